This is an optimization exercise on Yosys and OpenROAD, whose aim is small area, a short achievable clock period and few clock cycles per item, not a production implementation. RTL that was checked went through simulation tests only; none was proved equivalent to the original. Order is by start time. A run may have started before the one above it ended, and the first run may already hold edits. Not every run is shown, and edits may drop behaviour that the tests do not exercise. Function not checked in run 1: the RTL went through the layout flow alone. Power figures rest on the tool's default switching activity, not on a simulated workload.

==> run.sh <==
#!/bin/bash
# synth_recipe.tcl (not shown) runs the flow's synth.tcl, then flattens the netlist and writes it again
# the make line also repeats each setting of config.mk as NAME=value (left out here)
make -C /OpenROAD-flow-scripts/flow DESIGN_CONFIG=/design/flow/config.mk WORK_HOME=/design/flow/orfs CLKGATE_MAP_FILE= SYNTH_SCRIPT=/design/flow/synth_recipe.tcl finish
==> config.mk <==
export PLATFORM = sky130hd
export DESIGN_NAME = svm_axi_wrapper
export DESIGN_NICKNAME = svm_axi_wrapper
export VERILOG_FILES = /design/flow/design.v
export SDC_FILE = /design/flow/constraint.sdc
export NUM_CORES = 4
export LEC_CHECK = 0
export CAP_MARGIN = 20
export CORE_MARGIN = 2
export CORE_UTILIZATION = 40
export SLEW_MARGIN = 20
==> constraint.sdc <==
create_clock -name core_clock -period 12.0 [get_ports {axi_clk}]
set_input_delay 2.4000 -clock core_clock [delete_from_list [all_inputs] [get_ports {axi_clk}]]
set_output_delay 2.4000 -clock core_clock [all_outputs]
set_load 0.01 [all_outputs]
==> design.v <==
`timescale 1ns / 1ps
module cordic_0 (
    input  wire        aclk,
    input  wire        aresetn,
    input  wire        s_axis_phase_tvalid,
    input  wire [15:0] s_axis_phase_tdata,
    output wire        m_axis_dout_tvalid,
    output wire [31:0] m_axis_dout_tdata
);
    localparam N_ST = 16;
    function [3:0] st_shift;
        input integer k;
        begin
            case (k)
                0: st_shift = 4'd1;   1: st_shift = 4'd2;   2: st_shift = 4'd3;
                3: st_shift = 4'd4;   4: st_shift = 4'd4;   5: st_shift = 4'd5;
                6: st_shift = 4'd6;   7: st_shift = 4'd7;   8: st_shift = 4'd8;
                9: st_shift = 4'd9;  10: st_shift = 4'd10; 11: st_shift = 4'd11;
               12: st_shift = 4'd12; 13: st_shift = 4'd13; 14: st_shift = 4'd13;
               default: st_shift = 4'd14;
            endcase
        end
    endfunction
    function signed [17:0] st_angle;
        input integer k;
        begin
            case (k)
                0: st_angle = 18'sd18000;  1: st_angle = 18'sd8369;
                2: st_angle = 18'sd4118;   3: st_angle = 18'sd2051;
                4: st_angle = 18'sd2051;   5: st_angle = 18'sd1024;
                6: st_angle = 18'sd512;    7: st_angle = 18'sd256;
                8: st_angle = 18'sd128;    9: st_angle = 18'sd64;
               10: st_angle = 18'sd32;    11: st_angle = 18'sd16;
               12: st_angle = 18'sd8;     13: st_angle = 18'sd4;
               14: st_angle = 18'sd4;     default: st_angle = 18'sd2;
            endcase
        end
    endfunction
    reg signed [17:0] xs [0:N_ST];
    reg signed [17:0] ys [0:N_ST];
    reg signed [17:0] zs [0:N_ST];
    reg [N_ST:0]      vs;
    always @(posedge aclk) begin
        if (!aresetn) begin
            vs <= {(N_ST+1){1'b0}};
        end else begin
            vs <= {vs[N_ST-1:0], s_axis_phase_tvalid};
        end
    end
    always @(posedge aclk) begin
        zs[0] <= {s_axis_phase_tdata, 2'b00};
    end
    genvar g;
    generate
        for (g = 0; g < N_ST; g = g + 1) begin : stage
            wire signed [17:0] xi  = (g == 0) ? 18'sd19784 : xs[g];
            wire signed [17:0] yi  = (g == 0) ? 18'sd0     : ys[g];
            wire signed [17:0] xsh = xi >>> st_shift(g);
            wire signed [17:0] ysh = yi >>> st_shift(g);
            always @(posedge aclk) begin
                if (zs[g] >= 0) begin
                    xs[g+1] <= xi + ysh;
                    ys[g+1] <= yi + xsh;
                    zs[g+1] <= zs[g] - st_angle(g);
                end else begin
                    xs[g+1] <= xi - ysh;
                    ys[g+1] <= yi - xsh;
                    zs[g+1] <= zs[g] + st_angle(g);
                end
            end
        end
    endgenerate
    assign m_axis_dout_tvalid = vs[N_ST];
    assign m_axis_dout_tdata  = {ys[N_ST][15:0], xs[N_ST][15:0]};
endmodule
`timescale 1ns / 1ps
module exp_ip(
    input wire clk,
    input wire rst,
    input wire signed [15:0] z_in,      
    input wire valid_in,
    output reg signed [15:0] exp_out,   
    output reg valid_out
    ); 
    wire signed [15:0] z_cordic = z_in <<< 1;
    wire [31:0] cordic_out;
    wire cordic_valid;
    cordic_0 cordic_inst(
        .aclk(clk),
        .aresetn(~rst),
        .s_axis_phase_tvalid(valid_in),
        .s_axis_phase_tdata(z_cordic),
        .m_axis_dout_tvalid(cordic_valid),
        .m_axis_dout_tdata(cordic_out)
    );
    reg signed [15:0] z_fifo [0:31];
    reg [4:0] wr_ptr, rd_ptr;
    always @(posedge clk) begin
        if (rst) begin
            wr_ptr <= 5'd0;
            rd_ptr <= 5'd0;
        end else begin
            if (valid_in) begin
                z_fifo[wr_ptr] <= z_in;
                wr_ptr <= wr_ptr + 1'b1;
            end
            if (cordic_valid) begin
                rd_ptr <= rd_ptr + 1'b1;
            end
        end
    end
    wire signed [15:0] z_delayed = z_fifo[rd_ptr];
    wire signed [15:0] sinh = cordic_out[31:16];
    wire signed [15:0] cosh = cordic_out[15:0];
    wire signed [16:0] sum = $signed(cosh) + $signed(sinh);
    localparam signed [15:0] K_INV = 16'h69ff;
    wire signed [32:0] scaled_result = sum * K_INV;  
    always @(posedge clk) begin
        if (rst) begin
            exp_out   <= 16'd0;
            valid_out <= 1'b0;
        end else begin
            valid_out <= cordic_valid;
            if (z_delayed <= 16'shEE00) begin 
                    exp_out <= 16'h0000;  
                end else 
                if (z_delayed > 16'sh11D0) begin
                    exp_out <= 16'h30ee;
                end else begin
                    exp_out <= scaled_result >>> 17; 
                end
        end
    end
endmodule
`timescale 1ns / 1ps
`timescale 1ns / 1ps
module dist_calc #(
    parameter N_FEATURES = 4,
    parameter WIDTH      = 16
)(
    input  wire              clk,
    input  wire              rst,
    input  wire              start,         
    input  wire signed [WIDTH-1:0] x_in,
    input  wire signed [WIDTH-1:0] sv_in,
    output reg signed [31:0] dist_out,
    output reg               done
);
    reg [2:0]         feature_count;
    reg signed [31:0] accumulator;
    reg               active;              
    wire signed [WIDTH-1:0]  diff   = x_in - sv_in;
    wire signed [31:0]        square = diff * diff;
    always @(posedge clk) begin
        if (rst) begin
            accumulator   <= 32'd0;
            dist_out      <= 32'd0;
            feature_count <= 3'd0;
            done          <= 1'b0;
            active        <= 1'b0;
        end else begin
            done <= 1'b0;  
            if (start) begin
                accumulator   <= square;
                feature_count <= 3'd1;
                active        <= 1'b1;
            end else if (active) begin
                if (feature_count < N_FEATURES - 1) begin
                    accumulator   <= accumulator + square;
                    feature_count <= feature_count + 1'b1;
                end else begin
                    dist_out      <= accumulator + square;
                    done          <= 1'b1;
                    feature_count <= 3'd0;
                    accumulator   <= 32'd0;
                    active        <= 1'b0;
                end
            end
        end
    end
endmodule
`timescale 1ns / 1ps
module kernel #(
    parameter WIDTH = 16,
    parameter N_FEATURES = 4
)(
    input wire clk,
    input wire rst,
    input wire start,
    input wire signed [WIDTH-1:0] x_in,    
    input wire signed [WIDTH-1:0] sv_in,   
    output wire signed [15:0] kernel_out,  
    output wire valid_out
);
    wire signed [31:0] squared_dist_q24;  
    wire dist_done;
    reg signed [15:0] z_to_exp;
    reg z_valid;
    dist_calc #(
        .N_FEATURES(N_FEATURES),
        .WIDTH(WIDTH)
    ) distance_inst (
        .clk(clk),
        .rst(rst),
        .start(start),
        .x_in(x_in),
        .sv_in(sv_in),
        .dist_out(squared_dist_q24), 
        .done(dist_done)
    );
    always @(posedge clk) begin
        if (rst) begin
            z_to_exp <= 16'd0;
            z_valid  <= 1'b0;
        end else if (dist_done) begin
            z_valid <= 1'b1;
            begin : scaling_logic
                integer scaled_z;
                scaled_z = -(squared_dist_q24 >>> 14);
                if (scaled_z < -16'sh1100) begin  
                    z_to_exp <= 16'shEE00;        
                end else begin
                    z_to_exp <= scaled_z[15:0];
                end
            end
        end else begin
            z_valid <= 1'b0;
        end
    end
    exp_ip exponential_inst (
        .clk(clk),
        .rst(rst),
        .z_in(z_to_exp),       
        .valid_in(z_valid),
        .exp_out(kernel_out),  
        .valid_out(valid_out)
    );
endmodule
`timescale 1ns / 1ps
module svm_decision_engine #(
    parameter WIDTH = 16,
    parameter FRAC = 12,
    parameter N_SV = 31
)(
    input  wire              clk,
    input  wire              rst,
    input  wire              start,          
    input  wire signed [15:0] kernel_val,     
    input  wire              kernel_valid,   
    input  wire signed [15:0] dual_coeff,     
    input  wire signed [15:0] intercept,      
    output reg signed [31:0]  decision_out,   
    output reg               done,           
    output wire [5:0]        sv_count_o      
);
    reg signed [31:0] accumulator;
    reg [5:0]         sv_count;
    assign sv_count_o = sv_count;
    wire signed [31:0] product = $signed(dual_coeff) * $signed(kernel_val);
    always @(posedge clk) begin
        if (rst) begin
            sv_count     <= 6'd0;
            done         <= 1'b0;
            decision_out <= 32'd0;
            accumulator  <= 32'd0;
        end else if (start) begin
            accumulator  <= -{ {4{intercept[15]}}, intercept, 12'd0 };
            sv_count     <= 6'd0;
            done         <= 1'b0;
        end else if (kernel_valid) begin
            accumulator <= accumulator + product;
            if (sv_count == (N_SV - 1)) begin
                done         <= 1'b1; 
                decision_out <= accumulator + product;
                sv_count     <= 6'd0; 
            end else begin
                sv_count     <= sv_count + 1;
                done         <= 1'b0;
            end
        end else begin
            done <= 1'b0;  
        end
    end
endmodule
`timescale 1ns / 1ps
module svm_top #(
    parameter WIDTH = 16,
    parameter N_FEATURES = 4,
    parameter N_SV = 31
)(
    input  wire              clk,
    input  wire              rst,
    input  wire              sample_start,    
    input  wire              sv_start,        
    input  wire signed [WIDTH-1:0] x_in,      
    input  wire signed [WIDTH-1:0] sv_in,     
    input  wire signed [WIDTH-1:0] alpha_0,   
    input  wire signed [WIDTH-1:0] alpha_1,   
    input  wire signed [WIDTH-1:0] rho_0,     
    input  wire signed [WIDTH-1:0] rho_1,     
    input  wire signed [WIDTH-1:0] rho_2,     
    output wire [1:0]        predicted_class,
    output wire              ready,           
    output wire              k_valid_out      
);
    wire signed [15:0] k_out;
    wire               k_valid;
    assign k_valid_out = k_valid;    
    wire signed [31:0] score_01, score_02, score_12;
    wire               done_01, done_02, done_12;
    reg signed [15:0] coeff_01, coeff_02, coeff_12;
    wire [5:0] sv_idx;
    always @(*) begin
        if (sv_idx < 7) begin
            coeff_01 = alpha_0;
            coeff_02 = alpha_1;
            coeff_12 = 16'd0;
        end else if (sv_idx < 20) begin
            coeff_01 = alpha_0;
            coeff_02 = 16'd0;
            coeff_12 = alpha_1;
        end else begin
            coeff_01 = 16'd0;
            coeff_02 = alpha_0;
            coeff_12 = alpha_1;
        end
    end
    kernel #(
        .WIDTH(WIDTH),
        .N_FEATURES(N_FEATURES)
    ) kernel_unit (
        .clk(clk),
        .rst(rst),
        .start(sv_start),
        .x_in(x_in),
        .sv_in(sv_in),
        .kernel_out(k_out),
        .valid_out(k_valid)
    );
    svm_decision_engine #(
        .WIDTH(WIDTH),
        .N_SV(N_SV)
    ) engine_01 (
        .clk(clk),
        .rst(rst),
        .start(sample_start),
        .kernel_val(k_out),
        .kernel_valid(k_valid),
        .dual_coeff(coeff_01),
        .intercept(rho_0),
        .decision_out(score_01),
        .done(done_01),
        .sv_count_o(sv_idx)
    );
    svm_decision_engine #(
        .WIDTH(WIDTH),
        .N_SV(N_SV)
    ) engine_02 (
        .clk(clk),
        .rst(rst),
        .start(sample_start),
        .kernel_val(k_out),
        .kernel_valid(k_valid),
        .dual_coeff(coeff_02),
        .intercept(rho_1),
        .decision_out(score_02),
        .done(done_02),
        .sv_count_o()
    );
    svm_decision_engine #(
        .WIDTH(WIDTH),
        .N_SV(N_SV)
    ) engine_12 (
        .clk(clk),
        .rst(rst),
        .start(sample_start),
        .kernel_val(k_out),
        .kernel_valid(k_valid),
        .dual_coeff(coeff_12),
        .intercept(rho_2),
        .decision_out(score_12),
        .done(done_12),
        .sv_count_o()
    );
    assign ready = done_01 & done_02 & done_12;
    wire [1:0] votes_0 = (score_01 > 0 ? 1 : 0) + (score_02 > 0 ? 1 : 0);
    wire [1:0] votes_1 = (score_01 <= 0 ? 1 : 0) + (score_12 > 0 ? 1 : 0);
    wire [1:0] votes_2 = (score_02 <= 0 ? 1 : 0) + (score_12 <= 0 ? 1 : 0);
    assign predicted_class = (votes_0 >= votes_1 && votes_0 >= votes_2) ? 2'd0 :
                             (votes_1 >= votes_0 && votes_1 >= votes_2) ? 2'd1 :
                                                                          2'd2;
endmodule
`timescale 1ns / 1ps
module svm_axi_wrapper #(
    parameter WIDTH     = 16,
    parameter N_FEATURES = 4,
    parameter N_SV      = 31,
    parameter C_S_AXIS_TDATA_WIDTH = 32,
    parameter C_M_AXIS_TDATA_WIDTH = 32
)(
    input  wire axi_clk,
    input  wire axi_reset_n,
    input  wire [C_S_AXIS_TDATA_WIDTH-1:0] s_axis_tdata,
    input  wire                            s_axis_tvalid,
    output wire                            s_axis_tready,
    input  wire                            s_axis_tlast,
    output wire [C_M_AXIS_TDATA_WIDTH-1:0] m_axis_tdata,
    output reg                             m_axis_tvalid,
    input  wire                            m_axis_tready,
    output reg                             m_axis_tlast
);
    wire rst = ~axi_reset_n;
    localparam [3:0]
        S_IDLE        = 4'd0,    
        S_LOAD_HDR    = 4'd1,    
        S_LOAD_SV     = 4'd2,    
        S_FEED_F0     = 4'd3,    
        S_FEED_F1     = 4'd4,    
        S_FEED_F2     = 4'd5,    
        S_FEED_F3     = 4'd6,    
        S_WAIT_KERNEL = 4'd7,    
        S_DONE_WAIT   = 4'd8,    
        S_OUTPUT      = 4'd9;    
    reg [3:0] state;
    reg signed [15:0] x_reg [0:N_FEATURES-1];
    reg signed [15:0] sv_reg [0:N_FEATURES-1];
    reg signed [15:0] alpha0_reg;        
    reg signed [15:0] alpha1_reg;        
    reg signed [15:0] rho_reg [0:2];
    reg [1:0] hdr_cnt;           
    reg [1:0] sv_word_cnt;       
    reg [5:0] sv_idx;            
    reg       first_sv_flag;     
    reg       tlast_captured;    
    reg              sample_start_r;     
    reg              sv_start_r;         
    reg signed [15:0] x_in_r;            
    reg signed [15:0] sv_in_r;           
    wire [1:0] predicted_class;          
    wire       svm_ready;                
    wire       k_valid;                  
    assign s_axis_tready = (state == S_IDLE) 
                         | (state == S_LOAD_HDR) 
                         | (state == S_LOAD_SV);
    wire axis_handshake = s_axis_tvalid & s_axis_tready;
    assign m_axis_tdata = {30'd0, predicted_class};
    always @(posedge axi_clk) begin
        if (rst) begin
            state          <= S_IDLE;
            hdr_cnt        <= 2'd0;
            sv_word_cnt    <= 2'd0;
            sv_idx         <= 6'd0;
            first_sv_flag  <= 1'b0;
            tlast_captured <= 1'b0;
            sample_start_r <= 1'b0;
            sv_start_r     <= 1'b0;
            m_axis_tvalid  <= 1'b0;
            m_axis_tlast   <= 1'b0;
            x_in_r         <= 16'd0;
            sv_in_r        <= 16'd0;
            alpha0_reg     <= 16'd0;
            alpha1_reg     <= 16'd0;
        end else begin
            sample_start_r <= 1'b0;
            sv_start_r     <= 1'b0;
            if (axis_handshake && s_axis_tlast) begin
                tlast_captured <= 1'b1;
            end
            case (state)
                S_IDLE: begin
                    m_axis_tvalid <= 1'b0;
                    m_axis_tlast  <= 1'b0;
                    if (axis_handshake) begin
                        x_reg[0] <= s_axis_tdata[15:0];
                        x_reg[1] <= s_axis_tdata[31:16];
                        hdr_cnt  <= 2'd1;
                        state    <= S_LOAD_HDR;
                    end
                end
                S_LOAD_HDR: begin
                    if (axis_handshake) begin
                        case (hdr_cnt)
                            2'd1: begin
                                x_reg[2] <= s_axis_tdata[15:0];
                                x_reg[3] <= s_axis_tdata[31:16];
                                hdr_cnt  <= 2'd2;
                            end
                            2'd2: begin
                                rho_reg[0] <= s_axis_tdata[15:0];
                                rho_reg[1] <= s_axis_tdata[31:16];
                                hdr_cnt    <= 2'd3;
                            end
                            2'd3: begin
                                rho_reg[2]    <= s_axis_tdata[15:0];
                                sv_idx        <= 6'd0;
                                first_sv_flag <= 1'b1;
                                sv_word_cnt   <= 2'd0;
                                hdr_cnt       <= 2'd0;
                                state         <= S_LOAD_SV;
                            end
                            default: ;
                        endcase
                    end
                end
                S_LOAD_SV: begin
                    if (axis_handshake) begin
                        case (sv_word_cnt)
                            2'd0: begin
                                sv_reg[0]   <= s_axis_tdata[15:0];
                                sv_reg[1]   <= s_axis_tdata[31:16];
                                sv_word_cnt <= 2'd1;
                            end
                            2'd1: begin
                                sv_reg[2]   <= s_axis_tdata[15:0];
                                sv_reg[3]   <= s_axis_tdata[31:16];
                                sv_word_cnt <= 2'd2;
                            end
                            2'd2: begin
                                alpha0_reg  <= s_axis_tdata[15:0];
                                alpha1_reg  <= s_axis_tdata[31:16];
                                sv_word_cnt <= 2'd0;
                                state <= S_FEED_F0;
                            end
                            default: ;
                        endcase
                    end
                end
                S_FEED_F0: begin
                    sv_start_r     <= 1'b1;
                    sample_start_r <= first_sv_flag;
                    first_sv_flag  <= 1'b0;
                    x_in_r         <= x_reg[0];
                    sv_in_r        <= sv_reg[0];
                    state          <= S_FEED_F1;
                end
                S_FEED_F1: begin
                    x_in_r  <= x_reg[1];
                    sv_in_r <= sv_reg[1];
                    state   <= S_FEED_F2;
                end
                S_FEED_F2: begin
                    x_in_r  <= x_reg[2];
                    sv_in_r <= sv_reg[2];
                    state   <= S_FEED_F3;
                end
                S_FEED_F3: begin
                    x_in_r  <= x_reg[3];
                    sv_in_r <= sv_reg[3];
                    state   <= S_WAIT_KERNEL;
                end
                S_WAIT_KERNEL: begin
                    if (k_valid) begin
                        if (sv_idx == N_SV - 1) begin
                            state <= S_DONE_WAIT;
                        end else begin
                            sv_idx <= sv_idx + 1'b1;
                            state  <= S_LOAD_SV;
                        end
                    end
                end
                S_DONE_WAIT: begin
                    m_axis_tvalid <= 1'b1;
                    m_axis_tlast  <= tlast_captured;
                    state         <= S_OUTPUT;
                end
                S_OUTPUT: begin
                    if (m_axis_tready) begin
                        m_axis_tvalid  <= 1'b0;
                        m_axis_tlast   <= 1'b0;
                        tlast_captured <= 1'b0;
                        state          <= S_IDLE;
                    end
                end
                default: state <= S_IDLE;
            endcase
        end
    end
    svm_top #(
        .WIDTH(WIDTH),
        .N_FEATURES(N_FEATURES),
        .N_SV(N_SV)
    ) svm_inst (
        .clk           (axi_clk),
        .rst           (rst),
        .sample_start  (sample_start_r),
        .sv_start      (sv_start_r),
        .x_in          (x_in_r),
        .sv_in         (sv_in_r),
        .alpha_0       (alpha0_reg),
        .alpha_1       (alpha1_reg),
        .rho_0         (rho_reg[0]),
        .rho_1         (rho_reg[1]),
        .rho_2         (rho_reg[2]),
        .predicted_class (predicted_class),
        .ready         (svm_ready),
        .k_valid_out   (k_valid)
    );
endmodule
==> impl_metrics.toml, run 1 <==
[sta]
final_hold_viol_count = 0
worstMarginPinSlew_ns = 1.085
finClkSkew_ns = 0.08457
rsz0062_at_grt = "no"
finalSetupViolCount = 0
layout_min_cycle_time_ns = 11.06
slew_headroom = 0.2714
fmax_mhz = 90.41
final_max_slew_viol_count = 0
tns_ns = 0
fin_crit_sh = 0.9218

[drt]
first_pass_iters = 7
dr.first_iter.drc_count = 5593
via_per_inst = 5.103
vias = 93950
wl_um = 323500
drc = 0
wl_per_cell_um = 17.57
antenna_left = 0

[global_route]
grt_max_degree = 138
grt_overflow = 0
grt_usage = 0.1856
antenna_found_initial = 13
grt_pass1_wl_um = 524700
first_global_vias = 95440

[clocking]
insertion_delay_ns = 0.89
postCtsSetupBuffers = 0
clkSinkCount = 1870
clockRootBuffer = "clkbuf_16"
cts_buffers = 211
cts.clk_slew.worst_paths_ns = 0.06
h-tree-depth = 4
clockBufferDepth = 4
cts_tree = "built"

[setup_path]
cp_max_fo = 12
r2r.worst_path.cells = 45
cpMostUsedCell = "fa_1"
worstReg2RegStart = "x_in_r[0]$_SDFFE_PN0P_"
cp_top_family = "adder cells"
arrival_ns = 11.81
crit_buf_inv = 7
crit_slowest_cell = "fa_1"
worst_ep_required_time_ns = 12.75
rrSetupSlack_ns = 0.94
path_depth = 45
critPathMaxStageDelay_ns = 0.57
crit_type = "register to register"
end_kind = "register"
start_kind = "register"

[status]
run_status = "no timing/DRC/antenna violations"

[floorplanning]
fp.dieH_um = 592.9
fp.dieW_um = 592.9
fp.dieArea_mm2 = 0.3515
io_pins = 72
start_util = 0.4013
core_mm2 = 0.3457
rows = 216

[synth]
syn_inst = 13650
postSynthAreaPerCell_um2 = 10.16
synth_edf_count = 688
ys_types = 87
synth_seq_area_share = 0.3195
synth-main-ff-cell = "dfxtp_1"
synth_area_mm2 = 0.1387
synth-async-reset-ratio = 0
ys_ff_latch = 1870
yosysWarnings = 16

[finish]
largest_register_ffs = 512
nNetsFinal = 16280
syn_to_final_growth_pct = 9.190
drive_above_1_share = 0.05699
top_register = "svm_inst.kernel_unit.exponential_inst.z_fifo"
largestRegisters = "svm_inst.kernel_unit.exponential_inst.z_fifo: 512 flops, svm_inst.kernel_unit.exponential_inst.cordic_inst.ys: 267 flops, svm_inst.kernel_unit.exponential_inst.cordic_inst.xs: 259 flops"

[placed_design]
port_buffers = 41
place_congestion = 0.8645
hpwl_um = 246700

[worst_hold_path]
worst_hold_path.num_cells = 0
hold_class = "register to register"

[flow_run]
drv_cap = 0
-- cells by family (layout without fill, tap and decap cells) --
family,Yosys count,in the layout,share of synthesized area
multiplexers,229,229,0.02862
AND/OR/NAND/NOR,3419,3419,0.1146
flip-flops,1870,1870,0.3195
AO/OA/AOI/OAI,2286,2286,0.1044
other,1,35,0.00002704
buffers and inverters,2162,2311,0.05981
adder cells (fa/ha/maj),2596,2596,0.3044
XOR/XNOR,1086,1086,0.06857
-- worst max path at each step --
| stage | from | to | slack [ns] |
|---|---|---|---|
| floorplan | x_in_r[0]$_SDFFE_PN0P_ | register | 2.15 |
| global placement | sv_in_r[1]$_SDFFE_PN0P_ | register | 1.14 |
| detailed placement | sv_in_r[1]$_SDFFE_PN0P_ | register | 1.04 |
| CTS | sv_in_r[1]$_SDFFE_PN0P_ | register | 1.02 |
| global route | sv_in_r[1]$_SDFFE_PN0P_ | register | 0.03 |
| finish | x_in_r[0]$_SDFFE_PN0P_ | register | 0.94 |
-- placed cells by master (no fill, tap or decap), types with 44 or more instances in the layout --
cell type  Yosys  routed
ha_1        1298    1298
o41ai_1       68      68
inv_1       1712    1711
nand3_1      141     141
nor2b_1      102     100
nand4_1       44      44
xor2_1       241     240
fa_1        1298    1297
nor4_1        86      85
and3_1       255     255
clkbuf_1     368      45
nand2_1     1200    1199
clkbuf_16      0     213
a21o_1       181     181
buf_4         32     155
and2_1       186     186
a211oi_1      95      95
a221oi_1      56      56
o21a_1       142     142
o31ai_1       58      58
a21oi_1      758     758
xnor2_1      845     844
edfxtp_1     688     688
nand2b_1     145     145
nor2_1       884     880
o21ai_0      462     462
mux2i_1       58      58
or3_1         86      86
dfxtp_1     1182    1153
o21bai_1     154     154
nor3_1       177     173
mux4_2       130     130
-- metrics by stage --
stage	cells	area, um2	util	setup slack, ns	hold WS (ns)
floorplan	13680	138800	-	2.152	0.3096
CTS	18400	151400	0.4380	1.016	0.3251
finish	18410	151500	0.4382	0.9388	0.3245
global placement	18010	144400	0.4178	1.139	0.3104
detailed placement	18010	144400	0.4178	1.042	0.3121
global route	18410	151400	0.4381	0.03342	0.3304
-- worst reg2reg max path, delay by kind of cell (launching register included) --
kind	cells	cell delay, ns
adders and majority gates	10	4.32
AOI/OAI and AO/OA	15	3.39
and+or+nand+nor	10	1.55
buffers and inverters	7	0.89
xor gates and xnor gates	3	0.53
DFF	1	0.29
-- repair_timing --
action | 4_1_cts | 5_1_grt
resized for setup | 0 | 1
setup endpoints to repair | 0 | 1
hold buffers | 0 | 0
-- metal layers --
metal / wire length, um / vias to the layer above / global-route usage
li1: - / 45840 / -
met1: 147700 / 45940 / 0.2541
met2: 154600 / 1764 / 0.3159
met3: 13990 / 404 / 0.01875
met4: 7269 / 0 / 0.04319
met5: 0 / - / 0
-- layout make-up --
cell class / instances / area (um2)
clock buffers: 286 / 5884
inverters: 1723 / 6475
flip-flops and latches: 1870 / 44370
clock inverters: 105 / 1106
diodes: 5 / 12.51
fillers: 32820 / 194200
multi-input cells: 9646 / 86280
repair buffers: 197 / 1599
well taps: 4578 / 5728
-- cell usage after synthesis (all sizes together) (58+ instances only) --
master / number / area, um2
mux2i: 58 / 580.6
a21o: 181 / 1359
nor2: 885 / 3324
inv: 1714 / 6434
a211oi: 95 / 713.2
edfxtp: 688 / 20660
xor2: 241 / 2111
dfxtp: 1182 / 23660
a21oi: 759 / 3802
fa: 1298 / 25980
nand3: 141 / 705.7
nor4: 86 / 538.0
or3: 86 / 538.0
o21a: 142 / 1066
clkbuf: 368 / 1381
nand2: 1200 / 4504
nor2b: 102 / 638.1
nand2b: 146 / 920.9
o21ai: 463 / 2317
nor3: 178 / 895.9
ha: 1298 / 16240
o21bai: 154 / 1156
and3: 255 / 1595
buf: 71 / 447.9
o41ai: 68 / 595.6
mux4: 130 / 2928
and2: 190 / 1189
o31ai: 58 / 435.4
xnor2: 845 / 7401
Power of run 1 is not shown: default switching activity piles up to over one toggle a cycle in this logic, so the estimate is an artifact.
==> inputs of run 2 (changes only) <==
==> design.v (replaced) <==
`timescale 1ns / 1ps
module svm_axi_wrapper #(
    parameter WIDTH     = 16,
    parameter N_FEATURES = 4,
    parameter N_SV      = 31,
    parameter C_S_AXIS_TDATA_WIDTH = 32,
    parameter C_M_AXIS_TDATA_WIDTH = 32
)(
    input  wire axi_clk,
    input  wire axi_reset_n,
    input  wire [C_S_AXIS_TDATA_WIDTH-1:0] s_axis_tdata,
    input  wire                            s_axis_tvalid,
    output wire                            s_axis_tready,
    input  wire                            s_axis_tlast,
    output wire [C_M_AXIS_TDATA_WIDTH-1:0] m_axis_tdata,
    output reg                             m_axis_tvalid,
    input  wire                            m_axis_tready,
    output reg                             m_axis_tlast
);
    wire rst = ~axi_reset_n;
    reg        in_hdr;       
    reg  [1:0] wp;           
    reg  [4:0] svi;          
    reg        tl_acc;       
    reg        s_rdy;
    assign s_axis_tready = s_rdy;
    wire hs = s_axis_tvalid & s_rdy;
    wire at_last  = ~in_hdr & (wp == 2'd2) & (svi == 5'd30);
    wire pre_last = ~in_hdr & (wp == 2'd1) & (svi == 5'd30);
    reg signed [15:0] x0, x1, x2, x3;
    reg signed [15:0] rho0, rho1, rho2;
    reg [31:0] W;            
    reg        wv;           
    reg        wsec;         
    reg [31:0] A1, A2;
    reg [4:0]  T1, T2;       
    reg        tl1, tl2;     
    reg        zgo, c1, c2, c3, m0, m1, vt;
    wire [15:0] xsel_lo = (wp == 2'd0) ? x0 : x2;
    wire [15:0] xsel_hi = (wp == 2'd0) ? x1 : x3;
    wire [15:0] d_lo = xsel_lo - s_axis_tdata[15:0];
    wire [15:0] d_hi = xsel_hi - s_axis_tdata[31:16];
    wire [1:0] grp = (svi < 5'd7) ? 2'd0 : (svi < 5'd20) ? 2'd1 : 2'd2;
    reg  [1:0] cls;
    wire       mv_next;
    always @(posedge axi_clk) begin
        if (rst) begin
            in_hdr <= 1'b1;
            wp     <= 2'd0;
            svi    <= 5'd0;
            tl_acc <= 1'b0;
            wv     <= 1'b0;
            zgo    <= 1'b0;
        end else begin
            wv  <= 1'b0;
            zgo <= 1'b0;
            if (hs) begin
                if (in_hdr) begin
                    wp <= wp + 2'd1;
                    if (wp == 2'd3) begin
                        in_hdr <= 1'b0;
                        wp     <= 2'd0;
                        svi    <= 5'd0;
                    end
                    tl_acc <= tl_acc | s_axis_tlast;
                end else begin
                    if (wp == 2'd2) begin
                        wp  <= 2'd0;
                        zgo <= 1'b1;
                        if (svi == 5'd30) begin
                            in_hdr <= 1'b1;
                            tl_acc <= 1'b0;
                        end else begin
                            svi    <= svi + 5'd1;
                            tl_acc <= tl_acc | s_axis_tlast;
                        end
                    end else begin
                        wp     <= wp + 2'd1;
                        wv     <= 1'b1;
                        tl_acc <= tl_acc | s_axis_tlast;
                    end
                end
            end
        end
    end
    always @(posedge axi_clk) begin
        if (hs) begin
            if (in_hdr) begin
                case (wp)
                    2'd0: begin x0 <= s_axis_tdata[15:0]; x1 <= s_axis_tdata[31:16]; end
                    2'd1: begin x2 <= s_axis_tdata[15:0]; x3 <= s_axis_tdata[31:16]; end
                    2'd2: begin rho0 <= s_axis_tdata[15:0]; rho1 <= s_axis_tdata[31:16]; end
                    default: rho2 <= s_axis_tdata[15:0];
                endcase
            end else if (wp == 2'd2) begin
                A1  <= s_axis_tdata;
                T1  <= {svi == 5'd30, svi == 5'd7, svi == 5'd0, grp};
                tl1 <= tl_acc | s_axis_tlast;
            end else begin
                W    <= {d_hi, d_lo};
                wsec <= wp[0];
            end
        end
    end
    wire last_next = hs ? pre_last : at_last;
    always @(posedge axi_clk) begin
        if (rst) s_rdy <= 1'b1;
        else     s_rdy <= ~(last_next & mv_next);
    end
    reg [31:0] Q;
    wire signed [15:0] ql = W[15:0];
    wire signed [15:0] qh = W[31:16];
    wire [31:0] sql = ql * ql;
    wire [31:0] sqh = qh * qh;
    always @(posedge axi_clk) begin
        if (wv) Q <= (wsec ? Q : 32'd0) + sql + sqh;
    end
    wire        zsat = ~Q[31] & (Q[30:14] > 17'd4352);
    wire [15:0] zn   = -Q[29:14];                     
    wire        zlo  = zsat | ($signed(zn) <= -16'sd4608);
    wire        zhi  = ~zsat & ($signed(zn) > 16'sd4560);
    wire signed [17:0] zz0 = {zn[14:0], 3'b000};
    wire s0 = ~zz0[17];
    wire signed [17:0] zz1 = s0 ? zz0 - 18'sd18000 : zz0 + 18'sd18000;
    wire s1 = ~zz1[17];
    wire signed [17:0] zz2 = s1 ? zz1 - 18'sd8369 : zz1 + 18'sd8369;
    wire s2 = ~zz2[17];
    wire signed [17:0] zz3 = s2 ? zz2 - 18'sd4118 : zz2 + 18'sd4118;
    wire s3 = ~zz3[17];
    wire signed [17:0] zz4 = s3 ? zz3 - 18'sd2051 : zz3 + 18'sd2051;
    wire s4 = ~zz4[17];
    wire signed [17:0] zz5 = s4 ? zz4 - 18'sd2051 : zz4 + 18'sd2051;
    wire signed [17:0] zu  = zz5 + 18'sd2047;
    wire        u_neg = zu[17];
    wire        u_big = ~zu[17] & (zu[16:12] != 5'd0);
    wire [7:0]  stop  = u_neg ? 8'h00 : u_big ? 8'hff : zu[11:4];
    wire [3:0]  u4    = zu[3:0];
    reg  [2:0]  stail;
    always @(*) begin
        if (u_neg)        stail = 3'b000;
        else if (u_big)   stail = 3'b111;
        else if (u4 < 4'd3)  stail = 3'b001;
        else if (u4 < 4'd7)  stail = 3'b010;
        else if (u4 < 4'd11) stail = 3'b101;
        else if (u4 < 4'd15) stail = 3'b110;
        else                 stail = 3'b111;
    end
    reg [15:0] Zs;           
    reg        Zlo, Zhi;
    always @(posedge axi_clk) begin
        if (zgo) begin
            Zs  <= {s0, s1, s2, s3, s4, stop, stail};
            Zlo <= zlo;
            Zhi <= zhi;
        end
    end
    reg [14:0]        rx;
    reg signed [15:0] ry;
    always @(*) begin
        case (Zs[15:11])
            5'd0: begin rx = 15'd26410; ry = -16'sd20702; end
            5'd1: begin rx = 15'd24018; ry = -16'sd17552; end
            5'd2: begin rx = 15'd24018; ry = -16'sd17551; end
            5'd3: begin rx = 15'd22002; ry = -16'sd14675; end
            5'd4: begin rx = 15'd21990; ry = -16'sd14653; end
            5'd5: begin rx = 15'd20322; ry = -16'sd12009; end
            5'd6: begin rx = 15'd20322; ry = -16'sd12009; end
            5'd7: begin rx = 15'd18974; ry = -16'sd9553; end
            5'd8: begin rx = 15'd18890; ry = -16'sd9377; end
            5'd9: begin rx = 15'd17860; ry = -16'sd7081; end
            5'd10: begin rx = 15'd17860; ry = -16'sd7081; end
            5'd11: begin rx = 15'd17110; ry = -16'sd4897; end
            5'd12: begin rx = 15'd17106; ry = -16'sd4880; end
            5'd13: begin rx = 15'd16626; ry = -16'sd2772; end
            5'd14: begin rx = 15'd16627; ry = -16'sd2772; end
            5'd15: begin rx = 15'd16409; ry = -16'sd708; end
            5'd16: begin rx = 15'd16412; ry = 16'sd708; end
            5'd17: begin rx = 15'd16628; ry = 16'sd2772; end
            5'd18: begin rx = 15'd16627; ry = 16'sd2772; end
            5'd19: begin rx = 15'd17105; ry = 16'sd4880; end
            5'd20: begin rx = 15'd17111; ry = 16'sd4897; end
            5'd21: begin rx = 15'd17859; ry = 16'sd7081; end
            5'd22: begin rx = 15'd17859; ry = 16'sd7081; end
            5'd23: begin rx = 15'd18887; ry = 16'sd9377; end
            5'd24: begin rx = 15'd18977; ry = 16'sd9553; end
            5'd25: begin rx = 15'd20323; ry = 16'sd12009; end
            5'd26: begin rx = 15'd20323; ry = 16'sd12009; end
            5'd27: begin rx = 15'd21989; ry = 16'sd14653; end
            5'd28: begin rx = 15'd22003; ry = 16'sd14676; end
            5'd29: begin rx = 15'd24017; ry = 16'sd17552; end
            5'd30: begin rx = 15'd24017; ry = 16'sd17551; end
            default: begin rx = 15'd26407; ry = 16'sd20701; end
        endcase
    end
    reg [14:0]        XX;
    reg signed [15:0] YY;
    wire [14:0]        xi0 = c1 ? rx : XX;
    wire signed [15:0] yi0 = c1 ? ry : YY;
    function [30:0] citer;
        input [14:0]        xi;
        input signed [15:0] yi;
        input               sg;
        input [3:0]         sh;
        reg   [14:0]        xs;
        reg   signed [15:0] ys;
        begin
            xs = xi >> sh;
            ys = yi >>> sh;
            if (sg) citer = {xi + ys[14:0], yi + {1'b0, xs}};
            else    citer = {xi - ys[14:0], yi - {1'b0, xs}};
        end
    endfunction
    wire [3:0] sh0 = c1 ? 4'd5 : c2 ? 4'd9  : 4'd13;
    wire [3:0] sh1 = c1 ? 4'd6 : c2 ? 4'd10 : 4'd13;
    wire [3:0] sh2 = c1 ? 4'd7 : c2 ? 4'd11 : 4'd14;
    wire [3:0] sh3 = c1 ? 4'd8 : 4'd12;
    wire g0 = c1 ? Zs[10] : c2 ? Zs[6] : Zs[2];
    wire g1 = c1 ? Zs[9]  : c2 ? Zs[5] : Zs[1];
    wire g2 = c1 ? Zs[8]  : c2 ? Zs[4] : Zs[0];
    wire g3 = c1 ? Zs[7]  : Zs[3];
    wire [30:0] it0 = citer(xi0, yi0, g0, sh0);
    wire [30:0] it1 = citer(it0[30:16], it0[15:0], g1, sh1);
    wire [30:0] it2 = citer(it1[30:16], it1[15:0], g2, sh2);
    wire [30:0] it3 = citer(it2[30:16], it2[15:0], g3, sh3);
    wire signed [16:0] esum = $signed({2'b00, it2[30:16]}) + $signed(it2[15:0]);
    wire signed [32:0] eprod = esum * $signed(17'sd27135);
    wire [13:0] eval = eprod[30:17];
    reg [13:0] K;
    always @(posedge axi_clk) begin
        if (c1 | c2) begin
            XX <= it3[30:16];
            YY <= it3[15:0];
        end
        if (c3) K <= Zlo ? 14'd0 : Zhi ? 14'h30ee : eval;
    end
    always @(posedge axi_clk) begin
        if (rst) begin
            c1 <= 1'b0; c2 <= 1'b0; c3 <= 1'b0;
            m0 <= 1'b0; m1 <= 1'b0; vt <= 1'b0;
        end else begin
            c1 <= zgo;
            c2 <= c1;
            c3 <= c2;
            m0 <= c3;
            m1 <= m0;
            vt <= m1 & T2[4];
        end
    end
    always @(posedge axi_clk) begin
        if (c2) begin
            A2  <= A1;
            T2  <= T1;
            tl2 <= tl1;
        end
    end
    reg [31:0] acc01, acc02, acc12;
    wire signed [15:0] ma   = m0 ? A2[15:0] : A2[31:16];
    wire signed [30:0] prod = ma * $signed({1'b0, K});
    wire sel01 = m0 & (T2[1:0] != 2'd2);
    wire sel12 = m1 & (T2[1:0] != 2'd0);
    wire sel02 = ~sel01 & ~sel12;
    wire init  = T2[2] | (m1 & T2[3]);
    wire signed [15:0] rsel = sel01 ? rho0 : sel02 ? rho1 : rho2;
    wire [31:0] accsel = sel01 ? acc01 : sel02 ? acc02 : acc12;
    wire [19:0] rneg = -{{4{rsel[15]}}, rsel};
    wire [31:0] opa = init ? {rneg, 12'd0} : accsel;
    wire [31:0] asum = opa + {{1{prod[30]}}, prod};
    always @(posedge axi_clk) begin
        if (m0 | m1) begin
            if (sel01) acc01 <= asum;
            if (sel02) acc02 <= asum;
            if (sel12) acc12 <= asum;
        end
    end
    wire p01 = ~acc01[31] & (|acc01[30:0]);
    wire p02 = ~acc02[31] & (|acc02[30:0]);
    wire p12 = ~acc12[31] & (|acc12[30:0]);
    wire [1:0] v0 = {1'b0, p01} + {1'b0, p02};
    wire [1:0] v1 = {1'b0, ~p01} + {1'b0, p12};
    wire [1:0] v2 = {1'b0, ~p02} + {1'b0, ~p12};
    wire [1:0] vcls = (v0 >= v1 && v0 >= v2) ? 2'd0 :
                      (v1 >= v0 && v1 >= v2) ? 2'd1 : 2'd2;
    assign mv_next = vt | (m_axis_tvalid & ~m_axis_tready);
    always @(posedge axi_clk) begin
        if (rst) begin
            m_axis_tvalid <= 1'b0;
        end else begin
            m_axis_tvalid <= mv_next;
        end
        if (vt) begin
            cls          <= vcls;
            m_axis_tlast <= tl2;
        end
    end
    assign m_axis_tdata = {30'd0, cls};
endmodule
==> impl_metrics.toml, run 2 <==
[status]
run_status = "failed layout checks"
failed_checks = "setup timing"

[floorplanning]
fp.dieArea_mm2 = 0.1667
start_util = 0.4022
rows = 148
fp.dieW_um = 408.3
core_mm2 = 0.1626
io_pins = 72
fp.dieH_um = 408.3

[clocking]
insertion_delay_ns = 0.67
cts_tree = "built"
cts_buffers = 52
clockRootBuffer = "clkbuf_16"
h-tree-depth = 2
clkSinkCount = 464
cts.clk_slew.worst_paths_ns = 0.07
clockBufferDepth = 3

[finish]
most-common-layout-cells = "inv_1, buf_4, fa_1"
final_util = 0.5043
final_common_cell = "inv_1"
drive_above_1_share = 0.2480
nNetsFinal = 9406
syn_to_final_growth_pct = 25.38
finalInstanceArea_mm2 = 0.08199

[drt]
dr.first_iter.drc_count = 2920
drc = 0
wl_per_cell_um = 17.59
via_per_inst = 5.015
first_pass_iters = 5
antenna_left = 0
vias = 50370
wl_um = 176700

[synth]
synth_top_cells_by_area = "fa_1, edfxtp_1, ha_1"
synth_edf_count = 415
ys_ff_latch = 464
ys_types = 122
synth_most_common_cell = "inv_1"
ys_top_cells_by_count = "inv_1, fa_1, ha_1"
synth_seq_area_share = 0.2056
yosysWarnings = 1
postSynthAreaPerCell_um2 = 9.849
syn_inst = 6640
synth_area_mm2 = 0.06540
synth_top_cell_by_area = "fa_1"
synth-main-ff-cell = "edfxtp_1"
yosysTopAreaCellShare = 0.2868
synth-async-reset-ratio = 0

[sta]
finClkSkew_ns = 0.02599
final_max_slew_viol_count = 0
whs_ns = 0.4115
setup_slack_ns = -4.493
final_hold_viol_count = 0
slew_headroom = 0.2506
rsz0062_at_grt = "yes"
fin_crit_sh = 1.374
finalSetupViolCount = 68
layout_min_cycle_time_ns = 16.49
worstMarginPinSlew_ns = 1.123
fmax_mhz = 60.63

[global_route]
first_global_vias = 53610
grt_usage = 0.2131
grt_pass1_wl_um = 284800
grt_overflow = 0
antenna_found_initial = 8
grt_max_degree = 53

[setup_path]
cp_max_fo = 7
crit_slowest_cell = "fa_1"
crit_type = "register to register"
critPathMaxStageDelay_ns = 0.57
worst_ep_required_time_ns = 12.36
arrival_ns = 16.85
cpMostUsedCell = "a21oi_2"
start_kind = "register"
end_kind = "register"

[worst_hold_path]
hold_class = "register to register"

[placed_design]
port_buffers = 41
dp_slack_ns = -4.968
place_congestion = 0.8955
postPlaceCellArea_mm2 = 0.07595
hpwl_um = 141400

[flow_run]
drv_cap = 0
## run 2: cell count changes after synthesis, moves of 225 or more
cell | previous run | this run
fa_1 | 1298 | 937
and3_1 | 255 | 30
o21ai_0 | 462 | 190
nor2_1 | 884 | 327
edfxtp_1 | 688 | 415
xnor2_1 | 845 | 331
dfxtp_1 | 1182 | 49
ha_1 | 1298 | 608
inv_1 | 1712 | 1362
a21oi_1 | 758 | 372
nand2_1 | 1200 | 417
## run 2: timing repair
action,CTS,global route
pin swaps,223,200
setup endpoints to repair,71,78
hold buffers,0,0
setup buffers,216,74
resized for setup,217,242
## run 2: cells by family after synthesis
kind of cell / share of synthesized area
buffers and inverters: 0.09291
adder cells (fa/ha/maj): 0.4036
AND/OR/NAND/NOR: 0.1024
AO/OA/AOI/OAI: 0.1095
flip-flops: 0.2056
XOR/XNOR: 0.06130
multiplexers: 0.02468
other: 0.00005734
## run 2: layout make-up
class	instances	area (um2)
Clock buffer	62	1391
Inverter	1366	5155
Sequential cell	464	13450
Fill cell	14870	80590
Antenna cell	2	5.005
Multi-Input combinational cell	4630	48560
Clock inverter	35	445.4
Tap cell	2175	2721
Timing Repair Buffer	1310	10260
## run 2: stage by stage
step | instances | TNS, ns
after detailed placement | 9670 | -118.98
after CTS | 9978 | -85.32
final | 10040 | -95.48
after global placement | 9670 | -109.73
after global routing | 10040 | -150.68
after floorplan | 6669 | -95.63
## run 2: final timing paths
kind	startpoint	to	slack (ns)	cells after the start
setup / recovery	c2$_SDFF_PN0_	K[13]$_SDFFCE_PP0P_	-4.49	85
setup reg to reg	c2$_SDFF_PN0_	K[13]$_SDFFCE_PP0P_	-4.49	85
hold / removal	T1[2]$_DFFE_PP_	T2[2]$_DFFE_PP_	0.41	0
hold reg to reg	T1[2]$_DFFE_PP_	T2[2]$_DFFE_PP_	0.41	0
## run 2: critical path: cells and delay by family, from the launching register on
kind                     cells  cell delay (ns)
AO/OA/AOI/OAI               39             6.47
adder cells (fa/ha/maj)     14             5.05
AND/OR/NAND/NOR             14             1.70
buffers and inverters       10             1.04
XOR/XNOR                     6             0.87
multiplexers                 2             0.65
flip-flops                   1             0.39
## run 2: routing by layer
| metal | GRT usage | vias to the layer above | routed length, um |
|---|---|---|---|
| met3 | 0.02238 | 262 | 8296 |
| met2 | 0.3634 | 1140 | 85710 |
| li1 | - | 23790 | - |
| met1 | 0.2877 | 25180 | 77620 |
| met5 | 0 | - | 17 |
| met4 | 0.05777 | 2 | 5067 |
Testbench counts for the RTL of run 2, summed over its fixed seeds: cycles 24,896, samples 256.
Power of run 2 is left out for the same reason.
==> inputs of run 3 (changes only) <==
==> design.v (replaced) <==
module svm_cordic_rom (
    input  wire [6:0]  s,
    output reg  [14:0] rx,
    output reg  [15:0] ry
);
    always @(*) begin
        case (s)
            7'd0: begin rx = 15'd27394; ry = 16'haa43; end
            7'd1: begin rx = 15'd26720; ry = 16'had8f; end
            7'd2: begin rx = 15'd26074; ry = 16'hb0c9; end
            7'd3: begin rx = 15'd25452; ry = 16'hb3ed; end
            7'd4: begin rx = 15'd24853; ry = 16'hb703; end
            7'd5: begin rx = 15'd24281; ry = 16'hba01; end
            7'd6: begin rx = 15'd23732; ry = 16'hbcf0; end
            7'd7: begin rx = 15'd23206; ry = 16'hbfcc; end
            7'd8: begin rx = 15'd24853; ry = 16'hb704; end
            7'd9: begin rx = 15'd24281; ry = 16'hba02; end
            7'd10: begin rx = 15'd23732; ry = 16'hbcf1; end
            7'd11: begin rx = 15'd23206; ry = 16'hbfcd; end
            7'd12: begin rx = 15'd22702; ry = 16'hc2a0; end
            7'd13: begin rx = 15'd22220; ry = 16'hc55c; end
            7'd14: begin rx = 15'd21762; ry = 16'hc80c; end
            7'd15: begin rx = 15'd21324; ry = 16'hcaac; end
            7'd16: begin rx = 15'd22688; ry = 16'hc2b6; end
            7'd17: begin rx = 15'd22208; ry = 16'hc572; end
            7'd18: begin rx = 15'd21751; ry = 16'hc822; end
            7'd19: begin rx = 15'd21313; ry = 16'hcac2; end
            7'd20: begin rx = 15'd20896; ry = 16'hcd59; end
            7'd21: begin rx = 15'd20500; ry = 16'hcfdf; end
            7'd22: begin rx = 15'd20124; ry = 16'hd25b; end
            7'd23: begin rx = 15'd19768; ry = 16'hd4c9; end
            7'd24: begin rx = 15'd20896; ry = 16'hcd59; end
            7'd25: begin rx = 15'd20500; ry = 16'hcfdf; end
            7'd26: begin rx = 15'd20124; ry = 16'hd25b; end
            7'd27: begin rx = 15'd19768; ry = 16'hd4c9; end
            7'd28: begin rx = 15'd19432; ry = 16'hd732; end
            7'd29: begin rx = 15'd19114; ry = 16'hd98c; end
            7'd30: begin rx = 15'd18816; ry = 16'hdbdc; end
            7'd31: begin rx = 15'd18534; ry = 16'hde22; end
            7'd32: begin rx = 15'd19340; ry = 16'hd7e6; end
            7'd33: begin rx = 15'd19028; ry = 16'hda3c; end
            7'd34: begin rx = 15'd18734; ry = 16'hdc8b; end
            7'd35: begin rx = 15'd18458; ry = 16'hdecf; end
            7'd36: begin rx = 15'd18202; ry = 16'he10f; end
            7'd37: begin rx = 15'd17962; ry = 16'he343; end
            7'd38: begin rx = 15'd17740; ry = 16'he572; end
            7'd39: begin rx = 15'd17536; ry = 16'he798; end
            7'd40: begin rx = 15'd18202; ry = 16'he10f; end
            7'd41: begin rx = 15'd17962; ry = 16'he343; end
            7'd42: begin rx = 15'd17740; ry = 16'he572; end
            7'd43: begin rx = 15'd17536; ry = 16'he798; end
            7'd44: begin rx = 15'd17349; ry = 16'he9bc; end
            7'd45: begin rx = 15'd17179; ry = 16'hebd6; end
            7'd46: begin rx = 15'd17025; ry = 16'heded; end
            7'd47: begin rx = 15'd16887; ry = 16'heffd; end
            7'd48: begin rx = 15'd17344; ry = 16'he9cd; end
            7'd49: begin rx = 15'd17174; ry = 16'hebe7; end
            7'd50: begin rx = 15'd17021; ry = 16'hedfe; end
            7'd51: begin rx = 15'd16885; ry = 16'hf00e; end
            7'd52: begin rx = 15'd16765; ry = 16'hf220; end
            7'd53: begin rx = 15'd16661; ry = 16'hf42a; end
            7'd54: begin rx = 15'd16575; ry = 16'hf631; end
            7'd55: begin rx = 15'd16503; ry = 16'hf835; end
            7'd56: begin rx = 15'd16766; ry = 16'hf220; end
            7'd57: begin rx = 15'd16662; ry = 16'hf42a; end
            7'd58: begin rx = 15'd16576; ry = 16'hf631; end
            7'd59: begin rx = 15'd16504; ry = 16'hf835; end
            7'd60: begin rx = 15'd16452; ry = 16'hfa3c; end
            7'd61: begin rx = 15'd16412; ry = 16'hfc3c; end
            7'd62: begin rx = 15'd16390; ry = 16'hfe3c; end
            7'd63: begin rx = 15'd16382; ry = 16'h003c; end
            7'd64: begin rx = 15'd16387; ry = 16'hffc4; end
            7'd65: begin rx = 15'd16393; ry = 16'h01c4; end
            7'd66: begin rx = 15'd16415; ry = 16'h03c4; end
            7'd67: begin rx = 15'd16453; ry = 16'h05c4; end
            7'd68: begin rx = 15'd16507; ry = 16'h07cb; end
            7'd69: begin rx = 15'd16577; ry = 16'h09cf; end
            7'd70: begin rx = 15'd16663; ry = 16'h0bd6; end
            7'd71: begin rx = 15'd16765; ry = 16'h0de0; end
            7'd72: begin rx = 15'd16506; ry = 16'h07cb; end
            7'd73: begin rx = 15'd16576; ry = 16'h09cf; end
            7'd74: begin rx = 15'd16662; ry = 16'h0bd6; end
            7'd75: begin rx = 15'd16764; ry = 16'h0de0; end
            7'd76: begin rx = 15'd16886; ry = 16'h0ff2; end
            7'd77: begin rx = 15'd17020; ry = 16'h1202; end
            7'd78: begin rx = 15'd17173; ry = 16'h1419; end
            7'd79: begin rx = 15'd17341; ry = 16'h1633; end
            7'd80: begin rx = 15'd16890; ry = 16'h1003; end
            7'd81: begin rx = 15'd17026; ry = 16'h1213; end
            7'd82: begin rx = 15'd17180; ry = 16'h142a; end
            7'd83: begin rx = 15'd17348; ry = 16'h1644; end
            7'd84: begin rx = 15'd17537; ry = 16'h1868; end
            7'd85: begin rx = 15'd17739; ry = 16'h1a8e; end
            7'd86: begin rx = 15'd17961; ry = 16'h1cbd; end
            7'd87: begin rx = 15'd18199; ry = 16'h1ef1; end
            7'd88: begin rx = 15'd17537; ry = 16'h1868; end
            7'd89: begin rx = 15'd17739; ry = 16'h1a8e; end
            7'd90: begin rx = 15'd17961; ry = 16'h1cbd; end
            7'd91: begin rx = 15'd18199; ry = 16'h1ef1; end
            7'd92: begin rx = 15'd18457; ry = 16'h2131; end
            7'd93: begin rx = 15'd18731; ry = 16'h2375; end
            7'd94: begin rx = 15'd19025; ry = 16'h25c4; end
            7'd95: begin rx = 15'd19335; ry = 16'h281a; end
            7'd96: begin rx = 15'd18539; ry = 16'h21dd; end
            7'd97: begin rx = 15'd18819; ry = 16'h2423; end
            7'd98: begin rx = 15'd19117; ry = 16'h2675; end
            7'd99: begin rx = 15'd19433; ry = 16'h28cf; end
            7'd100: begin rx = 15'd19771; ry = 16'h2b37; end
            7'd101: begin rx = 15'd20125; ry = 16'h2da5; end
            7'd102: begin rx = 15'd20501; ry = 16'h3021; end
            7'd103: begin rx = 15'd20895; ry = 16'h32a7; end
            7'd104: begin rx = 15'd19771; ry = 16'h2b37; end
            7'd105: begin rx = 15'd20125; ry = 16'h2da5; end
            7'd106: begin rx = 15'd20501; ry = 16'h3021; end
            7'd107: begin rx = 15'd20895; ry = 16'h32a7; end
            7'd108: begin rx = 15'd21314; ry = 16'h353e; end
            7'd109: begin rx = 15'd21750; ry = 16'h37de; end
            7'd110: begin rx = 15'd22207; ry = 16'h3a8e; end
            7'd111: begin rx = 15'd22685; ry = 16'h3d4a; end
            7'd112: begin rx = 15'd21327; ry = 16'h3555; end
            7'd113: begin rx = 15'd21763; ry = 16'h37f5; end
            7'd114: begin rx = 15'd22221; ry = 16'h3aa5; end
            7'd115: begin rx = 15'd22701; ry = 16'h3d61; end
            7'd116: begin rx = 15'd23207; ry = 16'h4034; end
            7'd117: begin rx = 15'd23731; ry = 16'h4310; end
            7'd118: begin rx = 15'd24280; ry = 16'h45ff; end
            7'd119: begin rx = 15'd24850; ry = 16'h48fd; end
            7'd120: begin rx = 15'd23207; ry = 16'h4033; end
            7'd121: begin rx = 15'd23731; ry = 16'h430f; end
            7'd122: begin rx = 15'd24280; ry = 16'h45fe; end
            7'd123: begin rx = 15'd24850; ry = 16'h48fc; end
            7'd124: begin rx = 15'd25451; ry = 16'h4c12; end
            7'd125: begin rx = 15'd26071; ry = 16'h4f36; end
            7'd126: begin rx = 15'd26717; ry = 16'h5270; end
            7'd127: begin rx = 15'd27389; ry = 16'h55bc; end
            default: begin rx = 15'd0; ry = 16'h0000; end
        endcase
    end
endmodule
module svm_sqsum (
    input  wire [15:0] a,
    input  wire [15:0] b,
    input  wire [31:0] c,
    output wire [31:0] y
);
    wire [14:0] av = a[14:0] ^ {15{a[15]}};
    wire [14:0] bv = b[14:0] ^ {15{b[15]}};
    wire t0 = (av[0] & av[9]) ^ (av[1] & av[8]) ^ (av[2] & av[7]);
    wire t1 = ((av[0] & av[9]) & (av[1] & av[8])) | ((av[0] & av[9]) & (av[2] & av[7])) | ((av[1] & av[8]) & (av[2] & av[7]));
    wire t2 = (av[0] & av[10]) ^ (av[1] & av[9]);
    wire t3 = (av[0] & av[10]) & (av[1] & av[9]);
    wire t4 = (av[0] & av[11]) ^ (av[1] & av[10]) ^ (av[2] & av[9]);
    wire t5 = ((av[0] & av[11]) & (av[1] & av[10])) | ((av[0] & av[11]) & (av[2] & av[9])) | ((av[1] & av[10]) & (av[2] & av[9]));
    wire t6 = (av[3] & av[8]) ^ (av[4] & av[7]) ^ (av[5] & av[6]);
    wire t7 = ((av[3] & av[8]) & (av[4] & av[7])) | ((av[3] & av[8]) & (av[5] & av[6])) | ((av[4] & av[7]) & (av[5] & av[6]));
    wire t8 = av[6] ^ (a[15] & av[11]);
    wire t9 = av[6] & (a[15] & av[11]);
    wire t10 = (av[0] & av[12]) ^ (av[1] & av[11]) ^ (av[2] & av[10]);
    wire t11 = ((av[0] & av[12]) & (av[1] & av[11])) | ((av[0] & av[12]) & (av[2] & av[10])) | ((av[1] & av[11]) & (av[2] & av[10]));
    wire t12 = (av[3] & av[9]) ^ (av[4] & av[8]) ^ (av[5] & av[7]);
    wire t13 = ((av[3] & av[9]) & (av[4] & av[8])) | ((av[3] & av[9]) & (av[5] & av[7])) | ((av[4] & av[8]) & (av[5] & av[7]));
    wire t14 = (a[15] & av[12]) ^ (bv[0] & bv[12]);
    wire t15 = (a[15] & av[12]) & (bv[0] & bv[12]);
    wire t16 = (av[0] & av[13]) ^ (av[1] & av[12]) ^ (av[2] & av[11]);
    wire t17 = ((av[0] & av[13]) & (av[1] & av[12])) | ((av[0] & av[13]) & (av[2] & av[11])) | ((av[1] & av[12]) & (av[2] & av[11]));
    wire t18 = (av[3] & av[10]) ^ (av[4] & av[9]) ^ (av[5] & av[8]);
    wire t19 = ((av[3] & av[10]) & (av[4] & av[9])) | ((av[3] & av[10]) & (av[5] & av[8])) | ((av[4] & av[9]) & (av[5] & av[8]));
    wire t20 = (av[6] & av[7]) ^ av[7] ^ (a[15] & av[13]);
    wire t21 = ((av[6] & av[7]) & av[7]) | ((av[6] & av[7]) & (a[15] & av[13])) | (av[7] & (a[15] & av[13]));
    wire t22 = (bv[0] & bv[13]) ^ (bv[1] & bv[12]) ^ (bv[2] & bv[11]);
    wire t23 = ((bv[0] & bv[13]) & (bv[1] & bv[12])) | ((bv[0] & bv[13]) & (bv[2] & bv[11])) | ((bv[1] & bv[12]) & (bv[2] & bv[11]));
    wire t24 = (bv[3] & bv[10]) ^ (bv[4] & bv[9]);
    wire t25 = (bv[3] & bv[10]) & (bv[4] & bv[9]);
    wire t26 = (av[0] & av[14]) ^ (av[1] & av[13]) ^ (av[2] & av[12]);
    wire t27 = ((av[0] & av[14]) & (av[1] & av[13])) | ((av[0] & av[14]) & (av[2] & av[12])) | ((av[1] & av[13]) & (av[2] & av[12]));
    wire t28 = (av[3] & av[11]) ^ (av[4] & av[10]) ^ (av[5] & av[9]);
    wire t29 = ((av[3] & av[11]) & (av[4] & av[10])) | ((av[3] & av[11]) & (av[5] & av[9])) | ((av[4] & av[10]) & (av[5] & av[9]));
    wire t30 = (av[6] & av[8]) ^ (a[15] & av[14]) ^ (bv[0] & bv[14]);
    wire t31 = ((av[6] & av[8]) & (a[15] & av[14])) | ((av[6] & av[8]) & (bv[0] & bv[14])) | ((a[15] & av[14]) & (bv[0] & bv[14]));
    wire t32 = (bv[1] & bv[13]) ^ (bv[2] & bv[12]) ^ (bv[3] & bv[11]);
    wire t33 = ((bv[1] & bv[13]) & (bv[2] & bv[12])) | ((bv[1] & bv[13]) & (bv[3] & bv[11])) | ((bv[2] & bv[12]) & (bv[3] & bv[11]));
    wire t34 = (bv[4] & bv[10]) ^ (bv[5] & bv[9]);
    wire t35 = (bv[4] & bv[10]) & (bv[5] & bv[9]);
    wire t36 = (av[1] & av[14]) ^ (av[2] & av[13]) ^ (av[3] & av[12]);
    wire t37 = ((av[1] & av[14]) & (av[2] & av[13])) | ((av[1] & av[14]) & (av[3] & av[12])) | ((av[2] & av[13]) & (av[3] & av[12]));
    wire t38 = (av[4] & av[11]) ^ (av[5] & av[10]) ^ (av[6] & av[9]);
    wire t39 = ((av[4] & av[11]) & (av[5] & av[10])) | ((av[4] & av[11]) & (av[6] & av[9])) | ((av[5] & av[10]) & (av[6] & av[9]));
    wire t40 = (av[7] & av[8]) ^ av[8] ^ (bv[1] & bv[14]);
    wire t41 = ((av[7] & av[8]) & av[8]) | ((av[7] & av[8]) & (bv[1] & bv[14])) | (av[8] & (bv[1] & bv[14]));
    wire t42 = (bv[2] & bv[13]) ^ (bv[3] & bv[12]) ^ (bv[4] & bv[11]);
    wire t43 = ((bv[2] & bv[13]) & (bv[3] & bv[12])) | ((bv[2] & bv[13]) & (bv[4] & bv[11])) | ((bv[3] & bv[12]) & (bv[4] & bv[11]));
    wire t44 = (bv[5] & bv[10]) ^ (bv[6] & bv[9]);
    wire t45 = (bv[5] & bv[10]) & (bv[6] & bv[9]);
    wire t46 = (av[2] & av[14]) ^ (av[3] & av[13]) ^ (av[4] & av[12]);
    wire t47 = ((av[2] & av[14]) & (av[3] & av[13])) | ((av[2] & av[14]) & (av[4] & av[12])) | ((av[3] & av[13]) & (av[4] & av[12]));
    wire t48 = (av[5] & av[11]) ^ (av[6] & av[10]) ^ (av[7] & av[9]);
    wire t49 = ((av[5] & av[11]) & (av[6] & av[10])) | ((av[5] & av[11]) & (av[7] & av[9])) | ((av[6] & av[10]) & (av[7] & av[9]));
    wire t50 = (bv[2] & bv[14]) ^ (bv[3] & bv[13]);
    wire t51 = (bv[2] & bv[14]) & (bv[3] & bv[13]);
    wire t52 = (av[3] & av[14]) ^ (av[4] & av[13]) ^ (av[5] & av[12]);
    wire t53 = ((av[3] & av[14]) & (av[4] & av[13])) | ((av[3] & av[14]) & (av[5] & av[12])) | ((av[4] & av[13]) & (av[5] & av[12]));
    wire t54 = (av[6] & av[11]) ^ (av[7] & av[10]) ^ (av[8] & av[9]);
    wire t55 = ((av[6] & av[11]) & (av[7] & av[10])) | ((av[6] & av[11]) & (av[8] & av[9])) | ((av[7] & av[10]) & (av[8] & av[9]));
    wire t56 = av[9] ^ (bv[3] & bv[14]);
    wire t57 = av[9] & (bv[3] & bv[14]);
    wire t58 = (av[4] & av[14]) ^ (av[5] & av[13]);
    wire t59 = (av[4] & av[14]) & (av[5] & av[13]);
    wire t60 = (av[5] & av[14]) ^ (av[6] & av[13]);
    wire t61 = (av[5] & av[14]) & (av[6] & av[13]);
    wire t62 = (av[0] & av[5]) ^ (av[1] & av[4]) ^ (av[2] & av[3]);
    wire t63 = ((av[0] & av[5]) & (av[1] & av[4])) | ((av[0] & av[5]) & (av[2] & av[3])) | ((av[1] & av[4]) & (av[2] & av[3]));
    wire t64 = (av[0] & av[6]) ^ (av[1] & av[5]);
    wire t65 = (av[0] & av[6]) & (av[1] & av[5]);
    wire t66 = (av[0] & av[7]) ^ (av[1] & av[6]) ^ (av[2] & av[5]);
    wire t67 = ((av[0] & av[7]) & (av[1] & av[6])) | ((av[0] & av[7]) & (av[2] & av[5])) | ((av[1] & av[6]) & (av[2] & av[5]));
    wire t68 = (av[3] & av[4]) ^ av[4] ^ (a[15] & av[7]);
    wire t69 = ((av[3] & av[4]) & av[4]) | ((av[3] & av[4]) & (a[15] & av[7])) | (av[4] & (a[15] & av[7]));
    wire t70 = (bv[0] & bv[7]) ^ (bv[1] & bv[6]);
    wire t71 = (bv[0] & bv[7]) & (bv[1] & bv[6]);
    wire t72 = (av[0] & av[8]) ^ (av[1] & av[7]) ^ (av[2] & av[6]);
    wire t73 = ((av[0] & av[8]) & (av[1] & av[7])) | ((av[0] & av[8]) & (av[2] & av[6])) | ((av[1] & av[7]) & (av[2] & av[6]));
    wire t74 = (av[3] & av[5]) ^ (a[15] & av[8]) ^ (bv[0] & bv[8]);
    wire t75 = ((av[3] & av[5]) & (a[15] & av[8])) | ((av[3] & av[5]) & (bv[0] & bv[8])) | ((a[15] & av[8]) & (bv[0] & bv[8]));
    wire t76 = (bv[1] & bv[7]) ^ (bv[2] & bv[6]);
    wire t77 = (bv[1] & bv[7]) & (bv[2] & bv[6]);
    wire t78 = t0 ^ (av[3] & av[6]) ^ (av[4] & av[5]);
    wire t79 = (t0 & (av[3] & av[6])) | (t0 & (av[4] & av[5])) | ((av[3] & av[6]) & (av[4] & av[5]));
    wire t80 = av[5] ^ (a[15] & av[9]) ^ (bv[0] & bv[9]);
    wire t81 = (av[5] & (a[15] & av[9])) | (av[5] & (bv[0] & bv[9])) | ((a[15] & av[9]) & (bv[0] & bv[9]));
    wire t82 = (bv[1] & bv[8]) ^ (bv[2] & bv[7]) ^ (bv[3] & bv[6]);
    wire t83 = ((bv[1] & bv[8]) & (bv[2] & bv[7])) | ((bv[1] & bv[8]) & (bv[3] & bv[6])) | ((bv[2] & bv[7]) & (bv[3] & bv[6]));
    wire t84 = (bv[4] & bv[5]) ^ bv[5];
    wire t85 = (bv[4] & bv[5]) & bv[5];
    wire t86 = t1 ^ t2 ^ (av[2] & av[8]);
    wire t87 = (t1 & t2) | (t1 & (av[2] & av[8])) | (t2 & (av[2] & av[8]));
    wire t88 = (av[3] & av[7]) ^ (av[4] & av[6]) ^ (a[15] & av[10]);
    wire t89 = ((av[3] & av[7]) & (av[4] & av[6])) | ((av[3] & av[7]) & (a[15] & av[10])) | ((av[4] & av[6]) & (a[15] & av[10]));
    wire t90 = (bv[0] & bv[10]) ^ (bv[1] & bv[9]) ^ (bv[2] & bv[8]);
    wire t91 = ((bv[0] & bv[10]) & (bv[1] & bv[9])) | ((bv[0] & bv[10]) & (bv[2] & bv[8])) | ((bv[1] & bv[9]) & (bv[2] & bv[8]));
    wire t92 = (bv[3] & bv[7]) ^ (bv[4] & bv[6]) ^ (b[15] & bv[10]);
    wire t93 = ((bv[3] & bv[7]) & (bv[4] & bv[6])) | ((bv[3] & bv[7]) & (b[15] & bv[10])) | ((bv[4] & bv[6]) & (b[15] & bv[10]));
    wire t94 = t3 ^ t4 ^ t6;
    wire t95 = (t3 & t4) | (t3 & t6) | (t4 & t6);
    wire t96 = t8 ^ (bv[0] & bv[11]) ^ (bv[1] & bv[10]);
    wire t97 = (t8 & (bv[0] & bv[11])) | (t8 & (bv[1] & bv[10])) | ((bv[0] & bv[11]) & (bv[1] & bv[10]));
    wire t98 = (bv[2] & bv[9]) ^ (bv[3] & bv[8]) ^ (bv[4] & bv[7]);
    wire t99 = ((bv[2] & bv[9]) & (bv[3] & bv[8])) | ((bv[2] & bv[9]) & (bv[4] & bv[7])) | ((bv[3] & bv[8]) & (bv[4] & bv[7]));
    wire t100 = (bv[5] & bv[6]) ^ bv[6] ^ (b[15] & bv[11]);
    wire t101 = ((bv[5] & bv[6]) & bv[6]) | ((bv[5] & bv[6]) & (b[15] & bv[11])) | (bv[6] & (b[15] & bv[11]));
    wire t102 = t5 ^ t7 ^ t9;
    wire t103 = (t5 & t7) | (t5 & t9) | (t7 & t9);
    wire t104 = t10 ^ t12 ^ t14;
    wire t105 = (t10 & t12) | (t10 & t14) | (t12 & t14);
    wire t106 = (bv[1] & bv[11]) ^ (bv[2] & bv[10]) ^ (bv[3] & bv[9]);
    wire t107 = ((bv[1] & bv[11]) & (bv[2] & bv[10])) | ((bv[1] & bv[11]) & (bv[3] & bv[9])) | ((bv[2] & bv[10]) & (bv[3] & bv[9]));
    wire t108 = (bv[4] & bv[8]) ^ (bv[5] & bv[7]) ^ (b[15] & bv[12]);
    wire t109 = ((bv[4] & bv[8]) & (bv[5] & bv[7])) | ((bv[4] & bv[8]) & (b[15] & bv[12])) | ((bv[5] & bv[7]) & (b[15] & bv[12]));
    wire t110 = t11 ^ t13 ^ t15;
    wire t111 = (t11 & t13) | (t11 & t15) | (t13 & t15);
    wire t112 = t16 ^ t18 ^ t20;
    wire t113 = (t16 & t18) | (t16 & t20) | (t18 & t20);
    wire t114 = t22 ^ t24 ^ (bv[5] & bv[8]);
    wire t115 = (t22 & t24) | (t22 & (bv[5] & bv[8])) | (t24 & (bv[5] & bv[8]));
    wire t116 = (bv[6] & bv[7]) ^ bv[7] ^ (b[15] & bv[13]);
    wire t117 = ((bv[6] & bv[7]) & bv[7]) | ((bv[6] & bv[7]) & (b[15] & bv[13])) | (bv[7] & (b[15] & bv[13]));
    wire t118 = t17 ^ t19 ^ t21;
    wire t119 = (t17 & t19) | (t17 & t21) | (t19 & t21);
    wire t120 = t23 ^ t25 ^ t26;
    wire t121 = (t23 & t25) | (t23 & t26) | (t25 & t26);
    wire t122 = t28 ^ t30 ^ t32;
    wire t123 = (t28 & t30) | (t28 & t32) | (t30 & t32);
    wire t124 = t34 ^ (bv[6] & bv[8]) ^ (b[15] & bv[14]);
    wire t125 = (t34 & (bv[6] & bv[8])) | (t34 & (b[15] & bv[14])) | ((bv[6] & bv[8]) & (b[15] & bv[14]));
    wire t126 = t27 ^ t29 ^ t31;
    wire t127 = (t27 & t29) | (t27 & t31) | (t29 & t31);
    wire t128 = t33 ^ t35 ^ t36;
    wire t129 = (t33 & t35) | (t33 & t36) | (t35 & t36);
    wire t130 = t38 ^ t40 ^ t42;
    wire t131 = (t38 & t40) | (t38 & t42) | (t40 & t42);
    wire t132 = t44 ^ (bv[7] & bv[8]) ^ bv[8];
    wire t133 = (t44 & (bv[7] & bv[8])) | (t44 & bv[8]) | ((bv[7] & bv[8]) & bv[8]);
    wire t134 = t37 ^ t39 ^ t41;
    wire t135 = (t37 & t39) | (t37 & t41) | (t39 & t41);
    wire t136 = t43 ^ t45 ^ t46;
    wire t137 = (t43 & t45) | (t43 & t46) | (t45 & t46);
    wire t138 = t48 ^ t50 ^ (bv[4] & bv[12]);
    wire t139 = (t48 & t50) | (t48 & (bv[4] & bv[12])) | (t50 & (bv[4] & bv[12]));
    wire t140 = (bv[5] & bv[11]) ^ (bv[6] & bv[10]) ^ (bv[7] & bv[9]);
    wire t141 = ((bv[5] & bv[11]) & (bv[6] & bv[10])) | ((bv[5] & bv[11]) & (bv[7] & bv[9])) | ((bv[6] & bv[10]) & (bv[7] & bv[9]));
    wire t142 = t47 ^ t49 ^ t51;
    wire t143 = (t47 & t49) | (t47 & t51) | (t49 & t51);
    wire t144 = t52 ^ t54 ^ t56;
    wire t145 = (t52 & t54) | (t52 & t56) | (t54 & t56);
    wire t146 = (bv[4] & bv[13]) ^ (bv[5] & bv[12]) ^ (bv[6] & bv[11]);
    wire t147 = ((bv[4] & bv[13]) & (bv[5] & bv[12])) | ((bv[4] & bv[13]) & (bv[6] & bv[11])) | ((bv[5] & bv[12]) & (bv[6] & bv[11]));
    wire t148 = (bv[7] & bv[10]) ^ (bv[8] & bv[9]) ^ bv[9];
    wire t149 = ((bv[7] & bv[10]) & (bv[8] & bv[9])) | ((bv[7] & bv[10]) & bv[9]) | ((bv[8] & bv[9]) & bv[9]);
    wire t150 = t53 ^ t55 ^ t57;
    wire t151 = (t53 & t55) | (t53 & t57) | (t55 & t57);
    wire t152 = t58 ^ (av[6] & av[12]) ^ (av[7] & av[11]);
    wire t153 = (t58 & (av[6] & av[12])) | (t58 & (av[7] & av[11])) | ((av[6] & av[12]) & (av[7] & av[11]));
    wire t154 = (av[8] & av[10]) ^ (bv[4] & bv[14]) ^ (bv[5] & bv[13]);
    wire t155 = ((av[8] & av[10]) & (bv[4] & bv[14])) | ((av[8] & av[10]) & (bv[5] & bv[13])) | ((bv[4] & bv[14]) & (bv[5] & bv[13]));
    wire t156 = (bv[6] & bv[12]) ^ (bv[7] & bv[11]) ^ (bv[8] & bv[10]);
    wire t157 = ((bv[6] & bv[12]) & (bv[7] & bv[11])) | ((bv[6] & bv[12]) & (bv[8] & bv[10])) | ((bv[7] & bv[11]) & (bv[8] & bv[10]));
    wire t158 = t59 ^ t60 ^ (av[7] & av[12]);
    wire t159 = (t59 & t60) | (t59 & (av[7] & av[12])) | (t60 & (av[7] & av[12]));
    wire t160 = (av[8] & av[11]) ^ (av[9] & av[10]) ^ av[10];
    wire t161 = ((av[8] & av[11]) & (av[9] & av[10])) | ((av[8] & av[11]) & av[10]) | ((av[9] & av[10]) & av[10]);
    wire t162 = (bv[5] & bv[14]) ^ (bv[6] & bv[13]) ^ (bv[7] & bv[12]);
    wire t163 = ((bv[5] & bv[14]) & (bv[6] & bv[13])) | ((bv[5] & bv[14]) & (bv[7] & bv[12])) | ((bv[6] & bv[13]) & (bv[7] & bv[12]));
    wire t164 = (bv[8] & bv[11]) ^ (bv[9] & bv[10]) ^ bv[10];
    wire t165 = ((bv[8] & bv[11]) & (bv[9] & bv[10])) | ((bv[8] & bv[11]) & bv[10]) | ((bv[9] & bv[10]) & bv[10]);
    wire t166 = t61 ^ (av[6] & av[14]) ^ (av[7] & av[13]);
    wire t167 = (t61 & (av[6] & av[14])) | (t61 & (av[7] & av[13])) | ((av[6] & av[14]) & (av[7] & av[13]));
    wire t168 = (av[8] & av[12]) ^ (av[9] & av[11]) ^ (bv[6] & bv[14]);
    wire t169 = ((av[8] & av[12]) & (av[9] & av[11])) | ((av[8] & av[12]) & (bv[6] & bv[14])) | ((av[9] & av[11]) & (bv[6] & bv[14]));
    wire t170 = (bv[7] & bv[13]) ^ (bv[8] & bv[12]);
    wire t171 = (bv[7] & bv[13]) & (bv[8] & bv[12]);
    wire t172 = (av[7] & av[14]) ^ (av[8] & av[13]) ^ (av[9] & av[12]);
    wire t173 = ((av[7] & av[14]) & (av[8] & av[13])) | ((av[7] & av[14]) & (av[9] & av[12])) | ((av[8] & av[13]) & (av[9] & av[12]));
    wire t174 = (av[10] & av[11]) ^ av[11] ^ (bv[7] & bv[14]);
    wire t175 = ((av[10] & av[11]) & av[11]) | ((av[10] & av[11]) & (bv[7] & bv[14])) | (av[11] & (bv[7] & bv[14]));
    wire t176 = (bv[8] & bv[13]) ^ (bv[9] & bv[12]);
    wire t177 = (bv[8] & bv[13]) & (bv[9] & bv[12]);
    wire t178 = (av[8] & av[14]) ^ (av[9] & av[13]);
    wire t179 = (av[8] & av[14]) & (av[9] & av[13]);
    wire t180 = (av[9] & av[14]) ^ (av[10] & av[13]);
    wire t181 = (av[9] & av[14]) & (av[10] & av[13]);
    wire t182 = (av[0] & av[1]) ^ av[1];
    wire t183 = (av[0] & av[1]) & av[1];
    wire t184 = (av[0] & av[3]) ^ (av[1] & av[2]) ^ av[2];
    wire t185 = ((av[0] & av[3]) & (av[1] & av[2])) | ((av[0] & av[3]) & av[2]) | ((av[1] & av[2]) & av[2]);
    wire t186 = (a[15] & av[3]) ^ (bv[0] & bv[3]);
    wire t187 = (a[15] & av[3]) & (bv[0] & bv[3]);
    wire t188 = (av[0] & av[4]) ^ (av[1] & av[3]) ^ (a[15] & av[4]);
    wire t189 = ((av[0] & av[4]) & (av[1] & av[3])) | ((av[0] & av[4]) & (a[15] & av[4])) | ((av[1] & av[3]) & (a[15] & av[4]));
    wire t190 = (bv[0] & bv[4]) ^ (bv[1] & bv[3]);
    wire t191 = (bv[0] & bv[4]) & (bv[1] & bv[3]);
    wire t192 = t62 ^ av[3] ^ (a[15] & av[5]);
    wire t193 = (t62 & av[3]) | (t62 & (a[15] & av[5])) | (av[3] & (a[15] & av[5]));
    wire t194 = (bv[0] & bv[5]) ^ (bv[1] & bv[4]) ^ (bv[2] & bv[3]);
    wire t195 = ((bv[0] & bv[5]) & (bv[1] & bv[4])) | ((bv[0] & bv[5]) & (bv[2] & bv[3])) | ((bv[1] & bv[4]) & (bv[2] & bv[3]));
    wire t196 = bv[3] ^ (b[15] & bv[5]);
    wire t197 = bv[3] & (b[15] & bv[5]);
    wire t198 = t63 ^ t64 ^ (av[2] & av[4]);
    wire t199 = (t63 & t64) | (t63 & (av[2] & av[4])) | (t64 & (av[2] & av[4]));
    wire t200 = (a[15] & av[6]) ^ (bv[0] & bv[6]) ^ (bv[1] & bv[5]);
    wire t201 = ((a[15] & av[6]) & (bv[0] & bv[6])) | ((a[15] & av[6]) & (bv[1] & bv[5])) | ((bv[0] & bv[6]) & (bv[1] & bv[5]));
    wire t202 = (bv[2] & bv[4]) ^ (b[15] & bv[6]) ^ c[7];
    wire t203 = ((bv[2] & bv[4]) & (b[15] & bv[6])) | ((bv[2] & bv[4]) & c[7]) | ((b[15] & bv[6]) & c[7]);
    wire t204 = t65 ^ t66 ^ t68;
    wire t205 = (t65 & t66) | (t65 & t68) | (t66 & t68);
    wire t206 = t70 ^ (bv[2] & bv[5]) ^ (bv[3] & bv[4]);
    wire t207 = (t70 & (bv[2] & bv[5])) | (t70 & (bv[3] & bv[4])) | ((bv[2] & bv[5]) & (bv[3] & bv[4]));
    wire t208 = bv[4] ^ (b[15] & bv[7]) ^ c[8];
    wire t209 = (bv[4] & (b[15] & bv[7])) | (bv[4] & c[8]) | ((b[15] & bv[7]) & c[8]);
    wire t210 = t67 ^ t69 ^ t71;
    wire t211 = (t67 & t69) | (t67 & t71) | (t69 & t71);
    wire t212 = t72 ^ t74 ^ t76;
    wire t213 = (t72 & t74) | (t72 & t76) | (t74 & t76);
    wire t214 = (bv[3] & bv[5]) ^ (b[15] & bv[8]) ^ c[9];
    wire t215 = ((bv[3] & bv[5]) & (b[15] & bv[8])) | ((bv[3] & bv[5]) & c[9]) | ((b[15] & bv[8]) & c[9]);
    wire t216 = t73 ^ t75 ^ t77;
    wire t217 = (t73 & t75) | (t73 & t77) | (t75 & t77);
    wire t218 = t78 ^ t80 ^ t82;
    wire t219 = (t78 & t80) | (t78 & t82) | (t80 & t82);
    wire t220 = t84 ^ (b[15] & bv[9]) ^ c[10];
    wire t221 = (t84 & (b[15] & bv[9])) | (t84 & c[10]) | ((b[15] & bv[9]) & c[10]);
    wire t222 = t79 ^ t81 ^ t83;
    wire t223 = (t79 & t81) | (t79 & t83) | (t81 & t83);
    wire t224 = t85 ^ t86 ^ t88;
    wire t225 = (t85 & t86) | (t85 & t88) | (t86 & t88);
    wire t226 = t90 ^ t92 ^ c[11];
    wire t227 = (t90 & t92) | (t90 & c[11]) | (t92 & c[11]);
    wire t228 = t87 ^ t89 ^ t91;
    wire t229 = (t87 & t89) | (t87 & t91) | (t89 & t91);
    wire t230 = t93 ^ t94 ^ t96;
    wire t231 = (t93 & t94) | (t93 & t96) | (t94 & t96);
    wire t232 = t98 ^ t100 ^ c[12];
    wire t233 = (t98 & t100) | (t98 & c[12]) | (t100 & c[12]);
    wire t234 = t95 ^ t97 ^ t99;
    wire t235 = (t95 & t97) | (t95 & t99) | (t97 & t99);
    wire t236 = t101 ^ t102 ^ t104;
    wire t237 = (t101 & t102) | (t101 & t104) | (t102 & t104);
    wire t238 = t106 ^ t108 ^ c[13];
    wire t239 = (t106 & t108) | (t106 & c[13]) | (t108 & c[13]);
    wire t240 = t103 ^ t105 ^ t107;
    wire t241 = (t103 & t105) | (t103 & t107) | (t105 & t107);
    wire t242 = t109 ^ t110 ^ t112;
    wire t243 = (t109 & t110) | (t109 & t112) | (t110 & t112);
    wire t244 = t114 ^ t116 ^ c[14];
    wire t245 = (t114 & t116) | (t114 & c[14]) | (t116 & c[14]);
    wire t246 = t111 ^ t113 ^ t115;
    wire t247 = (t111 & t113) | (t111 & t115) | (t113 & t115);
    wire t248 = t117 ^ t118 ^ t120;
    wire t249 = (t117 & t118) | (t117 & t120) | (t118 & t120);
    wire t250 = t122 ^ t124 ^ c[15];
    wire t251 = (t122 & t124) | (t122 & c[15]) | (t124 & c[15]);
    wire t252 = t119 ^ t121 ^ t123;
    wire t253 = (t119 & t121) | (t119 & t123) | (t121 & t123);
    wire t254 = t125 ^ t126 ^ t128;
    wire t255 = (t125 & t126) | (t125 & t128) | (t126 & t128);
    wire t256 = t130 ^ t132 ^ c[16];
    wire t257 = (t130 & t132) | (t130 & c[16]) | (t132 & c[16]);
    wire t258 = t127 ^ t129 ^ t131;
    wire t259 = (t127 & t129) | (t127 & t131) | (t129 & t131);
    wire t260 = t133 ^ t134 ^ t136;
    wire t261 = (t133 & t134) | (t133 & t136) | (t134 & t136);
    wire t262 = t138 ^ t140 ^ c[17];
    wire t263 = (t138 & t140) | (t138 & c[17]) | (t140 & c[17]);
    wire t264 = t135 ^ t137 ^ t139;
    wire t265 = (t135 & t137) | (t135 & t139) | (t137 & t139);
    wire t266 = t141 ^ t142 ^ t144;
    wire t267 = (t141 & t142) | (t141 & t144) | (t142 & t144);
    wire t268 = t146 ^ t148 ^ c[18];
    wire t269 = (t146 & t148) | (t146 & c[18]) | (t148 & c[18]);
    wire t270 = t143 ^ t145 ^ t147;
    wire t271 = (t143 & t145) | (t143 & t147) | (t145 & t147);
    wire t272 = t149 ^ t150 ^ t152;
    wire t273 = (t149 & t150) | (t149 & t152) | (t150 & t152);
    wire t274 = t154 ^ t156 ^ c[19];
    wire t275 = (t154 & t156) | (t154 & c[19]) | (t156 & c[19]);
    wire t276 = t151 ^ t153 ^ t155;
    wire t277 = (t151 & t153) | (t151 & t155) | (t153 & t155);
    wire t278 = t157 ^ t158 ^ t160;
    wire t279 = (t157 & t158) | (t157 & t160) | (t158 & t160);
    wire t280 = t162 ^ t164 ^ c[20];
    wire t281 = (t162 & t164) | (t162 & c[20]) | (t164 & c[20]);
    wire t282 = t159 ^ t161 ^ t163;
    wire t283 = (t159 & t161) | (t159 & t163) | (t161 & t163);
    wire t284 = t165 ^ t166 ^ t168;
    wire t285 = (t165 & t166) | (t165 & t168) | (t166 & t168);
    wire t286 = t170 ^ (bv[9] & bv[11]) ^ c[21];
    wire t287 = (t170 & (bv[9] & bv[11])) | (t170 & c[21]) | ((bv[9] & bv[11]) & c[21]);
    wire t288 = t167 ^ t169 ^ t171;
    wire t289 = (t167 & t169) | (t167 & t171) | (t169 & t171);
    wire t290 = t172 ^ t174 ^ t176;
    wire t291 = (t172 & t174) | (t172 & t176) | (t174 & t176);
    wire t292 = (bv[10] & bv[11]) ^ bv[11] ^ c[22];
    wire t293 = ((bv[10] & bv[11]) & bv[11]) | ((bv[10] & bv[11]) & c[22]) | (bv[11] & c[22]);
    wire t294 = t173 ^ t175 ^ t177;
    wire t295 = (t173 & t175) | (t173 & t177) | (t175 & t177);
    wire t296 = t178 ^ (av[10] & av[12]) ^ (bv[8] & bv[14]);
    wire t297 = (t178 & (av[10] & av[12])) | (t178 & (bv[8] & bv[14])) | ((av[10] & av[12]) & (bv[8] & bv[14]));
    wire t298 = (bv[9] & bv[13]) ^ (bv[10] & bv[12]) ^ c[23];
    wire t299 = ((bv[9] & bv[13]) & (bv[10] & bv[12])) | ((bv[9] & bv[13]) & c[23]) | ((bv[10] & bv[12]) & c[23]);
    wire t300 = t179 ^ t180 ^ (av[11] & av[12]);
    wire t301 = (t179 & t180) | (t179 & (av[11] & av[12])) | (t180 & (av[11] & av[12]));
    wire t302 = av[12] ^ (bv[9] & bv[14]) ^ (bv[10] & bv[13]);
    wire t303 = (av[12] & (bv[9] & bv[14])) | (av[12] & (bv[10] & bv[13])) | ((bv[9] & bv[14]) & (bv[10] & bv[13]));
    wire t304 = (bv[11] & bv[12]) ^ bv[12] ^ c[24];
    wire t305 = ((bv[11] & bv[12]) & bv[12]) | ((bv[11] & bv[12]) & c[24]) | (bv[12] & c[24]);
    wire t306 = t181 ^ (av[10] & av[14]) ^ (av[11] & av[13]);
    wire t307 = (t181 & (av[10] & av[14])) | (t181 & (av[11] & av[13])) | ((av[10] & av[14]) & (av[11] & av[13]));
    wire t308 = (bv[10] & bv[14]) ^ (bv[11] & bv[13]);
    wire t309 = (bv[10] & bv[14]) & (bv[11] & bv[13]);
    wire t310 = (av[11] & av[14]) ^ (av[12] & av[13]) ^ av[13];
    wire t311 = ((av[11] & av[14]) & (av[12] & av[13])) | ((av[11] & av[14]) & av[13]) | ((av[12] & av[13]) & av[13]);
    wire t312 = (bv[11] & bv[14]) ^ (bv[12] & bv[13]);
    wire t313 = (bv[11] & bv[14]) & (bv[12] & bv[13]);
    wire t314 = av[0] ^ a[15];
    wire t315 = av[0] & a[15];
    wire t316 = t182 ^ (a[15] & av[1]) ^ (bv[0] & bv[1]);
    wire t317 = (t182 & (a[15] & av[1])) | (t182 & (bv[0] & bv[1])) | ((a[15] & av[1]) & (bv[0] & bv[1]));
    wire t318 = t183 ^ (av[0] & av[2]) ^ (a[15] & av[2]);
    wire t319 = (t183 & (av[0] & av[2])) | (t183 & (a[15] & av[2])) | ((av[0] & av[2]) & (a[15] & av[2]));
    wire t320 = (bv[0] & bv[2]) ^ (b[15] & bv[2]);
    wire t321 = (bv[0] & bv[2]) & (b[15] & bv[2]);
    wire t322 = t184 ^ t186 ^ (bv[1] & bv[2]);
    wire t323 = (t184 & t186) | (t184 & (bv[1] & bv[2])) | (t186 & (bv[1] & bv[2]));
    wire t324 = bv[2] ^ (b[15] & bv[3]) ^ c[4];
    wire t325 = (bv[2] & (b[15] & bv[3])) | (bv[2] & c[4]) | ((b[15] & bv[3]) & c[4]);
    wire t326 = t185 ^ t187 ^ t188;
    wire t327 = (t185 & t187) | (t185 & t188) | (t187 & t188);
    wire t328 = t190 ^ (b[15] & bv[4]) ^ c[5];
    wire t329 = (t190 & (b[15] & bv[4])) | (t190 & c[5]) | ((b[15] & bv[4]) & c[5]);
    wire t330 = t189 ^ t191 ^ t192;
    wire t331 = (t189 & t191) | (t189 & t192) | (t191 & t192);
    wire t332 = t194 ^ t196 ^ c[6];
    wire t333 = (t194 & t196) | (t194 & c[6]) | (t196 & c[6]);
    wire t334 = t193 ^ t195 ^ t197;
    wire t335 = (t193 & t195) | (t193 & t197) | (t195 & t197);
    wire t336 = t198 ^ t200 ^ t202;
    wire t337 = (t198 & t200) | (t198 & t202) | (t200 & t202);
    wire t338 = t199 ^ t201 ^ t203;
    wire t339 = (t199 & t201) | (t199 & t203) | (t201 & t203);
    wire t340 = t204 ^ t206 ^ t208;
    wire t341 = (t204 & t206) | (t204 & t208) | (t206 & t208);
    wire t342 = t205 ^ t207 ^ t209;
    wire t343 = (t205 & t207) | (t205 & t209) | (t207 & t209);
    wire t344 = t210 ^ t212 ^ t214;
    wire t345 = (t210 & t212) | (t210 & t214) | (t212 & t214);
    wire t346 = t211 ^ t213 ^ t215;
    wire t347 = (t211 & t213) | (t211 & t215) | (t213 & t215);
    wire t348 = t216 ^ t218 ^ t220;
    wire t349 = (t216 & t218) | (t216 & t220) | (t218 & t220);
    wire t350 = t217 ^ t219 ^ t221;
    wire t351 = (t217 & t219) | (t217 & t221) | (t219 & t221);
    wire t352 = t222 ^ t224 ^ t226;
    wire t353 = (t222 & t224) | (t222 & t226) | (t224 & t226);
    wire t354 = t223 ^ t225 ^ t227;
    wire t355 = (t223 & t225) | (t223 & t227) | (t225 & t227);
    wire t356 = t228 ^ t230 ^ t232;
    wire t357 = (t228 & t230) | (t228 & t232) | (t230 & t232);
    wire t358 = t229 ^ t231 ^ t233;
    wire t359 = (t229 & t231) | (t229 & t233) | (t231 & t233);
    wire t360 = t234 ^ t236 ^ t238;
    wire t361 = (t234 & t236) | (t234 & t238) | (t236 & t238);
    wire t362 = t235 ^ t237 ^ t239;
    wire t363 = (t235 & t237) | (t235 & t239) | (t237 & t239);
    wire t364 = t240 ^ t242 ^ t244;
    wire t365 = (t240 & t242) | (t240 & t244) | (t242 & t244);
    wire t366 = t241 ^ t243 ^ t245;
    wire t367 = (t241 & t243) | (t241 & t245) | (t243 & t245);
    wire t368 = t246 ^ t248 ^ t250;
    wire t369 = (t246 & t248) | (t246 & t250) | (t248 & t250);
    wire t370 = t247 ^ t249 ^ t251;
    wire t371 = (t247 & t249) | (t247 & t251) | (t249 & t251);
    wire t372 = t252 ^ t254 ^ t256;
    wire t373 = (t252 & t254) | (t252 & t256) | (t254 & t256);
    wire t374 = t253 ^ t255 ^ t257;
    wire t375 = (t253 & t255) | (t253 & t257) | (t255 & t257);
    wire t376 = t258 ^ t260 ^ t262;
    wire t377 = (t258 & t260) | (t258 & t262) | (t260 & t262);
    wire t378 = t259 ^ t261 ^ t263;
    wire t379 = (t259 & t261) | (t259 & t263) | (t261 & t263);
    wire t380 = t264 ^ t266 ^ t268;
    wire t381 = (t264 & t266) | (t264 & t268) | (t266 & t268);
    wire t382 = t265 ^ t267 ^ t269;
    wire t383 = (t265 & t267) | (t265 & t269) | (t267 & t269);
    wire t384 = t270 ^ t272 ^ t274;
    wire t385 = (t270 & t272) | (t270 & t274) | (t272 & t274);
    wire t386 = t271 ^ t273 ^ t275;
    wire t387 = (t271 & t273) | (t271 & t275) | (t273 & t275);
    wire t388 = t276 ^ t278 ^ t280;
    wire t389 = (t276 & t278) | (t276 & t280) | (t278 & t280);
    wire t390 = t277 ^ t279 ^ t281;
    wire t391 = (t277 & t279) | (t277 & t281) | (t279 & t281);
    wire t392 = t282 ^ t284 ^ t286;
    wire t393 = (t282 & t284) | (t282 & t286) | (t284 & t286);
    wire t394 = t283 ^ t285 ^ t287;
    wire t395 = (t283 & t285) | (t283 & t287) | (t285 & t287);
    wire t396 = t288 ^ t290 ^ t292;
    wire t397 = (t288 & t290) | (t288 & t292) | (t290 & t292);
    wire t398 = t289 ^ t291 ^ t293;
    wire t399 = (t289 & t291) | (t289 & t293) | (t291 & t293);
    wire t400 = t294 ^ t296 ^ t298;
    wire t401 = (t294 & t296) | (t294 & t298) | (t296 & t298);
    wire t402 = t295 ^ t297 ^ t299;
    wire t403 = (t295 & t297) | (t295 & t299) | (t297 & t299);
    wire t404 = t300 ^ t302 ^ t304;
    wire t405 = (t300 & t302) | (t300 & t304) | (t302 & t304);
    wire t406 = t301 ^ t303 ^ t305;
    wire t407 = (t301 & t303) | (t301 & t305) | (t303 & t305);
    wire t408 = t306 ^ t308 ^ c[25];
    wire t409 = (t306 & t308) | (t306 & c[25]) | (t308 & c[25]);
    wire t410 = t307 ^ t309 ^ t310;
    wire t411 = (t307 & t309) | (t307 & t310) | (t309 & t310);
    wire t412 = t312 ^ bv[13] ^ c[26];
    wire t413 = (t312 & bv[13]) | (t312 & c[26]) | (bv[13] & c[26]);
    wire t414 = t311 ^ t313 ^ (av[12] & av[14]);
    wire t415 = (t311 & t313) | (t311 & (av[12] & av[14])) | (t313 & (av[12] & av[14]));
    wire t416 = (bv[12] & bv[14]) ^ c[27];
    wire t417 = (bv[12] & bv[14]) & c[27];
    wire t418 = (av[13] & av[14]) ^ av[14] ^ (bv[13] & bv[14]);
    wire t419 = ((av[13] & av[14]) & av[14]) | ((av[13] & av[14]) & (bv[13] & bv[14])) | (av[14] & (bv[13] & bv[14]));
    wire t420 = bv[14] ^ c[28];
    wire t421 = bv[14] & c[28];
    wire t422 = t314 ^ bv[0];
    wire t423 = t314 & bv[0];
    wire t424 = t315 ^ (a[15] & av[0]) ^ (b[15] & bv[0]);
    wire t425 = (t315 & (a[15] & av[0])) | (t315 & (b[15] & bv[0])) | ((a[15] & av[0]) & (b[15] & bv[0]));
    wire t426 = t316 ^ bv[1] ^ (b[15] & bv[1]);
    wire t427 = (t316 & bv[1]) | (t316 & (b[15] & bv[1])) | (bv[1] & (b[15] & bv[1]));
    wire t428 = t317 ^ t318 ^ t320;
    wire t429 = (t317 & t318) | (t317 & t320) | (t318 & t320);
    wire t430 = t319 ^ t321 ^ t322;
    wire t431 = (t319 & t321) | (t319 & t322) | (t321 & t322);
    wire t432 = t323 ^ t325 ^ t326;
    wire t433 = (t323 & t325) | (t323 & t326) | (t325 & t326);
    wire t434 = t327 ^ t329 ^ t330;
    wire t435 = (t327 & t329) | (t327 & t330) | (t329 & t330);
    wire t436 = t331 ^ t333 ^ t334;
    wire t437 = (t331 & t333) | (t331 & t334) | (t333 & t334);
    wire t438 = t335 ^ t337 ^ t338;
    wire t439 = (t335 & t337) | (t335 & t338) | (t337 & t338);
    wire t440 = t339 ^ t341 ^ t342;
    wire t441 = (t339 & t341) | (t339 & t342) | (t341 & t342);
    wire t442 = t343 ^ t345 ^ t346;
    wire t443 = (t343 & t345) | (t343 & t346) | (t345 & t346);
    wire t444 = t347 ^ t349 ^ t350;
    wire t445 = (t347 & t349) | (t347 & t350) | (t349 & t350);
    wire t446 = t351 ^ t353 ^ t354;
    wire t447 = (t351 & t353) | (t351 & t354) | (t353 & t354);
    wire t448 = t355 ^ t357 ^ t358;
    wire t449 = (t355 & t357) | (t355 & t358) | (t357 & t358);
    wire t450 = t359 ^ t361 ^ t362;
    wire t451 = (t359 & t361) | (t359 & t362) | (t361 & t362);
    wire t452 = t363 ^ t365 ^ t366;
    wire t453 = (t363 & t365) | (t363 & t366) | (t365 & t366);
    wire t454 = t367 ^ t369 ^ t370;
    wire t455 = (t367 & t369) | (t367 & t370) | (t369 & t370);
    wire t456 = t371 ^ t373 ^ t374;
    wire t457 = (t371 & t373) | (t371 & t374) | (t373 & t374);
    wire t458 = t375 ^ t377 ^ t378;
    wire t459 = (t375 & t377) | (t375 & t378) | (t377 & t378);
    wire t460 = t379 ^ t381 ^ t382;
    wire t461 = (t379 & t381) | (t379 & t382) | (t381 & t382);
    wire t462 = t383 ^ t385 ^ t386;
    wire t463 = (t383 & t385) | (t383 & t386) | (t385 & t386);
    wire t464 = t387 ^ t389 ^ t390;
    wire t465 = (t387 & t389) | (t387 & t390) | (t389 & t390);
    wire t466 = t391 ^ t393 ^ t394;
    wire t467 = (t391 & t393) | (t391 & t394) | (t393 & t394);
    wire t468 = t395 ^ t397 ^ t398;
    wire t469 = (t395 & t397) | (t395 & t398) | (t397 & t398);
    wire t470 = t399 ^ t401 ^ t402;
    wire t471 = (t399 & t401) | (t399 & t402) | (t401 & t402);
    wire t472 = t403 ^ t405 ^ t406;
    wire t473 = (t403 & t405) | (t403 & t406) | (t405 & t406);
    wire t474 = t407 ^ t409 ^ t410;
    wire t475 = (t407 & t409) | (t407 & t410) | (t409 & t410);
    wire t476 = t411 ^ t413 ^ t414;
    wire t477 = (t411 & t413) | (t411 & t414) | (t413 & t414);
    wire t478 = t415 ^ t417 ^ t418;
    wire t479 = (t415 & t417) | (t415 & t418) | (t417 & t418);
    wire t480 = t419 ^ t421;
    wire t481 = t419 & t421;
    wire t482 = t422 ^ b[15];
    wire t483 = t422 & b[15];
    wire t484 = t423 ^ t424 ^ c[1];
    wire t485 = (t423 & t424) | (t423 & c[1]) | (t424 & c[1]);
    wire t486 = t425 ^ t426 ^ c[2];
    wire t487 = (t425 & t426) | (t425 & c[2]) | (t426 & c[2]);
    wire t488 = t427 ^ t428 ^ c[3];
    wire t489 = (t427 & t428) | (t427 & c[3]) | (t428 & c[3]);
    wire t490 = t429 ^ t430 ^ t324;
    wire t491 = (t429 & t430) | (t429 & t324) | (t430 & t324);
    wire t492 = t431 ^ t432 ^ t328;
    wire t493 = (t431 & t432) | (t431 & t328) | (t432 & t328);
    wire t494 = t433 ^ t434 ^ t332;
    wire t495 = (t433 & t434) | (t433 & t332) | (t434 & t332);
    wire t496 = t435 ^ t436 ^ t336;
    wire t497 = (t435 & t436) | (t435 & t336) | (t436 & t336);
    wire t498 = t437 ^ t438 ^ t340;
    wire t499 = (t437 & t438) | (t437 & t340) | (t438 & t340);
    wire t500 = t439 ^ t440 ^ t344;
    wire t501 = (t439 & t440) | (t439 & t344) | (t440 & t344);
    wire t502 = t441 ^ t442 ^ t348;
    wire t503 = (t441 & t442) | (t441 & t348) | (t442 & t348);
    wire t504 = t443 ^ t444 ^ t352;
    wire t505 = (t443 & t444) | (t443 & t352) | (t444 & t352);
    wire t506 = t445 ^ t446 ^ t356;
    wire t507 = (t445 & t446) | (t445 & t356) | (t446 & t356);
    wire t508 = t447 ^ t448 ^ t360;
    wire t509 = (t447 & t448) | (t447 & t360) | (t448 & t360);
    wire t510 = t449 ^ t450 ^ t364;
    wire t511 = (t449 & t450) | (t449 & t364) | (t450 & t364);
    wire t512 = t451 ^ t452 ^ t368;
    wire t513 = (t451 & t452) | (t451 & t368) | (t452 & t368);
    wire t514 = t453 ^ t454 ^ t372;
    wire t515 = (t453 & t454) | (t453 & t372) | (t454 & t372);
    wire t516 = t455 ^ t456 ^ t376;
    wire t517 = (t455 & t456) | (t455 & t376) | (t456 & t376);
    wire t518 = t457 ^ t458 ^ t380;
    wire t519 = (t457 & t458) | (t457 & t380) | (t458 & t380);
    wire t520 = t459 ^ t460 ^ t384;
    wire t521 = (t459 & t460) | (t459 & t384) | (t460 & t384);
    wire t522 = t461 ^ t462 ^ t388;
    wire t523 = (t461 & t462) | (t461 & t388) | (t462 & t388);
    wire t524 = t463 ^ t464 ^ t392;
    wire t525 = (t463 & t464) | (t463 & t392) | (t464 & t392);
    wire t526 = t465 ^ t466 ^ t396;
    wire t527 = (t465 & t466) | (t465 & t396) | (t466 & t396);
    wire t528 = t467 ^ t468 ^ t400;
    wire t529 = (t467 & t468) | (t467 & t400) | (t468 & t400);
    wire t530 = t469 ^ t470 ^ t404;
    wire t531 = (t469 & t470) | (t469 & t404) | (t470 & t404);
    wire t532 = t471 ^ t472 ^ t408;
    wire t533 = (t471 & t472) | (t471 & t408) | (t472 & t408);
    wire t534 = t473 ^ t474 ^ t412;
    wire t535 = (t473 & t474) | (t473 & t412) | (t474 & t412);
    wire t536 = t475 ^ t476 ^ t416;
    wire t537 = (t475 & t476) | (t475 & t416) | (t476 & t416);
    wire t538 = t477 ^ t478 ^ t420;
    wire t539 = (t477 & t478) | (t477 & t420) | (t478 & t420);
    wire t540 = t479 ^ t480 ^ c[29];
    wire t541 = (t479 & t480) | (t479 & c[29]) | (t480 & c[29]);
    wire t542 = t481 ^ c[30];
    wire t543 = t481 & c[30];
    wire [31:0] r0 = {t543, t541, t539, t537, t535, t533, t531, t529, t527, t525, t523, t521, t519, t517, t515, t513, t511, t509, t507, t505, t503, t501, t499, t497, t495, t493, t491, t489, t487, t485, t483, t482};
    wire [31:0] r1 = {c[31], t542, t540, t538, t536, t534, t532, t530, t528, t526, t524, t522, t520, t518, t516, t514, t512, t510, t508, t506, t504, t502, t500, t498, t496, t494, t492, t490, t488, t486, t484, c[0]};
    assign y = r0 + r1;
endmodule
module svm_mac (
    input  wire [15:0] a,
    input  wire [13:0] k,
    input  wire [31:0] c,
    output wire [31:0] y
);
    wire t0 = (a[0] & k[12]) ^ (a[1] & k[11]);
    wire t1 = (a[0] & k[12]) & (a[1] & k[11]);
    wire t2 = (a[0] & k[13]) ^ (a[1] & k[12]) ^ (a[2] & k[11]);
    wire t3 = ((a[0] & k[13]) & (a[1] & k[12])) | ((a[0] & k[13]) & (a[2] & k[11])) | ((a[1] & k[12]) & (a[2] & k[11]));
    wire t4 = (a[3] & k[10]) ^ (a[4] & k[9]);
    wire t5 = (a[3] & k[10]) & (a[4] & k[9]);
    wire t6 = (a[1] & k[13]) ^ (a[2] & k[12]) ^ (a[3] & k[11]);
    wire t7 = ((a[1] & k[13]) & (a[2] & k[12])) | ((a[1] & k[13]) & (a[3] & k[11])) | ((a[2] & k[12]) & (a[3] & k[11]));
    wire t8 = (a[4] & k[10]) ^ (a[5] & k[9]) ^ (a[6] & k[8]);
    wire t9 = ((a[4] & k[10]) & (a[5] & k[9])) | ((a[4] & k[10]) & (a[6] & k[8])) | ((a[5] & k[9]) & (a[6] & k[8]));
    wire t10 = (a[2] & k[13]) ^ (a[3] & k[12]) ^ (a[4] & k[11]);
    wire t11 = ((a[2] & k[13]) & (a[3] & k[12])) | ((a[2] & k[13]) & (a[4] & k[11])) | ((a[3] & k[12]) & (a[4] & k[11]));
    wire t12 = (a[5] & k[10]) ^ (a[6] & k[9]) ^ (a[7] & k[8]);
    wire t13 = ((a[5] & k[10]) & (a[6] & k[9])) | ((a[5] & k[10]) & (a[7] & k[8])) | ((a[6] & k[9]) & (a[7] & k[8]));
    wire t14 = (a[8] & k[7]) ^ (a[9] & k[6]);
    wire t15 = (a[8] & k[7]) & (a[9] & k[6]);
    wire t16 = (a[3] & k[13]) ^ (a[4] & k[12]) ^ (a[5] & k[11]);
    wire t17 = ((a[3] & k[13]) & (a[4] & k[12])) | ((a[3] & k[13]) & (a[5] & k[11])) | ((a[4] & k[12]) & (a[5] & k[11]));
    wire t18 = (a[6] & k[10]) ^ (a[7] & k[9]) ^ (a[8] & k[8]);
    wire t19 = ((a[6] & k[10]) & (a[7] & k[9])) | ((a[6] & k[10]) & (a[8] & k[8])) | ((a[7] & k[9]) & (a[8] & k[8]));
    wire t20 = (a[4] & k[13]) ^ (a[5] & k[12]) ^ (a[6] & k[11]);
    wire t21 = ((a[4] & k[13]) & (a[5] & k[12])) | ((a[4] & k[13]) & (a[6] & k[11])) | ((a[5] & k[12]) & (a[6] & k[11]));
    wire t22 = (a[0] & k[8]) ^ (a[1] & k[7]);
    wire t23 = (a[0] & k[8]) & (a[1] & k[7]);
    wire t24 = (a[0] & k[9]) ^ (a[1] & k[8]) ^ (a[2] & k[7]);
    wire t25 = ((a[0] & k[9]) & (a[1] & k[8])) | ((a[0] & k[9]) & (a[2] & k[7])) | ((a[1] & k[8]) & (a[2] & k[7]));
    wire t26 = (a[3] & k[6]) ^ (a[4] & k[5]);
    wire t27 = (a[3] & k[6]) & (a[4] & k[5]);
    wire t28 = (a[0] & k[10]) ^ (a[1] & k[9]) ^ (a[2] & k[8]);
    wire t29 = ((a[0] & k[10]) & (a[1] & k[9])) | ((a[0] & k[10]) & (a[2] & k[8])) | ((a[1] & k[9]) & (a[2] & k[8]));
    wire t30 = (a[3] & k[7]) ^ (a[4] & k[6]) ^ (a[5] & k[5]);
    wire t31 = ((a[3] & k[7]) & (a[4] & k[6])) | ((a[3] & k[7]) & (a[5] & k[5])) | ((a[4] & k[6]) & (a[5] & k[5]));
    wire t32 = (a[6] & k[4]) ^ (a[7] & k[3]);
    wire t33 = (a[6] & k[4]) & (a[7] & k[3]);
    wire t34 = (a[0] & k[11]) ^ (a[1] & k[10]) ^ (a[2] & k[9]);
    wire t35 = ((a[0] & k[11]) & (a[1] & k[10])) | ((a[0] & k[11]) & (a[2] & k[9])) | ((a[1] & k[10]) & (a[2] & k[9]));
    wire t36 = (a[3] & k[8]) ^ (a[4] & k[7]) ^ (a[5] & k[6]);
    wire t37 = ((a[3] & k[8]) & (a[4] & k[7])) | ((a[3] & k[8]) & (a[5] & k[6])) | ((a[4] & k[7]) & (a[5] & k[6]));
    wire t38 = (a[6] & k[5]) ^ (a[7] & k[4]) ^ (a[8] & k[3]);
    wire t39 = ((a[6] & k[5]) & (a[7] & k[4])) | ((a[6] & k[5]) & (a[8] & k[3])) | ((a[7] & k[4]) & (a[8] & k[3]));
    wire t40 = (a[9] & k[2]) ^ (a[10] & k[1]);
    wire t41 = (a[9] & k[2]) & (a[10] & k[1]);
    wire t42 = t0 ^ (a[2] & k[10]) ^ (a[3] & k[9]);
    wire t43 = (t0 & (a[2] & k[10])) | (t0 & (a[3] & k[9])) | ((a[2] & k[10]) & (a[3] & k[9]));
    wire t44 = (a[4] & k[8]) ^ (a[5] & k[7]) ^ (a[6] & k[6]);
    wire t45 = ((a[4] & k[8]) & (a[5] & k[7])) | ((a[4] & k[8]) & (a[6] & k[6])) | ((a[5] & k[7]) & (a[6] & k[6]));
    wire t46 = (a[7] & k[5]) ^ (a[8] & k[4]) ^ (a[9] & k[3]);
    wire t47 = ((a[7] & k[5]) & (a[8] & k[4])) | ((a[7] & k[5]) & (a[9] & k[3])) | ((a[8] & k[4]) & (a[9] & k[3]));
    wire t48 = (a[10] & k[2]) ^ (a[11] & k[1]) ^ (a[12] & k[0]);
    wire t49 = ((a[10] & k[2]) & (a[11] & k[1])) | ((a[10] & k[2]) & (a[12] & k[0])) | ((a[11] & k[1]) & (a[12] & k[0]));
    wire t50 = t1 ^ t2 ^ t4;
    wire t51 = (t1 & t2) | (t1 & t4) | (t2 & t4);
    wire t52 = (a[5] & k[8]) ^ (a[6] & k[7]) ^ (a[7] & k[6]);
    wire t53 = ((a[5] & k[8]) & (a[6] & k[7])) | ((a[5] & k[8]) & (a[7] & k[6])) | ((a[6] & k[7]) & (a[7] & k[6]));
    wire t54 = (a[8] & k[5]) ^ (a[9] & k[4]) ^ (a[10] & k[3]);
    wire t55 = ((a[8] & k[5]) & (a[9] & k[4])) | ((a[8] & k[5]) & (a[10] & k[3])) | ((a[9] & k[4]) & (a[10] & k[3]));
    wire t56 = (a[11] & k[2]) ^ (a[12] & k[1]) ^ (a[13] & k[0]);
    wire t57 = ((a[11] & k[2]) & (a[12] & k[1])) | ((a[11] & k[2]) & (a[13] & k[0])) | ((a[12] & k[1]) & (a[13] & k[0]));
    wire t58 = t3 ^ t5 ^ t6;
    wire t59 = (t3 & t5) | (t3 & t6) | (t5 & t6);
    wire t60 = t8 ^ (a[7] & k[7]) ^ (a[8] & k[6]);
    wire t61 = (t8 & (a[7] & k[7])) | (t8 & (a[8] & k[6])) | ((a[7] & k[7]) & (a[8] & k[6]));
    wire t62 = (a[9] & k[5]) ^ (a[10] & k[4]) ^ (a[11] & k[3]);
    wire t63 = ((a[9] & k[5]) & (a[10] & k[4])) | ((a[9] & k[5]) & (a[11] & k[3])) | ((a[10] & k[4]) & (a[11] & k[3]));
    wire t64 = (a[12] & k[2]) ^ (a[13] & k[1]) ^ (a[14] & k[0]);
    wire t65 = ((a[12] & k[2]) & (a[13] & k[1])) | ((a[12] & k[2]) & (a[14] & k[0])) | ((a[13] & k[1]) & (a[14] & k[0]));
    wire t66 = t7 ^ t9 ^ t10;
    wire t67 = (t7 & t9) | (t7 & t10) | (t9 & t10);
    wire t68 = t12 ^ t14 ^ (a[10] & k[5]);
    wire t69 = (t12 & t14) | (t12 & (a[10] & k[5])) | (t14 & (a[10] & k[5]));
    wire t70 = (a[11] & k[4]) ^ (a[12] & k[3]) ^ (a[13] & k[2]);
    wire t71 = ((a[11] & k[4]) & (a[12] & k[3])) | ((a[11] & k[4]) & (a[13] & k[2])) | ((a[12] & k[3]) & (a[13] & k[2]));
    wire t72 = (a[14] & k[1]) ^ ~(a[15] & k[0]) ^ c[15];
    wire t73 = ((a[14] & k[1]) & ~(a[15] & k[0])) | ((a[14] & k[1]) & c[15]) | (~(a[15] & k[0]) & c[15]);
    wire t74 = t11 ^ t13 ^ t15;
    wire t75 = (t11 & t13) | (t11 & t15) | (t13 & t15);
    wire t76 = t16 ^ t18 ^ (a[9] & k[7]);
    wire t77 = (t16 & t18) | (t16 & (a[9] & k[7])) | (t18 & (a[9] & k[7]));
    wire t78 = (a[10] & k[6]) ^ (a[11] & k[5]) ^ (a[12] & k[4]);
    wire t79 = ((a[10] & k[6]) & (a[11] & k[5])) | ((a[10] & k[6]) & (a[12] & k[4])) | ((a[11] & k[5]) & (a[12] & k[4]));
    wire t80 = (a[13] & k[3]) ^ (a[14] & k[2]) ^ ~(a[15] & k[1]);
    wire t81 = ((a[13] & k[3]) & (a[14] & k[2])) | ((a[13] & k[3]) & ~(a[15] & k[1])) | ((a[14] & k[2]) & ~(a[15] & k[1]));
    wire t82 = t17 ^ t19 ^ t20;
    wire t83 = (t17 & t19) | (t17 & t20) | (t19 & t20);
    wire t84 = (a[7] & k[10]) ^ (a[8] & k[9]) ^ (a[9] & k[8]);
    wire t85 = ((a[7] & k[10]) & (a[8] & k[9])) | ((a[7] & k[10]) & (a[9] & k[8])) | ((a[8] & k[9]) & (a[9] & k[8]));
    wire t86 = (a[10] & k[7]) ^ (a[11] & k[6]) ^ (a[12] & k[5]);
    wire t87 = ((a[10] & k[7]) & (a[11] & k[6])) | ((a[10] & k[7]) & (a[12] & k[5])) | ((a[11] & k[6]) & (a[12] & k[5]));
    wire t88 = (a[13] & k[4]) ^ (a[14] & k[3]) ^ ~(a[15] & k[2]);
    wire t89 = ((a[13] & k[4]) & (a[14] & k[3])) | ((a[13] & k[4]) & ~(a[15] & k[2])) | ((a[14] & k[3]) & ~(a[15] & k[2]));
    wire t90 = t21 ^ (a[5] & k[13]) ^ (a[6] & k[12]);
    wire t91 = (t21 & (a[5] & k[13])) | (t21 & (a[6] & k[12])) | ((a[5] & k[13]) & (a[6] & k[12]));
    wire t92 = (a[7] & k[11]) ^ (a[8] & k[10]) ^ (a[9] & k[9]);
    wire t93 = ((a[7] & k[11]) & (a[8] & k[10])) | ((a[7] & k[11]) & (a[9] & k[9])) | ((a[8] & k[10]) & (a[9] & k[9]));
    wire t94 = (a[10] & k[8]) ^ (a[11] & k[7]) ^ (a[12] & k[6]);
    wire t95 = ((a[10] & k[8]) & (a[11] & k[7])) | ((a[10] & k[8]) & (a[12] & k[6])) | ((a[11] & k[7]) & (a[12] & k[6]));
    wire t96 = (a[13] & k[5]) ^ (a[14] & k[4]) ^ ~(a[15] & k[3]);
    wire t97 = ((a[13] & k[5]) & (a[14] & k[4])) | ((a[13] & k[5]) & ~(a[15] & k[3])) | ((a[14] & k[4]) & ~(a[15] & k[3]));
    wire t98 = (a[6] & k[13]) ^ (a[7] & k[12]) ^ (a[8] & k[11]);
    wire t99 = ((a[6] & k[13]) & (a[7] & k[12])) | ((a[6] & k[13]) & (a[8] & k[11])) | ((a[7] & k[12]) & (a[8] & k[11]));
    wire t100 = (a[9] & k[10]) ^ (a[10] & k[9]) ^ (a[11] & k[8]);
    wire t101 = ((a[9] & k[10]) & (a[10] & k[9])) | ((a[9] & k[10]) & (a[11] & k[8])) | ((a[10] & k[9]) & (a[11] & k[8]));
    wire t102 = (a[12] & k[7]) ^ (a[13] & k[6]) ^ (a[14] & k[5]);
    wire t103 = ((a[12] & k[7]) & (a[13] & k[6])) | ((a[12] & k[7]) & (a[14] & k[5])) | ((a[13] & k[6]) & (a[14] & k[5]));
    wire t104 = (a[7] & k[13]) ^ (a[8] & k[12]) ^ (a[9] & k[11]);
    wire t105 = ((a[7] & k[13]) & (a[8] & k[12])) | ((a[7] & k[13]) & (a[9] & k[11])) | ((a[8] & k[12]) & (a[9] & k[11]));
    wire t106 = (a[10] & k[10]) ^ (a[11] & k[9]) ^ (a[12] & k[8]);
    wire t107 = ((a[10] & k[10]) & (a[11] & k[9])) | ((a[10] & k[10]) & (a[12] & k[8])) | ((a[11] & k[9]) & (a[12] & k[8]));
    wire t108 = (a[8] & k[13]) ^ (a[9] & k[12]) ^ (a[10] & k[11]);
    wire t109 = ((a[8] & k[13]) & (a[9] & k[12])) | ((a[8] & k[13]) & (a[10] & k[11])) | ((a[9] & k[12]) & (a[10] & k[11]));
    wire t110 = (a[0] & k[5]) ^ (a[1] & k[4]);
    wire t111 = (a[0] & k[5]) & (a[1] & k[4]);
    wire t112 = (a[0] & k[6]) ^ (a[1] & k[5]) ^ (a[2] & k[4]);
    wire t113 = ((a[0] & k[6]) & (a[1] & k[5])) | ((a[0] & k[6]) & (a[2] & k[4])) | ((a[1] & k[5]) & (a[2] & k[4]));
    wire t114 = (a[3] & k[3]) ^ (a[4] & k[2]);
    wire t115 = (a[3] & k[3]) & (a[4] & k[2]);
    wire t116 = (a[0] & k[7]) ^ (a[1] & k[6]) ^ (a[2] & k[5]);
    wire t117 = ((a[0] & k[7]) & (a[1] & k[6])) | ((a[0] & k[7]) & (a[2] & k[5])) | ((a[1] & k[6]) & (a[2] & k[5]));
    wire t118 = (a[3] & k[4]) ^ (a[4] & k[3]) ^ (a[5] & k[2]);
    wire t119 = ((a[3] & k[4]) & (a[4] & k[3])) | ((a[3] & k[4]) & (a[5] & k[2])) | ((a[4] & k[3]) & (a[5] & k[2]));
    wire t120 = (a[6] & k[1]) ^ (a[7] & k[0]);
    wire t121 = (a[6] & k[1]) & (a[7] & k[0]);
    wire t122 = t22 ^ (a[2] & k[6]) ^ (a[3] & k[5]);
    wire t123 = (t22 & (a[2] & k[6])) | (t22 & (a[3] & k[5])) | ((a[2] & k[6]) & (a[3] & k[5]));
    wire t124 = (a[4] & k[4]) ^ (a[5] & k[3]) ^ (a[6] & k[2]);
    wire t125 = ((a[4] & k[4]) & (a[5] & k[3])) | ((a[4] & k[4]) & (a[6] & k[2])) | ((a[5] & k[3]) & (a[6] & k[2]));
    wire t126 = (a[7] & k[1]) ^ (a[8] & k[0]) ^ c[8];
    wire t127 = ((a[7] & k[1]) & (a[8] & k[0])) | ((a[7] & k[1]) & c[8]) | ((a[8] & k[0]) & c[8]);
    wire t128 = t23 ^ t24 ^ t26;
    wire t129 = (t23 & t24) | (t23 & t26) | (t24 & t26);
    wire t130 = (a[5] & k[4]) ^ (a[6] & k[3]) ^ (a[7] & k[2]);
    wire t131 = ((a[5] & k[4]) & (a[6] & k[3])) | ((a[5] & k[4]) & (a[7] & k[2])) | ((a[6] & k[3]) & (a[7] & k[2]));
    wire t132 = (a[8] & k[1]) ^ (a[9] & k[0]) ^ c[9];
    wire t133 = ((a[8] & k[1]) & (a[9] & k[0])) | ((a[8] & k[1]) & c[9]) | ((a[9] & k[0]) & c[9]);
    wire t134 = t25 ^ t27 ^ t28;
    wire t135 = (t25 & t27) | (t25 & t28) | (t27 & t28);
    wire t136 = t30 ^ t32 ^ (a[8] & k[2]);
    wire t137 = (t30 & t32) | (t30 & (a[8] & k[2])) | (t32 & (a[8] & k[2]));
    wire t138 = (a[9] & k[1]) ^ (a[10] & k[0]) ^ c[10];
    wire t139 = ((a[9] & k[1]) & (a[10] & k[0])) | ((a[9] & k[1]) & c[10]) | ((a[10] & k[0]) & c[10]);
    wire t140 = t29 ^ t31 ^ t33;
    wire t141 = (t29 & t31) | (t29 & t33) | (t31 & t33);
    wire t142 = t34 ^ t36 ^ t38;
    wire t143 = (t34 & t36) | (t34 & t38) | (t36 & t38);
    wire t144 = t40 ^ (a[11] & k[0]) ^ c[11];
    wire t145 = (t40 & (a[11] & k[0])) | (t40 & c[11]) | ((a[11] & k[0]) & c[11]);
    wire t146 = t35 ^ t37 ^ t39;
    wire t147 = (t35 & t37) | (t35 & t39) | (t37 & t39);
    wire t148 = t41 ^ t42 ^ t44;
    wire t149 = (t41 & t42) | (t41 & t44) | (t42 & t44);
    wire t150 = t46 ^ t48 ^ c[12];
    wire t151 = (t46 & t48) | (t46 & c[12]) | (t48 & c[12]);
    wire t152 = t43 ^ t45 ^ t47;
    wire t153 = (t43 & t45) | (t43 & t47) | (t45 & t47);
    wire t154 = t49 ^ t50 ^ t52;
    wire t155 = (t49 & t50) | (t49 & t52) | (t50 & t52);
    wire t156 = t54 ^ t56 ^ c[13];
    wire t157 = (t54 & t56) | (t54 & c[13]) | (t56 & c[13]);
    wire t158 = t51 ^ t53 ^ t55;
    wire t159 = (t51 & t53) | (t51 & t55) | (t53 & t55);
    wire t160 = t57 ^ t58 ^ t60;
    wire t161 = (t57 & t58) | (t57 & t60) | (t58 & t60);
    wire t162 = t62 ^ t64 ^ c[14];
    wire t163 = (t62 & t64) | (t62 & c[14]) | (t64 & c[14]);
    wire t164 = t59 ^ t61 ^ t63;
    wire t165 = (t59 & t61) | (t59 & t63) | (t61 & t63);
    wire t166 = t65 ^ t66 ^ t68;
    wire t167 = (t65 & t66) | (t65 & t68) | (t66 & t68);
    wire t168 = t70 ^ t72 ^ 1'b1;
    wire t169 = (t70 & t72) | (t70 & 1'b1) | (t72 & 1'b1);
    wire t170 = t67 ^ t69 ^ t71;
    wire t171 = (t67 & t69) | (t67 & t71) | (t69 & t71);
    wire t172 = t73 ^ t74 ^ t76;
    wire t173 = (t73 & t74) | (t73 & t76) | (t74 & t76);
    wire t174 = t78 ^ t80 ^ c[16];
    wire t175 = (t78 & t80) | (t78 & c[16]) | (t80 & c[16]);
    wire t176 = t75 ^ t77 ^ t79;
    wire t177 = (t75 & t77) | (t75 & t79) | (t77 & t79);
    wire t178 = t81 ^ t82 ^ t84;
    wire t179 = (t81 & t82) | (t81 & t84) | (t82 & t84);
    wire t180 = t86 ^ t88 ^ c[17];
    wire t181 = (t86 & t88) | (t86 & c[17]) | (t88 & c[17]);
    wire t182 = t83 ^ t85 ^ t87;
    wire t183 = (t83 & t85) | (t83 & t87) | (t85 & t87);
    wire t184 = t89 ^ t90 ^ t92;
    wire t185 = (t89 & t90) | (t89 & t92) | (t90 & t92);
    wire t186 = t94 ^ t96 ^ c[18];
    wire t187 = (t94 & t96) | (t94 & c[18]) | (t96 & c[18]);
    wire t188 = t91 ^ t93 ^ t95;
    wire t189 = (t91 & t93) | (t91 & t95) | (t93 & t95);
    wire t190 = t97 ^ t98 ^ t100;
    wire t191 = (t97 & t98) | (t97 & t100) | (t98 & t100);
    wire t192 = t102 ^ ~(a[15] & k[4]) ^ c[19];
    wire t193 = (t102 & ~(a[15] & k[4])) | (t102 & c[19]) | (~(a[15] & k[4]) & c[19]);
    wire t194 = t99 ^ t101 ^ t103;
    wire t195 = (t99 & t101) | (t99 & t103) | (t101 & t103);
    wire t196 = t104 ^ t106 ^ (a[13] & k[7]);
    wire t197 = (t104 & t106) | (t104 & (a[13] & k[7])) | (t106 & (a[13] & k[7]));
    wire t198 = (a[14] & k[6]) ^ ~(a[15] & k[5]) ^ c[20];
    wire t199 = ((a[14] & k[6]) & ~(a[15] & k[5])) | ((a[14] & k[6]) & c[20]) | (~(a[15] & k[5]) & c[20]);
    wire t200 = t105 ^ t107 ^ t108;
    wire t201 = (t105 & t107) | (t105 & t108) | (t107 & t108);
    wire t202 = (a[11] & k[10]) ^ (a[12] & k[9]) ^ (a[13] & k[8]);
    wire t203 = ((a[11] & k[10]) & (a[12] & k[9])) | ((a[11] & k[10]) & (a[13] & k[8])) | ((a[12] & k[9]) & (a[13] & k[8]));
    wire t204 = (a[14] & k[7]) ^ ~(a[15] & k[6]) ^ c[21];
    wire t205 = ((a[14] & k[7]) & ~(a[15] & k[6])) | ((a[14] & k[7]) & c[21]) | (~(a[15] & k[6]) & c[21]);
    wire t206 = t109 ^ (a[9] & k[13]) ^ (a[10] & k[12]);
    wire t207 = (t109 & (a[9] & k[13])) | (t109 & (a[10] & k[12])) | ((a[9] & k[13]) & (a[10] & k[12]));
    wire t208 = (a[11] & k[11]) ^ (a[12] & k[10]) ^ (a[13] & k[9]);
    wire t209 = ((a[11] & k[11]) & (a[12] & k[10])) | ((a[11] & k[11]) & (a[13] & k[9])) | ((a[12] & k[10]) & (a[13] & k[9]));
    wire t210 = (a[14] & k[8]) ^ ~(a[15] & k[7]) ^ c[22];
    wire t211 = ((a[14] & k[8]) & ~(a[15] & k[7])) | ((a[14] & k[8]) & c[22]) | (~(a[15] & k[7]) & c[22]);
    wire t212 = (a[10] & k[13]) ^ (a[11] & k[12]) ^ (a[12] & k[11]);
    wire t213 = ((a[10] & k[13]) & (a[11] & k[12])) | ((a[10] & k[13]) & (a[12] & k[11])) | ((a[11] & k[12]) & (a[12] & k[11]));
    wire t214 = (a[13] & k[10]) ^ (a[14] & k[9]) ^ ~(a[15] & k[8]);
    wire t215 = ((a[13] & k[10]) & (a[14] & k[9])) | ((a[13] & k[10]) & ~(a[15] & k[8])) | ((a[14] & k[9]) & ~(a[15] & k[8]));
    wire t216 = (a[11] & k[13]) ^ (a[12] & k[12]) ^ (a[13] & k[11]);
    wire t217 = ((a[11] & k[13]) & (a[12] & k[12])) | ((a[11] & k[13]) & (a[13] & k[11])) | ((a[12] & k[12]) & (a[13] & k[11]));
    wire t218 = (a[0] & k[3]) ^ (a[1] & k[2]);
    wire t219 = (a[0] & k[3]) & (a[1] & k[2]);
    wire t220 = (a[0] & k[4]) ^ (a[1] & k[3]) ^ (a[2] & k[2]);
    wire t221 = ((a[0] & k[4]) & (a[1] & k[3])) | ((a[0] & k[4]) & (a[2] & k[2])) | ((a[1] & k[3]) & (a[2] & k[2]));
    wire t222 = (a[3] & k[1]) ^ (a[4] & k[0]);
    wire t223 = (a[3] & k[1]) & (a[4] & k[0]);
    wire t224 = t110 ^ (a[2] & k[3]) ^ (a[3] & k[2]);
    wire t225 = (t110 & (a[2] & k[3])) | (t110 & (a[3] & k[2])) | ((a[2] & k[3]) & (a[3] & k[2]));
    wire t226 = (a[4] & k[1]) ^ (a[5] & k[0]) ^ c[5];
    wire t227 = ((a[4] & k[1]) & (a[5] & k[0])) | ((a[4] & k[1]) & c[5]) | ((a[5] & k[0]) & c[5]);
    wire t228 = t111 ^ t112 ^ t114;
    wire t229 = (t111 & t112) | (t111 & t114) | (t112 & t114);
    wire t230 = (a[5] & k[1]) ^ (a[6] & k[0]) ^ c[6];
    wire t231 = ((a[5] & k[1]) & (a[6] & k[0])) | ((a[5] & k[1]) & c[6]) | ((a[6] & k[0]) & c[6]);
    wire t232 = t113 ^ t115 ^ t116;
    wire t233 = (t113 & t115) | (t113 & t116) | (t115 & t116);
    wire t234 = t118 ^ t120 ^ c[7];
    wire t235 = (t118 & t120) | (t118 & c[7]) | (t120 & c[7]);
    wire t236 = t117 ^ t119 ^ t121;
    wire t237 = (t117 & t119) | (t117 & t121) | (t119 & t121);
    wire t238 = t122 ^ t124 ^ t126;
    wire t239 = (t122 & t124) | (t122 & t126) | (t124 & t126);
    wire t240 = t123 ^ t125 ^ t127;
    wire t241 = (t123 & t125) | (t123 & t127) | (t125 & t127);
    wire t242 = t128 ^ t130 ^ t132;
    wire t243 = (t128 & t130) | (t128 & t132) | (t130 & t132);
    wire t244 = t129 ^ t131 ^ t133;
    wire t245 = (t129 & t131) | (t129 & t133) | (t131 & t133);
    wire t246 = t134 ^ t136 ^ t138;
    wire t247 = (t134 & t136) | (t134 & t138) | (t136 & t138);
    wire t248 = t135 ^ t137 ^ t139;
    wire t249 = (t135 & t137) | (t135 & t139) | (t137 & t139);
    wire t250 = t140 ^ t142 ^ t144;
    wire t251 = (t140 & t142) | (t140 & t144) | (t142 & t144);
    wire t252 = t141 ^ t143 ^ t145;
    wire t253 = (t141 & t143) | (t141 & t145) | (t143 & t145);
    wire t254 = t146 ^ t148 ^ t150;
    wire t255 = (t146 & t148) | (t146 & t150) | (t148 & t150);
    wire t256 = t147 ^ t149 ^ t151;
    wire t257 = (t147 & t149) | (t147 & t151) | (t149 & t151);
    wire t258 = t152 ^ t154 ^ t156;
    wire t259 = (t152 & t154) | (t152 & t156) | (t154 & t156);
    wire t260 = t153 ^ t155 ^ t157;
    wire t261 = (t153 & t155) | (t153 & t157) | (t155 & t157);
    wire t262 = t158 ^ t160 ^ t162;
    wire t263 = (t158 & t160) | (t158 & t162) | (t160 & t162);
    wire t264 = t159 ^ t161 ^ t163;
    wire t265 = (t159 & t161) | (t159 & t163) | (t161 & t163);
    wire t266 = t164 ^ t166 ^ t168;
    wire t267 = (t164 & t166) | (t164 & t168) | (t166 & t168);
    wire t268 = t165 ^ t167 ^ t169;
    wire t269 = (t165 & t167) | (t165 & t169) | (t167 & t169);
    wire t270 = t170 ^ t172 ^ t174;
    wire t271 = (t170 & t172) | (t170 & t174) | (t172 & t174);
    wire t272 = t171 ^ t173 ^ t175;
    wire t273 = (t171 & t173) | (t171 & t175) | (t173 & t175);
    wire t274 = t176 ^ t178 ^ t180;
    wire t275 = (t176 & t178) | (t176 & t180) | (t178 & t180);
    wire t276 = t177 ^ t179 ^ t181;
    wire t277 = (t177 & t179) | (t177 & t181) | (t179 & t181);
    wire t278 = t182 ^ t184 ^ t186;
    wire t279 = (t182 & t184) | (t182 & t186) | (t184 & t186);
    wire t280 = t183 ^ t185 ^ t187;
    wire t281 = (t183 & t185) | (t183 & t187) | (t185 & t187);
    wire t282 = t188 ^ t190 ^ t192;
    wire t283 = (t188 & t190) | (t188 & t192) | (t190 & t192);
    wire t284 = t189 ^ t191 ^ t193;
    wire t285 = (t189 & t191) | (t189 & t193) | (t191 & t193);
    wire t286 = t194 ^ t196 ^ t198;
    wire t287 = (t194 & t196) | (t194 & t198) | (t196 & t198);
    wire t288 = t195 ^ t197 ^ t199;
    wire t289 = (t195 & t197) | (t195 & t199) | (t197 & t199);
    wire t290 = t200 ^ t202 ^ t204;
    wire t291 = (t200 & t202) | (t200 & t204) | (t202 & t204);
    wire t292 = t201 ^ t203 ^ t205;
    wire t293 = (t201 & t203) | (t201 & t205) | (t203 & t205);
    wire t294 = t206 ^ t208 ^ t210;
    wire t295 = (t206 & t208) | (t206 & t210) | (t208 & t210);
    wire t296 = t207 ^ t209 ^ t211;
    wire t297 = (t207 & t209) | (t207 & t211) | (t209 & t211);
    wire t298 = t212 ^ t214 ^ c[23];
    wire t299 = (t212 & t214) | (t212 & c[23]) | (t214 & c[23]);
    wire t300 = t213 ^ t215 ^ t216;
    wire t301 = (t213 & t215) | (t213 & t216) | (t215 & t216);
    wire t302 = (a[14] & k[10]) ^ ~(a[15] & k[9]) ^ c[24];
    wire t303 = ((a[14] & k[10]) & ~(a[15] & k[9])) | ((a[14] & k[10]) & c[24]) | (~(a[15] & k[9]) & c[24]);
    wire t304 = t217 ^ (a[12] & k[13]) ^ (a[13] & k[12]);
    wire t305 = (t217 & (a[12] & k[13])) | (t217 & (a[13] & k[12])) | ((a[12] & k[13]) & (a[13] & k[12]));
    wire t306 = (a[14] & k[11]) ^ ~(a[15] & k[10]) ^ c[25];
    wire t307 = ((a[14] & k[11]) & ~(a[15] & k[10])) | ((a[14] & k[11]) & c[25]) | (~(a[15] & k[10]) & c[25]);
    wire t308 = (a[13] & k[13]) ^ (a[14] & k[12]) ^ ~(a[15] & k[11]);
    wire t309 = ((a[13] & k[13]) & (a[14] & k[12])) | ((a[13] & k[13]) & ~(a[15] & k[11])) | ((a[14] & k[12]) & ~(a[15] & k[11]));
    wire t310 = (a[0] & k[2]) ^ (a[1] & k[1]);
    wire t311 = (a[0] & k[2]) & (a[1] & k[1]);
    wire t312 = t218 ^ (a[2] & k[1]) ^ (a[3] & k[0]);
    wire t313 = (t218 & (a[2] & k[1])) | (t218 & (a[3] & k[0])) | ((a[2] & k[1]) & (a[3] & k[0]));
    wire t314 = t219 ^ t220 ^ t222;
    wire t315 = (t219 & t220) | (t219 & t222) | (t220 & t222);
    wire t316 = t221 ^ t223 ^ t224;
    wire t317 = (t221 & t223) | (t221 & t224) | (t223 & t224);
    wire t318 = t225 ^ t227 ^ t228;
    wire t319 = (t225 & t227) | (t225 & t228) | (t227 & t228);
    wire t320 = t229 ^ t231 ^ t232;
    wire t321 = (t229 & t231) | (t229 & t232) | (t231 & t232);
    wire t322 = t233 ^ t235 ^ t236;
    wire t323 = (t233 & t235) | (t233 & t236) | (t235 & t236);
    wire t324 = t237 ^ t239 ^ t240;
    wire t325 = (t237 & t239) | (t237 & t240) | (t239 & t240);
    wire t326 = t241 ^ t243 ^ t244;
    wire t327 = (t241 & t243) | (t241 & t244) | (t243 & t244);
    wire t328 = t245 ^ t247 ^ t248;
    wire t329 = (t245 & t247) | (t245 & t248) | (t247 & t248);
    wire t330 = t249 ^ t251 ^ t252;
    wire t331 = (t249 & t251) | (t249 & t252) | (t251 & t252);
    wire t332 = t253 ^ t255 ^ t256;
    wire t333 = (t253 & t255) | (t253 & t256) | (t255 & t256);
    wire t334 = t257 ^ t259 ^ t260;
    wire t335 = (t257 & t259) | (t257 & t260) | (t259 & t260);
    wire t336 = t261 ^ t263 ^ t264;
    wire t337 = (t261 & t263) | (t261 & t264) | (t263 & t264);
    wire t338 = t265 ^ t267 ^ t268;
    wire t339 = (t265 & t267) | (t265 & t268) | (t267 & t268);
    wire t340 = t269 ^ t271 ^ t272;
    wire t341 = (t269 & t271) | (t269 & t272) | (t271 & t272);
    wire t342 = t273 ^ t275 ^ t276;
    wire t343 = (t273 & t275) | (t273 & t276) | (t275 & t276);
    wire t344 = t277 ^ t279 ^ t280;
    wire t345 = (t277 & t279) | (t277 & t280) | (t279 & t280);
    wire t346 = t281 ^ t283 ^ t284;
    wire t347 = (t281 & t283) | (t281 & t284) | (t283 & t284);
    wire t348 = t285 ^ t287 ^ t288;
    wire t349 = (t285 & t287) | (t285 & t288) | (t287 & t288);
    wire t350 = t289 ^ t291 ^ t292;
    wire t351 = (t289 & t291) | (t289 & t292) | (t291 & t292);
    wire t352 = t293 ^ t295 ^ t296;
    wire t353 = (t293 & t295) | (t293 & t296) | (t295 & t296);
    wire t354 = t297 ^ t299 ^ t300;
    wire t355 = (t297 & t299) | (t297 & t300) | (t299 & t300);
    wire t356 = t301 ^ t303 ^ t304;
    wire t357 = (t301 & t303) | (t301 & t304) | (t303 & t304);
    wire t358 = t305 ^ t307 ^ t308;
    wire t359 = (t305 & t307) | (t305 & t308) | (t307 & t308);
    wire t360 = t309 ^ (a[14] & k[13]) ^ ~(a[15] & k[12]);
    wire t361 = (t309 & (a[14] & k[13])) | (t309 & ~(a[15] & k[12])) | ((a[14] & k[13]) & ~(a[15] & k[12]));
    wire t362 = (a[0] & k[1]) ^ (a[1] & k[0]);
    wire t363 = (a[0] & k[1]) & (a[1] & k[0]);
    wire t364 = t310 ^ (a[2] & k[0]) ^ c[2];
    wire t365 = (t310 & (a[2] & k[0])) | (t310 & c[2]) | ((a[2] & k[0]) & c[2]);
    wire t366 = t311 ^ t312 ^ c[3];
    wire t367 = (t311 & t312) | (t311 & c[3]) | (t312 & c[3]);
    wire t368 = t313 ^ t314 ^ c[4];
    wire t369 = (t313 & t314) | (t313 & c[4]) | (t314 & c[4]);
    wire t370 = t315 ^ t316 ^ t226;
    wire t371 = (t315 & t316) | (t315 & t226) | (t316 & t226);
    wire t372 = t317 ^ t318 ^ t230;
    wire t373 = (t317 & t318) | (t317 & t230) | (t318 & t230);
    wire t374 = t319 ^ t320 ^ t234;
    wire t375 = (t319 & t320) | (t319 & t234) | (t320 & t234);
    wire t376 = t321 ^ t322 ^ t238;
    wire t377 = (t321 & t322) | (t321 & t238) | (t322 & t238);
    wire t378 = t323 ^ t324 ^ t242;
    wire t379 = (t323 & t324) | (t323 & t242) | (t324 & t242);
    wire t380 = t325 ^ t326 ^ t246;
    wire t381 = (t325 & t326) | (t325 & t246) | (t326 & t246);
    wire t382 = t327 ^ t328 ^ t250;
    wire t383 = (t327 & t328) | (t327 & t250) | (t328 & t250);
    wire t384 = t329 ^ t330 ^ t254;
    wire t385 = (t329 & t330) | (t329 & t254) | (t330 & t254);
    wire t386 = t331 ^ t332 ^ t258;
    wire t387 = (t331 & t332) | (t331 & t258) | (t332 & t258);
    wire t388 = t333 ^ t334 ^ t262;
    wire t389 = (t333 & t334) | (t333 & t262) | (t334 & t262);
    wire t390 = t335 ^ t336 ^ t266;
    wire t391 = (t335 & t336) | (t335 & t266) | (t336 & t266);
    wire t392 = t337 ^ t338 ^ t270;
    wire t393 = (t337 & t338) | (t337 & t270) | (t338 & t270);
    wire t394 = t339 ^ t340 ^ t274;
    wire t395 = (t339 & t340) | (t339 & t274) | (t340 & t274);
    wire t396 = t341 ^ t342 ^ t278;
    wire t397 = (t341 & t342) | (t341 & t278) | (t342 & t278);
    wire t398 = t343 ^ t344 ^ t282;
    wire t399 = (t343 & t344) | (t343 & t282) | (t344 & t282);
    wire t400 = t345 ^ t346 ^ t286;
    wire t401 = (t345 & t346) | (t345 & t286) | (t346 & t286);
    wire t402 = t347 ^ t348 ^ t290;
    wire t403 = (t347 & t348) | (t347 & t290) | (t348 & t290);
    wire t404 = t349 ^ t350 ^ t294;
    wire t405 = (t349 & t350) | (t349 & t294) | (t350 & t294);
    wire t406 = t351 ^ t352 ^ t298;
    wire t407 = (t351 & t352) | (t351 & t298) | (t352 & t298);
    wire t408 = t353 ^ t354 ^ t302;
    wire t409 = (t353 & t354) | (t353 & t302) | (t354 & t302);
    wire t410 = t355 ^ t356 ^ t306;
    wire t411 = (t355 & t356) | (t355 & t306) | (t356 & t306);
    wire t412 = t357 ^ t358 ^ c[26];
    wire t413 = (t357 & t358) | (t357 & c[26]) | (t358 & c[26]);
    wire t414 = t359 ^ t360 ^ c[27];
    wire t415 = (t359 & t360) | (t359 & c[27]) | (t360 & c[27]);
    wire t416 = t361 ^ ~(a[15] & k[13]) ^ c[28];
    wire t417 = (t361 & ~(a[15] & k[13])) | (t361 & c[28]) | (~(a[15] & k[13]) & c[28]);
    wire t418 = c[29] ^ 1'b1;
    wire t419 = c[29] & 1'b1;
    wire t420 = c[30] ^ 1'b1;
    wire t421 = c[30] & 1'b1;
    wire t422 = c[31] ^ 1'b1;
    wire [31:0] r0 = {t421, t419, t417, t415, t413, t411, t409, t407, t405, t403, t401, t399, t397, t395, t393, t391, t389, t387, t385, t383, t381, t379, t377, t375, t373, t371, t369, t367, t365, t363, t362, (a[0] & k[0])};
    wire [31:0] r1 = {t422, t420, t418, t416, t414, t412, t410, t408, t406, t404, t402, t400, t398, t396, t394, t392, t390, t388, t386, t384, t382, t380, t378, t376, t374, t372, t370, t368, t366, t364, c[1], c[0]};
    assign y = r0 + r1;
endmodule
`timescale 1ns / 1ps
module svm_axi_wrapper #(
    parameter WIDTH     = 16,
    parameter N_FEATURES = 4,
    parameter N_SV      = 31,
    parameter C_S_AXIS_TDATA_WIDTH = 32,
    parameter C_M_AXIS_TDATA_WIDTH = 32
)(
    input  wire axi_clk,
    input  wire axi_reset_n,
    input  wire [C_S_AXIS_TDATA_WIDTH-1:0] s_axis_tdata,
    input  wire                            s_axis_tvalid,
    output wire                            s_axis_tready,
    input  wire                            s_axis_tlast,
    output wire [C_M_AXIS_TDATA_WIDTH-1:0] m_axis_tdata,
    output reg                             m_axis_tvalid,
    input  wire                            m_axis_tready,
    output reg                             m_axis_tlast
);
    wire rst = ~axi_reset_n;
    reg        in_hdr;       
    reg  [1:0] wp;           
    reg  [4:0] svi;          
    reg        tl_acc;       
    reg        s_rdy;
    assign s_axis_tready = s_rdy;
    wire hs = s_axis_tvalid & s_rdy;
    wire at_last  = ~in_hdr & (wp == 2'd2) & (svi == 5'd30);
    wire pre_last = ~in_hdr & (wp == 2'd1) & (svi == 5'd30);
    reg signed [15:0] x0, x1, x2, x3;
    reg signed [15:0] rho0, rho1, rho2;
    reg [31:0] W;            
    reg        wv;           
    reg        wsec;         
    reg [31:0] A1, A2, A3;
    reg [4:0]  T1, T2, T3;   
    reg        tl1, tl2, tl3;  
    reg        zgo, z2, c1, c2, c3, ek, m0, m1, vt;
    wire [15:0] xsel_lo = (wp == 2'd0) ? x0 : x2;
    wire [15:0] xsel_hi = (wp == 2'd0) ? x1 : x3;
    wire [15:0] d_lo = xsel_lo - s_axis_tdata[15:0];
    wire [15:0] d_hi = xsel_hi - s_axis_tdata[31:16];
    wire [1:0] grp = (svi < 5'd7) ? 2'd0 : (svi < 5'd20) ? 2'd1 : 2'd2;
    reg  [1:0] cls;
    wire       mv_next;
    always @(posedge axi_clk) begin
        if (rst) begin
            in_hdr <= 1'b1;
            wp     <= 2'd0;
            svi    <= 5'd0;
            tl_acc <= 1'b0;
            wv     <= 1'b0;
            zgo    <= 1'b0;
        end else begin
            wv  <= 1'b0;
            zgo <= 1'b0;
            if (hs) begin
                if (in_hdr) begin
                    wp <= wp + 2'd1;
                    if (wp == 2'd3) begin
                        in_hdr <= 1'b0;
                        wp     <= 2'd0;
                        svi    <= 5'd0;
                    end
                    tl_acc <= tl_acc | s_axis_tlast;
                end else begin
                    if (wp == 2'd2) begin
                        wp  <= 2'd0;
                        zgo <= 1'b1;
                        if (svi == 5'd30) begin
                            in_hdr <= 1'b1;
                            tl_acc <= 1'b0;
                        end else begin
                            svi    <= svi + 5'd1;
                            tl_acc <= tl_acc | s_axis_tlast;
                        end
                    end else begin
                        wp     <= wp + 2'd1;
                        wv     <= 1'b1;
                        tl_acc <= tl_acc | s_axis_tlast;
                    end
                end
            end
        end
    end
    always @(posedge axi_clk) begin
        if (hs) begin
            if (in_hdr) begin
                case (wp)
                    2'd0: begin x0 <= s_axis_tdata[15:0]; x1 <= s_axis_tdata[31:16]; end
                    2'd1: begin x2 <= s_axis_tdata[15:0]; x3 <= s_axis_tdata[31:16]; end
                    2'd2: begin rho0 <= s_axis_tdata[15:0]; rho1 <= s_axis_tdata[31:16]; end
                    default: rho2 <= s_axis_tdata[15:0];
                endcase
            end else if (wp == 2'd2) begin
                A1  <= s_axis_tdata;
                T1  <= {svi == 5'd30, svi == 5'd7, svi == 5'd0, grp};
                tl1 <= tl_acc | s_axis_tlast;
            end else begin
                W    <= {d_hi, d_lo};
                wsec <= wp[0];
            end
        end
    end
    wire last_next = hs ? pre_last : at_last;
    always @(posedge axi_clk) begin
        if (rst) s_rdy <= 1'b1;
        else     s_rdy <= ~(last_next & mv_next);
    end
    reg  [31:0] Q;
    reg         dv;          
    wire [31:0] qsum;
    svm_sqsum u_sq (.a(W[15:0]), .b(W[31:16]), .c(wsec ? Q : 32'd0), .y(qsum));
    always @(posedge axi_clk) begin
        if (wv) Q <= qsum;
    end
    wire        zsat = ~Q[31] & (Q[30:14] > 17'd4352);
    wire [15:0] zt   = Q[29:14];
    wire [15:0] zn   = -zt;
    wire        zlo  = zsat | ($signed(zn) <= -16'sd4608);
    wire        zhi  = ~zsat & ($signed(zn) > 16'sd4560);
    wire               s0 = zt[15] | (zt == 16'd0);
    wire signed [17:0] p1 = {zt[14:0], 3'b000} + (s0 ? 18'sd17999 : -18'sd18001);
    wire               s1 = p1[17];
    wire signed [17:0] p2 = p1 + (s1 ? 18'sd8369 : -18'sd8369);
    wire               s2 = p2[17];
    wire signed [17:0] p3 = p2 + (s2 ? 18'sd4118 : -18'sd4118);
    reg  [17:0] Zp;
    reg  [2:0]  Zs3;
    reg         Zlo1, Zhi1;
    always @(posedge axi_clk) begin
        if (dv) begin
            Zp   <= p3;
            Zs3  <= {s0, s1, s2};
            Zlo1 <= zlo;
            Zhi1 <= zhi;
        end
    end
    wire               s3 = Zp[17];
    wire signed [17:0] p4 = Zp + (s3 ? 18'sd2051 : -18'sd2051);
    wire               s4 = p4[17];
    wire signed [17:0] zu = ~p4 + (s4 ? -18'sd4 : 18'sd4098);
    wire        u_neg = zu[17];
    wire        u_big = ~zu[17] & (zu[16:12] != 5'd0);
    wire [7:0]  stop  = u_neg ? 8'h00 : u_big ? 8'hff : zu[11:4];
    wire [3:0]  u4    = zu[3:0];
    reg  [2:0]  stail;
    always @(*) begin
        if (u_neg)           stail = 3'b000;
        else if (u_big)      stail = 3'b111;
        else if (u4 < 4'd3)  stail = 3'b001;
        else if (u4 < 4'd7)  stail = 3'b010;
        else if (u4 < 4'd11) stail = 3'b101;
        else if (u4 < 4'd15) stail = 3'b110;
        else                 stail = 3'b111;
    end
    reg  [15:0] Zs;          
    reg         Zlo, Zhi;
    always @(posedge axi_clk) begin
        if (z2) begin
            Zs  <= {Zs3, s3, s4, stop, stail};
            Zlo <= Zlo1;
            Zhi <= Zhi1;
        end
    end
    wire [14:0] rx;
    wire [15:0] ry;
    svm_cordic_rom u_rom (.s(Zs[15:9]), .rx(rx), .ry(ry));
    reg [14:0]        XX;
    reg signed [15:0] YY;
    reg               Xlo, Xhi;
    wire [14:0]        xi0 = c1 ? rx : XX;
    wire signed [15:0] yi0 = c1 ? ry : YY;
    function [30:0] citer;
        input [14:0]        xi;
        input signed [15:0] yi;
        input               sg;
        input [3:0]         sh;
        reg   [14:0]        xs;
        reg   signed [15:0] ys;
        begin
            xs = xi >> sh;
            ys = yi >>> sh;
            if (sg) citer = {xi + ys[14:0], yi + {1'b0, xs}};
            else    citer = {xi - ys[14:0], yi - {1'b0, xs}};
        end
    endfunction
    wire [3:0] sh0 = c1 ? 4'd7 : c2 ? 4'd10 : 4'd13;
    wire [3:0] sh1 = c1 ? 4'd8 : c2 ? 4'd11 : 4'd13;
    wire [3:0] sh2 = c1 ? 4'd9 : c2 ? 4'd12 : 4'd14;
    wire g0 = c1 ? Zs[8] : c2 ? Zs[5] : Zs[2];
    wire g1 = c1 ? Zs[7] : c2 ? Zs[4] : Zs[1];
    wire g2 = c1 ? Zs[6] : c2 ? Zs[3] : Zs[0];
    wire [30:0] it0 = citer(xi0, yi0, g0, sh0);
    wire [30:0] it1 = citer(it0[30:16], it0[15:0], g1, sh1);
    wire [30:0] it2 = citer(it1[30:16], it1[15:0], g2, sh2);
    always @(posedge axi_clk) begin
        if (c1 | c2 | c3) begin
            XX <= it2[30:16];
            YY <= it2[15:0];
        end
        if (c3) begin
            Xlo <= Zlo;
            Xhi <= Zhi;
        end
    end
    wire signed [16:0] esum  = $signed({2'b00, XX}) + YY;
    wire signed [32:0] eprod = esum * $signed(17'sd27135);
    wire [13:0]        eval  = eprod[30:17];
    reg [13:0] K;
    always @(posedge axi_clk) begin
        if (ek) K <= Xlo ? 14'd0 : Xhi ? 14'h30ee : eval;
    end
    always @(posedge axi_clk) begin
        if (rst) begin
            dv <= 1'b0; z2 <= 1'b0;
            c1 <= 1'b0; c2 <= 1'b0; c3 <= 1'b0; ek <= 1'b0;
            m0 <= 1'b0; m1 <= 1'b0; vt <= 1'b0;
        end else begin
            dv <= wv & wsec;
            z2 <= zgo;
            c1 <= z2;
            c2 <= c1;
            c3 <= c2;
            ek <= c3;
            m0 <= ek;
            m1 <= m0;
            vt <= m1 & T3[4];
        end
    end
    always @(posedge axi_clk) begin
        if (c1) begin
            A2  <= A1;
            T2  <= T1;
            tl2 <= tl1;
        end
        if (ek) begin
            A3  <= A2;
            T3  <= T2;
            tl3 <= tl2;
        end
    end
    reg [31:0] acc01, acc02, acc12;
    wire [15:0] ma    = m0 ? A3[15:0] : A3[31:16];
    wire sel01 = m0 & (T3[1:0] != 2'd2);
    wire sel12 = m1 & (T3[1:0] != 2'd0);
    wire sel02 = ~sel01 & ~sel12;
    wire init  = T3[2] | (m1 & T3[3]);
    wire signed [15:0] rsel = sel01 ? rho0 : sel02 ? rho1 : rho2;
    wire [31:0] accsel = sel01 ? acc01 : sel02 ? acc02 : acc12;
    wire [19:0] rneg = -{{4{rsel[15]}}, rsel};
    wire [31:0] opa = init ? {rneg, 12'd0} : accsel;
    wire [31:0] asum;
    svm_mac u_mac (.a(ma), .k(K), .c(opa), .y(asum));
    always @(posedge axi_clk) begin
        if (m0 | m1) begin
            if (sel01) acc01 <= asum;
            if (sel02) acc02 <= asum;
            if (sel12) acc12 <= asum;
        end
    end
    wire p01 = ~acc01[31] & (|acc01[30:0]);
    wire p02 = ~acc02[31] & (|acc02[30:0]);
    wire p12 = ~acc12[31] & (|acc12[30:0]);
    wire [1:0] v0 = {1'b0, p01} + {1'b0, p02};
    wire [1:0] v1 = {1'b0, ~p01} + {1'b0, p12};
    wire [1:0] v2 = {1'b0, ~p02} + {1'b0, ~p12};
    wire [1:0] vcls = (v0 >= v1 && v0 >= v2) ? 2'd0 :
                      (v1 >= v0 && v1 >= v2) ? 2'd1 : 2'd2;
    assign mv_next = vt | (m_axis_tvalid & ~m_axis_tready);
    always @(posedge axi_clk) begin
        if (rst) begin
            m_axis_tvalid <= 1'b0;
        end else begin
            m_axis_tvalid <= mv_next;
        end
        if (vt) begin
            cls          <= vcls;
            m_axis_tlast <= tl3;
        end
    end
    assign m_axis_tdata = {30'd0, cls};
endmodule
==> impl_metrics.toml, run 3 <==
[sta]
layout_min_cycle_time_ns = 11.40
worstMarginPinSlew_ns = 1.187
finClkSkew_ns = 0.05451
fmax_mhz = 87.73
final_max_slew_viol_count = 0
fin_crit_sh = 0.9499
slew_headroom = 0.1987
whs_ns = 0.3710
final_hold_viol_count = 0
setup_slack_ns = 0.6011
finalSetupViolCount = 0

[synth]
ys_top_cells_by_count = "inv_1, fa_1, nor2_1"
synth_seq_area_share = 0.2614
postSynthAreaPerCell_um2 = 9.564
syn_inst = 5894
synth-main-ff-cell = "edfxtp_1"
synth_top_cell_by_area = "edfxtp_1"
ys_ff_latch = 498
yosysWarnings = 2
synth_most_common_cell = "inv_1"
synth-async-reset-ratio = 0
synth_edf_count = 476
yosysTopAreaCellShare = 0.2536
synth_area_mm2 = 0.05637
synth_top_cells_by_area = "edfxtp_1, fa_1, ha_1"
ys_types = 109

[global_route]
grt_overflow = 0
first_global_vias = 43670
grt_pass1_wl_um = 259900
grt_max_degree = 62
grt_usage = 0.2348
antenna_found_initial = 12

[drt]
via_per_inst = 5.413
drc = 0
vias = 43440
dr.first_iter.drc_count = 3550
first_pass_iters = 5
antenna_left = 0
wl_um = 167800
wl_per_cell_um = 20.90

[setup_path]
arrival_ns = 11.78
worstReg2RegStart = "Zs[10]$_SDFFCE_PP0P_"
critPathLaunch = "Zs[10]$_SDFFCE_PP0P_"
rrSetupSlack_ns = 0.60
r2r.worst_path.cells = 56
endpoint = "YY[15]$_DFFE_PP_"
cp_max_fo = 8
worst_ep_required_time_ns = 12.38
critPathMaxStageDelay_ns = 0.55
crit_slowest_cell = "mux4_2"
crit_type = "register to register"
end_kind = "register"
start_kind = "register"
r2r_end = "YY[15]$_DFFE_PP_"

[finish]
final_common_cell = "inv_1"
most-common-layout-cells = "inv_1, fa_1, nor2_1"
finalInstanceArea_mm2 = 0.06303
drive_above_1_share = 0.1102
fillers = 13390
syn_to_final_growth_pct = 11.81
nNetsFinal = 7184
instances_no_fill = 8026

[clocking]
insertion_delay_ns = 0.69
clockRootBuffer = "clkbuf_16"
clockBufferDepth = 3
cts_buffers = 58
h-tree-depth = 2
clkSinkCount = 498
cts.clk_slew.worst_paths_ns = 0.07
cts_tree = "built"

[placed_design]
dp.cells = 7908
dp_slack_ns = 0.1362
hpwl_um = 131200
place_congestion = 0.9751
port_buffers = 41
postPlaceCellArea_mm2 = 0.06068

[worst_hold_path]
hold_class = "register to register"
hold_start = "T2[3]$_DFFE_PP_"

[floorplanning]
start_util = 0.4035
io_pins = 72
fp.dieW_um = 379.4
core_mm2 = 0.1397
fp.dieArea_mm2 = 0.1439
rows = 137
fp.dieH_um = 379.4

[pwr]
p_per_area_mw_per_mm2 = 83.58
p_leak_nw = 27.07
ir_drop_uv = 114.7

[status]
run_status = "no timing/DRC/antenna violations"

[flow_run]
drv_cap = 0
## run 3: changes by cell type after synthesis, moves of 70 or more
cell | before | now
nor2_1 | 327 | 480
ha_1 | 608 | 476
o21ai_0 | 190 | 260
nor2b_1 | 56 | 175
xnor2_1 | 331 | 223
fa_1 | 937 | 572
and2_1 | 254 | 114
inv_1 | 1362 | 871
nand2_1 | 417 | 306
## run 3: final cells by class
cell class,count,area [um2],area share
timing repair buffer,381,3084,0.04893
sequential,498,14740,0.2339
clock inverter,40,400.4,0.006353
tap,1876,2347,0.03724
multi-input combinational,4281,37640,0.5972
clock buffer,67,1505,0.02388
inverter,879,3303,0.05241
antenna,4,10.01,0.0001588
## run 3: logic make-up after synthesis
logic type,count (synthesis),share of synthesized area
fa+ha+maj,1048,0.3088
compound gates,1145,0.1326
buf+inv,1144,0.07942
flops,498,0.2614
other cells,2,0.0001332
xor+xnor,325,0.05114
mux,132,0.02612
simple gates,1600,0.1404
## run 3: repair_timing
| item | in CTS | in global routing |
|---|---|---|
| hold buffers | 0 | 0 |
| resized for setup | 0 | 90 |
| endpoints found under the setup margin | 0 | 16 |
| buffers inserted | 0 | 5 |
## run 3: metrics by stage
stage | setup TNS, ns | power [mW] | util
finish | 0 | 5.268 | 0.4511
global route | -0.1305 | 5.579 | 0.4511
CTS | 0 | 5.316 | 0.4480
detailed placement | 0 | 3.528 | 0.4344
global placement | 0 | 3.509 | 0.4343
floorplan | 0 | 3.197 | -
## run 3: how the worst min path moves through the flow
stage                                  end  depth (start not counted)  slack (ns)
after global routing       T3[3]$_DFFE_PP_                          0        0.38
after global placement    A3[11]$_DFFE_PP_                          0        0.40
final                      T3[3]$_DFFE_PP_                          0        0.37
after CTS                  T3[3]$_DFFE_PP_                          0        0.36
after floorplan            A2[0]$_DFFE_PP_                          0        0.40
after detailed placement  A2[13]$_DFFE_PP_                          0        0.40
## run 3: power breakdown
part | switching, mW | leakage [nW] | internal (mW)
Combinational | 0.833 | 21.7 | 0.657
Clock | 0.785 | 0.924 | 0.980
Sequential | 0.00862 | 4.48 | 2.00
Total | 1.63 | 27.1 | 3.64
## run 3: per-layer routing
metal	wire [um]	up-vias	GRT usage
met2	74160	1387	0.3646
met5	54	-	0
li1	-	20230	-
met4	4782	8	0.06499
met1	77710	21540	0.3418
met3	11060	279	0.03196
## run 3: critical path, delay by kind of cell, from the launching register on
family,cells,cell delay [ns]
fa+ha+maj,5,1.49
xor+xnor,6,1.38
flops,1,0.41
compound gates,24,4.17
simple gates,10,1.56
mux,2,0.83
buf+inv,9,1.24
Testbench counts for the RTL of run 3, summed over its fixed seeds: cycles 24,912, samples 256.
==> inputs of run 4 (changes only) <==
--- a/design.v
+++ b/design.v
@@ -138,4 +138,271 @@
     end
 endmodule
+module svm_emul (
+    input  wire [14:0] x,
+    input  wire [15:0] y,
+    output wire [30:0] p
+);
+    wire t0 = x[0] ^ y[0];
+    wire t1 = x[0] & y[0];
+    wire t2 = x[1] ^ y[1];
+    wire t3 = x[1] & y[1];
+    wire t4 = x[2] ^ y[2];
+    wire t5 = x[2] & y[2];
+    wire t6 = x[3] ^ y[3];
+    wire t7 = x[3] & y[3];
+    wire t8 = x[4] ^ y[4];
+    wire t9 = x[4] & y[4];
+    wire t10 = x[5] ^ y[5];
+    wire t11 = x[5] & y[5];
+    wire t12 = x[6] ^ y[6];
+    wire t13 = x[6] & y[6];
+    wire t14 = x[7] ^ y[7];
+    wire t15 = x[7] & y[7];
+    wire t16 = x[8] ^ y[8];
+    wire t17 = x[8] & y[8];
+    wire t18 = x[9] ^ y[9];
+    wire t19 = x[9] & y[9];
+    wire t20 = x[0] ^ y[0] ^ x[2];
+    wire t21 = (x[0] & y[0]) | (x[0] & x[2]) | (y[0] & x[2]);
+    wire t22 = t0 ^ x[1] ^ y[1];
+    wire t23 = (t0 & x[1]) | (t0 & y[1]) | (x[1] & y[1]);
+    wire t24 = x[3] ^ y[3] ^ x[5];
+    wire t25 = (x[3] & y[3]) | (x[3] & x[5]) | (y[3] & x[5]);
+    wire t26 = t1 ^ t2 ^ x[2];
+    wire t27 = (t1 & t2) | (t1 & x[2]) | (t2 & x[2]);
+    wire t28 = y[2] ^ x[4] ^ y[4];
+    wire t29 = (y[2] & x[4]) | (y[2] & y[4]) | (x[4] & y[4]);
+    wire t30 = x[6] ^ y[6];
+    wire t31 = x[6] & y[6];
+    wire t32 = t3 ^ t4 ^ x[3];
+    wire t33 = (t3 & t4) | (t3 & x[3]) | (t4 & x[3]);
+    wire t34 = y[3] ^ x[5] ^ y[5];
+    wire t35 = (y[3] & x[5]) | (y[3] & y[5]) | (x[5] & y[5]);
+    wire t36 = x[7] ^ y[7] ^ 1'b1;
+    wire t37 = (x[7] & y[7]) | (x[7] & 1'b1) | (y[7] & 1'b1);
+    wire t38 = t5 ^ t6 ^ x[4];
+    wire t39 = (t5 & t6) | (t5 & x[4]) | (t6 & x[4]);
+    wire t40 = y[4] ^ x[6] ^ y[6];
+    wire t41 = (y[4] & x[6]) | (y[4] & y[6]) | (x[6] & y[6]);
+    wire t42 = x[8] ^ y[8] ^ 1'b1;
+    wire t43 = (x[8] & y[8]) | (x[8] & 1'b1) | (y[8] & 1'b1);
+    wire t44 = t7 ^ t8 ^ x[5];
+    wire t45 = (t7 & t8) | (t7 & x[5]) | (t8 & x[5]);
+    wire t46 = y[5] ^ x[7] ^ y[7];
+    wire t47 = (y[5] & x[7]) | (y[5] & y[7]) | (x[7] & y[7]);
+    wire t48 = x[9] ^ y[9] ^ 1'b1;
+    wire t49 = (x[9] & y[9]) | (x[9] & 1'b1) | (y[9] & 1'b1);
+    wire t50 = t9 ^ t10 ^ x[6];
+    wire t51 = (t9 & t10) | (t9 & x[6]) | (t10 & x[6]);
+    wire t52 = y[6] ^ x[8] ^ y[8];
+    wire t53 = (y[6] & x[8]) | (y[6] & y[8]) | (x[8] & y[8]);
+    wire t54 = x[10] ^ y[10] ^ 1'b1;
+    wire t55 = (x[10] & y[10]) | (x[10] & 1'b1) | (y[10] & 1'b1);
+    wire t56 = t11 ^ t12 ^ x[7];
+    wire t57 = (t11 & t12) | (t11 & x[7]) | (t12 & x[7]);
+    wire t58 = y[7] ^ x[9] ^ y[9];
+    wire t59 = (y[7] & x[9]) | (y[7] & y[9]) | (x[9] & y[9]);
+    wire t60 = x[11] ^ y[11] ^ 1'b1;
+    wire t61 = (x[11] & y[11]) | (x[11] & 1'b1) | (y[11] & 1'b1);
+    wire t62 = t13 ^ t14 ^ x[8];
+    wire t63 = (t13 & t14) | (t13 & x[8]) | (t14 & x[8]);
+    wire t64 = y[8] ^ x[10] ^ y[10];
+    wire t65 = (y[8] & x[10]) | (y[8] & y[10]) | (x[10] & y[10]);
+    wire t66 = x[12] ^ y[12] ^ 1'b1;
+    wire t67 = (x[12] & y[12]) | (x[12] & 1'b1) | (y[12] & 1'b1);
+    wire t68 = t15 ^ t16 ^ x[9];
+    wire t69 = (t15 & t16) | (t15 & x[9]) | (t16 & x[9]);
+    wire t70 = y[9] ^ x[11] ^ y[11];
+    wire t71 = (y[9] & x[11]) | (y[9] & y[11]) | (x[11] & y[11]);
+    wire t72 = x[13] ^ y[13] ^ 1'b1;
+    wire t73 = (x[13] & y[13]) | (x[13] & 1'b1) | (y[13] & 1'b1);
+    wire t74 = t17 ^ t18 ^ x[10];
+    wire t75 = (t17 & t18) | (t17 & x[10]) | (t18 & x[10]);
+    wire t76 = y[10] ^ x[12] ^ y[12];
+    wire t77 = (y[10] & x[12]) | (y[10] & y[12]) | (x[12] & y[12]);
+    wire t78 = x[14] ^ y[14] ^ 1'b1;
+    wire t79 = (x[14] & y[14]) | (x[14] & 1'b1) | (y[14] & 1'b1);
+    wire t80 = t19 ^ x[10] ^ y[10];
+    wire t81 = (t19 & x[10]) | (t19 & y[10]) | (x[10] & y[10]);
+    wire t82 = x[11] ^ y[11] ^ x[13];
+    wire t83 = (x[11] & y[11]) | (x[11] & x[13]) | (y[11] & x[13]);
+    wire t84 = y[13] ^ ~y[15];
+    wire t85 = y[13] & ~y[15];
+    wire t86 = x[11] ^ y[11] ^ x[12];
+    wire t87 = (x[11] & y[11]) | (x[11] & x[12]) | (y[11] & x[12]);
+    wire t88 = y[12] ^ x[14] ^ y[14];
+    wire t89 = (y[12] & x[14]) | (y[12] & y[14]) | (x[14] & y[14]);
+    wire t90 = x[12] ^ y[12];
+    wire t91 = x[12] & y[12];
+    wire t92 = x[0] ^ y[0] ^ x[2];
+    wire t93 = (x[0] & y[0]) | (x[0] & x[2]) | (y[0] & x[2]);
+    wire t94 = x[1] ^ y[1] ^ x[3];
+    wire t95 = (x[1] & y[1]) | (x[1] & x[3]) | (y[1] & x[3]);
+    wire t96 = y[3] ^ ~x[12];
+    wire t97 = y[3] & ~x[12];
+    wire t98 = t20 ^ y[2] ^ x[4];
+    wire t99 = (t20 & y[2]) | (t20 & x[4]) | (y[2] & x[4]);
+    wire t100 = y[4] ^ ~x[13] ^ ~y[13];
+    wire t101 = (y[4] & ~x[13]) | (y[4] & ~y[13]) | (~x[13] & ~y[13]);
+    wire t102 = t21 ^ t22 ^ t24;
+    wire t103 = (t21 & t22) | (t21 & t24) | (t22 & t24);
+    wire t104 = y[5] ^ ~x[14] ^ ~y[14];
+    wire t105 = (y[5] & ~x[14]) | (y[5] & ~y[14]) | (~x[14] & ~y[14]);
+    wire t106 = t23 ^ t25 ^ t26;
+    wire t107 = (t23 & t25) | (t23 & t26) | (t25 & t26);
+    wire t108 = t28 ^ t30 ^ y[15];
+    wire t109 = (t28 & t30) | (t28 & y[15]) | (t30 & y[15]);
+    wire t110 = t27 ^ t29 ^ t31;
+    wire t111 = (t27 & t29) | (t27 & t31) | (t29 & t31);
+    wire t112 = t32 ^ t34 ^ t36;
+    wire t113 = (t32 & t34) | (t32 & t36) | (t34 & t36);
+    wire t114 = t33 ^ t35 ^ t37;
+    wire t115 = (t33 & t35) | (t33 & t37) | (t35 & t37);
+    wire t116 = t38 ^ t40 ^ t42;
+    wire t117 = (t38 & t40) | (t38 & t42) | (t40 & t42);
+    wire t118 = t39 ^ t41 ^ t43;
+    wire t119 = (t39 & t41) | (t39 & t43) | (t41 & t43);
+    wire t120 = t44 ^ t46 ^ t48;
+    wire t121 = (t44 & t46) | (t44 & t48) | (t46 & t48);
+    wire t122 = t45 ^ t47 ^ t49;
+    wire t123 = (t45 & t47) | (t45 & t49) | (t47 & t49);
+    wire t124 = t50 ^ t52 ^ t54;
+    wire t125 = (t50 & t52) | (t50 & t54) | (t52 & t54);
+    wire t126 = t51 ^ t53 ^ t55;
+    wire t127 = (t51 & t53) | (t51 & t55) | (t53 & t55);
+    wire t128 = t56 ^ t58 ^ t60;
+    wire t129 = (t56 & t58) | (t56 & t60) | (t58 & t60);
+    wire t130 = t57 ^ t59 ^ t61;
+    wire t131 = (t57 & t59) | (t57 & t61) | (t59 & t61);
+    wire t132 = t62 ^ t64 ^ t66;
+    wire t133 = (t62 & t64) | (t62 & t66) | (t64 & t66);
+    wire t134 = t63 ^ t65 ^ t67;
+    wire t135 = (t63 & t65) | (t63 & t67) | (t65 & t67);
+    wire t136 = t68 ^ t70 ^ t72;
+    wire t137 = (t68 & t70) | (t68 & t72) | (t70 & t72);
+    wire t138 = t69 ^ t71 ^ t73;
+    wire t139 = (t69 & t71) | (t69 & t73) | (t71 & t73);
+    wire t140 = t74 ^ t76 ^ t78;
+    wire t141 = (t74 & t76) | (t74 & t78) | (t76 & t78);
+    wire t142 = t75 ^ t77 ^ t79;
+    wire t143 = (t75 & t77) | (t75 & t79) | (t77 & t79);
+    wire t144 = t80 ^ t82 ^ t84;
+    wire t145 = (t80 & t82) | (t80 & t84) | (t82 & t84);
+    wire t146 = t81 ^ t83 ^ t85;
+    wire t147 = (t81 & t83) | (t81 & t85) | (t83 & t85);
+    wire t148 = t86 ^ t88 ^ 1'b1;
+    wire t149 = (t86 & t88) | (t86 & 1'b1) | (t88 & 1'b1);
+    wire t150 = t87 ^ t89 ^ t90;
+    wire t151 = (t87 & t89) | (t87 & t90) | (t89 & t90);
+    wire t152 = x[13] ^ y[13] ^ ~y[15];
+    wire t153 = (x[13] & y[13]) | (x[13] & ~y[15]) | (y[13] & ~y[15]);
+    wire t154 = t91 ^ x[13] ^ y[13];
+    wire t155 = (t91 & x[13]) | (t91 & y[13]) | (x[13] & y[13]);
+    wire t156 = x[14] ^ y[14] ^ 1'b1;
+    wire t157 = (x[14] & y[14]) | (x[14] & 1'b1) | (y[14] & 1'b1);
+    wire t158 = x[14] ^ y[14];
+    wire t159 = x[14] & y[14];
+    wire t160 = x[0] ^ y[0];
+    wire t161 = x[0] & y[0];
+    wire t162 = x[1] ^ y[1] ^ ~x[10];
+    wire t163 = (x[1] & y[1]) | (x[1] & ~x[10]) | (y[1] & ~x[10]);
+    wire t164 = t92 ^ y[2] ^ ~x[11];
+    wire t165 = (t92 & y[2]) | (t92 & ~x[11]) | (y[2] & ~x[11]);
+    wire t166 = t93 ^ t94 ^ t96;
+    wire t167 = (t93 & t94) | (t93 & t96) | (t94 & t96);
+    wire t168 = t95 ^ t97 ^ t98;
+    wire t169 = (t95 & t97) | (t95 & t98) | (t97 & t98);
+    wire t170 = t99 ^ t101 ^ t102;
+    wire t171 = (t99 & t101) | (t99 & t102) | (t101 & t102);
+    wire t172 = t103 ^ t105 ^ t106;
+    wire t173 = (t103 & t105) | (t103 & t106) | (t105 & t106);
+    wire t174 = t107 ^ t109 ^ t110;
+    wire t175 = (t107 & t109) | (t107 & t110) | (t109 & t110);
+    wire t176 = t111 ^ t113 ^ t114;
+    wire t177 = (t111 & t113) | (t111 & t114) | (t113 & t114);
+    wire t178 = t115 ^ t117 ^ t118;
+    wire t179 = (t115 & t117) | (t115 & t118) | (t117 & t118);
+    wire t180 = t119 ^ t121 ^ t122;
+    wire t181 = (t119 & t121) | (t119 & t122) | (t121 & t122);
+    wire t182 = t123 ^ t125 ^ t126;
+    wire t183 = (t123 & t125) | (t123 & t126) | (t125 & t126);
+    wire t184 = t127 ^ t129 ^ t130;
+    wire t185 = (t127 & t129) | (t127 & t130) | (t129 & t130);
+    wire t186 = t131 ^ t133 ^ t134;
+    wire t187 = (t131 & t133) | (t131 & t134) | (t133 & t134);
+    wire t188 = t135 ^ t137 ^ t138;
+    wire t189 = (t135 & t137) | (t135 & t138) | (t137 & t138);
+    wire t190 = t139 ^ t141 ^ t142;
+    wire t191 = (t139 & t141) | (t139 & t142) | (t141 & t142);
+    wire t192 = t143 ^ t145 ^ t146;
+    wire t193 = (t143 & t145) | (t143 & t146) | (t145 & t146);
+    wire t194 = t147 ^ t149 ^ t150;
+    wire t195 = (t147 & t149) | (t147 & t150) | (t149 & t150);
+    wire t196 = t151 ^ t153 ^ t154;
+    wire t197 = (t151 & t153) | (t151 & t154) | (t153 & t154);
+    wire t198 = t155 ^ t157 ^ t158;
+    wire t199 = (t155 & t157) | (t155 & t158) | (t157 & t158);
+    wire t200 = ~x[1] ^ ~y[1];
+    wire t201 = ~x[1] & ~y[1];
+    wire t202 = ~x[2] ^ ~y[2];
+    wire t203 = ~x[2] & ~y[2];
+    wire t204 = ~x[3] ^ ~y[3];
+    wire t205 = ~x[3] & ~y[3];
+    wire t206 = ~x[4] ^ ~y[4];
+    wire t207 = ~x[4] & ~y[4];
+    wire t208 = ~x[5] ^ ~y[5];
+    wire t209 = ~x[5] & ~y[5];
+    wire t210 = ~x[6] ^ ~y[6];
+    wire t211 = ~x[6] & ~y[6];
+    wire t212 = ~x[7] ^ ~y[7];
+    wire t213 = ~x[7] & ~y[7];
+    wire t214 = ~x[8] ^ ~y[8];
+    wire t215 = ~x[8] & ~y[8];
+    wire t216 = t160 ^ ~x[9] ^ ~y[9];
+    wire t217 = (t160 & ~x[9]) | (t160 & ~y[9]) | (~x[9] & ~y[9]);
+    wire t218 = t161 ^ t162 ^ ~y[10];
+    wire t219 = (t161 & t162) | (t161 & ~y[10]) | (t162 & ~y[10]);
+    wire t220 = t163 ^ t164 ^ ~y[11];
+    wire t221 = (t163 & t164) | (t163 & ~y[11]) | (t164 & ~y[11]);
+    wire t222 = t165 ^ t166 ^ ~y[12];
+    wire t223 = (t165 & t166) | (t165 & ~y[12]) | (t166 & ~y[12]);
+    wire t224 = t167 ^ t168 ^ t100;
+    wire t225 = (t167 & t168) | (t167 & t100) | (t168 & t100);
+    wire t226 = t169 ^ t170 ^ t104;
+    wire t227 = (t169 & t170) | (t169 & t104) | (t170 & t104);
+    wire t228 = t171 ^ t172 ^ t108;
+    wire t229 = (t171 & t172) | (t171 & t108) | (t172 & t108);
+    wire t230 = t173 ^ t174 ^ t112;
+    wire t231 = (t173 & t174) | (t173 & t112) | (t174 & t112);
+    wire t232 = t175 ^ t176 ^ t116;
+    wire t233 = (t175 & t176) | (t175 & t116) | (t176 & t116);
+    wire t234 = t177 ^ t178 ^ t120;
+    wire t235 = (t177 & t178) | (t177 & t120) | (t178 & t120);
+    wire t236 = t179 ^ t180 ^ t124;
+    wire t237 = (t179 & t180) | (t179 & t124) | (t180 & t124);
+    wire t238 = t181 ^ t182 ^ t128;
+    wire t239 = (t181 & t182) | (t181 & t128) | (t182 & t128);
+    wire t240 = t183 ^ t184 ^ t132;
+    wire t241 = (t183 & t184) | (t183 & t132) | (t184 & t132);
+    wire t242 = t185 ^ t186 ^ t136;
+    wire t243 = (t185 & t186) | (t185 & t136) | (t186 & t136);
+    wire t244 = t187 ^ t188 ^ t140;
+    wire t245 = (t187 & t188) | (t187 & t140) | (t188 & t140);
+    wire t246 = t189 ^ t190 ^ t144;
+    wire t247 = (t189 & t190) | (t189 & t144) | (t190 & t144);
+    wire t248 = t191 ^ t192 ^ t148;
+    wire t249 = (t191 & t192) | (t191 & t148) | (t192 & t148);
+    wire t250 = t193 ^ t194 ^ t152;
+    wire t251 = (t193 & t194) | (t193 & t152) | (t194 & t152);
+    wire t252 = t195 ^ t196 ^ t156;
+    wire t253 = (t195 & t196) | (t195 & t156) | (t196 & t156);
+    wire t254 = t197 ^ t198 ^ ~y[15];
+    wire t255 = (t197 & t198) | (t197 & ~y[15]) | (t198 & ~y[15]);
+    wire t256 = t199 ^ t159 ^ ~y[15];
+    wire t257 = (t199 & t159) | (t199 & ~y[15]) | (t159 & ~y[15]);
+    wire [30:0] r0 = {t257, t255, t253, t251, t249, t247, t245, t243, t241, t239, t237, t235, t233, t231, t229, t227, t225, t223, t221, t219, t217, t215, t213, t211, t209, t207, t205, t203, t201, t200, ~x[0]};
+    wire [30:0] r1 = {1'b1, t256, t254, t252, t250, t248, t246, t244, t242, t240, t238, t236, t234, t232, t230, t228, t226, t224, t222, t220, t218, t216, t214, t212, t210, t208, t206, t204, t202, 1'b1, ~y[0]};
+    assign p = r0 + r1;
+endmodule
 module svm_sqsum (
     input  wire [15:0] a,
@@ -1158,17 +1425,13 @@
     reg signed [15:0] x0, x1, x2, x3;
     reg signed [15:0] rho0, rho1, rho2;
+    reg [31:0] A1, A2;
+    reg [31:0] A3;
+    reg [4:0]  T1, T2, T3;   
+    reg        tl1, tl2, tl3;  
     reg [31:0] W;            
     reg        wv;           
     reg        wsec;         
-    reg [31:0] A1, A2, A3;
-    reg [4:0]  T1, T2, T3;   
-    reg        tl1, tl2, tl3;  
-    reg        zgo, z2, c1, c2, c3, ek, m0, m1, vt;
-    wire [15:0] xsel_lo = (wp == 2'd0) ? x0 : x2;
-    wire [15:0] xsel_hi = (wp == 2'd0) ? x1 : x3;
-    wire [15:0] d_lo = xsel_lo - s_axis_tdata[15:0];
-    wire [15:0] d_hi = xsel_hi - s_axis_tdata[31:16];
+    reg        dv, zgo, z2, c1, c2, c3, ek, m0, m1, vt;
     wire [1:0] grp = (svi < 5'd7) ? 2'd0 : (svi < 5'd20) ? 2'd1 : 2'd2;
-    reg  [1:0] cls;
     wire       mv_next;
     always @(posedge axi_clk) begin
@@ -1212,4 +1475,8 @@
         end
     end
+    wire [15:0] xsel_lo = wp[0] ? x2 : x0;
+    wire [15:0] xsel_hi = wp[0] ? x3 : x1;
+    wire [15:0] d_lo = xsel_lo - s_axis_tdata[15:0];
+    wire [15:0] d_hi = xsel_hi - s_axis_tdata[31:16];
     always @(posedge axi_clk) begin
         if (hs) begin
@@ -1237,5 +1504,4 @@
     end
     reg  [31:0] Q;
-    reg         dv;          
     wire [31:0] qsum;
     svm_sqsum u_sq (.a(W[15:0]), .b(W[31:16]), .c(wsec ? Q : 32'd0), .y(qsum));
@@ -1283,21 +1549,25 @@
         else                 stail = 3'b111;
     end
-    reg  [15:0] Zs;          
+    wire [14:0] rx;
+    wire [15:0] ry;
+    svm_cordic_rom u_rom (.s({Zs3, s3, s4, stop[7:6]}), .rx(rx), .ry(ry));
+    reg  [8:0]  Zs;          
     reg         Zlo, Zhi;
+    reg  [14:0] RX;
+    reg  [15:0] RY;
     always @(posedge axi_clk) begin
+        RX <= rx;
+        RY <= ry;
         if (z2) begin
-            Zs  <= {Zs3, s3, s4, stop, stail};
+            Zs  <= {stop[5:0], stail};
             Zlo <= Zlo1;
             Zhi <= Zhi1;
         end
     end
-    wire [14:0] rx;
-    wire [15:0] ry;
-    svm_cordic_rom u_rom (.s(Zs[15:9]), .rx(rx), .ry(ry));
     reg [14:0]        XX;
     reg signed [15:0] YY;
     reg               Xlo, Xhi;
-    wire [14:0]        xi0 = c1 ? rx : XX;
-    wire signed [15:0] yi0 = c1 ? ry : YY;
+    wire [14:0]        xi0 = c1 ? RX : XX;
+    wire signed [15:0] yi0 = c1 ? RY : YY;
     function [30:0] citer;
         input [14:0]        xi;
@@ -1324,8 +1594,6 @@
     wire [30:0] it2 = citer(it1[30:16], it1[15:0], g2, sh2);
     always @(posedge axi_clk) begin
-        if (c1 | c2 | c3) begin
-            XX <= it2[30:16];
-            YY <= it2[15:0];
-        end
+        XX <= it2[30:16];
+        YY <= it2[15:0];
         if (c3) begin
             Xlo <= Zlo;
@@ -1333,10 +1601,9 @@
         end
     end
-    wire signed [16:0] esum  = $signed({2'b00, XX}) + YY;
-    wire signed [32:0] eprod = esum * $signed(17'sd27135);
-    wire [13:0]        eval  = eprod[30:17];
+    wire [30:0] eprod;
+    svm_emul u_emul (.x(XX), .y(YY), .p(eprod));
     reg [13:0] K;
     always @(posedge axi_clk) begin
-        if (ek) K <= Xlo ? 14'd0 : Xhi ? 14'h30ee : eval;
+        if (ek) K <= Xlo ? 14'd0 : Xhi ? 14'h30ee : eprod[30:17];
     end
     always @(posedge axi_clk) begin
@@ -1370,9 +1637,10 @@
     end
     reg [31:0] acc01, acc02, acc12;
+    wire [4:0]  tg    = T3;
     wire [15:0] ma    = m0 ? A3[15:0] : A3[31:16];
-    wire sel01 = m0 & (T3[1:0] != 2'd2);
-    wire sel12 = m1 & (T3[1:0] != 2'd0);
+    wire sel01 = m0 & (tg[1:0] != 2'd2);
+    wire sel12 = m1 & (tg[1:0] != 2'd0);
     wire sel02 = ~sel01 & ~sel12;
-    wire init  = T3[2] | (m1 & T3[3]);
+    wire init  = tg[2] | (m1 & tg[3]);
     wire signed [15:0] rsel = sel01 ? rho0 : sel02 ? rho1 : rho2;
     wire [31:0] accsel = sel01 ? acc01 : sel02 ? acc02 : acc12;
@@ -1388,4 +1656,5 @@
         end
     end
+    reg  [1:0] cls;
     wire p01 = ~acc01[31] & (|acc01[30:0]);
     wire p02 = ~acc02[31] & (|acc02[30:0]);
==> impl_metrics.toml, run 4 <==
[status]
run_status = "no timing/DRC/antenna violations"

[finish]
most-common-layout-cells = "inv_1, fa_1, nor2_1"
drive_above_1_share = 0.06415
nNetsFinal = 6555
multi_input_area_mm2 = 0.03503
syn_to_final_growth_pct = 8.293
fillers = 12990
final_common_cell = "inv_1"
seq_area_mm2 = 0.01485

[sta]
slew_headroom = 0.2602
finalSetupViolCount = 0
fin_crit_sh = 0.9215
rsz0062_at_grt = "no"
layout_min_cycle_time_ns = 11.06
final_hold_viol_count = 0
tns_ns = 0
fmax_mhz = 90.43
final_max_slew_viol_count = 0
finClkSkew_ns = 0.02456
worstMarginPinSlew_ns = 1.110

[synth]
ys_top_cells_by_count = "inv_1, fa_1, nor2_1"
synth_most_common_cell = "inv_1"
yosysWarnings = 2
synth_area_mm2 = 0.05368
synth_edf_count = 438
syn_inst = 5609
ys_ff_latch = 522
synth-async-reset-ratio = 0
synth_seq_area_share = 0.2763
yosysTopAreaCellShare = 0.2450
synth_top_cell_by_area = "edfxtp_1"
synth_top_cells_by_area = "edfxtp_1, fa_1, ha_1"
ys_types = 114
synth-main-ff-cell = "edfxtp_1"
postSynthAreaPerCell_um2 = 9.571

[drt]
drc = 0
wl_per_cell_um = 21.76
antenna_left = 0
dr.first_iter.drc_count = 3341
first_pass_iters = 6
wl_um = 160900
vias = 40870
via_per_inst = 5.526

[global_route]
grt_pass1_wl_um = 249100
first_global_vias = 41250
grt_usage = 0.2361
grt_overflow = 0
grt_max_degree = 134
antenna_found_initial = 25

[setup_path]
cp_max_fo = 12
crit_type = "register to register"
worst_ep_required_time_ns = 12.56
critPathMaxStageDelay_ns = 0.47
arrival_ns = 11.62
cpMostUsedCell = "o21ai_0"
end_kind = "register"
start_kind = "register"
crit_slowest_cell = "a221oi_4"

[floorplanning]
core_mm2 = 0.1333
fp.dieW_um = 370.3
fp.dieH_um = 370.3
start_util = 0.4028
rows = 134
fp.dieArea_mm2 = 0.1372
io_pins = 72

[clocking]
cts_buffers = 59
insertion_delay_ns = 0.65
cts.clk_slew.worst_paths_ns = 0.06
cts_tree = "built"
clockBufferDepth = 3
h-tree-depth = 2
clkSinkCount = 522
ctsHoldBuffers = 0
clockRootBuffer = "clkbuf_16"

[placed_design]
place_congestion = 1.034
hpwl_um = 122500
port_buffers = 41

[flow_run]
drv_cap = 0

[worst_hold_path]
hold_class = "register to register"
==> run 4: cell count changes in the layout (fill, tap and decap cells not counted), moves of 39 or more <==
cell | previous run | this run
buf_4 | 327 | 82
inv_1 | 870 | 764
dfxtp_1 | 20 | 78
fa_1 | 572 | 524
ha_1 | 470 | 429
nand2_1 | 306 | 347
nor2_1 | 478 | 439
==> run 4: layout make-up <==
cell class              instances  area share
multi-input cells            4087      0.6025
flip-flops and latches        522      0.2554
inverters                     770     0.04974
well taps                    1768     0.03805
clock buffers                  73     0.02813
repair buffers                125     0.01842
clock inverters                35    0.007124
diodes                         15   0.0006457
==> run 4: critical path: cells and delay by family (launching register included) <==
family | cells | cell delay (ns)
DFF | 1 | 0.46
adders and majority gates | 5 | 1.33
and+or+nand+nor | 14 | 1.90
AOI/OAI and AO/OA | 28 | 5.88
xor gates and xnor gates | 4 | 0.68
buffers and inverters | 3 | 0.47
muxes | 1 | 0.24
==> run 4: cell families after synthesis <==
group,synth area share
and+or+nand+nor,0.1439
adders and majority gates,0.2954
xor gates and xnor gates,0.04878
DFF,0.2763
buffers and inverters,0.07470
other,0.0001399
muxes,0.02424
AOI/OAI and AO/OA,0.1365
==> run 4: through the flow <==
| stage | instances | hold slack [ns] | cell area [um2] | worst slack [ns] | util |
|---|---|---|---|---|---|
| 2_1_floorplan | 5638 | 0.4003 | 53790 | 0.1492 | - |
| 3_3_place_gp | 7271 | 0.4001 | 55990 | 0.7331 | 0.4201 |
| 3_5_place_dp | 7271 | 0.4045 | 55990 | 0.6754 | 0.4201 |
| 4_1_cts | 7379 | 0.4102 | 58040 | 0.5895 | 0.4355 |
| 5_1_grt | 7393 | 0.4207 | 58130 | 0.04925 | 0.4361 |
| 6_report | 7395 | 0.4097 | 58140 | 0.9415 | 0.4362 |
==> run 4: routing by layer <==
| layer | track usage | vias to the layer above | routed length [um] |
|---|---|---|---|
| met1 | 0.3080 | 20330 | 68590 |
| met3 | 0.03453 | 336 | 9115 |
| met4 | 0.1006 | 8 | 7182 |
| met2 | 0.3906 | 1338 | 76010 |
| li1 | - | 18860 | - |
| met5 | 0 | - | 53 |
==> run 4: what timing repair did <==
action	in CTS	in global routing
setup endpoints to repair	0	7
buffers inserted	0	1
endpoints found under the hold margin	0	0
resized for setup	0	7
==> run 4: path summary, 6_finish.rpt <==
path | start | end | slack, ns | cells past startpoint
setup / recovery | c2$_SDFF_PN0_ | XX[14]$_DFF_P_ | 0.94 | 55
hold / removal | A1[16]$_DFFE_PP_ | A2[16]$_DFFE_PP_ | 0.41 | 0
setup reg to reg | c2$_SDFF_PN0_ | XX[14]$_DFF_P_ | 0.94 | 55
hold reg to reg | A1[16]$_DFFE_PP_ | A2[16]$_DFFE_PP_ | 0.41 | 0
Testbench counts for the RTL of run 4, summed over its fixed seeds: cycles 24,912, samples 256.
Power of run 4 is not shown: default switching activity piles up to over one toggle a cycle in this logic, so the estimate is an artifact.
==> inputs of run 5 (changes only) <==
--- a/config.mk
+++ b/config.mk
@@ -6,4 +6,5 @@
 export NUM_CORES = 4
 export LEC_CHECK = 0
+export ABC_AREA = 1
 export CAP_MARGIN = 20
 export CORE_MARGIN = 2
==> impl_metrics.toml, run 5 <==
[placed_design]
hpwl_um = 125200
port_buffers = 41
place_congestion = 1.010

[finish]
seq_area_mm2 = 0.01484
fillers = 13040
n_antenna_cell = 0
nNetsFinal = 7249
multi_input_area_mm2 = 0.03290
most-common-layout-cells = "inv_1, nand2_1, nor2_1"
drive_above_1_share = 0.04978
final_common_cell = "inv_1"
syn_to_final_growth_pct = 8.180

[clocking]
cts_tree = "built"
clockRootBuffer = "clkbuf_16"
ctsHoldBuffers = 0
postCtsSetupBuffers = 0
cts_resized = 0
clkSinkCount = 522
insertion_delay_ns = 0.65
h-tree-depth = 2
clockBufferDepth = 3
cts.clk_slew.worst_paths_ns = 0.06
cts_buffers = 59

[drt]
top_layer = "met5"
met1_length_um = 68240
vias = 41840
dr.first_iter.drc_count = 3324
first_pass_iters = 6
via_per_inst = 5.189
wl_met3_um = 8871
wl_per_cell_um = 19.52
antenna_left = 0
wl_met2_um = 73420
wl_um = 157400
drc = 0

[setup_path]
critPathMaxStageDelay_ns = 0.59
crit_slowest_cell = "and2_1"
endpoint = "Zp[13]$_DFFE_PP_"
cpMostUsedCell = "nand2_1"
worst_ep_required_time_ns = 12.39
crit_buf_inv = 7
path_depth = 53
r2r.worst_path.cells = 53
worstReg2RegStart = "Q[14]$_DFFE_PP_"
cp_max_fo = 17
r2r_end = "Zp[13]$_DFFE_PP_"
arrival_ns = 10.30
crit_type = "register to register"
start_kind = "register"
rrSetupSlack_ns = 2.09
critPathLaunch = "Q[14]$_DFFE_PP_"
cp_top_family = "simple AND/OR/NAND/NOR gates"
end_kind = "register"

[status]
run_status = "no timing/DRC/antenna violations"

[sta]
layout_min_cycle_time_ns = 9.909
final_hold_viol_count = 0
rsz0062_at_grt = "no"
final_max_slew_viol_count = 0
worstMarginPinSlew_ns = 1.150
tns_ns = 0
slew_headroom = 0.2283
fmax_mhz = 100.9
finalSetupViolCount = 0
fin_crit_sh = 0.8258
finClkSkew_ns = 0.03941
whs_ns = 0.4121

[global_route]
grt_pass1_wl_um = 244100
antenna_found_initial = 2
grt_overflow = 0
grt_max_degree = 63
grt_usage = 0.2316
first_global_vias = 41950

[synth]
synth_compound_area_frac = 0.09454
ys_types = 78
synthSimpleGateAreaFrac = 0.1755
synth_most_common_cell = "inv_1"
synth_area_mm2 = 0.05311
ys_top_cells_by_count = "inv_1, nand2_1, nor2_1"
synth_mux_area_frac = 0.0005890
synth-main-ff-cell = "edfxtp_1"
postSynthAreaPerCell_um2 = 8.484
synth_top_family_by_area = "adder cells"
yosysTopAreaCellShare = 0.2477
synth_xor_area_frac = 0.04665
syn_inst = 6260
synth_top_cell_by_area = "edfxtp_1"
synth-async-reset-ratio = 0
ys_ff_latch = 522
synth_top_cells_by_area = "edfxtp_1, fa_1, ha_1"
synth_seq_area_share = 0.2793
synthAdderAreaFrac = 0.2986
yosysWarnings = 2
synth_edf_count = 438

[floorplanning]
fp.dieArea_mm2 = 0.1357
io_pins = 72
rows = 133
start_util = 0.4035
core_mm2 = 0.1316
fp.dieW_um = 368.4
fp.dieH_um = 368.4

[worst_hold_path]
hold_start = "A2[8]$_DFFE_PP_"
hold_class = "register to register"

[flow_run]
drv_cap = 0
## run 5: cell families (layout without fill, tap and decap cells)
logic type	Yosys count	after routing
buf+inv	1429	1448
flops	522	522
compound gates	882	882
mux	3	3
other cells	2	31
xor+xnor	282	282
simple gates	2187	2187
fa+ha+maj	953	953
## run 5: per-stage QoR
stage	instances	setup WS, ns	utilization	cell area [um2]
3_3_place_gp	7951	2.298	0.4210	55420
4_1_cts	8062	2.138	0.4363	57430
6_report	8063	2.091	0.4365	57450
3_5_place_dp	7952	2.203	0.4212	55440
2_1_floorplan	6289	2.715	-	53220
5_1_grt	8063	0.9675	0.4365	57450
## run 5: per-layer routing
metal  vias to the layer above  global-route usage
met5                         -                   0
met4                         4             0.09286
met3                       331             0.02472
met2                      1314              0.3811
met1                     20310              0.3123
li1                      19890                   -
## run 5: worst min-delay path by stage
stage,to,cells after the start
6_report,A3[8]$_DFFE_PP_,0
5_1_grt,A3[8]$_DFFE_PP_,0
3_3_place_gp,A3[6]$_DFFE_PP_,0
4_1_cts,A3[8]$_DFFE_PP_,0
2_1_floorplan,z2$_SDFF_PN0_,2
3_5_place_dp,A2[16]$_DFFE_PP_,0
## run 5: layout make-up
cell class,count,area share
clock buffers,71,0.02722
clock inverters,39,0.007383
inverters,1239,0.08099
multi-input cells,4338,0.5726
flip-flops and latches,522,0.2583
well taps,1755,0.03822
repair buffers,99,0.01529
## run 5: worst register-to-register path: cells and delay by family (launching register included)
family / cells / cell delay [ns]
simple gates: 28 / 3.64
compound gates: 12 / 2.42
fa+ha+maj: 5 / 1.67
buf+inv: 7 / 1.31
flops: 1 / 0.54
xor+xnor: 1 / 0.10
Power of run 5 is left out for the same reason.
==> inputs of run 6 (changes only) <==
--- a/design.v
+++ b/design.v
@@ -141,4 +141,5 @@
     input  wire [14:0] x,
     input  wire [15:0] y,
+    input  wire [5:0]  c,
     output wire [30:0] p
 );
@@ -401,6 +402,154 @@
     wire t256 = t199 ^ t159 ^ ~y[15];
     wire t257 = (t199 & t159) | (t199 & ~y[15]) | (t159 & ~y[15]);
-    wire [30:0] r0 = {t257, t255, t253, t251, t249, t247, t245, t243, t241, t239, t237, t235, t233, t231, t229, t227, t225, t223, t221, t219, t217, t215, t213, t211, t209, t207, t205, t203, t201, t200, ~x[0]};
-    wire [30:0] r1 = {1'b1, t256, t254, t252, t250, t248, t246, t244, t242, t240, t238, t236, t234, t232, t230, t228, t226, t224, t222, t220, t218, t216, t214, t212, t210, t208, t206, t204, t202, 1'b1, ~y[0]};
+    wire t258 = t219 ^ t220;
+    wire t259 = t219 & t220;
+    wire t260 = t221 ^ t222 ^ c[1];
+    wire t261 = (t221 & t222) | (t221 & c[1]) | (t222 & c[1]);
+    wire t262 = t223 ^ t224 ^ c[0];
+    wire t263 = (t223 & t224) | (t223 & c[0]) | (t224 & c[0]);
+    wire t264 = c[2] ^ c[4];
+    wire t265 = c[2] & c[4];
+    wire t266 = t225 ^ t226 ^ c[0];
+    wire t267 = (t225 & t226) | (t225 & c[0]) | (t226 & c[0]);
+    wire t268 = c[1] ^ c[3] ^ ~c[5];
+    wire t269 = (c[1] & c[3]) | (c[1] & ~c[5]) | (c[3] & ~c[5]);
+    wire t270 = t227 ^ t228 ^ c[1];
+    wire t271 = (t227 & t228) | (t227 & c[1]) | (t228 & c[1]);
+    wire t272 = c[2] ^ c[4] ^ 1'b1;
+    wire t273 = (c[2] & c[4]) | (c[2] & 1'b1) | (c[4] & 1'b1);
+    wire t274 = t229 ^ t230 ^ c[2];
+    wire t275 = (t229 & t230) | (t229 & c[2]) | (t230 & c[2]);
+    wire t276 = c[3] ^ ~c[5];
+    wire t277 = c[3] & ~c[5];
+    wire t278 = t231 ^ t232 ^ c[3];
+    wire t279 = (t231 & t232) | (t231 & c[3]) | (t232 & c[3]);
+    wire t280 = c[4] ^ 1'b1;
+    wire t281 = c[4] & 1'b1;
+    wire t282 = t233 ^ t234 ^ c[4];
+    wire t283 = (t233 & t234) | (t233 & c[4]) | (t234 & c[4]);
+    wire t284 = ~x[0] ^ ~y[0];
+    wire t285 = ~x[0] & ~y[0];
+    wire t286 = t200 ^ 1'b1;
+    wire t287 = t200 & 1'b1;
+    wire t288 = t201 ^ t202;
+    wire t289 = t201 & t202;
+    wire t290 = t203 ^ t204;
+    wire t291 = t203 & t204;
+    wire t292 = t205 ^ t206;
+    wire t293 = t205 & t206;
+    wire t294 = t207 ^ t208 ^ c[5];
+    wire t295 = (t207 & t208) | (t207 & c[5]) | (t208 & c[5]);
+    wire t296 = t209 ^ t210;
+    wire t297 = t209 & t210;
+    wire t298 = t211 ^ t212;
+    wire t299 = t211 & t212;
+    wire t300 = t213 ^ t214;
+    wire t301 = t213 & t214;
+    wire t302 = t215 ^ t216 ^ c[0];
+    wire t303 = (t215 & t216) | (t215 & c[0]) | (t216 & c[0]);
+    wire t304 = t217 ^ t218 ^ c[1];
+    wire t305 = (t217 & t218) | (t217 & c[1]) | (t218 & c[1]);
+    wire t306 = t258 ^ c[0] ^ c[2];
+    wire t307 = (t258 & c[0]) | (t258 & c[2]) | (c[0] & c[2]);
+    wire t308 = t259 ^ t260 ^ c[3];
+    wire t309 = (t259 & t260) | (t259 & c[3]) | (t260 & c[3]);
+    wire t310 = t261 ^ t262 ^ t264;
+    wire t311 = (t261 & t262) | (t261 & t264) | (t262 & t264);
+    wire t312 = t263 ^ t265 ^ t266;
+    wire t313 = (t263 & t265) | (t263 & t266) | (t265 & t266);
+    wire t314 = t267 ^ t269 ^ t270;
+    wire t315 = (t267 & t269) | (t267 & t270) | (t269 & t270);
+    wire t316 = t271 ^ t273 ^ t274;
+    wire t317 = (t271 & t273) | (t271 & t274) | (t273 & t274);
+    wire t318 = t275 ^ t277 ^ t278;
+    wire t319 = (t275 & t277) | (t275 & t278) | (t277 & t278);
+    wire t320 = t279 ^ t281 ^ t282;
+    wire t321 = (t279 & t281) | (t279 & t282) | (t281 & t282);
+    wire t322 = t283 ^ t235 ^ t236;
+    wire t323 = (t283 & t235) | (t283 & t236) | (t235 & t236);
+    wire t324 = t237 ^ t238;
+    wire t325 = t237 & t238;
+    wire t326 = t239 ^ t240;
+    wire t327 = t239 & t240;
+    wire t328 = t241 ^ t242;
+    wire t329 = t241 & t242;
+    wire t330 = t243 ^ t244;
+    wire t331 = t243 & t244;
+    wire t332 = t245 ^ t246;
+    wire t333 = t245 & t246;
+    wire t334 = t247 ^ t248;
+    wire t335 = t247 & t248;
+    wire t336 = t249 ^ t250;
+    wire t337 = t249 & t250;
+    wire t338 = t251 ^ t252;
+    wire t339 = t251 & t252;
+    wire t340 = t253 ^ t254;
+    wire t341 = t253 & t254;
+    wire t342 = t255 ^ t256;
+    wire t343 = t255 & t256;
+    wire t344 = t257 ^ 1'b1;
+    wire t345 = t284 ^ ~c[0];
+    wire t346 = t284 & ~c[0];
+    wire t347 = t285 ^ t286 ^ ~c[1];
+    wire t348 = (t285 & t286) | (t285 & ~c[1]) | (t286 & ~c[1]);
+    wire t349 = t287 ^ t288 ^ ~c[2];
+    wire t350 = (t287 & t288) | (t287 & ~c[2]) | (t288 & ~c[2]);
+    wire t351 = t289 ^ t290 ^ ~c[3];
+    wire t352 = (t289 & t290) | (t289 & ~c[3]) | (t290 & ~c[3]);
+    wire t353 = t291 ^ t292 ^ ~c[4];
+    wire t354 = (t291 & t292) | (t291 & ~c[4]) | (t292 & ~c[4]);
+    wire t355 = t293 ^ t294 ^ 1'b1;
+    wire t356 = (t293 & t294) | (t293 & 1'b1) | (t294 & 1'b1);
+    wire t357 = t295 ^ t296 ^ 1'b1;
+    wire t358 = (t295 & t296) | (t295 & 1'b1) | (t296 & 1'b1);
+    wire t359 = t297 ^ t298 ^ 1'b1;
+    wire t360 = (t297 & t298) | (t297 & 1'b1) | (t298 & 1'b1);
+    wire t361 = t299 ^ t300 ^ 1'b1;
+    wire t362 = (t299 & t300) | (t299 & 1'b1) | (t300 & 1'b1);
+    wire t363 = t301 ^ t302 ^ 1'b1;
+    wire t364 = (t301 & t302) | (t301 & 1'b1) | (t302 & 1'b1);
+    wire t365 = t303 ^ t304 ^ 1'b1;
+    wire t366 = (t303 & t304) | (t303 & 1'b1) | (t304 & 1'b1);
+    wire t367 = t305 ^ t306 ^ 1'b1;
+    wire t368 = (t305 & t306) | (t305 & 1'b1) | (t306 & 1'b1);
+    wire t369 = t307 ^ t308 ^ 1'b1;
+    wire t370 = (t307 & t308) | (t307 & 1'b1) | (t308 & 1'b1);
+    wire t371 = t309 ^ t310 ^ 1'b1;
+    wire t372 = (t309 & t310) | (t309 & 1'b1) | (t310 & 1'b1);
+    wire t373 = t311 ^ t312 ^ t268;
+    wire t374 = (t311 & t312) | (t311 & t268) | (t312 & t268);
+    wire t375 = t313 ^ t314 ^ t272;
+    wire t376 = (t313 & t314) | (t313 & t272) | (t314 & t272);
+    wire t377 = t315 ^ t316 ^ t276;
+    wire t378 = (t315 & t316) | (t315 & t276) | (t316 & t276);
+    wire t379 = t317 ^ t318 ^ t280;
+    wire t380 = (t317 & t318) | (t317 & t280) | (t318 & t280);
+    wire t381 = t319 ^ t320 ^ ~c[5];
+    wire t382 = (t319 & t320) | (t319 & ~c[5]) | (t320 & ~c[5]);
+    wire t383 = t321 ^ t322 ^ ~c[5];
+    wire t384 = (t321 & t322) | (t321 & ~c[5]) | (t322 & ~c[5]);
+    wire t385 = t323 ^ t324 ^ 1'b1;
+    wire t386 = (t323 & t324) | (t323 & 1'b1) | (t324 & 1'b1);
+    wire t387 = t325 ^ t326 ^ 1'b1;
+    wire t388 = (t325 & t326) | (t325 & 1'b1) | (t326 & 1'b1);
+    wire t389 = t327 ^ t328 ^ 1'b1;
+    wire t390 = (t327 & t328) | (t327 & 1'b1) | (t328 & 1'b1);
+    wire t391 = t329 ^ t330 ^ 1'b1;
+    wire t392 = (t329 & t330) | (t329 & 1'b1) | (t330 & 1'b1);
+    wire t393 = t331 ^ t332 ^ 1'b1;
+    wire t394 = (t331 & t332) | (t331 & 1'b1) | (t332 & 1'b1);
+    wire t395 = t333 ^ t334 ^ 1'b1;
+    wire t396 = (t333 & t334) | (t333 & 1'b1) | (t334 & 1'b1);
+    wire t397 = t335 ^ t336 ^ 1'b1;
+    wire t398 = (t335 & t336) | (t335 & 1'b1) | (t336 & 1'b1);
+    wire t399 = t337 ^ t338 ^ 1'b1;
+    wire t400 = (t337 & t338) | (t337 & 1'b1) | (t338 & 1'b1);
+    wire t401 = t339 ^ t340 ^ 1'b1;
+    wire t402 = (t339 & t340) | (t339 & 1'b1) | (t340 & 1'b1);
+    wire t403 = t341 ^ t342 ^ 1'b1;
+    wire t404 = (t341 & t342) | (t341 & 1'b1) | (t342 & 1'b1);
+    wire t405 = t343 ^ t344 ^ 1'b1;
+    wire [30:0] r0 = {t404, t402, t400, t398, t396, t394, t392, t390, t388, t386, t384, t382, t380, t378, t376, t374, t372, t370, t368, t366, t364, t362, t360, t358, t356, t354, t352, t350, t348, t346, t345};
+    wire [30:0] r1 = {t405, t403, t401, t399, t397, t395, t393, t391, t389, t387, t385, t383, t381, t379, t377, t375, t373, t371, t369, t367, t365, t363, t361, t359, t357, t355, t353, t351, t349, t347, 1'b1};
     assign p = r0 + r1;
 endmodule
@@ -961,8 +1110,962 @@
     assign y = r0 + r1;
 endmodule
+module svm_ecorr (
+    input  wire [14:0] x,        
+    input  wire [15:0] y,        
+    input  wire        s13,
+    input  wire        s14,
+    input  wire        s15,
+    output wire [5:0]  ec        
+);
+    function [1:0] f_c2;
+        input [7:0] i;
+        begin
+            case (i)
+                8'b00000000: f_c2 = 2'b00;
+                8'b00000001: f_c2 = 2'b00;
+                8'b00000010: f_c2 = 2'b00;
+                8'b00000011: f_c2 = 2'b00;
+                8'b00000100: f_c2 = 2'b00;
+                8'b00000101: f_c2 = 2'b00;
+                8'b00000110: f_c2 = 2'b00;
+                8'b00000111: f_c2 = 2'b00;
+                8'b00001000: f_c2 = 2'b00;
+                8'b00001001: f_c2 = 2'b00;
+                8'b00001010: f_c2 = 2'b00;
+                8'b00001011: f_c2 = 2'b00;
+                8'b00001100: f_c2 = 2'b00;
+                8'b00001101: f_c2 = 2'b00;
+                8'b00001110: f_c2 = 2'b00;
+                8'b00001111: f_c2 = 2'b00;
+                8'b00010000: f_c2 = 2'b00;
+                8'b00010001: f_c2 = 2'b11;
+                8'b00010010: f_c2 = 2'b00;
+                8'b00010011: f_c2 = 2'b11;
+                8'b00010100: f_c2 = 2'b00;
+                8'b00010101: f_c2 = 2'b00;
+                8'b00010110: f_c2 = 2'b00;
+                8'b00010111: f_c2 = 2'b00;
+                8'b00011000: f_c2 = 2'b00;
+                8'b00011001: f_c2 = 2'b00;
+                8'b00011010: f_c2 = 2'b00;
+                8'b00011011: f_c2 = 2'b00;
+                8'b00011100: f_c2 = 2'b00;
+                8'b00011101: f_c2 = 2'b00;
+                8'b00011110: f_c2 = 2'b00;
+                8'b00011111: f_c2 = 2'b00;
+                8'b00100000: f_c2 = 2'b00;
+                8'b00100001: f_c2 = 2'b11;
+                8'b00100010: f_c2 = 2'b00;
+                8'b00100011: f_c2 = 2'b11;
+                8'b00100100: f_c2 = 2'b00;
+                8'b00100101: f_c2 = 2'b11;
+                8'b00100110: f_c2 = 2'b00;
+                8'b00100111: f_c2 = 2'b11;
+                8'b00101000: f_c2 = 2'b00;
+                8'b00101001: f_c2 = 2'b00;
+                8'b00101010: f_c2 = 2'b00;
+                8'b00101011: f_c2 = 2'b00;
+                8'b00101100: f_c2 = 2'b00;
+                8'b00101101: f_c2 = 2'b00;
+                8'b00101110: f_c2 = 2'b00;
+                8'b00101111: f_c2 = 2'b00;
+                8'b00110000: f_c2 = 2'b00;
+                8'b00110001: f_c2 = 2'b11;
+                8'b00110010: f_c2 = 2'b00;
+                8'b00110011: f_c2 = 2'b11;
+                8'b00110100: f_c2 = 2'b00;
+                8'b00110101: f_c2 = 2'b11;
+                8'b00110110: f_c2 = 2'b00;
+                8'b00110111: f_c2 = 2'b11;
+                8'b00111000: f_c2 = 2'b00;
+                8'b00111001: f_c2 = 2'b11;
+                8'b00111010: f_c2 = 2'b00;
+                8'b00111011: f_c2 = 2'b11;
+                8'b00111100: f_c2 = 2'b00;
+                8'b00111101: f_c2 = 2'b00;
+                8'b00111110: f_c2 = 2'b00;
+                8'b00111111: f_c2 = 2'b00;
+                8'b01000000: f_c2 = 2'b00;
+                8'b01000001: f_c2 = 2'b00;
+                8'b01000010: f_c2 = 2'b01;
+                8'b01000011: f_c2 = 2'b01;
+                8'b01000100: f_c2 = 2'b00;
+                8'b01000101: f_c2 = 2'b00;
+                8'b01000110: f_c2 = 2'b01;
+                8'b01000111: f_c2 = 2'b01;
+                8'b01001000: f_c2 = 2'b00;
+                8'b01001001: f_c2 = 2'b00;
+                8'b01001010: f_c2 = 2'b01;
+                8'b01001011: f_c2 = 2'b01;
+                8'b01001100: f_c2 = 2'b00;
+                8'b01001101: f_c2 = 2'b00;
+                8'b01001110: f_c2 = 2'b01;
+                8'b01001111: f_c2 = 2'b01;
+                8'b01010000: f_c2 = 2'b00;
+                8'b01010001: f_c2 = 2'b00;
+                8'b01010010: f_c2 = 2'b00;
+                8'b01010011: f_c2 = 2'b00;
+                8'b01010100: f_c2 = 2'b00;
+                8'b01010101: f_c2 = 2'b00;
+                8'b01010110: f_c2 = 2'b01;
+                8'b01010111: f_c2 = 2'b01;
+                8'b01011000: f_c2 = 2'b00;
+                8'b01011001: f_c2 = 2'b00;
+                8'b01011010: f_c2 = 2'b01;
+                8'b01011011: f_c2 = 2'b01;
+                8'b01011100: f_c2 = 2'b00;
+                8'b01011101: f_c2 = 2'b00;
+                8'b01011110: f_c2 = 2'b01;
+                8'b01011111: f_c2 = 2'b01;
+                8'b01100000: f_c2 = 2'b00;
+                8'b01100001: f_c2 = 2'b00;
+                8'b01100010: f_c2 = 2'b00;
+                8'b01100011: f_c2 = 2'b00;
+                8'b01100100: f_c2 = 2'b00;
+                8'b01100101: f_c2 = 2'b00;
+                8'b01100110: f_c2 = 2'b00;
+                8'b01100111: f_c2 = 2'b00;
+                8'b01101000: f_c2 = 2'b00;
+                8'b01101001: f_c2 = 2'b00;
+                8'b01101010: f_c2 = 2'b01;
+                8'b01101011: f_c2 = 2'b01;
+                8'b01101100: f_c2 = 2'b00;
+                8'b01101101: f_c2 = 2'b00;
+                8'b01101110: f_c2 = 2'b01;
+                8'b01101111: f_c2 = 2'b01;
+                8'b01110000: f_c2 = 2'b00;
+                8'b01110001: f_c2 = 2'b00;
+                8'b01110010: f_c2 = 2'b00;
+                8'b01110011: f_c2 = 2'b00;
+                8'b01110100: f_c2 = 2'b00;
+                8'b01110101: f_c2 = 2'b00;
+                8'b01110110: f_c2 = 2'b00;
+                8'b01110111: f_c2 = 2'b00;
+                8'b01111000: f_c2 = 2'b00;
+                8'b01111001: f_c2 = 2'b00;
+                8'b01111010: f_c2 = 2'b00;
+                8'b01111011: f_c2 = 2'b00;
+                8'b01111100: f_c2 = 2'b00;
+                8'b01111101: f_c2 = 2'b00;
+                8'b01111110: f_c2 = 2'b01;
+                8'b01111111: f_c2 = 2'b01;
+                8'b10000000: f_c2 = 2'b00;
+                8'b10000001: f_c2 = 2'b00;
+                8'b10000010: f_c2 = 2'b00;
+                8'b10000011: f_c2 = 2'b00;
+                8'b10000100: f_c2 = 2'b00;
+                8'b10000101: f_c2 = 2'b00;
+                8'b10000110: f_c2 = 2'b00;
+                8'b10000111: f_c2 = 2'b00;
+                8'b10001000: f_c2 = 2'b00;
+                8'b10001001: f_c2 = 2'b00;
+                8'b10001010: f_c2 = 2'b00;
+                8'b10001011: f_c2 = 2'b00;
+                8'b10001100: f_c2 = 2'b00;
+                8'b10001101: f_c2 = 2'b00;
+                8'b10001110: f_c2 = 2'b00;
+                8'b10001111: f_c2 = 2'b00;
+                8'b10010000: f_c2 = 2'b00;
+                8'b10010001: f_c2 = 2'b00;
+                8'b10010010: f_c2 = 2'b00;
+                8'b10010011: f_c2 = 2'b00;
+                8'b10010100: f_c2 = 2'b00;
+                8'b10010101: f_c2 = 2'b00;
+                8'b10010110: f_c2 = 2'b00;
+                8'b10010111: f_c2 = 2'b00;
+                8'b10011000: f_c2 = 2'b00;
+                8'b10011001: f_c2 = 2'b00;
+                8'b10011010: f_c2 = 2'b00;
+                8'b10011011: f_c2 = 2'b00;
+                8'b10011100: f_c2 = 2'b00;
+                8'b10011101: f_c2 = 2'b00;
+                8'b10011110: f_c2 = 2'b01;
+                8'b10011111: f_c2 = 2'b01;
+                8'b10100000: f_c2 = 2'b00;
+                8'b10100001: f_c2 = 2'b00;
+                8'b10100010: f_c2 = 2'b00;
+                8'b10100011: f_c2 = 2'b00;
+                8'b10100100: f_c2 = 2'b00;
+                8'b10100101: f_c2 = 2'b00;
+                8'b10100110: f_c2 = 2'b00;
+                8'b10100111: f_c2 = 2'b00;
+                8'b10101000: f_c2 = 2'b00;
+                8'b10101001: f_c2 = 2'b00;
+                8'b10101010: f_c2 = 2'b01;
+                8'b10101011: f_c2 = 2'b01;
+                8'b10101100: f_c2 = 2'b00;
+                8'b10101101: f_c2 = 2'b00;
+                8'b10101110: f_c2 = 2'b01;
+                8'b10101111: f_c2 = 2'b01;
+                8'b10110000: f_c2 = 2'b00;
+                8'b10110001: f_c2 = 2'b00;
+                8'b10110010: f_c2 = 2'b00;
+                8'b10110011: f_c2 = 2'b00;
+                8'b10110100: f_c2 = 2'b00;
+                8'b10110101: f_c2 = 2'b00;
+                8'b10110110: f_c2 = 2'b01;
+                8'b10110111: f_c2 = 2'b01;
+                8'b10111000: f_c2 = 2'b00;
+                8'b10111001: f_c2 = 2'b00;
+                8'b10111010: f_c2 = 2'b01;
+                8'b10111011: f_c2 = 2'b01;
+                8'b10111100: f_c2 = 2'b00;
+                8'b10111101: f_c2 = 2'b00;
+                8'b10111110: f_c2 = 2'b01;
+                8'b10111111: f_c2 = 2'b01;
+                8'b11000000: f_c2 = 2'b00;
+                8'b11000001: f_c2 = 2'b11;
+                8'b11000010: f_c2 = 2'b00;
+                8'b11000011: f_c2 = 2'b11;
+                8'b11000100: f_c2 = 2'b00;
+                8'b11000101: f_c2 = 2'b11;
+                8'b11000110: f_c2 = 2'b00;
+                8'b11000111: f_c2 = 2'b11;
+                8'b11001000: f_c2 = 2'b00;
+                8'b11001001: f_c2 = 2'b11;
+                8'b11001010: f_c2 = 2'b00;
+                8'b11001011: f_c2 = 2'b11;
+                8'b11001100: f_c2 = 2'b00;
+                8'b11001101: f_c2 = 2'b11;
+                8'b11001110: f_c2 = 2'b00;
+                8'b11001111: f_c2 = 2'b11;
+                8'b11010000: f_c2 = 2'b00;
+                8'b11010001: f_c2 = 2'b11;
+                8'b11010010: f_c2 = 2'b00;
+                8'b11010011: f_c2 = 2'b11;
+                8'b11010100: f_c2 = 2'b00;
+                8'b11010101: f_c2 = 2'b11;
+                8'b11010110: f_c2 = 2'b00;
+                8'b11010111: f_c2 = 2'b11;
+                8'b11011000: f_c2 = 2'b00;
+                8'b11011001: f_c2 = 2'b11;
+                8'b11011010: f_c2 = 2'b00;
+                8'b11011011: f_c2 = 2'b11;
+                8'b11011100: f_c2 = 2'b00;
+                8'b11011101: f_c2 = 2'b00;
+                8'b11011110: f_c2 = 2'b00;
+                8'b11011111: f_c2 = 2'b00;
+                8'b11100000: f_c2 = 2'b00;
+                8'b11100001: f_c2 = 2'b11;
+                8'b11100010: f_c2 = 2'b00;
+                8'b11100011: f_c2 = 2'b11;
+                8'b11100100: f_c2 = 2'b00;
+                8'b11100101: f_c2 = 2'b11;
+                8'b11100110: f_c2 = 2'b00;
+                8'b11100111: f_c2 = 2'b11;
+                8'b11101000: f_c2 = 2'b00;
+                8'b11101001: f_c2 = 2'b00;
+                8'b11101010: f_c2 = 2'b00;
+                8'b11101011: f_c2 = 2'b00;
+                8'b11101100: f_c2 = 2'b00;
+                8'b11101101: f_c2 = 2'b00;
+                8'b11101110: f_c2 = 2'b00;
+                8'b11101111: f_c2 = 2'b00;
+                8'b11110000: f_c2 = 2'b00;
+                8'b11110001: f_c2 = 2'b11;
+                8'b11110010: f_c2 = 2'b00;
+                8'b11110011: f_c2 = 2'b11;
+                8'b11110100: f_c2 = 2'b00;
+                8'b11110101: f_c2 = 2'b00;
+                8'b11110110: f_c2 = 2'b00;
+                8'b11110111: f_c2 = 2'b00;
+                8'b11111000: f_c2 = 2'b00;
+                8'b11111001: f_c2 = 2'b00;
+                8'b11111010: f_c2 = 2'b00;
+                8'b11111011: f_c2 = 2'b00;
+                8'b11111100: f_c2 = 2'b00;
+                8'b11111101: f_c2 = 2'b00;
+                8'b11111110: f_c2 = 2'b00;
+                8'b11111111: f_c2 = 2'b00;
+                default: f_c2 = 2'b0;
+            endcase
+        end
+    endfunction
+    function [4:0] f_dd;
+        input [6:0] i;
+        begin
+            case (i)
+                7'b0000000: f_dd = 5'b00000;
+                7'b0000001: f_dd = 5'b11111;
+                7'b0000010: f_dd = 5'b00010;
+                7'b0000011: f_dd = 5'b00001;
+                7'b0000100: f_dd = 5'b11110;
+                7'b0000101: f_dd = 5'b11101;
+                7'b0000110: f_dd = 5'b00000;
+                7'b0000111: f_dd = 5'b11111;
+                7'b0001000: f_dd = 5'b11100;
+                7'b0001001: f_dd = 5'b11011;
+                7'b0001010: f_dd = 5'b11110;
+                7'b0001011: f_dd = 5'b11101;
+                7'b0001100: f_dd = 5'b11010;
+                7'b0001101: f_dd = 5'b11001;
+                7'b0001110: f_dd = 5'b11100;
+                7'b0001111: f_dd = 5'b11011;
+                7'b0010000: f_dd = 5'b01000;
+                7'b0010001: f_dd = 5'b00111;
+                7'b0010010: f_dd = 5'b01010;
+                7'b0010011: f_dd = 5'b01001;
+                7'b0010100: f_dd = 5'b00110;
+                7'b0010101: f_dd = 5'b00101;
+                7'b0010110: f_dd = 5'b01000;
+                7'b0010111: f_dd = 5'b00111;
+                7'b0011000: f_dd = 5'b00100;
+                7'b0011001: f_dd = 5'b00011;
+                7'b0011010: f_dd = 5'b00110;
+                7'b0011011: f_dd = 5'b00101;
+                7'b0011100: f_dd = 5'b00010;
+                7'b0011101: f_dd = 5'b00001;
+                7'b0011110: f_dd = 5'b00100;
+                7'b0011111: f_dd = 5'b00011;
+                7'b0100000: f_dd = 5'b00000;
+                7'b0100001: f_dd = 5'b00001;
+                7'b0100010: f_dd = 5'b11110;
+                7'b0100011: f_dd = 5'b11111;
+                7'b0100100: f_dd = 5'b00000;
+                7'b0100101: f_dd = 5'b00001;
+                7'b0100110: f_dd = 5'b11110;
+                7'b0100111: f_dd = 5'b11111;
+                7'b0101000: f_dd = 5'b00000;
+                7'b0101001: f_dd = 5'b00001;
+                7'b0101010: f_dd = 5'b11110;
+                7'b0101011: f_dd = 5'b11111;
+                7'b0101100: f_dd = 5'b00000;
+                7'b0101101: f_dd = 5'b00001;
+                7'b0101110: f_dd = 5'b11110;
+                7'b0101111: f_dd = 5'b11111;
+                7'b0110000: f_dd = 5'b00000;
+                7'b0110001: f_dd = 5'b00001;
+                7'b0110010: f_dd = 5'b11110;
+                7'b0110011: f_dd = 5'b11111;
+                7'b0110100: f_dd = 5'b00000;
+                7'b0110101: f_dd = 5'b00001;
+                7'b0110110: f_dd = 5'b11110;
+                7'b0110111: f_dd = 5'b11111;
+                7'b0111000: f_dd = 5'b00000;
+                7'b0111001: f_dd = 5'b00001;
+                7'b0111010: f_dd = 5'b11110;
+                7'b0111011: f_dd = 5'b11111;
+                7'b0111100: f_dd = 5'b00000;
+                7'b0111101: f_dd = 5'b00001;
+                7'b0111110: f_dd = 5'b11110;
+                7'b0111111: f_dd = 5'b11111;
+                7'b1000000: f_dd = 5'b00000;
+                7'b1000001: f_dd = 5'b11111;
+                7'b1000010: f_dd = 5'b00010;
+                7'b1000011: f_dd = 5'b00001;
+                7'b1000100: f_dd = 5'b00000;
+                7'b1000101: f_dd = 5'b11111;
+                7'b1000110: f_dd = 5'b00010;
+                7'b1000111: f_dd = 5'b00001;
+                7'b1001000: f_dd = 5'b00000;
+                7'b1001001: f_dd = 5'b11111;
+                7'b1001010: f_dd = 5'b00010;
+                7'b1001011: f_dd = 5'b00001;
+                7'b1001100: f_dd = 5'b00000;
+                7'b1001101: f_dd = 5'b11111;
+                7'b1001110: f_dd = 5'b00010;
+                7'b1001111: f_dd = 5'b00001;
+                7'b1010000: f_dd = 5'b00000;
+                7'b1010001: f_dd = 5'b11111;
+                7'b1010010: f_dd = 5'b00010;
+                7'b1010011: f_dd = 5'b00001;
+                7'b1010100: f_dd = 5'b00000;
+                7'b1010101: f_dd = 5'b11111;
+                7'b1010110: f_dd = 5'b00010;
+                7'b1010111: f_dd = 5'b00001;
+                7'b1011000: f_dd = 5'b00000;
+                7'b1011001: f_dd = 5'b11111;
+                7'b1011010: f_dd = 5'b00010;
+                7'b1011011: f_dd = 5'b00001;
+                7'b1011100: f_dd = 5'b00000;
+                7'b1011101: f_dd = 5'b11111;
+                7'b1011110: f_dd = 5'b00010;
+                7'b1011111: f_dd = 5'b00001;
+                7'b1100000: f_dd = 5'b00000;
+                7'b1100001: f_dd = 5'b00001;
+                7'b1100010: f_dd = 5'b11110;
+                7'b1100011: f_dd = 5'b11111;
+                7'b1100100: f_dd = 5'b00010;
+                7'b1100101: f_dd = 5'b00011;
+                7'b1100110: f_dd = 5'b00000;
+                7'b1100111: f_dd = 5'b00001;
+                7'b1101000: f_dd = 5'b00100;
+                7'b1101001: f_dd = 5'b00101;
+                7'b1101010: f_dd = 5'b00010;
+                7'b1101011: f_dd = 5'b00011;
+                7'b1101100: f_dd = 5'b00110;
+                7'b1101101: f_dd = 5'b00111;
+                7'b1101110: f_dd = 5'b00100;
+                7'b1101111: f_dd = 5'b00101;
+                7'b1110000: f_dd = 5'b11000;
+                7'b1110001: f_dd = 5'b11001;
+                7'b1110010: f_dd = 5'b10110;
+                7'b1110011: f_dd = 5'b10111;
+                7'b1110100: f_dd = 5'b11010;
+                7'b1110101: f_dd = 5'b11011;
+                7'b1110110: f_dd = 5'b11000;
+                7'b1110111: f_dd = 5'b11001;
+                7'b1111000: f_dd = 5'b11100;
+                7'b1111001: f_dd = 5'b11101;
+                7'b1111010: f_dd = 5'b11010;
+                7'b1111011: f_dd = 5'b11011;
+                7'b1111100: f_dd = 5'b11110;
+                7'b1111101: f_dd = 5'b11111;
+                7'b1111110: f_dd = 5'b11100;
+                7'b1111111: f_dd = 5'b11101;
+                default: f_dd = 5'b0;
+            endcase
+        end
+    endfunction
+    function [1:0] f_ou;
+        input [7:0] i;
+        begin
+            case (i)
+                8'b00000000: f_ou = 2'b00;
+                8'b00000001: f_ou = 2'b00;
+                8'b00000010: f_ou = 2'b00;
+                8'b00000011: f_ou = 2'b00;
+                8'b00000100: f_ou = 2'b00;
+                8'b00000101: f_ou = 2'b00;
+                8'b00000110: f_ou = 2'b00;
+                8'b00000111: f_ou = 2'b00;
+                8'b00001000: f_ou = 2'b10;
+                8'b00001001: f_ou = 2'b10;
+                8'b00001010: f_ou = 2'b10;
+                8'b00001011: f_ou = 2'b10;
+                8'b00001100: f_ou = 2'b10;
+                8'b00001101: f_ou = 2'b10;
+                8'b00001110: f_ou = 2'b10;
+                8'b00001111: f_ou = 2'b10;
+                8'b00010000: f_ou = 2'b01;
+                8'b00010001: f_ou = 2'b01;
+                8'b00010010: f_ou = 2'b01;
+                8'b00010011: f_ou = 2'b01;
+                8'b00010100: f_ou = 2'b01;
+                8'b00010101: f_ou = 2'b01;
+                8'b00010110: f_ou = 2'b01;
+                8'b00010111: f_ou = 2'b01;
+                8'b00011000: f_ou = 2'b01;
+                8'b00011001: f_ou = 2'b01;
+                8'b00011010: f_ou = 2'b01;
+                8'b00011011: f_ou = 2'b01;
+                8'b00011100: f_ou = 2'b01;
+                8'b00011101: f_ou = 2'b01;
+                8'b00011110: f_ou = 2'b01;
+                8'b00011111: f_ou = 2'b01;
+                8'b00100000: f_ou = 2'b00;
+                8'b00100001: f_ou = 2'b00;
+                8'b00100010: f_ou = 2'b00;
+                8'b00100011: f_ou = 2'b00;
+                8'b00100100: f_ou = 2'b00;
+                8'b00100101: f_ou = 2'b00;
+                8'b00100110: f_ou = 2'b00;
+                8'b00100111: f_ou = 2'b10;
+                8'b00101000: f_ou = 2'b10;
+                8'b00101001: f_ou = 2'b10;
+                8'b00101010: f_ou = 2'b10;
+                8'b00101011: f_ou = 2'b10;
+                8'b00101100: f_ou = 2'b10;
+                8'b00101101: f_ou = 2'b10;
+                8'b00101110: f_ou = 2'b10;
+                8'b00101111: f_ou = 2'b10;
+                8'b00110000: f_ou = 2'b01;
+                8'b00110001: f_ou = 2'b01;
+                8'b00110010: f_ou = 2'b01;
+                8'b00110011: f_ou = 2'b01;
+                8'b00110100: f_ou = 2'b01;
+                8'b00110101: f_ou = 2'b01;
+                8'b00110110: f_ou = 2'b01;
+                8'b00110111: f_ou = 2'b01;
+                8'b00111000: f_ou = 2'b01;
+                8'b00111001: f_ou = 2'b01;
+                8'b00111010: f_ou = 2'b01;
+                8'b00111011: f_ou = 2'b01;
+                8'b00111100: f_ou = 2'b01;
+                8'b00111101: f_ou = 2'b01;
+                8'b00111110: f_ou = 2'b01;
+                8'b00111111: f_ou = 2'b00;
+                8'b01000000: f_ou = 2'b00;
+                8'b01000001: f_ou = 2'b00;
+                8'b01000010: f_ou = 2'b00;
+                8'b01000011: f_ou = 2'b00;
+                8'b01000100: f_ou = 2'b00;
+                8'b01000101: f_ou = 2'b00;
+                8'b01000110: f_ou = 2'b10;
+                8'b01000111: f_ou = 2'b10;
+                8'b01001000: f_ou = 2'b10;
+                8'b01001001: f_ou = 2'b10;
+                8'b01001010: f_ou = 2'b10;
+                8'b01001011: f_ou = 2'b10;
+                8'b01001100: f_ou = 2'b10;
+                8'b01001101: f_ou = 2'b10;
+                8'b01001110: f_ou = 2'b10;
+                8'b01001111: f_ou = 2'b10;
+                8'b01010000: f_ou = 2'b01;
+                8'b01010001: f_ou = 2'b01;
+                8'b01010010: f_ou = 2'b01;
+                8'b01010011: f_ou = 2'b01;
+                8'b01010100: f_ou = 2'b01;
+                8'b01010101: f_ou = 2'b01;
+                8'b01010110: f_ou = 2'b01;
+                8'b01010111: f_ou = 2'b01;
+                8'b01011000: f_ou = 2'b01;
+                8'b01011001: f_ou = 2'b01;
+                8'b01011010: f_ou = 2'b01;
+                8'b01011011: f_ou = 2'b01;
+                8'b01011100: f_ou = 2'b01;
+                8'b01011101: f_ou = 2'b01;
+                8'b01011110: f_ou = 2'b00;
+                8'b01011111: f_ou = 2'b00;
+                8'b01100000: f_ou = 2'b00;
+                8'b01100001: f_ou = 2'b00;
+                8'b01100010: f_ou = 2'b00;
+                8'b01100011: f_ou = 2'b00;
+                8'b01100100: f_ou = 2'b00;
+                8'b01100101: f_ou = 2'b10;
+                8'b01100110: f_ou = 2'b10;
+                8'b01100111: f_ou = 2'b10;
+                8'b01101000: f_ou = 2'b10;
+                8'b01101001: f_ou = 2'b10;
+                8'b01101010: f_ou = 2'b10;
+                8'b01101011: f_ou = 2'b10;
+                8'b01101100: f_ou = 2'b10;
+                8'b01101101: f_ou = 2'b10;
+                8'b01101110: f_ou = 2'b10;
+                8'b01101111: f_ou = 2'b10;
+                8'b01110000: f_ou = 2'b01;
+                8'b01110001: f_ou = 2'b01;
+                8'b01110010: f_ou = 2'b01;
+                8'b01110011: f_ou = 2'b01;
+                8'b01110100: f_ou = 2'b01;
+                8'b01110101: f_ou = 2'b01;
+                8'b01110110: f_ou = 2'b01;
+                8'b01110111: f_ou = 2'b01;
+                8'b01111000: f_ou = 2'b01;
+                8'b01111001: f_ou = 2'b01;
+                8'b01111010: f_ou = 2'b01;
+                8'b01111011: f_ou = 2'b01;
+                8'b01111100: f_ou = 2'b01;
+                8'b01111101: f_ou = 2'b00;
+                8'b01111110: f_ou = 2'b00;
+                8'b01111111: f_ou = 2'b00;
+                8'b10000000: f_ou = 2'b00;
+                8'b10000001: f_ou = 2'b00;
+                8'b10000010: f_ou = 2'b00;
+                8'b10000011: f_ou = 2'b00;
+                8'b10000100: f_ou = 2'b10;
+                8'b10000101: f_ou = 2'b10;
+                8'b10000110: f_ou = 2'b10;
+                8'b10000111: f_ou = 2'b10;
+                8'b10001000: f_ou = 2'b10;
+                8'b10001001: f_ou = 2'b10;
+                8'b10001010: f_ou = 2'b10;
+                8'b10001011: f_ou = 2'b10;
+                8'b10001100: f_ou = 2'b10;
+                8'b10001101: f_ou = 2'b10;
+                8'b10001110: f_ou = 2'b10;
+                8'b10001111: f_ou = 2'b10;
+                8'b10010000: f_ou = 2'b01;
+                8'b10010001: f_ou = 2'b01;
+                8'b10010010: f_ou = 2'b01;
+                8'b10010011: f_ou = 2'b01;
+                8'b10010100: f_ou = 2'b01;
+                8'b10010101: f_ou = 2'b01;
+                8'b10010110: f_ou = 2'b01;
+                8'b10010111: f_ou = 2'b01;
+                8'b10011000: f_ou = 2'b01;
+                8'b10011001: f_ou = 2'b01;
+                8'b10011010: f_ou = 2'b01;
+                8'b10011011: f_ou = 2'b01;
+                8'b10011100: f_ou = 2'b00;
+                8'b10011101: f_ou = 2'b00;
+                8'b10011110: f_ou = 2'b00;
+                8'b10011111: f_ou = 2'b00;
+                8'b10100000: f_ou = 2'b00;
+                8'b10100001: f_ou = 2'b00;
+                8'b10100010: f_ou = 2'b00;
+                8'b10100011: f_ou = 2'b10;
+                8'b10100100: f_ou = 2'b10;
+                8'b10100101: f_ou = 2'b10;
+                8'b10100110: f_ou = 2'b10;
+                8'b10100111: f_ou = 2'b10;
+                8'b10101000: f_ou = 2'b10;
+                8'b10101001: f_ou = 2'b10;
+                8'b10101010: f_ou = 2'b10;
+                8'b10101011: f_ou = 2'b10;
+                8'b10101100: f_ou = 2'b10;
+                8'b10101101: f_ou = 2'b10;
+                8'b10101110: f_ou = 2'b10;
+                8'b10101111: f_ou = 2'b10;
+                8'b10110000: f_ou = 2'b01;
+                8'b10110001: f_ou = 2'b01;
+                8'b10110010: f_ou = 2'b01;
+                8'b10110011: f_ou = 2'b01;
+                8'b10110100: f_ou = 2'b01;
+                8'b10110101: f_ou = 2'b01;
+                8'b10110110: f_ou = 2'b01;
+                8'b10110111: f_ou = 2'b01;
+                8'b10111000: f_ou = 2'b01;
+                8'b10111001: f_ou = 2'b01;
+                8'b10111010: f_ou = 2'b01;
+                8'b10111011: f_ou = 2'b00;
+                8'b10111100: f_ou = 2'b00;
+                8'b10111101: f_ou = 2'b00;
+                8'b10111110: f_ou = 2'b00;
+                8'b10111111: f_ou = 2'b00;
+                8'b11000000: f_ou = 2'b00;
+                8'b11000001: f_ou = 2'b00;
+                8'b11000010: f_ou = 2'b10;
+                8'b11000011: f_ou = 2'b10;
+                8'b11000100: f_ou = 2'b10;
+                8'b11000101: f_ou = 2'b10;
+                8'b11000110: f_ou = 2'b10;
+                8'b11000111: f_ou = 2'b10;
+                8'b11001000: f_ou = 2'b10;
+                8'b11001001: f_ou = 2'b10;
+                8'b11001010: f_ou = 2'b10;
+                8'b11001011: f_ou = 2'b10;
+                8'b11001100: f_ou = 2'b10;
+                8'b11001101: f_ou = 2'b10;
+                8'b11001110: f_ou = 2'b10;
+                8'b11001111: f_ou = 2'b10;
+                8'b11010000: f_ou = 2'b01;
+                8'b11010001: f_ou = 2'b01;
+                8'b11010010: f_ou = 2'b01;
+                8'b11010011: f_ou = 2'b01;
+                8'b11010100: f_ou = 2'b01;
+                8'b11010101: f_ou = 2'b01;
+                8'b11010110: f_ou = 2'b01;
+                8'b11010111: f_ou = 2'b01;
+                8'b11011000: f_ou = 2'b01;
+                8'b11011001: f_ou = 2'b01;
+                8'b11011010: f_ou = 2'b00;
+                8'b11011011: f_ou = 2'b00;
+                8'b11011100: f_ou = 2'b00;
+                8'b11011101: f_ou = 2'b00;
+                8'b11011110: f_ou = 2'b00;
+                8'b11011111: f_ou = 2'b00;
+                8'b11100000: f_ou = 2'b00;
+                8'b11100001: f_ou = 2'b10;
+                8'b11100010: f_ou = 2'b10;
+                8'b11100011: f_ou = 2'b10;
+                8'b11100100: f_ou = 2'b10;
+                8'b11100101: f_ou = 2'b10;
+                8'b11100110: f_ou = 2'b10;
+                8'b11100111: f_ou = 2'b10;
+                8'b11101000: f_ou = 2'b10;
+                8'b11101001: f_ou = 2'b10;
+                8'b11101010: f_ou = 2'b10;
+                8'b11101011: f_ou = 2'b10;
+                8'b11101100: f_ou = 2'b10;
+                8'b11101101: f_ou = 2'b10;
+                8'b11101110: f_ou = 2'b10;
+                8'b11101111: f_ou = 2'b10;
+                8'b11110000: f_ou = 2'b01;
+                8'b11110001: f_ou = 2'b01;
+                8'b11110010: f_ou = 2'b01;
+                8'b11110011: f_ou = 2'b01;
+                8'b11110100: f_ou = 2'b01;
+                8'b11110101: f_ou = 2'b01;
+                8'b11110110: f_ou = 2'b01;
+                8'b11110111: f_ou = 2'b01;
+                8'b11111000: f_ou = 2'b01;
+                8'b11111001: f_ou = 2'b00;
+                8'b11111010: f_ou = 2'b00;
+                8'b11111011: f_ou = 2'b00;
+                8'b11111100: f_ou = 2'b00;
+                8'b11111101: f_ou = 2'b00;
+                8'b11111110: f_ou = 2'b00;
+                8'b11111111: f_ou = 2'b00;
+                default: f_ou = 2'b0;
+            endcase
+        end
+    endfunction
+    function [3:0] f_e3;
+        input [7:0] i;
+        begin
+            case (i)
+                8'b00000000: f_e3 = 4'b0000;
+                8'b00000001: f_e3 = 4'b1111;
+                8'b00000010: f_e3 = 4'b0010;
+                8'b00000011: f_e3 = 4'b0001;
+                8'b00000100: f_e3 = 4'b1111;
+                8'b00000101: f_e3 = 4'b1110;
+                8'b00000110: f_e3 = 4'b0001;
+                8'b00000111: f_e3 = 4'b0000;
+                8'b00001000: f_e3 = 4'b1111;
+                8'b00001001: f_e3 = 4'b1110;
+                8'b00001010: f_e3 = 4'b0001;
+                8'b00001011: f_e3 = 4'b0000;
+                8'b00001100: f_e3 = 4'b1110;
+                8'b00001101: f_e3 = 4'b1101;
+                8'b00001110: f_e3 = 4'b0000;
+                8'b00001111: f_e3 = 4'b1111;
+                8'b00010000: f_e3 = 4'b0010;
+                8'b00010001: f_e3 = 4'b0001;
+                8'b00010010: f_e3 = 4'b0100;
+                8'b00010011: f_e3 = 4'b0011;
+                8'b00010100: f_e3 = 4'b0001;
+                8'b00010101: f_e3 = 4'b0000;
+                8'b00010110: f_e3 = 4'b0011;
+                8'b00010111: f_e3 = 4'b0010;
+                8'b00011000: f_e3 = 4'b0001;
+                8'b00011001: f_e3 = 4'b0000;
+                8'b00011010: f_e3 = 4'b0011;
+                8'b00011011: f_e3 = 4'b0010;
+                8'b00011100: f_e3 = 4'b0000;
+                8'b00011101: f_e3 = 4'b1111;
+                8'b00011110: f_e3 = 4'b0010;
+                8'b00011111: f_e3 = 4'b0001;
+                8'b00100000: f_e3 = 4'b1111;
+                8'b00100001: f_e3 = 4'b1110;
+                8'b00100010: f_e3 = 4'b0001;
+                8'b00100011: f_e3 = 4'b0000;
+                8'b00100100: f_e3 = 4'b1110;
+                8'b00100101: f_e3 = 4'b1101;
+                8'b00100110: f_e3 = 4'b0000;
+                8'b00100111: f_e3 = 4'b1111;
+                8'b00101000: f_e3 = 4'b1110;
+                8'b00101001: f_e3 = 4'b1101;
+                8'b00101010: f_e3 = 4'b0000;
+                8'b00101011: f_e3 = 4'b1111;
+                8'b00101100: f_e3 = 4'b1101;
+                8'b00101101: f_e3 = 4'b1100;
+                8'b00101110: f_e3 = 4'b1111;
+                8'b00101111: f_e3 = 4'b1110;
+                8'b00110000: f_e3 = 4'b0001;
+                8'b00110001: f_e3 = 4'b0000;
+                8'b00110010: f_e3 = 4'b0011;
+                8'b00110011: f_e3 = 4'b0010;
+                8'b00110100: f_e3 = 4'b0000;
+                8'b00110101: f_e3 = 4'b1111;
+                8'b00110110: f_e3 = 4'b0010;
+                8'b00110111: f_e3 = 4'b0001;
+                8'b00111000: f_e3 = 4'b0000;
+                8'b00111001: f_e3 = 4'b1111;
+                8'b00111010: f_e3 = 4'b0010;
+                8'b00111011: f_e3 = 4'b0001;
+                8'b00111100: f_e3 = 4'b1111;
+                8'b00111101: f_e3 = 4'b1110;
+                8'b00111110: f_e3 = 4'b0001;
+                8'b00111111: f_e3 = 4'b0000;
+                8'b01000000: f_e3 = 4'b0010;
+                8'b01000001: f_e3 = 4'b0001;
+                8'b01000010: f_e3 = 4'b0100;
+                8'b01000011: f_e3 = 4'b0011;
+                8'b01000100: f_e3 = 4'b0001;
+                8'b01000101: f_e3 = 4'b0000;
+                8'b01000110: f_e3 = 4'b0011;
+                8'b01000111: f_e3 = 4'b0010;
+                8'b01001000: f_e3 = 4'b0001;
+                8'b01001001: f_e3 = 4'b0000;
+                8'b01001010: f_e3 = 4'b0011;
+                8'b01001011: f_e3 = 4'b0010;
+                8'b01001100: f_e3 = 4'b0000;
+                8'b01001101: f_e3 = 4'b1111;
+                8'b01001110: f_e3 = 4'b0010;
+                8'b01001111: f_e3 = 4'b0001;
+                8'b01010000: f_e3 = 4'b0100;
+                8'b01010001: f_e3 = 4'b0011;
+                8'b01010010: f_e3 = 4'b0110;
+                8'b01010011: f_e3 = 4'b0101;
+                8'b01010100: f_e3 = 4'b0011;
+                8'b01010101: f_e3 = 4'b0010;
+                8'b01010110: f_e3 = 4'b0101;
+                8'b01010111: f_e3 = 4'b0100;
+                8'b01011000: f_e3 = 4'b0011;
+                8'b01011001: f_e3 = 4'b0010;
+                8'b01011010: f_e3 = 4'b0101;
+                8'b01011011: f_e3 = 4'b0100;
+                8'b01011100: f_e3 = 4'b0010;
+                8'b01011101: f_e3 = 4'b0001;
+                8'b01011110: f_e3 = 4'b0100;
+                8'b01011111: f_e3 = 4'b0011;
+                8'b01100000: f_e3 = 4'b0001;
+                8'b01100001: f_e3 = 4'b0000;
+                8'b01100010: f_e3 = 4'b0011;
+                8'b01100011: f_e3 = 4'b0010;
+                8'b01100100: f_e3 = 4'b0000;
+                8'b01100101: f_e3 = 4'b1111;
+                8'b01100110: f_e3 = 4'b0010;
+                8'b01100111: f_e3 = 4'b0001;
+                8'b01101000: f_e3 = 4'b0000;
+                8'b01101001: f_e3 = 4'b1111;
+                8'b01101010: f_e3 = 4'b0010;
+                8'b01101011: f_e3 = 4'b0001;
+                8'b01101100: f_e3 = 4'b1111;
+                8'b01101101: f_e3 = 4'b1110;
+                8'b01101110: f_e3 = 4'b0001;
+                8'b01101111: f_e3 = 4'b0000;
+                8'b01110000: f_e3 = 4'b0011;
+                8'b01110001: f_e3 = 4'b0010;
+                8'b01110010: f_e3 = 4'b0101;
+                8'b01110011: f_e3 = 4'b0100;
+                8'b01110100: f_e3 = 4'b0010;
+                8'b01110101: f_e3 = 4'b0001;
+                8'b01110110: f_e3 = 4'b0100;
+                8'b01110111: f_e3 = 4'b0011;
+                8'b01111000: f_e3 = 4'b0010;
+                8'b01111001: f_e3 = 4'b0001;
+                8'b01111010: f_e3 = 4'b0100;
+                8'b01111011: f_e3 = 4'b0011;
+                8'b01111100: f_e3 = 4'b0001;
+                8'b01111101: f_e3 = 4'b0000;
+                8'b01111110: f_e3 = 4'b0011;
+                8'b01111111: f_e3 = 4'b0010;
+                8'b10000000: f_e3 = 4'b0000;
+                8'b10000001: f_e3 = 4'b0001;
+                8'b10000010: f_e3 = 4'b1110;
+                8'b10000011: f_e3 = 4'b1111;
+                8'b10000100: f_e3 = 4'b0001;
+                8'b10000101: f_e3 = 4'b0010;
+                8'b10000110: f_e3 = 4'b1111;
+                8'b10000111: f_e3 = 4'b0000;
+                8'b10001000: f_e3 = 4'b0001;
+                8'b10001001: f_e3 = 4'b0010;
+                8'b10001010: f_e3 = 4'b1111;
+                8'b10001011: f_e3 = 4'b0000;
+                8'b10001100: f_e3 = 4'b0010;
+                8'b10001101: f_e3 = 4'b0011;
+                8'b10001110: f_e3 = 4'b0000;
+                8'b10001111: f_e3 = 4'b0001;
+                8'b10010000: f_e3 = 4'b1110;
+                8'b10010001: f_e3 = 4'b1111;
+                8'b10010010: f_e3 = 4'b1100;
+                8'b10010011: f_e3 = 4'b1101;
+                8'b10010100: f_e3 = 4'b1111;
+                8'b10010101: f_e3 = 4'b0000;
+                8'b10010110: f_e3 = 4'b1101;
+                8'b10010111: f_e3 = 4'b1110;
+                8'b10011000: f_e3 = 4'b1111;
+                8'b10011001: f_e3 = 4'b0000;
+                8'b10011010: f_e3 = 4'b1101;
+                8'b10011011: f_e3 = 4'b1110;
+                8'b10011100: f_e3 = 4'b0000;
+                8'b10011101: f_e3 = 4'b0001;
+                8'b10011110: f_e3 = 4'b1110;
+                8'b10011111: f_e3 = 4'b1111;
+                8'b10100000: f_e3 = 4'b0001;
+                8'b10100001: f_e3 = 4'b0010;
+                8'b10100010: f_e3 = 4'b1111;
+                8'b10100011: f_e3 = 4'b0000;
+                8'b10100100: f_e3 = 4'b0010;
+                8'b10100101: f_e3 = 4'b0011;
+                8'b10100110: f_e3 = 4'b0000;
+                8'b10100111: f_e3 = 4'b0001;
+                8'b10101000: f_e3 = 4'b0010;
+                8'b10101001: f_e3 = 4'b0011;
+                8'b10101010: f_e3 = 4'b0000;
+                8'b10101011: f_e3 = 4'b0001;
+                8'b10101100: f_e3 = 4'b0011;
+                8'b10101101: f_e3 = 4'b0100;
+                8'b10101110: f_e3 = 4'b0001;
+                8'b10101111: f_e3 = 4'b0010;
+                8'b10110000: f_e3 = 4'b1111;
+                8'b10110001: f_e3 = 4'b0000;
+                8'b10110010: f_e3 = 4'b1101;
+                8'b10110011: f_e3 = 4'b1110;
+                8'b10110100: f_e3 = 4'b0000;
+                8'b10110101: f_e3 = 4'b0001;
+                8'b10110110: f_e3 = 4'b1110;
+                8'b10110111: f_e3 = 4'b1111;
+                8'b10111000: f_e3 = 4'b0000;
+                8'b10111001: f_e3 = 4'b0001;
+                8'b10111010: f_e3 = 4'b1110;
+                8'b10111011: f_e3 = 4'b1111;
+                8'b10111100: f_e3 = 4'b0001;
+                8'b10111101: f_e3 = 4'b0010;
+                8'b10111110: f_e3 = 4'b1111;
+                8'b10111111: f_e3 = 4'b0000;
+                8'b11000000: f_e3 = 4'b1110;
+                8'b11000001: f_e3 = 4'b1111;
+                8'b11000010: f_e3 = 4'b1100;
+                8'b11000011: f_e3 = 4'b1101;
+                8'b11000100: f_e3 = 4'b1111;
+                8'b11000101: f_e3 = 4'b0000;
+                8'b11000110: f_e3 = 4'b1101;
+                8'b11000111: f_e3 = 4'b1110;
+                8'b11001000: f_e3 = 4'b1111;
+                8'b11001001: f_e3 = 4'b0000;
+                8'b11001010: f_e3 = 4'b1101;
+                8'b11001011: f_e3 = 4'b1110;
+                8'b11001100: f_e3 = 4'b0000;
+                8'b11001101: f_e3 = 4'b0001;
+                8'b11001110: f_e3 = 4'b1110;
+                8'b11001111: f_e3 = 4'b1111;
+                8'b11010000: f_e3 = 4'b1100;
+                8'b11010001: f_e3 = 4'b1101;
+                8'b11010010: f_e3 = 4'b1010;
+                8'b11010011: f_e3 = 4'b1011;
+                8'b11010100: f_e3 = 4'b1101;
+                8'b11010101: f_e3 = 4'b1110;
+                8'b11010110: f_e3 = 4'b1011;
+                8'b11010111: f_e3 = 4'b1100;
+                8'b11011000: f_e3 = 4'b1101;
+                8'b11011001: f_e3 = 4'b1110;
+                8'b11011010: f_e3 = 4'b1011;
+                8'b11011011: f_e3 = 4'b1100;
+                8'b11011100: f_e3 = 4'b1110;
+                8'b11011101: f_e3 = 4'b1111;
+                8'b11011110: f_e3 = 4'b1100;
+                8'b11011111: f_e3 = 4'b1101;
+                8'b11100000: f_e3 = 4'b1111;
+                8'b11100001: f_e3 = 4'b0000;
+                8'b11100010: f_e3 = 4'b1101;
+                8'b11100011: f_e3 = 4'b1110;
+                8'b11100100: f_e3 = 4'b0000;
+                8'b11100101: f_e3 = 4'b0001;
+                8'b11100110: f_e3 = 4'b1110;
+                8'b11100111: f_e3 = 4'b1111;
+                8'b11101000: f_e3 = 4'b0000;
+                8'b11101001: f_e3 = 4'b0001;
+                8'b11101010: f_e3 = 4'b1110;
+                8'b11101011: f_e3 = 4'b1111;
+                8'b11101100: f_e3 = 4'b0001;
+                8'b11101101: f_e3 = 4'b0010;
+                8'b11101110: f_e3 = 4'b1111;
+                8'b11101111: f_e3 = 4'b0000;
+                8'b11110000: f_e3 = 4'b1101;
+                8'b11110001: f_e3 = 4'b1110;
+                8'b11110010: f_e3 = 4'b1011;
+                8'b11110011: f_e3 = 4'b1100;
+                8'b11110100: f_e3 = 4'b1110;
+                8'b11110101: f_e3 = 4'b1111;
+                8'b11110110: f_e3 = 4'b1100;
+                8'b11110111: f_e3 = 4'b1101;
+                8'b11111000: f_e3 = 4'b1110;
+                8'b11111001: f_e3 = 4'b1111;
+                8'b11111010: f_e3 = 4'b1100;
+                8'b11111011: f_e3 = 4'b1101;
+                8'b11111100: f_e3 = 4'b1111;
+                8'b11111101: f_e3 = 4'b0000;
+                8'b11111110: f_e3 = 4'b1101;
+                8'b11111111: f_e3 = 4'b1110;
+                default: f_e3 = 4'b0;
+            endcase
+        end
+    endfunction
+    wire hx2 = &x[12:2], lx2 = ~|x[12:2];
+    wire hy2 = &y[12:2], ly2 = ~|y[12:2];
+    wire hx3 = &x[13:3], lx3 = ~|x[13:3];
+    wire hy3 = &y[13:3], ly3 = ~|y[13:3];
+    wire [2:0] t1x = y[15:13];                   
+    wire [2:0] t1y = {1'b0, x[14:13]};           
+    wire [1:0] cx1 = f_c2({s13, t1x, x[1:0], hx2, lx2});
+    wire [1:0] cy1 = f_c2({s13, t1y, y[1:0], hy2, ly2});
+    wire [4:0] ddx = f_dd({s13, s14, t1x, cy1});
+    wire [4:0] ddy = f_dd({s13, s14, t1y, cx1});
+    wire [1:0] oux = f_ou({x[2:0], ddx});
+    wire [1:0] ouy = f_ou({y[2:0], ddy});
+    wire [1:0] cx3 = (hx3 & oux[1]) ? 2'b01 : (lx3 & oux[0]) ? 2'b11 : 2'b00;
+    wire [1:0] cy3 = (hy3 & ouy[1]) ? 2'b01 : (ly3 & ouy[0]) ? 2'b11 : 2'b00;
+    wire [3:0] e3 = f_e3({s15, y[15:14], cy3, x[14], cx3});
+    assign ec = {ddx[4], ddx} + {ddy[4], ddy} + {{2{e3[3]}}, e3};
+endmodule
 module svm_mac (
     input  wire [15:0] a,
     input  wire [13:0] k,
     input  wire [31:0] c,
+    input  wire        ci,
     output wire [31:0] y
 );
@@ -1329,67 +2432,69 @@
     wire t360 = t309 ^ (a[14] & k[13]) ^ ~(a[15] & k[12]);
     wire t361 = (t309 & (a[14] & k[13])) | (t309 & ~(a[15] & k[12])) | ((a[14] & k[13]) & ~(a[15] & k[12]));
-    wire t362 = (a[0] & k[1]) ^ (a[1] & k[0]);
-    wire t363 = (a[0] & k[1]) & (a[1] & k[0]);
-    wire t364 = t310 ^ (a[2] & k[0]) ^ c[2];
-    wire t365 = (t310 & (a[2] & k[0])) | (t310 & c[2]) | ((a[2] & k[0]) & c[2]);
-    wire t366 = t311 ^ t312 ^ c[3];
-    wire t367 = (t311 & t312) | (t311 & c[3]) | (t312 & c[3]);
-    wire t368 = t313 ^ t314 ^ c[4];
-    wire t369 = (t313 & t314) | (t313 & c[4]) | (t314 & c[4]);
-    wire t370 = t315 ^ t316 ^ t226;
-    wire t371 = (t315 & t316) | (t315 & t226) | (t316 & t226);
-    wire t372 = t317 ^ t318 ^ t230;
-    wire t373 = (t317 & t318) | (t317 & t230) | (t318 & t230);
-    wire t374 = t319 ^ t320 ^ t234;
-    wire t375 = (t319 & t320) | (t319 & t234) | (t320 & t234);
-    wire t376 = t321 ^ t322 ^ t238;
-    wire t377 = (t321 & t322) | (t321 & t238) | (t322 & t238);
-    wire t378 = t323 ^ t324 ^ t242;
-    wire t379 = (t323 & t324) | (t323 & t242) | (t324 & t242);
-    wire t380 = t325 ^ t326 ^ t246;
-    wire t381 = (t325 & t326) | (t325 & t246) | (t326 & t246);
-    wire t382 = t327 ^ t328 ^ t250;
-    wire t383 = (t327 & t328) | (t327 & t250) | (t328 & t250);
-    wire t384 = t329 ^ t330 ^ t254;
-    wire t385 = (t329 & t330) | (t329 & t254) | (t330 & t254);
-    wire t386 = t331 ^ t332 ^ t258;
-    wire t387 = (t331 & t332) | (t331 & t258) | (t332 & t258);
-    wire t388 = t333 ^ t334 ^ t262;
-    wire t389 = (t333 & t334) | (t333 & t262) | (t334 & t262);
-    wire t390 = t335 ^ t336 ^ t266;
-    wire t391 = (t335 & t336) | (t335 & t266) | (t336 & t266);
-    wire t392 = t337 ^ t338 ^ t270;
-    wire t393 = (t337 & t338) | (t337 & t270) | (t338 & t270);
-    wire t394 = t339 ^ t340 ^ t274;
-    wire t395 = (t339 & t340) | (t339 & t274) | (t340 & t274);
-    wire t396 = t341 ^ t342 ^ t278;
-    wire t397 = (t341 & t342) | (t341 & t278) | (t342 & t278);
-    wire t398 = t343 ^ t344 ^ t282;
-    wire t399 = (t343 & t344) | (t343 & t282) | (t344 & t282);
-    wire t400 = t345 ^ t346 ^ t286;
-    wire t401 = (t345 & t346) | (t345 & t286) | (t346 & t286);
-    wire t402 = t347 ^ t348 ^ t290;
-    wire t403 = (t347 & t348) | (t347 & t290) | (t348 & t290);
-    wire t404 = t349 ^ t350 ^ t294;
-    wire t405 = (t349 & t350) | (t349 & t294) | (t350 & t294);
-    wire t406 = t351 ^ t352 ^ t298;
-    wire t407 = (t351 & t352) | (t351 & t298) | (t352 & t298);
-    wire t408 = t353 ^ t354 ^ t302;
-    wire t409 = (t353 & t354) | (t353 & t302) | (t354 & t302);
-    wire t410 = t355 ^ t356 ^ t306;
-    wire t411 = (t355 & t356) | (t355 & t306) | (t356 & t306);
-    wire t412 = t357 ^ t358 ^ c[26];
-    wire t413 = (t357 & t358) | (t357 & c[26]) | (t358 & c[26]);
-    wire t414 = t359 ^ t360 ^ c[27];
-    wire t415 = (t359 & t360) | (t359 & c[27]) | (t360 & c[27]);
-    wire t416 = t361 ^ ~(a[15] & k[13]) ^ c[28];
-    wire t417 = (t361 & ~(a[15] & k[13])) | (t361 & c[28]) | (~(a[15] & k[13]) & c[28]);
-    wire t418 = c[29] ^ 1'b1;
-    wire t419 = c[29] & 1'b1;
-    wire t420 = c[30] ^ 1'b1;
-    wire t421 = c[30] & 1'b1;
-    wire t422 = c[31] ^ 1'b1;
-    wire [31:0] r0 = {t421, t419, t417, t415, t413, t411, t409, t407, t405, t403, t401, t399, t397, t395, t393, t391, t389, t387, t385, t383, t381, t379, t377, t375, t373, t371, t369, t367, t365, t363, t362, (a[0] & k[0])};
-    wire [31:0] r1 = {t422, t420, t418, t416, t414, t412, t410, t408, t406, t404, t402, t400, t398, t396, t394, t392, t390, t388, t386, t384, t382, t380, t378, t376, t374, t372, t370, t368, t366, t364, c[1], c[0]};
+    wire t362 = (a[0] & k[0]) ^ c[0];
+    wire t363 = (a[0] & k[0]) & c[0];
+    wire t364 = (a[0] & k[1]) ^ (a[1] & k[0]) ^ c[1];
+    wire t365 = ((a[0] & k[1]) & (a[1] & k[0])) | ((a[0] & k[1]) & c[1]) | ((a[1] & k[0]) & c[1]);
+    wire t366 = t310 ^ (a[2] & k[0]) ^ c[2];
+    wire t367 = (t310 & (a[2] & k[0])) | (t310 & c[2]) | ((a[2] & k[0]) & c[2]);
+    wire t368 = t311 ^ t312 ^ c[3];
+    wire t369 = (t311 & t312) | (t311 & c[3]) | (t312 & c[3]);
+    wire t370 = t313 ^ t314 ^ c[4];
+    wire t371 = (t313 & t314) | (t313 & c[4]) | (t314 & c[4]);
+    wire t372 = t315 ^ t316 ^ t226;
+    wire t373 = (t315 & t316) | (t315 & t226) | (t316 & t226);
+    wire t374 = t317 ^ t318 ^ t230;
+    wire t375 = (t317 & t318) | (t317 & t230) | (t318 & t230);
+    wire t376 = t319 ^ t320 ^ t234;
+    wire t377 = (t319 & t320) | (t319 & t234) | (t320 & t234);
+    wire t378 = t321 ^ t322 ^ t238;
+    wire t379 = (t321 & t322) | (t321 & t238) | (t322 & t238);
+    wire t380 = t323 ^ t324 ^ t242;
+    wire t381 = (t323 & t324) | (t323 & t242) | (t324 & t242);
+    wire t382 = t325 ^ t326 ^ t246;
+    wire t383 = (t325 & t326) | (t325 & t246) | (t326 & t246);
+    wire t384 = t327 ^ t328 ^ t250;
+    wire t385 = (t327 & t328) | (t327 & t250) | (t328 & t250);
+    wire t386 = t329 ^ t330 ^ t254;
+    wire t387 = (t329 & t330) | (t329 & t254) | (t330 & t254);
+    wire t388 = t331 ^ t332 ^ t258;
+    wire t389 = (t331 & t332) | (t331 & t258) | (t332 & t258);
+    wire t390 = t333 ^ t334 ^ t262;
+    wire t391 = (t333 & t334) | (t333 & t262) | (t334 & t262);
+    wire t392 = t335 ^ t336 ^ t266;
+    wire t393 = (t335 & t336) | (t335 & t266) | (t336 & t266);
+    wire t394 = t337 ^ t338 ^ t270;
+    wire t395 = (t337 & t338) | (t337 & t270) | (t338 & t270);
+    wire t396 = t339 ^ t340 ^ t274;
+    wire t397 = (t339 & t340) | (t339 & t274) | (t340 & t274);
+    wire t398 = t341 ^ t342 ^ t278;
+    wire t399 = (t341 & t342) | (t341 & t278) | (t342 & t278);
+    wire t400 = t343 ^ t344 ^ t282;
+    wire t401 = (t343 & t344) | (t343 & t282) | (t344 & t282);
+    wire t402 = t345 ^ t346 ^ t286;
+    wire t403 = (t345 & t346) | (t345 & t286) | (t346 & t286);
+    wire t404 = t347 ^ t348 ^ t290;
+    wire t405 = (t347 & t348) | (t347 & t290) | (t348 & t290);
+    wire t406 = t349 ^ t350 ^ t294;
+    wire t407 = (t349 & t350) | (t349 & t294) | (t350 & t294);
+    wire t408 = t351 ^ t352 ^ t298;
+    wire t409 = (t351 & t352) | (t351 & t298) | (t352 & t298);
+    wire t410 = t353 ^ t354 ^ t302;
+    wire t411 = (t353 & t354) | (t353 & t302) | (t354 & t302);
+    wire t412 = t355 ^ t356 ^ t306;
+    wire t413 = (t355 & t356) | (t355 & t306) | (t356 & t306);
+    wire t414 = t357 ^ t358 ^ c[26];
+    wire t415 = (t357 & t358) | (t357 & c[26]) | (t358 & c[26]);
+    wire t416 = t359 ^ t360 ^ c[27];
+    wire t417 = (t359 & t360) | (t359 & c[27]) | (t360 & c[27]);
+    wire t418 = t361 ^ ~(a[15] & k[13]) ^ c[28];
+    wire t419 = (t361 & ~(a[15] & k[13])) | (t361 & c[28]) | (~(a[15] & k[13]) & c[28]);
+    wire t420 = c[29] ^ 1'b1;
+    wire t421 = c[29] & 1'b1;
+    wire t422 = c[30] ^ 1'b1;
+    wire t423 = c[30] & 1'b1;
+    wire t424 = c[31] ^ 1'b1;
+    wire [31:0] r0 = {t423, t421, t419, t417, t415, t413, t411, t409, t407, t405, t403, t401, t399, t397, t395, t393, t391, t389, t387, t385, t383, t381, t379, t377, t375, t373, t371, t369, t367, t365, t363, t362};
+    wire [31:0] r1 = {t424, t422, t420, t418, t416, t414, t412, t410, t408, t406, t404, t402, t400, t398, t396, t394, t392, t390, t388, t386, t384, t382, t380, t378, t376, t374, t372, t370, t368, t366, t364, ci};
     assign y = r0 + r1;
 endmodule
@@ -1492,10 +2597,11 @@
                 T1  <= {svi == 5'd30, svi == 5'd7, svi == 5'd0, grp};
                 tl1 <= tl_acc | s_axis_tlast;
-            end else begin
-                W    <= {d_hi, d_lo};
-                wsec <= wp[0];
             end
         end
     end
+    always @(posedge axi_clk) begin
+        W    <= {d_hi, d_lo};
+        wsec <= wp[0];
+    end
     wire last_next = hs ? pre_last : at_last;
     always @(posedge axi_clk) begin
@@ -1511,7 +2617,7 @@
     wire        zsat = ~Q[31] & (Q[30:14] > 17'd4352);
     wire [15:0] zt   = Q[29:14];
-    wire [15:0] zn   = -zt;
-    wire        zlo  = zsat | ($signed(zn) <= -16'sd4608);
-    wire        zhi  = ~zsat & ($signed(zn) > 16'sd4560);
+    wire        zmin = (zt == 16'h8000);
+    wire        zlo  = zsat | ($signed(zt) >= 16'sd4608) | zmin;
+    wire        zhi  = ~zsat & ($signed(zt) < -16'sd4560) & ~zmin;
     wire               s0 = zt[15] | (zt == 16'd0);
     wire signed [17:0] p1 = {zt[14:0], 3'b000} + (s0 ? 18'sd17999 : -18'sd18001);
@@ -1568,4 +2674,5 @@
     reg signed [15:0] YY;
     reg               Xlo, Xhi;
+    reg [2:0]         Xs;        
     wire [14:0]        xi0 = c1 ? RX : XX;
     wire signed [15:0] yi0 = c1 ? RY : YY;
@@ -1584,23 +2691,23 @@
         end
     endfunction
-    wire [3:0] sh0 = c1 ? 4'd7 : c2 ? 4'd10 : 4'd13;
-    wire [3:0] sh1 = c1 ? 4'd8 : c2 ? 4'd11 : 4'd13;
-    wire [3:0] sh2 = c1 ? 4'd9 : c2 ? 4'd12 : 4'd14;
-    wire g0 = c1 ? Zs[8] : c2 ? Zs[5] : Zs[2];
-    wire g1 = c1 ? Zs[7] : c2 ? Zs[4] : Zs[1];
-    wire g2 = c1 ? Zs[6] : c2 ? Zs[3] : Zs[0];
+    wire [3:0] sh0 = c1 ? 4'd7 : c2 ? 4'd9  : 4'd11;
+    wire [3:0] sh1 = c1 ? 4'd8 : c2 ? 4'd10 : 4'd12;
+    wire g0 = c1 ? Zs[8] : c2 ? Zs[6] : Zs[4];
+    wire g1 = c1 ? Zs[7] : c2 ? Zs[5] : Zs[3];
     wire [30:0] it0 = citer(xi0, yi0, g0, sh0);
     wire [30:0] it1 = citer(it0[30:16], it0[15:0], g1, sh1);
-    wire [30:0] it2 = citer(it1[30:16], it1[15:0], g2, sh2);
     always @(posedge axi_clk) begin
-        XX <= it2[30:16];
-        YY <= it2[15:0];
+        XX <= it1[30:16];
+        YY <= it1[15:0];
         if (c3) begin
             Xlo <= Zlo;
             Xhi <= Zhi;
+            Xs  <= Zs[2:0];
         end
     end
+    wire [5:0] ec;
+    svm_ecorr u_ecorr (.x(XX), .y(YY), .s13(Xs[2]), .s14(Xs[1]), .s15(Xs[0]), .ec(ec));
     wire [30:0] eprod;
-    svm_emul u_emul (.x(XX), .y(YY), .p(eprod));
+    svm_emul u_emul (.x(XX), .y(YY), .c(ec), .p(eprod));
     reg [13:0] K;
     always @(posedge axi_clk) begin
@@ -1645,8 +2752,7 @@
     wire signed [15:0] rsel = sel01 ? rho0 : sel02 ? rho1 : rho2;
     wire [31:0] accsel = sel01 ? acc01 : sel02 ? acc02 : acc12;
-    wire [19:0] rneg = -{{4{rsel[15]}}, rsel};
-    wire [31:0] opa = init ? {rneg, 12'd0} : accsel;
+    wire [31:0] opa = init ? {~{{4{rsel[15]}}, rsel}, 12'hfff} : accsel;
     wire [31:0] asum;
-    svm_mac u_mac (.a(ma), .k(K), .c(opa), .y(asum));
+    svm_mac u_mac (.a(ma), .k(K), .c(opa), .ci(init), .y(asum));
     always @(posedge axi_clk) begin
         if (m0 | m1) begin
==> impl_metrics.toml, run 6 <==
[drt]
wl_per_cell_um = 20.01
vias = 43150
dr.first_iter.drc_count = 3454
drc = 0
first_pass_iters = 6
via_per_inst = 5.187
wl_um = 166500
antenna_left = 0

[synth]
yosysWarnings = 3
synth_most_common_cell = "inv_1"
synth_top_cell_by_area = "edfxtp_1"
syn_inst = 6482
ys_top_cells_by_count = "inv_1, nand2_1, nor2_1"
synth_area_mm2 = 0.05425
yosysTopAreaCellShare = 0.2259
synth-main-ff-cell = "edfxtp_1"
ys_ff_latch = 525
synth_top_cells_by_area = "edfxtp_1, fa_1, ha_1"
synth-async-reset-ratio = 0
ys_types = 74
synth_edf_count = 408
postSynthAreaPerCell_um2 = 8.369
synth_seq_area_share = 0.2690

[sta]
rsz0062_at_grt = "no"
finalSetupViolCount = 0
tns_ns = 0
fmax_mhz = 99.90
final_max_slew_viol_count = 0
slew_headroom = 0.3062
final_hold_viol_count = 0
worstMarginPinSlew_ns = 1.038
finClkSkew_ns = 0.03472
layout_min_cycle_time_ns = 10.01
fin_crit_sh = 0.8342

[placed_design]
hpwl_um = 132800
port_buffers = 41
place_congestion = 0.9975

[flow_run]
drv_cap = 0

[clocking]
ctsHoldBuffers = 0
cts_buffers = 66
cts_resized = 0
h-tree-depth = 3
cts.clk_slew.worst_paths_ns = 0.06
clockRootBuffer = "clkbuf_16"
cts_tree = "built"
postCtsSetupBuffers = 0
insertion_delay_ns = 0.67
clockBufferDepth = 3
clkSinkCount = 525

[global_route]
antenna_found_initial = 3
grt_pass1_wl_um = 257400
grt_overflow = 0
grt_max_degree = 64
first_global_vias = 43740
grt_usage = 0.2425

[setup_path]
end_kind = "register"
crit_type = "register to register"
critPathLaunch = "YY[12]$_DFF_P_"
r2r_end = "K[6]$_SDFFCE_PP0P_"
critPathMaxStageDelay_ns = 0.56
cp_max_fo = 6
crit_buf_inv = 13
crit_slowest_cell = "dfxtp_1"
worst_ep_required_time_ns = 12.42
rrSetupSlack_ns = 1.99
start_kind = "register"
r2r.worst_path.cells = 50
arrival_ns = 10.44
cpMostUsedCell = "inv_1"
cp_top_family = "adder cells"
worstReg2RegStart = "YY[12]$_DFF_P_"

[floorplanning]
start_util = 0.4019
fp.dieH_um = 372.3
fp.dieW_um = 372.3
rows = 135
core_mm2 = 0.1350
fp.dieArea_mm2 = 0.1386
io_pins = 72

[finish]
syn_to_final_growth_pct = 8.868
nNetsFinal = 7535
n_antenna_cell = 0
final_common_cell = "inv_1"
most-common-layout-cells = "inv_1, nand2_1, nor2_1"
drive_above_1_share = 0.04481

[worst_hold_path]
hold_path_end = "T2[2]$_DFFE_PP_"
hold_class = "register to register"
hold_start = "T1[2]$_DFFE_PP_"
worst_hold_path.num_cells = 0

[status]
run_status = "no timing/DRC/antenna violations"
==> run 6: cell count changes in the layout (fill, tap and decap cells not counted), sizes merged, moves of 25 or more <==
cell | previous run | this run
edfxtp | 438 | 408
fa | 524 | 558
nand3 | 285 | 241
dfxtp | 84 | 117
nand2 | 1099 | 1160
ha | 429 | 454
inv | 1229 | 1354
a21oi | 362 | 392
==> run 6: layout make-up <==
class	instances	area (um2)
Timing Repair Buffer	103	915.9
Clock buffer	80	1764
Tap cell	1781	2228
Inverter	1358	5097
Multi-Input combinational cell	4432	33810
Clock inverter	41	639.4
Sequential cell	525	14600
Fill cell	13360	75900
==> run 6: metrics by stage <==
step / cells / cell area (um2) / hold WS, ns / worst slack [ns] / util
2_1_floorplan: 6511 / 54360 / 0.3905 / 3.791 / -
3_3_place_gp: 8197 / 56600 / 0.4005 / 2.134 / 0.4194
3_5_place_dp: 8197 / 56600 / 0.4045 / 2.023 / 0.4194
4_1_cts: 8318 / 59000 / 0.3947 / 2.015 / 0.4372
5_1_grt: 8320 / 59060 / 0.3971 / 1.141 / 0.4376
6_report: 8320 / 59060 / 0.3990 / 1.990 / 0.4376
==> run 6: metal layers <==
layer  routed length (um)  vias to the layer above  GRT usage
met5                   32                        -          0
met2                78620                     1442     0.4053
met4                 6326                        4    0.09011
met3                10040                      295    0.03196
met1                71480                    20970     0.3199
li1                     -                    20450          -
==> run 6: worst reg2reg max path: cells and delay by family, from the launching register on <==
kind / cells / cell delay [ns]
fa+ha+maj: 7 / 2.67
xor+xnor: 2 / 0.64
flops: 1 / 0.56
compound gates: 11 / 1.98
buf+inv: 13 / 1.49
simple gates: 17 / 2.42
==> run 6: cell families (layout without fill, tap and decap cells) <==
family | Yosys count | after routing | share of synthesized area
buffers and inverters | 1554 | 1582 | 0.1109
AOI/OAI and AO/OA | 927 | 927 | 0.09727
DFF | 525 | 525 | 0.2690
muxes | 4 | 4 | 0.0007381
and+or+nand+nor | 2203 | 2203 | 0.1691
other | 1 | 30 | 0.00006913
xor gates and xnor gates | 256 | 256 | 0.04230
adders and majority gates | 1012 | 1012 | 0.3106
==> run 6: how the worst max path moves through the flow <==
| stage | end | slack (ns) | depth (start not counted) |
|---|---|---|---|
| after floorplan | K[6]$_SDFFCE_PP0P_ | 3.79 | 60 |
| after detailed placement | K[6]$_SDFFCE_PP0P_ | 2.02 | 50 |
| after CTS | K[6]$_SDFFCE_PP0P_ | 2.01 | 50 |
| after global placement | K[6]$_SDFFCE_PP0P_ | 2.13 | 50 |
| final | K[6]$_SDFFCE_PP0P_ | 1.99 | 50 |
| after global routing | K[10]$_SDFFCE_PP0P_ | 1.14 | 51 |
Testbench counts for the RTL of run 6, summed over its fixed seeds: cycles 24,912, samples 256.
Power of run 6 is left out for the same reason.
==> inputs of run 7 (changes only) <==
--- a/config.mk
+++ b/config.mk
@@ -10,3 +10,4 @@
 export CORE_MARGIN = 2
 export CORE_UTILIZATION = 40
+export SETUP_SLACK_MARGIN = 3.0
 export SLEW_MARGIN = 20
==> impl_metrics.toml, run 7 <==
[status]
run_status = "no timing/DRC/antenna violations"

[sta]
final_max_slew_viol_count = 0
tns_ns = 0
fmax_mhz = 118.9
slew_headroom = 0.3018
final_hold_viol_count = 0
layout_min_cycle_time_ns = 8.409
setup_slack_ns = 3.591
finClkSkew_ns = 0.03783
fin_crit_sh = 0.7007
rsz0062_at_grt = "no"
finalSetupViolCount = 0
worstMarginPinSlew_ns = 1.045

[synth]
postSynthAreaPerCell_um2 = 8.369
synth_most_common_cell = "inv_1"
synth-async-reset-ratio = 0
synth-main-ff-cell = "edfxtp_1"
yosysWarnings = 3
ys_ff_latch = 525
ys_top_cells_by_count = "inv_1, nand2_1, nor2_1"
yosysTopAreaCellShare = 0.2259
synth_edf_count = 408
ys_types = 74
synth_seq_area_share = 0.2690
synth_top_cells_by_area = "edfxtp_1, fa_1, ha_1"
synth_area_mm2 = 0.05425
synth_top_cell_by_area = "edfxtp_1"
syn_inst = 6482

[clocking]
clockRootBuffer = "clkbuf_16"
cts_tree = "built"
ctsHoldBuffers = 0
cts.clk_slew.worst_paths_ns = 0.06
clockBufferDepth = 3
cts_buffers = 66
clkSinkCount = 525
h-tree-depth = 3
insertion_delay_ns = 0.67

[setup_path]
critPathMaxStageDelay_ns = 0.48
cp_max_fo = 5
crit_type = "register to register"
worst_ep_required_time_ns = 12.42
start_kind = "register"
arrival_ns = 8.83
cpMostUsedCell = "nand2_1"
crit_slowest_cell = "fa_1"
end_kind = "register"
rrSetupSlack_ns = 3.59

[global_route]
grt_overflow = 0
grt_max_degree = 64
first_global_vias = 43830
grt_pass1_wl_um = 258000
antenna_found_initial = 3
grt_usage = 0.2430

[floorplanning]
fp.dieArea_mm2 = 0.1386
start_util = 0.4019
fp.dieH_um = 372.3
rows = 135
core_mm2 = 0.1350
fp.dieW_um = 372.3
io_pins = 72

[finish]
final_common_cell = "inv_1"
most-common-layout-cells = "inv_1, nand2_1, nor2_1"
fillers = 13330
drive_above_1_share = 0.05928
n_antenna_cell = 0
syn_to_final_growth_pct = 9.660
nNetsFinal = 7558

[worst_hold_path]
hold_class = "register to register"

[placed_design]
place_congestion = 0.9975
port_buffers = 41
dp_slack_ns = 2.023
hpwl_um = 132800

[drt]
vias = 43470
wl_per_cell_um = 20.07
drc = 0
antenna_left = 0
via_per_inst = 5.210
wl_um = 167400
dr.first_iter.drc_count = 3375
first_pass_iters = 6

[flow_run]
drv_cap = 0
-- run 7: final cells by class --
type / count / area [um2] / share of cell area
clock buffers: 80 / 1764 / 0.02966
clock inverters: 41 / 639.4 / 0.01075
well taps: 1781 / 2228 / 0.03746
inverters: 1358 / 5121 / 0.08609
repair inverters: 1 / 5.005 / 0.00008413
multi-input cells: 4432 / 33980 / 0.5713
flip-flops and latches: 525 / 14650 / 0.2463
repair buffers: 125 / 1094 / 0.01838
-- run 7: final timing paths --
path,to,startpoint,depth (start not counted)
min,A2[31]$_DFFE_PP_,A1[31]$_DFFE_PP_,0
max,K[6]$_SDFFCE_PP0P_,YY[7]$_DFF_P_,52
min reg2reg,A2[31]$_DFFE_PP_,A1[31]$_DFFE_PP_,0
max reg2reg,K[6]$_SDFFCE_PP0P_,YY[7]$_DFF_P_,52
-- run 7: cells by family after synthesis --
family / Yosys count / share of synthesized area
adder cells (fa/ha/maj): 1012 / 0.3106
multiplexers: 4 / 0.0007381
other: 1 / 0.00006913
AO/OA/AOI/OAI: 927 / 0.09727
buffers and inverters: 1554 / 0.1109
flip-flops: 525 / 0.2690
XOR/XNOR: 256 / 0.04230
AND/OR/NAND/NOR: 2203 / 0.1691
-- run 7: repair_timing --
action,4_1_cts,5_1_grt
pin swaps,2,6
resized for setup,27,65
buffers inserted,5,17
endpoints found under the setup margin,13,18
gates cloned,1,0
endpoints found under the hold margin,0,0
-- run 7: metal layers --
metal	wire length [um]	track usage
met1	71810	0.3206
met2	78940	0.4055
met4	6475	0.09235
met5	32	0
met3	10180	0.03187
-- run 7: critical path, delay by kind of cell, from the launching register on --
| family | cells | cell delay (ns) |
|---|---|---|
| adders and majority gates | 8 | 2.74 |
| DFF | 1 | 0.41 |
| and+or+nand+nor | 22 | 2.62 |
| AOI/OAI and AO/OA | 9 | 1.17 |
| xor gates and xnor gates | 2 | 0.36 |
| buffers and inverters | 11 | 0.83 |
-- run 7: per-stage QoR --
stage / hold slack [ns] / cell area (um2) / util / std cells
floorplan: 0.3905 / 54360 / - / 6511
global placement: 0.4005 / 56600 / 0.4194 / 8197
detailed placement: 0.4045 / 56600 / 0.4194 / 8197
CTS: 0.3947 / 59130 / 0.4381 / 8324
global route: 0.3971 / 59490 / 0.4408 / 8343
finish: 0.3973 / 59490 / 0.4408 / 8343
Power of run 7 is left out for the same reason.
==> inputs of run 8 (changes only) <==
--- a/config.mk
+++ b/config.mk
@@ -9,5 +9,6 @@
 export CAP_MARGIN = 20
 export CORE_MARGIN = 2
-export CORE_UTILIZATION = 40
+export CORE_UTILIZATION = 60
+export PLACE_DENSITY = 0.75
 export SETUP_SLACK_MARGIN = 3.0
 export SLEW_MARGIN = 20
==> impl_metrics.toml, run 8 <==
[setup_path]
arrival_ns = 8.89
cp_max_fo = 4
start_kind = "register"
r2r_end = "K[6]$_SDFFCE_PP0P_"
crit_buf_inv = 12
path_depth = 52
worst_ep_required_time_ns = 12.42
worstReg2RegStart = "Xs[2]$_DFFE_PP_"
rrSetupSlack_ns = 3.53
cp_top_family = "adder cells"
end_kind = "register"
crit_type = "register to register"
r2r.worst_path.cells = 52
critPathMaxStageDelay_ns = 0.51
crit_slowest_cell = "edfxtp_1"

[global_route]
grt_overflow = 0
grt_usage = 0.3585
grt_max_degree = 66
antenna_found_initial = 11
first_global_vias = 44290
grt_pass1_wl_um = 255200

[drt]
dr.first_iter.drc_count = 4207
vias = 44250
antenna_left = 0
first_pass_iters = 6
drc = 0
wl_um = 166500
via_per_inst = 5.732
wl_per_cell_um = 21.56

[floorplanning]
rows = 110
core_mm2 = 0.08987
start_util = 0.6036
fp.dieArea_mm2 = 0.09283
io_pins = 72
fp.dieW_um = 304.7
fp.dieH_um = 304.7

[finish]
drive_above_1_share = 0.05597
nNetsFinal = 7538
final_common_cell = "inv_1"
syn_to_final_growth_pct = 7.388
most-common-layout-cells = "inv_1, nand2_1, nor2_1"

[clocking]
clockRootBuffer = "clkbuf_16"
cts_tree = "built"
h-tree-depth = 2
insertion_delay_ns = 0.67
cts_buffers = 58
clkSinkCount = 525
clockBufferDepth = 3
cts.clk_slew.worst_paths_ns = 0.07
ctsHoldBuffers = 0

[worst_hold_path]
hold_class = "register to register"
worst_hold_path.num_cells = 0
hold_start = "A2[11]$_DFFE_PP_"
hold_path_end = "A3[11]$_DFFE_PP_"

[flow_run]
drv_cap = 0

[status]
run_status = "no timing/DRC/antenna violations"

[synth]
ys_ff_latch = 525
synth_most_common_cell = "inv_1"
ys_top_cells_by_count = "inv_1, nand2_1, nor2_1"
synth_edf_count = 408
yosysTopAreaCellShare = 0.2259
ys_types = 74
postSynthAreaPerCell_um2 = 8.369
synth-async-reset-ratio = 0
synth_seq_area_share = 0.2690
syn_inst = 6482
synth-main-ff-cell = "edfxtp_1"
synth_top_cell_by_area = "edfxtp_1"
synth_area_mm2 = 0.05425
synth_top_cells_by_area = "edfxtp_1, fa_1, ha_1"
yosysWarnings = 3

[sta]
fin_crit_sh = 0.7060
final_hold_viol_count = 0
fmax_mhz = 118.0
finalSetupViolCount = 0
finClkSkew_ns = 0.04936
tns_ns = 0
whs_ns = 0.3791
layout_min_cycle_time_ns = 8.472
rsz0062_at_grt = "yes"
worstMarginPinSlew_ns = 1.045
slew_headroom = 0.3016
final_max_slew_viol_count = 0

[placed_design]
hpwl_um = 131600
place_congestion = 1.017
port_buffers = 41
==> run 8: cell counts after synthesis <==
No cell type changed its count.
==> run 8: repair_timing <==
item,4_1_cts,5_1_grt
setup buffers,7,16
cloned,1,0
gates resized for setup,31,63
pin swaps,1,10
setup endpoints to repair,13,20
==> run 8: cell families (layout without fill, tap and decap cells) <==
| family | after synthesis | in the layout | share of synthesized area |
|---|---|---|---|
| XOR/XNOR | 256 | 256 | 0.04230 |
| multiplexers | 4 | 4 | 0.0007381 |
| other | 1 | 35 | 0.00006913 |
| AO/OA/AOI/OAI | 927 | 927 | 0.09727 |
| adder cells (fa/ha/maj) | 1012 | 1012 | 0.3106 |
| buffers and inverters | 1554 | 1582 | 0.1109 |
| flip-flops | 525 | 525 | 0.2690 |
| AND/OR/NAND/NOR | 2203 | 2203 | 0.1691 |
==> run 8: how the worst max path moves through the flow <==
stage / to / start
5_1_grt: K[11]$_SDFFCE_PP0P_ / XX[11]$_DFF_P_
2_1_floorplan: K[6]$_SDFFCE_PP0P_ / XX[1]$_DFF_P_
3_5_place_dp: K[10]$_SDFFCE_PP0P_ / YY[11]$_DFF_P_
3_3_place_gp: K[10]$_SDFFCE_PP0P_ / YY[14]$_DFF_P_
6_report: K[6]$_SDFFCE_PP0P_ / Xs[2]$_DFFE_PP_
4_1_cts: K[10]$_SDFFCE_PP0P_ / YY[11]$_DFF_P_
==> run 8: per-layer routing <==
layer,part of all wire,track usage,up-vias
met4,0.047,0.1430,6
li1,-,-,20460
met2,0.47,0.5967,2045
met5,0.00021,0,-
met1,0.40,0.4758,21340
met3,0.081,0.04916,398
==> run 8: area by class of cell <==
type                       instances  area [um2]
multi-input combinational       4432       33990
fill                            7739       31620
sequential                       525       14650
inverter                        1358        5121
clock buffer                      69        1544
tap                             1176        1471
timing repair buffer             113       983.4
clock inverter                    41       476.7
antenna                            5       12.51
timing repair inverter             1       5.005
==> run 8: per-stage QoR <==
stage,worst slack [ns],cells,instance area [um2],util
after global placement,2.075,7580,55750,0.6203
after detailed placement,1.986,7580,55750,0.6203
after floorplan,3.791,6511,54360,-
after CTS,3.022,7698,57920,0.6444
final,3.528,7720,58250,0.6482
after global routing,2.934,7719,58250,0.6482
Power of run 8 is left out for the same reason.
==> inputs of run 9 (changes only) <==
--- a/design.v
+++ b/design.v
@@ -139,417 +139,190 @@
 endmodule
 module svm_emul (
-    input  wire [14:0] x,
-    input  wire [15:0] y,
+    input  wire [16:0] s,
     input  wire [5:0]  c,
     output wire [30:0] p
 );
-    wire t0 = x[0] ^ y[0];
-    wire t1 = x[0] & y[0];
-    wire t2 = x[1] ^ y[1];
-    wire t3 = x[1] & y[1];
-    wire t4 = x[2] ^ y[2];
-    wire t5 = x[2] & y[2];
-    wire t6 = x[3] ^ y[3];
-    wire t7 = x[3] & y[3];
-    wire t8 = x[4] ^ y[4];
-    wire t9 = x[4] & y[4];
-    wire t10 = x[5] ^ y[5];
-    wire t11 = x[5] & y[5];
-    wire t12 = x[6] ^ y[6];
-    wire t13 = x[6] & y[6];
-    wire t14 = x[7] ^ y[7];
-    wire t15 = x[7] & y[7];
-    wire t16 = x[8] ^ y[8];
-    wire t17 = x[8] & y[8];
-    wire t18 = x[9] ^ y[9];
-    wire t19 = x[9] & y[9];
-    wire t20 = x[0] ^ y[0] ^ x[2];
-    wire t21 = (x[0] & y[0]) | (x[0] & x[2]) | (y[0] & x[2]);
-    wire t22 = t0 ^ x[1] ^ y[1];
-    wire t23 = (t0 & x[1]) | (t0 & y[1]) | (x[1] & y[1]);
-    wire t24 = x[3] ^ y[3] ^ x[5];
-    wire t25 = (x[3] & y[3]) | (x[3] & x[5]) | (y[3] & x[5]);
-    wire t26 = t1 ^ t2 ^ x[2];
-    wire t27 = (t1 & t2) | (t1 & x[2]) | (t2 & x[2]);
-    wire t28 = y[2] ^ x[4] ^ y[4];
-    wire t29 = (y[2] & x[4]) | (y[2] & y[4]) | (x[4] & y[4]);
-    wire t30 = x[6] ^ y[6];
-    wire t31 = x[6] & y[6];
-    wire t32 = t3 ^ t4 ^ x[3];
-    wire t33 = (t3 & t4) | (t3 & x[3]) | (t4 & x[3]);
-    wire t34 = y[3] ^ x[5] ^ y[5];
-    wire t35 = (y[3] & x[5]) | (y[3] & y[5]) | (x[5] & y[5]);
-    wire t36 = x[7] ^ y[7] ^ 1'b1;
-    wire t37 = (x[7] & y[7]) | (x[7] & 1'b1) | (y[7] & 1'b1);
-    wire t38 = t5 ^ t6 ^ x[4];
-    wire t39 = (t5 & t6) | (t5 & x[4]) | (t6 & x[4]);
-    wire t40 = y[4] ^ x[6] ^ y[6];
-    wire t41 = (y[4] & x[6]) | (y[4] & y[6]) | (x[6] & y[6]);
-    wire t42 = x[8] ^ y[8] ^ 1'b1;
-    wire t43 = (x[8] & y[8]) | (x[8] & 1'b1) | (y[8] & 1'b1);
-    wire t44 = t7 ^ t8 ^ x[5];
-    wire t45 = (t7 & t8) | (t7 & x[5]) | (t8 & x[5]);
-    wire t46 = y[5] ^ x[7] ^ y[7];
-    wire t47 = (y[5] & x[7]) | (y[5] & y[7]) | (x[7] & y[7]);
-    wire t48 = x[9] ^ y[9] ^ 1'b1;
-    wire t49 = (x[9] & y[9]) | (x[9] & 1'b1) | (y[9] & 1'b1);
-    wire t50 = t9 ^ t10 ^ x[6];
-    wire t51 = (t9 & t10) | (t9 & x[6]) | (t10 & x[6]);
-    wire t52 = y[6] ^ x[8] ^ y[8];
-    wire t53 = (y[6] & x[8]) | (y[6] & y[8]) | (x[8] & y[8]);
-    wire t54 = x[10] ^ y[10] ^ 1'b1;
-    wire t55 = (x[10] & y[10]) | (x[10] & 1'b1) | (y[10] & 1'b1);
-    wire t56 = t11 ^ t12 ^ x[7];
-    wire t57 = (t11 & t12) | (t11 & x[7]) | (t12 & x[7]);
-    wire t58 = y[7] ^ x[9] ^ y[9];
-    wire t59 = (y[7] & x[9]) | (y[7] & y[9]) | (x[9] & y[9]);
-    wire t60 = x[11] ^ y[11] ^ 1'b1;
-    wire t61 = (x[11] & y[11]) | (x[11] & 1'b1) | (y[11] & 1'b1);
-    wire t62 = t13 ^ t14 ^ x[8];
-    wire t63 = (t13 & t14) | (t13 & x[8]) | (t14 & x[8]);
-    wire t64 = y[8] ^ x[10] ^ y[10];
-    wire t65 = (y[8] & x[10]) | (y[8] & y[10]) | (x[10] & y[10]);
-    wire t66 = x[12] ^ y[12] ^ 1'b1;
-    wire t67 = (x[12] & y[12]) | (x[12] & 1'b1) | (y[12] & 1'b1);
-    wire t68 = t15 ^ t16 ^ x[9];
-    wire t69 = (t15 & t16) | (t15 & x[9]) | (t16 & x[9]);
-    wire t70 = y[9] ^ x[11] ^ y[11];
-    wire t71 = (y[9] & x[11]) | (y[9] & y[11]) | (x[11] & y[11]);
-    wire t72 = x[13] ^ y[13] ^ 1'b1;
-    wire t73 = (x[13] & y[13]) | (x[13] & 1'b1) | (y[13] & 1'b1);
-    wire t74 = t17 ^ t18 ^ x[10];
-    wire t75 = (t17 & t18) | (t17 & x[10]) | (t18 & x[10]);
-    wire t76 = y[10] ^ x[12] ^ y[12];
-    wire t77 = (y[10] & x[12]) | (y[10] & y[12]) | (x[12] & y[12]);
-    wire t78 = x[14] ^ y[14] ^ 1'b1;
-    wire t79 = (x[14] & y[14]) | (x[14] & 1'b1) | (y[14] & 1'b1);
-    wire t80 = t19 ^ x[10] ^ y[10];
-    wire t81 = (t19 & x[10]) | (t19 & y[10]) | (x[10] & y[10]);
-    wire t82 = x[11] ^ y[11] ^ x[13];
-    wire t83 = (x[11] & y[11]) | (x[11] & x[13]) | (y[11] & x[13]);
-    wire t84 = y[13] ^ ~y[15];
-    wire t85 = y[13] & ~y[15];
-    wire t86 = x[11] ^ y[11] ^ x[12];
-    wire t87 = (x[11] & y[11]) | (x[11] & x[12]) | (y[11] & x[12]);
-    wire t88 = y[12] ^ x[14] ^ y[14];
-    wire t89 = (y[12] & x[14]) | (y[12] & y[14]) | (x[14] & y[14]);
-    wire t90 = x[12] ^ y[12];
-    wire t91 = x[12] & y[12];
-    wire t92 = x[0] ^ y[0] ^ x[2];
-    wire t93 = (x[0] & y[0]) | (x[0] & x[2]) | (y[0] & x[2]);
-    wire t94 = x[1] ^ y[1] ^ x[3];
-    wire t95 = (x[1] & y[1]) | (x[1] & x[3]) | (y[1] & x[3]);
-    wire t96 = y[3] ^ ~x[12];
-    wire t97 = y[3] & ~x[12];
-    wire t98 = t20 ^ y[2] ^ x[4];
-    wire t99 = (t20 & y[2]) | (t20 & x[4]) | (y[2] & x[4]);
-    wire t100 = y[4] ^ ~x[13] ^ ~y[13];
-    wire t101 = (y[4] & ~x[13]) | (y[4] & ~y[13]) | (~x[13] & ~y[13]);
-    wire t102 = t21 ^ t22 ^ t24;
-    wire t103 = (t21 & t22) | (t21 & t24) | (t22 & t24);
-    wire t104 = y[5] ^ ~x[14] ^ ~y[14];
-    wire t105 = (y[5] & ~x[14]) | (y[5] & ~y[14]) | (~x[14] & ~y[14]);
-    wire t106 = t23 ^ t25 ^ t26;
-    wire t107 = (t23 & t25) | (t23 & t26) | (t25 & t26);
-    wire t108 = t28 ^ t30 ^ y[15];
-    wire t109 = (t28 & t30) | (t28 & y[15]) | (t30 & y[15]);
-    wire t110 = t27 ^ t29 ^ t31;
-    wire t111 = (t27 & t29) | (t27 & t31) | (t29 & t31);
-    wire t112 = t32 ^ t34 ^ t36;
-    wire t113 = (t32 & t34) | (t32 & t36) | (t34 & t36);
-    wire t114 = t33 ^ t35 ^ t37;
-    wire t115 = (t33 & t35) | (t33 & t37) | (t35 & t37);
-    wire t116 = t38 ^ t40 ^ t42;
-    wire t117 = (t38 & t40) | (t38 & t42) | (t40 & t42);
-    wire t118 = t39 ^ t41 ^ t43;
-    wire t119 = (t39 & t41) | (t39 & t43) | (t41 & t43);
-    wire t120 = t44 ^ t46 ^ t48;
-    wire t121 = (t44 & t46) | (t44 & t48) | (t46 & t48);
-    wire t122 = t45 ^ t47 ^ t49;
-    wire t123 = (t45 & t47) | (t45 & t49) | (t47 & t49);
-    wire t124 = t50 ^ t52 ^ t54;
-    wire t125 = (t50 & t52) | (t50 & t54) | (t52 & t54);
-    wire t126 = t51 ^ t53 ^ t55;
-    wire t127 = (t51 & t53) | (t51 & t55) | (t53 & t55);
-    wire t128 = t56 ^ t58 ^ t60;
-    wire t129 = (t56 & t58) | (t56 & t60) | (t58 & t60);
-    wire t130 = t57 ^ t59 ^ t61;
-    wire t131 = (t57 & t59) | (t57 & t61) | (t59 & t61);
-    wire t132 = t62 ^ t64 ^ t66;
-    wire t133 = (t62 & t64) | (t62 & t66) | (t64 & t66);
-    wire t134 = t63 ^ t65 ^ t67;
-    wire t135 = (t63 & t65) | (t63 & t67) | (t65 & t67);
-    wire t136 = t68 ^ t70 ^ t72;
-    wire t137 = (t68 & t70) | (t68 & t72) | (t70 & t72);
-    wire t138 = t69 ^ t71 ^ t73;
-    wire t139 = (t69 & t71) | (t69 & t73) | (t71 & t73);
-    wire t140 = t74 ^ t76 ^ t78;
-    wire t141 = (t74 & t76) | (t74 & t78) | (t76 & t78);
-    wire t142 = t75 ^ t77 ^ t79;
-    wire t143 = (t75 & t77) | (t75 & t79) | (t77 & t79);
-    wire t144 = t80 ^ t82 ^ t84;
-    wire t145 = (t80 & t82) | (t80 & t84) | (t82 & t84);
-    wire t146 = t81 ^ t83 ^ t85;
-    wire t147 = (t81 & t83) | (t81 & t85) | (t83 & t85);
-    wire t148 = t86 ^ t88 ^ 1'b1;
-    wire t149 = (t86 & t88) | (t86 & 1'b1) | (t88 & 1'b1);
-    wire t150 = t87 ^ t89 ^ t90;
-    wire t151 = (t87 & t89) | (t87 & t90) | (t89 & t90);
-    wire t152 = x[13] ^ y[13] ^ ~y[15];
-    wire t153 = (x[13] & y[13]) | (x[13] & ~y[15]) | (y[13] & ~y[15]);
-    wire t154 = t91 ^ x[13] ^ y[13];
-    wire t155 = (t91 & x[13]) | (t91 & y[13]) | (x[13] & y[13]);
-    wire t156 = x[14] ^ y[14] ^ 1'b1;
-    wire t157 = (x[14] & y[14]) | (x[14] & 1'b1) | (y[14] & 1'b1);
-    wire t158 = x[14] ^ y[14];
-    wire t159 = x[14] & y[14];
-    wire t160 = x[0] ^ y[0];
-    wire t161 = x[0] & y[0];
-    wire t162 = x[1] ^ y[1] ^ ~x[10];
-    wire t163 = (x[1] & y[1]) | (x[1] & ~x[10]) | (y[1] & ~x[10]);
-    wire t164 = t92 ^ y[2] ^ ~x[11];
-    wire t165 = (t92 & y[2]) | (t92 & ~x[11]) | (y[2] & ~x[11]);
-    wire t166 = t93 ^ t94 ^ t96;
-    wire t167 = (t93 & t94) | (t93 & t96) | (t94 & t96);
-    wire t168 = t95 ^ t97 ^ t98;
-    wire t169 = (t95 & t97) | (t95 & t98) | (t97 & t98);
-    wire t170 = t99 ^ t101 ^ t102;
-    wire t171 = (t99 & t101) | (t99 & t102) | (t101 & t102);
-    wire t172 = t103 ^ t105 ^ t106;
-    wire t173 = (t103 & t105) | (t103 & t106) | (t105 & t106);
-    wire t174 = t107 ^ t109 ^ t110;
-    wire t175 = (t107 & t109) | (t107 & t110) | (t109 & t110);
-    wire t176 = t111 ^ t113 ^ t114;
-    wire t177 = (t111 & t113) | (t111 & t114) | (t113 & t114);
-    wire t178 = t115 ^ t117 ^ t118;
-    wire t179 = (t115 & t117) | (t115 & t118) | (t117 & t118);
-    wire t180 = t119 ^ t121 ^ t122;
-    wire t181 = (t119 & t121) | (t119 & t122) | (t121 & t122);
-    wire t182 = t123 ^ t125 ^ t126;
-    wire t183 = (t123 & t125) | (t123 & t126) | (t125 & t126);
-    wire t184 = t127 ^ t129 ^ t130;
-    wire t185 = (t127 & t129) | (t127 & t130) | (t129 & t130);
-    wire t186 = t131 ^ t133 ^ t134;
-    wire t187 = (t131 & t133) | (t131 & t134) | (t133 & t134);
-    wire t188 = t135 ^ t137 ^ t138;
-    wire t189 = (t135 & t137) | (t135 & t138) | (t137 & t138);
-    wire t190 = t139 ^ t141 ^ t142;
-    wire t191 = (t139 & t141) | (t139 & t142) | (t141 & t142);
-    wire t192 = t143 ^ t145 ^ t146;
-    wire t193 = (t143 & t145) | (t143 & t146) | (t145 & t146);
-    wire t194 = t147 ^ t149 ^ t150;
-    wire t195 = (t147 & t149) | (t147 & t150) | (t149 & t150);
-    wire t196 = t151 ^ t153 ^ t154;
-    wire t197 = (t151 & t153) | (t151 & t154) | (t153 & t154);
-    wire t198 = t155 ^ t157 ^ t158;
-    wire t199 = (t155 & t157) | (t155 & t158) | (t157 & t158);
-    wire t200 = ~x[1] ^ ~y[1];
-    wire t201 = ~x[1] & ~y[1];
-    wire t202 = ~x[2] ^ ~y[2];
-    wire t203 = ~x[2] & ~y[2];
-    wire t204 = ~x[3] ^ ~y[3];
-    wire t205 = ~x[3] & ~y[3];
-    wire t206 = ~x[4] ^ ~y[4];
-    wire t207 = ~x[4] & ~y[4];
-    wire t208 = ~x[5] ^ ~y[5];
-    wire t209 = ~x[5] & ~y[5];
-    wire t210 = ~x[6] ^ ~y[6];
-    wire t211 = ~x[6] & ~y[6];
-    wire t212 = ~x[7] ^ ~y[7];
-    wire t213 = ~x[7] & ~y[7];
-    wire t214 = ~x[8] ^ ~y[8];
-    wire t215 = ~x[8] & ~y[8];
-    wire t216 = t160 ^ ~x[9] ^ ~y[9];
-    wire t217 = (t160 & ~x[9]) | (t160 & ~y[9]) | (~x[9] & ~y[9]);
-    wire t218 = t161 ^ t162 ^ ~y[10];
-    wire t219 = (t161 & t162) | (t161 & ~y[10]) | (t162 & ~y[10]);
-    wire t220 = t163 ^ t164 ^ ~y[11];
-    wire t221 = (t163 & t164) | (t163 & ~y[11]) | (t164 & ~y[11]);
-    wire t222 = t165 ^ t166 ^ ~y[12];
-    wire t223 = (t165 & t166) | (t165 & ~y[12]) | (t166 & ~y[12]);
-    wire t224 = t167 ^ t168 ^ t100;
-    wire t225 = (t167 & t168) | (t167 & t100) | (t168 & t100);
-    wire t226 = t169 ^ t170 ^ t104;
-    wire t227 = (t169 & t170) | (t169 & t104) | (t170 & t104);
-    wire t228 = t171 ^ t172 ^ t108;
-    wire t229 = (t171 & t172) | (t171 & t108) | (t172 & t108);
-    wire t230 = t173 ^ t174 ^ t112;
-    wire t231 = (t173 & t174) | (t173 & t112) | (t174 & t112);
-    wire t232 = t175 ^ t176 ^ t116;
-    wire t233 = (t175 & t176) | (t175 & t116) | (t176 & t116);
-    wire t234 = t177 ^ t178 ^ t120;
-    wire t235 = (t177 & t178) | (t177 & t120) | (t178 & t120);
-    wire t236 = t179 ^ t180 ^ t124;
-    wire t237 = (t179 & t180) | (t179 & t124) | (t180 & t124);
-    wire t238 = t181 ^ t182 ^ t128;
-    wire t239 = (t181 & t182) | (t181 & t128) | (t182 & t128);
-    wire t240 = t183 ^ t184 ^ t132;
-    wire t241 = (t183 & t184) | (t183 & t132) | (t184 & t132);
-    wire t242 = t185 ^ t186 ^ t136;
-    wire t243 = (t185 & t186) | (t185 & t136) | (t186 & t136);
-    wire t244 = t187 ^ t188 ^ t140;
-    wire t245 = (t187 & t188) | (t187 & t140) | (t188 & t140);
-    wire t246 = t189 ^ t190 ^ t144;
-    wire t247 = (t189 & t190) | (t189 & t144) | (t190 & t144);
-    wire t248 = t191 ^ t192 ^ t148;
-    wire t249 = (t191 & t192) | (t191 & t148) | (t192 & t148);
-    wire t250 = t193 ^ t194 ^ t152;
-    wire t251 = (t193 & t194) | (t193 & t152) | (t194 & t152);
-    wire t252 = t195 ^ t196 ^ t156;
-    wire t253 = (t195 & t196) | (t195 & t156) | (t196 & t156);
-    wire t254 = t197 ^ t198 ^ ~y[15];
-    wire t255 = (t197 & t198) | (t197 & ~y[15]) | (t198 & ~y[15]);
-    wire t256 = t199 ^ t159 ^ ~y[15];
-    wire t257 = (t199 & t159) | (t199 & ~y[15]) | (t159 & ~y[15]);
-    wire t258 = t219 ^ t220;
-    wire t259 = t219 & t220;
-    wire t260 = t221 ^ t222 ^ c[1];
-    wire t261 = (t221 & t222) | (t221 & c[1]) | (t222 & c[1]);
-    wire t262 = t223 ^ t224 ^ c[0];
-    wire t263 = (t223 & t224) | (t223 & c[0]) | (t224 & c[0]);
-    wire t264 = c[2] ^ c[4];
-    wire t265 = c[2] & c[4];
-    wire t266 = t225 ^ t226 ^ c[0];
-    wire t267 = (t225 & t226) | (t225 & c[0]) | (t226 & c[0]);
-    wire t268 = c[1] ^ c[3] ^ ~c[5];
-    wire t269 = (c[1] & c[3]) | (c[1] & ~c[5]) | (c[3] & ~c[5]);
-    wire t270 = t227 ^ t228 ^ c[1];
-    wire t271 = (t227 & t228) | (t227 & c[1]) | (t228 & c[1]);
-    wire t272 = c[2] ^ c[4] ^ 1'b1;
-    wire t273 = (c[2] & c[4]) | (c[2] & 1'b1) | (c[4] & 1'b1);
-    wire t274 = t229 ^ t230 ^ c[2];
-    wire t275 = (t229 & t230) | (t229 & c[2]) | (t230 & c[2]);
-    wire t276 = c[3] ^ ~c[5];
-    wire t277 = c[3] & ~c[5];
-    wire t278 = t231 ^ t232 ^ c[3];
-    wire t279 = (t231 & t232) | (t231 & c[3]) | (t232 & c[3]);
-    wire t280 = c[4] ^ 1'b1;
-    wire t281 = c[4] & 1'b1;
-    wire t282 = t233 ^ t234 ^ c[4];
-    wire t283 = (t233 & t234) | (t233 & c[4]) | (t234 & c[4]);
-    wire t284 = ~x[0] ^ ~y[0];
-    wire t285 = ~x[0] & ~y[0];
-    wire t286 = t200 ^ 1'b1;
-    wire t287 = t200 & 1'b1;
-    wire t288 = t201 ^ t202;
-    wire t289 = t201 & t202;
-    wire t290 = t203 ^ t204;
-    wire t291 = t203 & t204;
-    wire t292 = t205 ^ t206;
-    wire t293 = t205 & t206;
-    wire t294 = t207 ^ t208 ^ c[5];
-    wire t295 = (t207 & t208) | (t207 & c[5]) | (t208 & c[5]);
-    wire t296 = t209 ^ t210;
-    wire t297 = t209 & t210;
-    wire t298 = t211 ^ t212;
-    wire t299 = t211 & t212;
-    wire t300 = t213 ^ t214;
-    wire t301 = t213 & t214;
-    wire t302 = t215 ^ t216 ^ c[0];
-    wire t303 = (t215 & t216) | (t215 & c[0]) | (t216 & c[0]);
-    wire t304 = t217 ^ t218 ^ c[1];
-    wire t305 = (t217 & t218) | (t217 & c[1]) | (t218 & c[1]);
-    wire t306 = t258 ^ c[0] ^ c[2];
-    wire t307 = (t258 & c[0]) | (t258 & c[2]) | (c[0] & c[2]);
-    wire t308 = t259 ^ t260 ^ c[3];
-    wire t309 = (t259 & t260) | (t259 & c[3]) | (t260 & c[3]);
-    wire t310 = t261 ^ t262 ^ t264;
-    wire t311 = (t261 & t262) | (t261 & t264) | (t262 & t264);
-    wire t312 = t263 ^ t265 ^ t266;
-    wire t313 = (t263 & t265) | (t263 & t266) | (t265 & t266);
-    wire t314 = t267 ^ t269 ^ t270;
-    wire t315 = (t267 & t269) | (t267 & t270) | (t269 & t270);
-    wire t316 = t271 ^ t273 ^ t274;
-    wire t317 = (t271 & t273) | (t271 & t274) | (t273 & t274);
-    wire t318 = t275 ^ t277 ^ t278;
-    wire t319 = (t275 & t277) | (t275 & t278) | (t277 & t278);
-    wire t320 = t279 ^ t281 ^ t282;
-    wire t321 = (t279 & t281) | (t279 & t282) | (t281 & t282);
-    wire t322 = t283 ^ t235 ^ t236;
-    wire t323 = (t283 & t235) | (t283 & t236) | (t235 & t236);
-    wire t324 = t237 ^ t238;
-    wire t325 = t237 & t238;
-    wire t326 = t239 ^ t240;
-    wire t327 = t239 & t240;
-    wire t328 = t241 ^ t242;
-    wire t329 = t241 & t242;
-    wire t330 = t243 ^ t244;
-    wire t331 = t243 & t244;
-    wire t332 = t245 ^ t246;
-    wire t333 = t245 & t246;
-    wire t334 = t247 ^ t248;
-    wire t335 = t247 & t248;
-    wire t336 = t249 ^ t250;
-    wire t337 = t249 & t250;
-    wire t338 = t251 ^ t252;
-    wire t339 = t251 & t252;
-    wire t340 = t253 ^ t254;
-    wire t341 = t253 & t254;
-    wire t342 = t255 ^ t256;
-    wire t343 = t255 & t256;
-    wire t344 = t257 ^ 1'b1;
-    wire t345 = t284 ^ ~c[0];
-    wire t346 = t284 & ~c[0];
-    wire t347 = t285 ^ t286 ^ ~c[1];
-    wire t348 = (t285 & t286) | (t285 & ~c[1]) | (t286 & ~c[1]);
-    wire t349 = t287 ^ t288 ^ ~c[2];
-    wire t350 = (t287 & t288) | (t287 & ~c[2]) | (t288 & ~c[2]);
-    wire t351 = t289 ^ t290 ^ ~c[3];
-    wire t352 = (t289 & t290) | (t289 & ~c[3]) | (t290 & ~c[3]);
-    wire t353 = t291 ^ t292 ^ ~c[4];
-    wire t354 = (t291 & t292) | (t291 & ~c[4]) | (t292 & ~c[4]);
-    wire t355 = t293 ^ t294 ^ 1'b1;
-    wire t356 = (t293 & t294) | (t293 & 1'b1) | (t294 & 1'b1);
-    wire t357 = t295 ^ t296 ^ 1'b1;
-    wire t358 = (t295 & t296) | (t295 & 1'b1) | (t296 & 1'b1);
-    wire t359 = t297 ^ t298 ^ 1'b1;
-    wire t360 = (t297 & t298) | (t297 & 1'b1) | (t298 & 1'b1);
-    wire t361 = t299 ^ t300 ^ 1'b1;
-    wire t362 = (t299 & t300) | (t299 & 1'b1) | (t300 & 1'b1);
-    wire t363 = t301 ^ t302 ^ 1'b1;
-    wire t364 = (t301 & t302) | (t301 & 1'b1) | (t302 & 1'b1);
-    wire t365 = t303 ^ t304 ^ 1'b1;
-    wire t366 = (t303 & t304) | (t303 & 1'b1) | (t304 & 1'b1);
-    wire t367 = t305 ^ t306 ^ 1'b1;
-    wire t368 = (t305 & t306) | (t305 & 1'b1) | (t306 & 1'b1);
-    wire t369 = t307 ^ t308 ^ 1'b1;
-    wire t370 = (t307 & t308) | (t307 & 1'b1) | (t308 & 1'b1);
-    wire t371 = t309 ^ t310 ^ 1'b1;
-    wire t372 = (t309 & t310) | (t309 & 1'b1) | (t310 & 1'b1);
-    wire t373 = t311 ^ t312 ^ t268;
-    wire t374 = (t311 & t312) | (t311 & t268) | (t312 & t268);
-    wire t375 = t313 ^ t314 ^ t272;
-    wire t376 = (t313 & t314) | (t313 & t272) | (t314 & t272);
-    wire t377 = t315 ^ t316 ^ t276;
-    wire t378 = (t315 & t316) | (t315 & t276) | (t316 & t276);
-    wire t379 = t317 ^ t318 ^ t280;
-    wire t380 = (t317 & t318) | (t317 & t280) | (t318 & t280);
-    wire t381 = t319 ^ t320 ^ ~c[5];
-    wire t382 = (t319 & t320) | (t319 & ~c[5]) | (t320 & ~c[5]);
-    wire t383 = t321 ^ t322 ^ ~c[5];
-    wire t384 = (t321 & t322) | (t321 & ~c[5]) | (t322 & ~c[5]);
-    wire t385 = t323 ^ t324 ^ 1'b1;
-    wire t386 = (t323 & t324) | (t323 & 1'b1) | (t324 & 1'b1);
-    wire t387 = t325 ^ t326 ^ 1'b1;
-    wire t388 = (t325 & t326) | (t325 & 1'b1) | (t326 & 1'b1);
-    wire t389 = t327 ^ t328 ^ 1'b1;
-    wire t390 = (t327 & t328) | (t327 & 1'b1) | (t328 & 1'b1);
-    wire t391 = t329 ^ t330 ^ 1'b1;
-    wire t392 = (t329 & t330) | (t329 & 1'b1) | (t330 & 1'b1);
-    wire t393 = t331 ^ t332 ^ 1'b1;
-    wire t394 = (t331 & t332) | (t331 & 1'b1) | (t332 & 1'b1);
-    wire t395 = t333 ^ t334 ^ 1'b1;
-    wire t396 = (t333 & t334) | (t333 & 1'b1) | (t334 & 1'b1);
-    wire t397 = t335 ^ t336 ^ 1'b1;
-    wire t398 = (t335 & t336) | (t335 & 1'b1) | (t336 & 1'b1);
-    wire t399 = t337 ^ t338 ^ 1'b1;
-    wire t400 = (t337 & t338) | (t337 & 1'b1) | (t338 & 1'b1);
-    wire t401 = t339 ^ t340 ^ 1'b1;
-    wire t402 = (t339 & t340) | (t339 & 1'b1) | (t340 & 1'b1);
-    wire t403 = t341 ^ t342 ^ 1'b1;
-    wire t404 = (t341 & t342) | (t341 & 1'b1) | (t342 & 1'b1);
-    wire t405 = t343 ^ t344 ^ 1'b1;
-    wire [30:0] r0 = {t404, t402, t400, t398, t396, t394, t392, t390, t388, t386, t384, t382, t380, t378, t376, t374, t372, t370, t368, t366, t364, t362, t360, t358, t356, t354, t352, t350, t348, t346, t345};
-    wire [30:0] r1 = {t405, t403, t401, t399, t397, t395, t393, t391, t389, t387, t385, t383, t381, t379, t377, t375, t373, t371, t369, t367, t365, t363, t361, t359, t357, t355, t353, t351, t349, t347, 1'b1};
+    wire t0 = s[0] ^ s[2] ^ s[4];
+    wire t1 = (s[0] & s[2]) | (s[0] & s[4]) | (s[2] & s[4]);
+    wire t2 = s[0] ^ s[1] ^ s[3];
+    wire t3 = (s[0] & s[1]) | (s[0] & s[3]) | (s[1] & s[3]);
+    wire t4 = s[5] ^ ~s[14] ^ c[0];
+    wire t5 = (s[5] & ~s[14]) | (s[5] & c[0]) | (~s[14] & c[0]);
+    wire t6 = s[1] ^ s[2] ^ s[4];
+    wire t7 = (s[1] & s[2]) | (s[1] & s[4]) | (s[2] & s[4]);
+    wire t8 = s[6] ^ ~s[15] ^ c[1];
+    wire t9 = (s[6] & ~s[15]) | (s[6] & c[1]) | (~s[15] & c[1]);
+    wire t10 = c[2] ^ c[4];
+    wire t11 = c[2] & c[4];
+    wire t12 = s[2] ^ s[3] ^ s[5];
+    wire t13 = (s[2] & s[3]) | (s[2] & s[5]) | (s[3] & s[5]);
+    wire t14 = s[7] ^ s[16] ^ c[2];
+    wire t15 = (s[7] & s[16]) | (s[7] & c[2]) | (s[16] & c[2]);
+    wire t16 = c[3] ^ ~c[5] ^ 1'b1;
+    wire t17 = (c[3] & ~c[5]) | (c[3] & 1'b1) | (~c[5] & 1'b1);
+    wire t18 = s[3] ^ s[4] ^ s[6];
+    wire t19 = (s[3] & s[4]) | (s[3] & s[6]) | (s[4] & s[6]);
+    wire t20 = s[8] ^ c[3];
+    wire t21 = s[8] & c[3];
+    wire t22 = s[4] ^ s[5] ^ s[7];
+    wire t23 = (s[4] & s[5]) | (s[4] & s[7]) | (s[5] & s[7]);
+    wire t24 = s[0] ^ s[2] ^ ~s[11];
+    wire t25 = (s[0] & s[2]) | (s[0] & ~s[11]) | (s[2] & ~s[11]);
+    wire t26 = s[1] ^ s[3] ^ ~s[12];
+    wire t27 = (s[1] & s[3]) | (s[1] & ~s[12]) | (s[3] & ~s[12]);
+    wire t28 = c[1] ^ c[3];
+    wire t29 = c[1] & c[3];
+    wire t30 = t0 ^ ~s[13] ^ c[0];
+    wire t31 = (t0 & ~s[13]) | (t0 & c[0]) | (~s[13] & c[0]);
+    wire t32 = c[2] ^ c[4] ^ 1'b1;
+    wire t33 = (c[2] & c[4]) | (c[2] & 1'b1) | (c[4] & 1'b1);
+    wire t34 = t1 ^ t2 ^ t4;
+    wire t35 = (t1 & t2) | (t1 & t4) | (t2 & t4);
+    wire t36 = c[1] ^ c[3] ^ ~c[5];
+    wire t37 = (c[1] & c[3]) | (c[1] & ~c[5]) | (c[3] & ~c[5]);
+    wire t38 = t3 ^ t5 ^ t6;
+    wire t39 = (t3 & t5) | (t3 & t6) | (t5 & t6);
+    wire t40 = t8 ^ t10 ^ 1'b1;
+    wire t41 = (t8 & t10) | (t8 & 1'b1) | (t10 & 1'b1);
+    wire t42 = t7 ^ t9 ^ t11;
+    wire t43 = (t7 & t9) | (t7 & t11) | (t9 & t11);
+    wire t44 = t12 ^ t14 ^ t16;
+    wire t45 = (t12 & t14) | (t12 & t16) | (t14 & t16);
+    wire t46 = t13 ^ t15 ^ t17;
+    wire t47 = (t13 & t15) | (t13 & t17) | (t15 & t17);
+    wire t48 = t18 ^ t20 ^ c[4];
+    wire t49 = (t18 & t20) | (t18 & c[4]) | (t20 & c[4]);
+    wire t50 = t19 ^ t21 ^ t22;
+    wire t51 = (t19 & t21) | (t19 & t22) | (t21 & t22);
+    wire t52 = s[9] ^ c[4] ^ ~c[5];
+    wire t53 = (s[9] & c[4]) | (s[9] & ~c[5]) | (c[4] & ~c[5]);
+    wire t54 = t23 ^ s[5] ^ s[6];
+    wire t55 = (t23 & s[5]) | (t23 & s[6]) | (s[5] & s[6]);
+    wire t56 = s[8] ^ s[10] ^ ~c[5];
+    wire t57 = (s[8] & s[10]) | (s[8] & ~c[5]) | (s[10] & ~c[5]);
+    wire t58 = s[6] ^ s[7] ^ s[9];
+    wire t59 = (s[6] & s[7]) | (s[6] & s[9]) | (s[7] & s[9]);
+    wire t60 = s[11] ^ 1'b1;
+    wire t61 = s[11] & 1'b1;
+    wire t62 = s[7] ^ s[8] ^ s[10];
+    wire t63 = (s[7] & s[8]) | (s[7] & s[10]) | (s[8] & s[10]);
+    wire t64 = s[12] ^ 1'b1;
+    wire t65 = s[12] & 1'b1;
+    wire t66 = s[8] ^ s[9] ^ s[11];
+    wire t67 = (s[8] & s[9]) | (s[8] & s[11]) | (s[9] & s[11]);
+    wire t68 = s[13] ^ 1'b1;
+    wire t69 = s[13] & 1'b1;
+    wire t70 = s[9] ^ s[10] ^ s[12];
+    wire t71 = (s[9] & s[10]) | (s[9] & s[12]) | (s[10] & s[12]);
+    wire t72 = s[14] ^ 1'b1;
+    wire t73 = s[14] & 1'b1;
+    wire t74 = s[10] ^ s[11] ^ s[13];
+    wire t75 = (s[10] & s[11]) | (s[10] & s[13]) | (s[11] & s[13]);
+    wire t76 = s[15] ^ 1'b1;
+    wire t77 = s[15] & 1'b1;
+    wire t78 = s[11] ^ s[12] ^ s[14];
+    wire t79 = (s[11] & s[12]) | (s[11] & s[14]) | (s[12] & s[14]);
+    wire t80 = s[12] ^ s[13];
+    wire t81 = s[12] & s[13];
+    wire t82 = s[0] ^ ~s[9];
+    wire t83 = s[0] & ~s[9];
+    wire t84 = s[1] ^ ~s[10] ^ c[1];
+    wire t85 = (s[1] & ~s[10]) | (s[1] & c[1]) | (~s[10] & c[1]);
+    wire t86 = t24 ^ c[0] ^ c[2];
+    wire t87 = (t24 & c[0]) | (t24 & c[2]) | (c[0] & c[2]);
+    wire t88 = t25 ^ t26 ^ t28;
+    wire t89 = (t25 & t26) | (t25 & t28) | (t26 & t28);
+    wire t90 = t27 ^ t29 ^ t30;
+    wire t91 = (t27 & t29) | (t27 & t30) | (t29 & t30);
+    wire t92 = t31 ^ t33 ^ t34;
+    wire t93 = (t31 & t33) | (t31 & t34) | (t33 & t34);
+    wire t94 = t35 ^ t37 ^ t38;
+    wire t95 = (t35 & t37) | (t35 & t38) | (t37 & t38);
+    wire t96 = t39 ^ t41 ^ t42;
+    wire t97 = (t39 & t41) | (t39 & t42) | (t41 & t42);
+    wire t98 = t43 ^ t45 ^ t46;
+    wire t99 = (t43 & t45) | (t43 & t46) | (t45 & t46);
+    wire t100 = t47 ^ t49 ^ t50;
+    wire t101 = (t47 & t49) | (t47 & t50) | (t49 & t50);
+    wire t102 = t51 ^ t53 ^ t54;
+    wire t103 = (t51 & t53) | (t51 & t54) | (t53 & t54);
+    wire t104 = t55 ^ t57 ^ t58;
+    wire t105 = (t55 & t57) | (t55 & t58) | (t57 & t58);
+    wire t106 = t59 ^ t61 ^ t62;
+    wire t107 = (t59 & t61) | (t59 & t62) | (t61 & t62);
+    wire t108 = t63 ^ t65 ^ t66;
+    wire t109 = (t63 & t65) | (t63 & t66) | (t65 & t66);
+    wire t110 = t67 ^ t69 ^ t70;
+    wire t111 = (t67 & t69) | (t67 & t70) | (t69 & t70);
+    wire t112 = t71 ^ t73 ^ t74;
+    wire t113 = (t71 & t73) | (t71 & t74) | (t73 & t74);
+    wire t114 = t75 ^ t77 ^ t78;
+    wire t115 = (t75 & t77) | (t75 & t78) | (t77 & t78);
+    wire t116 = t79 ^ t80 ^ s[15];
+    wire t117 = (t79 & t80) | (t79 & s[15]) | (t80 & s[15]);
+    wire t118 = t81 ^ s[13] ^ s[14];
+    wire t119 = (t81 & s[13]) | (t81 & s[14]) | (s[13] & s[14]);
+    wire t120 = s[14] ^ s[15];
+    wire t121 = s[14] & s[15];
+    wire t122 = ~s[1] ^ ~c[1];
+    wire t123 = ~s[1] & ~c[1];
+    wire t124 = ~s[2] ^ ~c[2];
+    wire t125 = ~s[2] & ~c[2];
+    wire t126 = ~s[3] ^ ~c[3];
+    wire t127 = ~s[3] & ~c[3];
+    wire t128 = ~s[4] ^ ~c[4];
+    wire t129 = ~s[4] & ~c[4];
+    wire t130 = ~s[5] ^ c[5] ^ 1'b1;
+    wire t131 = (~s[5] & c[5]) | (~s[5] & 1'b1) | (c[5] & 1'b1);
+    wire t132 = ~s[6] ^ 1'b1;
+    wire t133 = ~s[6] & 1'b1;
+    wire t134 = ~s[7] ^ 1'b1;
+    wire t135 = ~s[7] & 1'b1;
+    wire t136 = ~s[8] ^ 1'b1;
+    wire t137 = ~s[8] & 1'b1;
+    wire t138 = t82 ^ c[0] ^ 1'b1;
+    wire t139 = (t82 & c[0]) | (t82 & 1'b1) | (c[0] & 1'b1);
+    wire t140 = t83 ^ t84 ^ 1'b1;
+    wire t141 = (t83 & t84) | (t83 & 1'b1) | (t84 & 1'b1);
+    wire t142 = t85 ^ t86 ^ 1'b1;
+    wire t143 = (t85 & t86) | (t85 & 1'b1) | (t86 & 1'b1);
+    wire t144 = t87 ^ t88 ^ 1'b1;
+    wire t145 = (t87 & t88) | (t87 & 1'b1) | (t88 & 1'b1);
+    wire t146 = t89 ^ t90 ^ t32;
+    wire t147 = (t89 & t90) | (t89 & t32) | (t90 & t32);
+    wire t148 = t91 ^ t92 ^ t36;
+    wire t149 = (t91 & t92) | (t91 & t36) | (t92 & t36);
+    wire t150 = t93 ^ t94 ^ t40;
+    wire t151 = (t93 & t94) | (t93 & t40) | (t94 & t40);
+    wire t152 = t95 ^ t96 ^ t44;
+    wire t153 = (t95 & t96) | (t95 & t44) | (t96 & t44);
+    wire t154 = t97 ^ t98 ^ t48;
+    wire t155 = (t97 & t98) | (t97 & t48) | (t98 & t48);
+    wire t156 = t99 ^ t100 ^ t52;
+    wire t157 = (t99 & t100) | (t99 & t52) | (t100 & t52);
+    wire t158 = t101 ^ t102 ^ t56;
+    wire t159 = (t101 & t102) | (t101 & t56) | (t102 & t56);
+    wire t160 = t103 ^ t104 ^ t60;
+    wire t161 = (t103 & t104) | (t103 & t60) | (t104 & t60);
+    wire t162 = t105 ^ t106 ^ t64;
+    wire t163 = (t105 & t106) | (t105 & t64) | (t106 & t64);
+    wire t164 = t107 ^ t108 ^ t68;
+    wire t165 = (t107 & t108) | (t107 & t68) | (t108 & t68);
+    wire t166 = t109 ^ t110 ^ t72;
+    wire t167 = (t109 & t110) | (t109 & t72) | (t110 & t72);
+    wire t168 = t111 ^ t112 ^ t76;
+    wire t169 = (t111 & t112) | (t111 & t76) | (t112 & t76);
+    wire t170 = t113 ^ t114 ^ ~s[16];
+    wire t171 = (t113 & t114) | (t113 & ~s[16]) | (t114 & ~s[16]);
+    wire t172 = t115 ^ t116 ^ 1'b1;
+    wire t173 = (t115 & t116) | (t115 & 1'b1) | (t116 & 1'b1);
+    wire t174 = t117 ^ t118 ^ ~s[16];
+    wire t175 = (t117 & t118) | (t117 & ~s[16]) | (t118 & ~s[16]);
+    wire t176 = t119 ^ t120 ^ 1'b1;
+    wire t177 = (t119 & t120) | (t119 & 1'b1) | (t120 & 1'b1);
+    wire t178 = t121 ^ s[15] ^ ~s[16];
+    wire t179 = (t121 & s[15]) | (t121 & ~s[16]) | (s[15] & ~s[16]);
+    wire [30:0] r0 = {t179, t177, t175, t173, t171, t169, t167, t165, t163, t161, t159, t157, t155, t153, t151, t149, t147, t145, t143, t141, t139, t137, t135, t133, t131, t129, t127, t125, t123, t122, ~s[0]};
+    wire [30:0] r1 = {~s[16], t178, t176, t174, t172, t170, t168, t166, t164, t162, t160, t158, t156, t154, t152, t150, t148, t146, t144, t142, t140, t138, t136, t134, t132, t130, t128, t126, t124, 1'b1, ~c[0]};
     assign p = r0 + r1;
 endmodule
@@ -2537,5 +2310,5 @@
     reg        wv;           
     reg        wsec;         
-    reg        dv, zgo, z2, c1, c2, c3, ek, m0, m1, vt;
+    reg        dv, zgo, z2, c1, c2, c3, ek, ek2, m0, m1, vt;
     wire [1:0] grp = (svi < 5'd7) ? 2'd0 : (svi < 5'd20) ? 2'd1 : 2'd2;
     wire       mv_next;
@@ -2708,14 +2481,20 @@
     wire [5:0] ec;
     svm_ecorr u_ecorr (.x(XX), .y(YY), .s13(Xs[2]), .s14(Xs[1]), .s15(Xs[0]), .ec(ec));
+    reg [16:0] ES;
+    reg [5:0]  EC;
+    always @(posedge axi_clk) begin
+        ES <= {2'b00, XX} + {YY[15], YY};
+        EC <= ec;
+    end
     wire [30:0] eprod;
-    svm_emul u_emul (.x(XX), .y(YY), .c(ec), .p(eprod));
+    svm_emul u_emul (.s(ES), .c(EC), .p(eprod));
     reg [13:0] K;
     always @(posedge axi_clk) begin
-        if (ek) K <= Xlo ? 14'd0 : Xhi ? 14'h30ee : eprod[30:17];
+        if (ek2) K <= Xlo ? 14'd0 : Xhi ? 14'h30ee : eprod[30:17];
     end
     always @(posedge axi_clk) begin
         if (rst) begin
             dv <= 1'b0; z2 <= 1'b0;
-            c1 <= 1'b0; c2 <= 1'b0; c3 <= 1'b0; ek <= 1'b0;
+            c1 <= 1'b0; c2 <= 1'b0; c3 <= 1'b0; ek <= 1'b0; ek2 <= 1'b0;
             m0 <= 1'b0; m1 <= 1'b0; vt <= 1'b0;
         end else begin
@@ -2726,5 +2505,6 @@
             c3 <= c2;
             ek <= c3;
-            m0 <= ek;
+            ek2 <= ek;
+            m0 <= ek2;
             m1 <= m0;
             vt <= m1 & T3[4];
--- a/config.mk
+++ b/config.mk
@@ -9,6 +9,5 @@
 export CAP_MARGIN = 20
 export CORE_MARGIN = 2
-export CORE_UTILIZATION = 60
-export PLACE_DENSITY = 0.75
-export SETUP_SLACK_MARGIN = 3.0
+export CORE_UTILIZATION = 40
+export SETUP_SLACK_MARGIN = 4.0
 export SLEW_MARGIN = 20
==> impl_metrics.toml, run 9 <==
[status]
run_status = "no timing/DRC/antenna violations"

[global_route]
met2_usage = 0.3853
grt_pass1_wl_um = 244600
grt_overflow = 0
grt_max_degree = 66
met1_usage = 0.3054
antenna_found_initial = 6
grt_usage = 0.2296
first_global_vias = 43370
grt_use_met3 = 0.02855
grt_busiest_layer = "met2"

[sta]
layout_min_cycle_time_ns = 7.502
whs_ns = 0.3769
final_hold_viol_count = 0
setup_slack_ns = 4.498
finalSetupViolCount = 0
tns_ns = 0
finClkSkew_ns = 0.05456
final_max_slew_viol_count = 0
worstMarginPinSlew_ns = 0.9239
rsz0062_at_grt = "yes"
fmax_mhz = 133.3
fin_crit_sh = 0.6252
slew_headroom = 0.3841

[floorplanning]
core_mm2 = 0.1315
fp.dieArea_mm2 = 0.1355
start_util = 0.4034
fp.dieW_um = 368.1
fp.dieH_um = 368.1
io_pins = 72
rows = 133

[drt]
via_per_inst = 5.223
dr.first_iter.drc_count = 3627
wl_per_cell_um = 18.99
vias = 42990
drc = 0
first_pass_iters = 6
wl_um = 156300
antenna_left = 0

[finish]
most-common-layout-cells = "inv_1, nand2_1, nor2_1"
nNetsFinal = 7376
fillers = 13180
n_antenna_cell = 0
syn_to_final_growth_pct = 8.742
final_common_cell = "inv_1"
drive_above_1_share = 0.04680

[clocking]
clkSinkCount = 549
clockBufferDepth = 3
cts.clk_slew.worst_paths_ns = 0.07
cts_buffers = 59
cts_tree = "built"
clockRootBuffer = "clkbuf_16"
insertion_delay_ns = 0.68
h-tree-depth = 2

[placed_design]
hpwl_um = 121300
dp_slack_ns = 3.689
port_buffers = 41
place_congestion = 0.9640

[synth]
synth_top_cell_by_area = "edfxtp_1"
yosysWarnings = 3
synth_seq_area_share = 0.2843
yosysTopAreaCellShare = 0.2310
synth-main-ff-cell = "edfxtp_1"
ys_types = 71
synth_area_mm2 = 0.05303
synth-async-reset-ratio = 0
ys_top_cells_by_count = "inv_1, nand2_1, nor2_1"
postSynthAreaPerCell_um2 = 8.267
ys_ff_latch = 549
synth_edf_count = 408
synth_most_common_cell = "inv_1"
syn_inst = 6415
synth_top_cells_by_area = "edfxtp_1, fa_1, ha_1"

[setup_path]
crit_type = "register to register"
start_kind = "register"
worst_ep_required_time_ns = 12.43
cp_max_fo = 16
end_kind = "register"
arrival_ns = 7.94

[flow_run]
drv_cap = 0

[worst_hold_path]
hold_class = "register to register"
run 9: changes by cell type in the layout (fill, tap and decap cells not counted), moves of 12 or more:
cell | before | now
nand2_1 | 1128 | 1165
dfxtp_2 | 19 | 2
nand3_1 | 226 | 241
nor2_1 | 614 | 641
fa_1 | 557 | 496
a21oi_1 | 384 | 410
ha_1 | 451 | 419
o21ai_1 | 25 | 13
inv_1 | 1319 | 1243
dfxtp_1 | 90 | 138
run 9: worst max-delay path: stages, from the launching register on:
cell      delay, ns
dfxtp_1        0.89
ha_1           0.51
inv_1          0.48
nand2_1        0.15
fa_1           0.57
inv_1          0.06
fa_1           0.53
inv_1          0.05
fa_1           0.47
inv_1          0.06
fa_1           0.38
inv_1          0.08
fa_1           0.41
inv_1          0.10
fa_1           0.43
ha_1           0.36
a21oi_1        0.16
o21ai_0        0.09
a21oi_1        0.30
o21ai_0        0.21
a21boi_0       0.33
o21ai_0        0.22
a21oi_1        0.24
inv_1          0.06
nand2_1        0.06
nand2_1        0.04
run 9: timing repair:
action | CTS | global route
hold endpoints to repair | 0 | 0
setup buffers | 1 | 16
cloned | 0 | 1
pin swaps | 0 | 1
endpoints found under the setup margin | 12 | 45
gates resized for setup | 3 | 19
hold buffers | 0 | 0
run 9: layout make-up:
cell class / count / area [um2] / area share
Multi-Input combinational cell: 4430 / 32450 / 0.5628
Clock inverter: 39 / 590.6 / 0.01024
Sequential cell: 549 / 15080 / 0.2615
Tap cell: 1755 / 2196 / 0.03808
Clock buffer: 73 / 1569 / 0.02721
Timing Repair Buffer: 111 / 979.7 / 0.01699
Inverter: 1273 / 4798 / 0.08321
run 9: metrics by stage:
stage	area, um2	cells	util
3_3_place_gp	55260	8099	0.4204
3_5_place_dp	55260	8099	0.4204
4_1_cts	57450	8212	0.4370
6_report	57670	8230	0.4387
2_1_floorplan	53140	6444	-
5_1_grt	57670	8230	0.4387
run 9: final timing paths:
| path | startpoint | endpoint | slack (ns) | cells past startpoint |
|---|---|---|---|---|
| worst max-delay path | W[15]$_DFF_P_ | Q[31]$_DFFE_PP_ | 4.50 | 25 |
| worst min-delay path | A1[2]$_DFFE_PP_ | A2[2]$_DFFE_PP_ | 0.38 | 0 |
| worst min register to register | A1[2]$_DFFE_PP_ | A2[2]$_DFFE_PP_ | 0.38 | 0 |
| worst max register to register | W[15]$_DFF_P_ | Q[31]$_DFFE_PP_ | 4.50 | 25 |
run 9: kinds of logic after synthesis:
logic type,synth area share
simple gates,0.1787
xor+xnor,0.04228
buf+inv,0.1075
flops,0.2843
fa+ha+maj,0.2861
compound gates,0.1007
mux,0.0003775
other cells,0.00007071
run 9: metal layers:
metal	up-vias	wire length [um]
li1	20370	-
met1	20890	66880
met2	1412	74230
met3	325	9587
met4	0	5560
met5	-	0
Testbench counts for the RTL of run 9, summed over its fixed seeds: cycles 24,920, samples 256.
Power of run 9 is left out for the same reason.
==> inputs of run 10 (changes only) <==
--- a/config.mk
+++ b/config.mk
@@ -10,4 +10,4 @@
 export CORE_MARGIN = 2
 export CORE_UTILIZATION = 40
-export SETUP_SLACK_MARGIN = 4.0
+export SETUP_SLACK_MARGIN = 5.0
 export SLEW_MARGIN = 20
==> impl_metrics.toml, run 10 <==
[setup_path]
r2r_end = "acc01[31]$_DFFE_PP_"
worst_ep_required_time_ns = 12.47
arrival_ns = 7.14
crit_type = "register to register"
start_kind = "register"
end_kind = "register"
rrSetupSlack_ns = 5.33
cp_max_fo = 35
r2r.worst_path.cells = 26
worstReg2RegStart = "m1$_SDFF_PN0_"

[synth]
synth_top_cell_by_area = "edfxtp_1"
synth_compound_area_frac = 0.1007
synth_mux_area_frac = 0.0003775
synth_most_common_cell = "inv_1"
synth_top_cells_by_area = "edfxtp_1, fa_1, ha_1"
synth-async-reset-ratio = 0
synth-main-ff-cell = "edfxtp_1"
synth_edf_count = 408
synth_top_family_by_area = "adder cells"
syn_inst = 6415
postSynthAreaPerCell_um2 = 8.267
ys_ff_latch = 549
yosysTopAreaCellShare = 0.2310
ys_types = 71
yosysWarnings = 3
synthAdderAreaFrac = 0.2861
ys_top_cells_by_count = "inv_1, nand2_1, nor2_1"
synth_area_mm2 = 0.05303
synthSimpleGateAreaFrac = 0.1787
synth_seq_area_share = 0.2843
synth_xor_area_frac = 0.04228

[drt]
drc = 0
dr.first_iter.drc_count = 3637
via_per_inst = 5.239
wl_um = 159300
first_pass_iters = 5
vias = 43450
antenna_left = 0
wl_per_cell_um = 19.21

[placed_design]
postPlaceCellArea_mm2 = 0.05525
hpwl_um = 121400
port_buffers = 41
place_congestion = 0.9575

[global_route]
grt_max_degree = 62
first_global_vias = 43340
grt_pass1_wl_um = 245500
antenna_found_initial = 4
grt_usage = 0.2312
grt_overflow = 0

[sta]
finalSetupViolCount = 0
rsz0062_at_grt = "yes"
final_hold_viol_count = 0
fmax_mhz = 149.9
layout_min_cycle_time_ns = 6.671
tns_ns = 0
fin_crit_sh = 0.5559
whs_ns = 0.4092
final_max_slew_viol_count = 0
finClkSkew_ns = 0.04604
slew_headroom = 0.3907
worstMarginPinSlew_ns = 0.9139

[finish]
syn_to_final_growth_pct = 10.66
multi_input_area_mm2 = 0.03295
finalInstanceArea_mm2 = 0.05869
drive_above_1_share = 0.06837
fillers = 13090
final_common_cell = "inv_1"
nNetsFinal = 7437
seq_area_mm2 = 0.01509
most-common-layout-cells = "inv_1, nand2_1, nor2_1"
n_antenna_cell = 0

[floorplanning]
fp.dieH_um = 368.1
core_mm2 = 0.1315
start_util = 0.4034
fp.dieW_um = 368.1
io_pins = 72
fp.dieArea_mm2 = 0.1355
rows = 133

[status]
run_status = "no timing/DRC/antenna violations"

[worst_hold_path]
hold_path_end = "A2[16]$_DFFE_PP_"
hold_start = "A1[16]$_DFFE_PP_"
hold_class = "register to register"
worst_hold_path.num_cells = 0

[clocking]
cts_buffers = 61
clockBufferDepth = 3
h-tree-depth = 2
cts_tree = "built"
ctsHoldBuffers = 0
clockRootBuffer = "clkbuf_16"
cts.clk_slew.worst_paths_ns = 0.07
clkSinkCount = 549
insertion_delay_ns = 0.68

[flow_run]
drv_cap = 0
[run 10: cell counts after synthesis]
Identical to the previous run, type by type.
[run 10: critical path: stages, from the launching register on]
cell	delay, ns
dfxtp_1	0.46
o21ai_2	0.08
buf_4	0.23
inv_4	0.38
nor2_4	0.12
buf_4	0.25
o22ai_1	0.15
nand2_1	0.08
o211ai_1	0.19
o21ai_0	0.32
fa_1	0.53
fa_1	0.55
inv_1	0.06
fa_1	0.52
inv_1	0.05
fa_1	0.49
inv_1	0.04
ha_1	0.37
nand2_1	0.07
o21ai_0	0.23
a21oi_2	0.11
o21ai_1	0.24
a21boi_0	0.21
o21ai_1	0.28
nand2_1	0.09
nand2_1	0.09
xor2_1	0.26
[run 10: cell type report]
class,count,share of cell area
clock buffer,77,0.02727
clock inverter,39,0.007420
inverter,1273,0.08289
multi-input combinational,4432,0.5615
sequential,549,0.2572
tap,1755,0.03742
timing repair buffer,168,0.02625
[run 10: per-layer routing]
metal | share of wire | vias to the layer above | GRT usage | wire [um]
met5 | 0 | - | 0 | 0
met4 | 0.044 | 0 | 0.09089 | 7000
met3 | 0.068 | 408 | 0.02931 | 10880
met2 | 0.47 | 1699 | 0.3840 | 74430
met1 | 0.42 | 20830 | 0.3060 | 66970
li1 | - | 20510 | - | -
[run 10: stage by stage]
step | worst slack (ns) | std cells | util
floorplan | 5.028 | 6444 | -
global placement | 3.616 | 8096 | 0.4202
detailed placement | 3.490 | 8096 | 0.4203
CTS | 4.941 | 8229 | 0.4383
global route | 4.825 | 8293 | 0.4464
finish | 5.329 | 8293 | 0.4464
[run 10: repair_timing]
item / 4_1_cts / 5_1_grt
gates cloned: 1 / 5
gates resized for setup: 45 / 127
setup endpoints to repair: 126 / 80
buffers inserted: 16 / 57
pin swaps: 1 / 23
[run 10: worst max-delay path by stage]
stage                    startpoint                   to  depth (start not counted)
floorplan           Q[14]$_DFFE_PP_     Zp[14]$_DFFE_PP_                         43
global placement      c1$_SDFF_PN0_       YY[15]$_DFF_P_                         45
detailed placement    c1$_SDFF_PN0_       YY[15]$_DFF_P_                         45
CTS                   c1$_SDFF_PN0_       YY[15]$_DFF_P_                         48
global route          c1$_SDFF_PN0_       YY[15]$_DFF_P_                         47
finish                m1$_SDFF_PN0_  acc01[31]$_DFFE_PP_                         26
[run 10: cells by family after synthesis]
| group | Yosys count |
|---|---|
| adders and majority gates | 915 |
| xor gates and xnor gates | 256 |
| and+or+nand+nor | 2282 |
| other | 1 |
| AOI/OAI and AO/OA | 944 |
| DFF | 549 |
| muxes | 2 |
| buffers and inverters | 1466 |
Power of run 10 is left out for the same reason.
==> inputs of run 11 (changes only) <==
==> flow/run.sh (new file) <==
#!/bin/bash
# Standard layout (standard.sh, standard synthesis unchanged) with a
# larger setup-slack target for ORFS's timing repair. make's full output goes
# to flow_make.log in the work folder.
set -euo pipefail
bash standard.sh SETUP_SLACK_MARGIN=7 finish > flow_make.log 2>&1
==> standard.sh (new file) <==
#!/bin/bash
# synth_recipe.tcl (not shown) runs the flow's synth.tcl, then flattens the netlist and writes it again
# the make line also repeats each setting of config.mk as NAME=value (left out here)
make -C /OpenROAD-flow-scripts/flow DESIGN_CONFIG=/design/flow/config.mk WORK_HOME=/design/flow/orfs CLKGATE_MAP_FILE= SYNTH_SCRIPT=/design/flow/synth_recipe.tcl "${@:-finish}"
removed: run.sh
==> impl_metrics.toml, run 11 <==
[status]
run_status = "no timing/DRC/antenna violations"

[drt]
first_pass_iters = 8
drc = 0
wl_um = 179500
via_per_inst = 5.322
vias = 47140
wl_per_cell_um = 20.27
antenna_left = 0
dr.first_iter.drc_count = 4057

[synth]
synth-async-reset-ratio = 0
yosysTopAreaCellShare = 0.2310
synth_edf_count = 408
synth_most_common_cell = "inv_1"
postSynthAreaPerCell_um2 = 8.267
synth_top_cells_by_area = "edfxtp_1, fa_1, ha_1"
ys_top_cells_by_count = "inv_1, nand2_1, nor2_1"
synth_top_family_by_area = "adder cells"
synthSimpleGateAreaFrac = 0.1787
ys_types = 71
synth_area_mm2 = 0.05303
synthAdderAreaFrac = 0.2861
synth-main-ff-cell = "edfxtp_1"
synth_seq_area_share = 0.2843
yosysWarnings = 3
synth_xor_area_frac = 0.04228
synth_compound_area_frac = 0.1007
synth_mux_area_frac = 0.0003775
syn_inst = 6415
synth_top_cell_by_area = "edfxtp_1"
ys_ff_latch = 549

[finish]
syn_to_final_growth_pct = 32.42
nNetsFinal = 8001
final_common_cell = "inv_1"
most-common-layout-cells = "inv_1, nand2_1, nor2_1"
fillers = 11800
drive_above_1_share = 0.2915

[clocking]
cts_buffers = 61
cts.clk_slew.worst_paths_ns = 0.06
clockRootBuffer = "clkbuf_16"
ctsHoldBuffers = 0
insertion_delay_ns = 0.68
h-tree-depth = 2
clockBufferDepth = 3
clkSinkCount = 549
cts_tree = "built"

[sta]
rsz0062_at_grt = "yes"
fmax_mhz = 159.8
worstMarginPinSlew_ns = 0.9405
fin_crit_sh = 0.5216
slew_headroom = 0.3721
finClkSkew_ns = 0.05891
tns_ns = 0
final_hold_viol_count = 0
layout_min_cycle_time_ns = 6.259
final_max_slew_viol_count = 0
finalSetupViolCount = 0

[global_route]
grt_overflow = 0
grt_pass1_wl_um = 269900
grt_max_degree = 47
grt_usage = 0.2560
first_global_vias = 46480
antenna_found_initial = 3

[floorplanning]
io_pins = 72
rows = 133
start_util = 0.4034
fp.dieW_um = 368.1
fp.dieH_um = 368.1
core_mm2 = 0.1315
fp.dieArea_mm2 = 0.1355

[setup_path]
cpMostUsedCell = "nand2_1"
arrival_ns = 6.68
worst_ep_required_time_ns = 12.42
start_kind = "register"
end_kind = "register"
crit_type = "register to register"
crit_slowest_cell = "edfxtp_1"
critPathMaxStageDelay_ns = 0.42
cp_max_fo = 8

[placed_design]
port_buffers = 41
place_congestion = 0.9576
hpwl_um = 125600

[worst_hold_path]
hold_class = "register to register"

[flow_run]
drv_cap = 0
## run 11: changes by cell type in the layout (fill, tap and decap cells not counted), sizes merged, moves of 2 or more
cell           change
clkinv             +4
inv                -5
clkbuf             +3
clkdlybuf4s50      -6
dlymetal6s2s       +3
bufbuf            +11
clkdlybuf4s15      +2
buf              +548
clkinvlp           +4
## run 11: final cells by class
class	count	area (um2)	share of cell area
Sequential cell	549	15130	0.2154
Clock inverter	34	316.6	0.004508
Inverter	1273	5072	0.07223
Multi-Input combinational cell	4431	38600	0.5497
Antenna cell	1	2.502	0.00003564
Tap cell	1755	2196	0.03127
Clock buffer	81	1717	0.02445
Timing Repair Buffer	726	7114	0.1013
Timing Repair inverter	7	77.57	0.001105
## run 11: worst max-delay path, delay by kind of cell, from the launching register on
family	cells	cell delay, ns
xor gates and xnor gates	1	0.08
buffers and inverters	8	0.92
and+or+nand+nor	16	2.12
DFF	1	0.42
adders and majority gates	4	0.88
AOI/OAI and AO/OA	11	1.57
## run 11: worst paths after layout
kind | cells past startpoint | endpoint | from | slack (ns)
max reg2reg | 40 | Zp[14]$_DFFE_PP_ | Q[14]$_DFFE_PP_ | 5.74
min | 0 | A2[7]$_DFFE_PP_ | A1[7]$_DFFE_PP_ | 0.39
max | 40 | Zp[14]$_DFFE_PP_ | Q[14]$_DFFE_PP_ | 5.74
min reg2reg | 0 | A2[7]$_DFFE_PP_ | A1[7]$_DFFE_PP_ | 0.39
## run 11: repair_timing
item                       in CTS  in global routing
cloned                         22                  1
resized for setup             720                835
setup endpoints to repair     188                173
pin swaps                     359                425
setup buffers                 423                202
## run 11: logic make-up after synthesis
kind of cell / Yosys count
compound gates: 944
xor+xnor: 256
fa+ha+maj: 915
buf+inv: 1466
flops: 549
mux: 2
other cells: 1
simple gates: 2282
## run 11: per-layer routing
| metal | vias up | GRT usage | wire length (um) |
|---|---|---|---|
| met3 | 510 | 0.03336 | 11900 |
| li1 | 21640 | - | - |
| met2 | 1957 | 0.4287 | 86270 |
| met1 | 23030 | 0.3336 | 72450 |
| met4 | 2 | 0.1053 | 8905 |
| met5 | - | 0 | 13 |
## run 11: through the flow
| stage | instance area (um2) | setup WS, ns | util | std cells | hold WS, ns |
|---|---|---|---|---|---|
| finish | 70220 | 5.741 | 0.5341 | 8857 | 0.3865 |
| global route | 70220 | 5.408 | 0.5341 | 8856 | 0.3993 |
| CTS | 65560 | 6.031 | 0.4987 | 8652 | 0.3877 |
| detailed placement | 56810 | 4.478 | 0.4321 | 8092 | 0.4045 |
| global placement | 56810 | 4.491 | 0.4321 | 8092 | 0.4010 |
| floorplan | 55120 | 5.956 | - | 6444 | 0.3905 |
Power of run 11 is left out for the same reason.
==> inputs of run 12 (changes only) <==
==> run.sh (new file) <==
#!/bin/bash
# synth_recipe.tcl (not shown) runs the flow's synth.tcl, then flattens the netlist and writes it again
# the make line also repeats each setting of config.mk as NAME=value (left out here)
make -C /OpenROAD-flow-scripts/flow DESIGN_CONFIG=/design/flow/config.mk WORK_HOME=/design/flow/orfs CLKGATE_MAP_FILE= SYNTH_SCRIPT=/design/flow/synth_recipe.tcl finish
--- a/config.mk
+++ b/config.mk
@@ -10,4 +10,4 @@
 export CORE_MARGIN = 2
 export CORE_UTILIZATION = 40
-export SETUP_SLACK_MARGIN = 5.0
+export SETUP_SLACK_MARGIN = 4.5
 export SLEW_MARGIN = 20
removed: flow/run.sh
removed: standard.sh
==> impl_metrics.toml, run 12 <==
[global_route]
grt_usage = 0.2299
antenna_found_initial = 6
grt_pass1_wl_um = 244900
grt_overflow = 0
first_global_vias = 43390
grt_max_degree = 66

[synth]
ys_top_cells_by_count = "inv_1, nand2_1, nor2_1"
ys_types = 71
synth_area_mm2 = 0.05303
synth-main-ff-cell = "edfxtp_1"
synth_top_cell_by_area = "edfxtp_1"
synth_most_common_cell = "inv_1"
synth-async-reset-ratio = 0
yosysTopAreaCellShare = 0.2310
postSynthAreaPerCell_um2 = 8.267
synth_seq_area_share = 0.2843
synth_top_cells_by_area = "edfxtp_1, fa_1, ha_1"
ys_ff_latch = 549
syn_inst = 6415
yosysWarnings = 3
synth_edf_count = 408

[floorplanning]
fp.dieW_um = 368.1
rows = 133
io_pins = 72
fp.dieH_um = 368.1
fp.dieArea_mm2 = 0.1355
start_util = 0.4034
core_mm2 = 0.1315

[setup_path]
arrival_ns = 7.67
cp_top_family = "simple AND/OR/NAND/NOR gates"
cp_max_fo = 53
start_kind = "register"
worst_ep_required_time_ns = 12.52
end_kind = "register"
critPathMaxStageDelay_ns = 0.41
crit_slowest_cell = "buf_6"
crit_type = "register to register"
crit_buf_inv = 8
cpMostUsedCell = "nand2_1"

[sta]
rsz0062_at_grt = "yes"
finClkSkew_ns = 0.05418
finalSetupViolCount = 0
fmax_mhz = 139.8
layout_min_cycle_time_ns = 7.154
slew_headroom = 0.3860
final_max_slew_viol_count = 0
fin_crit_sh = 0.5962
worstMarginPinSlew_ns = 0.9210
final_hold_viol_count = 0
tns_ns = 0

[finish]
n_antenna_cell = 0
nNetsFinal = 7383
final_common_cell = "inv_1"
most-common-layout-cells = "inv_1, nand2_1, nor2_1"
drive_above_1_share = 0.05168
syn_to_final_growth_pct = 9.145

[clocking]
clockBufferDepth = 3
insertion_delay_ns = 0.68
cts_buffers = 59
clkSinkCount = 549
h-tree-depth = 2
ctsHoldBuffers = 0
cts_tree = "built"
cts.clk_slew.worst_paths_ns = 0.07
clockRootBuffer = "clkbuf_16"

[placed_design]
port_buffers = 41
hpwl_um = 121300
place_congestion = 0.9640

[drt]
via_per_inst = 5.241
wl_per_cell_um = 18.99
vias = 43170
drc = 0
dr.first_iter.drc_count = 3570
antenna_left = 0
first_pass_iters = 8
wl_um = 156400

[flow_run]
drv_cap = 0

[status]
run_status = "no timing/DRC/antenna violations"

[worst_hold_path]
hold_class = "register to register"
run 12: cell counts after synthesis:
No cell type changed its count.
run 12: worst paths after layout:
path | endpoint | slack, ns | depth (start not counted) | start
min | A2[2]$_DFFE_PP_ | 0.37 | 0 | A1[2]$_DFFE_PP_
max reg2reg | RY[2]$_DFF_P_ | 4.85 | 37 | Zp[17]$_DFFE_PP_
min reg2reg | A2[2]$_DFFE_PP_ | 0.37 | 0 | A1[2]$_DFFE_PP_
max | RY[2]$_DFF_P_ | 4.85 | 37 | Zp[17]$_DFFE_PP_
run 12: kinds of logic (layout without fill, tap and decap cells):
group	after synthesis	count (layout)	synth area share
and+or+nand+nor	2282	2282	0.1787
buffers and inverters	1466	1503	0.1075
AOI/OAI and AO/OA	944	945	0.1007
adders and majority gates	915	915	0.2861
DFF	549	549	0.2843
xor gates and xnor gates	256	256	0.04228
muxes	2	2	0.0003775
other	1	30	0.00007071
run 12: metrics by stage:
stage          cells  area [um2]  hold slack (ns)  setup slack [ns]    util
6_report        8237       57880           0.3745             4.846  0.4403
5_1_grt         8237       57880           0.4054             4.372  0.4403
4_1_cts         8213       57480           0.3931             4.479  0.4372
3_5_place_dp    8099       55260           0.4004             3.689  0.4204
3_3_place_gp    8099       55260           0.3962             3.775  0.4204
2_1_floorplan   6444       53140           0.3905             4.934       -
run 12: timing repair:
| action | 4_1_cts | 5_1_grt |
|---|---|---|
| endpoints found under the setup margin | 44 | 72 |
| pin swaps | 0 | 4 |
| resized for setup | 13 | 51 |
| cloned | 1 | 1 |
| buffers inserted | 1 | 22 |
run 12: cell type report:
cell class                 instances  area (um2)
fill                           13160       73580
multi-input combinational       4430       32580
sequential                       549       15090
inverter                        1273        4817
tap                             1755        2196
clock buffer                      73        1569
timing repair buffer             117        1041
clock inverter                    39       590.6
timing repair inverter             1       5.005
run 12: layer usage:
metal  track usage  wire (um)
met3       0.02855       9991
met1        0.3055      66270
met5             0          0
met2        0.3860      74350
met4       0.07967       5819
Power of run 12 is left out for the same reason.
==> inputs of run 13 (changes only) <==
--- a/config.mk
+++ b/config.mk
@@ -9,5 +9,6 @@
 export CAP_MARGIN = 20
 export CORE_MARGIN = 2
-export CORE_UTILIZATION = 40
-export SETUP_SLACK_MARGIN = 4.5
+export CORE_UTILIZATION = 60
+export PLACE_DENSITY = 0.75
+export SETUP_SLACK_MARGIN = 5.0
 export SLEW_MARGIN = 20
==> impl_metrics.toml, run 13 <==
[status]
run_status = "no timing/DRC/antenna violations"

[worst_hold_path]
hold_class = "register to register"
hold_start = "A2[1]$_DFFE_PP_"

[floorplanning]
fp.dieArea_mm2 = 0.09078
core_mm2 = 0.08797
fp.dieH_um = 301.3
fp.dieW_um = 301.3
rows = 109
io_pins = 72
start_util = 0.6029

[synth]
synth_top_cell_by_area = "edfxtp_1"
yosysWarnings = 3
yosysTopAreaCellShare = 0.2310
ys_top_cells_by_count = "inv_1, nand2_1, nor2_1"
ys_types = 71
synth_most_common_cell = "inv_1"
synth_seq_area_share = 0.2843
synth-main-ff-cell = "edfxtp_1"
ys_ff_latch = 549
synth_edf_count = 408
synth-async-reset-ratio = 0
synth_area_mm2 = 0.05303
postSynthAreaPerCell_um2 = 8.267
synth_top_cells_by_area = "edfxtp_1, fa_1, ha_1"
syn_inst = 6415

[sta]
worstMarginPinSlew_ns = 1.041
setup_slack_ns = 5.328
tns_ns = 0
fmax_mhz = 149.9
layout_min_cycle_time_ns = 6.672
fin_crit_sh = 0.5560
finClkSkew_ns = 0.04415
finalSetupViolCount = 0
rsz0062_at_grt = "yes"
slew_headroom = 0.3041
final_max_slew_viol_count = 0
final_hold_viol_count = 0

[setup_path]
start_kind = "register"
cpMostUsedCell = "inv_1"
critPathLaunch = "W[15]$_DFF_P_"
end_kind = "register"
critPathMaxStageDelay_ns = 0.54
worstReg2RegStart = "W[15]$_DFF_P_"
cp_max_fo = 16
crit_type = "register to register"
crit_slowest_cell = "fa_1"
arrival_ns = 7.06
worst_ep_required_time_ns = 12.38

[global_route]
first_global_vias = 43950
grt_overflow = 0
grt_usage = 0.3425
grt_max_degree = 60
grt_pass1_wl_um = 241200
antenna_found_initial = 2

[drt]
via_per_inst = 5.738
wl_um = 154900
dr.first_iter.drc_count = 4220
vias = 44020
antenna_left = 0
wl_per_cell_um = 20.20
first_pass_iters = 8
drc = 0

[clocking]
clockBufferDepth = 3
clkSinkCount = 549
cts.clk_slew.worst_paths_ns = 0.07
h-tree-depth = 2
cts_tree = "built"
ctsHoldBuffers = 0
clockRootBuffer = "clkbuf_16"
insertion_delay_ns = 0.65
cts_buffers = 59

[finish]
most-common-layout-cells = "inv_1, nand2_1, nor2_1"
syn_to_final_growth_pct = 8.480
n_antenna_cell = 0
final_common_cell = "inv_1"
nNetsFinal = 7409
drive_above_1_share = 0.06317

[placed_design]
place_congestion = 1.014
port_buffers = 41
dp_slack_ns = 3.862
hpwl_um = 118800

[flow_run]
drv_cap = 0
[run 13: cell types whose count changed in the layout (fill, tap and decap cells not counted), sizes merged, moves of 2 or more]
cell	change
buf	+24
bufinv	-5
clkbuf	-3
clkinv	+3
clkinvlp	+2
inv	+3
[run 13: what timing repair did]
item	in CTS	in global routing
resized for setup	44	113
setup buffers	15	38
hold endpoints to repair	0	0
gates cloned	1	2
pin swaps	1	14
endpoints found under the setup margin	110	72
[run 13: logic make-up after synthesis]
group | Yosys count | synth area share
AOI/OAI and AO/OA | 944 | 0.1007
xor gates and xnor gates | 256 | 0.04228
buffers and inverters | 1466 | 0.1075
and+or+nand+nor | 2282 | 0.1787
muxes | 2 | 0.0003775
adders and majority gates | 915 | 0.2861
DFF | 549 | 0.2843
other | 1 | 0.00007071
[run 13: per-layer routing]
metal	global-route usage	wire, um
met5	0	0
met3	0.05389	13200
met4	0.1562	8032
met2	0.5515	71490
met1	0.4573	62220
[run 13: path summary, 6_finish.rpt]
| check | cells past startpoint | endpoint | slack (ns) |
|---|---|---|---|
| worst max-delay path | 25 | Q[31]$_DFFE_PP_ | 5.33 |
| worst min-delay path | 0 | A3[1]$_DFFE_PP_ | 0.39 |
| worst max register to register | 25 | Q[31]$_DFFE_PP_ | 5.33 |
| worst min register to register | 0 | A3[1]$_DFFE_PP_ | 0.39 |
[run 13: worst max-delay path, delay by kind of cell, from the launching register on]
kind	cells	cell delay, ns
fa+ha+maj	8	3.59
compound gates	7	1.40
buf+inv	7	0.67
flops	1	0.51
simple gates	3	0.20
[run 13: area by class of cell]
type | count | area (um2)
tap | 1165 | 1458
clock inverter | 42 | 469.2
multi-input combinational | 4430 | 32870
inverter | 1273 | 4845
clock buffer | 68 | 1520
timing repair inverter | 1 | 5.005
sequential | 549 | 15100
timing repair buffer | 143 | 1266
fill | 7453 | 30440
[run 13: per-stage QoR]
stage	hold WS [ns]	instance area (um2)	utilization	std cells
floorplan	0.3905	53140	-	6444
global placement	0.3981	54490	0.6195	7505
detailed placement	0.4045	54490	0.6195	7505
CTS	0.3894	56750	0.6451	7631
global route	0.4069	57530	0.6540	7671
finish	0.3897	57530	0.6540	7671
Power of run 13 is left out for the same reason.
==> inputs of run 14 (changes only) <==
--- a/design.v
+++ b/design.v
@@ -333,6 +333,6 @@
     output wire [31:0] y
 );
-    wire [14:0] av = a[14:0] ^ {15{a[15]}};
-    wire [14:0] bv = b[14:0] ^ {15{b[15]}};
+    wire [14:0] av = a[14:0];
+    wire [14:0] bv = b[14:0];
     wire t0 = (av[0] & av[9]) ^ (av[1] & av[8]) ^ (av[2] & av[7]);
     wire t1 = ((av[0] & av[9]) & (av[1] & av[8])) | ((av[0] & av[9]) & (av[2] & av[7])) | ((av[1] & av[8]) & (av[2] & av[7]));
@@ -2305,11 +2305,9 @@
     reg [31:0] A1, A2;
     reg [31:0] A3;
-    reg [4:0]  T1, T2, T3;   
-    reg        tl1, tl2, tl3;  
+    reg        tlp;          
     reg [31:0] W;            
     reg        wv;           
     reg        wsec;         
     reg        dv, zgo, z2, c1, c2, c3, ek, ek2, m0, m1, vt;
-    wire [1:0] grp = (svi < 5'd7) ? 2'd0 : (svi < 5'd20) ? 2'd1 : 2'd2;
     wire       mv_next;
     always @(posedge axi_clk) begin
@@ -2368,11 +2366,10 @@
             end else if (wp == 2'd2) begin
                 A1  <= s_axis_tdata;
-                T1  <= {svi == 5'd30, svi == 5'd7, svi == 5'd0, grp};
-                tl1 <= tl_acc | s_axis_tlast;
+                if (svi == 5'd30) tlp <= tl_acc | s_axis_tlast;
             end
         end
     end
     always @(posedge axi_clk) begin
-        W    <= {d_hi, d_lo};
+        W    <= {d_hi[15], d_hi[14:0] ^ {15{d_hi[15]}}, d_lo[15], d_lo[14:0] ^ {15{d_lo[15]}}};
         wsec <= wp[0];
     end
@@ -2393,10 +2390,23 @@
     wire        zlo  = zsat | ($signed(zt) >= 16'sd4608) | zmin;
     wire        zhi  = ~zsat & ($signed(zt) < -16'sd4560) & ~zmin;
-    wire               s0 = zt[15] | (zt == 16'd0);
-    wire signed [17:0] p1 = {zt[14:0], 3'b000} + (s0 ? 18'sd17999 : -18'sd18001);
-    wire               s1 = p1[17];
-    wire signed [17:0] p2 = p1 + (s1 ? 18'sd8369 : -18'sd8369);
-    wire               s2 = p2[17];
-    wire signed [17:0] p3 = p2 + (s2 ? 18'sd4118 : -18'sd4118);
+    wire signed [15:0] ts = zt;
+    wire               s0 = ts[15] | (ts == 16'sd0);
+    wire               s1 = s0 ? (ts <= -16'sd2250) : (ts <= 16'sd2250);
+    wire               s2 = s0 ? (s1 ? (ts <= -16'sd3297) : (ts <= -16'sd1204))
+                               : (s1 ? (ts <= 16'sd1203)  : (ts <= 16'sd3296));
+    reg  signed [17:0] pc3;
+    always @(*) begin
+        case ({s0, s1, s2})
+            3'b000:  pc3 = -18'sd30488;
+            3'b001:  pc3 = -18'sd22252;
+            3'b010:  pc3 = -18'sd13750;
+            3'b011:  pc3 = -18'sd5514;
+            3'b100:  pc3 = 18'sd5512;
+            3'b101:  pc3 = 18'sd13748;
+            3'b110:  pc3 = 18'sd22250;
+            default: pc3 = 18'sd30486;
+        endcase
+    end
+    wire signed [17:0] p3 = {zt[14:0], 3'b000} + pc3;
     reg  [17:0] Zp;
     reg  [2:0]  Zs3;
@@ -2411,7 +2421,7 @@
     end
     wire               s3 = Zp[17];
-    wire signed [17:0] p4 = Zp + (s3 ? 18'sd2051 : -18'sd2051);
-    wire               s4 = p4[17];
-    wire signed [17:0] zu = ~p4 + (s4 ? -18'sd4 : 18'sd4098);
+    wire               s4 = s3 ? ($signed(Zp) < -18'sd2051) : ($signed(Zp) < 18'sd2051);
+    wire signed [17:0] zu = ~Zp + (s3 ? (s4 ? -18'sd2055 : 18'sd2047)
+                                      : (s4 ? 18'sd2047 : 18'sd6149));
     wire        u_neg = zu[17];
     wire        u_big = ~zu[17] & (zu[16:12] != 5'd0);
@@ -2440,4 +2450,8 @@
         if (z2) begin
             Zs  <= {stop[5:0], stail};
+        end else begin
+            Zs  <= {Zs[6:0], 2'b00};     
+        end
+        if (z2) begin
             Zlo <= Zlo1;
             Zhi <= Zhi1;
@@ -2466,6 +2480,6 @@
     wire [3:0] sh0 = c1 ? 4'd7 : c2 ? 4'd9  : 4'd11;
     wire [3:0] sh1 = c1 ? 4'd8 : c2 ? 4'd10 : 4'd12;
-    wire g0 = c1 ? Zs[8] : c2 ? Zs[6] : Zs[4];
-    wire g1 = c1 ? Zs[7] : c2 ? Zs[5] : Zs[3];
+    wire g0 = Zs[8];
+    wire g1 = Zs[7];
     wire [30:0] it0 = citer(xi0, yi0, g0, sh0);
     wire [30:0] it1 = citer(it0[30:16], it0[15:0], g1, sh1);
@@ -2476,5 +2490,5 @@
             Xlo <= Zlo;
             Xhi <= Zhi;
-            Xs  <= Zs[2:0];
+            Xs  <= Zs[6:4];
         end
     end
@@ -2508,5 +2522,5 @@
             m0 <= ek2;
             m1 <= m0;
-            vt <= m1 & T3[4];
+            vt <= m1 & (pj == 5'd30);
         end
     end
@@ -2514,16 +2528,20 @@
         if (c1) begin
             A2  <= A1;
-            T2  <= T1;
-            tl2 <= tl1;
         end
         if (ek) begin
             A3  <= A2;
-            T3  <= T2;
-            tl3 <= tl2;
+        end else if (m0) begin
+            A3[15:0] <= A3[31:16];       
         end
     end
     reg [31:0] acc01, acc02, acc12;
-    wire [4:0]  tg    = T3;
-    wire [15:0] ma    = m0 ? A3[15:0] : A3[31:16];
+    reg  [4:0]  pj;
+    always @(posedge axi_clk) begin
+        if (rst)                   pj <= 5'd0;
+        else if (m1)               pj <= (pj == 5'd30) ? 5'd0 : pj + 5'd1;
+    end
+    wire [1:0]  grp   = (pj < 5'd7) ? 2'd0 : (pj < 5'd20) ? 2'd1 : 2'd2;
+    wire [4:0]  tg    = {pj == 5'd30, pj == 5'd7, pj == 5'd0, grp};
+    wire [15:0] ma    = A3[15:0];
     wire sel01 = m0 & (tg[1:0] != 2'd2);
     wire sel12 = m1 & (tg[1:0] != 2'd0);
@@ -2560,5 +2578,5 @@
         if (vt) begin
             cls          <= vcls;
-            m_axis_tlast <= tl3;
+            m_axis_tlast <= tlp;
         end
     end
--- a/config.mk
+++ b/config.mk
@@ -9,6 +9,5 @@
 export CAP_MARGIN = 20
 export CORE_MARGIN = 2
-export CORE_UTILIZATION = 60
-export PLACE_DENSITY = 0.75
+export CORE_UTILIZATION = 40
 export SETUP_SLACK_MARGIN = 5.0
 export SLEW_MARGIN = 20
==> impl_metrics.toml, run 14 <==
[drt]
vias = 41820
wl_um = 152800
via_per_inst = 5.104
first_pass_iters = 6
antenna_left = 0
drc = 0
dr.first_iter.drc_count = 3363
wl_per_cell_um = 18.65

[finish]
n_antenna_cell = 0
drive_above_1_share = 0.04682
seq_area_mm2 = 0.01458
fillers = 12860
nNetsFinal = 7276
most-common-layout-cells = "nand2_1, inv_1, fa_1"
multi_input_area_mm2 = 0.03131
final_common_cell = "nand2_1"
syn_to_final_growth_pct = 9.121

[clocking]
cts.clk_slew.worst_paths_ns = 0.07
clockBufferDepth = 3
cts_tree = "built"
ctsHoldBuffers = 0
clkSinkCount = 537
cts_buffers = 60
insertion_delay_ns = 0.70
clockRootBuffer = "clkbuf_16"
h-tree-depth = 2

[setup_path]
worstReg2RegStart = "c1$_SDFF_PN0_"
endpoint = "YY[15]$_DFF_P_"
critPathMaxStageDelay_ns = 0.38
r2r_end = "YY[15]$_DFF_P_"
critPathLaunch = "c1$_SDFF_PN0_"
crit_type = "register to register"
cpMostUsedCell = "nand2_1"
worst_ep_required_time_ns = 12.55
r2r.worst_path.cells = 43
rrSetupSlack_ns = 5.27
crit_slowest_cell = "dfxtp_4"
end_kind = "register"
arrival_ns = 7.28
cp_max_fo = 30
start_kind = "register"

[synth]
synth-main-ff-cell = "edfxtp_1"
postSynthAreaPerCell_um2 = 8.069
yosysTopAreaCellShare = 0.2213
synth-async-reset-ratio = 0
ys_ff_latch = 537
ys_top_cells_by_count = "nand2_1, inv_1, fa_1"
synth_top_cells_by_area = "edfxtp_1, fa_1, nand2_1"
synth_top_cell_by_area = "edfxtp_1"
yosysWarnings = 3
synth_most_common_cell = "nand2_1"
ys_types = 72
synth_seq_area_share = 0.2812
synth_area_mm2 = 0.05182
synth_edf_count = 382
syn_inst = 6423

[global_route]
grt_max_degree = 62
antenna_found_initial = 3
grt_overflow = 0
grt_pass1_wl_um = 240400
grt_usage = 0.2318
first_global_vias = 41980

[placed_design]
place_congestion = 0.9534
hpwl_um = 116000
port_buffers = 41

[sta]
fin_crit_sh = 0.5605
final_max_slew_viol_count = 0
worstMarginPinSlew_ns = 1.092
slew_headroom = 0.2641
tns_ns = 0
finClkSkew_ns = 0.07202
layout_min_cycle_time_ns = 6.726
rsz0062_at_grt = "yes"
finalSetupViolCount = 0
final_hold_viol_count = 0
fmax_mhz = 148.7

[floorplanning]
fp.dieW_um = 363.9
fp.dieArea_mm2 = 0.1325
core_mm2 = 0.1290
start_util = 0.4018
io_pins = 72
fp.dieH_um = 363.9
rows = 132

[worst_hold_path]
hold_class = "register to register"
worst_hold_path.num_cells = 0

[status]
run_status = "no timing/DRC/antenna violations"

[flow_run]
drv_cap = 0
[run 14: cell families after synthesis]
group | after synthesis | synth area share
compound gates | 902 | 0.09966
flops | 537 | 0.2812
other cells | 1 | 0.00007236
fa+ha+maj | 841 | 0.2750
simple gates | 2246 | 0.1779
buf+inv | 1636 | 0.1216
xor+xnor | 258 | 0.04411
mux | 2 | 0.0003863
[run 14: worst max-delay path: cells and delay by family, from the launching register on]
kind | cells | cell delay [ns]
buffers and inverters | 6 | 0.49
xor gates and xnor gates | 2 | 0.43
AOI/OAI and AO/OA | 14 | 2.14
and+or+nand+nor | 16 | 1.70
DFF | 1 | 0.38
adders and majority gates | 5 | 1.44
[run 14: cell type report]
cell class                      instances  share of cell area
Sequential cell                       537              0.2579
Multi-Input combinational cell       4279              0.5536
Clock buffer                           77             0.02934
Inverter                             1401             0.09343
Clock inverter                         37            0.007368
Tap cell                             1742             0.03854
Timing Repair Buffer                  119             0.01982
[run 14: timing repair]
item | in CTS | in global routing
setup buffers | 5 | 23
cloned | 1 | 1
pin swaps | 2 | 26
setup endpoints to repair | 53 | 65
resized for setup | 16 | 68
[run 14: worst min path at each step]
| stage | slack [ns] | startpoint | endpoint |
|---|---|---|---|
| global route | 0.41 | A1[9]$_DFFE_PP_ | A2[9]$_DFFE_PP_ |
| global placement | 0.40 | zgo$_SDFF_PP0_ | z2$_SDFF_PN0_ |
| detailed placement | 0.40 | A1[16]$_DFFE_PP_ | A2[16]$_DFFE_PP_ |
| floorplan | 0.39 | zgo$_SDFF_PP0_ | z2$_SDFF_PN0_ |
| finish | 0.38 | A1[7]$_DFFE_PP_ | A2[7]$_DFFE_PP_ |
| CTS | 0.39 | A1[7]$_DFFE_PP_ | A2[7]$_DFFE_PP_ |
[run 14: through the flow]
stage               utilization  cells  instance area [um2]  hold WS [ns]  setup WS [ns]
floorplan                     -   6452                51930        0.3905          5.228
global placement         0.4177   8047                53880        0.3966          3.511
detailed placement       0.4177   8047                53880        0.4045          3.570
CTS                      0.4350   8167                56110        0.3865          4.915
global route             0.4384   8192                56550        0.4054          4.700
finish                   0.4384   8192                56550        0.3774          5.274
[run 14: per-layer routing]
metal / share of wire / wire [um] / vias to the layer above / track usage
met5: 0.000085 / 13 / - / 0
met1: 0.44 / 67440 / 20270 / 0.3170
met2: 0.47 / 71740 / 1252 / 0.3849
met4: 0.031 / 4768 / 2 / 0.07314
met3: 0.058 / 8823 / 261 / 0.02476
li1: - / - / 20030 / -
Testbench counts for the RTL of run 14, summed over its fixed seeds: cycles 24,920, samples 256.
Power of run 14 is left out for the same reason.
==> inputs of run 15 (changes only) <==
--- a/design.v
+++ b/design.v
@@ -2474,6 +2474,6 @@
             xs = xi >> sh;
             ys = yi >>> sh;
-            if (sg) citer = {xi + ys[14:0], yi + {1'b0, xs}};
-            else    citer = {xi - ys[14:0], yi - {1'b0, xs}};
+            citer = {xi + (ys[14:0] ^ {15{~sg}}) + {14'd0, ~sg},
+                     yi + ({1'b0, xs} ^ {16{~sg}}) + {15'd0, ~sg}};
         end
     endfunction
@@ -2522,5 +2522,5 @@
             m0 <= ek2;
             m1 <= m0;
-            vt <= m1 & (pj == 5'd30);
+            vt <= m1 & tg[4];
         end
     end
@@ -2537,26 +2537,37 @@
     reg [31:0] acc01, acc02, acc12;
     reg  [4:0]  pj;
+    reg  [4:0]  tg;
+    wire [4:0]  pj_n  = (pj == 5'd30) ? 5'd0 : pj + 5'd1;
     always @(posedge axi_clk) begin
-        if (rst)                   pj <= 5'd0;
-        else if (m1)               pj <= (pj == 5'd30) ? 5'd0 : pj + 5'd1;
+        if (rst) begin
+            pj <= 5'd0;
+            tg <= 5'b00100;
+        end else if (m1) begin
+            pj <= pj_n;
+            tg <= {pj_n == 5'd30, pj_n == 5'd7, pj_n == 5'd0,
+                   (pj_n < 5'd7) ? 2'd0 : (pj_n < 5'd20) ? 2'd1 : 2'd2};
+        end
     end
-    wire [1:0]  grp   = (pj < 5'd7) ? 2'd0 : (pj < 5'd20) ? 2'd1 : 2'd2;
-    wire [4:0]  tg    = {pj == 5'd30, pj == 5'd7, pj == 5'd0, grp};
     wire [15:0] ma    = A3[15:0];
-    wire sel01 = m0 & (tg[1:0] != 2'd2);
-    wire sel12 = m1 & (tg[1:0] != 2'd0);
-    wire sel02 = ~sel01 & ~sel12;
-    wire init  = tg[2] | (m1 & tg[3]);
-    wire signed [15:0] rsel = sel01 ? rho0 : sel02 ? rho1 : rho2;
-    wire [31:0] accsel = sel01 ? acc01 : sel02 ? acc02 : acc12;
+    reg  sel01, sel02, sel12, init;
+    always @(posedge axi_clk) begin
+        if (rst) begin
+            sel01 <= 1'b0; sel02 <= 1'b0; sel12 <= 1'b0; init <= 1'b0;
+        end else begin
+            sel01 <= ek2 & (tg[1:0] != 2'd2);
+            sel02 <= (ek2 & (tg[1:0] == 2'd2)) | (m0 & (tg[1:0] == 2'd0));
+            sel12 <= m0 & (tg[1:0] != 2'd0);
+            init  <= (ek2 & tg[2]) | (m0 & (tg[2] | tg[3]));
+        end
+    end
+    wire signed [15:0] rsel = ({16{sel01}} & rho0) | ({16{sel02}} & rho1) | ({16{sel12}} & rho2);
+    wire [31:0] accsel = ({32{sel01}} & acc01) | ({32{sel02}} & acc02) | ({32{sel12}} & acc12);
     wire [31:0] opa = init ? {~{{4{rsel[15]}}, rsel}, 12'hfff} : accsel;
     wire [31:0] asum;
     svm_mac u_mac (.a(ma), .k(K), .c(opa), .ci(init), .y(asum));
     always @(posedge axi_clk) begin
-        if (m0 | m1) begin
-            if (sel01) acc01 <= asum;
-            if (sel02) acc02 <= asum;
-            if (sel12) acc12 <= asum;
-        end
+        if (sel01) acc01 <= asum;
+        if (sel02) acc02 <= asum;
+        if (sel12) acc12 <= asum;
     end
     reg  [1:0] cls;
==> impl_metrics.toml, run 15 <==
[drt]
wl_per_cell_um = 20.02
wl_um = 160100
via_per_inst = 5.120
vias = 40960
first_pass_iters = 6
drc = 0
wl_met2_um = 73300
met1_length_um = 71560
wl_met3_um = 8821
dr.first_iter.drc_count = 3169
antenna_left = 0
top_layer = "met5"

[sta]
layout_min_cycle_time_ns = 6.661
whs_ns = 0.4159
rsz0062_at_grt = "yes"
finalSetupViolCount = 0
finClkSkew_ns = 0.03850
tns_ns = 0
final_max_slew_viol_count = 0
fin_crit_sh = 0.5551
fmax_mhz = 150.1
worstMarginPinSlew_ns = 1.110
slew_headroom = 0.2572
final_hold_viol_count = 0

[synth]
yosysTopAreaCellShare = 0.2236
synth_edf_count = 382
synth_compound_area_frac = 0.09167
synth_mux_area_frac = 0.0003903
synthAdderAreaFrac = 0.2754
synth_top_cell_by_area = "edfxtp_1"
syn_inst = 6312
synth-main-ff-cell = "edfxtp_1"
ys_types = 67
synthSimpleGateAreaFrac = 0.1766
synth-async-reset-ratio = 0
synth_xor_area_frac = 0.04654
ys_ff_latch = 546
synth_seq_area_share = 0.2876
postSynthAreaPerCell_um2 = 8.127
synth_most_common_cell = "nand2_1"
synth_top_family_by_area = "adder cells"
synth_area_mm2 = 0.05130
ys_top_cells_by_count = "nand2_1, inv_1, fa_1"
yosysWarnings = 3
synth_top_cells_by_area = "edfxtp_1, fa_1, nand2_1"

[setup_path]
path_depth = 34
arrival_ns = 7.25
r2r.worst_path.cells = 34
worst_ep_required_time_ns = 12.59
start_kind = "register"
crit_buf_inv = 10
end_kind = "register"
crit_type = "register to register"
critPathLaunch = "Zp[17]$_DFFE_PP_"
cp_top_family = "simple AND/OR/NAND/NOR gates"
worstReg2RegStart = "Zp[17]$_DFFE_PP_"
critPathMaxStageDelay_ns = 0.40
crit_slowest_cell = "edfxtp_1"
cp_max_fo = 51
cpMostUsedCell = "nand2_1"

[clocking]
clkSinkCount = 546
clockRootBuffer = "clkbuf_16"
h-tree-depth = 2
insertion_delay_ns = 0.68
cts_buffers = 61
clockBufferDepth = 3
cts_tree = "built"
ctsHoldBuffers = 0
cts.clk_slew.worst_paths_ns = 0.07

[global_route]
first_global_vias = 41170
grt_pass1_wl_um = 247200
antenna_found_initial = 21
grt_max_degree = 57
grt_usage = 0.2455
grt_overflow = 0

[floorplanning]
rows = 131
fp.dieH_um = 362.1
io_pins = 72
fp.dieArea_mm2 = 0.1311
start_util = 0.4028
core_mm2 = 0.1274
fp.dieW_um = 362.1

[finish]
finalInstanceArea_mm2 = 0.05560
nNetsFinal = 7143
fillers = 12700
drive_above_1_share = 0.04078
syn_to_final_growth_pct = 8.386
final_common_cell = "nand2_1"
most-common-layout-cells = "nand2_1, inv_1, fa_1"

[placed_design]
postPlaceCellArea_mm2 = 0.05325
port_buffers = 41
hpwl_um = 124000
place_congestion = 0.9640

[worst_hold_path]
worst_hold_path.num_cells = 0
hold_start = "A1[30]$_DFFE_PP_"
hold_class = "register to register"

[flow_run]
drv_cap = 0

[status]
run_status = "no timing/DRC/antenna violations"
-- run 15: cell count changes in the layout (fill, tap and decap cells not counted), moves of 10 or more --
cell	before	now
a21oi_1	373	327
a31oi_1	37	20
buf_4	69	56
dfxtp_1	149	159
diode_2	0	12
nand2_1	1553	1527
nand3_1	234	255
nor2_1	254	266
o211ai_1	46	35
o21ai_0	236	212
xor2_1	170	183
-- run 15: cell families after synthesis --
| logic type | count (synthesis) |
|---|---|
| and+or+nand+nor | 2227 |
| buffers and inverters | 1625 |
| adders and majority gates | 831 |
| AOI/OAI and AO/OA | 810 |
| DFF | 546 |
| xor gates and xnor gates | 270 |
| muxes | 2 |
| other | 1 |
-- run 15: metrics by stage --
step,util,setup slack [ns],cells
after global placement,0.4181,4.287,7856
after detailed placement,0.4181,4.223,7856
after CTS,0.4346,5.028,7971
after floorplan,-,5.393,6341
after global routing,0.4364,4.871,7994
final,0.4365,5.339,8000
-- run 15: cell type report --
class,count,area [um2],share of cell area
multi-input combinational,4171,30520,0.5489
timing repair buffer,101,897.1,0.01614
antenna,12,30.03,0.0005401
inverter,1394,5246,0.09436
clock buffer,77,1773,0.03189
sequential,546,14770,0.2656
clock inverter,37,284.0,0.005109
tap,1662,2079,0.03740
-- run 15: routing by layer --
layer,vias to the layer above,global-route usage
li1,19610,-
met1,19870,0.3348
met4,12,0.09395
met2,1153,0.3950
met3,303,0.03489
met5,-,0
-- run 15: worst reg2reg max path: cells and delay by family, from the launching register on --
family	cells	cell delay, ns
flops	1	0.40
compound gates	3	0.63
fa+ha+maj	4	1.42
xor+xnor	1	0.09
buf+inv	10	1.64
simple gates	16	2.40
-- run 15: worst paths after layout --
kind	endpoint	slack (ns)
worst max register to register	RX[7]$_DFF_P_	5.34
worst min register to register	A2[30]$_DFFE_PP_	0.42
worst min-delay path	A2[30]$_DFFE_PP_	0.42
worst max-delay path	RX[7]$_DFF_P_	5.34
-- run 15: what timing repair did --
item                       CTS  global route
pin swaps                    0             4
setup buffers                1            16
gates resized for setup      9            24
setup endpoints to repair   30            39
gates cloned                 0             1
Testbench counts for the RTL of run 15, summed over its fixed seeds: cycles 24,920, samples 256.
Power of run 15 is left out for the same reason.
==> inputs of run 16 (changes only) <==
==> flow/run.sh (new file) <==
#!/bin/bash
# Standard layout (standard.sh, standard synthesis unchanged) with a
# larger setup-slack target for ORFS's timing repair. make's full output goes
# to flow_make.log in the work folder.
set -euo pipefail
bash standard.sh SETUP_SLACK_MARGIN=7 finish > flow_make.log 2>&1
==> standard.sh (new file) <==
#!/bin/bash
# synth_recipe.tcl (not shown) runs the flow's synth.tcl, then flattens the netlist and writes it again
# the make line also repeats each setting of config.mk as NAME=value (left out here)
make -C /OpenROAD-flow-scripts/flow DESIGN_CONFIG=/design/flow/config.mk WORK_HOME=/design/flow/orfs CLKGATE_MAP_FILE= SYNTH_SCRIPT=/design/flow/synth_recipe.tcl "${@:-finish}"
removed: run.sh
==> impl_metrics.toml, run 16 <==
[status]
run_status = "no timing/DRC/antenna violations"

[setup_path]
crit_slowest_cell = "fa_1"
endpoint = "acc02[30]$_DFFE_PP_"
crit_chain = "buf_6 > nand2_4 > inv_2 > fa_1 > inv_1 > fa_1 > inv_2 > fa_2 > fa_1 > fa_1 > inv_2 > fa_1 > inv_2 > ha_4 > a21oi_4 > o21ai_4 > a21oi_4 > nor2_2 > a211oi_2 > o31ai_4 > nand2_2 > o311ai_4 > xor2_2"
cp_max_fo = 3
end_kind = "register"
rrSetupSlack_ns = 6.42
worstReg2RegStart = "K[10]$_SDFFCE_PP0P_"
cpMostUsedCell = "fa_1"
start_kind = "register"
critPathMaxStageDelay_ns = 0.53
worst_ep_required_time_ns = 12.35
arrival_ns = 5.94
critPathLaunch = "K[10]$_SDFFCE_PP0P_"
r2r_end = "acc02[30]$_DFFE_PP_"
crit_type = "register to register"
r2r.worst_path.cells = 23

[global_route]
grt_overflow = 0
grt_usage = 0.2584
antenna_found_initial = 33
first_global_vias = 43500
grt_pass1_wl_um = 259800
grt_max_degree = 70

[synth]
synth_area_mm2 = 0.05130
syn_inst = 6312
synth_mux_area_frac = 0.0003903
yosysTopAreaCellShare = 0.2236
synth_top_cells_by_area = "edfxtp_1, fa_1, nand2_1"
ys_types = 67
synth_edf_count = 382
synth_xor_area_frac = 0.04654
synth-main-ff-cell = "edfxtp_1"
synthAdderAreaFrac = 0.2754
synth_compound_area_frac = 0.09167
synth-async-reset-ratio = 0
synth_top_cell_by_area = "edfxtp_1"
synth_seq_area_share = 0.2876
ys_ff_latch = 546
ys_top_cells_by_count = "nand2_1, inv_1, fa_1"
synth_most_common_cell = "nand2_1"
synth_top_family_by_area = "adder cells"
yosysWarnings = 3
synthSimpleGateAreaFrac = 0.1766
postSynthAreaPerCell_um2 = 8.127

[clocking]
ctsHoldBuffers = 0
h-tree-depth = 3
clockRootBuffer = "clkbuf_16"
clockBufferDepth = 3
cts_buffers = 66
cts.clk_slew.worst_paths_ns = 0.06
clkSinkCount = 546
cts_tree = "built"
insertion_delay_ns = 0.64

[drt]
wl_per_cell_um = 20.51
wl_um = 173800
drc = 0
via_per_inst = 5.194
dr.first_iter.drc_count = 3963
antenna_left = 0
vias = 44000
first_pass_iters = 6

[floorplanning]
io_pins = 72
fp.dieArea_mm2 = 0.1311
core_mm2 = 0.1274
start_util = 0.4028
fp.dieW_um = 362.1
fp.dieH_um = 362.1
rows = 131

[placed_design]
port_buffers = 41
postPlaceCellArea_mm2 = 0.05386
place_congestion = 0.9401
hpwl_um = 124400

[sta]
rsz0062_at_grt = "yes"
layout_min_cycle_time_ns = 5.583
finalSetupViolCount = 0
final_hold_viol_count = 0
slew_headroom = 0.2381
finClkSkew_ns = 0.02617
fmax_mhz = 179.1
worstMarginPinSlew_ns = 1.143
fin_crit_sh = 0.4652
final_max_slew_viol_count = 0
tns_ns = 0

[finish]
drive_above_1_share = 0.2066
nNetsFinal = 7610
syn_to_final_growth_pct = 24.58
fillers = 11990
finalInstanceArea_mm2 = 0.06391
most-common-layout-cells = "nand2_1, inv_1, fa_1"
final_common_cell = "nand2_1"
final_util = 0.5018

[worst_hold_path]
hold_class = "register to register"

[flow_run]
drv_cap = 0
run 16: changes by cell type in the layout (fill, tap and decap cells not counted), sizes merged, moves of 3 or more:
| cell | previous run | this run |
|---|---|---|
| clkbuf | 77 | 95 |
| clkinvlp | 5 | 11 |
| bufinv | 0 | 6 |
| clkdlybuf4s50 | 41 | 35 |
| clkinv | 29 | 32 |
| inv | 1397 | 1382 |
| dlymetal6s2s | 0 | 6 |
| buf | 60 | 509 |
run 16: worst max-delay path, delay by kind of cell, from the launching register on:
kind / cells / cell delay, ns
simple gates: 3 / 0.21
compound gates: 6 / 0.87
xor+xnor: 1 / 0.21
flops: 1 / 0.51
fa+ha+maj: 7 / 3.11
buf+inv: 6 / 0.39
run 16: through the flow:
step	hold slack (ns)	cells	setup slack (ns)
2_1_floorplan	0.3905	6341	6.331
3_3_place_gp	0.4001	7852	4.451
3_5_place_dp	0.4045	7852	4.551
4_1_cts	0.4184	8273	6.432
5_1_grt	0.4170	8468	6.296
6_report	0.4175	8472	6.417
run 16: final cells by class:
type / count / area (um2) / area share
repair buffers: 560 / 5309 / 0.08307
multi-input cells: 4172 / 33920 / 0.5307
inverters: 1394 / 5375 / 0.08411
flip-flops and latches: 546 / 14900 / 0.2332
well taps: 1662 / 2079 / 0.03254
repair inverters: 2 / 16.27 / 0.0002545
diodes: 14 / 35.03 / 0.0005482
clock inverters: 35 / 426.7 / 0.006676
clock buffers: 87 / 1843 / 0.02884
run 16: kinds of logic (layout without fill, tap and decap cells):
kind of cell	after synthesis	after routing
and+or+nand+nor	2227	2229
buffers and inverters	1625	2078
adders and majority gates	831	831
AOI/OAI and AO/OA	810	810
DFF	546	546
xor gates and xnor gates	270	270
muxes	2	2
other	1	44
run 16: metal layers:
layer	wire (um)	up-vias	part of all wire	track usage
met5	93	-	0.00054	0
met4	7569	12	0.044	0.1041
met3	11350	412	0.065	0.03774
met2	80150	1607	0.46	0.4146
met1	74620	21380	0.43	0.3506
li1	-	20590	-	-
run 16: worst min-delay path by stage:
stage	start	endpoint	cells past startpoint
finish	A2[21]$_DFFE_PP_	A3[21]$_DFFE_PP_	0
floorplan	zgo$_SDFF_PP0_	z2$_SDFF_PN0_	2
global placement	A2[17]$_DFFE_PP_	A3[17]$_DFFE_PP_	0
global route	A1[22]$_DFFE_PP_	A2[22]$_DFFE_PP_	0
CTS	A1[21]$_DFFE_PP_	A2[21]$_DFFE_PP_	0
detailed placement	A1[21]$_DFFE_PP_	A2[21]$_DFFE_PP_	0
run 16: what timing repair did:
item                       CTS  global route
pin swaps                  249           250
buffers inserted           293           178
setup endpoints to repair  189           138
resized for setup          582           430
gates cloned                 6             7
Power of run 16 is left out for the same reason.
==> inputs of run 17 (changes only) <==
--- a/flow/run.sh
+++ b/flow/run.sh
@@ -4,3 +4,3 @@
 # to flow_make.log in the work folder.
 set -euo pipefail
-bash standard.sh SETUP_SLACK_MARGIN=7 finish > flow_make.log 2>&1
+bash standard.sh SETUP_SLACK_MARGIN=6.5 finish > flow_make.log 2>&1
==> impl_metrics.toml, run 17 <==
[global_route]
grt_max_degree = 77
grt_pass1_wl_um = 250000
antenna_found_initial = 22
grt_usage = 0.2480
grt_overflow = 0
first_global_vias = 42030

[finish]
syn_to_final_growth_pct = 18.44
drive_above_1_share = 0.1512
final_common_cell = "nand2_1"
most-common-layout-cells = "nand2_1, inv_1, fa_1"
nNetsFinal = 7436

[clocking]
h-tree-depth = 2
clockRootBuffer = "clkbuf_16"
clockBufferDepth = 3
ctsHoldBuffers = 0
insertion_delay_ns = 0.69
cts_tree = "built"
cts_buffers = 61
clkSinkCount = 546
cts.clk_slew.worst_paths_ns = 0.07

[synth]
postSynthAreaPerCell_um2 = 8.127
ys_types = 67
synth_edf_count = 382
synth-async-reset-ratio = 0
synth_area_mm2 = 0.05130
ys_ff_latch = 546
synth_top_cell_by_area = "edfxtp_1"
synth_most_common_cell = "nand2_1"
yosysTopAreaCellShare = 0.2236
synth_seq_area_share = 0.2876
syn_inst = 6312
ys_top_cells_by_count = "nand2_1, inv_1, fa_1"
synth-main-ff-cell = "edfxtp_1"
synth_top_cells_by_area = "edfxtp_1, fa_1, nand2_1"
yosysWarnings = 3

[setup_path]
crit_slowest_cell = "nor2_1"
critPathMaxStageDelay_ns = 0.40
worst_ep_required_time_ns = 12.64
end_kind = "register"
crit_buf_inv = 6
start_kind = "register"
crit_type = "register to register"
arrival_ns = 6.21
cp_max_fo = 6
cpMostUsedCell = "nand3_2"
cp_top_family = "simple AND/OR/NAND/NOR gates"

[drt]
antenna_left = 0
wl_met3_um = 12110
via_per_inst = 5.177
wl_um = 166400
wl_per_cell_um = 20.06
dr.first_iter.drc_count = 3687
first_pass_iters = 6
top_layer = "met5"
drc = 0
met1_length_um = 71230
vias = 42960
wl_met2_um = 76140

[floorplanning]
fp.dieH_um = 362.1
fp.dieArea_mm2 = 0.1311
start_util = 0.4028
io_pins = 72
rows = 131
fp.dieW_um = 362.1
core_mm2 = 0.1274

[sta]
final_hold_viol_count = 0
finClkSkew_ns = 0.03847
slew_headroom = 0.2481
tns_ns = 0
final_max_slew_viol_count = 0
worstMarginPinSlew_ns = 1.117
layout_min_cycle_time_ns = 5.564
fin_crit_sh = 0.4637
fmax_mhz = 179.7
rsz0062_at_grt = "yes"
finalSetupViolCount = 0
whs_ns = 0.4140

[worst_hold_path]
hold_class = "register to register"

[status]
run_status = "no timing/DRC/antenna violations"

[placed_design]
place_congestion = 0.9785
hpwl_um = 120900
port_buffers = 41

[flow_run]
drv_cap = 0
run 17: cell count changes in the layout (fill, tap and decap cells not counted), sizes merged:
| cell | before | now |
|---|---|---|
| diode | 14 | 16 |
| buf | 509 | 342 |
| inv | 1382 | 1387 |
| clkbuf | 95 | 81 |
| bufinv | 6 | 5 |
| dlymetal6s2s | 6 | 0 |
| clkdlybuf4s50 | 35 | 41 |
run 17: metal layers:
layer,global-route usage,vias to the layer above
met5,0,-
met4,0.1006,8
met3,0.03602,350
met2,0.3958,1590
met1,0.3384,20790
li1,-,20220
run 17: per-stage QoR:
stage / utilization / setup slack (ns) / cells / area [um2]
after CTS: 0.4533 / 6.415 / 8125 / 57740
after global routing: 0.4769 / 6.192 / 8291 / 60740
after floorplan: - / 6.331 / 6341 / 51720
after global placement: 0.4195 / 4.761 / 7858 / 53430
final: 0.4770 / 6.436 / 8297 / 60750
after detailed placement: 0.4195 / 4.735 / 7858 / 53430
run 17: worst reg2reg max path: cells and delay by family (launching register included):
kind	cells	cell delay, ns
fa+ha+maj	4	1.17
xor+xnor	1	0.09
simple gates	20	2.71
buf+inv	6	0.64
compound gates	3	0.51
flops	1	0.39
run 17: timing repair:
action / CTS / global route
setup endpoints to repair: 124 / 99
pin swaps: 71 / 206
resized for setup: 247 / 452
cloned: 6 / 5
buffers inserted: 147 / 150
run 17: area by class of cell:
cell class | count | area [um2]
Fill cell | 12200 | 66600
Multi-Input combinational cell | 4172 | 32730
Sequential cell | 546 | 14850
Inverter | 1394 | 5335
Timing Repair Buffer | 392 | 3635
Tap cell | 1662 | 2079
Clock buffer | 74 | 1658
Clock inverter | 40 | 410.4
Antenna cell | 16 | 40.04
Timing Repair inverter | 1 | 8.758
run 17: kinds of logic after synthesis:
kind of cell	Yosys count	synth area share
other	1	0.00007311
DFF	546	0.2876
xor gates and xnor gates	270	0.04654
buffers and inverters	1625	0.1216
AOI/OAI and AO/OA	810	0.09167
and+or+nand+nor	2227	0.1766
muxes	2	0.0003903
adders and majority gates	831	0.2754
run 17: path summary, 6_finish.rpt:
path | startpoint | end | slack, ns | cells after the start
max reg2reg | Zp[4]$_DFFE_PP_ | RX[5]$_DFF_P_ | 6.44 | 34
min reg2reg | A1[22]$_DFFE_PP_ | A2[22]$_DFFE_PP_ | 0.41 | 0
min | A1[22]$_DFFE_PP_ | A2[22]$_DFFE_PP_ | 0.41 | 0
max | Zp[4]$_DFFE_PP_ | RX[5]$_DFF_P_ | 6.44 | 34
Power of run 17 is left out for the same reason.
==> inputs of run 18 (changes only) <==
--- a/flow/run.sh
+++ b/flow/run.sh
@@ -4,3 +4,3 @@
 # to flow_make.log in the work folder.
 set -euo pipefail
-bash standard.sh SETUP_SLACK_MARGIN=6.5 finish > flow_make.log 2>&1
+bash standard.sh SETUP_SLACK_MARGIN=6 finish > flow_make.log 2>&1
==> impl_metrics.toml, run 18 <==
[status]
run_status = "no timing/DRC/antenna violations"

[synth]
synth_xor_area_frac = 0.04654
synth_area_mm2 = 0.05130
synth_top_family_by_area = "adder cells"
synthAdderAreaFrac = 0.2754
syn_inst = 6312
yosysWarnings = 3
synth_compound_area_frac = 0.09167
synth-main-ff-cell = "edfxtp_1"
ys_types = 67
postSynthAreaPerCell_um2 = 8.127
synth-async-reset-ratio = 0
yosysTopAreaCellShare = 0.2236
synth_most_common_cell = "nand2_1"
synth_mux_area_frac = 0.0003903
synth_top_cell_by_area = "edfxtp_1"
ys_top_cells_by_count = "nand2_1, inv_1, fa_1"
synth_edf_count = 382
synth_top_cells_by_area = "edfxtp_1, fa_1, nand2_1"
synth_seq_area_share = 0.2876
synthSimpleGateAreaFrac = 0.1766
ys_ff_latch = 546

[drt]
first_pass_iters = 6
wl_um = 160200
dr.first_iter.drc_count = 3414
antenna_left = 0
vias = 41950
drc = 0
wl_per_cell_um = 19.73
via_per_inst = 5.166

[setup_path]
worst_ep_required_time_ns = 12.37
endpoint = "acc01[30]$_DFFE_PP_"
r2r_end = "acc01[30]$_DFFE_PP_"
cpMostUsedCell = "fa_1"
critPathLaunch = "K[8]$_SDFFCE_PP0P_"
worstReg2RegStart = "K[8]$_SDFFCE_PP0P_"
r2r.worst_path.cells = 23
arrival_ns = 6.15
end_kind = "register"
path_depth = 23
crit_type = "register to register"
cp_max_fo = 8
crit_buf_inv = 6
start_kind = "register"
critPathMaxStageDelay_ns = 0.55
rrSetupSlack_ns = 6.22
crit_slowest_cell = "fa_1"
crit_chain = "buf_12 > nand2_1 > inv_1 > fa_1 > inv_1 > fa_1 > inv_1 > fa_1 > fa_1 > fa_1 > inv_1 > fa_1 > inv_1 > ha_4 > a21oi_2 > o21ai_0 > a21oi_1 > nor2_1 > a211oi_2 > o31ai_4 > nand2_1 > o311ai_1 > xor2_1"
cp_top_family = "adder cells"

[clocking]
h-tree-depth = 2
cts.clk_slew.worst_paths_ns = 0.07
clockRootBuffer = "clkbuf_16"
cts_tree = "built"
clockBufferDepth = 3
insertion_delay_ns = 0.68
clkSinkCount = 546
ctsHoldBuffers = 0
cts_buffers = 60

[worst_hold_path]
hold_class = "register to register"
hold_start = "A1[31]$_DFFE_PP_"

[finish]
syn_to_final_growth_pct = 11.97
most-common-layout-cells = "nand2_1, inv_1, fa_1"
nNetsFinal = 7253
final_common_cell = "nand2_1"
multi_input_area_mm2 = 0.03107
drive_above_1_share = 0.07784
seq_area_mm2 = 0.01483
fillers = 12590

[sta]
tns_ns = 0
finClkSkew_ns = 0.06016
rsz0062_at_grt = "yes"
fin_crit_sh = 0.4818
layout_min_cycle_time_ns = 5.781
slew_headroom = 0.3003
worstMarginPinSlew_ns = 1.048
setup_slack_ns = 6.219
fmax_mhz = 173.0
whs_ns = 0.3713
finalSetupViolCount = 0
final_hold_viol_count = 0
final_max_slew_viol_count = 0

[global_route]
antenna_found_initial = 31
grt_usage = 0.2428
grt_overflow = 0
grt_pass1_wl_um = 245600
first_global_vias = 41470
grt_max_degree = 64

[flow_run]
drv_cap = 0

[placed_design]
port_buffers = 41
place_congestion = 0.9756
hpwl_um = 120300
dp_slack_ns = 4.402

[floorplanning]
rows = 131
io_pins = 72
start_util = 0.4028
fp.dieArea_mm2 = 0.1311
core_mm2 = 0.1274
fp.dieH_um = 362.1
fp.dieW_um = 362.1
[run 18: cell count changes in the layout (fill, tap and decap cells not counted), sizes merged, moves of 4 or more]
cell / change
clkbuf: +7
diode: +6
clkinv: -10
buf: -177
bufinv: -4
inv: +4
[run 18: worst min path at each step]
stage | to | cells past startpoint
CTS | A2[31]$_DFFE_PP_ | 0
finish | A2[31]$_DFFE_PP_ | 0
detailed placement | z2$_SDFF_PN0_ | 2
floorplan | z2$_SDFF_PN0_ | 2
global placement | A2[30]$_DFFE_PP_ | 0
global route | A2[31]$_DFFE_PP_ | 0
[run 18: metal layers]
metal | vias up | share of wire | global-route usage
li1 | 19880 | - | -
met1 | 20350 | 0.44 | 0.3320
met2 | 1374 | 0.45 | 0.3856
met3 | 335 | 0.065 | 0.03602
met4 | 12 | 0.043 | 0.09877
met5 | - | 0.00046 | 0
[run 18: timing repair]
action | in CTS | in global routing
buffers inserted | 57 | 62
gates resized for setup | 91 | 158
endpoints found under the setup margin | 83 | 69
pin swaps | 8 | 42
gates cloned | 3 | 4
[run 18: area by class of cell]
class	count	area share
clock buffer	84	0.03148
sequential	546	0.2582
tap	1662	0.03621
inverter	1394	0.09213
timing repair buffer	211	0.03614
antenna	22	0.0009585
multi-input combinational	4172	0.5410
clock inverter	29	0.003943
[run 18: cell families after synthesis]
kind of cell	after synthesis
and+or+nand+nor	2227
AOI/OAI and AO/OA	810
buffers and inverters	1625
adders and majority gates	831
DFF	546
muxes	2
other	1
xor gates and xnor gates	270
[run 18: per-stage QoR]
| step | instances | instance area [um2] | utilization |
|---|---|---|---|
| floorplan | 6341 | 51490 | - |
| global placement | 7859 | 53330 | 0.4187 |
| detailed placement | 7859 | 53330 | 0.4187 |
| CTS | 8032 | 56240 | 0.4416 |
| global route | 8112 | 57420 | 0.4508 |
| finish | 8120 | 57440 | 0.4510 |
[run 18: worst register-to-register path: stages (launching register included)]
cell and delay, ns:
edfxtp_1 0.41, buf_12 0.17, nand2_1 0.06, inv_1 0.05
fa_1 0.55, inv_1 0.05, fa_1 0.48, inv_1 0.06
fa_1 0.43, fa_1 0.48, fa_1 0.54, inv_1 0.05
fa_1 0.50, inv_1 0.07, ha_4 0.23, a21oi_2 0.15
o21ai_0 0.08, a21oi_1 0.17, nor2_1 0.07, a211oi_2 0.29
o31ai_4 0.16, nand2_1 0.08, o311ai_1 0.12, xor2_1 0.22
Power of run 18 is left out for the same reason.
==> inputs of run 19 (changes only) <==
--- a/flow/run.sh
+++ b/flow/run.sh
@@ -4,3 +4,3 @@
 # to flow_make.log in the work folder.
 set -euo pipefail
-bash standard.sh SETUP_SLACK_MARGIN=6 finish > flow_make.log 2>&1
+bash standard.sh SETUP_SLACK_MARGIN=5.5 finish > flow_make.log 2>&1
==> impl_metrics.toml, run 19 <==
[setup_path]
cp_max_fo = 12
cpMostUsedCell = "inv_1"
crit_slowest_cell = "fa_1"
end_kind = "register"
start_kind = "register"
crit_type = "register to register"
critPathMaxStageDelay_ns = 0.41
worst_ep_required_time_ns = 12.63
arrival_ns = 6.80

[floorplanning]
core_mm2 = 0.1274
start_util = 0.4028
rows = 131
fp.dieArea_mm2 = 0.1311
fp.dieH_um = 362.1
fp.dieW_um = 362.1
io_pins = 72

[synth]
ys_top_cells_by_count = "nand2_1, inv_1, fa_1"
ys_types = 67
synth_area_mm2 = 0.05130
synth_top_family_by_area = "adder cells"
synthAdderAreaFrac = 0.2754
synth_mux_area_frac = 0.0003903
synthSimpleGateAreaFrac = 0.1766
yosysWarnings = 3
postSynthAreaPerCell_um2 = 8.127
synth_most_common_cell = "nand2_1"
synth_top_cells_by_area = "edfxtp_1, fa_1, nand2_1"
synth_seq_area_share = 0.2876
synth-main-ff-cell = "edfxtp_1"
yosysTopAreaCellShare = 0.2236
syn_inst = 6312
synth_xor_area_frac = 0.04654
synth_top_cell_by_area = "edfxtp_1"
synth_compound_area_frac = 0.09167
synth_edf_count = 382
synth-async-reset-ratio = 0
ys_ff_latch = 546

[drt]
first_pass_iters = 5
drc = 0
via_per_inst = 5.169
wl_um = 160800
wl_per_cell_um = 19.97
antenna_left = 0
dr.first_iter.drc_count = 3444
vias = 41640

[sta]
rsz0062_at_grt = "yes"
worstMarginPinSlew_ns = 1.075
whs_ns = 0.3947
slew_headroom = 0.2816
final_max_slew_viol_count = 0
finalSetupViolCount = 0
final_hold_viol_count = 0
layout_min_cycle_time_ns = 6.174
tns_ns = 0
finClkSkew_ns = 0.06371
fmax_mhz = 162.0
fin_crit_sh = 0.5145

[clocking]
cts_buffers = 67
h-tree-depth = 3
ctsHoldBuffers = 0
insertion_delay_ns = 0.69
clockRootBuffer = "clkbuf_16"
clkSinkCount = 546
cts_tree = "built"
clockBufferDepth = 3
cts.clk_slew.worst_paths_ns = 0.07

[global_route]
grt_overflow = 0
antenna_found_initial = 29
grt_pass1_wl_um = 247400
grt_max_degree = 49
first_global_vias = 41130
grt_usage = 0.2454

[flow_run]
drv_cap = 0

[placed_design]
port_buffers = 41
place_congestion = 1.002
hpwl_um = 121700

[worst_hold_path]
hold_class = "register to register"

[finish]
final_common_cell = "nand2_1"
most-common-layout-cells = "nand2_1, inv_1, fa_1"
nNetsFinal = 7191
fillers = 12680
drive_above_1_share = 0.05315
syn_to_final_growth_pct = 10.00

[status]
run_status = "no timing/DRC/antenna violations"
## run 19: cell counts after synthesis
Identical to the previous run, type by type.
## run 19: cell families after synthesis
group                    after synthesis
buffers and inverters               1625
AO/OA/AOI/OAI                        810
other                                  1
AND/OR/NAND/NOR                     2227
multiplexers                           2
XOR/XNOR                             270
flip-flops                           546
adder cells (fa/ha/maj)              831
## run 19: final cells by class
cell class	instances	area, um2	share of cell area
diodes	15	37.54	0.0006652
clock buffers	91	1901	0.03368
clock inverters	33	392.9	0.006963
inverters	1394	5265	0.09331
multi-input cells	4172	30630	0.5428
flip-flops and latches	546	14800	0.2623
well taps	1662	2079	0.03685
repair buffers	142	1325	0.02348
## run 19: worst paths after layout
| path | start | endpoint | slack [ns] | cells past startpoint |
|---|---|---|---|---|
| hold / removal | A2[23]$_DFFE_PP_ | A3[23]$_DFFE_PP_ | 0.39 | 0 |
| setup reg to reg | Zp[5]$_DFFE_PP_ | RY[1]$_DFF_P_ | 5.83 | 37 |
| hold reg to reg | A2[23]$_DFFE_PP_ | A3[23]$_DFFE_PP_ | 0.39 | 0 |
| setup / recovery | Zp[5]$_DFFE_PP_ | RY[1]$_DFF_P_ | 5.83 | 37 |
## run 19: metrics by stage
stage | cell area (um2) | cells | setup WS, ns | utilization
5_1_grt | 56400 | 8046 | 5.432 | 0.4429
6_report | 56430 | 8055 | 5.826 | 0.4431
3_3_place_gp | 53260 | 7857 | 4.491 | 0.4182
3_5_place_dp | 53260 | 7857 | 4.570 | 0.4182
4_1_cts | 55720 | 7990 | 5.504 | 0.4375
2_1_floorplan | 51410 | 6341 | 5.530 | -
## run 19: what timing repair did
| action | CTS | global route |
|---|---|---|
| endpoints found under the setup margin | 41 | 66 |
| pin swaps | 2 | 10 |
| resized for setup | 28 | 55 |
| buffers inserted | 8 | 48 |
| cloned | 1 | 2 |
## run 19: worst max-delay path: cells and delay by family, from the launching register on
| family | cells | cell delay [ns] |
|---|---|---|
| fa+ha+maj | 4 | 1.32 |
| simple gates | 16 | 2.10 |
| xor+xnor | 1 | 0.08 |
| compound gates | 6 | 1.05 |
| buf+inv | 10 | 1.20 |
| flops | 1 | 0.39 |
## run 19: routing by layer
metal	GRT usage	routed length, um	vias to the layer above
met5	0	82	-
met1	0.3286	70120	20260
met4	0.09338	6992	12
met3	0.04484	10550	347
li1	-	-	19690
met2	0.3947	73080	1330
Power of run 19 is left out for the same reason.
==> inputs of run 20 (changes only) <==
--- a/flow/run.sh
+++ b/flow/run.sh
@@ -4,3 +4,3 @@
 # to flow_make.log in the work folder.
 set -euo pipefail
-bash standard.sh SETUP_SLACK_MARGIN=5.5 finish > flow_make.log 2>&1
+bash standard.sh SETUP_SLACK_MARGIN=6 finish > flow_make.log 2>&1
--- a/config.mk
+++ b/config.mk
@@ -6,5 +6,4 @@
 export NUM_CORES = 4
 export LEC_CHECK = 0
-export ABC_AREA = 1
 export CAP_MARGIN = 20
 export CORE_MARGIN = 2
==> impl_metrics.toml, run 20 <==
[finish]
seq_area_mm2 = 0.01488
most-common-layout-cells = "inv_1, fa_1, nand2_1"
syn_to_final_growth_pct = 17.00
final_common_cell = "inv_1"
nNetsFinal = 6373
drive_above_1_share = 0.1599
multi_input_area_mm2 = 0.03382
fillers = 11740

[clocking]
insertion_delay_ns = 0.67
h-tree-depth = 3
cts_tree = "built"
clkSinkCount = 546
clockRootBuffer = "clkbuf_16"
cts_buffers = 69
cts.clk_slew.worst_paths_ns = 0.07
clockBufferDepth = 3

[setup_path]
r2r_end = "acc12[28]$_DFFE_PP_"
crit_chain = "buf_6 > buf_6 > and2_4 > ha_4 > fa_1 > fa_2 > fa_1 > fa_1 > inv_2 > fa_1 > inv_2 > ha_4 > a21o_1 > a21o_1 > a21oi_2 > nor3b_2 > a21o_1 > o21ai_4 > a31o_4 > o21a_4 > nor4_2 > nor3_2 > xnor2_1 > buf_4"
end_kind = "register"
worstReg2RegStart = "K[11]$_SDFFCE_PP0P_"
crit_slowest_cell = "fa_1"
worst_ep_required_time_ns = 12.39
arrival_ns = 6.44
start_kind = "register"
cp_max_fo = 4
crit_buf_inv = 5
cp_top_family = "adder cells"
path_depth = 24
r2r.worst_path.cells = 24
cpMostUsedCell = "fa_1"
crit_type = "register to register"
critPathMaxStageDelay_ns = 0.57
rrSetupSlack_ns = 5.96

[drt]
drc = 0
antenna_left = 0
via_per_inst = 5.532
vias = 39940
dr.first_iter.drc_count = 3098
first_pass_iters = 6
wl_per_cell_um = 21.79
wl_um = 157300

[synth]
yosysWarnings = 3
synth_area_mm2 = 0.05090
synth_top_cells_by_area = "edfxtp_1, fa_1, ha_1"
synth-async-reset-ratio = 0
synth-main-ff-cell = "edfxtp_1"
synth_seq_area_share = 0.2899
synth_edf_count = 382
synth_top_cell_by_area = "edfxtp_1"
postSynthAreaPerCell_um2 = 9.600
yosysTopAreaCellShare = 0.2254
syn_inst = 5302
synth_most_common_cell = "inv_1"
ys_top_cells_by_count = "inv_1, fa_1, nand2_1"
ys_types = 107
ys_ff_latch = 546

[global_route]
antenna_found_initial = 20
grt_overflow = 0
grt_usage = 0.2380
grt_max_degree = 57
first_global_vias = 40080
grt_pass1_wl_um = 240100

[flow_run]
drv_cap = 0

[worst_hold_path]
worst_hold_path.num_cells = 0
hold_path_end = "A2[4]$_DFFE_PP_"
hold_class = "register to register"
hold_start = "A1[4]$_DFFE_PP_"

[sta]
final_max_slew_viol_count = 0
rsz0062_at_grt = "yes"
layout_min_cycle_time_ns = 6.043
fmax_mhz = 165.5
slew_headroom = 0.3131
finClkSkew_ns = 0.03239
worstMarginPinSlew_ns = 1.023
finalSetupViolCount = 0
final_hold_viol_count = 0
tns_ns = 0
fin_crit_sh = 0.5036

[floorplanning]
start_util = 0.4043
rows = 130
fp.dieArea_mm2 = 0.1301
core_mm2 = 0.1259
io_pins = 72
fp.dieW_um = 360.7
fp.dieH_um = 360.7

[status]
run_status = "no timing/DRC/antenna violations"

[placed_design]
place_congestion = 0.9633
hpwl_um = 109200
port_buffers = 41
## run 20: cell count changes in the layout (fill, tap and decap cells not counted), moves of 92 or more
cell,delta
nand2_1,-1141
inv_1,-637
nand3_1,-188
xnor2_1,+109
and2_1,+357
a21oi_1,-92
xor2_1,-107
buf_4,+188
## run 20: worst reg2reg max path, stage by stage, from the launching register on
cell      delay [ns]
edfxtp_1        0.43
buf_6           0.15
buf_6           0.11
and2_4          0.14
ha_4            0.27
fa_1            0.44
fa_2            0.36
fa_1            0.52
fa_1            0.57
inv_2           0.04
fa_1            0.49
inv_2           0.05
ha_4            0.21
a21o_1          0.17
a21o_1          0.18
a21oi_2         0.13
nor3b_2         0.18
a21o_1          0.20
o21ai_4         0.09
a31o_4          0.24
o21a_4          0.21
nor4_2          0.19
nor3_2          0.10
xnor2_1         0.16
buf_4           0.17
## run 20: cells by family (layout without fill, tap and decap cells)
logic type,count (synthesis),count (layout),share of synthesized area
simple gates,1443,1444,0.1425
buf+inv,1039,1266,0.07994
fa+ha+maj,831,831,0.2776
flops,546,546,0.2899
mux,94,94,0.02045
xor+xnor,280,280,0.04833
compound gates,1068,1068,0.1413
other cells,1,41,0.00007367
## run 20: repair_timing
action	4_1_cts	5_1_grt
setup endpoints to repair	105	105
pin swaps	93	176
gates cloned	5	5
hold buffers	0	0
setup buffers	146	126
resized for setup	196	266
## run 20: worst max-delay path by stage
stage                        start                   to  slack, ns
3_5_place_dp       Zp[1]$_DFFE_PP_        RX[8]$_DFF_P_       4.17
6_report       K[11]$_SDFFCE_PP0P_  acc12[28]$_DFFE_PP_       5.96
2_1_floorplan     Zp[17]$_DFFE_PP_        RY[5]$_DFF_P_       5.77
5_1_grt        K[11]$_SDFFCE_PP0P_  acc12[28]$_DFFE_PP_       5.71
3_3_place_gp       Zp[1]$_DFFE_PP_        RX[8]$_DFF_P_       4.26
4_1_cts            Zp[5]$_DFFE_PP_        RY[3]$_DFF_P_       5.99
## run 20: cell type report
class / count / area share
Multi-Input combinational cell: 3747 / 0.5679
Sequential cell: 546 / 0.2499
Timing Repair Buffer: 372 / 0.05845
Inverter: 769 / 0.04914
Tap cell: 1650 / 0.03467
Clock buffer: 83 / 0.03040
Clock inverter: 42 / 0.009118
Antenna cell: 11 / 0.0004622
## run 20: metrics by stage
step	hold slack, ns	std cells	area, um2	util	setup WS, ns
2_1_floorplan	0.4003	5331	51360	-	5.769
3_3_place_gp	0.4009	6802	52890	0.4201	4.260
3_5_place_dp	0.4045	6802	52900	0.4202	4.175
4_1_cts	0.4108	7078	57370	0.4557	5.990
5_1_grt	0.4156	7219	59550	0.4730	5.713
6_report	0.3917	7220	59550	0.4730	5.957
## run 20: layer usage
layer  GRT usage  vias up  wire [um]
li1            -    18290          -
met1      0.3107    19780      65660
met2      0.3836     1482      72870
met3     0.04091      383      10540
met4      0.1137        6       8226
met5           0        -         32
Power of run 20 is left out for the same reason.
==> inputs of run 21 (changes only) <==
--- a/config.mk
+++ b/config.mk
@@ -6,7 +6,9 @@
 export NUM_CORES = 4
 export LEC_CHECK = 0
+export ABC_AREA = 1
 export CAP_MARGIN = 20
 export CORE_MARGIN = 2
 export CORE_UTILIZATION = 40
+export PLACE_DENSITY = 0.7
 export SETUP_SLACK_MARGIN = 5.0
 export SLEW_MARGIN = 20
==> impl_metrics.toml, run 21 <==
[finish]
fillers = 12270
syn_to_final_growth_pct = 11.99
most-common-layout-cells = "nand2_1, inv_1, fa_1"
drive_above_1_share = 0.08342
final_common_cell = "nand2_1"
nNetsFinal = 7247
final_util = 0.4511

[clocking]
clockRootBuffer = "clkbuf_16"
clockBufferDepth = 3
cts_buffers = 58
cts_tree = "built"
clkSinkCount = 546
cts.clk_slew.worst_paths_ns = 0.07
insertion_delay_ns = 0.70
h-tree-depth = 2

[sta]
fmax_mhz = 172.9
tns_ns = 0
layout_min_cycle_time_ns = 5.785
fin_crit_sh = 0.4821
worstMarginPinSlew_ns = 1.046
slew_headroom = 0.3012
final_max_slew_viol_count = 0
whs_ns = 0.3983
finalSetupViolCount = 0
finClkSkew_ns = 0.06988
rsz0062_at_grt = "yes"
final_hold_viol_count = 0

[global_route]
met1_usage = 0.3301
antenna_found_initial = 22
met2_usage = 0.4009
grt_busiest_layer = "met2"
grt_use_met3 = 0.03484
grt_usage = 0.2487
grt_overflow = 0
first_global_vias = 42570
grt_max_degree = 61
grt_pass1_wl_um = 250800

[synth]
yosysWarnings = 3
syn_inst = 6312
synth_area_mm2 = 0.05130
synth_seq_area_share = 0.2876
ys_top_cells_by_count = "nand2_1, inv_1, fa_1"
synth_compound_area_frac = 0.09167
yosysTopAreaCellShare = 0.2236
synth-async-reset-ratio = 0
synth-main-ff-cell = "edfxtp_1"
synth_top_family_by_area = "adder cells"
ys_ff_latch = 546
synth_top_cells_by_area = "edfxtp_1, fa_1, nand2_1"
synth_mux_area_frac = 0.0003903
synth_most_common_cell = "nand2_1"
postSynthAreaPerCell_um2 = 8.127
synth_xor_area_frac = 0.04654
synth_edf_count = 382
synth_top_cell_by_area = "edfxtp_1"
ys_types = 67
synthAdderAreaFrac = 0.2754
synthSimpleGateAreaFrac = 0.1766

[floorplanning]
rows = 131
core_mm2 = 0.1274
start_util = 0.4028
io_pins = 72
fp.dieW_um = 362.1
fp.dieArea_mm2 = 0.1311
fp.dieH_um = 362.1

[drt]
drc = 0
vias = 42590
antenna_left = 0
first_pass_iters = 8
via_per_inst = 5.255
wl_per_cell_um = 20.21
dr.first_iter.drc_count = 3703
wl_um = 163800

[worst_hold_path]
hold_class = "register to register"

[placed_design]
hpwl_um = 123400
port_buffers = 41
place_congestion = 1.038

[setup_path]
critPathMaxStageDelay_ns = 0.56
crit_buf_inv = 4
cp_max_fo = 14
crit_type = "register to register"
cp_top_family = "adder cells"
crit_slowest_cell = "fa_1"
worst_ep_required_time_ns = 12.38
crit_chain = "buf_4 > nand2_1 > inv_1 > fa_1 > fa_1 > fa_1 > fa_1 > fa_1 > inv_1 > fa_1 > inv_1 > ha_1 > nand2_1 > o21ai_0 > a21oi_2 > nor2_1 > a211oi_2 > o31ai_4 > nand2_1 > o311ai_0 > xor2_1"
cpMostUsedCell = "fa_1"
end_kind = "register"
arrival_ns = 6.16
rrSetupSlack_ns = 6.21
start_kind = "register"

[flow_run]
drv_cap = 0

[status]
run_status = "no timing/DRC/antenna violations"
==> run 21: cell types whose count changed after synthesis, moves of 106 or more <==
cell / change
nand3_1: +186
and2_1: -366
nand2_1: +1133
xor2_1: +106
xnor2_1: -118
inv_1: +613
==> run 21: path summary, 6_finish.rpt <==
kind	startpoint	to	cells past startpoint
max	A3[7]$_DFFE_PP_	acc02[30]$_DFFE_PP_	21
min	tlp$_DFFE_PP_	m_axis_tlast$_DFFE_PP_	0
max reg2reg	A3[7]$_DFFE_PP_	acc02[30]$_DFFE_PP_	21
min reg2reg	tlp$_DFFE_PP_	m_axis_tlast$_DFFE_PP_	0
==> run 21: cells by family (layout without fill, tap and decap cells) <==
kind of cell | Yosys count | in the layout
AO/OA/AOI/OAI | 810 | 810
XOR/XNOR | 270 | 270
adder cells (fa/ha/maj) | 831 | 831
buffers and inverters | 1625 | 1707
flip-flops | 546 | 546
multiplexers | 2 | 2
other | 1 | 49
AND/OR/NAND/NOR | 2227 | 2229
==> run 21: worst register-to-register path: cells and delay by family, from the launching register on <==
kind,cells,cell delay [ns]
and+or+nand+nor,4,0.37
buffers and inverters,4,0.36
xor gates and xnor gates,1,0.20
adders and majority gates,7,3.33
AOI/OAI and AO/OA,5,0.86
DFF,1,0.36
==> run 21: metal layers <==
metal  wire length [um]  part of all wire
met4               8636             0.053
met1              68420              0.42
met5                 30           0.00018
met2              75090              0.46
met3              11630             0.071
==> run 21: what timing repair did <==
action / CTS / global route
gates cloned: 4 / 1
gates resized for setup: 133 / 175
buffers inserted: 55 / 69
pin swaps: 18 / 52
endpoints found under the setup margin: 93 / 85
hold buffers: 0 / 0
==> run 21: final cells by class <==
class                      count  area [um2]  share of cell area
inverter                    1394        5293             0.09213
timing repair buffer         207        1963             0.03417
clock buffer                  71        1530             0.02664
clock inverter                35       414.1            0.007209
sequential                   546       14830              0.2582
antenna                       19       47.55           0.0008276
multi-input combinational   4172       31290              0.5446
tap                         1662        2079             0.03620
==> run 21: stage by stage <==
stage / cell area [um2] / worst slack [ns] / instances
4_1_cts: 56190 / 5.941 / 8017
2_1_floorplan: 51490 / 6.018 / 6341
5_1_grt: 57440 / 5.839 / 8104
6_report: 57450 / 6.215 / 8106
3_3_place_gp: 53270 / 4.238 / 7852
3_5_place_dp: 53270 / 4.142 / 7852
Power of run 21 is left out for the same reason.
==> inputs of run 22 (changes only) <==
--- a/config.mk
+++ b/config.mk
@@ -10,5 +10,6 @@
 export CORE_MARGIN = 2
 export CORE_UTILIZATION = 40
-export PLACE_DENSITY = 0.7
+export CTS_CLUSTER_DIAMETER = 100
+export CTS_CLUSTER_SIZE = 24
 export SETUP_SLACK_MARGIN = 5.0
 export SLEW_MARGIN = 20
==> impl_metrics.toml, run 22 <==
[status]
run_status = "no timing/DRC/antenna violations"

[setup_path]
r2r_end = "XX[12]$_DFF_P_"
worstReg2RegStart = "c2$_SDFF_PN0_"
rrSetupSlack_ns = 6.22
crit_type = "register to register"
r2r.worst_path.cells = 36
arrival_ns = 6.31
start_kind = "register"
worst_ep_required_time_ns = 12.53
crit_slowest_cell = "fa_1"
cp_max_fo = 9
end_kind = "register"
critPathMaxStageDelay_ns = 0.47

[finish]
final_common_cell = "nand2_1"
fillers = 12700
nNetsFinal = 7220
instances_no_fill = 8060
syn_to_final_growth_pct = 9.993
finalInstanceArea_mm2 = 0.05642
drive_above_1_share = 0.06930
most-common-layout-cells = "nand2_1, inv_1, fa_1"
final_util = 0.4430

[worst_hold_path]
hold_path_end = "A2[31]$_DFFE_PP_"
hold_class = "register to register"
worst_hold_path.num_cells = 0
hold_start = "A1[31]$_DFFE_PP_"

[clocking]
cts_tree = "built"
clockRootBuffer = "clkbuf_16"
h-tree-depth = 2
cts.clk_slew.worst_paths_ns = 0.10
clkSinkCount = 546
ctsHoldBuffers = 0
insertion_delay_ns = 0.65
cts_buffers = 34
clockBufferDepth = 3

[sta]
finalSetupViolCount = 0
fmax_mhz = 172.9
rsz0062_at_grt = "yes"
layout_min_cycle_time_ns = 5.784
tns_ns = 0
fin_crit_sh = 0.4820
finClkSkew_ns = 0.05175
final_max_slew_viol_count = 0
worstMarginPinSlew_ns = 1.064
slew_headroom = 0.2888
final_hold_viol_count = 0

[synth]
yosysTopAreaCellShare = 0.2236
ys_types = 67
synth_top_cells_by_area = "edfxtp_1, fa_1, nand2_1"
synth-main-ff-cell = "edfxtp_1"
ys_top_cells_by_count = "nand2_1, inv_1, fa_1"
syn_inst = 6312
synth-async-reset-ratio = 0
postSynthAreaPerCell_um2 = 8.127
synth_most_common_cell = "nand2_1"
synth_area_mm2 = 0.05130
ys_ff_latch = 546
yosysWarnings = 3
synth_seq_area_share = 0.2876
synth_edf_count = 382
synth_top_cell_by_area = "edfxtp_1"

[drt]
via_per_inst = 5.165
antenna_left = 0
wl_per_cell_um = 19.75
drc = 0
vias = 41630
first_pass_iters = 7
dr.first_iter.drc_count = 3313
wl_um = 159200

[global_route]
grt_usage = 0.2416
first_global_vias = 41220
grt_pass1_wl_um = 244500
antenna_found_initial = 32
grt_overflow = 0
grt_max_degree = 64

[floorplanning]
core_mm2 = 0.1274
fp.dieH_um = 362.1
io_pins = 72
fp.dieW_um = 362.1
fp.dieArea_mm2 = 0.1311
rows = 131
start_util = 0.4028

[placed_design]
port_buffers = 41
postPlaceCellArea_mm2 = 0.05333
hpwl_um = 120300
place_congestion = 0.9756
dp.cells = 7859

[flow_run]
drv_cap = 0
[run 22: cells by family (layout without fill, tap and decap cells)]
group,Yosys count,in the layout,synth area share
muxes,2,2,0.0003903
AOI/OAI and AO/OA,810,810,0.09167
xor gates and xnor gates,270,270,0.04654
DFF,546,546,0.2876
and+or+nand+nor,2227,2229,0.1766
other,1,50,0.00007311
buffers and inverters,1625,1660,0.1216
adders and majority gates,831,831,0.2754
[run 22: how the worst max path moves through the flow]
stage	from	endpoint	depth (start not counted)
finish	c2$_SDFF_PN0_	XX[12]$_DFF_P_	36
global route	c2$_SDFF_PN0_	XX[12]$_DFF_P_	37
CTS	Zp[2]$_DFFE_PP_	RX[7]$_DFF_P_	35
detailed placement	Zp[2]$_DFFE_PP_	RX[7]$_DFF_P_	37
global placement	Zp[2]$_DFFE_PP_	RX[7]$_DFF_P_	37
floorplan	Zp[17]$_DFFE_PP_	RY[9]$_DFF_P_	39
[run 22: metal layers]
metal / wire length, um / vias up / GRT usage
met2: 72160 / 1353 / 0.3852
met1: 70330 / 20190 / 0.3311
met3: 9869 / 332 / 0.03420
met5: 74 / - / 0
li1: - / 19750 / -
met4: 6770 / 12 / 0.09575
[run 22: what timing repair did]
action                                  in CTS  in global routing
cloned                                       3                  3
setup buffers                               57                 56
endpoints found under the setup margin      83                 72
hold endpoints to repair                     0                  0
resized for setup                           96                150
pin swaps                                    9                 44
[run 22: final cells by class]
class	count	area, um2	area share
Clock buffer	46	905.9	0.01606
Sequential cell	546	14830	0.2628
Antenna cell	20	50.05	0.0008870
Inverter	1394	5283	0.09363
Multi-Input combinational cell	4172	31070	0.5507
Clock inverter	16	206.4	0.003659
Tap cell	1662	2079	0.03686
Timing Repair Buffer	204	1996	0.03537
[run 22: worst max-delay path: cells and delay by family (launching register included)]
kind,cells,cell delay [ns]
AOI/OAI and AO/OA,15,2.23
xor gates and xnor gates,3,0.62
adders and majority gates,2,0.81
buffers and inverters,8,0.84
DFF,1,0.37
and+or+nand+nor,8,0.77
[run 22: per-stage QoR]
| step | worst slack [ns] | hold WS (ns) |
|---|---|---|
| 2_1_floorplan | 6.018 | 0.3905 |
| 3_3_place_gp | 4.385 | 0.4010 |
| 3_5_place_dp | 4.402 | 0.4040 |
| 4_1_cts | 5.981 | 0.4066 |
| 5_1_grt | 5.811 | 0.4170 |
| 6_report | 6.216 | 0.4035 |
Power of run 22 is left out for the same reason.

[static timing again, ports no longer ideal]
The results above use ideal ports. As a check the final layouts listed here were re-extracted and re-timed, cells and wires unchanged.
Step 1 assumes that a clkbuf_16 drives the clock port and a buf_2 every other input.
Step 2 adds t to the input delays and takes it off the output delays; t is the mean of the earliest and latest rising clock arrival at the registers after step 1. Input paths then give back, and output paths get back, about the clock's delay inside the block.
Slacks: ideal / step 1 / step 2; pairs: ideal / step 1.
| run | t, ns | setup slack, ns | hold slack, ns | worst setup path at the end |
|---|---|---|---|---|
| run 1 | 0.944 | 0.939 / 0.939 / 0.939 | 0.324 / 0.324 / 0.324 | register to register |
| run 2 | 0.730 | -4.493 / -4.493 / -4.493 | 0.412 / 0.412 / 0.412 | register to register |
| run 3 | 0.740 | 0.601 / 0.601 / 0.601 | 0.371 / 0.371 / 0.371 | register to register |
| run 4 | 0.713 | 0.941 / 0.941 / 0.941 | 0.410 / 0.410 / 0.410 | register to register |
| run 5 | 0.713 | 2.091 / 2.091 / 2.091 | 0.412 / 0.412 / 0.412 | register to register |
| run 6 | 0.720 | 1.990 / 1.990 / 1.990 | 0.399 / 0.399 / 0.399 | register to register |
| run 7 | 0.720 | 3.591 / 3.591 / 3.591 | 0.397 / 0.397 / 0.397 | register to register |
| run 8 | 0.705 | 3.528 / 3.528 / 3.528 | 0.379 / 0.379 / 0.379 | register to register |
| run 9 | 0.725 | 4.498 / 4.498 / 4.498 | 0.377 / 0.377 / 0.377 | register to register |
| run 10 | 0.726 | 5.329 / 5.329 / 5.329 | 0.409 / 0.409 / 0.409 | register to register |
| run 11 | 0.724 | 5.741 / 5.741 / 5.741 | 0.387 / 0.387 / 0.387 | register to register |
| run 12 | 0.725 | 4.846 / 4.846 / 4.846 | 0.375 / 0.374 / 0.374 | register to register |
| run 13 | 0.700 | 5.328 / 5.328 / 5.328 | 0.390 / 0.390 / 0.390 | register to register |
| run 14 | 0.732 | 5.274 / 5.274 / 5.274 | 0.377 / 0.377 / 0.377 | register to register |
| run 15 | 0.735 | 5.339 / 5.339 / 5.339 | 0.416 / 0.416 / 0.416 | register to register |
| run 16 | 0.703 | 6.417 / 6.417 / 6.417 | 0.418 / 0.418 / 0.418 | register to register |
| run 17 | 0.747 | 6.436 / 6.436 / 5.945 | 0.414 / 0.414 / 0.414 | input to register |
| run 18 | 0.735 | 6.219 / 6.219 / 5.807 | 0.371 / 0.371 / 0.371 | input to register |
| run 19 | 0.732 | 5.826 / 5.826 / 5.802 | 0.395 / 0.395 / 0.395 | input to register |
| run 20 | 0.724 | 5.957 / 5.957 / 5.593 | 0.392 / 0.392 / 0.392 | input to register |
| run 21 | 0.740 | 6.215 / 6.215 / 5.882 | 0.398 / 0.398 / 0.398 | input to register |
| run 22 | 0.691 | 6.216 / 6.216 / 5.809 | 0.404 / 0.404 / 0.404 | input to register |
For run 17, which loses most, drivers alone change the setup slack by 0.000 ns; drivers and shift together by -0.491 ns.
